This is an optimization exercise on Yosys and OpenROAD, whose aim is small area and a short achievable clock period, not a production implementation. RTL that was checked went through simulation tests only; none was proved equivalent to the original. Order is by start time. A run may have started before the one above it ended, and the first run may already hold edits. Some runs may be left out. An edit can pass the tests and still lose a function that they never use. Only the layout flow was run in runs 6, 7, 11, 12, 14, 15, 17, 18, 22, 23, 25, 26 and 31; the RTL was not checked for function there. Power and IR drop assume default switching activity.

### design/flow/config.mk
export PLATFORM = sky130hd
export DESIGN_NAME = wallace_mult_top
export DESIGN_NICKNAME = wallace_mult_top
export VERILOG_FILES = /design/flow/design.v
export SDC_FILE = /design/flow/constraint.sdc
export NUM_CORES = 4
export LEC_CHECK = 0
export CAP_MARGIN = 20
export CORE_MARGIN = 2
export CORE_UTILIZATION = 40
export SLEW_MARGIN = 20
### design/flow/constraint.sdc
create_clock -name core_clock -period 8.5 [get_ports {clk}]
set_input_delay 1.7000 -clock core_clock [delete_from_list [all_inputs] [get_ports {clk}]]
set_output_delay 1.7000 -clock core_clock [all_outputs]
set_load 0.01 [all_outputs]
### design/flow/run.sh
#!/bin/bash
# synth_recipe.tcl (not shown) runs the flow's synth.tcl, then flattens the netlist and writes it again
# the make line also repeats each setting of config.mk as NAME=value (left out here)
make -C /OpenROAD-flow-scripts/flow DESIGN_CONFIG=/design/flow/config.mk WORK_HOME=/design/flow/orfs CLKGATE_MAP_FILE= SYNTH_SCRIPT=/design/flow/synth_recipe.tcl finish
### design/flow/design.v
module wallace_adder #(
	parameter W = 32,  
	parameter N = 2    
) (
	input  wire [W*N-1:0] in,
	output wire [W-1:0]   out
);
generate
if (N == 2) begin: base
	assign out = in[0 +: W] + in[W +: W];
end else begin: recurse
	localparam N_NEXT = N / 3 * 2 + N % 3;
	integer i;
	reg [N_NEXT*W-1:0] psum;
	wallace_adder #(
		.W(W),
		.N(N_NEXT)
	) wadd (
		.in(psum),
		.out(out)
	);
	always @ (*) begin
		for (i = 0; i < N; i = i + 3) begin
			if (N - i >= 3) begin
				psum[(i / 3 * 2 + 0) * W +: W] = in[(i + 0) * W +: W] ^ in[(i + 1) * W +: W] ^ in[(i + 2) * W +: W];
				psum[(i / 3 * 2 + 1) * W +: W] = (
					(in[(i + 0) * W +: W] & in[(i + 1) * W +: W]) |
					(in[(i + 1) * W +: W] & in[(i + 2) * W +: W]) |
					(in[(i + 2) * W +: W] & in[(i + 0) * W +: W])) << 1;
			end else if (N - i == 2) begin
				psum[i / 3 * 2 * W +: 2 * W] = in[i * W +: 2 * W];
			end else begin
				psum[i / 3 * 2 * W +: W] = in[i * W +: W];
			end
		end
	end
end
endgenerate
endmodule
module wallace_mult #(
	parameter W = 32
) (
	input wire            sext_a,
	input wire            sext_b,
	input wire  [W-1:0]   a,
	input wire  [W-1:0]   b,
	output wire [W*2-1:0] out
);
reg [W*W*2-1:0] pprod_noinv;
reg [W*W*2-1:0] pprod;
integer i;
always @ (*) begin
	for (i = 0; i < W; i = i + 1) begin
		pprod_noinv[i * W * 2 +: W * 2] = ({2*W{b[i]}} & {{W{sext_a && a[W-1]}}, a}) << i;
		if (sext_b && i == W - 1) begin
			pprod[i * W * 2 +: W * 2] = -pprod_noinv[i * W * 2 +: W * 2];
		end else begin
			pprod[i * W * 2 +: W * 2] =  pprod_noinv[i * W * 2 +: W * 2];
		end
	end
end
wallace_adder #(
	.W(W * 2),
	.N(W)
) add0 (
	.in(pprod),
	.out(out)
);
endmodule
module wallace_mult_top (
	input  wire        clk,
	input  wire        sext_a,
	input  wire        sext_b,
	input  wire [31:0] a,
	input  wire [31:0] b,
	output reg  [63:0] out
);
reg        sext_a_r;
reg        sext_b_r;
reg [31:0] a_r;
reg [31:0] b_r;
wire [63:0] prod;
always @ (posedge clk) begin
	sext_a_r <= sext_a;
	sext_b_r <= sext_b;
	a_r <= a;
	b_r <= b;
	out <= prod;
end
wallace_mult #(
	.W(32)
) mult (
	.sext_a (sext_a_r),
	.sext_b (sext_b_r),
	.a      (a_r),
	.b      (b_r),
	.out    (prod)
);
endmodule
==> results of run 1 <==
[metrics by stage]
| stage | hold slack [ns] | cells |
|---|---|---|
| finish | 0.788 | 5616 |
| floorplan | 0.524 | 4241 |
| detailed placement | 0.776 | 5583 |
| global placement | 0.769 | 5583 |
| global route | 0.831 | 5615 |
| CTS | 0.793 | 5615 |
[tightest hold or removal path, stage by stage, from the launching register on]
cell and delay (ns):
dfxtp_1 0.31, buf_4 0.23, and2_1 0.18
[area by class of cell]
| cell class | instances | area [um2] | area share, % |
|---|---|---|---|
| Clock inverter | 14 | 193 | 0.441 |
| Clock buffer | 18 | 439 | 1.01 |
| Timing Repair Buffer | 304 | 2860 | 6.55 |
| Inverter | 1061 | 3980 | 9.12 |
| Sequential cell | 130 | 2620 | 5.99 |
| Tap cell | 1287 | 1610 | 3.69 |
| Antenna cell | 1 | 2.50 | 0.00573 |
| Multi-Input combinational cell | 2801 | 32000 | 73.2 |
[registers in the layout, summed over array words and instances (netlist names)]
signal,cells
sext_a_r,1
sext_b_r,1
a_r,32
out,64
b_r,32
[repair_timing]
action,4_1_cts,5_1_grt
pin swaps,0,1
setup endpoints to repair,1,3
buffers inserted,0,0
resized for setup,3,19
[routing by layer]
metal  track usage [%]  routed length (um)  vias up
met1              30.5               46600    14500
met3              5.22                6910      118
li1                  -                   -    12200
met2              33.5               46800      670
met5                 0                  20        -
met4              5.74                2290        4
[logic make-up (layout without fill, tap and decap cells)]
| kind of cell | count (synthesis) | after routing | share of synthesized area, % |
|---|---|---|---|
| xor gates and xnor gates | 105 | 105 | 2.33 |
| buffers and inverters | 1310 | 1397 | 12.5 |
| other | 0 | 1 | 0 |
| and+or+nand+nor | 1249 | 1249 | 16.2 |
| DFF | 130 | 130 | 6.60 |
| AOI/OAI and AO/OA | 228 | 228 | 3.72 |
| adders and majority gates | 1219 | 1219 | 58.7 |
[worst paths after layout]
check | slack, ns | startpoint | endpoint | cells past startpoint
hold / removal | 0.79 | b_r[0] | out[0] | 2
hold reg to reg | 0.79 | b_r[0] | out[0] | 2
setup reg to reg | 0.24 | a_r[13] | out[62] | 26
setup / recovery | 0.24 | a_r[13] | out[62] | 26
[cells in the final DEF, fill, tap and decap left out, types with 17 or more instances in the layout]
cell type and instances:
clkbuf_16 17, fa_1 1056, nand3_1 20, nand2_1 520, xnor2_1 63, clkdlybuf4s50_1 130, a21o_1 19, buf_4 153
buf_12 20, ha_1 153, nor2_1 56, dfxtp_1 118, inv_1 1060, o21ai_0 52, nor3_1 20, and2_1 567
xor2_1 41, a21oi_1 71
==> key figures, run 1 <==
Timing
  – RSZ-0062 raised after global routing: no
  – Worst Tran Pin Value: 0.915 ns
  – Setup Skew: 0.0304 ns
  – Max-slew violations: 0
  – Fin crit share: 97.2%
  – Final setup vio count: 0
  – Setup TNS: 0 ns
  – Setup WS post-layout: 0.239 ns
  – Fmax: 121 MHz
  – Max_slew headroom: 38.9%
  – Final Hold Vio Count: 0
  – Final min period: 8.26 ns

Worst setup path
  – Most frequent CP cell: fa_1
  – Crit-path max cell delay: 0.56 ns
  – Element type at the critical path end: flop
  – CP Launch Type: flop
  – Slowest-stage cell, CP: fa_1
  – CP Class: reg -> reg
  – WP buf/inv: 4
  – CP max FO: 6
  – Required time worst endpoint: 8.92 ns
  – Data arrival time of the worst path: 8.68 ns
  – Cell family with most CP delay: adder cells

Detailed routing
  – DR pass1 iterations: 6
  – Post-route DRC: 0
  – Drt wl/cell: 18.3 um
  – Via Count: 27.5k
  – DR vias/cell: 4.90
  – 1st-iter DRT viols: 1,330
  – WL final: 103,000 um
  – Antenna viol nets, final: 0

CTS
  – Clock Sinks: 130
  – TritonCTS buffer count: 17
  – Htree depth: 4
  – CTS root buf: clkbuf_16
  – Clk slew on worst S/H paths: 0.07 ns
  – Clock Latency Late Sink: 0.54 ns
  – Hold_buf cts: 0
  – CTS tree: yes
  – CTS max path bufs: 2

GRT
  – First-pass GRT wire length: 170,000 um
  – Initial antenna violation count: 3
  – Largest net degree at the start of global routing: 39
  – Grt ovf: 0
  – Vias in the first global route: 30.3k
  – Total GRT Usage: 21.7%

Layout
  – Share of post-route cells with drive strength above 1: 5.45%
  – FILL cells: 9,432
  – Finished Cell Area: 43,700 um2
  – Area growth, synth to finish: 10.7%
  – Fin util: 44.6%
  – Nets: 5,591

Placed design
  – IO Port Bufs: 130
  – Placed Instance Area: 43,000 um2
  – Detail Placement HPWL: 86,800 um
  – GPL Wtd Cong: 0.858
  – Setup WS pre-CTS: -0.173 ns

Floorplan
  – Core area: 98,000 um2
  – Die Wd: 318 um
  – Total die area: 101,000 um2
  – Initial Util: 40.3%
  – Height of the die: 318 um
  – Site row count: 115
  – Io pins: 131

Yosys
  – Ys flop type: dfxtp_1
  – Register area share after synthesis: 6.60%
  – Post-synth EDFFs: 0
  – Synthesized area: 39,400 um2
  – Ys async rst share: 0%
  – Synth Area per Inst: 9.30 um2
  – #FFs+latches synth: 130
  – Cell type with the largest total area after synthesis: fa_1
  – Netlist cell types: 62
  – Most numerous cell in the Yosys netlist: inv_1
  – Top cells by count, synth: inv_1 (1,061), fa_1 (1,056), and2_1 (567), nand2_1 (520), clkbuf_1 (239)
  – Largest cells by area after synthesis: fa_1 (54%), inv_1 (10%), and2_1 (9.0%)
  – Ys Warns: 10
  – Gate Count Post-Synth: 4,241
  – Post-synth top area share: 53.6%

Run
  – Total of max-cap violations: 0

Min path
  – Worst min path class: reg -> reg

Outcome
  – Status: complete, no violations
Power of run 1 is not shown: default switching activity piles up to over one toggle a cycle in this logic, so the estimate is an artifact.
--- run 2: outline of the changes from run 1 ---
design/flow/design.v: 99 -> 4131 lines; modules unchanged: 0
  wallace_adder: edited, 39 -> 457 lines, not shown
  wallace_mult: edited, 30 -> 3620 lines, shown in part
  wallace_mult_top: edited, 30 -> 54 lines
==> module wallace_mult, changes in run 2, first 98 of 3648 lines <==
@@ -1,30 +1,3620 @@
-module wallace_mult #(
-	parameter W = 32
-) (
-	input wire            sext_a,
-	input wire            sext_b,
-	input wire  [W-1:0]   a,
-	input wire  [W-1:0]   b,
-	output wire [W*2-1:0] out
+module wallace_mult (
+	input  wire        clk,
+	input  wire [31:0] a_r,
+	input  wire        ae_r,
+	input  wire [15:0] one_r,
+	input  wire [15:0] two_r,
+	input  wire [15:0] neg_r,
+	input  wire        sel16_r,
+	output wire [63:0] x_r,
+	output wire [63:0] y_r
 );
-reg [W*W*2-1:0] pprod_noinv;
-reg [W*W*2-1:0] pprod;
-integer i;
-always @ (*) begin
-	for (i = 0; i < W; i = i + 1) begin
-		pprod_noinv[i * W * 2 +: W * 2] = ({2*W{b[i]}} & {{W{sext_a && a[W-1]}}, a}) << i;
-		if (sext_b && i == W - 1) begin
-			pprod[i * W * 2 +: W * 2] = -pprod_noinv[i * W * 2 +: W * 2];
-		end else begin
-			pprod[i * W * 2 +: W * 2] =  pprod_noinv[i * W * 2 +: W * 2];
-		end
-	end
+wire pp0_0;
+wire pp0_1;
+wire pp0_2;
+wire pp0_3;
+wire pp0_4;
+wire pp0_5;
+wire pp0_6;
+wire pp0_7;
+wire pp0_8;
+wire pp0_9;
+wire pp0_10;
+wire pp0_11;
+wire pp0_12;
+wire pp0_13;
+wire pp0_14;
+wire pp0_15;
+wire pp0_16;
+wire pp0_17;
+wire pp0_18;
+wire pp0_19;
+wire pp0_20;
+wire pp0_21;
+wire pp0_22;
+wire pp0_23;
+wire pp0_24;
+wire pp0_25;
+wire pp0_26;
+wire pp0_27;
+wire pp0_28;
+wire pp0_29;
+wire pp0_30;
+wire pp0_31;
+wire pp0_32;
+wire pp0_33;
+wire pp1_0;
+wire pp1_1;
+wire pp1_2;
+wire pp1_3;
+wire pp1_4;
+wire pp1_5;
+wire pp1_6;
+wire pp1_7;
+wire pp1_8;
+wire pp1_9;
+wire pp1_10;
+wire pp1_11;
+wire pp1_12;
+wire pp1_13;
+wire pp1_14;
+wire pp1_15;
+wire pp1_16;
+wire pp1_17;
+wire pp1_18;
+wire pp1_19;
+wire pp1_20;
+wire pp1_21;
+wire pp1_22;
+wire pp1_23;
+wire pp1_24;
+wire pp1_25;
+wire pp1_26;
+wire pp1_27;
+wire pp1_28;
+wire pp1_29;
+wire pp1_30;
+wire pp1_31;
==> module wallace_mult_top as of run 2 <==
module wallace_mult_top (
	input  wire        clk,
	input  wire        sext_a,
	input  wire        sext_b,
	input  wire [31:0] a,
	input  wire [31:0] b,
	output wire [63:0] out
);
reg  [31:0] a_r;
reg         ae_r;
reg  [15:0] one_r;
reg  [15:0] two_r;
reg  [15:0] neg_r;
reg         sel16_r;
wire [63:0] x_r;
wire [63:0] y_r;
integer i;
reg [15:0] one_d, two_d, neg_d;
reg        b2, b1, b0;
always @ (*) begin
	for (i = 0; i < 16; i = i + 1) begin
		b2 = b[2 * i + 1];
		b1 = b[2 * i];
		b0 = (i == 0) ? 1'b0 : b[2 * i - 1];
		one_d[i] = b1 ^ b0;
		two_d[i] = (b2 & ~b1 & ~b0) | (~b2 & b1 & b0);
		neg_d[i] = b2;
	end
end
always @ (posedge clk) begin
	a_r     <= a;
	ae_r    <= sext_a & a[31];
	one_r   <= one_d;
	two_r   <= two_d;
	neg_r   <= neg_d;
	sel16_r <= b[31] & ~sext_b;
end
wallace_mult mult (
	.clk     (clk),
	.a_r     (a_r),
	.ae_r    (ae_r),
	.one_r   (one_r),
	.two_r   (two_r),
	.neg_r   (neg_r),
	.sel16_r (sel16_r),
	.x_r     (x_r),
	.y_r     (y_r)
);
wallace_adder add (
	.x   (x_r),
	.y   (y_r),
	.out (out)
);
endmodule
==> key figures, run 2 <==
Min path
  – Hold path endpoint: mult.y63_q
  – Hold Path Depth: 3 (+1)
  – Min-Delay Startpoint: sel16_r
  – Worst min path class: reg -> reg

Yosys
  – Post-synth top area share: 33.3% (-20 points)
  – Most numerous cell in the Yosys netlist: a22oi_1
  – Top cells by count, synth: a22oi_1 (513), fa_1 (484), inv_1 (481), xor2_1 (318), clkbuf_1 (292)
  – Synthesized area: 29,100 um2 (-26%)
  – Post-synth EDFFs: 0 (unchanged)
  – Cell type with the largest total area after synthesis: fa_1
  – Largest cells by area after synthesis: fa_1 (33%), dfxtp_1 (14%), a22oi_1 (13%)
  – Ys Warns: 2 (-8)
  – Netlist cell types: 61 (-1.6%)
  – Ys async rst share: 0% (unchanged)
  – Ys flop type: dfxtp_1
  – Gate Count Post-Synth: 3,043 (-28%)
  – Register area share after synthesis: 14.4% (+7.8 points)
  – #FFs+latches synth: 209 (+61%)
  – Synth Area per Inst: 9.57 um2 (+2.9%)

GRT
  – Initial antenna violation count: 2 (-1)
  – First-pass GRT wire length: 151,000 um (-11%)
  – Grt ovf: 0 (unchanged)
  – Largest net degree at the start of global routing: 36 (-7.7%)
  – Total GRT Usage: 26.2% (+4.5 points)
  – Vias in the first global route: 24.9k (-18%)

Placed design
  – Placed cell count: 3,855 (-31%)
  – GPL Wtd Cong: 0.902 (+5.1%)
  – Detail Placement HPWL: 64,400 um (-26%)
  – IO Port Bufs: 130 (unchanged)

Timing
  – Max_slew headroom: 23.2% (-16 points)
  – Fmax: 156 MHz (+29%)
  – Worst Tran Pin Value: 1.15 ns (+0.237 ns)
  – Setup TNS: 0 ns (unchanged)
  – Max-slew violations: 0 (unchanged)
  – Fin crit share: 75.5% (-22 points)
  – Final min period: 6.41 ns (-1.85 ns)
  – Setup Skew: 0.0244 ns (-0.00608 ns)
  – RSZ-0062 raised after global routing: no
  – Final Hold Vio Count: 0 (unchanged)
  – Final setup vio count: 0 (unchanged)

Worst setup path
  – CP startpoint: mult.y0_q
  – Element type at the critical path end: output port
  – Worst r2r dst: mult.y32_q
  – CP Launch Type: flop
  – CP max FO: 4 (-2)
  – Required time worst endpoint: 6.80 ns (-2.12 ns)
  – Data arrival time of the worst path: 4.71 ns (-3.97 ns)
  – CP Class: reg -> out
  – R2R cell count: 12 (-54%)
  – R2R setup slack: 3.61 ns (+3.37 ns)
  – Worst R2R Start: one_r[6]

CTS
  – TritonCTS buffer count: 23 (+6)
  – CTS max path bufs: 3 (+1)
  – Post-CTS Setup Inserts: 0 (unchanged)
  – Htree depth: 1 (-3)
  – CTS tree: yes
  – Clock Sinks: 209 (+61%)
  – Clock Latency Late Sink: 0.58 ns (+0.04 ns)
  – Resized cells post-CTS: 0 (-3)
  – CTS root buf: clkbuf_16
  – Clk slew on worst S/H paths: 0.06 ns (about the same)
  – Hold_buf cts: 0 (unchanged)

Layout
  – Share of post-route cells with drive strength above 1: 5.73% (+0.28 points)
  – Max FFs per register: 32 (-50%)
  – Diodes inserted: 0 (-1)
  – Nets: 3,575 (-36%)
  – Commonest non-fill, non-tap cell in the layout: a22oi_1
  – Layout Cells excl Fill: 3,898 (-31%)
  – Biggest register: a_r
  – Area growth, synth to finish: 8.54%
  – Commonest cells after routing, fill and taps aside: a22oi_1 (513), fa_1 (484), inv_1 (481)

Floorplan
  – Total die area: 75,000 um2 (-26%)
  – Site row count: 98 (-15%)
  – Core area: 71,700 um2 (-27%)
  – Initial Util: 40.6% (+0.34 points)
  – Io pins: 131 (unchanged)
  – Height of the die: 274 um (-14%)
  – Die Wd: 274 um (-14%)

Detailed routing
  – Drt wl/cell: 25.2 um (+38%)
  – DR pass1 iterations: 6 (unchanged)
  – Post-route DRC: 0 (unchanged)
  – Antenna viol nets, final: 0 (unchanged)
  – Via Count: 23.1k (-16%)
  – 1st-iter DRT viols: 2,865 (+120%)
  – WL final: 98,100 um (-4.3%)
  – DR vias/cell: 5.91 (+21%)

Outcome
  – Status: complete, no violations

Run
  – Total of max-cap violations: 0 (unchanged)
==> run 2: changes by cell type after synthesis, moves of 30 or more <==
cell and change:
a21oi_1 -42, a22oi_1 +512, and2_1 -561, clkbuf_1 +53
dfxtp_1 +79, fa_1 -572, ha_1 -60, inv_1 -580
nand2_1 -452, nor2_1 -30, xnor2_1 +225, xor2_1 +276
==> run 2: layout make-up <==
type                            count  area [um2]
Multi-Input combinational cell   2025       21900
Clock inverter                      8        48.8
Sequential cell                   209        4260
Clock buffer                       34         657
Fill cell                        6815       40100
Timing Repair Buffer              188        1740
Tap cell                          950        1190
Inverter                          484        1820
==> run 2: cells by family (layout without fill, tap and decap cells) <==
group	after synthesis	in the layout	synth area share [%]
compound gates	664	664	16.6
xor+xnor	606	606	18.2
fa+ha+maj	577	577	37.3
buf+inv	809	714	10.4
flops	209	209	14.4
mux	2	2	0.0730
simple gates	176	176	3.03
==> run 2: per-layer routing <==
| layer | vias to the layer above | wire length (um) | track usage (%) |
|---|---|---|---|
| li1 | 9528 | - | - |
| met1 | 11600 | 37800 | 34.2 |
| met3 | 332 | 12200 | 7.58 |
| met5 | - | 26 | 0 |
| met2 | 1589 | 43600 | 40.6 |
| met4 | 4 | 4500 | 10.8 |
==> run 2: how the worst max path moves through the flow <==
stage                  to  slack [ns]  depth (start not counted)
3_3_place_gp      out[52]        2.57                         12
6_report          out[51]        2.09                         13
2_1_floorplan  mult.y32_q        4.16                         13
5_1_grt           out[51]        1.83                         13
4_1_cts           out[46]        1.93                         11
3_5_place_dp      out[46]        2.54                         11
==> run 2: critical path, stage by stage, from the launching register on <==
cell             delay [ns]
dfxtp_1                0.30
ha_1                   0.19
ha_1                   0.24
a211oi_1               0.29
nor3_1                 0.15
o21ai_1                0.61
a211oi_1               0.17
buf_4                  0.19
nor3_1                 0.74
o21bai_2               0.15
a21oi_2                0.26
o21bai_1               0.11
xnor2_1                0.15
clkdlybuf4s50_1        0.57
==> run 2: stage by stage <==
step	utilization [%]	cell area (um2)	setup slack (ns)	hold slack, ns
6_report	44.1	31600	2.09	0.811
5_1_grt	44.1	31600	1.83	0.843
4_1_cts	44.1	31600	1.93	0.804
3_5_place_dp	43.1	30900	2.54	0.794
3_3_place_gp	43.1	30900	2.57	0.776
2_1_floorplan	-	29100	4.16	0.329
Power of run 2 is not shown: the default activity estimate is doubtful for this run.
## Run 3: large edit since run 2, in outline
design/flow/design.v: 4131 -> 3599 lines; modules unchanged: 0
  fa: new, 4 lines
  ha: new, 4 lines
  bcel: new, 3 lines
  bceln: new, 3 lines
  wallace_mult_top: edited, 54 -> 3585 lines, shown in part
  removed: wallace_adder, wallace_mult
==> module fa as of run 3 <==
module fa (input wire a, input wire b, input wire c, output wire s, output wire co);
assign s = a ^ b ^ c;
assign co = (a & b) | (b & c) | (a & c);
endmodule
==> module ha as of run 3 <==
module ha (input wire a, input wire b, output wire s, output wire c);
assign s = a ^ b;
assign c = a & b;
endmodule
==> module bcel as of run 3 <==
module bcel (input wire one, input wire two, input wire neg, input wire x1, input wire x0, output wire p);
assign p = ((one & x1) | (two & x0)) ^ neg;
endmodule
==> module bceln as of run 3 <==
module bceln (input wire one, input wire two, input wire neg, input wire x1, input wire x0, output wire p);
assign p = ~((one & x1) | (two & x0)) ^ neg;
endmodule
==> module wallace_mult_top, changes in run 3, first 119 of 3582 lines <==
@@ -12,8 +12,6 @@
 reg  [15:0] two_r;
 reg  [15:0] neg_r;
 reg         sel16_r;
-wire [63:0] x_r;
-wire [63:0] y_r;
 integer i;
 reg [15:0] one_d, two_d, neg_d;
 reg        b2, b1, b0;
@@ -33,22 +31,3555 @@
 	one_r   <= one_d;
 	two_r   <= two_d;
 	neg_r   <= neg_d;
-	sel16_r <= b[31] & ~sext_b;
+	sel16_r <= b[31] & ~sext_b;    
 end
-wallace_mult mult (
-	.clk     (clk),
-	.a_r     (a_r),
-	.ae_r    (ae_r),
-	.one_r   (one_r),
-	.two_r   (two_r),
-	.neg_r   (neg_r),
-	.sel16_r (sel16_r),
-	.x_r     (x_r),
-	.y_r     (y_r)
-);
-wallace_adder add (
-	.x   (x_r),
-	.y   (y_r),
-	.out (out)
-);
+wire pp0_0;
+wire pp0_1;
+wire pp0_2;
+wire pp0_3;
+wire pp0_4;
+wire pp0_5;
+wire pp0_6;
+wire pp0_7;
+wire pp0_8;
+wire pp0_9;
+wire pp0_10;
+wire pp0_11;
+wire pp0_12;
+wire pp0_13;
+wire pp0_14;
+wire pp0_15;
+wire pp0_16;
+wire pp0_17;
+wire pp0_18;
+wire pp0_19;
+wire pp0_20;
+wire pp0_21;
+wire pp0_22;
+wire pp0_23;
+wire pp0_24;
+wire pp0_25;
+wire pp0_26;
+wire pp0_27;
+wire pp0_28;
+wire pp0_29;
+wire pp0_30;
+wire pp0_31;
+wire pp0_32;
+wire pp0_33;
+wire pp1_0;
+wire pp1_1;
+wire pp1_2;
+wire pp1_3;
+wire pp1_4;
+wire pp1_5;
+wire pp1_6;
+wire pp1_7;
+wire pp1_8;
+wire pp1_9;
+wire pp1_10;
+wire pp1_11;
+wire pp1_12;
+wire pp1_13;
+wire pp1_14;
+wire pp1_15;
+wire pp1_16;
+wire pp1_17;
+wire pp1_18;
+wire pp1_19;
+wire pp1_20;
+wire pp1_21;
+wire pp1_22;
+wire pp1_23;
+wire pp1_24;
+wire pp1_25;
+wire pp1_26;
+wire pp1_27;
+wire pp1_28;
+wire pp1_29;
+wire pp1_30;
+wire pp1_31;
+wire pp1_32;
+wire pp1_33;
+wire pp2_0;
+wire pp2_1;
+wire pp2_2;
+wire pp2_3;
+wire pp2_4;
+wire pp2_5;
+wire pp2_6;
+wire pp2_7;
+wire pp2_8;
+wire pp2_9;
+wire pp2_10;
+wire pp2_11;
+wire pp2_12;
+wire pp2_13;
+wire pp2_14;
+wire pp2_15;
+wire pp2_16;
+wire pp2_17;
+wire pp2_18;
--- a/design/flow/config.mk
+++ b/design/flow/config.mk
@@ -9,3 +9,5 @@
 export CORE_MARGIN = 2
 export CORE_UTILIZATION = 40
 export SLEW_MARGIN = 20
+export SYNTH_HIERARCHICAL = 1
+export SYNTH_MINIMUM_KEEP_SIZE = 0
==> key figures, run 3 <==
CTS
  – TritonCTS buffer count: 25 (+8.7%)
  – Resized cells post-CTS: 0 (unchanged)
  – Clock Latency Late Sink: 0.58 ns (about the same)
  – Hold_buf cts: 0 (unchanged)
  – Htree depth: 1 (unchanged)
  – CTS max path bufs: 3 (unchanged)
  – CTS root buf: clkbuf_16
  – Post-CTS Setup Inserts: 0 (unchanged)
  – Clk slew on worst S/H paths: 0.06 ns (about the same)
  – Clock Sinks: 209 (unchanged)
  – CTS tree: yes

Outcome
  – Status: complete, no violations

Yosys
  – Largest family of logic cells by synthesized area: adder cells
  – XOR/XNOR Fraction of Synth Area: 19.2% (+0.95 points)
  – Register area share after synthesis: 15.1% (+0.78 points)
  – Synth Area in Adders: 39.4% (+2.1 points)
  – Gate Count Post-Synth: 2,611 (-14%)
  – Compound-cell area share of the yosys netlist: 17.7% (+1.1 points)
  – Ys async rst share: 0% (unchanged)
  – Ys Warns: 7 (+5)
  – Most numerous cell in the Yosys netlist: xnor2_1
  – Largest cells by area after synthesis: fa_1 (35%), xnor2_1 (18%), dfxtp_1 (15%)
  – Cell type with the largest total area after synthesis: fa_1
  – Synth Area in Simple Gates: 3.46% (+0.44 points)
  – Post-synth top area share: 35.1% (+1.9 points)
  – Post-synth EDFFs: 0 (unchanged)
  – #FFs+latches synth: 209 (unchanged)
  – Ys flop type: dfxtp_1
  – Synth Area per Inst: 10.6 um2 (+11%)
  – Synthesized area: 27,600 um2 (-5.1%)
  – Netlist cell types: 62 (+1.6%)
  – Mux cell area share after synthesis: 0.0725% (-0.00059 points)
  – Top cells by count, synth: xnor2_1 (560), a22oi_1 (512), fa_1 (485), clkbuf_1 (298), dfxtp_1 (209)

Timing
  – Final setup vio count: 0 (unchanged)
  – Setup TNS: 0 ns (unchanged)
  – Fmax: 154 MHz (-1.4%)
  – Final min period: 6.50 ns (+0.0896 ns)
  – Setup Skew: 0.0127 ns (-0.0117 ns)
  – Max-slew violations: 0 (unchanged)
  – Worst Tran Pin Value: 1.11 ns (-0.0415 ns)
  – Fin crit share: 76.5% (+1.1 points)
  – Max_slew headroom: 26.0% (+2.8 points)
  – Final Hold Vio Count: 0 (unchanged)
  – RSZ-0062 raised after global routing: no

Detailed routing
  – DR pass1 iterations: 7 (+1)
  – WL final: 97,200 um (-0.99%)
  – Drt wl/cell: 28.4 um (+13%)
  – Via Count: 21.9k (-5.2%)
  – Antenna viol nets, final: 0 (unchanged)
  – DR vias/cell: 6.40 (+8.2%)
  – Post-route DRC: 0 (unchanged)
  – 1st-iter DRT viols: 2,925 (+2.1%)

Worst setup path
  – Element type at the critical path end: output port
  – Slowest-stage cell, CP: nor3_1
  – WP buf/inv: 1 (-1)
  – CP max FO: 7 (+3)
  – CP Cell Sequence: ha_1, nand4_1, nor3_1, a22o_1, o21a_1, o31a_1, a21o_2, a21oi_2, xnor2_1, clkdlybuf4s50_1
  – R2R setup slack: 3.36 ns (-0.25 ns)
  – Crit-path max cell delay: 0.68 ns (-0.06 ns)
  – CP Launch Type: flop
  – Required time worst endpoint: 6.80 ns (about the same)
  – CP Class: reg -> out
  – Data arrival time of the worst path: 4.80 ns (+0.09 ns)
  – Cell family with most CP delay: compound AO/OA/AOI/OAI gates

GRT
  – Grt ovf: 0 (unchanged)
  – Initial antenna violation count: 0 (-2)
  – Vias in the first global route: 23.7k (-4.9%)
  – Total GRT Usage: 27.2% (+1.0 points)
  – Largest net degree at the start of global routing: 36 (unchanged)
  – First-pass GRT wire length: 147,000 um (-2.6%)

Layout
  – Share of post-route cells with drive strength above 1: 7.02% (+1.3 points)
  – Biggest register: a_r
  – Area growth, synth to finish: 9.50%
  – Commonest non-fill, non-tap cell in the layout: xnor2_1
  – Diodes inserted: 0 (unchanged)
  – Max FFs per register: 32 (unchanged)
  – Commonest cells after routing, fill and taps aside: xnor2_1 (560), a22oi_1 (512), fa_1 (485)
  – Nets: 3,161 (-12%)

Floorplan
  – Die Wd: 267 um (-2.6%)
  – Total die area: 71,200 um2 (-5.0%)
  – Io pins: 131 (unchanged)
  – Core area: 68,500 um2 (-4.6%)
  – Height of the die: 267 um (-2.6%)
  – Site row count: 96 (-2.0%)
  – Initial Util: 40.4% (-0.24 points)

Min path
  – Worst min path class: reg -> reg

Run
  – Total of max-cap violations: 0 (unchanged)

Placed design
  – IO Port Bufs: 130 (unchanged)
  – GPL Wtd Cong: 0.960 (+6.4%)
  – Detail Placement HPWL: 61,400 um (-4.6%)
## run 3: worst reg2reg max path, cell delays in order (launching register included)
cell and delay (ns):
dfxtp_1 0.81, buf_4 0.45, a22oi_1 0.16, xnor2_1 0.24, fa_1 0.50, fa_1 0.48
fa_1 0.44, fa_1 0.44, fa_1 0.47, fa_1 0.44, fa_1 0.55
## run 3: layout make-up
class,instances,area [um2]
clock buffers,34,689
clock inverters,12,124
well taps,882,1100
flip-flops and latches,209,4240
repair buffers,205,1860
inverters,46,173
fillers,6311,38200
multi-input cells,2029,22100
## run 3: stage by stage
step / setup slack [ns] / util, % / cell area (um2) / cells / hold slack, ns
floorplan: 4.07 / - / 27600 / 2611 / 0.329
global placement: 2.56 / 43.0 / 29400 / 3371 / 0.771
detailed placement: 2.77 / 43.0 / 29400 / 3371 / 0.777
CTS: 2.12 / 44.2 / 30300 / 3417 / 0.787
global route: 1.88 / 44.2 / 30300 / 3417 / 0.797
finish: 2.00 / 44.2 / 30300 / 3417 / 0.778
## run 3: path summary, 6_finish.rpt
check / from / to / cells past startpoint
setup / recovery: x29_q / out[57] / 10
hold / removal: neg_r[0] / y0_q / 1
setup reg to reg: a_r[20] / y32_q / 10
hold reg to reg: neg_r[0] / y0_q / 1
## run 3: per-module statistics from Yosys (local to each module, per instance)
module | copies in the design | cells
wallace_mult_top | 1 | 2101
fa | 480 | 1
ha | 30 | 1
## run 3: kinds of logic after synthesis
| kind of cell | Yosys count |
|---|---|
| AO/OA/AOI/OAI | 666 |
| XOR/XNOR | 605 |
| adder cells (fa/ha/maj) | 578 |
| buffers and inverters | 373 |
| flip-flops | 209 |
| AND/OR/NAND/NOR | 178 |
| multiplexers | 2 |
## run 3: layer usage
layer	track usage (%)	vias up	part of all wire, %
li1	-	8725	-
met1	34.9	11100	37
met2	41.9	1641	45
met3	8.05	362	13
met4	13.1	0	5.4
met5	0.277	-	0
Power of run 3 is not shown: the default activity estimate is doubtful for this run.
==> run 4: changes to the inputs <==
--- a/design/flow/config.mk
+++ b/design/flow/config.mk
@@ -8,6 +8,7 @@
 export CAP_MARGIN = 20
 export CORE_MARGIN = 2
 export CORE_UTILIZATION = 40
+export SETUP_SLACK_MARGIN = 4.5
 export SLEW_MARGIN = 20
 export SYNTH_HIERARCHICAL = 1
 export SYNTH_MINIMUM_KEEP_SIZE = 0
==> key figures, run 4 <==
Detailed routing
  – DR WL met3: 15,300 um (+25%)
  – DR pass1 iterations: 10 (+3)
  – Max Used Layer: met5
  – WL final: 112,000 um (+15%)
  – DR vias/cell: 6.50 (+1.6%)
  – Post-route DRC: 0 (unchanged)
  – Via Count: 23.7k (+8.5%)
  – Antenna viol nets, final: 0 (unchanged)
  – Met2 wire len: 49,100 um (+13%)
  – 1st-iter DRT viols: 3,735 (+28%)
  – M1 WL: 39,400 um (+8.4%)
  – Drt wl/cell: 30.7 um (+8.0%)

Yosys
  – #FFs+latches synth: 209 (unchanged)
  – Ys async rst share: 0% (unchanged)
  – Largest cells by area after synthesis: fa_1 (35%), xnor2_1 (18%), dfxtp_1 (15%)
  – Cell type with the largest total area after synthesis: fa_1
  – Most numerous cell in the Yosys netlist: xnor2_1
  – Synth Area per Inst: 10.6 um2 (unchanged)
  – Ys Warns: 7 (unchanged)
  – Netlist cell types: 62 (unchanged)
  – Gate Count Post-Synth: 2,611 (unchanged)
  – Ys flop type: dfxtp_1
  – Top cells by count, synth: xnor2_1 (560), a22oi_1 (512), fa_1 (485), clkbuf_1 (298), dfxtp_1 (209)
  – Register area share after synthesis: 15.1% (unchanged)
  – Post-synth top area share: 35.1% (unchanged)
  – Synthesized area: 27,600 um2 (unchanged)
  – Post-synth EDFFs: 0 (unchanged)

Timing
  – Fin Hold WS: 0.618 ns (-0.160 ns)
  – Fmax: 197 MHz (+28%)
  – Final Hold Vio Count: 0 (unchanged)
  – Setup Skew: 0.0210 ns (+0.00832 ns)
  – Fin crit share: 59.7% (-17 points)
  – Max_slew headroom: 64.3% (+38 points)
  – Max-slew violations: 0 (unchanged)
  – Final setup vio count: 0 (unchanged)
  – Setup TNS: 0 ns (unchanged)
  – Worst Tran Pin Value: 0.531 ns (-0.580 ns)
  – Final min period: 5.07 ns (-1.43 ns)
  – RSZ-0062 raised after global routing: yes

GRT
  – Initial antenna violation count: 1 (+1)
  – Grt ovf: 0 (unchanged)
  – Vias in the first global route: 25.1k (+6.0%)
  – Largest net degree at the start of global routing: 36 (unchanged)
  – Total GRT Usage: 30.3% (+3.1 points)
  – First-pass GRT wire length: 160,000 um (+9.3%)

CTS
  – CTS max path bufs: 3 (unchanged)
  – CTS tree: yes
  – Htree depth: 1 (unchanged)
  – Clock Latency Late Sink: 0.59 ns (about the same)
  – Clk slew on worst S/H paths: 0.06 ns (about the same)
  – CTS root buf: clkbuf_16
  – Clock Sinks: 209 (unchanged)
  – TritonCTS buffer count: 26 (+4.0%)

Worst setup path
  – Slowest-stage cell, CP: a221o_1
  – CP Cell Sequence: ha_4, buf_4, a221oi_4, o211ai_4, a221o_1, o31a_4, buf_12, a21bo_4, a21oi_4, xnor2_2, buf_2
  – Required time worst endpoint: 6.80 ns (about the same)
  – CP Launch Type: flop
  – CP max FO: 4 (-3)
  – Crit-path max cell delay: 0.41 ns (-0.27 ns)
  – Element type at the critical path end: output port
  – CP Class: reg -> out
  – Data arrival time of the worst path: 3.37 ns (-1.43 ns)

Placed design
  – GPL Wtd Cong: 0.904 (-5.9%)
  – IO Port Bufs: 130 (unchanged)
  – Placed cell count: 3,373 (+0.059%)
  – Detail Placement HPWL: 63,200 um (+3.0%)

Min path
  – Worst min path class: reg -> reg

Floorplan
  – Initial Util: 40.4% (unchanged)
  – Die Wd: 267 um (unchanged)
  – Total die area: 71,200 um2 (unchanged)
  – Io pins: 131 (unchanged)
  – Core area: 68,500 um2 (unchanged)
  – Site row count: 96 (unchanged)
  – Height of the die: 267 um (unchanged)

Layout
  – Commonest cells after routing, fill and taps aside: xnor2_1 (520), a22oi_1 (449), fa_1 (361)
  – Area growth, synth to finish: 30.6%
  – Share of post-route cells with drive strength above 1: 32.0% (+25 points)
  – Layout Cells excl Fill: 3,650 (+6.8%)
  – Commonest non-fill, non-tap cell in the layout: xnor2_1
  – Nets: 3,392 (+7.3%)
  – Max FFs per register: 32 (unchanged)
  – Biggest register: a_r

Run
  – Total of max-cap violations: 0 (unchanged)

Outcome
  – Status: complete, no violations
==> run 4: cell counts after synthesis <==
Identical to the previous run, type by type.
==> run 4: worst paths after layout <==
| check | from | end | slack [ns] | depth (start not counted) |
|---|---|---|---|---|
| max | x19_q | out[55] | 3.43 | 11 |
| min reg2reg | neg_r[0] | y0_q | 0.62 | 1 |
| min | neg_r[0] | y0_q | 0.62 | 1 |
| max reg2reg | a_r[26] | y32_q | 4.34 | 9 |
==> run 4: cells by family after synthesis <==
logic type	Yosys count	share of synthesized area, %
compound gates	666	17.7
xor+xnor	605	19.2
fa+ha+maj	578	39.4
buf+inv	373	5.07
flops	209	15.1
simple gates	178	3.46
mux	2	0.0725
==> run 4: area by class of cell <==
type	instances	area, um2
inverter	46	173
clock inverter	18	269
multi-input combinational	2029	24200
antenna	1	2.50
timing repair buffer	435	5230
tap	882	1100
clock buffer	30	696
sequential	209	4410
fill	5730	32400
==> run 4: layer usage <==
metal / up-vias / GRT usage (%)
met3: 567 / 9.78
met1: 11900 / 37.1
met2: 2027 / 46.4
met4: 2 / 18.3
met5: - / 0
li1: 9208 / -
==> run 4: worst max-delay path, delay by kind of cell, from the launching register on <==
kind	cells	cell delay, ns
buf+inv	3	0.44
compound gates	6	1.62
fa+ha+maj	1	0.25
flops	1	0.33
xor+xnor	1	0.12
==> run 4: stage by stage <==
stage | util [%] | worst slack, ns | instance area, um2
4_1_cts | 49.7 | 3.35 | 34000
3_5_place_dp | 43.2 | 2.78 | 29600
5_1_grt | 52.7 | 3.34 | 36100
3_3_place_gp | 43.2 | 2.82 | 29600
6_report | 52.7 | 3.43 | 36100
2_1_floorplan | - | 4.37 | 28000
==> run 4: timing repair <==
action	4_1_cts	5_1_grt
cloned	20	8
gates resized for setup	708	286
setup buffers	129	71
pin swaps	132	179
hold buffers	0	0
endpoints found under the setup margin	125	98
==> run 4: Yosys stat by module, one instance, submodules excluded <==
module | area [um2] | flops+latches
wallace_mult_top | 17600 | 209
fa | 20.0 | 0
ha | 12.5 | 0
Power of run 4 is not shown: the default activity estimate is doubtful for this run.
==> run 5: changes to the inputs <==
--- a/design/flow/config.mk
+++ b/design/flow/config.mk
@@ -8,7 +8,7 @@
 export CAP_MARGIN = 20
 export CORE_MARGIN = 2
 export CORE_UTILIZATION = 40
-export SETUP_SLACK_MARGIN = 4.5
+export SETUP_SLACK_MARGIN = 3.5
 export SLEW_MARGIN = 20
 export SYNTH_HIERARCHICAL = 1
 export SYNTH_MINIMUM_KEEP_SIZE = 0
==> key figures, run 5 <==
Outcome
  – Status: complete, no violations

Placed design
  – GPL Wtd Cong: 0.960 (+6.2%)
  – Detail Placement HPWL: 61,400 um (-2.9%)
  – Placed cell count: 3,371 (-0.059%)
  – IO Port Bufs: 130 (unchanged)

Yosys
  – Post-synth top area share: 35.1% (unchanged)
  – Synth Area per Inst: 10.6 um2 (unchanged)
  – Gate Count Post-Synth: 2,611 (unchanged)
  – Register area share after synthesis: 15.1% (unchanged)
  – Ys flop type: dfxtp_1
  – #FFs+latches synth: 209 (unchanged)
  – Post-synth EDFFs: 0 (unchanged)
  – Synthesized area: 27,600 um2 (unchanged)
  – Ys async rst share: 0% (unchanged)
  – Cell type with the largest total area after synthesis: fa_1
  – Netlist cell types: 62 (unchanged)
  – Ys Warns: 7 (unchanged)
  – Top cells by count, synth: xnor2_1 (560), a22oi_1 (512), fa_1 (485), clkbuf_1 (298), dfxtp_1 (209)
  – Largest cells by area after synthesis: fa_1 (35%), xnor2_1 (18%), dfxtp_1 (15%)
  – Most numerous cell in the Yosys netlist: xnor2_1

Layout
  – Max FFs per register: 32 (unchanged)
  – Biggest register: a_r
  – Commonest non-fill, non-tap cell in the layout: xnor2_1
  – FILL cells: 6,187 (+8.0%)
  – Nets: 3,224 (-5.0%)
  – Layout Cells excl Fill: 3,480 (-4.7%)
  – Area growth, synth to finish: 14.4%
  – Share of post-route cells with drive strength above 1: 15.6% (-16 points)
  – Diodes inserted: 0 (-1)
  – Commonest cells after routing, fill and taps aside: xnor2_1 (556), a22oi_1 (512), fa_1 (484)

GRT
  – First-pass GRT wire length: 150,000 um (-6.4%)
  – Grt ovf: 0 (unchanged)
  – Initial antenna violation count: 0 (-1)
  – Vias in the first global route: 24.2k (-3.4%)
  – Total GRT Usage: 27.8% (-2.5 points)
  – Largest net degree at the start of global routing: 36 (unchanged)

CTS
  – Clk slew on worst S/H paths: 0.06 ns (about the same)
  – Htree depth: 1 (unchanged)
  – TritonCTS buffer count: 25 (-3.8%)
  – Clock Latency Late Sink: 0.59 ns (about the same)
  – Clock Sinks: 209 (unchanged)
  – CTS root buf: clkbuf_16
  – CTS tree: yes
  – Hold_buf cts: 0 (unchanged)
  – CTS max path bufs: 3 (unchanged)

Timing
  – Final Hold Vio Count: 0 (unchanged)
  – Fin crit share: 61.3% (+1.5 points)
  – Final setup vio count: 0 (unchanged)
  – Setup TNS: 0 ns (unchanged)
  – Final min period: 5.21 ns (+0.132 ns)
  – RSZ-0062 raised after global routing: yes
  – Setup Skew: 0.0234 ns (+0.00239 ns)
  – Max_slew headroom: 28.4% (-36 points)
  – Fmax: 192 MHz (-2.5%)
  – Worst Tran Pin Value: 1.07 ns (+0.541 ns)
  – Max-slew violations: 0 (unchanged)

Detailed routing
  – Via Count: 22.2k (-6.3%)
  – WL final: 99,500 um (-11%)
  – DR pass1 iterations: 7 (-3)
  – Drt wl/cell: 28.6 um (-6.9%)
  – Antenna viol nets, final: 0 (unchanged)
  – Post-route DRC: 0 (unchanged)
  – DR vias/cell: 6.39 (-1.7%)
  – 1st-iter DRT viols: 2,949 (-21%)

Worst setup path
  – CP Launch Type: flop
  – CP Cell Sequence: ha_4, a21o_1, a21o_1, a41o_1, a221o_2, buf_6, o31ai_4, nand2_2, a2111oi_4, xnor2_1, buf_2
  – Required time worst endpoint: 6.80 ns (about the same)
  – Element type at the critical path end: output port
  – Crit-path max cell delay: 0.50 ns (+0.09 ns)
  – Cell family with most CP delay: compound AO/OA/AOI/OAI gates
  – Data arrival time of the worst path: 3.51 ns (+0.14 ns)
  – CP Class: reg -> out
  – WP buf/inv: 2 (-1)
  – Worst r2r dst: y32_q
  – Worst R2R Start: two_r[8]
  – Most frequent CP cell: a21o_1
  – R2R cell count: 9 (unchanged)
  – R2R setup slack: 3.57 ns (-0.77 ns)
  – CP max FO: 5 (+1)
  – Slowest-stage cell, CP: a221o_2

Min path
  – Min-Delay Startpoint: neg_r[0]
  – Worst min path class: reg -> reg
  – Hold Path Depth: 1 (unchanged)
  – Hold path endpoint: y0_q

Floorplan
  – Die Wd: 267 um (unchanged)
  – Site row count: 96 (unchanged)
  – Height of the die: 267 um (unchanged)
  – Io pins: 131 (unchanged)
  – Total die area: 71,200 um2 (unchanged)
  – Initial Util: 40.4% (unchanged)
  – Core area: 68,500 um2 (unchanged)

Run
  – Total of max-cap violations: 0 (unchanged)
run 5: cell count changes in the layout (fill, tap and decap cells not counted), moves of 16 or more:
cell,before,now
bufbuf_16,16,0
buf_6,41,6
buf_2,49,22
xnor2_2,38,4
buf_12,80,3
fa_1,361,484
buf_4,149,129
fa_2,124,1
xnor2_1,520,556
dfxtp_4,41,5
a22oi_2,63,0
a22oi_1,449,512
dfxtp_1,114,139
run 5: Yosys stat by module, one instance, submodules excluded:
module            times used  flip-flops and latches  cells inside
fa                       480                       0             1
wallace_mult_top           1                     209          2101
ha                        30                       0             1
run 5: how the worst max path moves through the flow:
stage / startpoint / endpoint / slack (ns) / cells after the start
2_1_floorplan: neg_r[2] / y32_q / 4.07 / 10
4_1_cts: y19_q / out[63] / 3.35 / 11
3_5_place_dp: y36_q / out[57] / 2.77 / 10
5_1_grt: y45_q / out[63] / 3.20 / 11
3_3_place_gp: x36_q / out[58] / 2.56 / 10
6_report: y45_q / out[63] / 3.29 / 11
run 5: logic make-up (layout without fill, tap and decap cells):
kind of cell	Yosys count	after routing	synth area share (%)
AOI/OAI and AO/OA	666	666	17.7
xor gates and xnor gates	605	605	19.2
adders and majority gates	578	578	39.4
buffers and inverters	373	360	5.07
DFF	209	209	15.1
and+or+nand+nor	178	178	3.46
muxes	2	2	0.0725
run 5: metal layers:
layer  GRT usage (%)  share of wire [%]  up-vias
met5           0.277                  0        -
met2            43.4                 45     1698
met4            13.4                5.6        0
met3            8.20                 12      391
li1                -                  -     8840
met1            35.3                 37    11300
run 5: worst reg2reg max path, cell delays in order (launching register included):
cell,delay [ns]
dfxtp_2,1.03
a22oi_1,0.24
xnor2_1,0.22
fa_1,0.49
fa_1,0.52
fa_1,0.39
fa_1,0.43
fa_1,0.47
fa_1,0.44
fa_1,0.55
run 5: stage by stage:
step / instance area [um2] / utilization [%] / setup slack, ns / hold slack (ns)
after floorplan: 27600 / - / 4.07 / 0.329
after global placement: 29400 / 43.0 / 2.56 / 0.771
after detailed placement: 29400 / 43.0 / 2.77 / 0.777
after CTS: 31400 / 45.8 / 3.35 / 0.778
after global routing: 31600 / 46.2 / 3.20 / 0.785
final: 31600 / 46.2 / 3.29 / 0.766
run 5: what timing repair did:
action,CTS,global route
resized for setup,245,90
buffers inserted,47,16
setup endpoints to repair,55,47
pin swaps,65,43
run 5: layout make-up:
class,instances,area (um2),share of cell area [%]
well taps,882,1100,3.49
clock inverters,12,124,0.392
inverters,46,173,0.546
multi-input cells,2029,23000,72.8
repair buffers,268,2220,7.04
clock buffers,34,689,2.18
flip-flops and latches,209,4280,13.5
Power of run 5 is not shown: the default activity estimate is doubtful for this run.
## Run 6: large edit since run 5, in outline
design/flow/design.v: 3599 -> 3873 lines; modules unchanged: 4
  pg00: new, 4 lines
  pg01: new, 4 lines
  pg10: new, 4 lines
  pg11: new, 4 lines
  wallace_mult_top: edited, 3585 -> 3843 lines, shown in part
==> module pg00 as of run 6 <==
module pg00 (input wire gi, input wire pi, input wire gj, input wire pj, output wire go, output wire po);
assign go = ~(gi | (pi & gj));
assign po = ~(pi & pj);
endmodule
==> module pg01 as of run 6 <==
module pg01 (input wire gi, input wire pi, input wire gj, input wire pj, output wire go, output wire po);
assign go = ~(gi | (pi & ~gj));
assign po = ~(pi & ~pj);
endmodule
==> module pg10 as of run 6 <==
module pg10 (input wire gi, input wire pi, input wire gj, input wire pj, output wire go, output wire po);
assign go = (~gi | (~pi & gj));
assign po = (~pi & pj);
endmodule
==> module pg11 as of run 6 <==
module pg11 (input wire gi, input wire pi, input wire gj, input wire pj, output wire go, output wire po);
assign go = (~gi | (~pi & ~gj));
assign po = (~pi & ~pj);
endmodule
==> module wallace_mult_top, changes in run 6, first 51 of 1086 lines <==
@@ -3134,399 +3134,657 @@
 assign y_r[63] = y63_q;
 wire [63:0] g0 = x_r & y_r;
 wire [63:0] p0 = x_r ^ y_r;
-wire G1_1 = g0[1] | (p0[1] & g0[0]);
-wire P1_1 = p0[1] & p0[0];
-wire G1_3 = g0[3] | (p0[3] & g0[2]);
-wire P1_3 = p0[3] & p0[2];
-wire G1_5 = g0[5] | (p0[5] & g0[4]);
-wire P1_5 = p0[5] & p0[4];
-wire G1_7 = g0[7] | (p0[7] & g0[6]);
-wire P1_7 = p0[7] & p0[6];
-wire G1_9 = g0[9] | (p0[9] & g0[8]);
-wire P1_9 = p0[9] & p0[8];
-wire G1_11 = g0[11] | (p0[11] & g0[10]);
-wire P1_11 = p0[11] & p0[10];
-wire G1_13 = g0[13] | (p0[13] & g0[12]);
-wire P1_13 = p0[13] & p0[12];
-wire G1_15 = g0[15] | (p0[15] & g0[14]);
-wire P1_15 = p0[15] & p0[14];
-wire G1_17 = g0[17] | (p0[17] & g0[16]);
-wire P1_17 = p0[17] & p0[16];
-wire G1_19 = g0[19] | (p0[19] & g0[18]);
-wire P1_19 = p0[19] & p0[18];
-wire G1_21 = g0[21] | (p0[21] & g0[20]);
-wire P1_21 = p0[21] & p0[20];
-wire G1_23 = g0[23] | (p0[23] & g0[22]);
-wire P1_23 = p0[23] & p0[22];
-wire G1_25 = g0[25] | (p0[25] & g0[24]);
-wire P1_25 = p0[25] & p0[24];
-wire G1_27 = g0[27] | (p0[27] & g0[26]);
-wire P1_27 = p0[27] & p0[26];
-wire G1_29 = g0[29] | (p0[29] & g0[28]);
-wire P1_29 = p0[29] & p0[28];
-wire G1_31 = g0[31] | (p0[31] & g0[30]);
-wire P1_31 = p0[31] & p0[30];
-wire G1_33 = g0[33] | (p0[33] & g0[32]);
-wire P1_33 = p0[33] & p0[32];
-wire G1_35 = g0[35] | (p0[35] & g0[34]);
-wire P1_35 = p0[35] & p0[34];
-wire G1_37 = g0[37] | (p0[37] & g0[36]);
-wire P1_37 = p0[37] & p0[36];
-wire G1_39 = g0[39] | (p0[39] & g0[38]);
-wire P1_39 = p0[39] & p0[38];
-wire G1_41 = g0[41] | (p0[41] & g0[40]);
-wire P1_41 = p0[41] & p0[40];
-wire G1_43 = g0[43] | (p0[43] & g0[42]);
-wire P1_43 = p0[43] & p0[42];
-wire G1_45 = g0[45] | (p0[45] & g0[44]);
-wire P1_45 = p0[45] & p0[44];
-wire G1_47 = g0[47] | (p0[47] & g0[46]);
--- a/design/flow/config.mk
+++ b/design/flow/config.mk
@@ -8,7 +8,7 @@
 export CAP_MARGIN = 20
 export CORE_MARGIN = 2
 export CORE_UTILIZATION = 40
-export SETUP_SLACK_MARGIN = 3.5
+export SETUP_SLACK_MARGIN = 4.5
 export SLEW_MARGIN = 20
 export SYNTH_HIERARCHICAL = 1
 export SYNTH_MINIMUM_KEEP_SIZE = 0
==> key figures, run 6 <==
Outcome
  – Status: complete, no violations

GRT
  – Total GRT Usage: 31.3% (+3.5 points)
  – Largest net degree at the start of global routing: 36 (unchanged)
  – Initial antenna violation count: 3 (+3)
  – First-pass GRT wire length: 198,000 um (+32%)
  – Grt ovf: 0 (unchanged)
  – Vias in the first global route: 28.2k (+16%)

CTS
  – TritonCTS buffer count: 29 (+16%)
  – Clk slew on worst S/H paths: 0.06 ns (about the same)
  – CTS max path bufs: 3 (unchanged)
  – Hold_buf cts: 0 (unchanged)
  – Clock Sinks: 209 (unchanged)
  – Clock Latency Late Sink: 0.61 ns (+0.02 ns)
  – CTS tree: yes
  – CTS root buf: clkbuf_16
  – Htree depth: 1 (unchanged)

Worst setup path
  – CP max FO: 4 (-1)
  – R2R cell count: 9 (unchanged)
  – Required time worst endpoint: 6.80 ns (about the same)
  – Data arrival time of the worst path: 2.84 ns (-0.67 ns)
  – Worst R2R Start: one_r[6]
  – Element type at the critical path end: output port
  – R2R setup slack: 4.31 ns (+0.74 ns)
  – CP Launch Type: flop
  – CP Class: reg -> out
  – Worst r2r dst: y32_q
  – Worst setup endpoint: out[63]
  – CP startpoint: x8_q

Floorplan
  – Core area: 83,600 um2 (+22%)
  – Io pins: 131 (unchanged)
  – Height of the die: 294 um (+10%)
  – Site row count: 106 (+10%)
  – Total die area: 86,600 um2 (+22%)
  – Die Wd: 294 um (+10%)
  – Initial Util: 40.3% (about the same)

Timing
  – Fmax: 220 MHz (+15%)
  – Setup Skew: 0.0291 ns (+0.00572 ns)
  – Max-slew violations: 0 (unchanged)
  – Final Hold Vio Count: 0 (unchanged)
  – Final min period: 4.54 ns (-0.664 ns)
  – Fin crit share: 53.4% (-7.8 points)
  – Setup TNS: 0 ns (unchanged)
  – Max_slew headroom: 59.3% (+31 points)
  – RSZ-0062 raised after global routing: yes
  – Final setup vio count: 0 (unchanged)
  – Setup WS post-layout: 3.96 ns (+0.664 ns)
  – Worst Tran Pin Value: 0.610 ns (-0.462 ns)

Layout
  – Max FFs per register: 32 (unchanged)
  – Area growth, synth to finish: 34.5%
  – Commonest cells after routing, fill and taps aside: a22oi_2 (512), xnor2_1 (482), fa_1 (361)
  – Nets: 3,963 (+23%)
  – Commonest non-fill, non-tap cell in the layout: a22oi_2
  – FILL cells: 6,792 (+9.8%)
  – Share of post-route cells with drive strength above 1: 59.9% (+44 points)
  – Biggest register: a_r

Yosys
  – Ys Warns: 7 (unchanged)
  – Synthesized area: 33,700 um2 (+22%)
  – Synth Area per Inst: 11.4 um2 (+7.5%)
  – Gate Count Post-Synth: 2,961 (+13%)

Placed design
  – GPL Wtd Cong: 0.939 (-2.2%)
  – Detail Placement HPWL: 78,900 um (+29%)
  – Setup WS pre-CTS: 3.57 ns (+0.801 ns)
  – IO Port Bufs: 130 (unchanged)

Detailed routing
  – Antenna viol nets, final: 0 (unchanged)
  – Post-route DRC: 0 (unchanged)
  – 1st-iter DRT viols: 2,860 (-3.0%)
  – Drt wl/cell: 31.8 um (+11%)
  – Via Count: 27.2k (+22%)
  – DR vias/cell: 6.15 (-3.8%)
  – DR pass1 iterations: 5 (-2)
  – WL final: 141,000 um (+42%)

Min path
  – Worst min path class: reg -> reg

Run
  – Total of max-cap violations: 0 (unchanged)
[run 6: metal layers]
| metal | vias to the layer above | global-route usage [%] | part of all wire, % |
|---|---|---|---|
| met5 | - | 0 | 0.019 |
| met4 | 4 | 16.8 | 6.7 |
| met2 | 2018 | 47.4 | 43 |
| met3 | 565 | 9.84 | 13 |
| met1 | 13800 | 39.9 | 37 |
| li1 | 10800 | - | - |
[run 6: critical path, cell delays in order (launching register included)]
cell and delay, ns:
dfxtp_1 0.33, ha_4 0.33, nand2_4 0.11, nor2_4 0.22, nand2_4 0.10, o21ai_4 0.28
buf_6 0.15, a21oi_4 0.06, o21ai_4 0.22, xnor2_2 0.16, xnor2_2 0.13, buf_2 0.15
[run 6: stage by stage]
| stage | instances | util, % | hold WS (ns) | area (um2) |
|---|---|---|---|---|
| finish | 4428 | 54.2 | 0.616 | 45300 |
| detailed placement | 3927 | 40.8 | 0.788 | 34100 |
| floorplan | 2962 | - | 0.332 | 33700 |
| global route | 4427 | 54.2 | 0.630 | 45300 |
| global placement | 3927 | 40.8 | 0.790 | 34100 |
| CTS | 4306 | 51.5 | 0.651 | 43100 |
[run 6: final cells by class]
class	count	area [um2]	area share (%)
antenna	1	2.50	0.00552
clock buffer	33	771	1.70
clock inverter	21	215	0.475
inverter	37	139	0.306
multi-input combinational	2389	30600	67.5
sequential	209	4460	9.84
tap	1080	1350	2.98
timing repair buffer	658	7810	17.2
[run 6: how the worst min path moves through the flow]
stage	depth (start not counted)	to	from
2_1_floorplan	0	y0_q	neg_r[0]
3_3_place_gp	1	y0_q	neg_r[0]
3_5_place_dp	1	y0_q	neg_r[0]
4_1_cts	1	y0_q	neg_r[0]
5_1_grt	1	y0_q	neg_r[0]
6_report	1	y0_q	neg_r[0]
[run 6: repair_timing]
action	in CTS	in global routing
gates cloned	38	7
buffers inserted	287	114
resized for setup	1215	302
setup endpoints to repair	127	101
pin swaps	183	199
Power of run 6 is not shown: the default activity estimate is doubtful for this run.
## Run 7: large edit since run 6, in outline
design/flow/design.v: 3873 -> 3615 lines; modules unchanged: 8
  wallace_mult_top: edited, 3843 -> 3585 lines, shown in part
==> module wallace_mult_top, changes in run 7, first 35 of 869 lines <==
@@ -3136,708 +3136,450 @@
 wire [63:0] p0 = x_r ^ y_r;
 wire G1_1, P1_1;
 pg00 u_G1_1 (.gi(g0[1]), .pi(p0[1]), .gj(g0[0]), .pj(p0[0]), .go(G1_1), .po(P1_1));
-wire G1_2, P1_2;
-pg00 u_G1_2 (.gi(g0[2]), .pi(p0[2]), .gj(g0[1]), .pj(p0[1]), .go(G1_2), .po(P1_2));
 wire G1_3, P1_3;
 pg00 u_G1_3 (.gi(g0[3]), .pi(p0[3]), .gj(g0[2]), .pj(p0[2]), .go(G1_3), .po(P1_3));
-wire G1_4, P1_4;
-pg00 u_G1_4 (.gi(g0[4]), .pi(p0[4]), .gj(g0[3]), .pj(p0[3]), .go(G1_4), .po(P1_4));
 wire G1_5, P1_5;
 pg00 u_G1_5 (.gi(g0[5]), .pi(p0[5]), .gj(g0[4]), .pj(p0[4]), .go(G1_5), .po(P1_5));
-wire G1_6, P1_6;
-pg00 u_G1_6 (.gi(g0[6]), .pi(p0[6]), .gj(g0[5]), .pj(p0[5]), .go(G1_6), .po(P1_6));
 wire G1_7, P1_7;
 pg00 u_G1_7 (.gi(g0[7]), .pi(p0[7]), .gj(g0[6]), .pj(p0[6]), .go(G1_7), .po(P1_7));
-wire G1_8, P1_8;
-pg00 u_G1_8 (.gi(g0[8]), .pi(p0[8]), .gj(g0[7]), .pj(p0[7]), .go(G1_8), .po(P1_8));
 wire G1_9, P1_9;
 pg00 u_G1_9 (.gi(g0[9]), .pi(p0[9]), .gj(g0[8]), .pj(p0[8]), .go(G1_9), .po(P1_9));
-wire G1_10, P1_10;
-pg00 u_G1_10 (.gi(g0[10]), .pi(p0[10]), .gj(g0[9]), .pj(p0[9]), .go(G1_10), .po(P1_10));
 wire G1_11, P1_11;
 pg00 u_G1_11 (.gi(g0[11]), .pi(p0[11]), .gj(g0[10]), .pj(p0[10]), .go(G1_11), .po(P1_11));
-wire G1_12, P1_12;
-pg00 u_G1_12 (.gi(g0[12]), .pi(p0[12]), .gj(g0[11]), .pj(p0[11]), .go(G1_12), .po(P1_12));
 wire G1_13, P1_13;
 pg00 u_G1_13 (.gi(g0[13]), .pi(p0[13]), .gj(g0[12]), .pj(p0[12]), .go(G1_13), .po(P1_13));
-wire G1_14, P1_14;
-pg00 u_G1_14 (.gi(g0[14]), .pi(p0[14]), .gj(g0[13]), .pj(p0[13]), .go(G1_14), .po(P1_14));
 wire G1_15, P1_15;
 pg00 u_G1_15 (.gi(g0[15]), .pi(p0[15]), .gj(g0[14]), .pj(p0[14]), .go(G1_15), .po(P1_15));
-wire G1_16, P1_16;
-pg00 u_G1_16 (.gi(g0[16]), .pi(p0[16]), .gj(g0[15]), .pj(p0[15]), .go(G1_16), .po(P1_16));
 wire G1_17, P1_17;
==> key figures, run 7 <==
Outcome
  – Status: complete, no violations

Detailed routing
  – Post-route DRC: 0 (unchanged)
  – Antenna viol nets, final: 0 (unchanged)
  – Via Count: 23.8k (-13%)
  – DR pass1 iterations: 5 (unchanged)
  – WL final: 115,000 um (-18%)
  – DR vias/cell: 5.92 (-3.7%)
  – Drt wl/cell: 28.6 um (-10%)
  – 1st-iter DRT viols: 1,953 (-32%)

Worst setup path
  – Element type at the critical path end: output port
  – Cell family with most CP delay: buffers and inverters
  – Required time worst endpoint: 6.80 ns (about the same)
  – CP Cell Sequence: ha_1, nand2_2, nor2_4, nand2_2, o21ai_2, a21oi_4, buf_12, buf_4, buf_12, buf_4, o21ai_2, xor2_1, buf_2
  – WP buf/inv: 5 (+3)
  – Data arrival time of the worst path: 2.95 ns (+0.11 ns)
  – CP Launch Type: flop
  – Crit-path max cell delay: 0.38 ns (+0.05 ns)
  – CP max FO: 8 (+4)
  – CP Class: reg -> out
  – Slowest-stage cell, CP: ha_1

Timing
  – Fin crit share: 54.7% (+1.2 points)
  – RSZ-0062 raised after global routing: yes
  – Final setup vio count: 0 (unchanged)
  – Max-slew violations: 0 (unchanged)
  – Setup Skew: 0.0230 ns (-0.00613 ns)
  – Setup WS post-layout: 3.85 ns (-0.106 ns)
  – Final min period: 4.65 ns (+0.106 ns)
  – Worst Tran Pin Value: 0.742 ns (+0.132 ns)
  – Max_slew headroom: 50.5% (-8.8 points)
  – Setup TNS: 0 ns (unchanged)
  – Final Hold Vio Count: 0 (unchanged)
  – Fmax: 215 MHz (-2.3%)

Run
  – Total of max-cap violations: 0 (unchanged)

Layout
  – Area growth, synth to finish: 21.8%
  – Nets: 3,580 (-9.7%)
  – Commonest non-fill, non-tap cell in the layout: a22oi_2
  – Share of post-route cells with drive strength above 1: 48.0% (-12 points)
  – FILL cells: 6,998 (+3.0%)
  – Biggest register: a_r
  – Commonest cells after routing, fill and taps aside: a22oi_2 (512), xnor2_1 (511), fa_1 (387)
  – Finished Cell Area: 39,800 um2 (-12%)
  – Max FFs per register: 32 (unchanged)

Yosys
  – Synth Area per Inst: 11.8 um2 (+4.0%)
  – Gate Count Post-Synth: 2,762 (-6.7%)
  – Synthesized area: 32,700 um2 (-3.0%)
  – Ys Warns: 7 (unchanged)

GRT
  – Total GRT Usage: 26.9% (-4.4 points)
  – First-pass GRT wire length: 170,000 um (-14%)
  – GR Layer Usage met1: 32.0% (-7.9 points)
  – Initial antenna violation count: 1 (-2)
  – Vias in the first global route: 25.9k (-8.2%)
  – Most used routing layer: met2
  – Largest net degree at the start of global routing: 36 (unchanged)
  – GRT met3 Usage: 4.66% (-5.2 points)
  – Grt ovf: 0 (unchanged)
  – Met2 usage: 45.6% (-1.8 points)

Placed design
  – Placed Instance Area: 33,100 um2 (-2.8%)
  – IO Port Bufs: 130 (unchanged)
  – Setup WS pre-CTS: 3.05 ns (-0.518 ns)
  – Detail Placement HPWL: 67,100 um (-15%)
  – GPL Wtd Cong: 0.896 (-4.6%)

CTS
  – CTS tree: yes
  – Clk slew on worst S/H paths: 0.06 ns (about the same)
  – Clock Sinks: 209 (unchanged)
  – Clock Latency Late Sink: 0.58 ns (-0.03 ns)
  – CTS max path bufs: 3 (unchanged)
  – Htree depth: 1 (unchanged)
  – TritonCTS buffer count: 26 (-10%)
  – Hold_buf cts: 0 (unchanged)
  – CTS root buf: clkbuf_16

Floorplan
  – Total die area: 84,000 um2 (-2.9%)
  – Site row count: 104 (-1.9%)
  – Die Wd: 290 um (-1.5%)
  – Initial Util: 40.5% (+0.19 points)
  – Height of the die: 290 um (-1.5%)
  – Io pins: 131 (unchanged)
  – Core area: 80,700 um2 (-3.4%)

Power
  – Post-layout power: 17.0 mW
  – Worst VDD drop: 0.381 mV
  – Internal power: 8.92 mW
  – Leak pwr: 14.0 nW
  – Sequential power share: 10.5%
  – Combinational power share: 82.5%
  – Sw frac: 47.7%
  – P_sw: 8.13 mW
  – P per Cell Area: 428 nW/um2
  – Clk network pwr share: 7.0%

Min path
  – Worst min path class: reg -> reg
[run 7: stage by stage]
stage / instances / utilization, % / hold slack (ns)
finish: 4023 / 49.4 / 0.604
global route: 4021 / 49.3 / 0.628
CTS: 3962 / 47.7 / 0.624
detailed placement: 3709 / 41.0 / 0.781
global placement: 3709 / 41.0 / 0.784
floorplan: 2762 / - / 0.332
[run 7: area by class of cell]
cell class / count / area (um2) / area share (%)
flip-flops and latches: 209 / 4410 / 11.1
clock buffers: 29 / 703 / 1.77
well taps: 1060 / 1330 / 3.33
repair buffers: 477 / 5990 / 15.0
inverters: 96 / 393 / 0.987
diodes: 2 / 5.00 / 0.0126
multi-input cells: 2131 / 26800 / 67.2
clock inverters: 19 / 228 / 0.572
[run 7: final timing paths]
check | from | to | slack [ns] | depth (start not counted)
min | neg_r[0] | y0_q | 0.60 | 1
max reg2reg | a_r[26] | y32_q | 4.37 | 10
max | y27_q | out[35] | 3.85 | 13
min reg2reg | neg_r[0] | y0_q | 0.60 | 1
[run 7: repair_timing]
item / 4_1_cts / 5_1_grt
gates cloned: 37 / 2
resized for setup: 623 / 234
pin swaps: 72 / 114
endpoints found under the setup margin: 129 / 89
buffers inserted: 168 / 57
endpoints found under the hold margin: 0 / 0
[run 7: per-layer routing]
metal	part of all wire (%)	up-vias
met5	0.011	-
met4	7.1	2
met3	7.2	467
met2	49	1295
met1	37	12400
li1	-	9651
[run 7: power by group through the flow]
stage,clock (mW),sequential [mW],combinational (mW)
global route,1.27,1.81,15.4
global placement,0,1.80,12.2
floorplan,0,1.66,7.93
detailed placement,0,1.81,12.4
finish,1.20,1.79,14.1
CTS,1.23,1.78,13.6
## Run 8: large edit since run 7, in outline
design/flow/design.v: 3615 -> 3401 lines; modules unchanged: 6
  wallace_mult_top: edited, 3585 -> 3377 lines, shown in part
  removed: bcel, bceln
==> module wallace_mult_top as of run 8, first 117 of 3377 lines <==
module wallace_mult_top (
	input  wire        clk,
	input  wire        sext_a,
	input  wire        sext_b,
	input  wire [31:0] a,
	input  wire [31:0] b,
	output wire [63:0] out
);
reg  [31:0] a_r;
reg         ae_r;
reg  [15:0] one_r;
reg  [15:0] two_r;
reg  [15:0] neg_r;
reg         sel16_r;
integer i;
reg [15:0] one_d, two_d, neg_d;
reg        b2, b1, b0;
always @ (*) begin
	for (i = 0; i < 16; i = i + 1) begin
		b2 = b[2 * i + 1];
		b1 = b[2 * i];
		b0 = (i == 0) ? 1'b0 : b[2 * i - 1];
		one_d[i] = b1 ^ b0;
		two_d[i] = (b2 & ~b1 & ~b0) | (~b2 & b1 & b0);
		neg_d[i] = b2;
	end
end
always @ (posedge clk) begin
	a_r     <= a;
	ae_r    <= sext_a & a[31];
	one_r   <= one_d;
	two_r   <= two_d;
	neg_r   <= neg_d;
	sel16_r <= b[31] & ~sext_b;    
end
wire pp0_0;
wire pp0_1;
wire pp0_2;
wire pp0_3;
wire pp0_4;
wire pp0_5;
wire pp0_6;
wire pp0_7;
wire pp0_8;
wire pp0_9;
wire pp0_10;
wire pp0_11;
wire pp0_12;
wire pp0_13;
wire pp0_14;
wire pp0_15;
wire pp0_16;
wire pp0_17;
wire pp0_18;
wire pp0_19;
wire pp0_20;
wire pp0_21;
wire pp0_22;
wire pp0_23;
wire pp0_24;
wire pp0_25;
wire pp0_26;
wire pp0_27;
wire pp0_28;
wire pp0_29;
wire pp0_30;
wire pp0_31;
wire pp0_32;
wire pp0_33;
wire pp1_0;
wire pp1_1;
wire pp1_2;
wire pp1_3;
wire pp1_4;
wire pp1_5;
wire pp1_6;
wire pp1_7;
wire pp1_8;
wire pp1_9;
wire pp1_10;
wire pp1_11;
wire pp1_12;
wire pp1_13;
wire pp1_14;
wire pp1_15;
wire pp1_16;
wire pp1_17;
wire pp1_18;
wire pp1_19;
wire pp1_20;
wire pp1_21;
wire pp1_22;
wire pp1_23;
wire pp1_24;
wire pp1_25;
wire pp1_26;
wire pp1_27;
wire pp1_28;
wire pp1_29;
wire pp1_30;
wire pp1_31;
wire pp1_32;
wire pp1_33;
wire pp2_0;
wire pp2_1;
wire pp2_2;
wire pp2_3;
wire pp2_4;
wire pp2_5;
wire pp2_6;
wire pp2_7;
wire pp2_8;
wire pp2_9;
wire pp2_10;
wire pp2_11;
wire pp2_12;
wire pp2_13;
--- a/design/flow/config.mk
+++ b/design/flow/config.mk
@@ -8,7 +8,7 @@
 export CAP_MARGIN = 20
 export CORE_MARGIN = 2
 export CORE_UTILIZATION = 40
-export SETUP_SLACK_MARGIN = 4.5
+export SETUP_SLACK_MARGIN = 4.3
 export SLEW_MARGIN = 20
 export SYNTH_HIERARCHICAL = 1
 export SYNTH_MINIMUM_KEEP_SIZE = 0
==> key figures, run 8 <==
Timing
  – Setup TNS: 0 ns (unchanged)
  – Worst Tran Pin Value: 1.01 ns (+0.271 ns)
  – Final Hold Vio Count: 0 (unchanged)
  – Max-slew violations: 0 (unchanged)
  – Fin Hold WS: 0.734 ns (+0.130 ns)
  – RSZ-0062 raised after global routing: yes
  – Final min period: 4.61 ns (-0.0404 ns)
  – Fin crit share: 54.2% (-0.48 points)
  – Final setup vio count: 0 (unchanged)
  – Fmax: 217 MHz (+0.88%)
  – Max_slew headroom: 32.5% (-18 points)
  – Setup Skew: 0.0237 ns (+0.000726 ns)

GRT
  – Initial antenna violation count: 1 (unchanged)
  – Total GRT Usage: 27.3% (+0.45 points)
  – Largest net degree at the start of global routing: 38 (+5.6%)
  – Grt ovf: 0 (unchanged)
  – First-pass GRT wire length: 147,000 um (-13%)
  – Vias in the first global route: 23.7k (-8.6%)

Yosys
  – Cell type with the largest total area after synthesis: fa_1
  – Largest cells by area after synthesis: fa_1 (35%), xnor2_1 (17%), dfxtp_1 (14%)
  – Synthesized area: 28,100 um2 (-14%)
  – Gate Count Post-Synth: 2,728 (-1.2%)
  – Synth Area per Inst: 10.3 um2 (-13%)
  – Post-synth EDFFs: 0
  – Most numerous cell in the Yosys netlist: xnor2_1
  – #FFs+latches synth: 193
  – Ys async rst share: 0%
  – Register area share after synthesis: 13.7%
  – Ys flop type: dfxtp_1
  – Netlist cell types: 45
  – Ys Warns: 7 (unchanged)
  – Top cells by count, synth: xnor2_1 (553), a22oi_1 (511), fa_1 (486), clkbuf_1 (287), dfxtp_1 (193)
  – Post-synth top area share: 34.6%

Layout
  – Area growth, synth to finish: 13.9%
  – Diodes inserted: 0 (-2)
  – Share of post-route cells with drive strength above 1: 15.8% (-32 points)
  – Finished Cell Area: 32,000 um2 (-20%)
  – Commonest non-fill, non-tap cell in the layout: xnor2_1
  – Nets: 3,277 (-8.5%)
  – Max FFs per register: 32 (unchanged)
  – FILL cells: 6,333 (-9.5%)
  – Biggest register: a_r
  – Commonest cells after routing, fill and taps aside: xnor2_1 (551), a22oi_1 (509), fa_1 (475)

Worst setup path
  – Crit path depth: 11 (-2)
  – Required time worst endpoint: 6.80 ns (about the same)
  – Cell family with most CP delay: adder cells
  – WP buf/inv: 4 (-1)
  – Slowest-stage cell, CP: fa_2
  – Most frequent CP cell: a21oi_2
  – CP startpoint: x28_q
  – Worst r2r dst: y36_q
  – CP Cell Sequence: ha_1, a21oi_2, o21ai_4, a21oi_2, o21a_4, inv_8, a21oi_4, buf_12, inv_12, fa_2, buf_6
  – CP Launch Type: flop
  – Worst R2R Start: a_r[17]
  – Worst setup endpoint: out[49]
  – CP max FO: 6 (-2)
  – CP Class: reg -> out
  – R2R setup slack: 4.36 ns (about the same)
  – Data arrival time of the worst path: 2.91 ns (-0.04 ns)
  – Element type at the critical path end: output port
  – R2R cell count: 8 (-2)
  – Crit-path max cell delay: 0.53 ns (+0.15 ns)

Detailed routing
  – Drt wl/cell: 28.7 um (+0.22%)
  – Post-route DRC: 0 (unchanged)
  – Antenna viol nets, final: 0 (unchanged)
  – WL final: 103,000 um (-11%)
  – 1st-iter DRT viols: 2,799 (+43%)
  – DR pass1 iterations: 8 (+3)
  – Via Count: 22.4k (-5.9%)
  – DR vias/cell: 6.25 (+5.6%)

CTS
  – Htree depth: 4 (+3)
  – CTS root buf: clkbuf_16
  – CTS tree: yes
  – Clock Sinks: 193 (-7.7%)
  – Clock Latency Late Sink: 0.52 ns (-0.06 ns)
  – TritonCTS buffer count: 17 (-35%)
  – Clk slew on worst S/H paths: 0.08 ns (+0.02 ns)
  – CTS max path bufs: 2 (-1)

Floorplan
  – Site row count: 97 (-6.7%)
  – Height of the die: 269 um (-7.2%)
  – Io pins: 131 (unchanged)
  – Total die area: 72,400 um2 (-14%)
  – Initial Util: 40.3% (-0.24 points)
  – Die Wd: 269 um (-7.2%)
  – Core area: 69,800 um2 (-14%)

Placed design
  – IO Port Bufs: 130 (unchanged)
  – GPL Wtd Cong: 0.885 (-1.2%)
  – Detail Placement HPWL: 58,300 um (-13%)
  – Placed Instance Area: 29,300 um2 (-11%)

Run
  – Total of max-cap violations: 0 (unchanged)

Outcome
  – Status: complete, no violations

Min path
  – Worst min path class: reg -> reg
## run 8: changes by cell type in the layout (fill, tap and decap cells not counted), sizes merged, moves of 7 or more
cell / before / now
o21ai: 107 / 87
nand2: 84 / 77
buf: 367 / 167
nand2b: 42 / 32
bufbuf: 32 / 0
clkdlybuf4s50: 69 / 88
a21oi: 109 / 76
inv: 97 / 58
nor2b: 24 / 12
dfxtp: 209 / 193
xnor2: 560 / 553
## run 8: logic make-up (layout without fill, tap and decap cells)
kind of cell               Yosys count  after routing  synth area share (%)
AOI/OAI and AO/OA                  702            702                  18.1
DFF                                193            193                  13.7
and+or+nand+nor                    194            194                  3.40
buffers and inverters              445            361                  6.82
adders and majority gates          578            578                  38.7
muxes                                2              2                0.0712
xor gates and xnor gates           614            614                  19.1
## run 8: through the flow
step | util (%) | instances | setup WS [ns]
3_5_place_dp | 42.0 | 3459 | 3.18
6_report | 45.9 | 3584 | 3.89
2_1_floorplan | - | 2728 | 4.31
3_3_place_gp | 42.0 | 3459 | 3.18
4_1_cts | 44.2 | 3524 | 3.84
5_1_grt | 45.9 | 3584 | 3.75
## run 8: per-layer routing
layer,global-route usage (%),routed length [um],share of wire (%)
met1,34.6,38500,37
met2,42.3,44900,44
met3,7.77,13200,13
met4,14.6,6070,5.9
met5,0,0,0
## run 8: how the worst min path moves through the flow
stage	from	to	depth (start not counted)
after floorplan	neg_r[0]	s0_q	2
after global placement	sel16_r	x63_q	3
after detailed placement	sel16_r	y62_q	3
after CTS	neg_r[0]	s0_q	2
after global routing	neg_r[0]	s0_q	2
final	neg_r[0]	s0_q	2
## run 8: layout make-up
class,count,area (um2),share of cell area [%]
Timing Repair Buffer,277,3200,10.0
Multi-Input combinational cell,2090,22800,71.1
Clock inverter,13,168,0.524
Sequential cell,193,4050,12.7
Tap cell,940,1180,3.67
Inverter,53,219,0.684
Clock buffer,18,439,1.37
## run 8: worst reg2reg max path, cell delays in order (launching register included)
cell and delay [ns]:
dfxtp_4 0.63, a22oi_1 0.19, xnor2_1 0.18, fa_1 0.56, fa_1 0.43, fa_1 0.59, fa_1 0.50, fa_1 0.52
fa_1 0.40
## run 8: what timing repair did
item	4_1_cts	5_1_grt
hold buffers	0	0
pin swaps	26	31
buffers inserted	34	50
gates resized for setup	300	143
setup endpoints to repair	89	64
cloned	0	10
## run 8: modules after synthesis (local to each module, per instance)
module	copies in the design	cells inside	flops+latches
fa	480	1	0
ha	30	1	0
pg01	17	3	0
wallace_mult_top	1	2044	193
pg10	9	3	0
pg11	17	2	0
pg00	31	2	0
Power of run 8 is not shown: the default activity estimate is doubtful for this run.
==> run 9: changes to the inputs <==
--- a/design/flow/config.mk
+++ b/design/flow/config.mk
@@ -8,7 +8,7 @@
 export CAP_MARGIN = 20
 export CORE_MARGIN = 2
 export CORE_UTILIZATION = 40
-export SETUP_SLACK_MARGIN = 4.3
+export SETUP_SLACK_MARGIN = 4.0
 export SLEW_MARGIN = 20
 export SYNTH_HIERARCHICAL = 1
 export SYNTH_MINIMUM_KEEP_SIZE = 0
==> key figures, run 9 <==
Floorplan
  – Height of the die: 269 um (unchanged)
  – Site row count: 97 (unchanged)
  – Io pins: 131 (unchanged)
  – Die Wd: 269 um (unchanged)
  – Core area: 69,800 um2 (unchanged)
  – Total die area: 72,400 um2 (unchanged)
  – Initial Util: 40.3% (unchanged)

Yosys
  – Cell type with the largest total area after synthesis: fa_1
  – Largest cells by area after synthesis: fa_1 (35%), xnor2_1 (17%), dfxtp_1 (14%)
  – Most numerous cell in the Yosys netlist: xnor2_1
  – Gate Count Post-Synth: 2,728 (unchanged)
  – Top cells by count, synth: xnor2_1 (553), a22oi_1 (511), fa_1 (486), clkbuf_1 (287), dfxtp_1 (193)
  – Post-synth top area share: 34.6% (unchanged)
  – Ys Warns: 7 (unchanged)
  – #FFs+latches synth: 193 (unchanged)
  – Synth Area per Inst: 10.3 um2 (unchanged)
  – Ys async rst share: 0% (unchanged)
  – Ys flop type: dfxtp_1
  – Synthesized area: 28,100 um2 (unchanged)
  – Register area share after synthesis: 13.7% (unchanged)
  – Post-synth EDFFs: 0 (unchanged)
  – Netlist cell types: 45 (unchanged)

CTS
  – TritonCTS buffer count: 17 (unchanged)
  – Hold_buf cts: 0 (unchanged)
  – Clk slew on worst S/H paths: 0.08 ns (about the same)
  – CTS tree: yes
  – Clock Sinks: 193 (unchanged)
  – Clock Latency Late Sink: 0.52 ns (about the same)
  – CTS root buf: clkbuf_16
  – CTS max path bufs: 2 (unchanged)
  – Htree depth: 4 (unchanged)

Timing
  – Max_slew headroom: 24.6% (-7.8 points)
  – Max-slew violations: 0 (unchanged)
  – Final min period: 4.60 ns (-0.00900 ns)
  – Fin Hold WS: 0.807 ns (+0.0734 ns)
  – Setup WS post-layout: 3.90 ns (+0.00900 ns)
  – RSZ-0062 raised after global routing: yes
  – Worst Tran Pin Value: 1.13 ns (+0.117 ns)
  – Setup TNS: 0 ns (unchanged)
  – Setup Skew: 0.0232 ns (-0.000493 ns)
  – Final setup vio count: 0 (unchanged)
  – Final Hold Vio Count: 0 (unchanged)
  – Fmax: 217 MHz (+0.20%)
  – Fin crit share: 54.1% (-0.11 points)

Layout
  – Area growth, synth to finish: 8.45%
  – Commonest cells after routing, fill and taps aside: xnor2_1 (553), a22oi_1 (511), fa_1 (483)
  – Max FFs per register: 32 (unchanged)
  – Share of post-route cells with drive strength above 1: 11.0% (-4.8 points)
  – Nets: 3,204 (-2.2%)
  – Fin util: 43.7% (-2.2 points)
  – Commonest non-fill, non-tap cell in the layout: xnor2_1
  – Biggest register: a_r
  – Diodes inserted: 0 (unchanged)

Worst setup path
  – Worst setup endpoint: out[49]
  – CP Class: reg -> out
  – Most frequent CP cell: a21oi_4
  – R2R cell count: 9 (+1)
  – Slowest-stage cell, CP: fa_2
  – WP buf/inv: 5 (+1)
  – Cell family with most CP delay: compound AO/OA/AOI/OAI gates
  – Crit path depth: 12 (+1)
  – CP Cell Sequence: ha_4, a21oi_2, o21a_1, inv_2, a21oi_4, o21a_4, inv_8, a21oi_4, buf_12, inv_12, fa_2, buf_6
  – Crit-path max cell delay: 0.52 ns (about the same)
  – CP max FO: 6 (unchanged)
  – R2R setup slack: 4.09 ns (-0.27 ns)
  – CP startpoint: y20_q
  – Required time worst endpoint: 6.80 ns (about the same)
  – Worst R2R Start: a_r[24]
  – CP Launch Type: flop
  – Worst r2r dst: y36_q
  – Element type at the critical path end: output port
  – Data arrival time of the worst path: 2.90 ns (about the same)

Detailed routing
  – DR vias/cell: 6.14 (-1.8%)
  – DR pass1 iterations: 9 (+1)
  – DR WL met3: 10,500 um (-20%)
  – Via Count: 21.6k (-3.8%)
  – Max Used Layer: met5
  – Met2 wire len: 42,200 um (-6.1%)
  – Post-route DRC: 0 (unchanged)
  – M1 WL: 36,700 um (-4.8%)
  – 1st-iter DRT viols: 2,517 (-10%)
  – Drt wl/cell: 26.5 um (-7.6%)
  – WL final: 93,000 um (-9.5%)
  – Antenna viol nets, final: 0 (unchanged)

Min path
  – Hold Path Depth: 2 (unchanged)
  – Worst min path class: reg -> reg

Placed design
  – GPL Wtd Cong: 0.899 (+1.5%)
  – IO Port Bufs: 130 (unchanged)
  – Setup WS pre-CTS: 3.19 ns (+0.0117 ns)
  – Detail Placement HPWL: 57,600 um (-1.1%)

Outcome
  – Status: complete, no violations

GRT
  – Grt ovf: 0 (unchanged)
  – Initial antenna violation count: 3 (+2)
  – First-pass GRT wire length: 141,000 um (-4.1%)
  – Largest net degree at the start of global routing: 38 (unchanged)
  – Total GRT Usage: 26.0% (-1.3 points)
  – Vias in the first global route: 23.1k (-2.7%)

Run
  – Total of max-cap violations: 0 (unchanged)
-- run 9: cell counts after synthesis --
No cell type changed its count.
-- run 9: worst min-delay path, stage by stage, from the launching register on --
cell and delay (ns):
dfxtp_2 0.32, buf_6 0.24, xnor2_1 0.19
-- run 9: area by class of cell --
cell class | instances | area [um2]
fillers | 6449 | 39300
multi-input cells | 2090 | 22600
flip-flops and latches | 193 | 4010
repair buffers | 204 | 1900
well taps | 940 | 1180
clock buffers | 17 | 425
inverters | 53 | 219
clock inverters | 15 | 188
-- run 9: routing by layer --
metal / GRT usage (%) / vias to the layer above
met1: 33.4 / 11000
li1: - / 8796
met5: 0 / -
met4: 12.1 / 4
met2: 40.6 / 1437
met3: 7.20 / 281
-- run 9: kinds of logic after synthesis --
family | after synthesis | share of synthesized area (%)
multiplexers | 2 | 0.0712
buffers and inverters | 445 | 6.82
AO/OA/AOI/OAI | 702 | 18.1
XOR/XNOR | 614 | 19.1
adder cells (fa/ha/maj) | 578 | 38.7
flip-flops | 193 | 13.7
AND/OR/NAND/NOR | 194 | 3.40
-- run 9: worst min-delay path by stage --
| stage | start | endpoint | slack, ns |
|---|---|---|---|
| detailed placement | neg_r[0] | s0_q | 0.92 |
| finish | neg_r[0] | s0_q | 0.81 |
| floorplan | neg_r[0] | s0_q | 0.54 |
| global route | neg_r[0] | s0_q | 0.82 |
| global placement | neg_r[0] | s0_q | 0.90 |
| CTS | neg_r[0] | s0_q | 0.93 |
-- run 9: per-stage QoR --
stage | cell area, um2 | std cells
CTS | 30100 | 3500
floorplan | 28100 | 2728
global route | 30500 | 3512
global placement | 29300 | 3460
finish | 30500 | 3512
detailed placement | 29300 | 3460
-- run 9: Yosys stat by module, one instance, submodules excluded --
module,times used,cells inside,area [um2],flip-flops and latches
pg11,17,2,8.76,0
pg10,9,3,15.0,0
ha,30,1,12.5,0
fa,480,1,20.0,0
pg00,31,2,12.5,0
wallace_mult_top,1,2044,17100,193
pg01,17,3,18.8,0
-- run 9: repair_timing --
item	CTS	global route
resized for setup	180	69
pin swaps	14	20
gates cloned	0	0
endpoints found under the setup margin	49	50
buffers inserted	8	12
Power of run 9 is not shown: the default activity estimate is doubtful for this run.
==> run 10: changes to the inputs <==
--- a/design/flow/design.v
+++ b/design/flow/design.v
@@ -22,6 +22,9 @@
 assign go = (~gi | (~pi & ~gj));
 assign po = (~pi & ~pj);
 endmodule
+module sx0 (input wire p, input wire g, output wire s);
+assign s = p ^ g;
+endmodule
 module wallace_mult_top (
 	input  wire        clk,
 	input  wire        sext_a,
@@ -3288,52 +3291,98 @@
 wire hi_G6_44 = hi_G4_44 | (hi_P4_44 & hi_G5_31);
 wire hi_G6_45 = ~hi_G4_45 | (~hi_P4_45 & hi_G5_31);
 wire hi_G6_46 = ~hi_G4_46 | (~hi_P4_46 & hi_G5_31);
-wire hi_s0 = hi_p0 ^ cK_q;
-wire hi_s1 = hi_p1 ^ hi_G1_1;
-wire hi_s2 = hi_p2 ^ hi_G2_2;
-wire hi_s3 = hi_p3 ^ hi_G2_3;
-wire hi_s4 = hi_p4 ^ hi_G3_4;
-wire hi_s5 = hi_p5 ^ hi_G3_5;
-wire hi_s6 = hi_p6 ^ hi_G3_6;
-wire hi_s7 = hi_p7 ^ hi_G3_7;
-wire hi_s8 = hi_p8 ^ hi_G4_8;
-wire hi_s9 = hi_p9 ^ hi_G4_9;
-wire hi_s10 = hi_p10 ^ hi_G4_10;
-wire hi_s11 = hi_p11 ^ hi_G4_11;
-wire hi_s12 = hi_p12 ^ hi_G4_12;
-wire hi_s13 = hi_p13 ^ hi_G4_13;
-wire hi_s14 = hi_p14 ^ hi_G4_14;
-wire hi_s15 = hi_p15 ^ hi_G4_15;
-wire hi_s16 = hi_p16 ^ hi_G5_16;
-wire hi_s17 = hi_p17 ^ hi_G5_17;
-wire hi_s18 = hi_p18 ^ hi_G5_18;
-wire hi_s19 = hi_p19 ^ hi_G5_19;
-wire hi_s20 = hi_p20 ^ hi_G5_20;
-wire hi_s21 = hi_p21 ^ hi_G5_21;
-wire hi_s22 = hi_p22 ^ hi_G5_22;
-wire hi_s23 = hi_p23 ^ hi_G5_23;
-wire hi_s24 = hi_p24 ^ hi_G5_24;
-wire hi_s25 = hi_p25 ^ hi_G5_25;
-wire hi_s26 = hi_p26 ^ hi_G5_26;
-wire hi_s27 = hi_p27 ^ hi_G5_27;
-wire hi_s28 = hi_p28 ^ hi_G5_28;
-wire hi_s29 = hi_p29 ^ hi_G5_29;
-wire hi_s30 = hi_p30 ^ hi_G5_30;
-wire hi_s31 = hi_p31 ^ hi_G5_31;
-wire hi_s32 = hi_p32 ^ hi_G6_32;
-wire hi_s33 = hi_p33 ^ hi_G6_33;
-wire hi_s34 = hi_p34 ^ hi_G6_34;
-wire hi_s35 = hi_p35 ^ hi_G6_35;
-wire hi_s36 = hi_p36 ^ hi_G6_36;
-wire hi_s37 = hi_p37 ^ hi_G6_37;
-wire hi_s38 = hi_p38 ^ hi_G6_38;
-wire hi_s39 = hi_p39 ^ hi_G6_39;
-wire hi_s40 = hi_p40 ^ hi_G6_40;
-wire hi_s41 = hi_p41 ^ hi_G6_41;
-wire hi_s42 = hi_p42 ^ hi_G6_42;
-wire hi_s43 = hi_p43 ^ hi_G6_43;
-wire hi_s44 = hi_p44 ^ hi_G6_44;
-wire hi_s45 = hi_p45 ^ hi_G6_45;
+wire hi_s0;
+sx0 u_hi_s0 (.p(hi_p0), .g(cK_q), .s(hi_s0));
+wire hi_s1;
+sx0 u_hi_s1 (.p(hi_p1), .g(hi_G1_1), .s(hi_s1));
+wire hi_s2;
+sx0 u_hi_s2 (.p(hi_p2), .g(hi_G2_2), .s(hi_s2));
+wire hi_s3;
+sx0 u_hi_s3 (.p(hi_p3), .g(hi_G2_3), .s(hi_s3));
+wire hi_s4;
+sx0 u_hi_s4 (.p(hi_p4), .g(hi_G3_4), .s(hi_s4));
+wire hi_s5;
+sx0 u_hi_s5 (.p(hi_p5), .g(hi_G3_5), .s(hi_s5));
+wire hi_s6;
+sx0 u_hi_s6 (.p(hi_p6), .g(hi_G3_6), .s(hi_s6));
+wire hi_s7;
+sx0 u_hi_s7 (.p(hi_p7), .g(hi_G3_7), .s(hi_s7));
+wire hi_s8;
+sx0 u_hi_s8 (.p(hi_p8), .g(hi_G4_8), .s(hi_s8));
+wire hi_s9;
+sx0 u_hi_s9 (.p(hi_p9), .g(hi_G4_9), .s(hi_s9));
+wire hi_s10;
+sx0 u_hi_s10 (.p(hi_p10), .g(hi_G4_10), .s(hi_s10));
+wire hi_s11;
+sx0 u_hi_s11 (.p(hi_p11), .g(hi_G4_11), .s(hi_s11));
+wire hi_s12;
+sx0 u_hi_s12 (.p(hi_p12), .g(hi_G4_12), .s(hi_s12));
+wire hi_s13;
+sx0 u_hi_s13 (.p(hi_p13), .g(hi_G4_13), .s(hi_s13));
+wire hi_s14;
+sx0 u_hi_s14 (.p(hi_p14), .g(hi_G4_14), .s(hi_s14));
+wire hi_s15;
+sx0 u_hi_s15 (.p(hi_p15), .g(hi_G4_15), .s(hi_s15));
+wire hi_s16;
+sx0 u_hi_s16 (.p(hi_p16), .g(hi_G5_16), .s(hi_s16));
+wire hi_s17;
+sx0 u_hi_s17 (.p(hi_p17), .g(hi_G5_17), .s(hi_s17));
+wire hi_s18;
+sx0 u_hi_s18 (.p(hi_p18), .g(hi_G5_18), .s(hi_s18));
+wire hi_s19;
+sx0 u_hi_s19 (.p(hi_p19), .g(hi_G5_19), .s(hi_s19));
+wire hi_s20;
+sx0 u_hi_s20 (.p(hi_p20), .g(hi_G5_20), .s(hi_s20));
+wire hi_s21;
+sx0 u_hi_s21 (.p(hi_p21), .g(hi_G5_21), .s(hi_s21));
+wire hi_s22;
+sx0 u_hi_s22 (.p(hi_p22), .g(hi_G5_22), .s(hi_s22));
+wire hi_s23;
+sx0 u_hi_s23 (.p(hi_p23), .g(hi_G5_23), .s(hi_s23));
+wire hi_s24;
+sx0 u_hi_s24 (.p(hi_p24), .g(hi_G5_24), .s(hi_s24));
+wire hi_s25;
+sx0 u_hi_s25 (.p(hi_p25), .g(hi_G5_25), .s(hi_s25));
+wire hi_s26;
+sx0 u_hi_s26 (.p(hi_p26), .g(hi_G5_26), .s(hi_s26));
+wire hi_s27;
+sx0 u_hi_s27 (.p(hi_p27), .g(hi_G5_27), .s(hi_s27));
+wire hi_s28;
+sx0 u_hi_s28 (.p(hi_p28), .g(hi_G5_28), .s(hi_s28));
+wire hi_s29;
+sx0 u_hi_s29 (.p(hi_p29), .g(hi_G5_29), .s(hi_s29));
+wire hi_s30;
+sx0 u_hi_s30 (.p(hi_p30), .g(hi_G5_30), .s(hi_s30));
+wire hi_s31;
+sx0 u_hi_s31 (.p(hi_p31), .g(hi_G5_31), .s(hi_s31));
+wire hi_s32;
+sx0 u_hi_s32 (.p(hi_p32), .g(hi_G6_32), .s(hi_s32));
+wire hi_s33;
+sx0 u_hi_s33 (.p(hi_p33), .g(hi_G6_33), .s(hi_s33));
+wire hi_s34;
+sx0 u_hi_s34 (.p(hi_p34), .g(hi_G6_34), .s(hi_s34));
+wire hi_s35;
+sx0 u_hi_s35 (.p(hi_p35), .g(hi_G6_35), .s(hi_s35));
+wire hi_s36;
+sx0 u_hi_s36 (.p(hi_p36), .g(hi_G6_36), .s(hi_s36));
+wire hi_s37;
+sx0 u_hi_s37 (.p(hi_p37), .g(hi_G6_37), .s(hi_s37));
+wire hi_s38;
+sx0 u_hi_s38 (.p(hi_p38), .g(hi_G6_38), .s(hi_s38));
+wire hi_s39;
+sx0 u_hi_s39 (.p(hi_p39), .g(hi_G6_39), .s(hi_s39));
+wire hi_s40;
+sx0 u_hi_s40 (.p(hi_p40), .g(hi_G6_40), .s(hi_s40));
+wire hi_s41;
+sx0 u_hi_s41 (.p(hi_p41), .g(hi_G6_41), .s(hi_s41));
+wire hi_s42;
+sx0 u_hi_s42 (.p(hi_p42), .g(hi_G6_42), .s(hi_s42));
+wire hi_s43;
+sx0 u_hi_s43 (.p(hi_p43), .g(hi_G6_43), .s(hi_s43));
+wire hi_s44;
+sx0 u_hi_s44 (.p(hi_p44), .g(hi_G6_44), .s(hi_s44));
+wire hi_s45;
+sx0 u_hi_s45 (.p(hi_p45), .g(hi_G6_45), .s(hi_s45));
 assign out[0] = s0_q;
 assign out[1] = s1_q;
 assign out[2] = s2_q;
==> key figures, run 10 <==
Yosys
  – Cell type with the largest total area after synthesis: fa_1
  – Gate Count Post-Synth: 2,743 (+0.55%)
  – Compound-cell area share of the yosys netlist: 18.5% (+0.35 points)
  – Top cells by count, synth: xnor2_1 (536), a22oi_1 (511), fa_1 (480), clkbuf_1 (280), dfxtp_1 (193)
  – Synth Area in Simple Gates: 3.52% (+0.12 points)
  – Synthesized area: 28,300 um2 (+0.64%)
  – Register area share after synthesis: 13.7% (-0.088 points)
  – Mux cell area share after synthesis: 0.124% (+0.053 points)
  – Netlist cell types: 51 (+13%)
  – XOR/XNOR Fraction of Synth Area: 19.2% (+0.033 points)
  – Ys flop type: dfxtp_1
  – Synth Area per Inst: 10.3 um2 (about the same)
  – Ys async rst share: 0% (unchanged)
  – Largest cells by area after synthesis: fa_1 (34%), xnor2_1 (17%), dfxtp_1 (14%)
  – Ys Warns: 7 (unchanged)
  – Largest family of logic cells by synthesized area: adder cells
  – #FFs+latches synth: 193 (unchanged)
  – Post-synth top area share: 34.0% (-0.65 points)
  – Post-synth EDFFs: 0 (unchanged)
  – Synth Area in Adders: 38.1% (-0.63 points)
  – Most numerous cell in the Yosys netlist: xnor2_1

Layout
  – Area growth, synth to finish: 8.96%
  – Share of post-route cells with drive strength above 1: 11.0% (about the same)
  – Diodes inserted: 0 (unchanged)
  – Commonest cells after routing, fill and taps aside: xnor2_1 (536), a22oi_1 (511), fa_1 (480)
  – Biggest register: a_r
  – FILL cells: 6,528 (+1.2%)
  – Commonest non-fill, non-tap cell in the layout: xnor2_1
  – Nets: 3,226 (+0.69%)
  – Max FFs per register: 32 (unchanged)
  – Finished Cell Area: 30,800 um2 (+1.1%)

Worst setup path
  – CP Class: reg -> out
  – CP Cell Sequence: ha_4, a21oi_2, o21a_2, inv_2, a21oi_4, o21a_4, inv_8, a21oi_4, buf_12, inv_8, a21o_1, xor2_1, buf_2
  – CP max FO: 8 (+2)
  – Cell family with most CP delay: compound AO/OA/AOI/OAI gates
  – WP buf/inv: 5 (unchanged)
  – Element type at the critical path end: output port
  – CP Launch Type: flop
  – Required time worst endpoint: 6.80 ns (about the same)
  – Data arrival time of the worst path: 2.82 ns (-0.08 ns)
  – Slowest-stage cell, CP: dfxtp_2
  – Crit-path max cell delay: 0.34 ns (-0.18 ns)

CTS
  – Clock Latency Late Sink: 0.53 ns (about the same)
  – TritonCTS buffer count: 17 (unchanged)
  – Htree depth: 4 (unchanged)
  – Clock Sinks: 193 (unchanged)
  – CTS tree: yes
  – Hold_buf cts: 0 (unchanged)
  – Clk slew on worst S/H paths: 0.09 ns (about the same)
  – CTS root buf: clkbuf_16
  – CTS max path bufs: 2 (unchanged)

Floorplan
  – Core area: 70,000 um2 (+0.35%)
  – Io pins: 131 (unchanged)
  – Height of the die: 270 um (+0.32%)
  – Initial Util: 40.4% (+0.12 points)
  – Die Wd: 270 um (+0.32%)
  – Total die area: 72,900 um2 (+0.63%)
  – Site row count: 97 (unchanged)

Timing
  – Worst Tran Pin Value: 1.07 ns (-0.0627 ns)
  – Setup Skew: 0.0253 ns (+0.00206 ns)
  – Setup TNS: 0 ns (unchanged)
  – Final Hold Vio Count: 0 (unchanged)
  – Fmax: 221 MHz (+1.7%)
  – Max_slew headroom: 28.8% (+4.2 points)
  – RSZ-0062 raised after global routing: yes
  – Fin crit share: 53.2% (-0.92 points)
  – Final min period: 4.52 ns (-0.0785 ns)
  – Final setup vio count: 0 (unchanged)
  – Max-slew violations: 0 (unchanged)

Run
  – Total of max-cap violations: 0 (unchanged)

GRT
  – Total GRT Usage: 25.5% (-0.52 points)
  – Largest net degree at the start of global routing: 38 (unchanged)
  – Met2 usage: 40.3% (-0.31 points)
  – Initial antenna violation count: 1 (-2)
  – Most used routing layer: met2
  – GRT met3 Usage: 6.91% (-0.29 points)
  – GR Layer Usage met1: 32.9% (-0.45 points)
  – First-pass GRT wire length: 142,000 um (+0.83%)
  – Vias in the first global route: 23.2k (+0.56%)
  – Grt ovf: 0 (unchanged)

Detailed routing
  – 1st-iter DRT viols: 2,398 (-4.7%)
  – Post-route DRC: 0 (unchanged)
  – DR pass1 iterations: 7 (-2)
  – DR vias/cell: 6.14 (about the same)
  – Antenna viol nets, final: 0 (unchanged)
  – Drt wl/cell: 26.5 um (about the same)
  – WL final: 93,700 um (+0.68%)
  – Via Count: 21.7k (+0.72%)

Outcome
  – Status: complete, no violations

Placed design
  – GPL Wtd Cong: 0.883 (-1.8%)
  – Detail Placement HPWL: 59,600 um (+3.4%)
  – Placed Instance Area: 29,600 um2 (+0.77%)
  – IO Port Bufs: 130 (unchanged)

Min path
  – Worst min path class: reg -> reg
-- run 10: changes by cell type after synthesis, moves of 5 or more --
cell,before,now
fa_1,486,480
a21oi_1,26,15
xnor2_1,553,536
o21ai_0,60,54
clkbuf_1,287,280
buf_1,36,8
buf_2,4,41
xor2_1,61,83
a21o_1,5,30
o21a_1,5,0
-- run 10: per-stage QoR --
stage | hold slack [ns] | util (%) | cells | setup slack (ns)
4_1_cts | 0.808 | 43.5 | 3529 | 3.81
2_1_floorplan | 0.572 | - | 2743 | 4.09
3_3_place_gp | 0.886 | 42.2 | 3488 | 3.65
6_report | 0.807 | 44.0 | 3539 | 3.98
3_5_place_dp | 0.902 | 42.2 | 3488 | 3.62
5_1_grt | 0.828 | 44.0 | 3539 | 3.86
-- run 10: per-layer routing --
metal / wire length (um) / up-vias
li1: - / 8892
met1: 36600 / 11100
met2: 43200 / 1458
met3: 10500 / 246
met4: 3390 / 0
met5: 0 / -
-- run 10: final timing paths --
path / slack (ns) / start / cells past startpoint / endpoint
min reg2reg: 0.81 / neg_r[0] / 2 / s0_q
min: 0.81 / neg_r[0] / 2 / s0_q
max reg2reg: 4.08 / neg_r[7] / 11 / s16_q
max: 3.98 / y20_q / 13 / out[59]
-- run 10: worst reg2reg max path, delay by kind of cell (launching register included) --
| family | cells | cell delay (ns) |
|---|---|---|
| AOI/OAI and AO/OA | 2 | 0.58 |
| adders and majority gates | 5 | 2.45 |
| buffers and inverters | 2 | 0.72 |
| DFF | 1 | 0.33 |
| muxes | 1 | 0.07 |
| and+or+nand+nor | 1 | 0.14 |
-- run 10: timing repair --
action / 4_1_cts / 5_1_grt
resized for setup: 141 / 82
pin swaps: 11 / 13
setup buffers: 9 / 10
setup endpoints to repair: 52 / 46
gates cloned: 0 / 0
-- run 10: cells by family after synthesis --
family	after synthesis
compound gates	712
xor+xnor	619
fa+ha+maj	573
buf+inv	445
simple gates	198
flops	193
mux	3
-- run 10: layout make-up --
type / instances / area [um2] / area share (%)
multi-input combinational: 2105 / 22700 / 73.6
sequential: 193 / 3970 / 12.9
timing repair buffer: 218 / 2130 / 6.91
tap: 940 / 1180 / 3.82
clock buffer: 17 / 425 / 1.38
clock inverter: 15 / 224 / 0.727
inverter: 51 / 206 / 0.670
-- run 10: Yosys stat by module (local to each module, per instance) --
module | cells | flops+latches | area (um2)
fa | 1 | 0 | 20.0
ha | 1 | 0 | 12.5
pg00 | 2 | 0 | 12.5
pg01 | 3 | 0 | 18.8
pg10 | 3 | 0 | 15.0
pg11 | 2 | 0 | 8.76
sx0 | 1 | 0 | 8.76
wallace_mult_top | 2013 | 193 | 16900
Power of run 10 is not shown: the default activity estimate is doubtful for this run.
--- run 11: outline of the changes from run 10 ---
design/flow/design.v: 3450 -> 2864 lines; modules unchanged: 7
  sx1: new, 3 lines
  wallace_mult_top: edited, 3423 -> 2834 lines, shown in part
==> module sx1 as of run 11 <==
module sx1 (input wire p, input wire g, output wire s);
assign s = p ^ ~g;
endmodule
==> module wallace_mult_top, changes in run 11, first 64 of 5108 lines <==
@@ -8,30 +8,298 @@
 );
 reg  [31:0] a_r;
 reg         ae_r;
-reg  [15:0] one_r;
-reg  [15:0] two_r;
-reg  [15:0] neg_r;
-reg         sel16_r;
+reg  [34:0] t_r;      
+reg  [10:0] one_r, two_r, three_r, four_r, neg_r;
+wire        ae_d = sext_a & a[31];
+wire [32:0] bx = {sext_b & b[31], b};
+wire t3_g1 = a[1] & a[0];
+wire t3_p1 = a[1] ^ a[0];
+wire t3_g2 = a[2] & a[1];
+wire t3_p2 = a[2] ^ a[1];
+wire t3_g3 = a[3] & a[2];
+wire t3_p3 = a[3] ^ a[2];
+wire t3_g4 = a[4] & a[3];
+wire t3_p4 = a[4] ^ a[3];
+wire t3_g5 = a[5] & a[4];
+wire t3_p5 = a[5] ^ a[4];
+wire t3_g6 = a[6] & a[5];
+wire t3_p6 = a[6] ^ a[5];
+wire t3_g7 = a[7] & a[6];
+wire t3_p7 = a[7] ^ a[6];
+wire t3_g8 = a[8] & a[7];
+wire t3_p8 = a[8] ^ a[7];
+wire t3_g9 = a[9] & a[8];
+wire t3_p9 = a[9] ^ a[8];
+wire t3_g10 = a[10] & a[9];
+wire t3_p10 = a[10] ^ a[9];
+wire t3_g11 = a[11] & a[10];
+wire t3_p11 = a[11] ^ a[10];
+wire t3_g12 = a[12] & a[11];
+wire t3_p12 = a[12] ^ a[11];
+wire t3_g13 = a[13] & a[12];
+wire t3_p13 = a[13] ^ a[12];
+wire t3_g14 = a[14] & a[13];
+wire t3_p14 = a[14] ^ a[13];
+wire t3_g15 = a[15] & a[14];
+wire t3_p15 = a[15] ^ a[14];
+wire t3_g16 = a[16] & a[15];
+wire t3_p16 = a[16] ^ a[15];
+wire t3_g17 = a[17] & a[16];
+wire t3_p17 = a[17] ^ a[16];
+wire t3_g18 = a[18] & a[17];
+wire t3_p18 = a[18] ^ a[17];
+wire t3_g19 = a[19] & a[18];
+wire t3_p19 = a[19] ^ a[18];
+wire t3_g20 = a[20] & a[19];
+wire t3_p20 = a[20] ^ a[19];
+wire t3_g21 = a[21] & a[20];
+wire t3_p21 = a[21] ^ a[20];
+wire t3_g22 = a[22] & a[21];
+wire t3_p22 = a[22] ^ a[21];
+wire t3_g23 = a[23] & a[22];
+wire t3_p23 = a[23] ^ a[22];
+wire t3_g24 = a[24] & a[23];
+wire t3_p24 = a[24] ^ a[23];
+wire t3_g25 = a[25] & a[24];
+wire t3_p25 = a[25] ^ a[24];
+wire t3_g26 = a[26] & a[25];
+wire t3_p26 = a[26] ^ a[25];
==> key figures, run 11 <==
Outcome
  – Status: complete, no violations

CTS
  – Clock Sinks: 232 (+20%)
  – Htree depth: 1 (-3)
  – CTS max path bufs: 3 (+1)
  – Clock Latency Late Sink: 0.61 ns (+0.08 ns)
  – Clk slew on worst S/H paths: 0.06 ns (-0.03 ns)
  – CTS tree: yes
  – TritonCTS buffer count: 27 (+10)
  – CTS root buf: clkbuf_16
  – Hold_buf cts: 0 (unchanged)

GRT
  – First-pass GRT wire length: 157,000 um (+10%)
  – Initial antenna violation count: 1 (unchanged)
  – Vias in the first global route: 25.0k (+7.9%)
  – Grt ovf: 0 (unchanged)
  – Total GRT Usage: 27.4% (+1.9 points)
  – Largest net degree at the start of global routing: 42 (+11%)

Timing
  – Max-slew violations: 0 (unchanged)
  – Worst Tran Pin Value: 1.21 ns (+0.139 ns)
  – Final Hold Vio Count: 0 (unchanged)
  – Setup Skew: 0.0448 ns (+0.0195 ns)
  – Setup TNS: 0 ns (unchanged)
  – Final setup vio count: 0 (unchanged)
  – Fmax: 222 MHz (+0.27%)
  – Final min period: 4.51 ns (-0.0120 ns)
  – Max_slew headroom: 19.4% (-9.4 points)
  – Fin crit share: 53.0% (-0.14 points)
  – RSZ-0062 raised after global routing: yes

Worst setup path
  – Data arrival time of the worst path: 2.81 ns (about the same)
  – CP Launch Type: flop
  – CP max FO: 5 (-3)
  – Element type at the critical path end: output port
  – CP Class: reg -> out
  – Required time worst endpoint: 6.80 ns (about the same)

Detailed routing
  – DR pass1 iterations: 9 (+2)
  – Drt wl/cell: 27.6 um (+4.4%)
  – Antenna viol nets, final: 0 (unchanged)
  – 1st-iter DRT viols: 3,665 (+53%)
  – Post-route DRC: 0 (unchanged)
  – Via Count: 25.0k (+15%)
  – DR vias/cell: 6.65 (+8.4%)
  – WL final: 104,000 um (+11%)

Yosys
  – Synth Area per Inst: 9.64 um2 (-6.6%)
  – Gate Count Post-Synth: 2,973 (+8.4%)
  – Synthesized area: 28,600 um2 (+1.3%)
  – Ys Warns: 7 (unchanged)

Layout
  – Biggest register: t_r
  – Diodes inserted: 0 (unchanged)
  – Area growth, synth to finish: 8.61%
  – Share of post-route cells with drive strength above 1: 11.3% (+0.25 points)
  – Regs by FF count: t_r x35, a_r x31
  – Commonest cells after routing, fill and taps aside: xnor2_1 (394), a22o_1 (330), a221oi_1 (326)
  – Commonest non-fill, non-tap cell in the layout: xnor2_1
  – Max FFs per register: 35 (+9.4%)
  – FILL cells: 6,732 (+3.1%)
  – Nets: 3,329 (+3.2%)

Floorplan
  – Total die area: 73,800 um2 (+1.2%)
  – Initial Util: 40.2% (-0.18 points)
  – Die Wd: 272 um (+0.62%)
  – Height of the die: 272 um (+0.62%)
  – Io pins: 131 (unchanged)
  – Core area: 71,200 um2 (+1.7%)
  – Site row count: 98 (+1.0%)

Placed design
  – IO Port Bufs: 130 (unchanged)
  – GPL Wtd Cong: 0.959 (+8.6%)
  – Detail Placement HPWL: 66,800 um (+12%)

Run
  – Total of max-cap violations: 0 (unchanged)

Min path
  – Worst min path class: reg -> reg
## run 11: worst max-delay path, stage by stage (launching register included)
cell and delay (ns):
dfxtp_2 0.33, a21oi_4 0.15, o21a_1 0.19, inv_2 0.07, a21oi_4 0.21, o21a_4 0.22
clkinv_8 0.08, buf_12 0.13, buf_4 0.12, xor2_1 0.16, clkdlybuf4s50_1 0.56
## run 11: layout make-up
class / count / area [um2] / share of cell area, %
well taps: 950 / 1190 / 3.82
multi-input cells: 2230 / 22000 / 70.7
repair buffers: 206 / 1880 / 6.04
clock inverters: 17 / 196 / 0.631
inverters: 90 / 358 / 1.15
clock buffers: 33 / 748 / 2.40
flip-flops and latches: 232 / 4730 / 15.2
## run 11: path summary, 6_finish.rpt
check             startpoint  endpoint  slack (ns)  cells after the start
setup / recovery        cK_q   out[33]        3.99                     10
setup reg to reg     t_r[15]     s17_q        4.03                     12
hold reg to reg     neg_r[0]      s0_q        0.88                      2
hold / removal      neg_r[0]      s0_q        0.88                      2
## run 11: layer usage
layer	GRT usage, %	routed length, um	vias to the layer above
li1	-	-	10500
met1	35.7	40700	12300
met2	40.5	43300	1860
met4	11.3	4920	4
met3	10.2	14800	411
met5	0.899	92	-
## run 11: timing repair
item                       CTS  global route
resized for setup           65            89
hold endpoints to repair     0             0
setup buffers                3            11
pin swaps                    3            15
setup endpoints to repair   38            32
## run 11: per-stage QoR
step | utilization (%) | cell area (um2) | worst slack (ns) | instances | hold slack, ns
floorplan | - | 28700 | 4.34 | 2976 | 0.590
global placement | 41.9 | 29800 | 3.30 | 3694 | 0.892
detailed placement | 41.9 | 29800 | 3.20 | 3694 | 0.875
CTS | 43.3 | 30800 | 3.89 | 3747 | 0.891
global route | 43.7 | 31100 | 3.80 | 3758 | 0.914
finish | 43.7 | 31100 | 3.99 | 3758 | 0.883
Power of run 11 is not shown: the default activity estimate is doubtful for this run.
==> run 12: changes to the inputs <==
--- a/design/flow/design.v
+++ b/design/flow/design.v
@@ -2189,98 +2189,6 @@
 ha u_hs62_59 (.a(k62), .b(hc61_55), .s(hs62_59), .c(hc62_59));
 ha u_hs63_60 (.a(pp10_32), .b(k63), .s(hs63_60), .c(hc63_60));
 wire [18:0] lo_sum = {c16_242, c15_241, c14_240, c13_239, c12_238, c11_237, c10_236, c9_235, c8_234, c7_233, c6_232, hc5_58, hc4_57, hc3_56, hs3_56, pp0_2, pp0_1, neg_r[0]} + {s17_243, s16_242, s15_241, s14_240, s13_239, s12_238, s11_237, s10_236, s9_235, s8_234, s7_233, s6_232, hs5_58, hs4_57, pp1_0, 1'b0, 1'b0, pp0_0};
-wire gm18, pm18;
-ha u_gp18 (.a(c17_243), .b(s18_244), .s(pm18), .c(gm18));
-wire gm19, pm19;
-ha u_gp19 (.a(c18_244), .b(s19_245), .s(pm19), .c(gm19));
-wire gm20, pm20;
-ha u_gp20 (.a(c19_245), .b(s20_246), .s(pm20), .c(gm20));
-wire gm21, pm21;
-ha u_gp21 (.a(c20_246), .b(s21_247), .s(pm21), .c(gm21));
-wire gm22, pm22;
-ha u_gp22 (.a(c21_247), .b(s22_248), .s(pm22), .c(gm22));
-wire gm23, pm23;
-ha u_gp23 (.a(c22_248), .b(s23_249), .s(pm23), .c(gm23));
-wire gm24, pm24;
-ha u_gp24 (.a(c23_249), .b(s24_250), .s(pm24), .c(gm24));
-wire gm25, pm25;
-ha u_gp25 (.a(c24_250), .b(s25_251), .s(pm25), .c(gm25));
-wire gm26, pm26;
-ha u_gp26 (.a(c25_251), .b(s26_252), .s(pm26), .c(gm26));
-wire gm27, pm27;
-ha u_gp27 (.a(c26_252), .b(s27_253), .s(pm27), .c(gm27));
-wire gm28, pm28;
-ha u_gp28 (.a(c27_253), .b(s28_254), .s(pm28), .c(gm28));
-wire gm29, pm29;
-ha u_gp29 (.a(c28_254), .b(s29_255), .s(pm29), .c(gm29));
-wire gm30, pm30;
-ha u_gp30 (.a(c29_255), .b(s30_256), .s(pm30), .c(gm30));
-wire gm31, pm31;
-ha u_gp31 (.a(c30_256), .b(s31_257), .s(pm31), .c(gm31));
-wire gm32, pm32;
-ha u_gp32 (.a(c31_257), .b(s32_258), .s(pm32), .c(gm32));
-wire gm33, pm33;
-ha u_gp33 (.a(c32_258), .b(s33_259), .s(pm33), .c(gm33));
-wire gm34, pm34;
-ha u_gp34 (.a(c33_259), .b(s34_260), .s(pm34), .c(gm34));
-wire gm35, pm35;
-ha u_gp35 (.a(c34_260), .b(s35_261), .s(pm35), .c(gm35));
-wire gm36, pm36;
-ha u_gp36 (.a(c35_261), .b(s36_262), .s(pm36), .c(gm36));
-wire gm37, pm37;
-ha u_gp37 (.a(c36_262), .b(s37_263), .s(pm37), .c(gm37));
-wire gm38, pm38;
-ha u_gp38 (.a(c37_263), .b(s38_264), .s(pm38), .c(gm38));
-wire gm39, pm39;
-ha u_gp39 (.a(c38_264), .b(s39_265), .s(pm39), .c(gm39));
-wire gm40, pm40;
-ha u_gp40 (.a(c39_265), .b(s40_266), .s(pm40), .c(gm40));
-wire gm41, pm41;
-ha u_gp41 (.a(c40_266), .b(s41_267), .s(pm41), .c(gm41));
-wire gm42, pm42;
-ha u_gp42 (.a(c41_267), .b(s42_268), .s(pm42), .c(gm42));
-wire gm43, pm43;
-ha u_gp43 (.a(c42_268), .b(s43_269), .s(pm43), .c(gm43));
-wire gm44, pm44;
-ha u_gp44 (.a(c43_269), .b(s44_270), .s(pm44), .c(gm44));
-wire gm45, pm45;
-ha u_gp45 (.a(c44_270), .b(s45_271), .s(pm45), .c(gm45));
-wire gm46, pm46;
-ha u_gp46 (.a(c45_271), .b(s46_272), .s(pm46), .c(gm46));
-wire gm47, pm47;
-ha u_gp47 (.a(c46_272), .b(s47_273), .s(pm47), .c(gm47));
-wire gm48, pm48;
-ha u_gp48 (.a(c47_273), .b(s48_274), .s(pm48), .c(gm48));
-wire gm49, pm49;
-ha u_gp49 (.a(c48_274), .b(s49_275), .s(pm49), .c(gm49));
-wire gm50, pm50;
-ha u_gp50 (.a(c49_275), .b(s50_276), .s(pm50), .c(gm50));
-wire gm51, pm51;
-ha u_gp51 (.a(c50_276), .b(s51_277), .s(pm51), .c(gm51));
-wire gm52, pm52;
-ha u_gp52 (.a(c51_277), .b(s52_278), .s(pm52), .c(gm52));
-wire gm53, pm53;
-ha u_gp53 (.a(c52_278), .b(s53_279), .s(pm53), .c(gm53));
-wire gm54, pm54;
-ha u_gp54 (.a(c53_279), .b(s54_280), .s(pm54), .c(gm54));
-wire gm55, pm55;
-ha u_gp55 (.a(c54_280), .b(s55_281), .s(pm55), .c(gm55));
-wire gm56, pm56;
-ha u_gp56 (.a(c55_281), .b(s56_282), .s(pm56), .c(gm56));
-wire gm57, pm57;
-ha u_gp57 (.a(c56_282), .b(s57_283), .s(pm57), .c(gm57));
-wire gm58, pm58;
-ha u_gp58 (.a(c57_283), .b(s58_284), .s(pm58), .c(gm58));
-wire gm59, pm59;
-ha u_gp59 (.a(c58_284), .b(s59_285), .s(pm59), .c(gm59));
-wire gm60, pm60;
-ha u_gp60 (.a(c59_285), .b(s60_286), .s(pm60), .c(gm60));
-wire gm61, pm61;
-ha u_gp61 (.a(c60_286), .b(s61_287), .s(pm61), .c(gm61));
-wire gm62, pm62;
-ha u_gp62 (.a(c61_287), .b(hs62_59), .s(pm62), .c(gm62));
-wire gm63, pm63;
-ha u_gp63 (.a(hc62_59), .b(hs63_60), .s(pm63), .c(gm63));
 reg s0_q;
 reg s1_q;
 reg s2_q;
@@ -2300,98 +2208,98 @@
 reg s16_q;
 reg s17_q;
 reg cK_q;
-reg g18_q;
-reg p18_q;
-reg g19_q;
-reg p19_q;
-reg g20_q;
-reg p20_q;
-reg g21_q;
-reg p21_q;
-reg g22_q;
-reg p22_q;
-reg g23_q;
-reg p23_q;
-reg g24_q;
-reg p24_q;
-reg g25_q;
-reg p25_q;
-reg g26_q;
-reg p26_q;
-reg g27_q;
-reg p27_q;
-reg g28_q;
-reg p28_q;
-reg g29_q;
-reg p29_q;
-reg g30_q;
-reg p30_q;
-reg g31_q;
-reg p31_q;
-reg g32_q;
-reg p32_q;
-reg g33_q;
-reg p33_q;
-reg g34_q;
-reg p34_q;
-reg g35_q;
-reg p35_q;
-reg g36_q;
-reg p36_q;
-reg g37_q;
-reg p37_q;
-reg g38_q;
-reg p38_q;
-reg g39_q;
-reg p39_q;
-reg g40_q;
-reg p40_q;
-reg g41_q;
-reg p41_q;
-reg g42_q;
-reg p42_q;
-reg g43_q;
-reg p43_q;
-reg g44_q;
-reg p44_q;
-reg g45_q;
-reg p45_q;
-reg g46_q;
-reg p46_q;
-reg g47_q;
-reg p47_q;
-reg g48_q;
-reg p48_q;
-reg g49_q;
-reg p49_q;
-reg g50_q;
-reg p50_q;
-reg g51_q;
-reg p51_q;
-reg g52_q;
-reg p52_q;
-reg g53_q;
-reg p53_q;
-reg g54_q;
-reg p54_q;
-reg g55_q;
-reg p55_q;
-reg g56_q;
-reg p56_q;
-reg g57_q;
-reg p57_q;
-reg g58_q;
-reg p58_q;
-reg g59_q;
-reg p59_q;
-reg g60_q;
-reg p60_q;
-reg g61_q;
-reg p61_q;
-reg g62_q;
-reg p62_q;
-reg g63_q;
-reg p63_q;
+reg x18_q;
+reg y18_q;
+reg x19_q;
+reg y19_q;
+reg x20_q;
+reg y20_q;
+reg x21_q;
+reg y21_q;
+reg x22_q;
+reg y22_q;
+reg x23_q;
+reg y23_q;
+reg x24_q;
+reg y24_q;
+reg x25_q;
+reg y25_q;
+reg x26_q;
+reg y26_q;
+reg x27_q;
+reg y27_q;
+reg x28_q;
+reg y28_q;
+reg x29_q;
+reg y29_q;
+reg x30_q;
+reg y30_q;
+reg x31_q;
+reg y31_q;
+reg x32_q;
+reg y32_q;
+reg x33_q;
+reg y33_q;
+reg x34_q;
+reg y34_q;
+reg x35_q;
+reg y35_q;
+reg x36_q;
+reg y36_q;
+reg x37_q;
+reg y37_q;
+reg x38_q;
+reg y38_q;
+reg x39_q;
+reg y39_q;
+reg x40_q;
+reg y40_q;
+reg x41_q;
+reg y41_q;
+reg x42_q;
+reg y42_q;
+reg x43_q;
+reg y43_q;
+reg x44_q;
+reg y44_q;
+reg x45_q;
+reg y45_q;
+reg x46_q;
+reg y46_q;
+reg x47_q;
+reg y47_q;
+reg x48_q;
+reg y48_q;
+reg x49_q;
+reg y49_q;
+reg x50_q;
+reg y50_q;
+reg x51_q;
+reg y51_q;
+reg x52_q;
+reg y52_q;
+reg x53_q;
+reg y53_q;
+reg x54_q;
+reg y54_q;
+reg x55_q;
+reg y55_q;
+reg x56_q;
+reg y56_q;
+reg x57_q;
+reg y57_q;
+reg x58_q;
+reg y58_q;
+reg x59_q;
+reg y59_q;
+reg x60_q;
+reg y60_q;
+reg x61_q;
+reg y61_q;
+reg x62_q;
+reg y62_q;
+reg x63_q;
+reg y63_q;
 always @ (posedge clk) begin
 	s0_q <= lo_sum[0];
 	s1_q <= lo_sum[1];
@@ -2412,194 +2320,286 @@
 	s16_q <= lo_sum[16];
 	s17_q <= lo_sum[17];
 	cK_q <= lo_sum[18];
-	g18_q <= gm18;
-	p18_q <= pm18;
-	g19_q <= gm19;
-	p19_q <= pm19;
-	g20_q <= gm20;
-	p20_q <= pm20;
-	g21_q <= gm21;
-	p21_q <= pm21;
-	g22_q <= gm22;
-	p22_q <= pm22;
-	g23_q <= gm23;
-	p23_q <= pm23;
-	g24_q <= gm24;
-	p24_q <= pm24;
-	g25_q <= gm25;
-	p25_q <= pm25;
-	g26_q <= gm26;
-	p26_q <= pm26;
-	g27_q <= gm27;
-	p27_q <= pm27;
-	g28_q <= gm28;
-	p28_q <= pm28;
-	g29_q <= gm29;
-	p29_q <= pm29;
-	g30_q <= gm30;
-	p30_q <= pm30;
-	g31_q <= gm31;
-	p31_q <= pm31;
-	g32_q <= gm32;
-	p32_q <= pm32;
-	g33_q <= gm33;
-	p33_q <= pm33;
-	g34_q <= gm34;
-	p34_q <= pm34;
-	g35_q <= gm35;
-	p35_q <= pm35;
-	g36_q <= gm36;
-	p36_q <= pm36;
-	g37_q <= gm37;
-	p37_q <= pm37;
-	g38_q <= gm38;
-	p38_q <= pm38;
-	g39_q <= gm39;
-	p39_q <= pm39;
-	g40_q <= gm40;
-	p40_q <= pm40;
-	g41_q <= gm41;
-	p41_q <= pm41;
-	g42_q <= gm42;
-	p42_q <= pm42;
-	g43_q <= gm43;
-	p43_q <= pm43;
-	g44_q <= gm44;
-	p44_q <= pm44;
-	g45_q <= gm45;
-	p45_q <= pm45;
-	g46_q <= gm46;
-	p46_q <= pm46;
-	g47_q <= gm47;
-	p47_q <= pm47;
-	g48_q <= gm48;
-	p48_q <= pm48;
-	g49_q <= gm49;
-	p49_q <= pm49;
-	g50_q <= gm50;
-	p50_q <= pm50;
-	g51_q <= gm51;
-	p51_q <= pm51;
-	g52_q <= gm52;
-	p52_q <= pm52;
-	g53_q <= gm53;
-	p53_q <= pm53;
-	g54_q <= gm54;
-	p54_q <= pm54;
-	g55_q <= gm55;
-	p55_q <= pm55;
-	g56_q <= gm56;
-	p56_q <= pm56;
-	g57_q <= gm57;
-	p57_q <= pm57;
-	g58_q <= gm58;
-	p58_q <= pm58;
-	g59_q <= gm59;
-	p59_q <= pm59;
-	g60_q <= gm60;
-	p60_q <= pm60;
-	g61_q <= gm61;
-	p61_q <= pm61;
-	g62_q <= gm62;
-	p62_q <= pm62;
-	g63_q <= gm63;
-	p63_q <= pm63;
+	x18_q <= c17_243;
+	y18_q <= s18_244;
+	x19_q <= c18_244;
+	y19_q <= s19_245;
+	x20_q <= c19_245;
+	y20_q <= s20_246;
+	x21_q <= c20_246;
+	y21_q <= s21_247;
+	x22_q <= c21_247;
+	y22_q <= s22_248;
+	x23_q <= c22_248;
+	y23_q <= s23_249;
+	x24_q <= c23_249;
+	y24_q <= s24_250;
+	x25_q <= c24_250;
+	y25_q <= s25_251;
+	x26_q <= c25_251;
+	y26_q <= s26_252;
+	x27_q <= c26_252;
+	y27_q <= s27_253;
+	x28_q <= c27_253;
+	y28_q <= s28_254;
+	x29_q <= c28_254;
+	y29_q <= s29_255;
+	x30_q <= c29_255;
+	y30_q <= s30_256;
+	x31_q <= c30_256;
+	y31_q <= s31_257;
+	x32_q <= c31_257;
+	y32_q <= s32_258;
+	x33_q <= c32_258;
+	y33_q <= s33_259;
+	x34_q <= c33_259;
+	y34_q <= s34_260;
+	x35_q <= c34_260;
+	y35_q <= s35_261;
+	x36_q <= c35_261;
+	y36_q <= s36_262;
+	x37_q <= c36_262;
+	y37_q <= s37_263;
+	x38_q <= c37_263;
+	y38_q <= s38_264;
+	x39_q <= c38_264;
+	y39_q <= s39_265;
+	x40_q <= c39_265;
+	y40_q <= s40_266;
+	x41_q <= c40_266;
+	y41_q <= s41_267;
+	x42_q <= c41_267;
+	y42_q <= s42_268;
+	x43_q <= c42_268;
+	y43_q <= s43_269;
+	x44_q <= c43_269;
+	y44_q <= s44_270;
+	x45_q <= c44_270;
+	y45_q <= s45_271;
+	x46_q <= c45_271;
+	y46_q <= s46_272;
+	x47_q <= c46_272;
+	y47_q <= s47_273;
+	x48_q <= c47_273;
+	y48_q <= s48_274;
+	x49_q <= c48_274;
+	y49_q <= s49_275;
+	x50_q <= c49_275;
+	y50_q <= s50_276;
+	x51_q <= c50_276;
+	y51_q <= s51_277;
+	x52_q <= c51_277;
+	y52_q <= s52_278;
+	x53_q <= c52_278;
+	y53_q <= s53_279;
+	x54_q <= c53_279;
+	y54_q <= s54_280;
+	x55_q <= c54_280;
+	y55_q <= s55_281;
+	x56_q <= c55_281;
+	y56_q <= s56_282;
+	x57_q <= c56_282;
+	y57_q <= s57_283;
+	x58_q <= c57_283;
+	y58_q <= s58_284;
+	x59_q <= c58_284;
+	y59_q <= s59_285;
+	x60_q <= c59_285;
+	y60_q <= s60_286;
+	x61_q <= c60_286;
+	y61_q <= s61_287;
+	x62_q <= c61_287;
+	y62_q <= hs62_59;
+	x63_q <= hc62_59;
+	y63_q <= hs63_60;
 end
-wire hi_G1_1 = g18_q | (p18_q & cK_q);
+wire hi_g0 = x18_q & y18_q;
+wire hi_p0 = x18_q ^ y18_q;
+wire hi_g1 = x19_q & y19_q;
+wire hi_p1 = x19_q ^ y19_q;
+wire hi_g2 = x20_q & y20_q;
+wire hi_p2 = x20_q ^ y20_q;
+wire hi_g3 = x21_q & y21_q;
+wire hi_p3 = x21_q ^ y21_q;
+wire hi_g4 = x22_q & y22_q;
+wire hi_p4 = x22_q ^ y22_q;
+wire hi_g5 = x23_q & y23_q;
+wire hi_p5 = x23_q ^ y23_q;
+wire hi_g6 = x24_q & y24_q;
+wire hi_p6 = x24_q ^ y24_q;
+wire hi_g7 = x25_q & y25_q;
+wire hi_p7 = x25_q ^ y25_q;
+wire hi_g8 = x26_q & y26_q;
+wire hi_p8 = x26_q ^ y26_q;
+wire hi_g9 = x27_q & y27_q;
+wire hi_p9 = x27_q ^ y27_q;
+wire hi_g10 = x28_q & y28_q;
+wire hi_p10 = x28_q ^ y28_q;
+wire hi_g11 = x29_q & y29_q;
+wire hi_p11 = x29_q ^ y29_q;
+wire hi_g12 = x30_q & y30_q;
+wire hi_p12 = x30_q ^ y30_q;
+wire hi_g13 = x31_q & y31_q;
+wire hi_p13 = x31_q ^ y31_q;
+wire hi_g14 = x32_q & y32_q;
+wire hi_p14 = x32_q ^ y32_q;
+wire hi_g15 = x33_q & y33_q;
+wire hi_p15 = x33_q ^ y33_q;
+wire hi_g16 = x34_q & y34_q;
+wire hi_p16 = x34_q ^ y34_q;
+wire hi_g17 = x35_q & y35_q;
+wire hi_p17 = x35_q ^ y35_q;
+wire hi_g18 = x36_q & y36_q;
+wire hi_p18 = x36_q ^ y36_q;
+wire hi_g19 = x37_q & y37_q;
+wire hi_p19 = x37_q ^ y37_q;
+wire hi_g20 = x38_q & y38_q;
+wire hi_p20 = x38_q ^ y38_q;
+wire hi_g21 = x39_q & y39_q;
+wire hi_p21 = x39_q ^ y39_q;
+wire hi_g22 = x40_q & y40_q;
+wire hi_p22 = x40_q ^ y40_q;
+wire hi_g23 = x41_q & y41_q;
+wire hi_p23 = x41_q ^ y41_q;
+wire hi_g24 = x42_q & y42_q;
+wire hi_p24 = x42_q ^ y42_q;
+wire hi_g25 = x43_q & y43_q;
+wire hi_p25 = x43_q ^ y43_q;
+wire hi_g26 = x44_q & y44_q;
+wire hi_p26 = x44_q ^ y44_q;
+wire hi_g27 = x45_q & y45_q;
+wire hi_p27 = x45_q ^ y45_q;
+wire hi_g28 = x46_q & y46_q;
+wire hi_p28 = x46_q ^ y46_q;
+wire hi_g29 = x47_q & y47_q;
+wire hi_p29 = x47_q ^ y47_q;
+wire hi_g30 = x48_q & y48_q;
+wire hi_p30 = x48_q ^ y48_q;
+wire hi_g31 = x49_q & y49_q;
+wire hi_p31 = x49_q ^ y49_q;
+wire hi_g32 = x50_q & y50_q;
+wire hi_p32 = x50_q ^ y50_q;
+wire hi_g33 = x51_q & y51_q;
+wire hi_p33 = x51_q ^ y51_q;
+wire hi_g34 = x52_q & y52_q;
+wire hi_p34 = x52_q ^ y52_q;
+wire hi_g35 = x53_q & y53_q;
+wire hi_p35 = x53_q ^ y53_q;
+wire hi_g36 = x54_q & y54_q;
+wire hi_p36 = x54_q ^ y54_q;
+wire hi_g37 = x55_q & y55_q;
+wire hi_p37 = x55_q ^ y55_q;
+wire hi_g38 = x56_q & y56_q;
+wire hi_p38 = x56_q ^ y56_q;
+wire hi_g39 = x57_q & y57_q;
+wire hi_p39 = x57_q ^ y57_q;
+wire hi_g40 = x58_q & y58_q;
+wire hi_p40 = x58_q ^ y58_q;
+wire hi_g41 = x59_q & y59_q;
+wire hi_p41 = x59_q ^ y59_q;
+wire hi_g42 = x60_q & y60_q;
+wire hi_p42 = x60_q ^ y60_q;
+wire hi_g43 = x61_q & y61_q;
+wire hi_p43 = x61_q ^ y61_q;
+wire hi_g44 = x62_q & y62_q;
+wire hi_p44 = x62_q ^ y62_q;
+wire hi_g45 = x63_q & y63_q;
+wire hi_p45 = x63_q ^ y63_q;
+wire hi_G1_1 = hi_g0 | (hi_p0 & cK_q);
 wire hi_G1_3, hi_P1_3;
-pg00 u_hi_G1_3 (.gi(g20_q), .pi(p20_q), .gj(g19_q), .pj(p19_q), .go(hi_G1_3), .po(hi_P1_3));
+pg00 u_hi_G1_3 (.gi(hi_g2), .pi(hi_p2), .gj(hi_g1), .pj(hi_p1), .go(hi_G1_3), .po(hi_P1_3));
 wire hi_G1_5, hi_P1_5;
-pg00 u_hi_G1_5 (.gi(g22_q), .pi(p22_q), .gj(g21_q), .pj(p21_q), .go(hi_G1_5), .po(hi_P1_5));
+pg00 u_hi_G1_5 (.gi(hi_g4), .pi(hi_p4), .gj(hi_g3), .pj(hi_p3), .go(hi_G1_5), .po(hi_P1_5));
 wire hi_G1_7, hi_P1_7;
-pg00 u_hi_G1_7 (.gi(g24_q), .pi(p24_q), .gj(g23_q), .pj(p23_q), .go(hi_G1_7), .po(hi_P1_7));
+pg00 u_hi_G1_7 (.gi(hi_g6), .pi(hi_p6), .gj(hi_g5), .pj(hi_p5), .go(hi_G1_7), .po(hi_P1_7));
 wire hi_G1_9, hi_P1_9;
-pg00 u_hi_G1_9 (.gi(g26_q), .pi(p26_q), .gj(g25_q), .pj(p25_q), .go(hi_G1_9), .po(hi_P1_9));
+pg00 u_hi_G1_9 (.gi(hi_g8), .pi(hi_p8), .gj(hi_g7), .pj(hi_p7), .go(hi_G1_9), .po(hi_P1_9));
 wire hi_G1_11, hi_P1_11;
-pg00 u_hi_G1_11 (.gi(g28_q), .pi(p28_q), .gj(g27_q), .pj(p27_q), .go(hi_G1_11), .po(hi_P1_11));
+pg00 u_hi_G1_11 (.gi(hi_g10), .pi(hi_p10), .gj(hi_g9), .pj(hi_p9), .go(hi_G1_11), .po(hi_P1_11));
 wire hi_G1_13, hi_P1_13;
-pg00 u_hi_G1_13 (.gi(g30_q), .pi(p30_q), .gj(g29_q), .pj(p29_q), .go(hi_G1_13), .po(hi_P1_13));
+pg00 u_hi_G1_13 (.gi(hi_g12), .pi(hi_p12), .gj(hi_g11), .pj(hi_p11), .go(hi_G1_13), .po(hi_P1_13));
 wire hi_G1_15, hi_P1_15;
-pg00 u_hi_G1_15 (.gi(g32_q), .pi(p32_q), .gj(g31_q), .pj(p31_q), .go(hi_G1_15), .po(hi_P1_15));
+pg00 u_hi_G1_15 (.gi(hi_g14), .pi(hi_p14), .gj(hi_g13), .pj(hi_p13), .go(hi_G1_15), .po(hi_P1_15));
 wire hi_G1_17, hi_P1_17;
-pg00 u_hi_G1_17 (.gi(g34_q), .pi(p34_q), .gj(g33_q), .pj(p33_q), .go(hi_G1_17), .po(hi_P1_17));
+pg00 u_hi_G1_17 (.gi(hi_g16), .pi(hi_p16), .gj(hi_g15), .pj(hi_p15), .go(hi_G1_17), .po(hi_P1_17));
 wire hi_G1_19, hi_P1_19;
-pg00 u_hi_G1_19 (.gi(g36_q), .pi(p36_q), .gj(g35_q), .pj(p35_q), .go(hi_G1_19), .po(hi_P1_19));
+pg00 u_hi_G1_19 (.gi(hi_g18), .pi(hi_p18), .gj(hi_g17), .pj(hi_p17), .go(hi_G1_19), .po(hi_P1_19));
 wire hi_G1_21, hi_P1_21;
-pg00 u_hi_G1_21 (.gi(g38_q), .pi(p38_q), .gj(g37_q), .pj(p37_q), .go(hi_G1_21), .po(hi_P1_21));
+pg00 u_hi_G1_21 (.gi(hi_g20), .pi(hi_p20), .gj(hi_g19), .pj(hi_p19), .go(hi_G1_21), .po(hi_P1_21));
 wire hi_G1_23, hi_P1_23;
-pg00 u_hi_G1_23 (.gi(g40_q), .pi(p40_q), .gj(g39_q), .pj(p39_q), .go(hi_G1_23), .po(hi_P1_23));
+pg00 u_hi_G1_23 (.gi(hi_g22), .pi(hi_p22), .gj(hi_g21), .pj(hi_p21), .go(hi_G1_23), .po(hi_P1_23));
 wire hi_G1_25, hi_P1_25;
-pg00 u_hi_G1_25 (.gi(g42_q), .pi(p42_q), .gj(g41_q), .pj(p41_q), .go(hi_G1_25), .po(hi_P1_25));
+pg00 u_hi_G1_25 (.gi(hi_g24), .pi(hi_p24), .gj(hi_g23), .pj(hi_p23), .go(hi_G1_25), .po(hi_P1_25));
 wire hi_G1_27, hi_P1_27;
-pg00 u_hi_G1_27 (.gi(g44_q), .pi(p44_q), .gj(g43_q), .pj(p43_q), .go(hi_G1_27), .po(hi_P1_27));
+pg00 u_hi_G1_27 (.gi(hi_g26), .pi(hi_p26), .gj(hi_g25), .pj(hi_p25), .go(hi_G1_27), .po(hi_P1_27));
 wire hi_G1_29, hi_P1_29;
-pg00 u_hi_G1_29 (.gi(g46_q), .pi(p46_q), .gj(g45_q), .pj(p45_q), .go(hi_G1_29), .po(hi_P1_29));
+pg00 u_hi_G1_29 (.gi(hi_g28), .pi(hi_p28), .gj(hi_g27), .pj(hi_p27), .go(hi_G1_29), .po(hi_P1_29));
 wire hi_G1_31, hi_P1_31;
-pg00 u_hi_G1_31 (.gi(g48_q), .pi(p48_q), .gj(g47_q), .pj(p47_q), .go(hi_G1_31), .po(hi_P1_31));
+pg00 u_hi_G1_31 (.gi(hi_g30), .pi(hi_p30), .gj(hi_g29), .pj(hi_p29), .go(hi_G1_31), .po(hi_P1_31));
 wire hi_G1_33, hi_P1_33;
-pg00 u_hi_G1_33 (.gi(g50_q), .pi(p50_q), .gj(g49_q), .pj(p49_q), .go(hi_G1_33), .po(hi_P1_33));
+pg00 u_hi_G1_33 (.gi(hi_g32), .pi(hi_p32), .gj(hi_g31), .pj(hi_p31), .go(hi_G1_33), .po(hi_P1_33));
 wire hi_G1_35, hi_P1_35;
-pg00 u_hi_G1_35 (.gi(g52_q), .pi(p52_q), .gj(g51_q), .pj(p51_q), .go(hi_G1_35), .po(hi_P1_35));
+pg00 u_hi_G1_35 (.gi(hi_g34), .pi(hi_p34), .gj(hi_g33), .pj(hi_p33), .go(hi_G1_35), .po(hi_P1_35));
 wire hi_G1_37, hi_P1_37;
-pg00 u_hi_G1_37 (.gi(g54_q), .pi(p54_q), .gj(g53_q), .pj(p53_q), .go(hi_G1_37), .po(hi_P1_37));
+pg00 u_hi_G1_37 (.gi(hi_g36), .pi(hi_p36), .gj(hi_g35), .pj(hi_p35), .go(hi_G1_37), .po(hi_P1_37));
 wire hi_G1_39, hi_P1_39;
-pg00 u_hi_G1_39 (.gi(g56_q), .pi(p56_q), .gj(g55_q), .pj(p55_q), .go(hi_G1_39), .po(hi_P1_39));
+pg00 u_hi_G1_39 (.gi(hi_g38), .pi(hi_p38), .gj(hi_g37), .pj(hi_p37), .go(hi_G1_39), .po(hi_P1_39));
 wire hi_G1_41, hi_P1_41;
-pg00 u_hi_G1_41 (.gi(g58_q), .pi(p58_q), .gj(g57_q), .pj(p57_q), .go(hi_G1_41), .po(hi_P1_41));
+pg00 u_hi_G1_41 (.gi(hi_g40), .pi(hi_p40), .gj(hi_g39), .pj(hi_p39), .go(hi_G1_41), .po(hi_P1_41));
 wire hi_G1_43, hi_P1_43;
-pg00 u_hi_G1_43 (.gi(g60_q), .pi(p60_q), .gj(g59_q), .pj(p59_q), .go(hi_G1_43), .po(hi_P1_43));
+pg00 u_hi_G1_43 (.gi(hi_g42), .pi(hi_p42), .gj(hi_g41), .pj(hi_p41), .go(hi_G1_43), .po(hi_P1_43));
 wire hi_G1_45, hi_P1_45;
-pg00 u_hi_G1_45 (.gi(g62_q), .pi(p62_q), .gj(g61_q), .pj(p61_q), .go(hi_G1_45), .po(hi_P1_45));
-wire hi_G2_2 = g19_q | (p19_q & hi_G1_1);
+pg00 u_hi_G1_45 (.gi(hi_g44), .pi(hi_p44), .gj(hi_g43), .pj(hi_p43), .go(hi_G1_45), .po(hi_P1_45));
+wire hi_G2_2 = hi_g1 | (hi_p1 & hi_G1_1);
 wire hi_G2_3 = ~hi_G1_3 | (~hi_P1_3 & hi_G1_1);
 wire hi_G2_6, hi_P2_6;
-pg01 u_hi_G2_6 (.gi(g23_q), .pi(p23_q), .gj(hi_G1_5), .pj(hi_P1_5), .go(hi_G2_6), .po(hi_P2_6));
+pg01 u_hi_G2_6 (.gi(hi_g5), .pi(hi_p5), .gj(hi_G1_5), .pj(hi_P1_5), .go(hi_G2_6), .po(hi_P2_6));
 wire hi_G2_7, hi_P2_7;
 pg11 u_hi_G2_7 (.gi(hi_G1_7), .pi(hi_P1_7), .gj(hi_G1_5), .pj(hi_P1_5), .go(hi_G2_7), .po(hi_P2_7));
 wire hi_G2_10, hi_P2_10;
-pg01 u_hi_G2_10 (.gi(g27_q), .pi(p27_q), .gj(hi_G1_9), .pj(hi_P1_9), .go(hi_G2_10), .po(hi_P2_10));
+pg01 u_hi_G2_10 (.gi(hi_g9), .pi(hi_p9), .gj(hi_G1_9), .pj(hi_P1_9), .go(hi_G2_10), .po(hi_P2_10));
 wire hi_G2_11, hi_P2_11;
 pg11 u_hi_G2_11 (.gi(hi_G1_11), .pi(hi_P1_11), .gj(hi_G1_9), .pj(hi_P1_9), .go(hi_G2_11), .po(hi_P2_11));
 wire hi_G2_14, hi_P2_14;
-pg01 u_hi_G2_14 (.gi(g31_q), .pi(p31_q), .gj(hi_G1_13), .pj(hi_P1_13), .go(hi_G2_14), .po(hi_P2_14));
+pg01 u_hi_G2_14 (.gi(hi_g13), .pi(hi_p13), .gj(hi_G1_13), .pj(hi_P1_13), .go(hi_G2_14), .po(hi_P2_14));
 wire hi_G2_15, hi_P2_15;
 pg11 u_hi_G2_15 (.gi(hi_G1_15), .pi(hi_P1_15), .gj(hi_G1_13), .pj(hi_P1_13), .go(hi_G2_15), .po(hi_P2_15));
 wire hi_G2_18, hi_P2_18;
-pg01 u_hi_G2_18 (.gi(g35_q), .pi(p35_q), .gj(hi_G1_17), .pj(hi_P1_17), .go(hi_G2_18), .po(hi_P2_18));
+pg01 u_hi_G2_18 (.gi(hi_g17), .pi(hi_p17), .gj(hi_G1_17), .pj(hi_P1_17), .go(hi_G2_18), .po(hi_P2_18));
 wire hi_G2_19, hi_P2_19;
 pg11 u_hi_G2_19 (.gi(hi_G1_19), .pi(hi_P1_19), .gj(hi_G1_17), .pj(hi_P1_17), .go(hi_G2_19), .po(hi_P2_19));
 wire hi_G2_22, hi_P2_22;
-pg01 u_hi_G2_22 (.gi(g39_q), .pi(p39_q), .gj(hi_G1_21), .pj(hi_P1_21), .go(hi_G2_22), .po(hi_P2_22));
+pg01 u_hi_G2_22 (.gi(hi_g21), .pi(hi_p21), .gj(hi_G1_21), .pj(hi_P1_21), .go(hi_G2_22), .po(hi_P2_22));
 wire hi_G2_23, hi_P2_23;
 pg11 u_hi_G2_23 (.gi(hi_G1_23), .pi(hi_P1_23), .gj(hi_G1_21), .pj(hi_P1_21), .go(hi_G2_23), .po(hi_P2_23));
 wire hi_G2_26, hi_P2_26;
-pg01 u_hi_G2_26 (.gi(g43_q), .pi(p43_q), .gj(hi_G1_25), .pj(hi_P1_25), .go(hi_G2_26), .po(hi_P2_26));
+pg01 u_hi_G2_26 (.gi(hi_g25), .pi(hi_p25), .gj(hi_G1_25), .pj(hi_P1_25), .go(hi_G2_26), .po(hi_P2_26));
 wire hi_G2_27, hi_P2_27;
 pg11 u_hi_G2_27 (.gi(hi_G1_27), .pi(hi_P1_27), .gj(hi_G1_25), .pj(hi_P1_25), .go(hi_G2_27), .po(hi_P2_27));
 wire hi_G2_30, hi_P2_30;
-pg01 u_hi_G2_30 (.gi(g47_q), .pi(p47_q), .gj(hi_G1_29), .pj(hi_P1_29), .go(hi_G2_30), .po(hi_P2_30));
+pg01 u_hi_G2_30 (.gi(hi_g29), .pi(hi_p29), .gj(hi_G1_29), .pj(hi_P1_29), .go(hi_G2_30), .po(hi_P2_30));
 wire hi_G2_31, hi_P2_31;
 pg11 u_hi_G2_31 (.gi(hi_G1_31), .pi(hi_P1_31), .gj(hi_G1_29), .pj(hi_P1_29), .go(hi_G2_31), .po(hi_P2_31));
 wire hi_G2_34, hi_P2_34;
-pg01 u_hi_G2_34 (.gi(g51_q), .pi(p51_q), .gj(hi_G1_33), .pj(hi_P1_33), .go(hi_G2_34), .po(hi_P2_34));
+pg01 u_hi_G2_34 (.gi(hi_g33), .pi(hi_p33), .gj(hi_G1_33), .pj(hi_P1_33), .go(hi_G2_34), .po(hi_P2_34));
 wire hi_G2_35, hi_P2_35;
 pg11 u_hi_G2_35 (.gi(hi_G1_35), .pi(hi_P1_35), .gj(hi_G1_33), .pj(hi_P1_33), .go(hi_G2_35), .po(hi_P2_35));
 wire hi_G2_38, hi_P2_38;
-pg01 u_hi_G2_38 (.gi(g55_q), .pi(p55_q), .gj(hi_G1_37), .pj(hi_P1_37), .go(hi_G2_38), .po(hi_P2_38));
+pg01 u_hi_G2_38 (.gi(hi_g37), .pi(hi_p37), .gj(hi_G1_37), .pj(hi_P1_37), .go(hi_G2_38), .po(hi_P2_38));
 wire hi_G2_39, hi_P2_39;
 pg11 u_hi_G2_39 (.gi(hi_G1_39), .pi(hi_P1_39), .gj(hi_G1_37), .pj(hi_P1_37), .go(hi_G2_39), .po(hi_P2_39));
 wire hi_G2_42, hi_P2_42;
-pg01 u_hi_G2_42 (.gi(g59_q), .pi(p59_q), .gj(hi_G1_41), .pj(hi_P1_41), .go(hi_G2_42), .po(hi_P2_42));
+pg01 u_hi_G2_42 (.gi(hi_g41), .pi(hi_p41), .gj(hi_G1_41), .pj(hi_P1_41), .go(hi_G2_42), .po(hi_P2_42));
 wire hi_G2_43, hi_P2_43;
 pg11 u_hi_G2_43 (.gi(hi_G1_43), .pi(hi_P1_43), .gj(hi_G1_41), .pj(hi_P1_41), .go(hi_G2_43), .po(hi_P2_43));
 wire hi_G2_46, hi_P2_46;
-pg01 u_hi_G2_46 (.gi(g63_q), .pi(p63_q), .gj(hi_G1_45), .pj(hi_P1_45), .go(hi_G2_46), .po(hi_P2_46));
-wire hi_G3_4 = g21_q | (p21_q & hi_G2_3);
+pg01 u_hi_G2_46 (.gi(hi_g45), .pi(hi_p45), .gj(hi_G1_45), .pj(hi_P1_45), .go(hi_G2_46), .po(hi_P2_46));
+wire hi_G3_4 = hi_g3 | (hi_p3 & hi_G2_3);
 wire hi_G3_5 = ~hi_G1_5 | (~hi_P1_5 & hi_G2_3);
 wire hi_G3_6 = ~hi_G2_6 | (~hi_P2_6 & hi_G2_3);
 wire hi_G3_7 = hi_G2_7 | (hi_P2_7 & hi_G2_3);
 wire hi_G3_12, hi_P3_12;
-pg00 u_hi_G3_12 (.gi(g29_q), .pi(p29_q), .gj(hi_G2_11), .pj(hi_P2_11), .go(hi_G3_12), .po(hi_P3_12));
+pg00 u_hi_G3_12 (.gi(hi_g11), .pi(hi_p11), .gj(hi_G2_11), .pj(hi_P2_11), .go(hi_G3_12), .po(hi_P3_12));
 wire hi_G3_13, hi_P3_13;
 pg10 u_hi_G3_13 (.gi(hi_G1_13), .pi(hi_P1_13), .gj(hi_G2_11), .pj(hi_P2_11), .go(hi_G3_13), .po(hi_P3_13));
 wire hi_G3_14, hi_P3_14;
@@ -2607,7 +2607,7 @@
 wire hi_G3_15, hi_P3_15;
 pg00 u_hi_G3_15 (.gi(hi_G2_15), .pi(hi_P2_15), .gj(hi_G2_11), .pj(hi_P2_11), .go(hi_G3_15), .po(hi_P3_15));
 wire hi_G3_20, hi_P3_20;
-pg00 u_hi_G3_20 (.gi(g37_q), .pi(p37_q), .gj(hi_G2_19), .pj(hi_P2_19), .go(hi_G3_20), .po(hi_P3_20));
+pg00 u_hi_G3_20 (.gi(hi_g19), .pi(hi_p19), .gj(hi_G2_19), .pj(hi_P2_19), .go(hi_G3_20), .po(hi_P3_20));
 wire hi_G3_21, hi_P3_21;
 pg10 u_hi_G3_21 (.gi(hi_G1_21), .pi(hi_P1_21), .gj(hi_G2_19), .pj(hi_P2_19), .go(hi_G3_21), .po(hi_P3_21));
 wire hi_G3_22, hi_P3_22;
@@ -2615,7 +2615,7 @@
 wire hi_G3_23, hi_P3_23;
 pg00 u_hi_G3_23 (.gi(hi_G2_23), .pi(hi_P2_23), .gj(hi_G2_19), .pj(hi_P2_19), .go(hi_G3_23), .po(hi_P3_23));
 wire hi_G3_28, hi_P3_28;
-pg00 u_hi_G3_28 (.gi(g45_q), .pi(p45_q), .gj(hi_G2_27), .pj(hi_P2_27), .go(hi_G3_28), .po(hi_P3_28));
+pg00 u_hi_G3_28 (.gi(hi_g27), .pi(hi_p27), .gj(hi_G2_27), .pj(hi_P2_27), .go(hi_G3_28), .po(hi_P3_28));
 wire hi_G3_29, hi_P3_29;
 pg10 u_hi_G3_29 (.gi(hi_G1_29), .pi(hi_P1_29), .gj(hi_G2_27), .pj(hi_P2_27), .go(hi_G3_29), .po(hi_P3_29));
 wire hi_G3_30, hi_P3_30;
@@ -2623,7 +2623,7 @@
 wire hi_G3_31, hi_P3_31;
 pg00 u_hi_G3_31 (.gi(hi_G2_31), .pi(hi_P2_31), .gj(hi_G2_27), .pj(hi_P2_27), .go(hi_G3_31), .po(hi_P3_31));
 wire hi_G3_36, hi_P3_36;
-pg00 u_hi_G3_36 (.gi(g53_q), .pi(p53_q), .gj(hi_G2_35), .pj(hi_P2_35), .go(hi_G3_36), .po(hi_P3_36));
+pg00 u_hi_G3_36 (.gi(hi_g35), .pi(hi_p35), .gj(hi_G2_35), .pj(hi_P2_35), .go(hi_G3_36), .po(hi_P3_36));
 wire hi_G3_37, hi_P3_37;
 pg10 u_hi_G3_37 (.gi(hi_G1_37), .pi(hi_P1_37), .gj(hi_G2_35), .pj(hi_P2_35), .go(hi_G3_37), .po(hi_P3_37));
 wire hi_G3_38, hi_P3_38;
@@ -2631,12 +2631,12 @@
 wire hi_G3_39, hi_P3_39;
 pg00 u_hi_G3_39 (.gi(hi_G2_39), .pi(hi_P2_39), .gj(hi_G2_35), .pj(hi_P2_35), .go(hi_G3_39), .po(hi_P3_39));
 wire hi_G3_44, hi_P3_44;
-pg00 u_hi_G3_44 (.gi(g61_q), .pi(p61_q), .gj(hi_G2_43), .pj(hi_P2_43), .go(hi_G3_44), .po(hi_P3_44));
+pg00 u_hi_G3_44 (.gi(hi_g43), .pi(hi_p43), .gj(hi_G2_43), .pj(hi_P2_43), .go(hi_G3_44), .po(hi_P3_44));
 wire hi_G3_45, hi_P3_45;
 pg10 u_hi_G3_45 (.gi(hi_G1_45), .pi(hi_P1_45), .gj(hi_G2_43), .pj(hi_P2_43), .go(hi_G3_45), .po(hi_P3_45));
 wire hi_G3_46, hi_P3_46;
 pg10 u_hi_G3_46 (.gi(hi_G2_46), .pi(hi_P2_46), .gj(hi_G2_43), .pj(hi_P2_43), .go(hi_G3_46), .po(hi_P3_46));
-wire hi_G4_8 = g25_q | (p25_q & hi_G3_7);
+wire hi_G4_8 = hi_g7 | (hi_p7 & hi_G3_7);
 wire hi_G4_9 = ~hi_G1_9 | (~hi_P1_9 & hi_G3_7);
 wire hi_G4_10 = ~hi_G2_10 | (~hi_P2_10 & hi_G3_7);
 wire hi_G4_11 = hi_G2_11 | (hi_P2_11 & hi_G3_7);
@@ -2645,7 +2645,7 @@
 wire hi_G4_14 = hi_G3_14 | (hi_P3_14 & hi_G3_7);
 wire hi_G4_15 = ~hi_G3_15 | (~hi_P3_15 & hi_G3_7);
 wire hi_G4_24, hi_P4_24;
-pg01 u_hi_G4_24 (.gi(g41_q), .pi(p41_q), .gj(hi_G3_23), .pj(hi_P3_23), .go(hi_G4_24), .po(hi_P4_24));
+pg01 u_hi_G4_24 (.gi(hi_g23), .pi(hi_p23), .gj(hi_G3_23), .pj(hi_P3_23), .go(hi_G4_24), .po(hi_P4_24));
 wire hi_G4_25, hi_P4_25;
 pg11 u_hi_G4_25 (.gi(hi_G1_25), .pi(hi_P1_25), .gj(hi_G3_23), .pj(hi_P3_23), .go(hi_G4_25), .po(hi_P4_25));
 wire hi_G4_26, hi_P4_26;
@@ -2661,7 +2661,7 @@
 wire hi_G4_31, hi_P4_31;
 pg11 u_hi_G4_31 (.gi(hi_G3_31), .pi(hi_P3_31), .gj(hi_G3_23), .pj(hi_P3_23), .go(hi_G4_31), .po(hi_P4_31));
 wire hi_G4_40, hi_P4_40;
-pg01 u_hi_G4_40 (.gi(g57_q), .pi(p57_q), .gj(hi_G3_39), .pj(hi_P3_39), .go(hi_G4_40), .po(hi_P4_40));
+pg01 u_hi_G4_40 (.gi(hi_g39), .pi(hi_p39), .gj(hi_G3_39), .pj(hi_P3_39), .go(hi_G4_40), .po(hi_P4_40));
 wire hi_G4_41, hi_P4_41;
 pg11 u_hi_G4_41 (.gi(hi_G1_41), .pi(hi_P1_41), .gj(hi_G3_39), .pj(hi_P3_39), .go(hi_G4_41), .po(hi_P4_41));
 wire hi_G4_42, hi_P4_42;
@@ -2674,7 +2674,7 @@
 pg01 u_hi_G4_45 (.gi(hi_G3_45), .pi(hi_P3_45), .gj(hi_G3_39), .pj(hi_P3_39), .go(hi_G4_45), .po(hi_P4_45));
 wire hi_G4_46, hi_P4_46;
 pg01 u_hi_G4_46 (.gi(hi_G3_46), .pi(hi_P3_46), .gj(hi_G3_39), .pj(hi_P3_39), .go(hi_G4_46), .po(hi_P4_46));
-wire hi_G5_16 = g33_q | (p33_q & hi_G4_15);
+wire hi_G5_16 = hi_g15 | (hi_p15 & hi_G4_15);
 wire hi_G5_17 = ~hi_G1_17 | (~hi_P1_17 & hi_G4_15);
 wire hi_G5_18 = ~hi_G2_18 | (~hi_P2_18 & hi_G4_15);
 wire hi_G5_19 = hi_G2_19 | (hi_P2_19 & hi_G4_15);
@@ -2690,7 +2690,7 @@
 wire hi_G5_29 = ~hi_G4_29 | (~hi_P4_29 & hi_G4_15);
 wire hi_G5_30 = ~hi_G4_30 | (~hi_P4_30 & hi_G4_15);
 wire hi_G5_31 = hi_G4_31 | (hi_P4_31 & hi_G4_15);
-wire hi_G6_32 = g49_q | (p49_q & hi_G5_31);
+wire hi_G6_32 = hi_g31 | (hi_p31 & hi_G5_31);
 wire hi_G6_33 = ~hi_G1_33 | (~hi_P1_33 & hi_G5_31);
 wire hi_G6_34 = ~hi_G2_34 | (~hi_P2_34 & hi_G5_31);
 wire hi_G6_35 = hi_G2_35 | (hi_P2_35 & hi_G5_31);
@@ -2706,97 +2706,97 @@
 wire hi_G6_45 = ~hi_G4_45 | (~hi_P4_45 & hi_G5_31);
 wire hi_G6_46 = ~hi_G4_46 | (~hi_P4_46 & hi_G5_31);
 wire hi_s0;
-sx0 u_hi_s0 (.p(p18_q), .g(cK_q), .s(hi_s0));
+sx0 u_hi_s0 (.p(hi_p0), .g(cK_q), .s(hi_s0));
 wire hi_s1;
-sx0 u_hi_s1 (.p(p19_q), .g(hi_G1_1), .s(hi_s1));
+sx0 u_hi_s1 (.p(hi_p1), .g(hi_G1_1), .s(hi_s1));
 wire hi_s2;
-sx0 u_hi_s2 (.p(p20_q), .g(hi_G2_2), .s(hi_s2));
+sx0 u_hi_s2 (.p(hi_p2), .g(hi_G2_2), .s(hi_s2));
 wire hi_s3;
-sx0 u_hi_s3 (.p(p21_q), .g(hi_G2_3), .s(hi_s3));
+sx0 u_hi_s3 (.p(hi_p3), .g(hi_G2_3), .s(hi_s3));
 wire hi_s4;
-sx0 u_hi_s4 (.p(p22_q), .g(hi_G3_4), .s(hi_s4));
+sx0 u_hi_s4 (.p(hi_p4), .g(hi_G3_4), .s(hi_s4));
 wire hi_s5;
-sx0 u_hi_s5 (.p(p23_q), .g(hi_G3_5), .s(hi_s5));
+sx0 u_hi_s5 (.p(hi_p5), .g(hi_G3_5), .s(hi_s5));
 wire hi_s6;
-sx0 u_hi_s6 (.p(p24_q), .g(hi_G3_6), .s(hi_s6));
+sx0 u_hi_s6 (.p(hi_p6), .g(hi_G3_6), .s(hi_s6));
 wire hi_s7;
-sx0 u_hi_s7 (.p(p25_q), .g(hi_G3_7), .s(hi_s7));
+sx0 u_hi_s7 (.p(hi_p7), .g(hi_G3_7), .s(hi_s7));
 wire hi_s8;
-sx0 u_hi_s8 (.p(p26_q), .g(hi_G4_8), .s(hi_s8));
+sx0 u_hi_s8 (.p(hi_p8), .g(hi_G4_8), .s(hi_s8));
 wire hi_s9;
-sx0 u_hi_s9 (.p(p27_q), .g(hi_G4_9), .s(hi_s9));
+sx0 u_hi_s9 (.p(hi_p9), .g(hi_G4_9), .s(hi_s9));
 wire hi_s10;
-sx0 u_hi_s10 (.p(p28_q), .g(hi_G4_10), .s(hi_s10));
+sx0 u_hi_s10 (.p(hi_p10), .g(hi_G4_10), .s(hi_s10));
 wire hi_s11;
-sx0 u_hi_s11 (.p(p29_q), .g(hi_G4_11), .s(hi_s11));
+sx0 u_hi_s11 (.p(hi_p11), .g(hi_G4_11), .s(hi_s11));
 wire hi_s12;
-sx0 u_hi_s12 (.p(p30_q), .g(hi_G4_12), .s(hi_s12));
+sx0 u_hi_s12 (.p(hi_p12), .g(hi_G4_12), .s(hi_s12));
 wire hi_s13;
-sx0 u_hi_s13 (.p(p31_q), .g(hi_G4_13), .s(hi_s13));
+sx0 u_hi_s13 (.p(hi_p13), .g(hi_G4_13), .s(hi_s13));
 wire hi_s14;
-sx0 u_hi_s14 (.p(p32_q), .g(hi_G4_14), .s(hi_s14));
+sx0 u_hi_s14 (.p(hi_p14), .g(hi_G4_14), .s(hi_s14));
 wire hi_s15;
-sx0 u_hi_s15 (.p(p33_q), .g(hi_G4_15), .s(hi_s15));
+sx0 u_hi_s15 (.p(hi_p15), .g(hi_G4_15), .s(hi_s15));
 wire hi_s16;
-sx0 u_hi_s16 (.p(p34_q), .g(hi_G5_16), .s(hi_s16));
+sx0 u_hi_s16 (.p(hi_p16), .g(hi_G5_16), .s(hi_s16));
 wire hi_s17;
-sx0 u_hi_s17 (.p(p35_q), .g(hi_G5_17), .s(hi_s17));
+sx0 u_hi_s17 (.p(hi_p17), .g(hi_G5_17), .s(hi_s17));
 wire hi_s18;
-sx0 u_hi_s18 (.p(p36_q), .g(hi_G5_18), .s(hi_s18));
+sx0 u_hi_s18 (.p(hi_p18), .g(hi_G5_18), .s(hi_s18));
 wire hi_s19;
-sx0 u_hi_s19 (.p(p37_q), .g(hi_G5_19), .s(hi_s19));
+sx0 u_hi_s19 (.p(hi_p19), .g(hi_G5_19), .s(hi_s19));
 wire hi_s20;
-sx0 u_hi_s20 (.p(p38_q), .g(hi_G5_20), .s(hi_s20));
+sx0 u_hi_s20 (.p(hi_p20), .g(hi_G5_20), .s(hi_s20));
 wire hi_s21;
-sx0 u_hi_s21 (.p(p39_q), .g(hi_G5_21), .s(hi_s21));
+sx0 u_hi_s21 (.p(hi_p21), .g(hi_G5_21), .s(hi_s21));
 wire hi_s22;
-sx0 u_hi_s22 (.p(p40_q), .g(hi_G5_22), .s(hi_s22));
+sx0 u_hi_s22 (.p(hi_p22), .g(hi_G5_22), .s(hi_s22));
 wire hi_s23;
-sx0 u_hi_s23 (.p(p41_q), .g(hi_G5_23), .s(hi_s23));
+sx0 u_hi_s23 (.p(hi_p23), .g(hi_G5_23), .s(hi_s23));
 wire hi_s24;
-sx0 u_hi_s24 (.p(p42_q), .g(hi_G5_24), .s(hi_s24));
+sx0 u_hi_s24 (.p(hi_p24), .g(hi_G5_24), .s(hi_s24));
 wire hi_s25;
-sx0 u_hi_s25 (.p(p43_q), .g(hi_G5_25), .s(hi_s25));
+sx0 u_hi_s25 (.p(hi_p25), .g(hi_G5_25), .s(hi_s25));
 wire hi_s26;
-sx0 u_hi_s26 (.p(p44_q), .g(hi_G5_26), .s(hi_s26));
+sx0 u_hi_s26 (.p(hi_p26), .g(hi_G5_26), .s(hi_s26));
 wire hi_s27;
-sx0 u_hi_s27 (.p(p45_q), .g(hi_G5_27), .s(hi_s27));
+sx0 u_hi_s27 (.p(hi_p27), .g(hi_G5_27), .s(hi_s27));
 wire hi_s28;
-sx0 u_hi_s28 (.p(p46_q), .g(hi_G5_28), .s(hi_s28));
+sx0 u_hi_s28 (.p(hi_p28), .g(hi_G5_28), .s(hi_s28));
 wire hi_s29;
-sx0 u_hi_s29 (.p(p47_q), .g(hi_G5_29), .s(hi_s29));
+sx0 u_hi_s29 (.p(hi_p29), .g(hi_G5_29), .s(hi_s29));
 wire hi_s30;
-sx0 u_hi_s30 (.p(p48_q), .g(hi_G5_30), .s(hi_s30));
+sx0 u_hi_s30 (.p(hi_p30), .g(hi_G5_30), .s(hi_s30));
 wire hi_s31;
-sx0 u_hi_s31 (.p(p49_q), .g(hi_G5_31), .s(hi_s31));
+sx0 u_hi_s31 (.p(hi_p31), .g(hi_G5_31), .s(hi_s31));
 wire hi_s32;
-sx0 u_hi_s32 (.p(p50_q), .g(hi_G6_32), .s(hi_s32));
+sx0 u_hi_s32 (.p(hi_p32), .g(hi_G6_32), .s(hi_s32));
 wire hi_s33;
-sx0 u_hi_s33 (.p(p51_q), .g(hi_G6_33), .s(hi_s33));
+sx0 u_hi_s33 (.p(hi_p33), .g(hi_G6_33), .s(hi_s33));
 wire hi_s34;
-sx0 u_hi_s34 (.p(p52_q), .g(hi_G6_34), .s(hi_s34));
+sx0 u_hi_s34 (.p(hi_p34), .g(hi_G6_34), .s(hi_s34));
 wire hi_s35;
-sx0 u_hi_s35 (.p(p53_q), .g(hi_G6_35), .s(hi_s35));
+sx0 u_hi_s35 (.p(hi_p35), .g(hi_G6_35), .s(hi_s35));
 wire hi_s36;
-sx0 u_hi_s36 (.p(p54_q), .g(hi_G6_36), .s(hi_s36));
+sx0 u_hi_s36 (.p(hi_p36), .g(hi_G6_36), .s(hi_s36));
 wire hi_s37;
-sx0 u_hi_s37 (.p(p55_q), .g(hi_G6_37), .s(hi_s37));
+sx0 u_hi_s37 (.p(hi_p37), .g(hi_G6_37), .s(hi_s37));
 wire hi_s38;
-sx0 u_hi_s38 (.p(p56_q), .g(hi_G6_38), .s(hi_s38));
+sx0 u_hi_s38 (.p(hi_p38), .g(hi_G6_38), .s(hi_s38));
 wire hi_s39;
-sx0 u_hi_s39 (.p(p57_q), .g(hi_G6_39), .s(hi_s39));
+sx0 u_hi_s39 (.p(hi_p39), .g(hi_G6_39), .s(hi_s39));
 wire hi_s40;
-sx0 u_hi_s40 (.p(p58_q), .g(hi_G6_40), .s(hi_s40));
+sx0 u_hi_s40 (.p(hi_p40), .g(hi_G6_40), .s(hi_s40));
 wire hi_s41;
-sx0 u_hi_s41 (.p(p59_q), .g(hi_G6_41), .s(hi_s41));
+sx0 u_hi_s41 (.p(hi_p41), .g(hi_G6_41), .s(hi_s41));
 wire hi_s42;
-sx0 u_hi_s42 (.p(p60_q), .g(hi_G6_42), .s(hi_s42));
+sx0 u_hi_s42 (.p(hi_p42), .g(hi_G6_42), .s(hi_s42));
 wire hi_s43;
-sx0 u_hi_s43 (.p(p61_q), .g(hi_G6_43), .s(hi_s43));
+sx0 u_hi_s43 (.p(hi_p43), .g(hi_G6_43), .s(hi_s43));
 wire hi_s44;
-sx0 u_hi_s44 (.p(p62_q), .g(hi_G6_44), .s(hi_s44));
+sx0 u_hi_s44 (.p(hi_p44), .g(hi_G6_44), .s(hi_s44));
 wire hi_s45;
-sx0 u_hi_s45 (.p(p63_q), .g(hi_G6_45), .s(hi_s45));
+sx0 u_hi_s45 (.p(hi_p45), .g(hi_G6_45), .s(hi_s45));
 assign out[0] = s0_q;
 assign out[1] = s1_q;
 assign out[2] = s2_q;
==> key figures, run 12 <==
Timing
  – Final Hold Vio Count: 0 (unchanged)
  – Max-slew violations: 0 (unchanged)
  – Max_slew headroom: 26.9% (+7.5 points)
  – Setup Skew: 0.0381 ns (-0.00667 ns)
  – Final min period: 4.63 ns (+0.123 ns)
  – Fmax: 216 MHz (-2.7%)
  – RSZ-0062 raised after global routing: yes
  – Worst Tran Pin Value: 1.10 ns (-0.111 ns)
  – Setup TNS: 0 ns (unchanged)
  – Final setup vio count: 0 (unchanged)
  – Fin crit share: 54.5% (+1.4 points)

Worst setup path
  – R2R setup slack: 4.16 ns (+0.13 ns)
  – CP Class: reg -> out
  – Worst r2r dst: y37_q
  – Data arrival time of the worst path: 2.93 ns (+0.12 ns)
  – R2R cell count: 9 (-3)
  – Required time worst endpoint: 6.80 ns (about the same)
  – Element type at the critical path end: output port
  – Worst R2R Start: a_r[13]
  – CP Launch Type: flop
  – CP max FO: 8 (+3)

GRT
  – Initial antenna violation count: 0 (-1)
  – Grt ovf: 0 (unchanged)
  – Largest net degree at the start of global routing: 39 (-7.1%)
  – Total GRT Usage: 27.2% (-0.19 points)
  – First-pass GRT wire length: 157,000 um (about the same)
  – Vias in the first global route: 25.4k (+1.6%)

Layout
  – Area growth, synth to finish: 9.16%
  – Commonest non-fill, non-tap cell in the layout: xnor2_1
  – Register area: 4720 um2 (-0.24%)
  – Max FFs per register: 35 (unchanged)
  – Biggest register: t_r
  – Diodes inserted: 0 (unchanged)
  – Regs by FF count: t_r x35, a_r x31
  – FILL cells: 6,789 (+0.85%)
  – Multi-input logic area: 22,200 um2 (+1.1%)
  – Nets: 3,358 (+0.87%)
  – Share of post-route cells with drive strength above 1: 12.5% (+1.3 points)
  – Commonest cells after routing, fill and taps aside: xnor2_1 (396), a221oi_1 (330), a22o_1 (330)

CTS
  – TritonCTS buffer count: 28 (+3.7%)
  – Hold_buf cts: 0 (unchanged)
  – Clock Latency Late Sink: 0.61 ns (about the same)
  – CTS tree: yes
  – CTS root buf: clkbuf_16
  – Clock Sinks: 233 (+0.43%)
  – Clk slew on worst S/H paths: 0.06 ns (about the same)
  – Htree depth: 1 (unchanged)
  – CTS max path bufs: 3 (unchanged)

Placed design
  – Detail Placement HPWL: 67,300 um (+0.65%)
  – GPL Wtd Cong: 0.924 (-3.6%)
  – IO Port Bufs: 130 (unchanged)

Run
  – Total of max-cap violations: 0 (unchanged)

Detailed routing
  – WL final: 103,000 um (-0.75%)
  – Drt wl/cell: 27.2 um (-1.6%)
  – DR pass1 iterations: 9 (unchanged)
  – 1st-iter DRT viols: 3,029 (-17%)
  – DR vias/cell: 6.58 (-1.1%)
  – Antenna viol nets, final: 0 (unchanged)
  – Via Count: 24.9k (-0.25%)
  – Post-route DRC: 0 (unchanged)

Floorplan
  – Core area: 71,400 um2 (+0.17%)
  – Initial Util: 40.3% (+0.080 points)
  – Io pins: 131 (unchanged)
  – Height of the die: 272 um (+0.18%)
  – Die Wd: 272 um (+0.18%)
  – Site row count: 98 (unchanged)
  – Total die area: 74,000 um2 (+0.36%)

Min path
  – Worst min path class: reg -> reg
  – Hold Path Depth: 2 (unchanged)
  – Min-Delay Startpoint: neg_r[0]
  – Hold path endpoint: s0_q

Yosys
  – Synthesized area: 28,800 um2 (+0.37%)
  – Gate Count Post-Synth: 2,986 (+0.44%)
  – Ys Warns: 7 (unchanged)
  – Synth Area per Inst: 9.63 um2 (about the same)

Outcome
  – Status: complete, no violations
[run 12: critical path, cell delays in order (launching register included)]
cell	delay, ns
dfxtp_2	0.33
ha_4	0.25
a21oi_2	0.11
o21a_1	0.16
inv_2	0.06
a21oi_4	0.19
o21a_4	0.21
inv_8	0.06
a21oi_4	0.22
buf_6	0.16
inv_8	0.04
a21o_1	0.19
xor2_1	0.19
buf_2	0.16
[run 12: metal layers]
metal	global-route usage (%)	up-vias	part of all wire (%)
met5	1.16	-	0.10
met1	34.6	12100	39
li1	-	10500	-
met4	11.8	2	5.0
met2	40.7	1827	42
met3	10.6	425	14
[run 12: cell type report]
cell class / instances / area share, %
timing repair buffer: 222 / 6.06
clock buffer: 33 / 2.42
multi-input combinational: 2241 / 70.9
clock inverter: 19 / 0.694
tap: 950 / 3.79
sequential: 233 / 15.0
inverter: 91 / 1.14
[run 12: worst max path at each step]
stage	end	start
3_3_place_gp	out[56]	x18_q
3_5_place_dp	out[60]	x18_q
6_report	out[50]	y20_q
2_1_floorplan	out[55]	x18_q
5_1_grt	out[50]	x18_q
4_1_cts	out[60]	y18_q
[run 12: timing repair]
item / CTS / global route
setup buffers: 10 / 8
resized for setup: 148 / 56
endpoints found under the setup margin: 39 / 41
pin swaps: 26 / 26
[run 12: metrics by stage]
step | setup WS (ns) | utilization [%] | std cells | hold slack [ns] | area [um2]
2_1_floorplan | 4.41 | - | 2989 | 0.557 | 28800
6_report | 3.87 | 44.0 | 3789 | 0.899 | 31400
5_1_grt | 3.75 | 44.0 | 3789 | 0.943 | 31400
4_1_cts | 3.78 | 43.6 | 3781 | 0.914 | 31100
3_3_place_gp | 3.08 | 42.1 | 3719 | 0.885 | 30000
3_5_place_dp | 2.94 | 42.1 | 3719 | 0.902 | 30000
Power of run 12 is not shown: the default activity estimate is doubtful for this run.
==> run 13: changes to the inputs <==
==> design/flow/design.v: back to that of run 10 <==
--- a/design/flow/config.mk
+++ b/design/flow/config.mk
@@ -8,6 +8,8 @@
 export CAP_MARGIN = 20
 export CORE_MARGIN = 2
 export CORE_UTILIZATION = 40
+export CTS_CLUSTER_DIAMETER = 200
+export CTS_CLUSTER_SIZE = 30
 export SETUP_SLACK_MARGIN = 4.0
 export SLEW_MARGIN = 20
 export SYNTH_HIERARCHICAL = 1
==> key figures, run 13 <==
Outcome
  – Status: complete, no violations

Layout
  – Register area: 3970 um2 (-16%)
  – Share of post-route cells with drive strength above 1: 11.0% (-1.5 points)
  – Max FFs per register: 32 (-8.6%)
  – FILL cells: 6,528 (-3.8%)
  – Layout Cells excl Fill: 3,539 (-6.6%)
  – Biggest register: a_r
  – Nets: 3,226 (-3.9%)
  – Commonest non-fill, non-tap cell in the layout: xnor2_1
  – Diodes inserted: 0 (unchanged)
  – Commonest cells after routing, fill and taps aside: xnor2_1 (536), a22oi_1 (511), fa_1 (480)
  – Multi-input logic area: 22,700 um2 (+2.0%)
  – Area growth, synth to finish: 8.96%

Yosys
  – Synthesized area: 28,300 um2 (-1.6%)
  – Post-synth top area share: 34.0%
  – Ys async rst share: 0%
  – Register area share after synthesis: 13.7%
  – #FFs+latches synth: 193
  – Netlist cell types: 51
  – Cell type with the largest total area after synthesis: fa_1
  – Post-synth EDFFs: 0
  – Gate Count Post-Synth: 2,743 (-8.1%)
  – Synth Area per Inst: 10.3 um2 (+7.1%)
  – Largest cells by area after synthesis: fa_1 (34%), xnor2_1 (17%), dfxtp_1 (14%)
  – Ys Warns: 7 (unchanged)
  – Most numerous cell in the Yosys netlist: xnor2_1
  – Top cells by count, synth: xnor2_1 (536), a22oi_1 (511), fa_1 (480), clkbuf_1 (280), dfxtp_1 (193)
  – Ys flop type: dfxtp_1

CTS
  – Htree depth: 4 (+3)
  – Hold_buf cts: 0 (unchanged)
  – Clock Sinks: 193 (-17%)
  – CTS max path bufs: 2 (-1)
  – Clk slew on worst S/H paths: 0.09 ns (+0.03 ns)
  – Clock Latency Late Sink: 0.53 ns (-0.08 ns)
  – CTS root buf: clkbuf_16
  – TritonCTS buffer count: 17 (-39%)
  – CTS tree: yes

Worst setup path
  – R2R setup slack: 4.08 ns (-0.08 ns)
  – CP max FO: 8 (unchanged)
  – Data arrival time of the worst path: 2.82 ns (-0.11 ns)
  – Element type at the critical path end: output port
  – CP Launch Type: flop
  – Required time worst endpoint: 6.80 ns (about the same)
  – CP Class: reg -> out

Floorplan
  – Height of the die: 270 um (-0.80%)
  – Initial Util: 40.4% (+0.10 points)
  – Die Wd: 270 um (-0.80%)
  – Io pins: 131 (unchanged)
  – Total die area: 72,900 um2 (-1.6%)
  – Site row count: 97 (-1.0%)
  – Core area: 70,000 um2 (-1.9%)

Detailed routing
  – DR pass1 iterations: 7 (-2)
  – DR vias/cell: 6.14 (-6.8%)
  – WL final: 93,700 um (-9.1%)
  – Drt wl/cell: 26.5 um (-2.7%)
  – 1st-iter DRT viols: 2,398 (-21%)
  – Antenna viol nets, final: 0 (unchanged)
  – Post-route DRC: 0 (unchanged)
  – Via Count: 21.7k (-13%)

Placed design
  – Placed cell count: 3,488 (-6.2%)
  – IO Port Bufs: 130 (unchanged)
  – GPL Wtd Cong: 0.883 (-4.4%)
  – Detail Placement HPWL: 59,600 um (-11%)

Timing
  – Max_slew headroom: 28.8% (+1.9 points)
  – Fmax: 221 MHz (+2.5%)
  – Max-slew violations: 0 (unchanged)
  – Final min period: 4.52 ns (-0.111 ns)
  – Setup TNS: 0 ns (unchanged)
  – Worst Tran Pin Value: 1.07 ns (-0.0282 ns)
  – Setup Skew: 0.0253 ns (-0.0128 ns)
  – Final setup vio count: 0 (unchanged)
  – Fin crit share: 53.2% (-1.3 points)
  – RSZ-0062 raised after global routing: yes
  – Final Hold Vio Count: 0 (unchanged)

GRT
  – Grt ovf: 0 (unchanged)
  – Initial antenna violation count: 1 (+1)
  – First-pass GRT wire length: 142,000 um (-9.2%)
  – Total GRT Usage: 25.5% (-1.7 points)
  – Vias in the first global route: 23.2k (-8.8%)
  – Largest net degree at the start of global routing: 38 (-2.6%)

Run
  – Total of max-cap violations: 0 (unchanged)

Min path
  – Worst min path class: reg -> reg
-- run 13: changes by cell type in the layout (fill, tap and decap cells not counted), moves of 35 or more --
cell      before  now
nor2_1        90   22
fa_1         288  480
dfxtp_1      189  141
buf_4         87   52
a22o_1       330    0
xnor2_1      396  536
inv_1         88   48
a22oi_1       42  511
a21oi_2       86   48
a221oi_1     330    0
ha_1         176   86
-- run 13: Yosys stat by module, one instance, submodules excluded, excerpt --
| module | flip-flops and latches | cells inside | times used |
|---|---|---|---|
| ha | 0 | 1 | 30 |
| wallace_mult_top | 193 | 2013 | 1 |
| pg11 | 0 | 2 | 17 |
| sx0 | 0 | 1 | 46 |
| pg00 | 0 | 2 | 31 |
| pg10 | 0 | 3 | 9 |
| fa | 0 | 1 | 480 |
-- run 13: critical path, cell delays in order (launching register included) --
cell and delay, ns:
dfxtp_2 0.34, ha_4 0.24, a21oi_2 0.13, o21a_2 0.17, inv_2 0.06, a21oi_4 0.21
o21a_4 0.21, inv_8 0.06, a21oi_4 0.16, buf_12 0.15, inv_8 0.05, a21o_1 0.18
xor2_1 0.16, buf_2 0.15
-- run 13: repair_timing --
action / 4_1_cts / 5_1_grt
resized for setup: 141 / 82
setup buffers: 9 / 10
hold endpoints to repair: 0 / 0
setup endpoints to repair: 52 / 46
pin swaps: 11 / 13
-- run 13: cells by family (layout without fill, tap and decap cells) --
group | Yosys count | in the layout | synth area share, %
compound gates | 712 | 712 | 18.5
xor+xnor | 619 | 619 | 19.2
fa+ha+maj | 573 | 573 | 38.1
buf+inv | 445 | 301 | 6.98
simple gates | 198 | 198 | 3.52
flops | 193 | 193 | 13.7
mux | 3 | 3 | 0.124
-- run 13: metrics by stage --
stage	setup slack, ns	util (%)	hold slack [ns]	area [um2]
finish	3.98	44.0	0.807	30800
global route	3.86	44.0	0.828	30800
CTS	3.81	43.5	0.808	30500
detailed placement	3.62	42.2	0.902	29600
global placement	3.65	42.2	0.886	29600
floorplan	4.09	-	0.572	28300
-- run 13: worst paths after layout --
kind | from | to | cells after the start
setup / recovery | y20_q | out[59] | 13
hold / removal | neg_r[0] | s0_q | 2
setup reg to reg | neg_r[7] | s16_q | 11
hold reg to reg | neg_r[0] | s0_q | 2
-- run 13: final cells by class --
class                   instances  area share [%]
clock buffers                  17            1.38
clock inverters                15           0.727
inverters                      51           0.670
multi-input cells            2105            73.6
flip-flops and latches        193            12.9
well taps                     940            3.82
repair buffers                218            6.91
-- run 13: layer usage --
| metal | up-vias | global-route usage (%) | routed length [um] |
|---|---|---|---|
| met2 | 1458 | 40.3 | 43200 |
| li1 | 8892 | - | - |
| met4 | 0 | 10.4 | 3390 |
| met3 | 246 | 6.91 | 10500 |
| met1 | 11100 | 32.9 | 36600 |
| met5 | - | 0 | 0 |
Power of run 13 is not shown: the default activity estimate is doubtful for this run.
--- run 14: outline of the changes from run 13 ---
design/flow/design.v: 3450 -> 2743 lines; modules unchanged: 7
  sx1: new, 3 lines
  wallace_mult_top: edited, 3423 -> 2713 lines, shown in part
==> module sx1 as of run 14 <==
module sx1 (input wire p, input wire g, output wire s);
assign s = p ^ ~g;
endmodule
==> module wallace_mult_top, changes in run 14, first 33 of 5019 lines <==
@@ -8,30 +8,41 @@
 );
 reg  [31:0] a_r;
 reg         ae_r;
-reg  [15:0] one_r;
-reg  [15:0] two_r;
-reg  [15:0] neg_r;
-reg         sel16_r;
+reg  [34:0] t_r;      
+reg  [10:0] one_r, two_r, three_r, four_r, neg_r;
+wire        ae_d = sext_a & a[31];
+wire [32:0] bx = {sext_b & b[31], b};
+wire [34:0] t3_sum = {ae_d, ae_d, ae_d, a[31], a[30], a[29], a[28], a[27], a[26], a[25], a[24], a[23], a[22], a[21], a[20], a[19], a[18], a[17], a[16], a[15], a[14], a[13], a[12], a[11], a[10], a[9], a[8], a[7], a[6], a[5], a[4], a[3], a[2], a[1], a[0]} + {ae_d, ae_d, a[31], a[30], a[29], a[28], a[27], a[26], a[25], a[24], a[23], a[22], a[21], a[20], a[19], a[18], a[17], a[16], a[15], a[14], a[13], a[12], a[11], a[10], a[9], a[8], a[7], a[6], a[5], a[4], a[3], a[2], a[1], a[0], 1'b0};
+wire [34:0] t_d = {t3_sum[34], t3_sum[33], t3_sum[32], t3_sum[31], t3_sum[30], t3_sum[29], t3_sum[28], t3_sum[27], t3_sum[26], t3_sum[25], t3_sum[24], t3_sum[23], t3_sum[22], t3_sum[21], t3_sum[20], t3_sum[19], t3_sum[18], t3_sum[17], t3_sum[16], t3_sum[15], t3_sum[14], t3_sum[13], t3_sum[12], t3_sum[11], t3_sum[10], t3_sum[9], t3_sum[8], t3_sum[7], t3_sum[6], t3_sum[5], t3_sum[4], t3_sum[3], t3_sum[2], t3_sum[1], t3_sum[0]};
 integer i;
-reg [15:0] one_d, two_d, neg_d;
-reg        b2, b1, b0;
+reg [10:0] one_d, two_d, three_d, four_d, neg_d;
+reg        b2, b1, b0, bm;
+reg  [2:0] m;
 always @ (*) begin
-	for (i = 0; i < 16; i = i + 1) begin
-		b2 = b[2 * i + 1];
-		b1 = b[2 * i];
-		b0 = (i == 0) ? 1'b0 : b[2 * i - 1];
-		one_d[i] = b1 ^ b0;
-		two_d[i] = (b2 & ~b1 & ~b0) | (~b2 & b1 & b0);
-		neg_d[i] = b2;
+	for (i = 0; i < 11; i = i + 1) begin
+		b2 = bx[3 * i + 2];
+		b1 = bx[3 * i + 1];
+		b0 = bx[3 * i];
+		bm = (i == 0) ? 1'b0 : bx[3 * i - 1];
--- a/design/flow/config.mk
+++ b/design/flow/config.mk
@@ -8,8 +8,6 @@
 export CAP_MARGIN = 20
 export CORE_MARGIN = 2
 export CORE_UTILIZATION = 40
-export CTS_CLUSTER_DIAMETER = 200
-export CTS_CLUSTER_SIZE = 30
 export SETUP_SLACK_MARGIN = 4.0
 export SLEW_MARGIN = 20
 export SYNTH_HIERARCHICAL = 1
==> key figures, run 14 <==
Worst setup path
  – Slowest-stage cell, CP: dfxtp_1
  – CP Cell Sequence: a22o_1, a221oi_1, xnor2_1, fa_1, fa_1, fa_1, fa_1, fa_1, ha_1
  – Required time worst endpoint: 8.95 ns (+2.15 ns)
  – Crit-path max cell delay: 1.04 ns (+0.70 ns)
  – Most frequent CP cell: fa_1
  – CP Launch Type: flop
  – Data arrival time of the worst path: 4.89 ns (+2.07 ns)
  – Element type at the critical path end: flop
  – CP Class: reg -> reg
  – CP max FO: 11 (+3)

CTS
  – CTS root buf: clkbuf_16
  – Hold_buf cts: 0 (unchanged)
  – CTS tree: yes
  – CTS max path bufs: 3 (+1)
  – Htree depth: 1 (-3)
  – TritonCTS buffer count: 26 (+9)
  – Clock Sinks: 231 (+20%)
  – Clk slew on worst S/H paths: 0.06 ns (-0.03 ns)
  – Clock Latency Late Sink: 0.59 ns (+0.06 ns)

Layout
  – Nets: 3,385 (+4.9%)
  – Layout Cells excl Fill: 3,815 (+7.8%)
  – Fin util: 43.7% (-0.31 points)
  – Commonest cells after routing, fill and taps aside: xnor2_1 (386), a22o_1 (331), a221oi_1 (331)
  – Biggest register: t_r
  – Commonest non-fill, non-tap cell in the layout: xnor2_1
  – Max FFs per register: 34 (+6.3%)
  – Share of post-route cells with drive strength above 1: 10.1% (-0.99 points)
  – Area growth, synth to finish: 8.28%
  – Regs by FF count: t_r x34, a_r x31

Run
  – Total of max-cap violations: 0 (unchanged)

Yosys
  – Gate Count Post-Synth: 3,024 (+10%)
  – Synth Area per Inst: 9.54 um2 (-7.5%)
  – Ys Warns: 7 (unchanged)
  – Synthesized area: 28,900 um2 (+2.0%)

Floorplan
  – Height of the die: 273 um (+0.97%)
  – Die Wd: 273 um (+0.97%)
  – Io pins: 131 (unchanged)
  – Site row count: 98 (+1.0%)
  – Total die area: 74,300 um2 (+2.0%)
  – Initial Util: 40.4% (about the same)
  – Core area: 71,500 um2 (+2.1%)

Min path
  – Worst min path class: reg -> reg

GRT
  – Grt ovf: 0 (unchanged)
  – Vias in the first global route: 26.2k (+13%)
  – First-pass GRT wire length: 162,000 um (+14%)
  – Total GRT Usage: 28.1% (+2.6 points)
  – Initial antenna violation count: 2 (+1)
  – Largest net degree at the start of global routing: 37 (-2.6%)

Placed design
  – GPL Wtd Cong: 0.934 (+5.7%)
  – IO Port Bufs: 130 (unchanged)
  – Placed cell count: 3,755 (+7.7%)
  – Detail Placement HPWL: 69,000 um (+16%)

Detailed routing
  – Drt wl/cell: 28.0 um (+5.8%)
  – DR pass1 iterations: 8 (+1)
  – 1st-iter DRT viols: 3,485 (+45%)
  – Via Count: 25.8k (+19%)
  – WL final: 107,000 um (+14%)
  – DR vias/cell: 6.76 (+10%)
  – Antenna viol nets, final: 0 (unchanged)
  – Post-route DRC: 0 (unchanged)

Timing
  – Fin crit share: 52.3% (-0.93 points)
  – Max-slew violations: 0 (unchanged)
  – Worst Tran Pin Value: 1.16 ns (+0.0968 ns)
  – Final Hold Vio Count: 0 (unchanged)
  – Setup TNS: 0 ns (unchanged)
  – Max_slew headroom: 22.3% (-6.6 points)
  – Setup Skew: 0.0300 ns (+0.00468 ns)
  – RSZ-0062 raised after global routing: yes
  – Fmax: 225 MHz (+1.8%)
  – Final setup vio count: 0 (unchanged)
  – Final min period: 4.44 ns (-0.0787 ns)

Outcome
  – Status: complete, no violations
-- run 14: changes by cell type in the layout (fill, tap and decap cells not counted), sizes merged, moves of 92 or more --
cell    change
fa        -191
a22o      +331
a22oi     -471
ha         +92
xnor2     -150
a221oi    +331
-- run 14: final timing paths --
path	start	end	slack [ns]	cells past startpoint
setup reg to reg	t_r[20]	p37_q	4.06	9
setup / recovery	t_r[20]	p37_q	4.06	9
hold / removal	neg_r[0]	s0_q	0.93	2
hold reg to reg	neg_r[0]	s0_q	0.93	2
-- run 14: critical path, delay by kind of cell (launching register included) --
family,cells,cell delay (ns)
xor+xnor,1,0.34
fa+ha+maj,6,2.60
flops,1,1.04
compound gates,2,0.31
-- run 14: final cells by class --
type,instances,area [um2]
Fill cell,6793,40200
Multi-Input combinational cell,2274,22100
Sequential cell,231,4690
Timing Repair Buffer,222,1950
Tap cell,950,1190
Clock buffer,36,738
Inverter,89,342
Clock inverter,12,190
Antenna cell,1,2.50
-- run 14: what timing repair did --
| item | 4_1_cts | 5_1_grt |
|---|---|---|
| endpoints found under the setup margin | 39 | 29 |
| setup buffers | 7 | 4 |
| pin swaps | 5 | 7 |
| gates resized for setup | 45 | 53 |
-- run 14: routing by layer --
metal	routed length (um)	share of wire (%)	global-route usage (%)
met1	41400	39	36.3
met2	46100	43	43.0
met4	4890	4.6	11.5
met5	16	0.015	0
met3	14500	14	9.51
-- run 14: per-stage QoR --
step | hold slack (ns) | instance area [um2] | worst slack, ns
floorplan | 0.548 | 28900 | 4.55
global placement | 0.926 | 30200 | 3.50
detailed placement | 0.933 | 30200 | 3.39
CTS | 0.942 | 31200 | 3.88
global route | 0.968 | 31200 | 3.95
finish | 0.933 | 31200 | 4.06
Power of run 14 is not shown: the default activity estimate is doubtful for this run.
==> run 15: changes to the inputs <==
--- a/design/flow/config.mk
+++ b/design/flow/config.mk
@@ -8,7 +8,7 @@
 export CAP_MARGIN = 20
 export CORE_MARGIN = 2
 export CORE_UTILIZATION = 40
-export SETUP_SLACK_MARGIN = 4.0
+export SETUP_SLACK_MARGIN = 4.4
 export SLEW_MARGIN = 20
 export SYNTH_HIERARCHICAL = 1
 export SYNTH_MINIMUM_KEEP_SIZE = 0
==> key figures, run 15 <==
CTS
  – Clock Latency Late Sink: 0.59 ns (about the same)
  – Clk slew on worst S/H paths: 0.06 ns (about the same)
  – CTS root buf: clkbuf_16
  – Clock Sinks: 231 (unchanged)
  – CTS tree: yes
  – Hold_buf cts: 0 (unchanged)
  – CTS max path bufs: 3 (unchanged)
  – TritonCTS buffer count: 26 (unchanged)
  – Htree depth: 1 (unchanged)

Timing
  – Final min period: 4.35 ns (-0.0937 ns)
  – Fin Hold WS: 0.940 ns (+0.00628 ns)
  – Fmax: 230 MHz (+2.2%)
  – Final setup vio count: 0 (unchanged)
  – Setup Skew: 0.0301 ns (+0.000136 ns)
  – Setup WS post-layout: 4.15 ns (+0.0937 ns)
  – Final Hold Vio Count: 0 (unchanged)
  – Max-slew violations: 0 (unchanged)
  – RSZ-0062 raised after global routing: yes
  – Worst Tran Pin Value: 0.904 ns (-0.261 ns)
  – Max_slew headroom: 39.7% (+17 points)
  – Setup TNS: 0 ns (unchanged)
  – Fin crit share: 51.2% (-1.1 points)

Floorplan
  – Site row count: 98 (unchanged)
  – Die Wd: 273 um (unchanged)
  – Total die area: 74,300 um2 (unchanged)
  – Core area: 71,500 um2 (unchanged)
  – Initial Util: 40.4% (unchanged)
  – Height of the die: 273 um (unchanged)
  – Io pins: 131 (unchanged)

Detailed routing
  – Antenna viol nets, final: 0 (unchanged)
  – DR pass1 iterations: 9 (+1)
  – 1st-iter DRT viols: 3,631 (+4.2%)
  – Drt wl/cell: 28.3 um (+1.1%)
  – DR vias/cell: 6.74 (-0.35%)
  – Post-route DRC: 0 (unchanged)
  – Via Count: 25.9k (+0.33%)
  – WL final: 109,000 um (+1.8%)

Worst setup path
  – CP Launch Type: flop
  – Most frequent CP cell: a21oi_4
  – CP Class: reg -> out
  – CP max FO: 8 (-3)
  – Crit-path max cell delay: 0.33 ns (-0.71 ns)
  – Data arrival time of the worst path: 2.65 ns (-2.24 ns)
  – Element type at the critical path end: output port
  – WP buf/inv: 5 (+5)
  – Slowest-stage cell, CP: dfxtp_2
  – CP Cell Sequence: a21oi_4, o21a_1, inv_2, a21oi_4, o21a_4, inv_8, a21oi_4, buf_6, inv_8, a21o_1, xor2_1, buf_2
  – Required time worst endpoint: 6.80 ns (-2.15 ns)
  – Cell family with most CP delay: compound AO/OA/AOI/OAI gates

Placed design
  – IO Port Bufs: 130 (unchanged)
  – Setup WS pre-CTS: 3.39 ns (unchanged)
  – Placed Instance Area: 30,200 um2 (unchanged)
  – Detail Placement HPWL: 69,000 um (unchanged)
  – GPL Wtd Cong: 0.934 (unchanged)

Yosys
  – Gate Count Post-Synth: 3,024 (unchanged)
  – Ys Warns: 7 (unchanged)
  – Synthesized area: 28,900 um2 (unchanged)
  – Synth Area per Inst: 9.54 um2 (unchanged)

Layout
  – Biggest register: t_r
  – Finished Cell Area: 32,100 um2 (+2.7%)
  – Area growth, synth to finish: 11.3%
  – Max FFs per register: 34 (unchanged)
  – Commonest non-fill, non-tap cell in the layout: xnor2_1
  – Diodes inserted: 0 (-1)
  – FILL cells: 6,748 (-0.66%)
  – Commonest cells after routing, fill and taps aside: xnor2_1 (385), a22o_1 (331), a221oi_1 (291)
  – Regs by FF count: t_r x34, a_r x31
  – Nets: 3,412 (+0.80%)
  – Share of post-route cells with drive strength above 1: 15.1% (+5.0 points)

Min path
  – Worst min path class: reg -> reg

Run
  – Total of max-cap violations: 0 (unchanged)

GRT
  – Vias in the first global route: 26.2k (+0.24%)
  – Initial antenna violation count: 0 (-2)
  – Total GRT Usage: 28.2% (+0.12 points)
  – First-pass GRT wire length: 163,000 um (+0.40%)
  – Grt ovf: 0 (unchanged)
  – Largest net degree at the start of global routing: 37 (unchanged)

Outcome
  – Status: complete, no violations
run 15: cell types whose count changed in the layout (fill, tap and decap cells not counted), sizes merged:
cell           change
clkinvlp           +1
dlymetal6s2s       -3
clkdlybuf4s15      -1
clkdlybuf4s50     -13
clkbuf             -1
diode              -1
inv                -1
dlygate4sd2       -10
buf               +55
run 15: worst paths after layout:
path,slack [ns],depth (start not counted),startpoint,end
setup / recovery,4.15,12,p18_q,out[55]
hold / removal,0.94,2,neg_r[0],s0_q
setup reg to reg,4.41,10,four_r[5],p37_q
hold reg to reg,0.94,2,neg_r[0],s0_q
run 15: metrics by stage:
stage | cells | utilization [%]
5_1_grt | 3841 | 44.9
3_5_place_dp | 3755 | 42.2
2_1_floorplan | 3024 | -
3_3_place_gp | 3755 | 42.2
6_report | 3841 | 44.9
4_1_cts | 3816 | 43.7
run 15: timing repair:
action                                  4_1_cts  5_1_grt
buffers inserted                             13       25
pin swaps                                    19       40
endpoints found under the setup margin       62       78
resized for setup                           206      177
run 15: per-layer routing:
layer	vias up	share of wire (%)	global-route usage [%]
met2	1901	43	42.9
met5	-	0.043	0
met1	12700	39	36.5
met3	497	13	9.68
met4	2	5.2	11.9
li1	10700	-	-
run 15: layout make-up:
| cell class | instances | area, um2 | area share (%) |
|---|---|---|---|
| clock buffers | 36 | 738 | 2.30 |
| multi-input cells | 2274 | 22600 | 70.3 |
| clock inverters | 12 | 190 | 0.593 |
| flip-flops and latches | 231 | 4770 | 14.9 |
| well taps | 950 | 1190 | 3.70 |
| repair buffers | 249 | 2310 | 7.18 |
| inverters | 89 | 353 | 1.10 |
run 15: tightest hold or removal path, stage by stage (launching register included):
cell and delay (ns):
dfxtp_2 0.31, buf_4 0.30, xnor2_1 0.25
Power of run 15 is not shown: the default activity estimate is doubtful for this run.
==> run 16: changes to the inputs <==
==> design/flow/design.v: back to that of run 10 <==
--- a/design/flow/config.mk
+++ b/design/flow/config.mk
@@ -8,7 +8,7 @@
 export CAP_MARGIN = 20
 export CORE_MARGIN = 2
 export CORE_UTILIZATION = 40
-export SETUP_SLACK_MARGIN = 4.4
+export SETUP_SLACK_MARGIN = 4.3
 export SLEW_MARGIN = 20
 export SYNTH_HIERARCHICAL = 1
 export SYNTH_MINIMUM_KEEP_SIZE = 0
==> key figures, run 16 <==
Worst setup path
  – Most frequent CP cell: buf_6
  – Crit path depth: 13 (+1)
  – CP max FO: 4 (-4)
  – R2R cell count: 14 (+4)
  – CP Launch Type: flop
  – Cell family with most CP delay: compound AO/OA/AOI/OAI gates
  – Worst r2r dst: s16_q
  – Worst R2R Start: a_r[11]
  – Element type at the critical path end: output port
  – Data arrival time of the worst path: 2.79 ns (+0.14 ns)
  – CP Cell Sequence: ha_4, a21oi_2, o21a_2, inv_2, a21oi_4, o21a_4, inv_8, buf_4, buf_6, buf_6, a21o_1, xor2_1, buf_2
  – Slowest-stage cell, CP: dfxtp_2
  – R2R setup slack: 4.31 ns (-0.10 ns)
  – CP Class: reg -> out
  – Required time worst endpoint: 6.80 ns (about the same)
  – Crit-path max cell delay: 0.34 ns (about the same)
  – WP buf/inv: 6 (+1)

CTS
  – CTS max path bufs: 2 (-1)
  – CTS tree: yes
  – CTS root buf: clkbuf_16
  – Clk slew on worst S/H paths: 0.09 ns (+0.03 ns)
  – Hold_buf cts: 0 (unchanged)
  – Clock Sinks: 193 (-16%)
  – Clock Latency Late Sink: 0.51 ns (-0.08 ns)
  – Htree depth: 4 (+3)
  – TritonCTS buffer count: 17 (-35%)

GRT
  – Largest net degree at the start of global routing: 38 (+2.7%)
  – First-pass GRT wire length: 146,000 um (-10%)
  – Initial antenna violation count: 2 (+2)
  – Grt ovf: 0 (unchanged)
  – Vias in the first global route: 23.5k (-10%)
  – Total GRT Usage: 26.4% (-1.9 points)

Layout
  – Fin util: 45.5% (+0.59 points)
  – Commonest non-fill, non-tap cell in the layout: xnor2_1
  – Max FFs per register: 32 (-5.9%)
  – Nets: 3,266 (-4.3%)
  – Commonest cells after routing, fill and taps aside: xnor2_1 (532), a22oi_1 (507), fa_1 (475)
  – Finished Cell Area: 31,900 um2 (-0.75%)
  – Biggest register: a_r
  – Share of post-route cells with drive strength above 1: 14.6% (-0.49 points)
  – Area growth, synth to finish: 12.6%
  – FILL cells: 6,420 (-4.9%)

Timing
  – Setup WS post-layout: 4.01 ns (-0.140 ns)
  – Final Hold Vio Count: 0 (unchanged)
  – Setup TNS: 0 ns (unchanged)
  – Max-slew violations: 0 (unchanged)
  – Fmax: 223 MHz (-3.1%)
  – Fin crit share: 52.8% (+1.6 points)
  – Final min period: 4.49 ns (+0.140 ns)
  – RSZ-0062 raised after global routing: yes
  – Max_slew headroom: 33.9% (-5.8 points)
  – Worst Tran Pin Value: 0.992 ns (+0.0883 ns)
  – Setup Skew: 0.0211 ns (-0.00896 ns)
  – Final setup vio count: 0 (unchanged)

Yosys
  – Top cells by count, synth: xnor2_1 (536), a22oi_1 (511), fa_1 (480), clkbuf_1 (280), dfxtp_1 (193)
  – Synthesized area: 28,300 um2 (-1.9%)
  – Ys flop type: dfxtp_1
  – Post-synth EDFFs: 0
  – Cell type with the largest total area after synthesis: fa_1
  – #FFs+latches synth: 193
  – Largest cells by area after synthesis: fa_1 (34%), xnor2_1 (17%), dfxtp_1 (14%)
  – Netlist cell types: 51
  – Gate Count Post-Synth: 2,743 (-9.3%)
  – Synth Area per Inst: 10.3 um2 (+8.1%)
  – Register area share after synthesis: 13.7%
  – Post-synth top area share: 34.0%
  – Ys Warns: 7 (unchanged)
  – Ys async rst share: 0%
  – Most numerous cell in the Yosys netlist: xnor2_1

Detailed routing
  – Post-route DRC: 0 (unchanged)
  – Antenna viol nets, final: 0 (unchanged)
  – DR pass1 iterations: 7 (-2)
  – Drt wl/cell: 27.6 um (-2.5%)
  – 1st-iter DRT viols: 2,698 (-26%)
  – DR vias/cell: 6.18 (-8.3%)
  – Via Count: 22.1k (-14%)
  – WL final: 98,800 um (-9.1%)

Min path
  – Worst min path class: reg -> reg
  – Hold path endpoint: s0_q
  – Hold Path Depth: 2 (unchanged)
  – Min-Delay Startpoint: neg_r[0]

Placed design
  – IO Port Bufs: 130 (unchanged)
  – Setup WS pre-CTS: 3.60 ns (+0.211 ns)
  – GPL Wtd Cong: 0.886 (-5.2%)
  – Placed Instance Area: 29,600 um2 (-1.9%)
  – Detail Placement HPWL: 59,400 um (-14%)

Floorplan
  – Height of the die: 270 um (-0.96%)
  – Die Wd: 270 um (-0.96%)
  – Site row count: 97 (-1.0%)
  – Initial Util: 40.4% (about the same)
  – Io pins: 131 (unchanged)
  – Total die area: 72,900 um2 (-1.9%)
  – Core area: 70,000 um2 (-2.0%)

Run
  – Total of max-cap violations: 0 (unchanged)

Outcome
  – Status: complete, no violations
run 16: cell families (layout without fill, tap and decap cells):
group | count (synthesis) | in the layout | synth area share (%)
fa+ha+maj | 573 | 573 | 38.1
mux | 3 | 3 | 0.124
buf+inv | 445 | 341 | 6.98
simple gates | 198 | 198 | 3.52
other cells | 0 | 1 | 0
flops | 193 | 193 | 13.7
xor+xnor | 619 | 619 | 19.2
compound gates | 712 | 712 | 18.5
run 16: worst register-to-register path: stages, from the launching register on:
cell and delay, ns:
dfxtp_4 0.38, buf_12 0.16, a22oi_2 0.23, xnor2_2 0.15, fa_1 0.46, fa_2 0.36
fa_1 0.49, fa_1 0.59, ha_4 0.24, a21o_1 0.17, a21oi_2 0.18, o21bai_4 0.09
or3_1 0.32, mux2i_1 0.18, a2111oi_2 0.05
run 16: cell type report:
| type | count | area [um2] | share of cell area, % |
|---|---|---|---|
| tap | 940 | 1180 | 3.69 |
| clock inverter | 14 | 159 | 0.499 |
| multi-input combinational | 2105 | 22900 | 71.8 |
| inverter | 51 | 206 | 0.648 |
| clock buffer | 18 | 439 | 1.38 |
| sequential | 193 | 4000 | 12.6 |
| timing repair buffer | 258 | 3010 | 9.44 |
| antenna | 1 | 2.50 | 0.00786 |
run 16: routing by layer:
metal	GRT usage [%]	part of all wire, %
met1	33.3	38
met5	0	0.037
met4	12.0	4.8
met2	41.6	45
met3	7.71	12
run 16: worst max path at each step:
stage | end | slack, ns | start
6_report | out[46] | 4.01 | y18_q
4_1_cts | out[62] | 3.90 | y18_q
3_5_place_dp | out[62] | 3.60 | x20_q
2_1_floorplan | s16_q | 4.30 | two_r[0]
5_1_grt | out[53] | 3.85 | y18_q
3_3_place_gp | out[60] | 3.64 | x20_q
run 16: per-module statistics from Yosys (local to each module, per instance):
module / copies in the design / cell area [um2] / cells
fa: 480 / 20.0 / 1
ha: 30 / 12.5 / 1
pg00: 31 / 12.5 / 2
pg01: 17 / 18.8 / 3
pg10: 9 / 15.0 / 3
pg11: 17 / 8.76 / 2
sx0: 46 / 8.76 / 1
wallace_mult_top: 1 / 16900 / 2013
run 16: stage by stage:
step                      hold slack, ns  std cells
after floorplan                    0.572       2743
after global placement             0.894       3488
after detailed placement           0.901       3488
after CTS                          0.787       3545
after global routing               0.816       3579
final                              0.769       3580
run 16: repair_timing:
item | CTS | global route
setup buffers | 20 | 28
cloned | 5 | 6
endpoints found under the setup margin | 78 | 67
gates resized for setup | 280 | 148
pin swaps | 25 | 35
Power of run 16 is not shown: the default activity estimate is doubtful for this run.
--- run 17: outline of the changes from run 16 ---
design/flow/design.v: 3450 -> 3702 lines; modules unchanged: 5
  wallace_mult_top: edited, 3423 -> 3683 lines, shown in part
  removed: pg01, pg10
==> module wallace_mult_top, changes in run 17, first 59 of 886 lines <==
@@ -2747,7 +2747,7 @@
 fa u_s61_477 (.a(pp15_31), .b(c60_418), .c(s61_419), .s(s61_477), .co(c61_477));
 fa u_s62_478 (.a(k62), .b(pp15_32), .c(c61_419), .s(s62_478), .co(c62_478));
 fa u_s63_479 (.a(pp16_31), .b(pp16_30), .c(pp15_33), .s(s63_479), .co(c63_479));
-wire [18:0] lo_sum = {c16_432, c15_431, c14_430, c13_429, c12_428, c11_427, c10_426, c9_425, c8_424, c7_423, c6_422, c5_421, c4_420, hc3_29, hc2_28, hs2_28, pp0_1, neg_r[0]} + {s17_433, s16_432, s15_431, s14_430, s13_429, s12_428, s11_427, s10_426, s9_425, s8_424, s7_423, s6_422, s5_421, s4_420, hs3_29, pp1_0, 1'b0, pp0_0};
+wire [14:0] lo_sum = {c12_428, c11_427, c10_426, c9_425, c8_424, c7_423, c6_422, c5_421, c4_420, hc3_29, hc2_28, hs2_28, pp0_1, neg_r[0]} + {s13_429, s12_428, s11_427, s10_426, s9_425, s8_424, s7_423, s6_422, s5_421, s4_420, hs3_29, pp1_0, 1'b0, pp0_0};
 reg s0_q;
 reg s1_q;
 reg s2_q;
@@ -2762,11 +2762,15 @@
 reg s11_q;
 reg s12_q;
 reg s13_q;
-reg s14_q;
-reg s15_q;
-reg s16_q;
-reg s17_q;
 reg cK_q;
+reg x14_q;
+reg y14_q;
+reg x15_q;
+reg y15_q;
+reg x16_q;
+reg y16_q;
+reg x17_q;
+reg y17_q;
 reg x18_q;
 reg y18_q;
 reg x19_q;
@@ -2874,11 +2878,15 @@
 	s11_q <= lo_sum[11];
 	s12_q <= lo_sum[12];
 	s13_q <= lo_sum[13];
-	s14_q <= lo_sum[14];
-	s15_q <= lo_sum[15];
-	s16_q <= lo_sum[16];
-	s17_q <= lo_sum[17];
-	cK_q <= lo_sum[18];
+	cK_q <= lo_sum[14];
+	x14_q <= c13_429;
+	y14_q <= s14_430;
+	x15_q <= c14_430;
+	y15_q <= s15_431;
+	x16_q <= c15_431;
+	y16_q <= s16_432;
+	x17_q <= c16_432;
+	y17_q <= s17_433;
 	x18_q <= c17_433;
 	y18_q <= s18_434;
 	x19_q <= c18_434;
@@ -2972,298 +2980,542 @@
 	x63_q <= c62_478;
 	y63_q <= s63_479;
 end
-wire hi_g0 = x18_q & y18_q;
-wire hi_p0 = x18_q ^ y18_q;
-wire hi_g1 = x19_q & y19_q;
-wire hi_p1 = x19_q ^ y19_q;
-wire hi_g2 = x20_q & y20_q;
==> key figures, run 17 <==
Worst setup path
  – Cell family with most CP delay: compound AO/OA/AOI/OAI gates
  – CP Launch Type: flop
  – Element type at the critical path end: output port
  – CP max FO: 4 (unchanged)
  – CP Class: reg -> out
  – Data arrival time of the worst path: 2.57 ns (-0.22 ns)
  – Slowest-stage cell, CP: dfxtp_2
  – Most frequent CP cell: buf_6
  – Required time worst endpoint: 6.80 ns (about the same)
  – CP Cell Sequence: ha_4, a21oi_4, o21a_1, inv_2, a21oi_4, buf_6, buf_6, inv_4, a21o_4, xor2_4, buf_6
  – Crit-path max cell delay: 0.34 ns (about the same)
  – WP buf/inv: 5 (-1)
  – R2R cell count: 9 (-5)
  – Crit path depth: 11 (-2)

Yosys
  – Synthesized area: 29,200 um2 (+3.4%)
  – Ys Warns: 7 (unchanged)
  – Register area share after synthesis: 13.5% (-0.17 points)
  – Most numerous cell in the Yosys netlist: xnor2_1
  – Largest cells by area after synthesis: fa_1 (33%), xnor2_1 (16%), dfxtp_1 (13%)
  – Cell type with the largest total area after synthesis: fa_1
  – Netlist cell types: 42 (-18%)
  – Post-synth EDFFs: 0 (unchanged)
  – #FFs+latches synth: 197 (+2.1%)
  – Ys async rst share: 0% (unchanged)
  – Synth Area per Inst: 9.97 um2 (-3.3%)
  – Top cells by count, synth: xnor2_1 (533), a22oi_1 (511), fa_1 (480), clkbuf_1 (271), dfxtp_1 (197)
  – Ys flop type: dfxtp_1
  – Post-synth top area share: 32.9% (-1.1 points)
  – Gate Count Post-Synth: 2,933 (+6.9%)

Detailed routing
  – Via Count: 24.3k (+10%)
  – 1st-iter DRT viols: 3,233 (+20%)
  – WL final: 114,000 um (+15%)
  – DR vias/cell: 6.34 (+2.6%)
  – DR pass1 iterations: 6 (-1)
  – Antenna viol nets, final: 0 (unchanged)
  – Drt wl/cell: 29.7 um (+7.5%)
  – Post-route DRC: 0 (unchanged)

Min path
  – Worst min path class: reg -> reg
  – Hold Path Depth: 2 (unchanged)

Timing
  – Max-slew violations: 0 (unchanged)
  – Final Hold Vio Count: 0 (unchanged)
  – Setup Skew: 0.0197 ns (-0.00148 ns)
  – Fmax: 234 MHz (+5.0%)
  – Final setup vio count: 0 (unchanged)
  – Final min period: 4.27 ns (-0.214 ns)
  – Fin crit share: 50.3% (-2.5 points)
  – Max_slew headroom: 43.0% (+9.1 points)
  – Worst Tran Pin Value: 0.855 ns (-0.137 ns)
  – Setup TNS: 0 ns (unchanged)
  – RSZ-0062 raised after global routing: yes

CTS
  – Clock Latency Late Sink: 0.49 ns (-0.02 ns)
  – CTS tree: yes
  – CTS max path bufs: 2 (unchanged)
  – Clock Sinks: 197 (+2.1%)
  – Clk slew on worst S/H paths: 0.08 ns (about the same)
  – CTS root buf: clkbuf_16
  – Hold_buf cts: 0 (unchanged)
  – Htree depth: 4 (unchanged)
  – TritonCTS buffer count: 17 (unchanged)

Layout
  – Max FFs per register: 32 (unchanged)
  – Biggest register: a_r
  – Nets: 3,505 (+7.3%)
  – Commonest cells after routing, fill and taps aside: xnor2_1 (533), a22oi_1 (510), fa_1 (477)
  – Register area: 4100 um2 (+2.5%)
  – Area growth, synth to finish: 20.1%
  – Commonest non-fill, non-tap cell in the layout: xnor2_1
  – Share of post-route cells with drive strength above 1: 25.5% (+11 points)
  – Multi-input logic area: 25,700 um2 (+13%)
  – FILL cells: 6,465 (+0.70%)

Floorplan
  – Total die area: 75,300 um2 (+3.3%)
  – Height of the die: 274 um (+1.6%)
  – Site row count: 99 (+2.1%)
  – Io pins: 131 (unchanged)
  – Core area: 72,700 um2 (+3.8%)
  – Initial Util: 40.2% (-0.18 points)
  – Die Wd: 274 um (+1.6%)

GRT
  – Total GRT Usage: 29.5% (+3.1 points)
  – Vias in the first global route: 25.9k (+11%)
  – First-pass GRT wire length: 165,000 um (+13%)
  – Grt ovf: 0 (unchanged)
  – Initial antenna violation count: 8 (+6)
  – Largest net degree at the start of global routing: 38 (unchanged)

Placed design
  – Detail Placement HPWL: 70,500 um (+19%)
  – IO Port Bufs: 130 (unchanged)
  – GPL Wtd Cong: 1.01 (+14%)

Run
  – Total of max-cap violations: 0 (unchanged)

Outcome
  – Status: complete, no violations
==> run 17: cell count changes in the layout (fill, tap and decap cells not counted), moves of 33 or more <==
cell | before | now
a21oi_4 | 5 | 42
nor2_4 | 4 | 55
ha_1 | 80 | 44
buf_4 | 48 | 83
ha_4 | 10 | 43
nand2_2 | 4 | 43
==> run 17: path summary, 6_finish.rpt <==
path / startpoint / end / slack, ns
setup / recovery: x15_q / out[36] / 4.23
hold / removal: neg_r[0] / s0_q / 0.79
setup reg to reg: one_r[9] / y37_q / 4.33
hold reg to reg: neg_r[0] / s0_q / 0.79
==> run 17: logic make-up (layout without fill, tap and decap cells) <==
group / Yosys count / count (layout) / share of synthesized area [%]
other: 0 / 2 / 0
adder cells (fa/ha/maj): 573 / 573 / 36.8
AO/OA/AOI/OAI: 821 / 821 / 20.2
multiplexers: 1 / 1 / 0.0342
XOR/XNOR: 617 / 617 / 18.5
buffers and inverters: 427 / 371 / 6.52
flip-flops: 197 / 197 / 13.5
AND/OR/NAND/NOR: 297 / 297 / 4.38
==> run 17: final cells by class <==
type	instances	area share, %
sequential	197	11.7
multi-input combinational	2309	73.3
antenna	2	0.0143
tap	959	3.42
timing repair buffer	303	9.43
clock buffer	17	1.21
clock inverter	14	0.510
inverter	37	0.417
==> run 17: worst register-to-register path, stage by stage (launching register included) <==
cell,delay [ns]
dfxtp_1,0.36
buf_12,0.24
a22oi_1,0.22
xnor2_1,0.18
fa_1,0.49
fa_1,0.58
fa_1,0.46
fa_1,0.41
fa_1,0.56
fa_2,0.51
==> run 17: metrics by stage <==
step	instance area (um2)	instances	hold slack, ns	utilization (%)	setup slack [ns]
final	35100	3838	0.791	48.3	4.23
after global routing	35100	3836	0.814	48.3	4.13
after CTS	33700	3776	0.812	46.3	4.10
after detailed placement	30500	3702	0.903	42.0	3.09
after global placement	30500	3702	0.906	42.0	3.00
after floorplan	29200	2933	0.554	-	4.44
==> run 17: metal layers <==
metal,GRT usage (%),vias to the layer above,part of all wire [%]
met5,0,-,0.023
met4,14.5,4,5.1
met3,10.4,412,13
met2,45.1,1946,44
met1,36.9,12200,38
li1,-,9768,-
==> run 17: modules after synthesis, one instance, submodules excluded <==
module            cells  cell area (um2)  copies in the design  flip-flops and latches
fa                    1             20.0                   480                       0
pg11                  2             8.76                    80                       0
ha                    1             12.5                    30                       0
wallace_mult_top   1997            16800                     1                     197
sx0                   1             8.76                    50                       0
pg00                  2             12.5                   108                       0
==> run 17: repair_timing <==
action,CTS,global route
gates resized for setup,648,299
endpoints found under the setup margin,90,70
setup buffers,43,48
pin swaps,90,113
cloned,0,12
hold endpoints to repair,0,0
Power of run 17 is not shown: the default activity estimate is doubtful for this run.
==> run 18: changes to the inputs <==
--- a/design/flow/design.v
+++ b/design/flow/design.v
@@ -10,6 +10,14 @@
 assign go = ~(gi | (pi & gj));
 assign po = ~(pi & pj);
 endmodule
+module pg01 (input wire gi, input wire pi, input wire gj, input wire pj, output wire go, output wire po);
+assign go = ~(gi | (pi & ~gj));
+assign po = ~(pi & ~pj);
+endmodule
+module pg10 (input wire gi, input wire pi, input wire gj, input wire pj, output wire go, output wire po);
+assign go = (~gi | (~pi & gj));
+assign po = (~pi & pj);
+endmodule
 module pg11 (input wire gi, input wire pi, input wire gj, input wire pj, output wire go, output wire po);
 assign go = (~gi | (~pi & ~gj));
 assign po = (~pi & ~pj);
@@ -3100,441 +3108,227 @@
 wire hi_g49 = x63_q & y63_q;
 wire hi_p49 = x63_q ^ y63_q;
 wire hi_G1_1 = hi_g0 | (hi_p0 & cK_q);
-wire hi_G1_2, hi_P1_2;
-pg00 u_hi_G1_2 (.gi(hi_g1), .pi(hi_p1), .gj(hi_g0), .pj(hi_p0), .go(hi_G1_2), .po(hi_P1_2));
 wire hi_G1_3, hi_P1_3;
 pg00 u_hi_G1_3 (.gi(hi_g2), .pi(hi_p2), .gj(hi_g1), .pj(hi_p1), .go(hi_G1_3), .po(hi_P1_3));
-wire hi_G1_4, hi_P1_4;
-pg00 u_hi_G1_4 (.gi(hi_g3), .pi(hi_p3), .gj(hi_g2), .pj(hi_p2), .go(hi_G1_4), .po(hi_P1_4));
 wire hi_G1_5, hi_P1_5;
 pg00 u_hi_G1_5 (.gi(hi_g4), .pi(hi_p4), .gj(hi_g3), .pj(hi_p3), .go(hi_G1_5), .po(hi_P1_5));
-wire hi_G1_6, hi_P1_6;
-pg00 u_hi_G1_6 (.gi(hi_g5), .pi(hi_p5), .gj(hi_g4), .pj(hi_p4), .go(hi_G1_6), .po(hi_P1_6));
 wire hi_G1_7, hi_P1_7;
 pg00 u_hi_G1_7 (.gi(hi_g6), .pi(hi_p6), .gj(hi_g5), .pj(hi_p5), .go(hi_G1_7), .po(hi_P1_7));
-wire hi_G1_8, hi_P1_8;
-pg00 u_hi_G1_8 (.gi(hi_g7), .pi(hi_p7), .gj(hi_g6), .pj(hi_p6), .go(hi_G1_8), .po(hi_P1_8));
 wire hi_G1_9, hi_P1_9;
 pg00 u_hi_G1_9 (.gi(hi_g8), .pi(hi_p8), .gj(hi_g7), .pj(hi_p7), .go(hi_G1_9), .po(hi_P1_9));
-wire hi_G1_10, hi_P1_10;
-pg00 u_hi_G1_10 (.gi(hi_g9), .pi(hi_p9), .gj(hi_g8), .pj(hi_p8), .go(hi_G1_10), .po(hi_P1_10));
 wire hi_G1_11, hi_P1_11;
 pg00 u_hi_G1_11 (.gi(hi_g10), .pi(hi_p10), .gj(hi_g9), .pj(hi_p9), .go(hi_G1_11), .po(hi_P1_11));
-wire hi_G1_12, hi_P1_12;
-pg00 u_hi_G1_12 (.gi(hi_g11), .pi(hi_p11), .gj(hi_g10), .pj(hi_p10), .go(hi_G1_12), .po(hi_P1_12));
 wire hi_G1_13, hi_P1_13;
 pg00 u_hi_G1_13 (.gi(hi_g12), .pi(hi_p12), .gj(hi_g11), .pj(hi_p11), .go(hi_G1_13), .po(hi_P1_13));
-wire hi_G1_14, hi_P1_14;
-pg00 u_hi_G1_14 (.gi(hi_g13), .pi(hi_p13), .gj(hi_g12), .pj(hi_p12), .go(hi_G1_14), .po(hi_P1_14));
 wire hi_G1_15, hi_P1_15;
 pg00 u_hi_G1_15 (.gi(hi_g14), .pi(hi_p14), .gj(hi_g13), .pj(hi_p13), .go(hi_G1_15), .po(hi_P1_15));
-wire hi_G1_16, hi_P1_16;
-pg00 u_hi_G1_16 (.gi(hi_g15), .pi(hi_p15), .gj(hi_g14), .pj(hi_p14), .go(hi_G1_16), .po(hi_P1_16));
 wire hi_G1_17, hi_P1_17;
 pg00 u_hi_G1_17 (.gi(hi_g16), .pi(hi_p16), .gj(hi_g15), .pj(hi_p15), .go(hi_G1_17), .po(hi_P1_17));
-wire hi_G1_18, hi_P1_18;
-pg00 u_hi_G1_18 (.gi(hi_g17), .pi(hi_p17), .gj(hi_g16), .pj(hi_p16), .go(hi_G1_18), .po(hi_P1_18));
 wire hi_G1_19, hi_P1_19;
 pg00 u_hi_G1_19 (.gi(hi_g18), .pi(hi_p18), .gj(hi_g17), .pj(hi_p17), .go(hi_G1_19), .po(hi_P1_19));
-wire hi_G1_20, hi_P1_20;
-pg00 u_hi_G1_20 (.gi(hi_g19), .pi(hi_p19), .gj(hi_g18), .pj(hi_p18), .go(hi_G1_20), .po(hi_P1_20));
 wire hi_G1_21, hi_P1_21;
 pg00 u_hi_G1_21 (.gi(hi_g20), .pi(hi_p20), .gj(hi_g19), .pj(hi_p19), .go(hi_G1_21), .po(hi_P1_21));
-wire hi_G1_22, hi_P1_22;
-pg00 u_hi_G1_22 (.gi(hi_g21), .pi(hi_p21), .gj(hi_g20), .pj(hi_p20), .go(hi_G1_22), .po(hi_P1_22));
 wire hi_G1_23, hi_P1_23;
 pg00 u_hi_G1_23 (.gi(hi_g22), .pi(hi_p22), .gj(hi_g21), .pj(hi_p21), .go(hi_G1_23), .po(hi_P1_23));
-wire hi_G1_24, hi_P1_24;
-pg00 u_hi_G1_24 (.gi(hi_g23), .pi(hi_p23), .gj(hi_g22), .pj(hi_p22), .go(hi_G1_24), .po(hi_P1_24));
 wire hi_G1_25, hi_P1_25;
 pg00 u_hi_G1_25 (.gi(hi_g24), .pi(hi_p24), .gj(hi_g23), .pj(hi_p23), .go(hi_G1_25), .po(hi_P1_25));
-wire hi_G1_26, hi_P1_26;
-pg00 u_hi_G1_26 (.gi(hi_g25), .pi(hi_p25), .gj(hi_g24), .pj(hi_p24), .go(hi_G1_26), .po(hi_P1_26));
 wire hi_G1_27, hi_P1_27;
 pg00 u_hi_G1_27 (.gi(hi_g26), .pi(hi_p26), .gj(hi_g25), .pj(hi_p25), .go(hi_G1_27), .po(hi_P1_27));
-wire hi_G1_28, hi_P1_28;
-pg00 u_hi_G1_28 (.gi(hi_g27), .pi(hi_p27), .gj(hi_g26), .pj(hi_p26), .go(hi_G1_28), .po(hi_P1_28));
 wire hi_G1_29, hi_P1_29;
 pg00 u_hi_G1_29 (.gi(hi_g28), .pi(hi_p28), .gj(hi_g27), .pj(hi_p27), .go(hi_G1_29), .po(hi_P1_29));
-wire hi_G1_30, hi_P1_30;
-pg00 u_hi_G1_30 (.gi(hi_g29), .pi(hi_p29), .gj(hi_g28), .pj(hi_p28), .go(hi_G1_30), .po(hi_P1_30));
 wire hi_G1_31, hi_P1_31;
 pg00 u_hi_G1_31 (.gi(hi_g30), .pi(hi_p30), .gj(hi_g29), .pj(hi_p29), .go(hi_G1_31), .po(hi_P1_31));
-wire hi_G1_32, hi_P1_32;
-pg00 u_hi_G1_32 (.gi(hi_g31), .pi(hi_p31), .gj(hi_g30), .pj(hi_p30), .go(hi_G1_32), .po(hi_P1_32));
 wire hi_G1_33, hi_P1_33;
 pg00 u_hi_G1_33 (.gi(hi_g32), .pi(hi_p32), .gj(hi_g31), .pj(hi_p31), .go(hi_G1_33), .po(hi_P1_33));
-wire hi_G1_34, hi_P1_34;
-pg00 u_hi_G1_34 (.gi(hi_g33), .pi(hi_p33), .gj(hi_g32), .pj(hi_p32), .go(hi_G1_34), .po(hi_P1_34));
 wire hi_G1_35, hi_P1_35;
 pg00 u_hi_G1_35 (.gi(hi_g34), .pi(hi_p34), .gj(hi_g33), .pj(hi_p33), .go(hi_G1_35), .po(hi_P1_35));
-wire hi_G1_36, hi_P1_36;
-pg00 u_hi_G1_36 (.gi(hi_g35), .pi(hi_p35), .gj(hi_g34), .pj(hi_p34), .go(hi_G1_36), .po(hi_P1_36));
 wire hi_G1_37, hi_P1_37;
 pg00 u_hi_G1_37 (.gi(hi_g36), .pi(hi_p36), .gj(hi_g35), .pj(hi_p35), .go(hi_G1_37), .po(hi_P1_37));
-wire hi_G1_38, hi_P1_38;
-pg00 u_hi_G1_38 (.gi(hi_g37), .pi(hi_p37), .gj(hi_g36), .pj(hi_p36), .go(hi_G1_38), .po(hi_P1_38));
 wire hi_G1_39, hi_P1_39;
 pg00 u_hi_G1_39 (.gi(hi_g38), .pi(hi_p38), .gj(hi_g37), .pj(hi_p37), .go(hi_G1_39), .po(hi_P1_39));
-wire hi_G1_40, hi_P1_40;
-pg00 u_hi_G1_40 (.gi(hi_g39), .pi(hi_p39), .gj(hi_g38), .pj(hi_p38), .go(hi_G1_40), .po(hi_P1_40));
 wire hi_G1_41, hi_P1_41;
 pg00 u_hi_G1_41 (.gi(hi_g40), .pi(hi_p40), .gj(hi_g39), .pj(hi_p39), .go(hi_G1_41), .po(hi_P1_41));
-wire hi_G1_42, hi_P1_42;
-pg00 u_hi_G1_42 (.gi(hi_g41), .pi(hi_p41), .gj(hi_g40), .pj(hi_p40), .go(hi_G1_42), .po(hi_P1_42));
 wire hi_G1_43, hi_P1_43;
 pg00 u_hi_G1_43 (.gi(hi_g42), .pi(hi_p42), .gj(hi_g41), .pj(hi_p41), .go(hi_G1_43), .po(hi_P1_43));
-wire hi_G1_44, hi_P1_44;
-pg00 u_hi_G1_44 (.gi(hi_g43), .pi(hi_p43), .gj(hi_g42), .pj(hi_p42), .go(hi_G1_44), .po(hi_P1_44));
 wire hi_G1_45, hi_P1_45;
 pg00 u_hi_G1_45 (.gi(hi_g44), .pi(hi_p44), .gj(hi_g43), .pj(hi_p43), .go(hi_G1_45), .po(hi_P1_45));
-wire hi_G1_46, hi_P1_46;
-pg00 u_hi_G1_46 (.gi(hi_g45), .pi(hi_p45), .gj(hi_g44), .pj(hi_p44), .go(hi_G1_46), .po(hi_P1_46));
 wire hi_G1_47, hi_P1_47;
 pg00 u_hi_G1_47 (.gi(hi_g46), .pi(hi_p46), .gj(hi_g45), .pj(hi_p45), .go(hi_G1_47), .po(hi_P1_47));
-wire hi_G1_48, hi_P1_48;
-pg00 u_hi_G1_48 (.gi(hi_g47), .pi(hi_p47), .gj(hi_g46), .pj(hi_p46), .go(hi_G1_48), .po(hi_P1_48));
 wire hi_G1_49, hi_P1_49;
 pg00 u_hi_G1_49 (.gi(hi_g48), .pi(hi_p48), .gj(hi_g47), .pj(hi_p47), .go(hi_G1_49), .po(hi_P1_49));
-wire hi_G1_50, hi_P1_50;
-pg00 u_hi_G1_50 (.gi(hi_g49), .pi(hi_p49), .gj(hi_g48), .pj(hi_p48), .go(hi_G1_50), .po(hi_P1_50));
-wire hi_G2_2 = ~hi_G1_2 | (~hi_P1_2 & cK_q);
+wire hi_G2_2 = hi_g1 | (hi_p1 & hi_G1_1);
 wire hi_G2_3 = ~hi_G1_3 | (~hi_P1_3 & hi_G1_1);
-wire hi_G2_4, hi_P2_4;
-pg11 u_hi_G2_4 (.gi(hi_G1_4), .pi(hi_P1_4), .gj(hi_G1_2), .pj(hi_P1_2), .go(hi_G2_4), .po(hi_P2_4));
-wire hi_G2_5, hi_P2_5;
-pg11 u_hi_G2_5 (.gi(hi_G1_5), .pi(hi_P1_5), .gj(hi_G1_3), .pj(hi_P1_3), .go(hi_G2_5), .po(hi_P2_5));
 wire hi_G2_6, hi_P2_6;
-pg11 u_hi_G2_6 (.gi(hi_G1_6), .pi(hi_P1_6), .gj(hi_G1_4), .pj(hi_P1_4), .go(hi_G2_6), .po(hi_P2_6));
+pg01 u_hi_G2_6 (.gi(hi_g5), .pi(hi_p5), .gj(hi_G1_5), .pj(hi_P1_5), .go(hi_G2_6), .po(hi_P2_6));
 wire hi_G2_7, hi_P2_7;
 pg11 u_hi_G2_7 (.gi(hi_G1_7), .pi(hi_P1_7), .gj(hi_G1_5), .pj(hi_P1_5), .go(hi_G2_7), .po(hi_P2_7));
-wire hi_G2_8, hi_P2_8;
-pg11 u_hi_G2_8 (.gi(hi_G1_8), .pi(hi_P1_8), .gj(hi_G1_6), .pj(hi_P1_6), .go(hi_G2_8), .po(hi_P2_8));
-wire hi_G2_9, hi_P2_9;
-pg11 u_hi_G2_9 (.gi(hi_G1_9), .pi(hi_P1_9), .gj(hi_G1_7), .pj(hi_P1_7), .go(hi_G2_9), .po(hi_P2_9));
 wire hi_G2_10, hi_P2_10;
-pg11 u_hi_G2_10 (.gi(hi_G1_10), .pi(hi_P1_10), .gj(hi_G1_8), .pj(hi_P1_8), .go(hi_G2_10), .po(hi_P2_10));
+pg01 u_hi_G2_10 (.gi(hi_g9), .pi(hi_p9), .gj(hi_G1_9), .pj(hi_P1_9), .go(hi_G2_10), .po(hi_P2_10));
 wire hi_G2_11, hi_P2_11;
 pg11 u_hi_G2_11 (.gi(hi_G1_11), .pi(hi_P1_11), .gj(hi_G1_9), .pj(hi_P1_9), .go(hi_G2_11), .po(hi_P2_11));
-wire hi_G2_12, hi_P2_12;
-pg11 u_hi_G2_12 (.gi(hi_G1_12), .pi(hi_P1_12), .gj(hi_G1_10), .pj(hi_P1_10), .go(hi_G2_12), .po(hi_P2_12));
-wire hi_G2_13, hi_P2_13;
-pg11 u_hi_G2_13 (.gi(hi_G1_13), .pi(hi_P1_13), .gj(hi_G1_11), .pj(hi_P1_11), .go(hi_G2_13), .po(hi_P2_13));
 wire hi_G2_14, hi_P2_14;
-pg11 u_hi_G2_14 (.gi(hi_G1_14), .pi(hi_P1_14), .gj(hi_G1_12), .pj(hi_P1_12), .go(hi_G2_14), .po(hi_P2_14));
+pg01 u_hi_G2_14 (.gi(hi_g13), .pi(hi_p13), .gj(hi_G1_13), .pj(hi_P1_13), .go(hi_G2_14), .po(hi_P2_14));
 wire hi_G2_15, hi_P2_15;
 pg11 u_hi_G2_15 (.gi(hi_G1_15), .pi(hi_P1_15), .gj(hi_G1_13), .pj(hi_P1_13), .go(hi_G2_15), .po(hi_P2_15));
-wire hi_G2_16, hi_P2_16;
-pg11 u_hi_G2_16 (.gi(hi_G1_16), .pi(hi_P1_16), .gj(hi_G1_14), .pj(hi_P1_14), .go(hi_G2_16), .po(hi_P2_16));
-wire hi_G2_17, hi_P2_17;
-pg11 u_hi_G2_17 (.gi(hi_G1_17), .pi(hi_P1_17), .gj(hi_G1_15), .pj(hi_P1_15), .go(hi_G2_17), .po(hi_P2_17));
 wire hi_G2_18, hi_P2_18;
-pg11 u_hi_G2_18 (.gi(hi_G1_18), .pi(hi_P1_18), .gj(hi_G1_16), .pj(hi_P1_16), .go(hi_G2_18), .po(hi_P2_18));
+pg01 u_hi_G2_18 (.gi(hi_g17), .pi(hi_p17), .gj(hi_G1_17), .pj(hi_P1_17), .go(hi_G2_18), .po(hi_P2_18));
 wire hi_G2_19, hi_P2_19;
 pg11 u_hi_G2_19 (.gi(hi_G1_19), .pi(hi_P1_19), .gj(hi_G1_17), .pj(hi_P1_17), .go(hi_G2_19), .po(hi_P2_19));
-wire hi_G2_20, hi_P2_20;
-pg11 u_hi_G2_20 (.gi(hi_G1_20), .pi(hi_P1_20), .gj(hi_G1_18), .pj(hi_P1_18), .go(hi_G2_20), .po(hi_P2_20));
-wire hi_G2_21, hi_P2_21;
-pg11 u_hi_G2_21 (.gi(hi_G1_21), .pi(hi_P1_21), .gj(hi_G1_19), .pj(hi_P1_19), .go(hi_G2_21), .po(hi_P2_21));
 wire hi_G2_22, hi_P2_22;
-pg11 u_hi_G2_22 (.gi(hi_G1_22), .pi(hi_P1_22), .gj(hi_G1_20), .pj(hi_P1_20), .go(hi_G2_22), .po(hi_P2_22));
+pg01 u_hi_G2_22 (.gi(hi_g21), .pi(hi_p21), .gj(hi_G1_21), .pj(hi_P1_21), .go(hi_G2_22), .po(hi_P2_22));
 wire hi_G2_23, hi_P2_23;
 pg11 u_hi_G2_23 (.gi(hi_G1_23), .pi(hi_P1_23), .gj(hi_G1_21), .pj(hi_P1_21), .go(hi_G2_23), .po(hi_P2_23));
-wire hi_G2_24, hi_P2_24;
-pg11 u_hi_G2_24 (.gi(hi_G1_24), .pi(hi_P1_24), .gj(hi_G1_22), .pj(hi_P1_22), .go(hi_G2_24), .po(hi_P2_24));
-wire hi_G2_25, hi_P2_25;
-pg11 u_hi_G2_25 (.gi(hi_G1_25), .pi(hi_P1_25), .gj(hi_G1_23), .pj(hi_P1_23), .go(hi_G2_25), .po(hi_P2_25));
 wire hi_G2_26, hi_P2_26;
-pg11 u_hi_G2_26 (.gi(hi_G1_26), .pi(hi_P1_26), .gj(hi_G1_24), .pj(hi_P1_24), .go(hi_G2_26), .po(hi_P2_26));
+pg01 u_hi_G2_26 (.gi(hi_g25), .pi(hi_p25), .gj(hi_G1_25), .pj(hi_P1_25), .go(hi_G2_26), .po(hi_P2_26));
 wire hi_G2_27, hi_P2_27;
 pg11 u_hi_G2_27 (.gi(hi_G1_27), .pi(hi_P1_27), .gj(hi_G1_25), .pj(hi_P1_25), .go(hi_G2_27), .po(hi_P2_27));
-wire hi_G2_28, hi_P2_28;
-pg11 u_hi_G2_28 (.gi(hi_G1_28), .pi(hi_P1_28), .gj(hi_G1_26), .pj(hi_P1_26), .go(hi_G2_28), .po(hi_P2_28));
-wire hi_G2_29, hi_P2_29;
-pg11 u_hi_G2_29 (.gi(hi_G1_29), .pi(hi_P1_29), .gj(hi_G1_27), .pj(hi_P1_27), .go(hi_G2_29), .po(hi_P2_29));
 wire hi_G2_30, hi_P2_30;
-pg11 u_hi_G2_30 (.gi(hi_G1_30), .pi(hi_P1_30), .gj(hi_G1_28), .pj(hi_P1_28), .go(hi_G2_30), .po(hi_P2_30));
+pg01 u_hi_G2_30 (.gi(hi_g29), .pi(hi_p29), .gj(hi_G1_29), .pj(hi_P1_29), .go(hi_G2_30), .po(hi_P2_30));
 wire hi_G2_31, hi_P2_31;
 pg11 u_hi_G2_31 (.gi(hi_G1_31), .pi(hi_P1_31), .gj(hi_G1_29), .pj(hi_P1_29), .go(hi_G2_31), .po(hi_P2_31));
-wire hi_G2_32, hi_P2_32;
-pg11 u_hi_G2_32 (.gi(hi_G1_32), .pi(hi_P1_32), .gj(hi_G1_30), .pj(hi_P1_30), .go(hi_G2_32), .po(hi_P2_32));
-wire hi_G2_33, hi_P2_33;
-pg11 u_hi_G2_33 (.gi(hi_G1_33), .pi(hi_P1_33), .gj(hi_G1_31), .pj(hi_P1_31), .go(hi_G2_33), .po(hi_P2_33));
 wire hi_G2_34, hi_P2_34;
-pg11 u_hi_G2_34 (.gi(hi_G1_34), .pi(hi_P1_34), .gj(hi_G1_32), .pj(hi_P1_32), .go(hi_G2_34), .po(hi_P2_34));
+pg01 u_hi_G2_34 (.gi(hi_g33), .pi(hi_p33), .gj(hi_G1_33), .pj(hi_P1_33), .go(hi_G2_34), .po(hi_P2_34));
 wire hi_G2_35, hi_P2_35;
 pg11 u_hi_G2_35 (.gi(hi_G1_35), .pi(hi_P1_35), .gj(hi_G1_33), .pj(hi_P1_33), .go(hi_G2_35), .po(hi_P2_35));
-wire hi_G2_36, hi_P2_36;
-pg11 u_hi_G2_36 (.gi(hi_G1_36), .pi(hi_P1_36), .gj(hi_G1_34), .pj(hi_P1_34), .go(hi_G2_36), .po(hi_P2_36));
-wire hi_G2_37, hi_P2_37;
-pg11 u_hi_G2_37 (.gi(hi_G1_37), .pi(hi_P1_37), .gj(hi_G1_35), .pj(hi_P1_35), .go(hi_G2_37), .po(hi_P2_37));
 wire hi_G2_38, hi_P2_38;
-pg11 u_hi_G2_38 (.gi(hi_G1_38), .pi(hi_P1_38), .gj(hi_G1_36), .pj(hi_P1_36), .go(hi_G2_38), .po(hi_P2_38));
+pg01 u_hi_G2_38 (.gi(hi_g37), .pi(hi_p37), .gj(hi_G1_37), .pj(hi_P1_37), .go(hi_G2_38), .po(hi_P2_38));
 wire hi_G2_39, hi_P2_39;
 pg11 u_hi_G2_39 (.gi(hi_G1_39), .pi(hi_P1_39), .gj(hi_G1_37), .pj(hi_P1_37), .go(hi_G2_39), .po(hi_P2_39));
-wire hi_G2_40, hi_P2_40;
-pg11 u_hi_G2_40 (.gi(hi_G1_40), .pi(hi_P1_40), .gj(hi_G1_38), .pj(hi_P1_38), .go(hi_G2_40), .po(hi_P2_40));
-wire hi_G2_41, hi_P2_41;
-pg11 u_hi_G2_41 (.gi(hi_G1_41), .pi(hi_P1_41), .gj(hi_G1_39), .pj(hi_P1_39), .go(hi_G2_41), .po(hi_P2_41));
 wire hi_G2_42, hi_P2_42;
-pg11 u_hi_G2_42 (.gi(hi_G1_42), .pi(hi_P1_42), .gj(hi_G1_40), .pj(hi_P1_40), .go(hi_G2_42), .po(hi_P2_42));
+pg01 u_hi_G2_42 (.gi(hi_g41), .pi(hi_p41), .gj(hi_G1_41), .pj(hi_P1_41), .go(hi_G2_42), .po(hi_P2_42));
 wire hi_G2_43, hi_P2_43;
 pg11 u_hi_G2_43 (.gi(hi_G1_43), .pi(hi_P1_43), .gj(hi_G1_41), .pj(hi_P1_41), .go(hi_G2_43), .po(hi_P2_43));
-wire hi_G2_44, hi_P2_44;
-pg11 u_hi_G2_44 (.gi(hi_G1_44), .pi(hi_P1_44), .gj(hi_G1_42), .pj(hi_P1_42), .go(hi_G2_44), .po(hi_P2_44));
-wire hi_G2_45, hi_P2_45;
-pg11 u_hi_G2_45 (.gi(hi_G1_45), .pi(hi_P1_45), .gj(hi_G1_43), .pj(hi_P1_43), .go(hi_G2_45), .po(hi_P2_45));
 wire hi_G2_46, hi_P2_46;
-pg11 u_hi_G2_46 (.gi(hi_G1_46), .pi(hi_P1_46), .gj(hi_G1_44), .pj(hi_P1_44), .go(hi_G2_46), .po(hi_P2_46));
+pg01 u_hi_G2_46 (.gi(hi_g45), .pi(hi_p45), .gj(hi_G1_45), .pj(hi_P1_45), .go(hi_G2_46), .po(hi_P2_46));
 wire hi_G2_47, hi_P2_47;
 pg11 u_hi_G2_47 (.gi(hi_G1_47), .pi(hi_P1_47), .gj(hi_G1_45), .pj(hi_P1_45), .go(hi_G2_47), .po(hi_P2_47));
-wire hi_G2_48, hi_P2_48;
-pg11 u_hi_G2_48 (.gi(hi_G1_48), .pi(hi_P1_48), .gj(hi_G1_46), .pj(hi_P1_46), .go(hi_G2_48), .po(hi_P2_48));
-wire hi_G2_49, hi_P2_49;
-pg11 u_hi_G2_49 (.gi(hi_G1_49), .pi(hi_P1_49), .gj(hi_G1_47), .pj(hi_P1_47), .go(hi_G2_49), .po(hi_P2_49));
 wire hi_G2_50, hi_P2_50;
-pg11 u_hi_G2_50 (.gi(hi_G1_50), .pi(hi_P1_50), .gj(hi_G1_48), .pj(hi_P1_48), .go(hi_G2_50), .po(hi_P2_50));
-wire hi_G3_4 = hi_G2_4 | (hi_P2_4 & cK_q);
-wire hi_G3_5 = hi_G2_5 | (hi_P2_5 & hi_G1_1);
-wire hi_G3_6 = hi_G2_6 | (hi_P2_6 & hi_G2_2);
+pg01 u_hi_G2_50 (.gi(hi_g49), .pi(hi_p49), .gj(hi_G1_49), .pj(hi_P1_49), .go(hi_G2_50), .po(hi_P2_50));
+wire hi_G3_4 = hi_g3 | (hi_p3 & hi_G2_3);
+wire hi_G3_5 = ~hi_G1_5 | (~hi_P1_5 & hi_G2_3);
+wire hi_G3_6 = ~hi_G2_6 | (~hi_P2_6 & hi_G2_3);
 wire hi_G3_7 = hi_G2_7 | (hi_P2_7 & hi_G2_3);
-wire hi_G3_8, hi_P3_8;
-pg00 u_hi_G3_8 (.gi(hi_G2_8), .pi(hi_P2_8), .gj(hi_G2_4), .pj(hi_P2_4), .go(hi_G3_8), .po(hi_P3_8));
-wire hi_G3_9, hi_P3_9;
-pg00 u_hi_G3_9 (.gi(hi_G2_9), .pi(hi_P2_9), .gj(hi_G2_5), .pj(hi_P2_5), .go(hi_G3_9), .po(hi_P3_9));
-wire hi_G3_10, hi_P3_10;
-pg00 u_hi_G3_10 (.gi(hi_G2_10), .pi(hi_P2_10), .gj(hi_G2_6), .pj(hi_P2_6), .go(hi_G3_10), .po(hi_P3_10));
-wire hi_G3_11, hi_P3_11;
-pg00 u_hi_G3_11 (.gi(hi_G2_11), .pi(hi_P2_11), .gj(hi_G2_7), .pj(hi_P2_7), .go(hi_G3_11), .po(hi_P3_11));
 wire hi_G3_12, hi_P3_12;
-pg00 u_hi_G3_12 (.gi(hi_G2_12), .pi(hi_P2_12), .gj(hi_G2_8), .pj(hi_P2_8), .go(hi_G3_12), .po(hi_P3_12));
+pg00 u_hi_G3_12 (.gi(hi_g11), .pi(hi_p11), .gj(hi_G2_11), .pj(hi_P2_11), .go(hi_G3_12), .po(hi_P3_12));
 wire hi_G3_13, hi_P3_13;
-pg00 u_hi_G3_13 (.gi(hi_G2_13), .pi(hi_P2_13), .gj(hi_G2_9), .pj(hi_P2_9), .go(hi_G3_13), .po(hi_P3_13));
+pg10 u_hi_G3_13 (.gi(hi_G1_13), .pi(hi_P1_13), .gj(hi_G2_11), .pj(hi_P2_11), .go(hi_G3_13), .po(hi_P3_13));
 wire hi_G3_14, hi_P3_14;
-pg00 u_hi_G3_14 (.gi(hi_G2_14), .pi(hi_P2_14), .gj(hi_G2_10), .pj(hi_P2_10), .go(hi_G3_14), .po(hi_P3_14));
+pg10 u_hi_G3_14 (.gi(hi_G2_14), .pi(hi_P2_14), .gj(hi_G2_11), .pj(hi_P2_11), .go(hi_G3_14), .po(hi_P3_14));
 wire hi_G3_15, hi_P3_15;
 pg00 u_hi_G3_15 (.gi(hi_G2_15), .pi(hi_P2_15), .gj(hi_G2_11), .pj(hi_P2_11), .go(hi_G3_15), .po(hi_P3_15));
-wire hi_G3_16, hi_P3_16;
-pg00 u_hi_G3_16 (.gi(hi_G2_16), .pi(hi_P2_16), .gj(hi_G2_12), .pj(hi_P2_12), .go(hi_G3_16), .po(hi_P3_16));
-wire hi_G3_17, hi_P3_17;
-pg00 u_hi_G3_17 (.gi(hi_G2_17), .pi(hi_P2_17), .gj(hi_G2_13), .pj(hi_P2_13), .go(hi_G3_17), .po(hi_P3_17));
-wire hi_G3_18, hi_P3_18;
-pg00 u_hi_G3_18 (.gi(hi_G2_18), .pi(hi_P2_18), .gj(hi_G2_14), .pj(hi_P2_14), .go(hi_G3_18), .po(hi_P3_18));
-wire hi_G3_19, hi_P3_19;
-pg00 u_hi_G3_19 (.gi(hi_G2_19), .pi(hi_P2_19), .gj(hi_G2_15), .pj(hi_P2_15), .go(hi_G3_19), .po(hi_P3_19));
 wire hi_G3_20, hi_P3_20;
-pg00 u_hi_G3_20 (.gi(hi_G2_20), .pi(hi_P2_20), .gj(hi_G2_16), .pj(hi_P2_16), .go(hi_G3_20), .po(hi_P3_20));
+pg00 u_hi_G3_20 (.gi(hi_g19), .pi(hi_p19), .gj(hi_G2_19), .pj(hi_P2_19), .go(hi_G3_20), .po(hi_P3_20));
 wire hi_G3_21, hi_P3_21;
-pg00 u_hi_G3_21 (.gi(hi_G2_21), .pi(hi_P2_21), .gj(hi_G2_17), .pj(hi_P2_17), .go(hi_G3_21), .po(hi_P3_21));
+pg10 u_hi_G3_21 (.gi(hi_G1_21), .pi(hi_P1_21), .gj(hi_G2_19), .pj(hi_P2_19), .go(hi_G3_21), .po(hi_P3_21));
 wire hi_G3_22, hi_P3_22;
-pg00 u_hi_G3_22 (.gi(hi_G2_22), .pi(hi_P2_22), .gj(hi_G2_18), .pj(hi_P2_18), .go(hi_G3_22), .po(hi_P3_22));
+pg10 u_hi_G3_22 (.gi(hi_G2_22), .pi(hi_P2_22), .gj(hi_G2_19), .pj(hi_P2_19), .go(hi_G3_22), .po(hi_P3_22));
 wire hi_G3_23, hi_P3_23;
 pg00 u_hi_G3_23 (.gi(hi_G2_23), .pi(hi_P2_23), .gj(hi_G2_19), .pj(hi_P2_19), .go(hi_G3_23), .po(hi_P3_23));
-wire hi_G3_24, hi_P3_24;
-pg00 u_hi_G3_24 (.gi(hi_G2_24), .pi(hi_P2_24), .gj(hi_G2_20), .pj(hi_P2_20), .go(hi_G3_24), .po(hi_P3_24));
-wire hi_G3_25, hi_P3_25;
-pg00 u_hi_G3_25 (.gi(hi_G2_25), .pi(hi_P2_25), .gj(hi_G2_21), .pj(hi_P2_21), .go(hi_G3_25), .po(hi_P3_25));
-wire hi_G3_26, hi_P3_26;
-pg00 u_hi_G3_26 (.gi(hi_G2_26), .pi(hi_P2_26), .gj(hi_G2_22), .pj(hi_P2_22), .go(hi_G3_26), .po(hi_P3_26));
-wire hi_G3_27, hi_P3_27;
-pg00 u_hi_G3_27 (.gi(hi_G2_27), .pi(hi_P2_27), .gj(hi_G2_23), .pj(hi_P2_23), .go(hi_G3_27), .po(hi_P3_27));
 wire hi_G3_28, hi_P3_28;
-pg00 u_hi_G3_28 (.gi(hi_G2_28), .pi(hi_P2_28), .gj(hi_G2_24), .pj(hi_P2_24), .go(hi_G3_28), .po(hi_P3_28));
+pg00 u_hi_G3_28 (.gi(hi_g27), .pi(hi_p27), .gj(hi_G2_27), .pj(hi_P2_27), .go(hi_G3_28), .po(hi_P3_28));
 wire hi_G3_29, hi_P3_29;
-pg00 u_hi_G3_29 (.gi(hi_G2_29), .pi(hi_P2_29), .gj(hi_G2_25), .pj(hi_P2_25), .go(hi_G3_29), .po(hi_P3_29));
+pg10 u_hi_G3_29 (.gi(hi_G1_29), .pi(hi_P1_29), .gj(hi_G2_27), .pj(hi_P2_27), .go(hi_G3_29), .po(hi_P3_29));
 wire hi_G3_30, hi_P3_30;
-pg00 u_hi_G3_30 (.gi(hi_G2_30), .pi(hi_P2_30), .gj(hi_G2_26), .pj(hi_P2_26), .go(hi_G3_30), .po(hi_P3_30));
+pg10 u_hi_G3_30 (.gi(hi_G2_30), .pi(hi_P2_30), .gj(hi_G2_27), .pj(hi_P2_27), .go(hi_G3_30), .po(hi_P3_30));
 wire hi_G3_31, hi_P3_31;
 pg00 u_hi_G3_31 (.gi(hi_G2_31), .pi(hi_P2_31), .gj(hi_G2_27), .pj(hi_P2_27), .go(hi_G3_31), .po(hi_P3_31));
-wire hi_G3_32, hi_P3_32;
-pg00 u_hi_G3_32 (.gi(hi_G2_32), .pi(hi_P2_32), .gj(hi_G2_28), .pj(hi_P2_28), .go(hi_G3_32), .po(hi_P3_32));
-wire hi_G3_33, hi_P3_33;
-pg00 u_hi_G3_33 (.gi(hi_G2_33), .pi(hi_P2_33), .gj(hi_G2_29), .pj(hi_P2_29), .go(hi_G3_33), .po(hi_P3_33));
-wire hi_G3_34, hi_P3_34;
-pg00 u_hi_G3_34 (.gi(hi_G2_34), .pi(hi_P2_34), .gj(hi_G2_30), .pj(hi_P2_30), .go(hi_G3_34), .po(hi_P3_34));
-wire hi_G3_35, hi_P3_35;
-pg00 u_hi_G3_35 (.gi(hi_G2_35), .pi(hi_P2_35), .gj(hi_G2_31), .pj(hi_P2_31), .go(hi_G3_35), .po(hi_P3_35));
 wire hi_G3_36, hi_P3_36;
-pg00 u_hi_G3_36 (.gi(hi_G2_36), .pi(hi_P2_36), .gj(hi_G2_32), .pj(hi_P2_32), .go(hi_G3_36), .po(hi_P3_36));
+pg00 u_hi_G3_36 (.gi(hi_g35), .pi(hi_p35), .gj(hi_G2_35), .pj(hi_P2_35), .go(hi_G3_36), .po(hi_P3_36));
 wire hi_G3_37, hi_P3_37;
-pg00 u_hi_G3_37 (.gi(hi_G2_37), .pi(hi_P2_37), .gj(hi_G2_33), .pj(hi_P2_33), .go(hi_G3_37), .po(hi_P3_37));
+pg10 u_hi_G3_37 (.gi(hi_G1_37), .pi(hi_P1_37), .gj(hi_G2_35), .pj(hi_P2_35), .go(hi_G3_37), .po(hi_P3_37));
 wire hi_G3_38, hi_P3_38;
-pg00 u_hi_G3_38 (.gi(hi_G2_38), .pi(hi_P2_38), .gj(hi_G2_34), .pj(hi_P2_34), .go(hi_G3_38), .po(hi_P3_38));
+pg10 u_hi_G3_38 (.gi(hi_G2_38), .pi(hi_P2_38), .gj(hi_G2_35), .pj(hi_P2_35), .go(hi_G3_38), .po(hi_P3_38));
 wire hi_G3_39, hi_P3_39;
 pg00 u_hi_G3_39 (.gi(hi_G2_39), .pi(hi_P2_39), .gj(hi_G2_35), .pj(hi_P2_35), .go(hi_G3_39), .po(hi_P3_39));
-wire hi_G3_40, hi_P3_40;
-pg00 u_hi_G3_40 (.gi(hi_G2_40), .pi(hi_P2_40), .gj(hi_G2_36), .pj(hi_P2_36), .go(hi_G3_40), .po(hi_P3_40));
-wire hi_G3_41, hi_P3_41;
-pg00 u_hi_G3_41 (.gi(hi_G2_41), .pi(hi_P2_41), .gj(hi_G2_37), .pj(hi_P2_37), .go(hi_G3_41), .po(hi_P3_41));
-wire hi_G3_42, hi_P3_42;
-pg00 u_hi_G3_42 (.gi(hi_G2_42), .pi(hi_P2_42), .gj(hi_G2_38), .pj(hi_P2_38), .go(hi_G3_42), .po(hi_P3_42));
-wire hi_G3_43, hi_P3_43;
-pg00 u_hi_G3_43 (.gi(hi_G2_43), .pi(hi_P2_43), .gj(hi_G2_39), .pj(hi_P2_39), .go(hi_G3_43), .po(hi_P3_43));
 wire hi_G3_44, hi_P3_44;
-pg00 u_hi_G3_44 (.gi(hi_G2_44), .pi(hi_P2_44), .gj(hi_G2_40), .pj(hi_P2_40), .go(hi_G3_44), .po(hi_P3_44));
+pg00 u_hi_G3_44 (.gi(hi_g43), .pi(hi_p43), .gj(hi_G2_43), .pj(hi_P2_43), .go(hi_G3_44), .po(hi_P3_44));
 wire hi_G3_45, hi_P3_45;
-pg00 u_hi_G3_45 (.gi(hi_G2_45), .pi(hi_P2_45), .gj(hi_G2_41), .pj(hi_P2_41), .go(hi_G3_45), .po(hi_P3_45));
+pg10 u_hi_G3_45 (.gi(hi_G1_45), .pi(hi_P1_45), .gj(hi_G2_43), .pj(hi_P2_43), .go(hi_G3_45), .po(hi_P3_45));
 wire hi_G3_46, hi_P3_46;
-pg00 u_hi_G3_46 (.gi(hi_G2_46), .pi(hi_P2_46), .gj(hi_G2_42), .pj(hi_P2_42), .go(hi_G3_46), .po(hi_P3_46));
+pg10 u_hi_G3_46 (.gi(hi_G2_46), .pi(hi_P2_46), .gj(hi_G2_43), .pj(hi_P2_43), .go(hi_G3_46), .po(hi_P3_46));
 wire hi_G3_47, hi_P3_47;
 pg00 u_hi_G3_47 (.gi(hi_G2_47), .pi(hi_P2_47), .gj(hi_G2_43), .pj(hi_P2_43), .go(hi_G3_47), .po(hi_P3_47));
-wire hi_G3_48, hi_P3_48;
-pg00 u_hi_G3_48 (.gi(hi_G2_48), .pi(hi_P2_48), .gj(hi_G2_44), .pj(hi_P2_44), .go(hi_G3_48), .po(hi_P3_48));
-wire hi_G3_49, hi_P3_49;
-pg00 u_hi_G3_49 (.gi(hi_G2_49), .pi(hi_P2_49), .gj(hi_G2_45), .pj(hi_P2_45), .go(hi_G3_49), .po(hi_P3_49));
-wire hi_G3_50, hi_P3_50;
-pg00 u_hi_G3_50 (.gi(hi_G2_50), .pi(hi_P2_50), .gj(hi_G2_46), .pj(hi_P2_46), .go(hi_G3_50), .po(hi_P3_50));
-wire hi_G4_8 = ~hi_G3_8 | (~hi_P3_8 & cK_q);
-wire hi_G4_9 = ~hi_G3_9 | (~hi_P3_9 & hi_G1_1);
-wire hi_G4_10 = ~hi_G3_10 | (~hi_P3_10 & hi_G2_2);
-wire hi_G4_11 = ~hi_G3_11 | (~hi_P3_11 & hi_G2_3);
-wire hi_G4_12 = ~hi_G3_12 | (~hi_P3_12 & hi_G3_4);
-wire hi_G4_13 = ~hi_G3_13 | (~hi_P3_13 & hi_G3_5);
-wire hi_G4_14 = ~hi_G3_14 | (~hi_P3_14 & hi_G3_6);
+wire hi_G4_8 = hi_g7 | (hi_p7 & hi_G3_7);
+wire hi_G4_9 = ~hi_G1_9 | (~hi_P1_9 & hi_G3_7);
+wire hi_G4_10 = ~hi_G2_10 | (~hi_P2_10 & hi_G3_7);
+wire hi_G4_11 = hi_G2_11 | (hi_P2_11 & hi_G3_7);
+wire hi_G4_12 = ~hi_G3_12 | (~hi_P3_12 & hi_G3_7);
+wire hi_G4_13 = hi_G3_13 | (hi_P3_13 & hi_G3_7);
+wire hi_G4_14 = hi_G3_14 | (hi_P3_14 & hi_G3_7);
 wire hi_G4_15 = ~hi_G3_15 | (~hi_P3_15 & hi_G3_7);
-wire hi_G4_16, hi_P4_16;
-pg11 u_hi_G4_16 (.gi(hi_G3_16), .pi(hi_P3_16), .gj(hi_G3_8), .pj(hi_P3_8), .go(hi_G4_16), .po(hi_P4_16));
-wire hi_G4_17, hi_P4_17;
-pg11 u_hi_G4_17 (.gi(hi_G3_17), .pi(hi_P3_17), .gj(hi_G3_9), .pj(hi_P3_9), .go(hi_G4_17), .po(hi_P4_17));
-wire hi_G4_18, hi_P4_18;
-pg11 u_hi_G4_18 (.gi(hi_G3_18), .pi(hi_P3_18), .gj(hi_G3_10), .pj(hi_P3_10), .go(hi_G4_18), .po(hi_P4_18));
-wire hi_G4_19, hi_P4_19;
-pg11 u_hi_G4_19 (.gi(hi_G3_19), .pi(hi_P3_19), .gj(hi_G3_11), .pj(hi_P3_11), .go(hi_G4_19), .po(hi_P4_19));
-wire hi_G4_20, hi_P4_20;
-pg11 u_hi_G4_20 (.gi(hi_G3_20), .pi(hi_P3_20), .gj(hi_G3_12), .pj(hi_P3_12), .go(hi_G4_20), .po(hi_P4_20));
-wire hi_G4_21, hi_P4_21;
-pg11 u_hi_G4_21 (.gi(hi_G3_21), .pi(hi_P3_21), .gj(hi_G3_13), .pj(hi_P3_13), .go(hi_G4_21), .po(hi_P4_21));
-wire hi_G4_22, hi_P4_22;
-pg11 u_hi_G4_22 (.gi(hi_G3_22), .pi(hi_P3_22), .gj(hi_G3_14), .pj(hi_P3_14), .go(hi_G4_22), .po(hi_P4_22));
-wire hi_G4_23, hi_P4_23;
-pg11 u_hi_G4_23 (.gi(hi_G3_23), .pi(hi_P3_23), .gj(hi_G3_15), .pj(hi_P3_15), .go(hi_G4_23), .po(hi_P4_23));
 wire hi_G4_24, hi_P4_24;
-pg11 u_hi_G4_24 (.gi(hi_G3_24), .pi(hi_P3_24), .gj(hi_G3_16), .pj(hi_P3_16), .go(hi_G4_24), .po(hi_P4_24));
+pg01 u_hi_G4_24 (.gi(hi_g23), .pi(hi_p23), .gj(hi_G3_23), .pj(hi_P3_23), .go(hi_G4_24), .po(hi_P4_24));
 wire hi_G4_25, hi_P4_25;
-pg11 u_hi_G4_25 (.gi(hi_G3_25), .pi(hi_P3_25), .gj(hi_G3_17), .pj(hi_P3_17), .go(hi_G4_25), .po(hi_P4_25));
+pg11 u_hi_G4_25 (.gi(hi_G1_25), .pi(hi_P1_25), .gj(hi_G3_23), .pj(hi_P3_23), .go(hi_G4_25), .po(hi_P4_25));
 wire hi_G4_26, hi_P4_26;
-pg11 u_hi_G4_26 (.gi(hi_G3_26), .pi(hi_P3_26), .gj(hi_G3_18), .pj(hi_P3_18), .go(hi_G4_26), .po(hi_P4_26));
+pg11 u_hi_G4_26 (.gi(hi_G2_26), .pi(hi_P2_26), .gj(hi_G3_23), .pj(hi_P3_23), .go(hi_G4_26), .po(hi_P4_26));
 wire hi_G4_27, hi_P4_27;
-pg11 u_hi_G4_27 (.gi(hi_G3_27), .pi(hi_P3_27), .gj(hi_G3_19), .pj(hi_P3_19), .go(hi_G4_27), .po(hi_P4_27));
+pg01 u_hi_G4_27 (.gi(hi_G2_27), .pi(hi_P2_27), .gj(hi_G3_23), .pj(hi_P3_23), .go(hi_G4_27), .po(hi_P4_27));
 wire hi_G4_28, hi_P4_28;
-pg11 u_hi_G4_28 (.gi(hi_G3_28), .pi(hi_P3_28), .gj(hi_G3_20), .pj(hi_P3_20), .go(hi_G4_28), .po(hi_P4_28));
+pg11 u_hi_G4_28 (.gi(hi_G3_28), .pi(hi_P3_28), .gj(hi_G3_23), .pj(hi_P3_23), .go(hi_G4_28), .po(hi_P4_28));
 wire hi_G4_29, hi_P4_29;
-pg11 u_hi_G4_29 (.gi(hi_G3_29), .pi(hi_P3_29), .gj(hi_G3_21), .pj(hi_P3_21), .go(hi_G4_29), .po(hi_P4_29));
+pg01 u_hi_G4_29 (.gi(hi_G3_29), .pi(hi_P3_29), .gj(hi_G3_23), .pj(hi_P3_23), .go(hi_G4_29), .po(hi_P4_29));
 wire hi_G4_30, hi_P4_30;
-pg11 u_hi_G4_30 (.gi(hi_G3_30), .pi(hi_P3_30), .gj(hi_G3_22), .pj(hi_P3_22), .go(hi_G4_30), .po(hi_P4_30));
+pg01 u_hi_G4_30 (.gi(hi_G3_30), .pi(hi_P3_30), .gj(hi_G3_23), .pj(hi_P3_23), .go(hi_G4_30), .po(hi_P4_30));
 wire hi_G4_31, hi_P4_31;
 pg11 u_hi_G4_31 (.gi(hi_G3_31), .pi(hi_P3_31), .gj(hi_G3_23), .pj(hi_P3_23), .go(hi_G4_31), .po(hi_P4_31));
-wire hi_G4_32, hi_P4_32;
-pg11 u_hi_G4_32 (.gi(hi_G3_32), .pi(hi_P3_32), .gj(hi_G3_24), .pj(hi_P3_24), .go(hi_G4_32), .po(hi_P4_32));
-wire hi_G4_33, hi_P4_33;
-pg11 u_hi_G4_33 (.gi(hi_G3_33), .pi(hi_P3_33), .gj(hi_G3_25), .pj(hi_P3_25), .go(hi_G4_33), .po(hi_P4_33));
-wire hi_G4_34, hi_P4_34;
-pg11 u_hi_G4_34 (.gi(hi_G3_34), .pi(hi_P3_34), .gj(hi_G3_26), .pj(hi_P3_26), .go(hi_G4_34), .po(hi_P4_34));
-wire hi_G4_35, hi_P4_35;
-pg11 u_hi_G4_35 (.gi(hi_G3_35), .pi(hi_P3_35), .gj(hi_G3_27), .pj(hi_P3_27), .go(hi_G4_35), .po(hi_P4_35));
-wire hi_G4_36, hi_P4_36;
-pg11 u_hi_G4_36 (.gi(hi_G3_36), .pi(hi_P3_36), .gj(hi_G3_28), .pj(hi_P3_28), .go(hi_G4_36), .po(hi_P4_36));
-wire hi_G4_37, hi_P4_37;
-pg11 u_hi_G4_37 (.gi(hi_G3_37), .pi(hi_P3_37), .gj(hi_G3_29), .pj(hi_P3_29), .go(hi_G4_37), .po(hi_P4_37));
-wire hi_G4_38, hi_P4_38;
-pg11 u_hi_G4_38 (.gi(hi_G3_38), .pi(hi_P3_38), .gj(hi_G3_30), .pj(hi_P3_30), .go(hi_G4_38), .po(hi_P4_38));
-wire hi_G4_39, hi_P4_39;
-pg11 u_hi_G4_39 (.gi(hi_G3_39), .pi(hi_P3_39), .gj(hi_G3_31), .pj(hi_P3_31), .go(hi_G4_39), .po(hi_P4_39));
 wire hi_G4_40, hi_P4_40;
-pg11 u_hi_G4_40 (.gi(hi_G3_40), .pi(hi_P3_40), .gj(hi_G3_32), .pj(hi_P3_32), .go(hi_G4_40), .po(hi_P4_40));
+pg01 u_hi_G4_40 (.gi(hi_g39), .pi(hi_p39), .gj(hi_G3_39), .pj(hi_P3_39), .go(hi_G4_40), .po(hi_P4_40));
 wire hi_G4_41, hi_P4_41;
-pg11 u_hi_G4_41 (.gi(hi_G3_41), .pi(hi_P3_41), .gj(hi_G3_33), .pj(hi_P3_33), .go(hi_G4_41), .po(hi_P4_41));
+pg11 u_hi_G4_41 (.gi(hi_G1_41), .pi(hi_P1_41), .gj(hi_G3_39), .pj(hi_P3_39), .go(hi_G4_41), .po(hi_P4_41));
 wire hi_G4_42, hi_P4_42;
-pg11 u_hi_G4_42 (.gi(hi_G3_42), .pi(hi_P3_42), .gj(hi_G3_34), .pj(hi_P3_34), .go(hi_G4_42), .po(hi_P4_42));
+pg11 u_hi_G4_42 (.gi(hi_G2_42), .pi(hi_P2_42), .gj(hi_G3_39), .pj(hi_P3_39), .go(hi_G4_42), .po(hi_P4_42));
 wire hi_G4_43, hi_P4_43;
-pg11 u_hi_G4_43 (.gi(hi_G3_43), .pi(hi_P3_43), .gj(hi_G3_35), .pj(hi_P3_35), .go(hi_G4_43), .po(hi_P4_43));
+pg01 u_hi_G4_43 (.gi(hi_G2_43), .pi(hi_P2_43), .gj(hi_G3_39), .pj(hi_P3_39), .go(hi_G4_43), .po(hi_P4_43));
 wire hi_G4_44, hi_P4_44;
-pg11 u_hi_G4_44 (.gi(hi_G3_44), .pi(hi_P3_44), .gj(hi_G3_36), .pj(hi_P3_36), .go(hi_G4_44), .po(hi_P4_44));
+pg11 u_hi_G4_44 (.gi(hi_G3_44), .pi(hi_P3_44), .gj(hi_G3_39), .pj(hi_P3_39), .go(hi_G4_44), .po(hi_P4_44));
 wire hi_G4_45, hi_P4_45;
-pg11 u_hi_G4_45 (.gi(hi_G3_45), .pi(hi_P3_45), .gj(hi_G3_37), .pj(hi_P3_37), .go(hi_G4_45), .po(hi_P4_45));
+pg01 u_hi_G4_45 (.gi(hi_G3_45), .pi(hi_P3_45), .gj(hi_G3_39), .pj(hi_P3_39), .go(hi_G4_45), .po(hi_P4_45));
 wire hi_G4_46, hi_P4_46;
-pg11 u_hi_G4_46 (.gi(hi_G3_46), .pi(hi_P3_46), .gj(hi_G3_38), .pj(hi_P3_38), .go(hi_G4_46), .po(hi_P4_46));
+pg01 u_hi_G4_46 (.gi(hi_G3_46), .pi(hi_P3_46), .gj(hi_G3_39), .pj(hi_P3_39), .go(hi_G4_46), .po(hi_P4_46));
 wire hi_G4_47, hi_P4_47;
 pg11 u_hi_G4_47 (.gi(hi_G3_47), .pi(hi_P3_47), .gj(hi_G3_39), .pj(hi_P3_39), .go(hi_G4_47), .po(hi_P4_47));
-wire hi_G4_48, hi_P4_48;
-pg11 u_hi_G4_48 (.gi(hi_G3_48), .pi(hi_P3_48), .gj(hi_G3_40), .pj(hi_P3_40), .go(hi_G4_48), .po(hi_P4_48));
-wire hi_G4_49, hi_P4_49;
-pg11 u_hi_G4_49 (.gi(hi_G3_49), .pi(hi_P3_49), .gj(hi_G3_41), .pj(hi_P3_41), .go(hi_G4_49), .po(hi_P4_49));
-wire hi_G4_50, hi_P4_50;
-pg11 u_hi_G4_50 (.gi(hi_G3_50), .pi(hi_P3_50), .gj(hi_G3_42), .pj(hi_P3_42), .go(hi_G4_50), .po(hi_P4_50));
-wire hi_G5_16 = hi_G4_16 | (hi_P4_16 & cK_q);
-wire hi_G5_17 = hi_G4_17 | (hi_P4_17 & hi_G1_1);
-wire hi_G5_18 = hi_G4_18 | (hi_P4_18 & hi_G2_2);
-wire hi_G5_19 = hi_G4_19 | (hi_P4_19 & hi_G2_3);
-wire hi_G5_20 = hi_G4_20 | (hi_P4_20 & hi_G3_4);
-wire hi_G5_21 = hi_G4_21 | (hi_P4_21 & hi_G3_5);
-wire hi_G5_22 = hi_G4_22 | (hi_P4_22 & hi_G3_6);
-wire hi_G5_23 = hi_G4_23 | (hi_P4_23 & hi_G3_7);
-wire hi_G5_24 = hi_G4_24 | (hi_P4_24 & hi_G4_8);
-wire hi_G5_25 = hi_G4_25 | (hi_P4_25 & hi_G4_9);
-wire hi_G5_26 = hi_G4_26 | (hi_P4_26 & hi_G4_10);
-wire hi_G5_27 = hi_G4_27 | (hi_P4_27 & hi_G4_11);
-wire hi_G5_28 = hi_G4_28 | (hi_P4_28 & hi_G4_12);
-wire hi_G5_29 = hi_G4_29 | (hi_P4_29 & hi_G4_13);
-wire hi_G5_30 = hi_G4_30 | (hi_P4_30 & hi_G4_14);
+wire hi_G5_16 = hi_g15 | (hi_p15 & hi_G4_15);
+wire hi_G5_17 = ~hi_G1_17 | (~hi_P1_17 & hi_G4_15);
+wire hi_G5_18 = ~hi_G2_18 | (~hi_P2_18 & hi_G4_15);
+wire hi_G5_19 = hi_G2_19 | (hi_P2_19 & hi_G4_15);
+wire hi_G5_20 = ~hi_G3_20 | (~hi_P3_20 & hi_G4_15);
+wire hi_G5_21 = hi_G3_21 | (hi_P3_21 & hi_G4_15);
+wire hi_G5_22 = hi_G3_22 | (hi_P3_22 & hi_G4_15);
+wire hi_G5_23 = ~hi_G3_23 | (~hi_P3_23 & hi_G4_15);
+wire hi_G5_24 = ~hi_G4_24 | (~hi_P4_24 & hi_G4_15);
+wire hi_G5_25 = hi_G4_25 | (hi_P4_25 & hi_G4_15);
+wire hi_G5_26 = hi_G4_26 | (hi_P4_26 & hi_G4_15);
+wire hi_G5_27 = ~hi_G4_27 | (~hi_P4_27 & hi_G4_15);
+wire hi_G5_28 = hi_G4_28 | (hi_P4_28 & hi_G4_15);
+wire hi_G5_29 = ~hi_G4_29 | (~hi_P4_29 & hi_G4_15);
+wire hi_G5_30 = ~hi_G4_30 | (~hi_P4_30 & hi_G4_15);
 wire hi_G5_31 = hi_G4_31 | (hi_P4_31 & hi_G4_15);
-wire hi_G5_32, hi_P5_32;
-pg00 u_hi_G5_32 (.gi(hi_G4_32), .pi(hi_P4_32), .gj(hi_G4_16), .pj(hi_P4_16), .go(hi_G5_32), .po(hi_P5_32));
-wire hi_G5_33, hi_P5_33;
-pg00 u_hi_G5_33 (.gi(hi_G4_33), .pi(hi_P4_33), .gj(hi_G4_17), .pj(hi_P4_17), .go(hi_G5_33), .po(hi_P5_33));
-wire hi_G5_34, hi_P5_34;
-pg00 u_hi_G5_34 (.gi(hi_G4_34), .pi(hi_P4_34), .gj(hi_G4_18), .pj(hi_P4_18), .go(hi_G5_34), .po(hi_P5_34));
-wire hi_G5_35, hi_P5_35;
-pg00 u_hi_G5_35 (.gi(hi_G4_35), .pi(hi_P4_35), .gj(hi_G4_19), .pj(hi_P4_19), .go(hi_G5_35), .po(hi_P5_35));
-wire hi_G5_36, hi_P5_36;
-pg00 u_hi_G5_36 (.gi(hi_G4_36), .pi(hi_P4_36), .gj(hi_G4_20), .pj(hi_P4_20), .go(hi_G5_36), .po(hi_P5_36));
-wire hi_G5_37, hi_P5_37;
-pg00 u_hi_G5_37 (.gi(hi_G4_37), .pi(hi_P4_37), .gj(hi_G4_21), .pj(hi_P4_21), .go(hi_G5_37), .po(hi_P5_37));
-wire hi_G5_38, hi_P5_38;
-pg00 u_hi_G5_38 (.gi(hi_G4_38), .pi(hi_P4_38), .gj(hi_G4_22), .pj(hi_P4_22), .go(hi_G5_38), .po(hi_P5_38));
-wire hi_G5_39, hi_P5_39;
-pg00 u_hi_G5_39 (.gi(hi_G4_39), .pi(hi_P4_39), .gj(hi_G4_23), .pj(hi_P4_23), .go(hi_G5_39), .po(hi_P5_39));
-wire hi_G5_40, hi_P5_40;
-pg00 u_hi_G5_40 (.gi(hi_G4_40), .pi(hi_P4_40), .gj(hi_G4_24), .pj(hi_P4_24), .go(hi_G5_40), .po(hi_P5_40));
-wire hi_G5_41, hi_P5_41;
-pg00 u_hi_G5_41 (.gi(hi_G4_41), .pi(hi_P4_41), .gj(hi_G4_25), .pj(hi_P4_25), .go(hi_G5_41), .po(hi_P5_41));
-wire hi_G5_42, hi_P5_42;
-pg00 u_hi_G5_42 (.gi(hi_G4_42), .pi(hi_P4_42), .gj(hi_G4_26), .pj(hi_P4_26), .go(hi_G5_42), .po(hi_P5_42));
-wire hi_G5_43, hi_P5_43;
-pg00 u_hi_G5_43 (.gi(hi_G4_43), .pi(hi_P4_43), .gj(hi_G4_27), .pj(hi_P4_27), .go(hi_G5_43), .po(hi_P5_43));
-wire hi_G5_44, hi_P5_44;
-pg00 u_hi_G5_44 (.gi(hi_G4_44), .pi(hi_P4_44), .gj(hi_G4_28), .pj(hi_P4_28), .go(hi_G5_44), .po(hi_P5_44));
-wire hi_G5_45, hi_P5_45;
-pg00 u_hi_G5_45 (.gi(hi_G4_45), .pi(hi_P4_45), .gj(hi_G4_29), .pj(hi_P4_29), .go(hi_G5_45), .po(hi_P5_45));
-wire hi_G5_46, hi_P5_46;
-pg00 u_hi_G5_46 (.gi(hi_G4_46), .pi(hi_P4_46), .gj(hi_G4_30), .pj(hi_P4_30), .go(hi_G5_46), .po(hi_P5_46));
-wire hi_G5_47, hi_P5_47;
-pg00 u_hi_G5_47 (.gi(hi_G4_47), .pi(hi_P4_47), .gj(hi_G4_31), .pj(hi_P4_31), .go(hi_G5_47), .po(hi_P5_47));
 wire hi_G5_48, hi_P5_48;
-pg00 u_hi_G5_48 (.gi(hi_G4_48), .pi(hi_P4_48), .gj(hi_G4_32), .pj(hi_P4_32), .go(hi_G5_48), .po(hi_P5_48));
+pg00 u_hi_G5_48 (.gi(hi_g47), .pi(hi_p47), .gj(hi_G4_47), .pj(hi_P4_47), .go(hi_G5_48), .po(hi_P5_48));
 wire hi_G5_49, hi_P5_49;
-pg00 u_hi_G5_49 (.gi(hi_G4_49), .pi(hi_P4_49), .gj(hi_G4_33), .pj(hi_P4_33), .go(hi_G5_49), .po(hi_P5_49));
+pg10 u_hi_G5_49 (.gi(hi_G1_49), .pi(hi_P1_49), .gj(hi_G4_47), .pj(hi_P4_47), .go(hi_G5_49), .po(hi_P5_49));
 wire hi_G5_50, hi_P5_50;
-pg00 u_hi_G5_50 (.gi(hi_G4_50), .pi(hi_P4_50), .gj(hi_G4_34), .pj(hi_P4_34), .go(hi_G5_50), .po(hi_P5_50));
-wire hi_G6_32 = ~hi_G5_32 | (~hi_P5_32 & cK_q);
-wire hi_G6_33 = ~hi_G5_33 | (~hi_P5_33 & hi_G1_1);
-wire hi_G6_34 = ~hi_G5_34 | (~hi_P5_34 & hi_G2_2);
-wire hi_G6_35 = ~hi_G5_35 | (~hi_P5_35 & hi_G2_3);
-wire hi_G6_36 = ~hi_G5_36 | (~hi_P5_36 & hi_G3_4);
-wire hi_G6_37 = ~hi_G5_37 | (~hi_P5_37 & hi_G3_5);
-wire hi_G6_38 = ~hi_G5_38 | (~hi_P5_38 & hi_G3_6);
-wire hi_G6_39 = ~hi_G5_39 | (~hi_P5_39 & hi_G3_7);
-wire hi_G6_40 = ~hi_G5_40 | (~hi_P5_40 & hi_G4_8);
-wire hi_G6_41 = ~hi_G5_41 | (~hi_P5_41 & hi_G4_9);
-wire hi_G6_42 = ~hi_G5_42 | (~hi_P5_42 & hi_G4_10);
-wire hi_G6_43 = ~hi_G5_43 | (~hi_P5_43 & hi_G4_11);
-wire hi_G6_44 = ~hi_G5_44 | (~hi_P5_44 & hi_G4_12);
-wire hi_G6_45 = ~hi_G5_45 | (~hi_P5_45 & hi_G4_13);
-wire hi_G6_46 = ~hi_G5_46 | (~hi_P5_46 & hi_G4_14);
-wire hi_G6_47 = ~hi_G5_47 | (~hi_P5_47 & hi_G4_15);
-wire hi_G6_48 = ~hi_G5_48 | (~hi_P5_48 & hi_G5_16);
-wire hi_G6_49 = ~hi_G5_49 | (~hi_P5_49 & hi_G5_17);
-wire hi_G6_50 = ~hi_G5_50 | (~hi_P5_50 & hi_G5_18);
+pg10 u_hi_G5_50 (.gi(hi_G2_50), .pi(hi_P2_50), .gj(hi_G4_47), .pj(hi_P4_47), .go(hi_G5_50), .po(hi_P5_50));
+wire hi_G6_32 = hi_g31 | (hi_p31 & hi_G5_31);
+wire hi_G6_33 = ~hi_G1_33 | (~hi_P1_33 & hi_G5_31);
+wire hi_G6_34 = ~hi_G2_34 | (~hi_P2_34 & hi_G5_31);
+wire hi_G6_35 = hi_G2_35 | (hi_P2_35 & hi_G5_31);
+wire hi_G6_36 = ~hi_G3_36 | (~hi_P3_36 & hi_G5_31);
+wire hi_G6_37 = hi_G3_37 | (hi_P3_37 & hi_G5_31);
+wire hi_G6_38 = hi_G3_38 | (hi_P3_38 & hi_G5_31);
+wire hi_G6_39 = ~hi_G3_39 | (~hi_P3_39 & hi_G5_31);
+wire hi_G6_40 = ~hi_G4_40 | (~hi_P4_40 & hi_G5_31);
+wire hi_G6_41 = hi_G4_41 | (hi_P4_41 & hi_G5_31);
+wire hi_G6_42 = hi_G4_42 | (hi_P4_42 & hi_G5_31);
+wire hi_G6_43 = ~hi_G4_43 | (~hi_P4_43 & hi_G5_31);
+wire hi_G6_44 = hi_G4_44 | (hi_P4_44 & hi_G5_31);
+wire hi_G6_45 = ~hi_G4_45 | (~hi_P4_45 & hi_G5_31);
+wire hi_G6_46 = ~hi_G4_46 | (~hi_P4_46 & hi_G5_31);
+wire hi_G6_47 = hi_G4_47 | (hi_P4_47 & hi_G5_31);
+wire hi_G6_48 = ~hi_G5_48 | (~hi_P5_48 & hi_G5_31);
+wire hi_G6_49 = hi_G5_49 | (hi_P5_49 & hi_G5_31);
+wire hi_G6_50 = hi_G5_50 | (hi_P5_50 & hi_G5_31);
 wire hi_s0;
 sx0 u_hi_s0 (.p(hi_p0), .g(cK_q), .s(hi_s0));
 wire hi_s1;
==> key figures, run 18 <==
Outcome
  – Status: complete, no violations

Worst setup path
  – Element type at the critical path end: output port
  – Data arrival time of the worst path: 2.68 ns (+0.11 ns)
  – R2R cell count: 9 (unchanged)
  – CP max FO: 5 (+1)
  – Crit-path max cell delay: 0.33 ns (about the same)
  – Required time worst endpoint: 6.80 ns (about the same)
  – Worst R2R Start: two_r[6]
  – CP Class: reg -> out
  – Slowest-stage cell, CP: dfxtp_2
  – Worst r2r dst: y36_q
  – R2R setup slack: 4.33 ns (about the same)
  – CP Cell Sequence: ha_4, nand2_1, o21a_2, inv_2, a21oi_4, o21a_4, buf_12, buf_16, buf_6, o21ai_4, xor2_1, buf_2
  – CP Launch Type: flop

Timing
  – Final Hold Vio Count: 0 (unchanged)
  – Worst Tran Pin Value: 0.965 ns (+0.110 ns)
  – Max-slew violations: 0 (unchanged)
  – Setup Skew: 0.0190 ns (-0.000654 ns)
  – Fmax: 228 MHz (-2.5%)
  – Final min period: 4.38 ns (+0.108 ns)
  – Setup TNS: 0 ns (unchanged)
  – Fin crit share: 51.6% (+1.3 points)
  – RSZ-0062 raised after global routing: yes
  – Final setup vio count: 0 (unchanged)
  – Max_slew headroom: 35.7% (-7.3 points)

Layout
  – Multi-input logic area: 23,400 um2 (-9.2%)
  – Register area: 4070 um2 (-0.67%)
  – FILL cells: 6,391 (-1.1%)
  – Diodes inserted: 0 (-2)
  – Commonest non-fill, non-tap cell in the layout: xnor2_1
  – Max FFs per register: 32 (unchanged)
  – Share of post-route cells with drive strength above 1: 17.3% (-8.2 points)
  – Biggest register: a_r
  – Nets: 3,325 (-5.1%)
  – Area growth, synth to finish: 13.9%
  – Commonest cells after routing, fill and taps aside: xnor2_1 (533), a22oi_1 (511), fa_1 (480)

Yosys
  – Post-synth EDFFs: 0 (unchanged)
  – Top cells by count, synth: xnor2_1 (533), a22oi_1 (511), fa_1 (480), clkbuf_1 (273), dfxtp_1 (197)
  – Largest cells by area after synthesis: fa_1 (34%), xnor2_1 (16%), dfxtp_1 (14%)
  – Synthesized area: 28,500 um2 (-2.7%)
  – Post-synth top area share: 33.8% (+0.90 points)
  – Ys async rst share: 0% (unchanged)
  – Synth Area in Simple Gates: 3.71% (-0.67 points)
  – #FFs+latches synth: 197 (unchanged)
  – Cell type with the largest total area after synthesis: fa_1
  – Gate Count Post-Synth: 2,774 (-5.4%)
  – Mux cell area share after synthesis: 0.0352% (+0.00093 points)
  – Register area share after synthesis: 13.9% (+0.37 points)
  – Most numerous cell in the Yosys netlist: xnor2_1
  – Netlist cell types: 45 (+7.1%)
  – Largest family of logic cells by synthesized area: adder cells
  – Synth Area in Adders: 37.8% (+1.0 points)
  – XOR/XNOR Fraction of Synth Area: 19.0% (+0.50 points)
  – Ys flop type: dfxtp_1
  – Synth Area per Inst: 10.3 um2 (+2.9%)
  – Ys Warns: 7 (unchanged)
  – Compound-cell area share of the yosys netlist: 18.5% (-1.7 points)

GRT
  – Largest net degree at the start of global routing: 38 (unchanged)
  – Initial antenna violation count: 1 (-7)
  – Vias in the first global route: 24.6k (-5.2%)
  – First-pass GRT wire length: 150,000 um (-8.8%)
  – Grt ovf: 0 (unchanged)
  – Total GRT Usage: 26.9% (-2.6 points)

Detailed routing
  – DR pass1 iterations: 6 (unchanged)
  – Post-route DRC: 0 (unchanged)
  – Antenna viol nets, final: 0 (unchanged)
  – DR vias/cell: 6.27 (-1.2%)
  – Via Count: 22.8k (-6.4%)
  – WL final: 101,000 um (-11%)
  – Drt wl/cell: 27.8 um (-6.4%)
  – 1st-iter DRT viols: 2,673 (-17%)

CTS
  – Clk slew on worst S/H paths: 0.08 ns (about the same)
  – CTS tree: yes
  – Clock Latency Late Sink: 0.51 ns (+0.02 ns)
  – Hold_buf cts: 0 (unchanged)
  – CTS max path bufs: 2 (unchanged)
  – Clock Sinks: 197 (unchanged)
  – Htree depth: 4 (unchanged)
  – TritonCTS buffer count: 17 (unchanged)
  – CTS root buf: clkbuf_16

Min path
  – Hold Path Depth: 2 (unchanged)
  – Min-Delay Startpoint: sel16_r
  – Worst min path class: reg -> reg
  – Hold path endpoint: x63_q

Placed design
  – Detail Placement HPWL: 58,700 um (-17%)
  – IO Port Bufs: 130 (unchanged)
  – GPL Wtd Cong: 0.873 (-13%)

Floorplan
  – Io pins: 131 (unchanged)
  – Core area: 70,300 um2 (-3.4%)
  – Height of the die: 271 um (-1.3%)
  – Total die area: 73,300 um2 (-2.6%)
  – Initial Util: 40.5% (+0.29 points)
  – Site row count: 97 (-2.0%)
  – Die Wd: 271 um (-1.3%)

Run
  – Total of max-cap violations: 0 (unchanged)
run 18: worst max path at each step:
stage | startpoint | end | slack, ns | cells after the start
3_3_place_gp | x31_q | out[62] | 3.55 | 10
4_1_cts | y14_q | out[62] | 4.03 | 11
5_1_grt | y19_q | out[55] | 4.01 | 11
2_1_floorplan | x37_q | out[46] | 4.52 | 10
3_5_place_dp | x31_q | out[62] | 3.47 | 10
6_report | x16_q | out[63] | 4.12 | 12
run 18: modules after synthesis (local to each module, per instance):
module            cell area (um2)  cells inside  flops+latches  copies in the design
wallace_mult_top            16900          2016            197                     1
ha                           12.5             1              0                    30
fa                           20.0             1              0                   480
pg01                         18.8             3              0                    19
pg11                         8.76             2              0                    19
sx0                          8.76             1              0                    50
pg00                         12.5             2              0                    35
pg10                         15.0             3              0                    11
run 18: what timing repair did:
item                       4_1_cts  5_1_grt
gates resized for setup        341      160
pin swaps                       53       44
setup endpoints to repair       78       73
gates cloned                     4        1
buffers inserted                33       48
run 18: kinds of logic (layout without fill, tap and decap cells):
logic type | Yosys count | after routing
compound gates | 726 | 726
xor+xnor | 617 | 617
fa+ha+maj | 573 | 573
buf+inv | 449 | 373
simple gates | 211 | 211
flops | 197 | 197
mux | 1 | 1
run 18: per-stage QoR:
step / instances / utilization (%) / area, um2 / hold WS, ns / worst slack (ns)
after detailed placement: 3520 / 42.3 / 29800 / 0.666 / 3.47
after global placement: 3520 / 42.3 / 29800 / 0.646 / 3.55
final: 3638 / 46.1 / 32400 / 0.681 / 4.12
after floorplan: 2774 / - / 28500 / 0.544 / 4.52
after global routing: 3638 / 46.1 / 32400 / 0.745 / 4.01
after CTS: 3589 / 44.5 / 31300 / 0.689 / 4.03
run 18: final cells by class:
class | instances | share of cell area, %
inverter | 54 | 0.672
timing repair buffer | 287 | 9.24
multi-input combinational | 2128 | 72.1
clock buffer | 19 | 1.37
clock inverter | 13 | 0.425
tap | 940 | 3.63
sequential | 197 | 12.6
run 18: critical path, delay by kind of cell (launching register included):
| kind | cells | cell delay (ns) |
|---|---|---|
| XOR/XNOR | 1 | 0.16 |
| AND/OR/NAND/NOR | 1 | 0.05 |
| AO/OA/AOI/OAI | 4 | 0.67 |
| adder cells (fa/ha/maj) | 1 | 0.28 |
| buffers and inverters | 5 | 0.66 |
| flip-flops | 1 | 0.33 |
run 18: per-layer routing:
metal | share of wire, % | global-route usage, % | vias to the layer above
li1 | - | - | 9133
met1 | 38 | 33.5 | 11700
met2 | 45 | 42.7 | 1614
met3 | 12 | 8.15 | 371
met4 | 4.9 | 12.5 | 2
met5 | 0.011 | 0 | -
Power of run 18 is not shown: the default activity estimate is doubtful for this run.
==> run 19: changes to the inputs <==
==> design/flow/design.v: back to that of run 10 <==
==> design/flow/config.mk (replaced) <==
export PLATFORM = sky130hd
export DESIGN_NAME = wallace_mult_top
export DESIGN_NICKNAME = wallace_mult_top
export VERILOG_FILES = /design/flow/design.v
export SDC_FILE = /design/flow/constraint.sdc
export NUM_CORES = 4
export LEC_CHECK = 0
export CAP_MARGIN = 0
export CORE_MARGIN = 2
export CORE_UTILIZATION = 40
export SETUP_SLACK_MARGIN = 4.0
export SLEW_MARGIN = 0
export SYNTH_HIERARCHICAL = 1
export SYNTH_MINIMUM_KEEP_SIZE = 0
==> key figures, run 19 <==
Timing
  – Fin crit share: 53.2% (+1.6 points)
  – Fmax: 221 MHz (-3.0%)
  – Final setup vio count: 0 (unchanged)
  – Setup Skew: 0.0224 ns (+0.00344 ns)
  – Worst Tran Pin Value: 1.09 ns (+0.126 ns)
  – Setup TNS: 0 ns (unchanged)
  – Max-slew violations: 0 (unchanged)
  – Final Hold Vio Count: 0 (unchanged)
  – Final min period: 4.52 ns (+0.137 ns)
  – Max_slew headroom: 27.3% (-8.4 points)
  – Setup WS post-layout: 3.98 ns (-0.137 ns)
  – RSZ-0062 raised after global routing: yes

Worst setup path
  – Crit-path max cell delay: 0.34 ns (about the same)
  – Slowest-stage cell, CP: dfxtp_2
  – Required time worst endpoint: 6.80 ns (about the same)
  – Most frequent CP cell: a21oi_4
  – CP max FO: 8 (+3)
  – Element type at the critical path end: output port
  – CP Class: reg -> out
  – CP Cell Sequence: ha_4, a21oi_4, o21a_2, inv_4, a21oi_4, o21a_4, inv_8, a21oi_4, buf_12, inv_8, a21o_1, xor2_1, clkbuf_2
  – Data arrival time of the worst path: 2.82 ns (+0.14 ns)
  – CP Launch Type: flop

CTS
  – TritonCTS buffer count: 17 (unchanged)
  – Clock Latency Late Sink: 0.53 ns (+0.02 ns)
  – CTS root buf: clkbuf_16
  – Clock Sinks: 193 (-2.0%)
  – Htree depth: 4 (unchanged)
  – CTS max path bufs: 2 (unchanged)
  – CTS tree: yes
  – Clk slew on worst S/H paths: 0.09 ns (about the same)
  – Hold_buf cts: 0 (unchanged)

Layout
  – Max FFs per register: 32 (unchanged)
  – Nets: 3,231 (-2.8%)
  – Area growth, synth to finish: 9.25%
  – Biggest register: a_r
  – Commonest non-fill, non-tap cell in the layout: xnor2_1
  – Commonest cells after routing, fill and taps aside: xnor2_1 (536), a22oi_1 (511), fa_1 (480)
  – Diodes inserted: 0 (unchanged)
  – Layout Cells excl Fill: 3,544 (-2.6%)
  – Share of post-route cells with drive strength above 1: 11.4% (-5.9 points)

Yosys
  – Post-synth top area share: 34.0% (+0.21 points)
  – Ys async rst share: 0% (unchanged)
  – Register area share after synthesis: 13.7% (-0.20 points)
  – Post-synth EDFFs: 0 (unchanged)
  – Top cells by count, synth: xnor2_1 (536), a22oi_1 (511), fa_1 (480), clkbuf_1 (280), dfxtp_1 (193)
  – #FFs+latches synth: 193 (-2.0%)
  – Synthesized area: 28,300 um2 (-0.61%)
  – Synth Area per Inst: 10.3 um2 (+0.51%)
  – Netlist cell types: 51 (+13%)
  – Cell type with the largest total area after synthesis: fa_1
  – Most numerous cell in the Yosys netlist: xnor2_1
  – Ys flop type: dfxtp_1
  – Gate Count Post-Synth: 2,743 (-1.1%)
  – Largest cells by area after synthesis: fa_1 (34%), xnor2_1 (17%), dfxtp_1 (14%)
  – Ys Warns: 7 (unchanged)

Placed design
  – Setup WS pre-CTS: 3.63 ns (+0.156 ns)
  – Detail Placement HPWL: 59,500 um (+1.4%)
  – Placed cell count: 3,488 (-0.91%)
  – IO Port Bufs: 130 (unchanged)
  – GPL Wtd Cong: 0.883 (+1.2%)

Detailed routing
  – 1st-iter DRT viols: 2,413 (-9.7%)
  – Post-route DRC: 0 (unchanged)
  – Drt wl/cell: 26.4 um (-4.9%)
  – Via Count: 21.7k (-4.8%)
  – WL final: 93,600 um (-7.4%)
  – DR vias/cell: 6.13 (-2.2%)
  – Antenna viol nets, final: 0 (unchanged)
  – DR pass1 iterations: 7 (+1)

Floorplan
  – Height of the die: 270 um (-0.30%)
  – Total die area: 72,900 um2 (-0.60%)
  – Initial Util: 40.4% (-0.11 points)
  – Site row count: 97 (unchanged)
  – Die Wd: 270 um (-0.30%)
  – Io pins: 131 (unchanged)
  – Core area: 70,000 um2 (-0.35%)

GRT
  – Vias in the first global route: 23.3k (-5.1%)
  – Largest net degree at the start of global routing: 38 (unchanged)
  – Grt ovf: 0 (unchanged)
  – Initial antenna violation count: 1 (unchanged)
  – First-pass GRT wire length: 143,000 um (-5.1%)
  – Total GRT Usage: 25.5% (-1.4 points)

Outcome
  – Status: complete, no violations

Run
  – Total of max-cap violations: 0 (unchanged)

Min path
  – Worst min path class: reg -> reg
run 19: cell count changes after synthesis, moves of 4 or more:
cell | previous run | this run
dfxtp_1 | 197 | 193
nand2_1 | 85 | 73
a21oi_2 | 55 | 51
o21a_1 | 5 | 0
inv_1 | 52 | 48
nand3_1 | 1 | 6
clkbuf_1 | 273 | 280
o221ai_1 | 9 | 0
o21ai_0 | 65 | 54
buf_2 | 51 | 41
a21o_1 | 17 | 30
nand2b_1 | 43 | 33
run 19: Yosys stat by module (local to each module, per instance):
module / flops+latches / cells
fa: 0 / 1
ha: 0 / 1
pg00: 0 / 2
pg01: 0 / 3
pg10: 0 / 3
pg11: 0 / 2
sx0: 0 / 1
wallace_mult_top: 193 / 2013
run 19: cells by family (layout without fill, tap and decap cells):
| group | after synthesis | after routing | share of synthesized area (%) |
|---|---|---|---|
| fa+ha+maj | 573 | 573 | 38.1 |
| compound gates | 712 | 712 | 18.5 |
| buf+inv | 445 | 306 | 6.98 |
| simple gates | 198 | 198 | 3.52 |
| mux | 3 | 3 | 0.124 |
| flops | 193 | 193 | 13.7 |
| xor+xnor | 619 | 619 | 19.2 |
run 19: routing by layer:
layer,up-vias,GRT usage (%),share of wire [%]
li1,8896,-,-
met1,11100,32.9,39
met2,1440,40.6,46
met3,256,6.53,11
met4,0,10.4,3.7
met5,-,0,0
run 19: cell type report:
| class | count | area [um2] |
|---|---|---|
| Tap cell | 940 | 1180 |
| Sequential cell | 193 | 3970 |
| Multi-Input combinational cell | 2105 | 22700 |
| Fill cell | 6522 | 39100 |
| Clock inverter | 15 | 224 |
| Clock buffer | 17 | 425 |
| Inverter | 51 | 209 |
| Timing Repair Buffer | 223 | 2210 |
run 19: stage by stage:
step / area [um2] / utilization [%] / hold WS [ns]
2_1_floorplan: 28300 / - / 0.572
3_3_place_gp: 29600 / 42.2 / 0.886
3_5_place_dp: 29600 / 42.2 / 0.900
4_1_cts: 30500 / 43.5 / 0.804
5_1_grt: 30900 / 44.1 / 0.899
6_report: 30900 / 44.1 / 0.852
run 19: worst paths after layout:
check	cells past startpoint	to	slack, ns	startpoint
hold / removal	4	s0_q	0.85	one_r[0]
hold reg to reg	4	s0_q	0.85	one_r[0]
setup / recovery	13	out[59]	3.98	y18_q
setup reg to reg	8	y37_q	4.02	neg_r[10]
run 19: timing repair:
item	4_1_cts	5_1_grt
pin swaps	10	17
setup buffers	10	12
gates resized for setup	140	98
cloned	0	2
endpoints found under the setup margin	51	38
run 19: critical path, delay by kind of cell, from the launching register on:
kind	cells	cell delay [ns]
xor gates and xnor gates	1	0.16
AOI/OAI and AO/OA	6	1.07
adders and majority gates	1	0.25
buffers and inverters	5	0.45
DFF	1	0.34
Power of run 19 is not shown: the default activity estimate is doubtful for this run.
==> run 20: changes to the inputs <==
==> design/flow/config.mk (replaced) <==
export PLATFORM = sky130hd
export DESIGN_NAME = wallace_mult_top
export DESIGN_NICKNAME = wallace_mult_top
export VERILOG_FILES = /design/flow/design.v
export SDC_FILE = /design/flow/constraint.sdc
export NUM_CORES = 4
export LEC_CHECK = 0
export CAP_MARGIN = 20
export CORE_MARGIN = 2
export CORE_UTILIZATION = 75
export SETUP_SLACK_MARGIN = 4.0
export SLEW_MARGIN = 20
export SYNTH_HIERARCHICAL = 1
export SYNTH_MINIMUM_KEEP_SIZE = 0
==> key figures, run 20 <==
CTS
  – Clock Sinks: 193 (unchanged)
  – CTS max path bufs: 2 (unchanged)
  – Htree depth: 4 (unchanged)
  – Hold_buf cts: 0 (unchanged)
  – Clk slew on worst S/H paths: 0.07 ns (-0.02 ns)
  – TritonCTS buffer count: 17 (unchanged)
  – CTS tree: yes
  – CTS root buf: clkbuf_16
  – Clock Latency Late Sink: 0.49 ns (-0.04 ns)

Timing
  – Max_slew headroom: 25.5% (-1.8 points)
  – Final Hold Vio Count: 0 (unchanged)
  – Fin crit share: 54.2% (+1.1 points)
  – Worst Tran Pin Value: 1.12 ns (+0.0270 ns)
  – Fmax: 217 MHz (-1.9%)
  – Setup Skew: 0.0109 ns (-0.0115 ns)
  – RSZ-0062 raised after global routing: yes
  – Final min period: 4.61 ns (+0.0896 ns)
  – Max-slew violations: 0 (unchanged)
  – Setup TNS: 0 ns (unchanged)
  – Final setup vio count: 0 (unchanged)

Detailed routing
  – 1st-iter DRT viols: 3,661 (+52%)
  – WL final: 88,900 um (-4.9%)
  – Post-route DRC: 0 (unchanged)
  – Antenna viol nets, final: 0 (unchanged)
  – Via Count: 22.7k (+4.7%)
  – Drt wl/cell: 28.5 um (+8.0%)
  – DR vias/cell: 7.29 (+19%)
  – DR pass1 iterations: 10 (+3)

Floorplan
  – Io pins: 131 (unchanged)
  – Core area: 37,400 um2 (-47%)
  – Die Wd: 198 um (-27%)
  – Total die area: 39,300 um2 (-46%)
  – Site row count: 71 (-27%)
  – Initial Util: 75.6% (+35 points)
  – Height of the die: 198 um (-27%)

GRT
  – Initial antenna violation count: 1 (unchanged)
  – Total GRT Usage: 46.0% (+21 points)
  – Vias in the first global route: 24.1k (+3.3%)
  – Largest net degree at the start of global routing: 38 (unchanged)
  – First-pass GRT wire length: 135,000 um (-5.1%)
  – Grt ovf: 0 (unchanged)

Yosys
  – Top cells by count, synth: xnor2_1 (536), a22oi_1 (511), fa_1 (480), clkbuf_1 (280), dfxtp_1 (193)
  – Synth Area per Inst: 10.3 um2 (unchanged)
  – Cell type with the largest total area after synthesis: fa_1
  – #FFs+latches synth: 193 (unchanged)
  – Post-synth top area share: 34.0% (unchanged)
  – Synth Area in Adders: 38.1% (unchanged)
  – Synth Area in Simple Gates: 3.52% (unchanged)
  – Netlist cell types: 51 (unchanged)
  – Ys async rst share: 0% (unchanged)
  – Most numerous cell in the Yosys netlist: xnor2_1
  – Compound-cell area share of the yosys netlist: 18.5% (unchanged)
  – Largest family of logic cells by synthesized area: adder cells
  – Post-synth EDFFs: 0 (unchanged)
  – Synthesized area: 28,300 um2 (unchanged)
  – Mux cell area share after synthesis: 0.124% (unchanged)
  – Gate Count Post-Synth: 2,743 (unchanged)
  – XOR/XNOR Fraction of Synth Area: 19.2% (unchanged)
  – Largest cells by area after synthesis: fa_1 (34%), xnor2_1 (17%), dfxtp_1 (14%)
  – Ys Warns: 7 (unchanged)
  – Register area share after synthesis: 13.7% (unchanged)
  – Ys flop type: dfxtp_1

Worst setup path
  – CP Class: reg -> out
  – CP max FO: 7 (-1)
  – Required time worst endpoint: 6.80 ns (about the same)
  – Worst R2R Start: a_r[11]
  – R2R cell count: 14 (+6)
  – Data arrival time of the worst path: 2.91 ns (+0.09 ns)
  – R2R setup slack: 3.97 ns (-0.05 ns)
  – Worst r2r dst: s16_q
  – Element type at the critical path end: output port
  – CP Launch Type: flop

Placed design
  – IO Port Bufs: 130 (unchanged)
  – Detail Placement HPWL: 55,300 um (-7.0%)
  – GPL Wtd Cong: 0.921 (+4.3%)

Layout
  – Share of post-route cells with drive strength above 1: 10.2% (-1.1 points)
  – Diodes inserted: 0 (unchanged)
  – FILL cells: 2,361 (-64%)
  – Multi-input logic area: 22,700 um2 (about the same)
  – Nets: 3,235 (+0.12%)
  – Register area: 3930 um2 (-1.1%)
  – Commonest cells after routing, fill and taps aside: xnor2_1 (535), a22oi_1 (510), fa_1 (480)
  – Biggest register: a_r
  – Commonest non-fill, non-tap cell in the layout: xnor2_1
  – Max FFs per register: 32 (unchanged)
  – Area growth, synth to finish: 6.54%

Outcome
  – Status: complete, no violations

Min path
  – Worst min path class: reg -> reg
  – Hold path endpoint: x63_q
  – Min-Delay Startpoint: a_r[30]
  – Hold Path Depth: 2 (-2)

Run
  – Total of max-cap violations: 0 (unchanged)
-- run 20: cell count changes in the layout (fill, tap and decap cells not counted), sizes merged --
cell and delta:
clkdlybuf4s50 +6, dlygate4sd2 +2, clkdlybuf4s15 -1, inv -8, clkinvlp +3, dlymetal6s2s -1
clkbuf -5, buf +7
-- run 20: Yosys stat by module (local to each module, per instance), excerpt --
module            cells  cell area, um2
pg00                  2            12.5
ha                    1            12.5
pg01                  3            18.8
pg10                  3            15.0
wallace_mult_top   2013           16900
sx0                   1            8.76
fa                    1            20.0
-- run 20: layer usage --
metal  up-vias  track usage [%]  wire length [um]
met5         -             1.40                80
met2      2159             67.3             38100
met1     11100             58.0             31300
li1       8900                -                 -
met3       545             19.0             14300
met4         4             25.0              5230
-- run 20: metrics by stage --
step           worst slack (ns)  instances  hold WS [ns]  util (%)  cell area [um2]
2_1_floorplan              4.09       2743         0.572         -            28300
3_3_place_gp               3.62       3064         0.693      77.6            29000
3_5_place_dp               3.49       3064         0.713      77.6            29000
4_1_cts                    3.91       3109         0.731      79.7            29800
5_1_grt                    3.82       3118         0.763      80.6            30100
6_report                   3.89       3118         0.722      80.6            30100
-- run 20: area by class of cell --
cell class                 count  area share (%)
multi-input combinational   2105            75.3
tap                          511            2.12
inverter                      51           0.685
sequential                   193            13.0
timing repair inverter         1          0.0208
clock inverter                 9           0.249
clock buffer                  22            1.54
timing repair buffer         226            7.04
-- run 20: cell families after synthesis --
family                     count (synthesis)
DFF                                      193
muxes                                      3
AOI/OAI and AO/OA                        712
and+or+nand+nor                          198
buffers and inverters                    445
xor gates and xnor gates                 619
adders and majority gates                573
-- run 20: worst max-delay path by stage --
| stage | start | to | slack [ns] | cells past startpoint |
|---|---|---|---|---|
| after floorplan | neg_r[1] | s16_q | 4.09 | 14 |
| after global placement | one_r[1] | s16_q | 3.62 | 12 |
| after detailed placement | one_r[1] | s16_q | 3.49 | 13 |
| after CTS | x18_q | out[56] | 3.91 | 14 |
| after global routing | y19_q | out[27] | 3.82 | 9 |
| final | x18_q | out[51] | 3.89 | 14 |
-- run 20: worst max-delay path, cell delays in order, from the launching register on --
cell and delay (ns):
dfxtp_2 0.34, ha_4 0.25, a21oi_4 0.15, o21a_2 0.18
inv_2 0.07, a21oi_4 0.20, o21a_4 0.20, buf_12 0.12
inv_8 0.04, a21oi_4 0.13, buf_12 0.15, buf_12 0.15
o21ai_4 0.05, xor2_1 0.21, buf_4 0.18
-- run 20: what timing repair did --
item                                   CTS  global route
cloned                                   1             1
pin swaps                                8            13
endpoints found under the hold margin    0             0
setup endpoints to repair               58            37
setup buffers                           13             8
gates resized for setup                130            61
Power of run 20 is not shown: the default activity estimate is doubtful for this run.
==> run 21: changes to the inputs <==
--- a/design/flow/config.mk
+++ b/design/flow/config.mk
@@ -7,8 +7,8 @@
 export LEC_CHECK = 0
 export CAP_MARGIN = 20
 export CORE_MARGIN = 2
-export CORE_UTILIZATION = 75
-export SETUP_SLACK_MARGIN = 4.0
+export CORE_UTILIZATION = 60
+export SETUP_SLACK_MARGIN = 4.2
 export SLEW_MARGIN = 20
 export SYNTH_HIERARCHICAL = 1
 export SYNTH_MINIMUM_KEEP_SIZE = 0
==> key figures, run 21 <==
Outcome
  – Status: complete, no violations

Yosys
  – Post-synth EDFFs: 0 (unchanged)
  – Synth Area per Inst: 10.3 um2 (unchanged)
  – Ys Warns: 7 (unchanged)
  – Cell type with the largest total area after synthesis: fa_1
  – Gate Count Post-Synth: 2,743 (unchanged)
  – Register area share after synthesis: 13.7% (unchanged)
  – Top cells by count, synth: xnor2_1 (536), a22oi_1 (511), fa_1 (480), clkbuf_1 (280), dfxtp_1 (193)
  – Ys flop type: dfxtp_1
  – Largest cells by area after synthesis: fa_1 (34%), xnor2_1 (17%), dfxtp_1 (14%)
  – Netlist cell types: 51 (unchanged)
  – #FFs+latches synth: 193 (unchanged)
  – Synthesized area: 28,300 um2 (unchanged)
  – Post-synth top area share: 34.0% (unchanged)
  – Ys async rst share: 0% (unchanged)
  – Most numerous cell in the Yosys netlist: xnor2_1

Floorplan
  – Site row count: 79 (+11%)
  – Core area: 46,600 um2 (+24%)
  – Io pins: 131 (unchanged)
  – Initial Util: 60.8% (-15 points)
  – Height of the die: 221 um (+12%)
  – Total die area: 48,900 um2 (+24%)
  – Die Wd: 221 um (+12%)

CTS
  – CTS max path bufs: 2 (unchanged)
  – Hold_buf cts: 0 (unchanged)
  – Clk slew on worst S/H paths: 0.08 ns (about the same)
  – Clock Latency Late Sink: 0.53 ns (+0.04 ns)
  – TritonCTS buffer count: 17 (unchanged)
  – Htree depth: 4 (unchanged)
  – Clock Sinks: 193 (unchanged)
  – CTS tree: yes
  – CTS root buf: clkbuf_16

Timing
  – Fmax: 224 MHz (+3.1%)
  – Final setup vio count: 0 (unchanged)
  – Max-slew violations: 0 (unchanged)
  – Worst Tran Pin Value: 1.04 ns (-0.0759 ns)
  – RSZ-0062 raised after global routing: yes
  – Setup WS post-layout: 4.03 ns (+0.139 ns)
  – Max_slew headroom: 30.5% (+5.1 points)
  – Final Hold Vio Count: 0 (unchanged)
  – Fin crit share: 52.6% (-1.6 points)
  – Final min period: 4.47 ns (-0.139 ns)
  – Setup TNS: 0 ns (unchanged)
  – Setup Skew: 0.0313 ns (+0.0204 ns)

Worst setup path
  – CP Launch Type: flop
  – Worst R2R Start: one_r[12]
  – Required time worst endpoint: 6.80 ns (about the same)
  – CP max FO: 8 (+1)
  – R2R cell count: 7 (-7)
  – CP Class: reg -> out
  – R2R setup slack: 4.25 ns (+0.28 ns)
  – Element type at the critical path end: output port
  – Data arrival time of the worst path: 2.77 ns (-0.14 ns)
  – Worst r2r dst: y38_q

Layout
  – Nets: 3,249 (+0.43%)
  – Commonest non-fill, non-tap cell in the layout: xnor2_1
  – Layout Cells excl Fill: 3,231 (+3.6%)
  – Max FFs per register: 32 (unchanged)
  – Area growth, synth to finish: 9.48%
  – Fin util: 66.5% (-14 points)
  – Biggest register: a_r
  – Share of post-route cells with drive strength above 1: 13.0% (+2.8 points)
  – Commonest cells after routing, fill and taps aside: xnor2_1 (535), a22oi_1 (510), fa_1 (478)

Placed design
  – Placed cell count: 3,162 (+3.2%)
  – IO Port Bufs: 130 (unchanged)
  – GPL Wtd Cong: 0.884 (-4.0%)
  – Detail Placement HPWL: 57,100 um (+3.2%)
  – Setup WS pre-CTS: 3.77 ns (+0.281 ns)

Detailed routing
  – 1st-iter DRT viols: 2,769 (-24%)
  – Via Count: 21.9k (-3.5%)
  – Antenna viol nets, final: 0 (unchanged)
  – DR pass1 iterations: 7 (-3)
  – WL final: 91,400 um (+2.7%)
  – DR vias/cell: 6.79 (-6.9%)
  – Drt wl/cell: 28.3 um (-0.86%)
  – Post-route DRC: 0 (unchanged)

GRT
  – Initial antenna violation count: 1 (unchanged)
  – Largest net degree at the start of global routing: 38 (unchanged)
  – First-pass GRT wire length: 138,000 um (+1.6%)
  – Total GRT Usage: 36.8% (-9.2 points)
  – Grt ovf: 0 (unchanged)
  – Vias in the first global route: 22.9k (-5.1%)

Min path
  – Min-Delay Startpoint: neg_r[0]
  – Worst min path class: reg -> reg
  – Hold path endpoint: s0_q
  – Hold Path Depth: 2 (unchanged)

Run
  – Total of max-cap violations: 0 (unchanged)
[run 21: cell counts after synthesis]
No cell type changed its count.
[run 21: layout make-up]
| type | count | area, um2 |
|---|---|---|
| Clock inverter | 14 | 190 |
| Timing Repair Buffer | 241 | 2550 |
| Clock buffer | 18 | 439 |
| Antenna cell | 2 | 5.00 |
| Tap cell | 607 | 759 |
| Inverter | 51 | 206 |
| Sequential cell | 193 | 3950 |
| Fill cell | 3655 | 15600 |
| Multi-Input combinational cell | 2105 | 22900 |
[run 21: metal layers]
metal  track usage, %  up-vias  wire length, um
li1                 -     8940                -
met1             50.5    11100            36000
met2             53.9     1628            39600
met3             13.3      257            13000
met4             12.7        2             2640
met5                0        -               13
[run 21: how the worst max path moves through the flow]
stage                     slack (ns)     start       to
after CTS                       4.01     y18_q  out[56]
after floorplan                 4.21  neg_r[0]    s16_q
after detailed placement        3.77     x20_q  out[63]
final                           4.03     y20_q  out[55]
after global routing            3.92     y20_q  out[59]
after global placement          3.81     x20_q  out[59]
[run 21: timing repair]
item	4_1_cts	5_1_grt
buffers inserted	14	12
endpoints found under the setup margin	63	57
pin swaps	26	33
resized for setup	217	144
cloned	2	7
endpoints found under the hold margin	0	0
[run 21: per-module statistics from Yosys, one instance, submodules excluded]
| module | times used | flops+latches |
|---|---|---|
| sx0 | 46 | 0 |
| pg00 | 31 | 0 |
| fa | 480 | 0 |
| pg11 | 17 | 0 |
| ha | 30 | 0 |
| pg01 | 17 | 0 |
| wallace_mult_top | 1 | 193 |
| pg10 | 9 | 0 |
[run 21: per-stage QoR]
| stage | hold WS [ns] | area (um2) |
|---|---|---|
| after floorplan | 0.572 | 28300 |
| after global placement | 0.874 | 29200 |
| after detailed placement | 0.891 | 29200 |
| after CTS | 0.801 | 30300 |
| after global routing | 0.800 | 31000 |
| final | 0.771 | 31000 |
[run 21: cells by family after synthesis]
family | share of synthesized area (%)
multiplexers | 0.124
AND/OR/NAND/NOR | 3.52
flip-flops | 13.7
buffers and inverters | 6.98
AO/OA/AOI/OAI | 18.5
XOR/XNOR | 19.2
adder cells (fa/ha/maj) | 38.1
[run 21: worst max-delay path, stage by stage (launching register included)]
cell and delay [ns]:
dfxtp_2 0.33, ha_4 0.24, a21oi_2 0.12, o21a_2 0.17, inv_2 0.06, a21oi_4 0.20, o21a_4 0.21, inv_8 0.04
a21oi_4 0.16, buf_12 0.17, inv_8 0.06, a21o_1 0.18, xor2_1 0.15, buf_2 0.14
Power of run 21 is not shown: the default activity estimate is doubtful for this run.
## Run 22: large edit since run 21, in outline
design/flow/design.v: 3450 -> 3470 lines; modules unchanged: 7
  ao4: new, 3 lines
  sx1: new, 3 lines
  wallace_mult_top: edited, 3423 -> 3437 lines, shown in part
==> module ao4 as of run 22 <==
module ao4 (input wire s1, input wire x1, input wire s2, input wire x2, input wire s3, input wire x3, input wire s4, input wire x4, output wire y);
assign y = ~(~((s1 & x1) | (s2 & x2)) & ~((s3 & x3) | (s4 & x4)));
endmodule
==> module sx1 as of run 22 <==
module sx1 (input wire p, input wire g, output wire s);
assign s = p ^ ~g;
endmodule
==> module wallace_mult_top, changes in run 22, first 33 of 5743 lines <==
@@ -8,30 +8,41 @@
 );
 reg  [31:0] a_r;
 reg         ae_r;
-reg  [15:0] one_r;
-reg  [15:0] two_r;
-reg  [15:0] neg_r;
-reg         sel16_r;
+reg  [34:0] t_r;      
+reg  [10:0] one_r, two_r, three_r, four_r, neg_r;
+wire        ae_d = sext_a & a[31];
+wire [32:0] bx = {sext_b & b[31], b};
+wire [34:0] t3_sum = {ae_d, ae_d, ae_d, a[31], a[30], a[29], a[28], a[27], a[26], a[25], a[24], a[23], a[22], a[21], a[20], a[19], a[18], a[17], a[16], a[15], a[14], a[13], a[12], a[11], a[10], a[9], a[8], a[7], a[6], a[5], a[4], a[3], a[2], a[1], a[0]} + {ae_d, ae_d, a[31], a[30], a[29], a[28], a[27], a[26], a[25], a[24], a[23], a[22], a[21], a[20], a[19], a[18], a[17], a[16], a[15], a[14], a[13], a[12], a[11], a[10], a[9], a[8], a[7], a[6], a[5], a[4], a[3], a[2], a[1], a[0], 1'b0};
+wire [34:0] t_d = {t3_sum[34], t3_sum[33], t3_sum[32], t3_sum[31], t3_sum[30], t3_sum[29], t3_sum[28], t3_sum[27], t3_sum[26], t3_sum[25], t3_sum[24], t3_sum[23], t3_sum[22], t3_sum[21], t3_sum[20], t3_sum[19], t3_sum[18], t3_sum[17], t3_sum[16], t3_sum[15], t3_sum[14], t3_sum[13], t3_sum[12], t3_sum[11], t3_sum[10], t3_sum[9], t3_sum[8], t3_sum[7], t3_sum[6], t3_sum[5], t3_sum[4], t3_sum[3], t3_sum[2], t3_sum[1], t3_sum[0]};
 integer i;
-reg [15:0] one_d, two_d, neg_d;
-reg        b2, b1, b0;
+reg [10:0] one_d, two_d, three_d, four_d, neg_d;
+reg        b2, b1, b0, bm;
+reg  [2:0] m;
 always @ (*) begin
-	for (i = 0; i < 16; i = i + 1) begin
-		b2 = b[2 * i + 1];
-		b1 = b[2 * i];
-		b0 = (i == 0) ? 1'b0 : b[2 * i - 1];
-		one_d[i] = b1 ^ b0;
-		two_d[i] = (b2 & ~b1 & ~b0) | (~b2 & b1 & b0);
-		neg_d[i] = b2;
+	for (i = 0; i < 11; i = i + 1) begin
+		b2 = bx[3 * i + 2];
+		b1 = bx[3 * i + 1];
+		b0 = bx[3 * i];
+		bm = (i == 0) ? 1'b0 : bx[3 * i - 1];
--- a/design/flow/config.mk
+++ b/design/flow/config.mk
@@ -8,7 +8,7 @@
 export CAP_MARGIN = 20
 export CORE_MARGIN = 2
 export CORE_UTILIZATION = 60
-export SETUP_SLACK_MARGIN = 4.2
+export SETUP_SLACK_MARGIN = 4.3
 export SLEW_MARGIN = 20
 export SYNTH_HIERARCHICAL = 1
 export SYNTH_MINIMUM_KEEP_SIZE = 0
==> key figures, run 22 <==
Outcome
  – Status: complete, no violations

CTS
  – CTS root buf: clkbuf_16
  – CTS tree: yes
  – Hold_buf cts: 0 (unchanged)
  – TritonCTS buffer count: 27 (+10)
  – Clock Latency Late Sink: 0.60 ns (+0.07 ns)
  – Clock Sinks: 231 (+20%)
  – Clk slew on worst S/H paths: 0.06 ns (-0.02 ns)
  – Htree depth: 1 (-3)
  – CTS max path bufs: 3 (+1)

Worst setup path
  – R2R setup slack: 4.31 ns (+0.06 ns)
  – Data arrival time of the worst path: 2.79 ns (+0.02 ns)
  – Worst R2R Start: t_r[22]
  – CP max FO: 8 (unchanged)
  – CP Cell Sequence: a21oi_2, o21a_1, inv_2, a21oi_4, o21a_4, inv_6, a21oi_4, buf_6, inv_6, a21o_1, xor2_1, buf_2
  – CP Class: reg -> out
  – Element type at the critical path end: output port
  – Required time worst endpoint: 6.80 ns (about the same)
  – Crit-path max cell delay: 0.32 ns (about the same)
  – Slowest-stage cell, CP: dfxtp_2
  – CP startpoint: p18_q
  – CP Launch Type: flop

Detailed routing
  – Antenna viol nets, final: 0 (unchanged)
  – DR vias/cell: 6.98 (+2.8%)
  – WL final: 99,200 um (+8.5%)
  – Drt wl/cell: 25.7 um (-9.0%)
  – DR pass1 iterations: 22 (+15)
  – 1st-iter DRT viols: 3,862 (+39%)
  – Via Count: 26.9k (+23%)
  – Post-route DRC: 0 (unchanged)

Floorplan
  – Die Wd: 222 um (+0.28%)
  – Height of the die: 222 um (+0.28%)
  – Initial Util: 61.0% (+0.22 points)
  – Total die area: 49,200 um2 (+0.56%)
  – Core area: 46,700 um2 (+0.21%)
  – Io pins: 131 (unchanged)
  – Site row count: 79 (unchanged)

GRT
  – Total GRT Usage: 39.8% (+3.0 points)
  – Grt ovf: 0 (unchanged)
  – First-pass GRT wire length: 155,000 um (+13%)
  – Initial antenna violation count: 0 (-1)
  – Vias in the first global route: 27.2k (+19%)
  – Largest net degree at the start of global routing: 74 (+95%)

Layout
  – Nets: 3,771 (+16%)
  – Finished Cell Area: 31,700 um2 (+2.2%)
  – Fin util: 67.9% (+1.3 points)
  – Commonest non-fill, non-tap cell in the layout: a22oi_1
  – Area growth, synth to finish: 11.3%
  – Max FFs per register: 34 (+6.3%)
  – Share of post-route cells with drive strength above 1: 10.4% (-2.6 points)
  – FILL cells: 3,780 (+3.4%)
  – Register area: 4700 um2 (+19%)
  – Diodes inserted: 0 (-2)
  – Biggest register: t_r
  – Multi-input logic area: 22,900 um2 (about the same)
  – Regs by FF count: t_r x34, a_r x31
  – Commonest cells after routing, fill and taps aside: a22oi_1 (735), nand2_1 (435), xor2_1 (420)

Timing
  – Max-slew violations: 0 (unchanged)
  – Setup TNS: 0 ns (unchanged)
  – Fin Hold WS: 0.883 ns (+0.111 ns)
  – RSZ-0062 raised after global routing: yes
  – Fmax: 223 MHz (-0.44%)
  – Worst Tran Pin Value: 1.04 ns (-0.00152 ns)
  – Fin crit share: 52.8% (+0.23 points)
  – Final setup vio count: 0 (unchanged)
  – Final Hold Vio Count: 0 (unchanged)
  – Final min period: 4.49 ns (+0.0196 ns)
  – Setup Skew: 0.0183 ns (-0.0130 ns)
  – Max_slew headroom: 30.6% (+0.10 points)

Min path
  – Min-Delay Startpoint: neg_r[0]
  – Worst min path class: reg -> reg

Yosys
  – Synthesized area: 28,400 um2 (+0.57%)
  – Ys Warns: 7 (unchanged)
  – Gate Count Post-Synth: 3,094 (+13%)
  – Synth Area per Inst: 9.20 um2 (-11%)

Run
  – Total of max-cap violations: 0 (unchanged)

Placed design
  – GPL Wtd Cong: 0.951 (+7.6%)
  – IO Port Bufs: 130 (unchanged)
  – Detail Placement HPWL: 66,500 um (+16%)
  – Placed Instance Area: 30,400 um2 (+4.2%)
run 22: per-layer routing:
metal,GRT usage [%],wire [um]
met5,0.489,0
met1,51.6,37200
met2,60.5,42700
met3,12.3,13400
met4,18.7,5890
run 22: path summary, 6_finish.rpt:
check	endpoint	cells after the start
min reg2reg	s0_q	2
max	out[60]	12
max reg2reg	p29_q	9
min	s0_q	2
run 22: through the flow:
| step | std cells | setup WS (ns) |
|---|---|---|
| after detailed placement | 3786 | 3.86 |
| after floorplan | 3094 | 4.49 |
| final | 3854 | 4.01 |
| after CTS | 3848 | 4.00 |
| after global placement | 3786 | 4.01 |
| after global routing | 3854 | 3.84 |
run 22: layout make-up:
class                   count  area share [%]
clock buffers              40            2.57
clock inverters             8           0.490
inverters                  89            1.09
multi-input cells        2645            72.2
flip-flops and latches    231            14.9
well taps                 607            2.40
repair buffers            233            6.39
repair inverters            1          0.0119
run 22: worst max-delay path, delay by kind of cell (launching register included):
| kind | cells | cell delay [ns] |
|---|---|---|
| XOR/XNOR | 1 | 0.16 |
| buffers and inverters | 5 | 0.49 |
| AO/OA/AOI/OAI | 6 | 1.22 |
| flip-flops | 1 | 0.32 |
run 22: what timing repair did:
item                       4_1_cts  5_1_grt
pin swaps                       17       11
gates cloned                     1        0
resized for setup              133       81
hold endpoints to repair         0        0
setup buffers                   13        6
setup endpoints to repair       51       60
Power of run 22 is not shown: the default activity estimate is doubtful for this run.
==> run 23: too many edits to list; what changed since run 22 <==
design/flow/design.v: 3470 -> 3512 lines; modules unchanged: 9
  wallace_mult_top: edited, 3437 -> 3479 lines, shown in part
==> module wallace_mult_top, changes in run 23, first 47 of 1274 lines <==
@@ -2762,98 +2762,213 @@
 sx0 u_lo_s16 (.p(lo_p16), .g(lo_G4_15), .s(lo_s16));
 wire lo_s17;
 sx1 u_lo_s17 (.p(lo_p17), .g(lo_G5_16), .s(lo_s17));
-wire gm18, pm18;
-ha u_gp18 (.a(c17_243), .b(s18_244), .s(pm18), .c(gm18));
-wire gm19, pm19;
-ha u_gp19 (.a(c18_244), .b(s19_245), .s(pm19), .c(gm19));
-wire gm20, pm20;
-ha u_gp20 (.a(c19_245), .b(s20_246), .s(pm20), .c(gm20));
-wire gm21, pm21;
-ha u_gp21 (.a(c20_246), .b(s21_247), .s(pm21), .c(gm21));
-wire gm22, pm22;
-ha u_gp22 (.a(c21_247), .b(s22_248), .s(pm22), .c(gm22));
-wire gm23, pm23;
-ha u_gp23 (.a(c22_248), .b(s23_249), .s(pm23), .c(gm23));
-wire gm24, pm24;
-ha u_gp24 (.a(c23_249), .b(s24_250), .s(pm24), .c(gm24));
-wire gm25, pm25;
-ha u_gp25 (.a(c24_250), .b(s25_251), .s(pm25), .c(gm25));
-wire gm26, pm26;
-ha u_gp26 (.a(c25_251), .b(s26_252), .s(pm26), .c(gm26));
-wire gm27, pm27;
-ha u_gp27 (.a(c26_252), .b(s27_253), .s(pm27), .c(gm27));
-wire gm28, pm28;
-ha u_gp28 (.a(c27_253), .b(s28_254), .s(pm28), .c(gm28));
-wire gm29, pm29;
-ha u_gp29 (.a(c28_254), .b(s29_255), .s(pm29), .c(gm29));
-wire gm30, pm30;
-ha u_gp30 (.a(c29_255), .b(s30_256), .s(pm30), .c(gm30));
-wire gm31, pm31;
-ha u_gp31 (.a(c30_256), .b(s31_257), .s(pm31), .c(gm31));
-wire gm32, pm32;
-ha u_gp32 (.a(c31_257), .b(s32_258), .s(pm32), .c(gm32));
-wire gm33, pm33;
-ha u_gp33 (.a(c32_258), .b(s33_259), .s(pm33), .c(gm33));
-wire gm34, pm34;
-ha u_gp34 (.a(c33_259), .b(s34_260), .s(pm34), .c(gm34));
-wire gm35, pm35;
-ha u_gp35 (.a(c34_260), .b(s35_261), .s(pm35), .c(gm35));
-wire gm36, pm36;
-ha u_gp36 (.a(c35_261), .b(s36_262), .s(pm36), .c(gm36));
-wire gm37, pm37;
-ha u_gp37 (.a(c36_262), .b(s37_263), .s(pm37), .c(gm37));
-wire gm38, pm38;
-ha u_gp38 (.a(c37_263), .b(s38_264), .s(pm38), .c(gm38));
-wire gm39, pm39;
==> key figures, run 23 <==
Floorplan
  – Site row count: 80 (+1.3%)
  – Initial Util: 61.1% (+0.13 points)
  – Total die area: 50,600 um2 (+2.9%)
  – Height of the die: 225 um (+1.5%)
  – Io pins: 131 (unchanged)
  – Core area: 47,900 um2 (+2.8%)
  – Die Wd: 225 um (+1.5%)

CTS
  – Htree depth: 1 (unchanged)
  – Clock Latency Late Sink: 0.64 ns (+0.04 ns)
  – CTS tree: yes
  – Hold_buf cts: 0 (unchanged)
  – CTS root buf: clkbuf_16
  – CTS max path bufs: 3 (unchanged)
  – Clk slew on worst S/H paths: 0.06 ns (about the same)
  – TritonCTS buffer count: 29 (+7.4%)
  – Clock Sinks: 253 (+9.5%)

Placed design
  – IO Port Bufs: 130 (unchanged)
  – Setup WS pre-CTS: 3.80 ns (-0.0562 ns)
  – Detail Placement HPWL: 69,200 um (+4.2%)
  – Placed Instance Area: 31,200 um2 (+2.7%)
  – GPL Wtd Cong: 0.985 (+3.5%)

Layout
  – Regs by FF count: t_r x34, a_r x31
  – Commonest cells after routing, fill and taps aside: a22oi_1 (694), nand2_1 (404), xor2_1 (373)
  – Nets: 3,882 (+2.9%)
  – Area growth, synth to finish: 19.2%
  – Commonest non-fill, non-tap cell in the layout: a22oi_1
  – FILL cells: 3,597 (-4.8%)
  – Biggest register: t_r
  – Share of post-route cells with drive strength above 1: 16.8% (+6.4 points)
  – Fin util: 72.8% (+5.0 points)
  – Finished Cell Area: 34,900 um2 (+10%)
  – Max FFs per register: 34 (unchanged)

GRT
  – Initial antenna violation count: 2 (+2)
  – Grt ovf: 0 (unchanged)
  – Total GRT Usage: 43.6% (+3.9 points)
  – Vias in the first global route: 27.8k (+1.9%)
  – First-pass GRT wire length: 168,000 um (+7.9%)
  – Largest net degree at the start of global routing: 37 (-50%)

Detailed routing
  – 1st-iter DRT viols: 4,621 (+20%)
  – DR vias/cell: 7.24 (+3.7%)
  – Drt wl/cell: 29.8 um (+16%)
  – Via Count: 28.5k (+5.9%)
  – Post-route DRC: 0 (unchanged)
  – DR pass1 iterations: 14 (-36%)
  – Antenna viol nets, final: 0 (unchanged)
  – WL final: 117,000 um (+18%)

Timing
  – Setup Skew: 0.0222 ns (+0.00386 ns)
  – Setup TNS: 0 ns (unchanged)
  – Setup WS post-layout: 4.17 ns (+0.164 ns)
  – Final Hold Vio Count: 0 (unchanged)
  – Max_slew headroom: 46.0% (+15 points)
  – Worst Tran Pin Value: 0.808 ns (-0.232 ns)
  – Final min period: 4.33 ns (-0.164 ns)
  – Fin crit share: 50.9% (-1.9 points)
  – RSZ-0062 raised after global routing: yes
  – Fmax: 231 MHz (+3.8%)
  – Max-slew violations: 0 (unchanged)
  – Final setup vio count: 0 (unchanged)

Min path
  – Worst min path class: reg -> reg
  – Hold Path Depth: 2 (unchanged)

Yosys
  – Ys Warns: 7 (unchanged)
  – Synth Area per Inst: 9.47 um2 (+3.0%)
  – Gate Count Post-Synth: 3,093 (-0.032%)
  – Synthesized area: 29,300 um2 (+3.0%)

Worst setup path
  – Slowest-stage cell, CP: dfxtp_4
  – Data arrival time of the worst path: 2.63 ns (-0.16 ns)
  – R2R cell count: 9 (unchanged)
  – CP Class: reg -> out
  – CP Cell Sequence: a21oi_4, o21ai_4, a21oi_4, o21ai_4, buf_12, buf_6, a21oi_4, mux2_4, buf_6
  – Required time worst endpoint: 6.80 ns (about the same)
  – CP max FO: 5 (-3)
  – Crit-path max cell delay: 0.36 ns (+0.04 ns)
  – CP Launch Type: flop
  – Most frequent CP cell: a21oi_4
  – Element type at the critical path end: output port

Outcome
  – Status: complete, no violations

Run
  – Total of max-cap violations: 0 (unchanged)
==> run 23: per-layer routing <==
layer  global-route usage [%]  vias up  part of all wire [%]
li1                         -    11600                     -
met1                     54.9    13600                    35
met2                     62.9     2578                    40
met3                     18.7      805                    17
met4                     24.1        6                   8.1
met5                        0        -                  0.19
==> run 23: critical path, delay by kind of cell (launching register included) <==
kind | cells | cell delay (ns)
multiplexers | 1 | 0.32
buffers and inverters | 3 | 0.40
flip-flops | 1 | 0.36
AO/OA/AOI/OAI | 5 | 0.89
==> run 23: area by class of cell <==
cell class	count	area [um2]	area share [%]
repair buffers	296	3460	9.92
flip-flops and latches	253	5300	15.2
well taps	615	769	2.20
clock buffers	34	806	2.31
inverters	113	424	1.21
multi-input cells	2604	23900	68.4
clock inverters	20	272	0.777
diodes	3	7.51	0.0215
==> run 23: repair_timing <==
item	CTS	global route
setup buffers	45	47
gates cloned	1	6
pin swaps	23	64
resized for setup	247	230
setup endpoints to repair	90	62
==> run 23: stage by stage <==
step           hold slack [ns]  std cells
6_report                 0.816       3938
5_1_grt                  0.848       3937
4_1_cts                  0.808       3882
3_5_place_dp             0.895       3782
3_3_place_gp             0.888       3782
2_1_floorplan            0.548       3093
==> run 23: final timing paths <==
kind | start | to | slack, ns
max | P22_q | out[61] | 4.17
max reg2reg | t_r[2] | s032_q | 4.23
min reg2reg | neg_r[0] | s0_q | 0.82
min | neg_r[0] | s0_q | 0.82
Power of run 23 is not shown: default switching activity piles up to over one toggle a cycle in this logic, so the estimate is an artifact.
==> run 24: changes to the inputs <==
==> design/flow/design.v: back to that of run 10 <==
--- a/design/flow/config.mk
+++ b/design/flow/config.mk
@@ -8,7 +8,7 @@
 export CAP_MARGIN = 20
 export CORE_MARGIN = 2
 export CORE_UTILIZATION = 60
-export SETUP_SLACK_MARGIN = 4.3
+export SETUP_SLACK_MARGIN = 4.0
 export SLEW_MARGIN = 20
 export SYNTH_HIERARCHICAL = 1
 export SYNTH_MINIMUM_KEEP_SIZE = 0
==> key figures, run 24 <==
Yosys
  – Synthesized area: 28,300 um2 (-3.5%)
  – Largest family of logic cells by synthesized area: adder cells
  – XOR/XNOR Fraction of Synth Area: 19.2%
  – Netlist cell types: 51
  – Compound-cell area share of the yosys netlist: 18.5%
  – Largest cells by area after synthesis: fa_1 (34%), xnor2_1 (17%), dfxtp_1 (14%)
  – Ys Warns: 7 (unchanged)
  – Synth Area per Inst: 10.3 um2 (+8.9%)
  – Register area share after synthesis: 13.7%
  – Ys async rst share: 0%
  – Post-synth top area share: 34.0%
  – Gate Count Post-Synth: 2,743 (-11%)
  – #FFs+latches synth: 193
  – Synth Area in Adders: 38.1%
  – Cell type with the largest total area after synthesis: fa_1
  – Top cells by count, synth: xnor2_1 (536), a22oi_1 (511), fa_1 (480), clkbuf_1 (280), dfxtp_1 (193)
  – Mux cell area share after synthesis: 0.124%
  – Ys flop type: dfxtp_1
  – Post-synth EDFFs: 0
  – Most numerous cell in the Yosys netlist: xnor2_1
  – Synth Area in Simple Gates: 3.52%

Worst setup path
  – Data arrival time of the worst path: 2.79 ns (+0.16 ns)
  – Element type at the critical path end: output port
  – Required time worst endpoint: 6.80 ns (about the same)
  – CP Launch Type: flop
  – CP Class: reg -> out
  – R2R cell count: 8 (-1)
  – CP max FO: 8 (+3)

Layout
  – FILL cells: 3,746 (+4.1%)
  – Biggest register: a_r
  – Commonest cells after routing, fill and taps aside: xnor2_1 (536), a22oi_1 (511), fa_1 (480)
  – Diodes inserted: 0 (-3)
  – Area growth, synth to finish: 6.60%
  – Nets: 3,229 (-17%)
  – Commonest non-fill, non-tap cell in the layout: xnor2_1
  – Max FFs per register: 32 (-5.9%)
  – Share of post-route cells with drive strength above 1: 9.84% (-6.9 points)

Placed design
  – Detail Placement HPWL: 57,100 um (-18%)
  – GPL Wtd Cong: 0.860 (-13%)
  – IO Port Bufs: 130 (unchanged)

CTS
  – CTS root buf: clkbuf_16
  – Clock Sinks: 193 (-24%)
  – CTS tree: yes
  – Clk slew on worst S/H paths: 0.08 ns (+0.02 ns)
  – Htree depth: 4 (+3)
  – Hold_buf cts: 0 (unchanged)
  – TritonCTS buffer count: 17 (-41%)
  – Clock Latency Late Sink: 0.52 ns (-0.12 ns)
  – CTS max path bufs: 2 (-1)

Timing
  – Max_slew headroom: 30.6% (-15 points)
  – Final min period: 4.49 ns (+0.169 ns)
  – Final setup vio count: 0 (unchanged)
  – Fmax: 222 MHz (-3.8%)
  – Final Hold Vio Count: 0 (unchanged)
  – Worst Tran Pin Value: 1.04 ns (+0.232 ns)
  – Setup Skew: 0.0291 ns (+0.00693 ns)
  – Setup TNS: 0 ns (unchanged)
  – RSZ-0062 raised after global routing: yes
  – Max-slew violations: 0 (unchanged)
  – Fin crit share: 52.9% (+2.0 points)

Detailed routing
  – WL final: 88,700 um (-24%)
  – Via Count: 21.7k (-24%)
  – DR pass1 iterations: 7 (-7)
  – DR vias/cell: 6.75 (-6.8%)
  – 1st-iter DRT viols: 2,591 (-44%)
  – Post-route DRC: 0 (unchanged)
  – Antenna viol nets, final: 0 (unchanged)
  – Drt wl/cell: 27.6 um (-7.2%)

Run
  – Total of max-cap violations: 0 (unchanged)

Min path
  – Hold Path Depth: 2 (unchanged)
  – Worst min path class: reg -> reg

Floorplan
  – Initial Util: 60.8% (-0.35 points)
  – Height of the die: 221 um (-1.7%)
  – Core area: 46,600 um2 (-2.9%)
  – Total die area: 48,900 um2 (-3.4%)
  – Die Wd: 221 um (-1.7%)
  – Io pins: 131 (unchanged)
  – Site row count: 79 (-1.3%)

GRT
  – Vias in the first global route: 22.9k (-17%)
  – Largest net degree at the start of global routing: 38 (+2.7%)
  – First-pass GRT wire length: 137,000 um (-19%)
  – Total GRT Usage: 36.4% (-7.2 points)
  – Grt ovf: 0 (unchanged)
  – Initial antenna violation count: 2 (unchanged)

Outcome
  – Status: complete, no violations
==> run 24: area by class of cell <==
type | count | area (um2) | share of cell area, %
Sequential cell | 193 | 3920 | 13.0
Clock buffer | 17 | 425 | 1.41
Tap cell | 607 | 759 | 2.52
Multi-Input combinational cell | 2105 | 22600 | 74.9
Clock inverter | 15 | 221 | 0.734
Inverter | 51 | 206 | 0.685
Timing Repair Buffer | 221 | 2040 | 6.78
==> run 24: worst max-delay path, stage by stage (launching register included) <==
cell	delay, ns
dfxtp_2	0.33
ha_4	0.25
a21oi_2	0.13
o21a_2	0.18
inv_2	0.06
a21oi_4	0.21
o21a_4	0.21
inv_8	0.05
a21oi_4	0.16
buf_12	0.17
inv_8	0.05
a21o_1	0.18
xor2_1	0.15
buf_2	0.14
==> run 24: worst paths after layout <==
check	start	end	slack, ns
worst min register to register	neg_r[0]	s0_q	0.80
worst max-delay path	y20_q	out[53]	4.01
worst min-delay path	neg_r[0]	s0_q	0.80
worst max register to register	two_r[9]	y37_q	4.09
==> run 24: logic make-up after synthesis <==
logic type / after synthesis
adder cells (fa/ha/maj): 573
XOR/XNOR: 619
buffers and inverters: 445
flip-flops: 193
AO/OA/AOI/OAI: 712
multiplexers: 3
AND/OR/NAND/NOR: 198
==> run 24: timing repair <==
| action | 4_1_cts | 5_1_grt |
|---|---|---|
| buffers inserted | 7 | 9 |
| pin swaps | 9 | 17 |
| endpoints found under the setup margin | 38 | 35 |
| gates cloned | 0 | 1 |
| resized for setup | 108 | 53 |
==> run 24: per-layer routing <==
metal	track usage, %	vias to the layer above	wire length [um]
li1	-	8888	-
met1	50.7	11000	35900
met2	52.7	1549	38100
met3	13.4	224	12200
met4	11.8	2	2350
met5	0	-	13
==> run 24: through the flow <==
step | util [%] | area, um2 | hold WS [ns] | cells | setup slack [ns]
floorplan | - | 28300 | 0.572 | 2743 | 4.09
global placement | 62.6 | 29200 | 0.875 | 3160 | 3.81
detailed placement | 62.6 | 29200 | 0.894 | 3160 | 3.75
CTS | 64.2 | 29900 | 0.810 | 3199 | 3.83
global route | 64.8 | 30200 | 0.825 | 3209 | 3.87
finish | 64.8 | 30200 | 0.797 | 3209 | 4.01
==> run 24: Yosys stat by module (local to each module, per instance) <==
module / area, um2 / copies in the design / flops+latches / cells
pg10: 15.0 / 9 / 0 / 3
sx0: 8.76 / 46 / 0 / 1
ha: 12.5 / 30 / 0 / 1
wallace_mult_top: 16900 / 1 / 193 / 2013
pg11: 8.76 / 17 / 0 / 2
pg01: 18.8 / 17 / 0 / 3
pg00: 12.5 / 31 / 0 / 2
fa: 20.0 / 480 / 0 / 1
Power of run 24 is not shown: the default activity estimate is doubtful for this run.
--- run 25: outline of the changes from run 24 ---
design/flow/design.v: 3450 -> 3520 lines; modules unchanged: 7
  wallace_mult_top: edited, 3423 -> 3493 lines, shown in part
==> module wallace_mult_top, changes in run 25, first 31 of 1137 lines <==
@@ -2747,7 +2747,111 @@
 fa u_s61_477 (.a(pp15_31), .b(c60_418), .c(s61_419), .s(s61_477), .co(c61_477));
 fa u_s62_478 (.a(k62), .b(pp15_32), .c(c61_419), .s(s62_478), .co(c62_478));
 fa u_s63_479 (.a(pp16_31), .b(pp16_30), .c(pp15_33), .s(s63_479), .co(c63_479));
-wire [18:0] lo_sum = {c16_432, c15_431, c14_430, c13_429, c12_428, c11_427, c10_426, c9_425, c8_424, c7_423, c6_422, c5_421, c4_420, hc3_29, hc2_28, hs2_28, pp0_1, neg_r[0]} + {s17_433, s16_432, s15_431, s14_430, s13_429, s12_428, s11_427, s10_426, s9_425, s8_424, s7_423, s6_422, s5_421, s4_420, hs3_29, pp1_0, 1'b0, pp0_0};
+wire [12:0] lo_sum = {c10_426, c9_425, c8_424, c7_423, c6_422, c5_421, c4_420, hc3_29, hc2_28, hs2_28, pp0_1, neg_r[0]} + {s11_427, s10_426, s9_425, s8_424, s7_423, s6_422, s5_421, s4_420, hs3_29, pp1_0, 1'b0, pp0_0};
+wire gm12, pm12;
+ha u_gp12 (.a(c11_427), .b(s12_428), .s(pm12), .c(gm12));
+wire gm13, pm13;
+ha u_gp13 (.a(c12_428), .b(s13_429), .s(pm13), .c(gm13));
+wire gm14, pm14;
+ha u_gp14 (.a(c13_429), .b(s14_430), .s(pm14), .c(gm14));
+wire gm15, pm15;
+ha u_gp15 (.a(c14_430), .b(s15_431), .s(pm15), .c(gm15));
+wire gm16, pm16;
+ha u_gp16 (.a(c15_431), .b(s16_432), .s(pm16), .c(gm16));
+wire gm17, pm17;
+ha u_gp17 (.a(c16_432), .b(s17_433), .s(pm17), .c(gm17));
+wire gm18, pm18;
+ha u_gp18 (.a(c17_433), .b(s18_434), .s(pm18), .c(gm18));
+wire gm19, pm19;
+ha u_gp19 (.a(c18_434), .b(s19_435), .s(pm19), .c(gm19));
+wire gm20, pm20;
+ha u_gp20 (.a(c19_435), .b(s20_436), .s(pm20), .c(gm20));
+wire gm21, pm21;
+ha u_gp21 (.a(c20_436), .b(s21_437), .s(pm21), .c(gm21));
+wire gm22, pm22;
+ha u_gp22 (.a(c21_437), .b(s22_438), .s(pm22), .c(gm22));
+wire gm23, pm23;
+ha u_gp23 (.a(c22_438), .b(s23_439), .s(pm23), .c(gm23));
+wire gm24, pm24;
==> key figures, run 25 <==
Floorplan
  – Die Wd: 221 um (+0.13%)
  – Total die area: 49,000 um2 (+0.25%)
  – Site row count: 79 (unchanged)
  – Initial Util: 60.9% (+0.16 points)
  – Io pins: 131 (unchanged)
  – Height of the die: 221 um (+0.13%)
  – Core area: 46,600 um2 (unchanged)

Worst setup path
  – Element type at the critical path end: flop
  – CP Launch Type: flop
  – Crit-path max cell delay: 1.08 ns (+0.75 ns)
  – Most frequent CP cell: fa_1
  – CP Cell Sequence: a22oi_1, xnor2_1, fa_1, fa_1, fa_1, fa_1, fa_1, ha_1
  – Cell family with most CP delay: adder cells
  – Required time worst endpoint: 8.91 ns (+2.11 ns)
  – CP Class: reg -> reg
  – Data arrival time of the worst path: 4.90 ns (+2.11 ns)
  – Slowest-stage cell, CP: dfxtp_2
  – WP buf/inv: 0 (-5)
  – CP max FO: 33 (+25)

Yosys
  – Synthesized area: 28,400 um2 (+0.26%)
  – Post-synth top area share: 33.9% (-0.088 points)
  – Register area share after synthesis: 14.0% (+0.32 points)
  – Largest cells by area after synthesis: fa_1 (34%), xnor2_1 (16%), dfxtp_1 (14%)
  – Synth Area in Adders: 38.0% (-0.055 points)
  – Cell type with the largest total area after synthesis: fa_1
  – XOR/XNOR Fraction of Synth Area: 19.1% (-0.050 points)
  – Synth Area per Inst: 10.3 um2 (about the same)
  – Synth Area in Simple Gates: 3.52% (-0.0048 points)
  – Most numerous cell in the Yosys netlist: xnor2_1
  – #FFs+latches synth: 198 (+2.6%)
  – Ys Warns: 7 (unchanged)
  – Mux cell area share after synthesis: 0.0353% (-0.089 points)
  – Ys flop type: dfxtp_1
  – Netlist cell types: 43 (-16%)
  – Gate Count Post-Synth: 2,752 (+0.33%)
  – Top cells by count, synth: xnor2_1 (530), a22oi_1 (511), fa_1 (480), clkbuf_1 (277), dfxtp_1 (198)
  – Post-synth EDFFs: 0 (unchanged)
  – Largest family of logic cells by synthesized area: adder cells
  – Ys async rst share: 0% (unchanged)
  – Compound-cell area share of the yosys netlist: 18.3% (-0.17 points)

CTS
  – CTS tree: yes
  – CTS max path bufs: 2 (unchanged)
  – CTS root buf: clkbuf_16
  – TritonCTS buffer count: 17 (unchanged)
  – Clock Latency Late Sink: 0.53 ns (about the same)
  – Clk slew on worst S/H paths: 0.09 ns (about the same)
  – Hold_buf cts: 0 (unchanged)
  – Htree depth: 4 (unchanged)
  – Clock Sinks: 198 (+2.6%)

Timing
  – Max-slew violations: 0 (unchanged)
  – Max_slew headroom: 25.1% (-5.6 points)
  – Worst Tran Pin Value: 1.12 ns (+0.0836 ns)
  – Fin crit share: 52.8% (-0.085 points)
  – RSZ-0062 raised after global routing: yes
  – Setup Skew: 0.0233 ns (-0.00585 ns)
  – Final setup vio count: 0 (unchanged)
  – Final min period: 4.49 ns (-0.00721 ns)
  – Final Hold Vio Count: 0 (unchanged)
  – Fmax: 223 MHz (+0.16%)
  – Setup TNS: 0 ns (unchanged)

Detailed routing
  – DR pass1 iterations: 27 (+20)
  – Via Count: 22.1k (+1.9%)
  – 1st-iter DRT viols: 2,684 (+3.6%)
  – Post-route DRC: 0 (unchanged)
  – DR vias/cell: 6.85 (+1.5%)
  – Antenna viol nets, final: 0 (unchanged)
  – WL final: 94,200 um (+6.2%)
  – Drt wl/cell: 29.2 um (+5.8%)

Placed design
  – IO Port Bufs: 130 (unchanged)
  – Detail Placement HPWL: 57,400 um (+0.50%)
  – GPL Wtd Cong: 0.890 (+3.6%)

Layout
  – Max FFs per register: 32 (unchanged)
  – Nets: 3,242 (+0.40%)
  – Commonest non-fill, non-tap cell in the layout: xnor2_1
  – Commonest cells after routing, fill and taps aside: xnor2_1 (530), a22oi_1 (511), fa_1 (480)
  – FILL cells: 3,665 (-2.2%)
  – Area growth, synth to finish: 7.95%
  – Share of post-route cells with drive strength above 1: 12.2% (+2.3 points)
  – Biggest register: a_r

Run
  – Total of max-cap violations: 0 (unchanged)

GRT
  – Total GRT Usage: 38.5% (+2.0 points)
  – Grt ovf: 0 (unchanged)
  – First-pass GRT wire length: 142,000 um (+4.3%)
  – Initial antenna violation count: 0 (-2)
  – Vias in the first global route: 23.8k (+3.8%)
  – Largest net degree at the start of global routing: 36 (-5.3%)

Min path
  – Worst min path class: reg -> reg

Outcome
  – Status: complete, no violations
==> run 25: cell type report <==
| class | count | area [um2] | share of cell area [%] |
|---|---|---|---|
| diodes | 1 | 2.50 | 0.00817 |
| clock buffers | 17 | 425 | 1.39 |
| clock inverters | 15 | 224 | 0.732 |
| inverters | 57 | 231 | 0.756 |
| multi-input cells | 2102 | 22600 | 74.0 |
| flip-flops and latches | 198 | 4110 | 13.4 |
| well taps | 607 | 759 | 2.48 |
| repair buffers | 225 | 2220 | 7.26 |
==> run 25: per-stage QoR <==
step	worst slack [ns]	utilization [%]	cell area (um2)	hold slack [ns]	cells
after global routing	3.92	65.8	30600	0.798	3221
final	4.01	65.8	30600	0.742	3222
after detailed placement	3.01	62.8	29200	0.831	3165
after CTS	3.81	65.0	30300	0.760	3212
after global placement	3.14	62.8	29200	0.831	3165
after floorplan	4.14	-	28400	0.544	2752
==> run 25: worst min-delay path: cells and delay by family (launching register included) <==
| kind | cells | cell delay, ns |
|---|---|---|
| flops | 1 | 0.41 |
| fa+ha+maj | 1 | 0.13 |
| simple gates | 1 | 0.09 |
| xor+xnor | 1 | 0.06 |
==> run 25: layer usage <==
layer	track usage, %	share of wire (%)
met1	49.9	38
met4	18.6	4.6
met3	12.3	13
met2	58.3	44
met5	0.978	0
==> run 25: kinds of logic (layout without fill, tap and decap cells) <==
kind of cell	after synthesis	count (layout)
other cells	0	1
fa+ha+maj	574	574
simple gates	196	196
flops	198	198
compound gates	711	712
buf+inv	453	314
xor+xnor	619	619
mux	1	1
==> run 25: final timing paths <==
| path | startpoint | end | slack (ns) | cells past startpoint |
|---|---|---|---|---|
| setup / recovery | two_r[11] | p42_q | 4.01 | 8 |
| hold reg to reg | one_r[0] | s0_q | 0.74 | 3 |
| hold / removal | one_r[0] | s0_q | 0.74 | 3 |
| setup reg to reg | two_r[11] | p42_q | 4.01 | 8 |
==> run 25: what timing repair did <==
item / in CTS / in global routing
setup endpoints to repair: 68 / 64
pin swaps: 20 / 12
cloned: 2 / 0
resized for setup: 173 / 85
buffers inserted: 13 / 9
==> run 25: Yosys stat by module, one instance, submodules excluded, excerpt <==
module            flops+latches  cell area, um2  times used  cells inside
ha                            0            12.5          82             1
fa                            0            20.0         480             1
pg10                          0            15.0          12             3
pg11                          0            8.76          20             2
wallace_mult_top            198           16100           1          1928
sx0                           0            8.76          52             1
pg01                          0            18.8          20             3
Power of run 25 is not shown: the default activity estimate is doubtful for this run.
==> run 26: changes to the inputs <==
--- a/design/flow/config.mk
+++ b/design/flow/config.mk
@@ -8,7 +8,7 @@
 export CAP_MARGIN = 20
 export CORE_MARGIN = 2
 export CORE_UTILIZATION = 60
-export SETUP_SLACK_MARGIN = 4.0
+export SETUP_SLACK_MARGIN = 4.3
 export SLEW_MARGIN = 20
 export SYNTH_HIERARCHICAL = 1
 export SYNTH_MINIMUM_KEEP_SIZE = 0
==> key figures, run 26 <==
Outcome
  – Status: complete, no violations

CTS
  – Hold_buf cts: 0 (unchanged)
  – CTS root buf: clkbuf_16
  – CTS tree: yes
  – CTS max path bufs: 2 (unchanged)
  – Htree depth: 4 (unchanged)
  – TritonCTS buffer count: 17 (unchanged)
  – Clock Sinks: 198 (unchanged)
  – Clk slew on worst S/H paths: 0.08 ns (about the same)
  – Clock Latency Late Sink: 0.50 ns (-0.03 ns)

Layout
  – Commonest non-fill, non-tap cell in the layout: xnor2_1
  – Commonest cells after routing, fill and taps aside: xnor2_1 (520), a22oi_1 (473), fa_1 (435)
  – Finished Cell Area: 33,000 um2 (+7.9%)
  – Share of post-route cells with drive strength above 1: 21.2% (+9.1 points)
  – FILL cells: 3,337 (-8.9%)
  – Biggest register: a_r
  – Nets: 3,344 (+3.1%)
  – Area growth, synth to finish: 16.5%
  – Layout Cells excl Fill: 3,323 (+3.1%)
  – Max FFs per register: 32 (unchanged)

Timing
  – Max_slew headroom: 58.4% (+33 points)
  – Final setup vio count: 0 (unchanged)
  – Worst Tran Pin Value: 0.618 ns (-0.506 ns)
  – Setup TNS: 0 ns (unchanged)
  – Max-slew violations: 0 (unchanged)
  – Fin crit share: 50.1% (-2.6 points)
  – Fmax: 235 MHz (+5.3%)
  – Fin Hold WS: 0.714 ns (-0.0276 ns)
  – RSZ-0062 raised after global routing: yes
  – Final min period: 4.26 ns (-0.225 ns)
  – Setup Skew: 0.0192 ns (-0.00402 ns)
  – Final Hold Vio Count: 0 (unchanged)

GRT
  – First-pass GRT wire length: 145,000 um (+1.8%)
  – Initial antenna violation count: 2 (+2)
  – Largest net degree at the start of global routing: 38 (+5.6%)
  – Total GRT Usage: 39.0% (+0.54 points)
  – Grt ovf: 0 (unchanged)
  – Vias in the first global route: 23.9k (+0.42%)

Floorplan
  – Total die area: 49,000 um2 (unchanged)
  – Io pins: 131 (unchanged)
  – Core area: 46,600 um2 (unchanged)
  – Initial Util: 60.9% (unchanged)
  – Die Wd: 221 um (unchanged)
  – Site row count: 79 (unchanged)
  – Height of the die: 221 um (unchanged)

Yosys
  – Ys flop type: dfxtp_1
  – Post-synth top area share: 33.9% (unchanged)
  – Register area share after synthesis: 14.0% (unchanged)
  – #FFs+latches synth: 198 (unchanged)
  – Top cells by count, synth: xnor2_1 (530), a22oi_1 (511), fa_1 (480), clkbuf_1 (277), dfxtp_1 (198)
  – Most numerous cell in the Yosys netlist: xnor2_1
  – Cell type with the largest total area after synthesis: fa_1
  – Synth Area per Inst: 10.3 um2 (unchanged)
  – Gate Count Post-Synth: 2,752 (unchanged)
  – Netlist cell types: 43 (unchanged)
  – Synthesized area: 28,400 um2 (unchanged)
  – Ys Warns: 7 (unchanged)
  – Post-synth EDFFs: 0 (unchanged)
  – Largest cells by area after synthesis: fa_1 (34%), xnor2_1 (16%), dfxtp_1 (14%)
  – Ys async rst share: 0% (unchanged)

Run
  – Total of max-cap violations: 0 (unchanged)

Worst setup path
  – Worst R2R Start: a_r[25]
  – Cell family with most CP delay: compound AO/OA/AOI/OAI gates
  – WP buf/inv: 3 (+3)
  – CP Cell Sequence: a21oi_4, o21ai_4, a21oi_4, o21ai_4, a2111oi_4, or2_4, buf_6, inv_8, a21o_1, xor2_1, buf_2
  – Data arrival time of the worst path: 2.56 ns (-2.34 ns)
  – Crit-path max cell delay: 0.37 ns (-0.71 ns)
  – Element type at the critical path end: output port
  – Required time worst endpoint: 6.80 ns (-2.11 ns)
  – CP Launch Type: flop
  – CP Class: reg -> out
  – Slowest-stage cell, CP: dfxtp_4
  – CP startpoint: p36_q
  – CP max FO: 11 (-67%)

Detailed routing
  – DR vias/cell: 6.97 (+1.8%)
  – DR pass1 iterations: 9 (-67%)
  – Antenna viol nets, final: 0 (unchanged)
  – Drt wl/cell: 30.4 um (+4.0%)
  – WL final: 101,000 um (+7.3%)
  – 1st-iter DRT viols: 3,019 (+12%)
  – Post-route DRC: 0 (unchanged)
  – Via Count: 23.2k (+5.0%)

Placed design
  – IO Port Bufs: 130 (unchanged)
  – Detail Placement HPWL: 56,700 um (-1.1%)
  – GPL Wtd Cong: 0.899 (+1.0%)
  – Placed cell count: 3,165 (unchanged)
  – Placed Instance Area: 29,200 um2 (unchanged)

Min path
  – Worst min path class: reg -> reg
  – Min-Delay Startpoint: neg_r[0]
-- run 26: cell types whose count changed in the layout (fill, tap and decap cells not counted), sizes merged, moves of 2 or more --
cell / change
clkdlybuf4s15: -3
clkbuf: +28
clkinv: +2
bufbuf: +9
inv: -4
dlymetal6s2s: -2
buf: +78
clkdlybuf4s50: -9
-- run 26: worst reg2reg max path, delay by kind of cell, from the launching register on --
family	cells	cell delay [ns]
fa+ha+maj	7	3.32
compound gates	1	0.26
xor+xnor	1	0.12
flops	1	0.36
buf+inv	1	0.15
-- run 26: path summary, 6_finish.rpt --
path / end / slack (ns) / cells past startpoint
max reg2reg: p36_q / 4.25 / 10
max: out[49] / 4.24 / 11
min: s0_q / 0.71 / 2
min reg2reg: s0_q / 0.71 / 2
-- run 26: per-module statistics from Yosys, one instance, submodules excluded --
module / flops+latches / cells inside / cell area, um2 / times used
wallace_mult_top: 198 / 1928 / 16100 / 1
pg10: 0 / 3 / 15.0 / 12
pg01: 0 / 3 / 18.8 / 20
fa: 0 / 1 / 20.0 / 480
pg00: 0 / 2 / 12.5 / 37
sx0: 0 / 1 / 8.76 / 52
pg11: 0 / 2 / 8.76 / 20
ha: 0 / 1 / 12.5 / 82
-- run 26: timing repair --
action / in CTS / in global routing
buffers inserted: 38 / 61
setup endpoints to repair: 93 / 65
gates resized for setup: 344 / 267
pin swaps: 31 / 92
gates cloned: 11 / 16
-- run 26: cells by family (layout without fill, tap and decap cells) --
| family | after synthesis | after routing | synth area share, % |
|---|---|---|---|
| other cells | 0 | 1 | 0 |
| compound gates | 711 | 712 | 18.3 |
| fa+ha+maj | 574 | 574 | 38.0 |
| buf+inv | 453 | 415 | 7.03 |
| flops | 198 | 198 | 14.0 |
| mux | 1 | 1 | 0.0353 |
| simple gates | 196 | 196 | 3.52 |
| xor+xnor | 619 | 619 | 19.1 |
-- run 26: layer usage --
| layer | up-vias | GRT usage (%) | wire length (um) | part of all wire, % |
|---|---|---|---|---|
| met4 | 6 | 17.6 | 5820 | 5.8 |
| met5 | - | 1.27 | 113 | 0.11 |
| met3 | 460 | 13.1 | 14800 | 15 |
| li1 | 9139 | - | - | - |
| met2 | 1958 | 60.0 | 44000 | 44 |
| met1 | 11600 | 50.0 | 36200 | 36 |
-- run 26: area by class of cell --
cell class | instances | area, um2 | share of cell area (%)
multi-input cells | 2102 | 23200 | 70.2
clock inverters | 14 | 183 | 0.553
flip-flops and latches | 198 | 4190 | 12.7
repair buffers | 327 | 4040 | 12.2
inverters | 57 | 229 | 0.693
well taps | 607 | 759 | 2.30
diodes | 1 | 2.50 | 0.00757
clock buffers | 17 | 425 | 1.29
-- run 26: stage by stage --
step / utilization (%) / worst slack, ns
final: 71.0 / 4.24
after global routing: 71.0 / 4.13
after CTS: 67.2 / 4.04
after detailed placement: 62.8 / 3.05
after global placement: 62.8 / 3.08
after floorplan: - / 4.31
Power of run 26 is not shown: the default activity estimate is doubtful for this run.
==> run 27: changes to the inputs <==
==> design/flow/design.v: back to that of run 10 <==
--- a/design/flow/config.mk
+++ b/design/flow/config.mk
@@ -8,7 +8,8 @@
 export CAP_MARGIN = 20
 export CORE_MARGIN = 2
 export CORE_UTILIZATION = 60
-export SETUP_SLACK_MARGIN = 4.3
+export SETUP_SLACK_MARGIN = 4.0
 export SLEW_MARGIN = 20
 export SYNTH_HIERARCHICAL = 1
 export SYNTH_MINIMUM_KEEP_SIZE = 0
+export TNS_END_PERCENT = 30
==> key figures, run 27 <==
GRT
  – Vias in the first global route: 22.9k (-4.1%)
  – First-pass GRT wire length: 136,000 um (-5.9%)
  – Largest net degree at the start of global routing: 38 (unchanged)
  – Initial antenna violation count: 2 (unchanged)
  – Total GRT Usage: 36.4% (-2.6 points)
  – Grt ovf: 0 (unchanged)

Worst setup path
  – WP buf/inv: 5 (+2)
  – Crit path depth: 13 (+2)
  – CP Cell Sequence: ha_4, a21oi_2, o21a_2, inv_2, a21oi_4, o21a_4, inv_8, a21oi_4, buf_12, buf_4, o21ai_1, xor2_1, clkdlybuf4s15_1
  – Most frequent CP cell: a21oi_4
  – Element type at the critical path end: output port
  – Data arrival time of the worst path: 2.86 ns (+0.30 ns)
  – Cell family with most CP delay: compound AO/OA/AOI/OAI gates
  – Worst R2R Start: two_r[8]
  – Required time worst endpoint: 6.80 ns (about the same)
  – Slowest-stage cell, CP: dfxtp_1
  – CP startpoint: x18_q
  – CP Class: reg -> out
  – CP max FO: 9 (-2)
  – CP Launch Type: flop
  – Crit-path max cell delay: 0.37 ns (about the same)
  – R2R cell count: 9 (-1)

Timing
  – Fmax: 219 MHz (-6.6%)
  – Fin Hold WS: 0.795 ns (+0.0809 ns)
  – Worst Tran Pin Value: 1.04 ns (+0.420 ns)
  – RSZ-0062 raised after global routing: yes
  – Final min period: 4.56 ns (+0.302 ns)
  – Max-slew violations: 0 (unchanged)
  – Final setup vio count: 0 (unchanged)
  – Setup TNS: 0 ns (unchanged)
  – Final Hold Vio Count: 0 (unchanged)
  – Max_slew headroom: 30.8% (-28 points)
  – Setup Skew: 0.0286 ns (+0.00931 ns)
  – Fin crit share: 53.7% (+3.6 points)

Layout
  – Nets: 3,226 (-3.5%)
  – Register area: 3910 um2 (-6.6%)
  – Area growth, synth to finish: 7.07%
  – FILL cells: 3,732 (+12%)
  – Biggest register: a_r
  – Max FFs per register: 32 (unchanged)
  – Commonest non-fill, non-tap cell in the layout: xnor2_1
  – Diodes inserted: 0 (-1)
  – Layout Cells excl Fill: 3,206 (-3.5%)
  – Multi-input logic area: 22,600 um2 (-2.7%)
  – Fin util: 65.1% (-5.9 points)
  – Share of post-route cells with drive strength above 1: 9.62% (-12 points)
  – Commonest cells after routing, fill and taps aside: xnor2_1 (536), a22oi_1 (511), fa_1 (480)

Floorplan
  – Initial Util: 60.8% (-0.16 points)
  – Die Wd: 221 um (-0.13%)
  – Io pins: 131 (unchanged)
  – Total die area: 48,900 um2 (-0.25%)
  – Site row count: 79 (unchanged)
  – Height of the die: 221 um (-0.13%)
  – Core area: 46,600 um2 (unchanged)

CTS
  – CTS tree: yes
  – CTS root buf: clkbuf_16
  – Clock Latency Late Sink: 0.52 ns (+0.02 ns)
  – Htree depth: 4 (unchanged)
  – TritonCTS buffer count: 17 (unchanged)
  – Clk slew on worst S/H paths: 0.08 ns (about the same)
  – Clock Sinks: 193 (-2.5%)
  – CTS max path bufs: 2 (unchanged)
  – Hold_buf cts: 0 (unchanged)

Yosys
  – Post-synth EDFFs: 0 (unchanged)
  – Post-synth top area share: 34.0% (+0.088 points)
  – Synthesized area: 28,300 um2 (-0.26%)
  – #FFs+latches synth: 193 (-2.5%)
  – Register area share after synthesis: 13.7% (-0.32 points)
  – Ys flop type: dfxtp_1
  – Ys Warns: 7 (unchanged)
  – Synth Area per Inst: 10.3 um2 (about the same)
  – Cell type with the largest total area after synthesis: fa_1
  – Netlist cell types: 51 (+19%)
  – Ys async rst share: 0% (unchanged)
  – Top cells by count, synth: xnor2_1 (536), a22oi_1 (511), fa_1 (480), clkbuf_1 (280), dfxtp_1 (193)
  – Largest cells by area after synthesis: fa_1 (34%), xnor2_1 (17%), dfxtp_1 (14%)
  – Most numerous cell in the Yosys netlist: xnor2_1
  – Gate Count Post-Synth: 2,743 (-0.33%)

Detailed routing
  – 1st-iter DRT viols: 2,618 (-13%)
  – Post-route DRC: 0 (unchanged)
  – Via Count: 21.7k (-6.5%)
  – DR vias/cell: 6.76 (-3.1%)
  – WL final: 89,000 um (-12%)
  – Drt wl/cell: 27.7 um (-8.7%)
  – Antenna viol nets, final: 0 (unchanged)
  – DR pass1 iterations: 7 (-2)

Min path
  – Hold Path Depth: 2 (unchanged)
  – Min-Delay Startpoint: neg_r[0]
  – Worst min path class: reg -> reg

Placed design
  – Placed cell count: 3,160 (-0.16%)
  – GPL Wtd Cong: 0.860 (-4.4%)
  – Detail Placement HPWL: 57,100 um (+0.58%)
  – IO Port Bufs: 130 (unchanged)

Outcome
  – Status: complete, no violations

Run
  – Total of max-cap violations: 0 (unchanged)
run 27: cell count changes after synthesis, moves of 5 or more:
cell | before | now
a21oi_2 | 59 | 51
buf_1 | 22 | 8
buf_2 | 31 | 41
dfxtp_1 | 198 | 193
inv_1 | 54 | 48
nor2_1 | 23 | 29
xnor2_1 | 530 | 536
xor2_1 | 89 | 83
run 27: metal layers:
layer  up-vias  track usage (%)  wire (um)
met5         -                0         13
met4         2             12.0       2190
met3       214             13.4      12300
met2      1570             52.6      38600
met1     11000             50.7      35900
li1       8882                -          -
run 27: path summary, 6_finish.rpt:
| kind | endpoint | slack, ns |
|---|---|---|
| max reg2reg | y37_q | 3.96 |
| min reg2reg | s0_q | 0.80 |
| min | s0_q | 0.80 |
| max | out[61] | 3.94 |
run 27: per-module statistics from Yosys, one instance, submodules excluded:
module / cell area, um2 / times used
sx0: 8.76 / 46
fa: 20.0 / 480
pg00: 12.5 / 31
wallace_mult_top: 16900 / 1
pg10: 15.0 / 9
ha: 12.5 / 30
pg01: 18.8 / 17
pg11: 8.76 / 17
run 27: area by class of cell:
cell class / instances / area share, %
Sequential cell: 193 / 12.9
Multi-Input combinational cell: 2105 / 74.5
Inverter: 51 / 0.665
Clock inverter: 15 / 0.731
Clock buffer: 17 / 1.40
Timing Repair Buffer: 218 / 7.23
Tap cell: 607 / 2.51
run 27: tightest hold or removal path, cell delays in order, from the launching register on:
cell and delay [ns]:
dfxtp_2 0.32, buf_6 0.23, xnor2_1 0.19
run 27: metrics by stage:
| step | cell area (um2) | setup WS (ns) |
|---|---|---|
| after global routing | 30300 | 3.83 |
| after floorplan | 28300 | 4.09 |
| after CTS | 29900 | 3.83 |
| after detailed placement | 29200 | 3.75 |
| final | 30300 | 3.94 |
| after global placement | 29200 | 3.81 |
run 27: logic make-up (layout without fill, tap and decap cells):
family | after synthesis | count (layout) | share of synthesized area, %
AO/OA/AOI/OAI | 712 | 712 | 18.5
XOR/XNOR | 619 | 619 | 19.2
adder cells (fa/ha/maj) | 573 | 573 | 38.1
buffers and inverters | 445 | 301 | 6.98
flip-flops | 193 | 193 | 13.7
multiplexers | 3 | 3 | 0.124
AND/OR/NAND/NOR | 198 | 198 | 3.52
run 27: repair_timing:
| item | in CTS | in global routing |
|---|---|---|
| setup buffers | 7 | 3 |
| setup endpoints to repair | 38 | 54 |
| cloned | 0 | 4 |
| resized for setup | 67 | 94 |
| pin swaps | 7 | 9 |
Power of run 27 is not shown: the default activity estimate is doubtful for this run.
==> run 28: changes to the inputs <==
==> design/flow/flow/run.sh (new file) <==
#!/bin/bash
# The standard layout (standard.sh, with the standard flow's synthesis and settings), except that
# the port buffers that global placement inserts are buf_1 cells instead of the
# default choice. make's own output goes to standard.log; each tool's log is under
# orfs/logs/.
set -euo pipefail
bash standard.sh 'BUFFER_PORTS_ARGS=-buffer_cell sky130_fd_sc_hd__buf_1' finish > standard.log 2>&1
==> design/flow/standard.sh (new file) <==
#!/bin/bash
# synth_recipe.tcl (not shown) runs the flow's synth.tcl, then flattens the netlist and writes it again
# the make line also repeats each setting of config.mk as NAME=value (left out here)
make -C /OpenROAD-flow-scripts/flow DESIGN_CONFIG=/design/flow/config.mk WORK_HOME=/design/flow/orfs CLKGATE_MAP_FILE= SYNTH_SCRIPT=/design/flow/synth_recipe.tcl "${@:-finish}"
--- a/design/flow/config.mk
+++ b/design/flow/config.mk
@@ -12,4 +12,3 @@
 export SLEW_MARGIN = 20
 export SYNTH_HIERARCHICAL = 1
 export SYNTH_MINIMUM_KEEP_SIZE = 0
-export TNS_END_PERCENT = 30
removed: design/flow/run.sh
==> key figures, run 28 <==
Worst setup path
  – Most frequent CP cell: a21oi_4
  – Slowest-stage cell, CP: dfxtp_2
  – Required time worst endpoint: 6.80 ns (about the same)
  – R2R cell count: 8 (-1)
  – Worst R2R Start: two_r[9]
  – WP buf/inv: 5 (unchanged)
  – Crit-path max cell delay: 0.34 ns (-0.03 ns)
  – CP Launch Type: flop
  – CP Cell Sequence: ha_4, a21oi_4, o21a_2, inv_2, a21oi_4, o21a_4, inv_8, a21oi_4, buf_12, inv_8, a21o_1, xor2_1, buf_2
  – Data arrival time of the worst path: 2.80 ns (-0.06 ns)
  – Worst r2r dst: y36_q
  – CP Class: reg -> out
  – R2R setup slack: 4.06 ns (+0.10 ns)
  – Element type at the critical path end: output port
  – CP max FO: 8 (-1)
  – Cell family with most CP delay: compound AO/OA/AOI/OAI gates
  – CP startpoint: y18_q

Yosys
  – Ys async rst share: 0% (unchanged)
  – Post-synth EDFFs: 0 (unchanged)
  – Ys Warns: 7 (unchanged)
  – Largest cells by area after synthesis: fa_1 (34%), xnor2_1 (17%), dfxtp_1 (14%)
  – Top cells by count, synth: xnor2_1 (536), a22oi_1 (511), fa_1 (480), clkbuf_1 (280), dfxtp_1 (193)
  – Synthesized area: 28,300 um2 (unchanged)
  – Cell type with the largest total area after synthesis: fa_1
  – Synth Area per Inst: 10.3 um2 (unchanged)
  – Gate Count Post-Synth: 2,743 (unchanged)
  – Post-synth top area share: 34.0% (unchanged)
  – Netlist cell types: 51 (unchanged)
  – #FFs+latches synth: 193 (unchanged)
  – Register area share after synthesis: 13.7% (unchanged)
  – Most numerous cell in the Yosys netlist: xnor2_1
  – Ys flop type: dfxtp_1

Detailed routing
  – DR vias/cell: 6.69 (-0.97%)
  – Via Count: 21.5k (-0.75%)
  – Antenna viol nets, final: 0 (unchanged)
  – Post-route DRC: 0 (unchanged)
  – WL final: 88,400 um (-0.63%)
  – DR pass1 iterations: 6 (-1)
  – Drt wl/cell: 27.5 um (-0.85%)
  – 1st-iter DRT viols: 2,552 (-2.5%)

Layout
  – Biggest register: a_r
  – Diodes inserted: 0 (unchanged)
  – FILL cells: 3,849 (+3.1%)
  – Layout Cells excl Fill: 3,213 (+0.22%)
  – Share of post-route cells with drive strength above 1: 9.55% (-0.064 points)
  – Nets: 3,233 (+0.22%)
  – Commonest non-fill, non-tap cell in the layout: xnor2_1
  – Multi-input logic area: 22,600 um2 (about the same)
  – Finished Cell Area: 29,400 um2 (-3.0%)
  – Max FFs per register: 32 (unchanged)
  – Register area: 3910 um2 (about the same)
  – Commonest cells after routing, fill and taps aside: xnor2_1 (536), a22oi_1 (511), fa_1 (480)
  – Area growth, synth to finish: 3.80%

Timing
  – Final min period: 4.50 ns (-0.0671 ns)
  – Max-slew violations: 0 (unchanged)
  – Setup Skew: 0.0258 ns (-0.00271 ns)
  – Final setup vio count: 0 (unchanged)
  – Fin crit share: 52.9% (-0.79 points)
  – Setup TNS: 0 ns (unchanged)
  – Fin Hold WS: 0.796 ns (+0.00133 ns)
  – RSZ-0062 raised after global routing: yes
  – Fmax: 222 MHz (+1.5%)
  – Max_slew headroom: 33.0% (+2.2 points)
  – Worst Tran Pin Value: 1.00 ns (-0.0332 ns)
  – Final Hold Vio Count: 0 (unchanged)

CTS
  – Clk slew on worst S/H paths: 0.09 ns (about the same)
  – Hold_buf cts: 0 (unchanged)
  – Clock Sinks: 193 (unchanged)
  – CTS tree: yes
  – Clock Latency Late Sink: 0.52 ns (about the same)
  – CTS root buf: clkbuf_16
  – TritonCTS buffer count: 17 (unchanged)
  – Htree depth: 4 (unchanged)
  – CTS max path bufs: 2 (unchanged)

Floorplan
  – Die Wd: 221 um (unchanged)
  – Initial Util: 60.8% (unchanged)
  – Site row count: 79 (unchanged)
  – Core area: 46,600 um2 (unchanged)
  – Height of the die: 221 um (unchanged)
  – Total die area: 48,900 um2 (unchanged)
  – Io pins: 131 (unchanged)

Outcome
  – Status: complete, no violations

Placed design
  – Placed Instance Area: 28,400 um2 (-2.7%)
  – GPL Wtd Cong: 0.888 (+3.3%)
  – IO Port Bufs: 130 (unchanged)
  – Detail Placement HPWL: 57,300 um (+0.35%)
  – Placed cell count: 3,165 (+0.16%)

Min path
  – Hold path endpoint: y63_q
  – Hold Path Depth: 2 (unchanged)
  – Min-Delay Startpoint: neg_r[15]
  – Worst min path class: reg -> reg

GRT
  – First-pass GRT wire length: 136,000 um (-0.52%)
  – Initial antenna violation count: 3 (+1)
  – Largest net degree at the start of global routing: 38 (unchanged)
  – Vias in the first global route: 22.7k (-0.95%)
  – Grt ovf: 0 (unchanged)
  – Total GRT Usage: 36.2% (-0.18 points)

Run
  – Total of max-cap violations: 0 (unchanged)
[run 28: cell count changes in the layout (fill, tap and decap cells not counted), moves of 10 or more]
| cell | before | now |
|---|---|---|
| dlymetal6s2s_1 | 11 | 0 |
| buf_1 | 0 | 118 |
| o21ai_1 | 35 | 25 |
| clkdlybuf4s50_1 | 104 | 0 |
| buf_4 | 57 | 70 |
[run 28: kinds of logic (layout without fill, tap and decap cells)]
| kind of cell | Yosys count | after routing | share of synthesized area (%) |
|---|---|---|---|
| buf+inv | 445 | 308 | 6.98 |
| compound gates | 712 | 712 | 18.5 |
| mux | 3 | 3 | 0.124 |
| simple gates | 198 | 198 | 3.52 |
| fa+ha+maj | 573 | 573 | 38.1 |
| xor+xnor | 619 | 619 | 19.2 |
| flops | 193 | 193 | 13.7 |
[run 28: worst max path at each step]
| stage | end | slack, ns | cells past startpoint |
|---|---|---|---|
| after floorplan | s16_q | 4.09 | 14 |
| after detailed placement | s16_q | 3.61 | 13 |
| after CTS | out[59] | 3.99 | 13 |
| after global routing | out[59] | 3.89 | 13 |
| after global placement | s16_q | 3.69 | 13 |
| final | out[59] | 4.00 | 13 |
[run 28: per-stage QoR]
step	util, %	setup slack, ns
3_3_place_gp	61.0	3.69
6_report	63.1	4.00
5_1_grt	63.1	3.89
2_1_floorplan	-	4.09
4_1_cts	62.7	3.99
3_5_place_dp	61.0	3.61
[run 28: worst reg2reg max path, delay by kind of cell (launching register included)]
family | cells | cell delay [ns]
fa+ha+maj | 6 | 2.87
flops | 1 | 0.98
compound gates | 1 | 0.24
xor+xnor | 1 | 0.22
[run 28: what timing repair did]
item | 4_1_cts | 5_1_grt
pin swaps | 15 | 8
resized for setup | 39 | 37
setup buffers | 9 | 7
setup endpoints to repair | 26 | 29
[run 28: area by class of cell]
| cell class | instances | share of cell area, % |
|---|---|---|
| Clock buffer | 18 | 1.50 |
| Tap cell | 607 | 2.59 |
| Timing Repair Buffer | 225 | 4.50 |
| Clock inverter | 14 | 0.554 |
| Inverter | 51 | 0.703 |
| Multi-Input combinational cell | 2105 | 76.8 |
| Sequential cell | 193 | 13.3 |
[run 28: modules after synthesis (local to each module, per instance)]
module	times used	flops+latches	cells inside	area [um2]
ha	30	0	1	12.5
pg00	31	0	2	12.5
pg01	17	0	3	18.8
sx0	46	0	1	8.76
fa	480	0	1	20.0
pg10	9	0	3	15.0
wallace_mult_top	1	193	2013	16900
pg11	17	0	2	8.76
[run 28: per-layer routing]
metal | share of wire [%] | GRT usage, % | wire length, um
met1 | 41 | 50.0 | 35900
met2 | 44 | 53.6 | 38800
met3 | 13 | 12.4 | 11400
met4 | 2.6 | 11.8 | 2260
met5 | 0.044 | 0 | 39
Power of run 28 is not shown: the default activity estimate is doubtful for this run.
==> run 29: changes to the inputs <==
--- a/design/flow/flow/run.sh
+++ b/design/flow/flow/run.sh
@@ -4,4 +4,4 @@
 # default choice. make's own output goes to standard.log; each tool's log is under
 # orfs/logs/.
 set -euo pipefail
-bash standard.sh 'BUFFER_PORTS_ARGS=-buffer_cell sky130_fd_sc_hd__buf_1' finish > standard.log 2>&1
+bash standard.sh 'BUFFER_PORTS_ARGS=-buffer_cell sky130_fd_sc_hd__buf_1' SKIP_GATE_CLONING=1 finish > standard.log 2>&1
==> key figures, run 29 <==
CTS
  – Hold_buf cts: 0 (unchanged)
  – TritonCTS buffer count: 17 (unchanged)
  – Clock Sinks: 193 (unchanged)
  – CTS tree: yes
  – CTS max path bufs: 2 (unchanged)
  – CTS root buf: clkbuf_16
  – Htree depth: 4 (unchanged)
  – Clk slew on worst S/H paths: 0.09 ns (about the same)
  – Clock Latency Late Sink: 0.52 ns (about the same)

Yosys
  – Most numerous cell in the Yosys netlist: xnor2_1
  – Synth Area per Inst: 10.3 um2 (unchanged)
  – Register area share after synthesis: 13.7% (unchanged)
  – Gate Count Post-Synth: 2,743 (unchanged)
  – Post-synth EDFFs: 0 (unchanged)
  – Post-synth top area share: 34.0% (unchanged)
  – Cell type with the largest total area after synthesis: fa_1
  – Synthesized area: 28,300 um2 (unchanged)
  – Top cells by count, synth: xnor2_1 (536), a22oi_1 (511), fa_1 (480), clkbuf_1 (280), dfxtp_1 (193)
  – Netlist cell types: 51 (unchanged)
  – Ys Warns: 7 (unchanged)
  – Ys flop type: dfxtp_1
  – Largest cells by area after synthesis: fa_1 (34%), xnor2_1 (17%), dfxtp_1 (14%)
  – #FFs+latches synth: 193 (unchanged)
  – Ys async rst share: 0% (unchanged)

Run
  – Total of max-cap violations: 0 (unchanged)

Timing
  – Fmax: 222 MHz (unchanged)
  – Max-slew violations: 0 (unchanged)
  – Final Hold Vio Count: 0 (unchanged)
  – Final setup vio count: 0 (unchanged)
  – Fin crit share: 52.9% (unchanged)
  – Max_slew headroom: 33.0% (unchanged)
  – RSZ-0062 raised after global routing: yes
  – Final min period: 4.50 ns (unchanged)
  – Worst Tran Pin Value: 1.00 ns (unchanged)
  – Setup TNS: 0 ns (unchanged)
  – Setup Skew: 0.0258 ns (unchanged)

GRT
  – Initial antenna violation count: 3 (unchanged)
  – Grt ovf: 0 (unchanged)
  – Vias in the first global route: 22.7k (unchanged)
  – First-pass GRT wire length: 136,000 um (unchanged)
  – Largest net degree at the start of global routing: 38 (unchanged)
  – Total GRT Usage: 36.2% (unchanged)

Worst setup path
  – Data arrival time of the worst path: 2.80 ns (about the same)
  – CP Launch Type: flop
  – CP max FO: 8 (unchanged)
  – Required time worst endpoint: 6.80 ns (about the same)
  – CP Class: reg -> out
  – Element type at the critical path end: output port

Min path
  – Worst min path class: reg -> reg

Detailed routing
  – Drt wl/cell: 27.5 um (unchanged)
  – DR pass1 iterations: 6 (unchanged)
  – DR vias/cell: 6.69 (unchanged)
  – 1st-iter DRT viols: 2,552 (unchanged)
  – Via Count: 21.5k (unchanged)
  – Antenna viol nets, final: 0 (unchanged)
  – WL final: 88,400 um (unchanged)
  – Post-route DRC: 0 (unchanged)

Placed design
  – IO Port Bufs: 130 (unchanged)
  – GPL Wtd Cong: 0.888 (unchanged)
  – Detail Placement HPWL: 57,300 um (unchanged)

Layout
  – Share of post-route cells with drive strength above 1: 9.55% (unchanged)
  – Nets: 3,233 (unchanged)
  – Register area: 3910 um2 (unchanged)
  – Fin util: 63.1% (unchanged)
  – Biggest register: a_r
  – Multi-input logic area: 22,600 um2 (unchanged)
  – Max FFs per register: 32 (unchanged)
  – FILL cells: 3,849 (unchanged)
  – Commonest cells after routing, fill and taps aside: xnor2_1 (536), a22oi_1 (511), fa_1 (480)
  – Area growth, synth to finish: 3.80% (unchanged)
  – Diodes inserted: 0 (unchanged)
  – Commonest non-fill, non-tap cell in the layout: xnor2_1

Floorplan
  – Site row count: 79 (unchanged)
  – Die Wd: 221 um (unchanged)
  – Initial Util: 60.8% (unchanged)
  – Io pins: 131 (unchanged)
  – Core area: 46,600 um2 (unchanged)
  – Height of the die: 221 um (unchanged)
  – Total die area: 48,900 um2 (unchanged)

Outcome
  – Status: complete, no violations
run 29: cell counts after synthesis:
No cell type changed its count.
run 29: cells by family (layout without fill, tap and decap cells):
| family | count (synthesis) | after routing | synth area share, % |
|---|---|---|---|
| buffers and inverters | 445 | 308 | 6.98 |
| xor gates and xnor gates | 619 | 619 | 19.2 |
| adders and majority gates | 573 | 573 | 38.1 |
| muxes | 3 | 3 | 0.124 |
| AOI/OAI and AO/OA | 712 | 712 | 18.5 |
| DFF | 193 | 193 | 13.7 |
| and+or+nand+nor | 198 | 198 | 3.52 |
run 29: path summary, 6_finish.rpt:
path | from | end | slack (ns) | cells after the start
worst max-delay path | y18_q | out[59] | 4.00 | 13
worst min-delay path | neg_r[15] | y63_q | 0.80 | 2
worst max register to register | two_r[9] | y36_q | 4.06 | 8
worst min register to register | neg_r[15] | y63_q | 0.80 | 2
run 29: per-layer routing:
metal | global-route usage [%] | share of wire [%] | up-vias
met1 | 50.0 | 41 | 11000
met4 | 11.8 | 2.6 | 6
met5 | 0 | 0.044 | -
li1 | - | - | 8905
met2 | 53.6 | 44 | 1397
met3 | 12.4 | 13 | 189
run 29: through the flow:
step	instance area (um2)	cells	worst slack [ns]	hold slack, ns
after detailed placement	28400	3165	3.61	0.812
after CTS	29200	3206	3.99	0.809
after global routing	29400	3213	3.89	0.820
after floorplan	28300	2743	4.09	0.572
after global placement	28400	3165	3.69	0.790
final	29400	3213	4.00	0.796
run 29: repair_timing:
| action | in CTS | in global routing |
|---|---|---|
| hold endpoints to repair | 0 | 0 |
| gates resized for setup | 39 | 37 |
| setup endpoints to repair | 26 | 29 |
| buffers inserted | 9 | 7 |
| pin swaps | 15 | 8 |
run 29: layout make-up:
| class | instances | share of cell area, % |
|---|---|---|
| flip-flops and latches | 193 | 13.3 |
| repair buffers | 225 | 4.50 |
| clock inverters | 14 | 0.554 |
| well taps | 607 | 2.59 |
| multi-input cells | 2105 | 76.8 |
| clock buffers | 18 | 1.50 |
| inverters | 51 | 0.703 |
run 29: worst max-delay path, cell delays in order, from the launching register on:
cell	delay [ns]
dfxtp_2	0.34
ha_4	0.25
a21oi_4	0.23
o21a_2	0.19
inv_2	0.05
a21oi_4	0.15
o21a_4	0.22
inv_8	0.04
a21oi_4	0.13
buf_12	0.16
inv_8	0.05
a21o_1	0.16
xor2_1	0.15
buf_2	0.14
run 29: per-module statistics from Yosys, one instance, submodules excluded:
module            area, um2  cells inside  times used
fa                     20.0             1         480
wallace_mult_top      16900          2013           1
ha                     12.5             1          30
pg10                   15.0             3           9
pg00                   12.5             2          31
sx0                    8.76             1          46
pg01                   18.8             3          17
pg11                   8.76             2          17
Power of run 29 is not shown: the default activity estimate is doubtful for this run.
==> run 30: changes to the inputs <==
==> design/flow/flow/run.sh (replaced) <==
#!/bin/bash
# The standard layout (standard.sh, with the standard flow's synthesis and settings), except that
# the port buffers that global placement inserts are buf_1 cells instead of the
# default choice. make's own output goes to standard.log; each tool's log is under
# orfs/logs/.
set -euo pipefail
bash standard.sh 'BUFFER_PORTS_ARGS=-buffer_cell sky130_fd_sc_hd__buf_1' finish > standard.log 2>&1
--- a/design/flow/config.mk
+++ b/design/flow/config.mk
@@ -8,7 +8,7 @@
 export CAP_MARGIN = 20
 export CORE_MARGIN = 2
 export CORE_UTILIZATION = 60
-export SETUP_SLACK_MARGIN = 4.0
+export SETUP_SLACK_MARGIN = 4.15
 export SLEW_MARGIN = 20
 export SYNTH_HIERARCHICAL = 1
 export SYNTH_MINIMUM_KEEP_SIZE = 0
==> key figures, run 30 <==
Worst setup path
  – R2R setup slack: 4.21 ns (+0.15 ns)
  – Worst r2r dst: s16_q
  – Required time worst endpoint: 6.80 ns (about the same)
  – CP max FO: 8 (unchanged)
  – R2R cell count: 14 (+6)
  – Crit-path max cell delay: 0.34 ns (about the same)
  – Slowest-stage cell, CP: dfxtp_2
  – CP Class: reg -> out
  – Data arrival time of the worst path: 2.85 ns (+0.05 ns)
  – Worst R2R Start: a_r[10]
  – Element type at the critical path end: output port
  – WP buf/inv: 5 (unchanged)
  – Cell family with most CP delay: compound AO/OA/AOI/OAI gates
  – Most frequent CP cell: a21oi_4
  – CP Launch Type: flop
  – CP Cell Sequence: ha_4, a21oi_4, o21a_2, inv_2, a21oi_4, o21a_4, inv_8, a21oi_4, buf_12, inv_8, a21o_1, xor2_1, buf_2

Detailed routing
  – DR vias/cell: 6.70 (about the same)
  – Drt wl/cell: 27.7 um (+0.77%)
  – Post-route DRC: 0 (unchanged)
  – DR pass1 iterations: 7 (+1)
  – WL final: 89,400 um (+1.1%)
  – Via Count: 21.6k (+0.45%)
  – Antenna viol nets, final: 0 (unchanged)
  – 1st-iter DRT viols: 2,920 (+14%)

Yosys
  – Post-synth top area share: 34.0% (unchanged)
  – Cell type with the largest total area after synthesis: fa_1
  – Register area share after synthesis: 13.7% (unchanged)
  – Synth Area per Inst: 10.3 um2 (unchanged)
  – Ys Warns: 7 (unchanged)
  – Ys async rst share: 0% (unchanged)
  – Top cells by count, synth: xnor2_1 (536), a22oi_1 (511), fa_1 (480), clkbuf_1 (280), dfxtp_1 (193)
  – Largest cells by area after synthesis: fa_1 (34%), xnor2_1 (17%), dfxtp_1 (14%)
  – Netlist cell types: 51 (unchanged)
  – Most numerous cell in the Yosys netlist: xnor2_1
  – Gate Count Post-Synth: 2,743 (unchanged)
  – Ys flop type: dfxtp_1
  – Post-synth EDFFs: 0 (unchanged)
  – Synthesized area: 28,300 um2 (unchanged)
  – #FFs+latches synth: 193 (unchanged)

Min path
  – Min-Delay Startpoint: one_r[0]
  – Worst min path class: reg -> reg
  – Hold Path Depth: 4 (+2)
  – Hold path endpoint: s0_q

Layout
  – Finished Cell Area: 29,900 um2 (+2.0%)
  – Commonest non-fill, non-tap cell in the layout: xnor2_1
  – Share of post-route cells with drive strength above 1: 11.3% (+1.7 points)
  – Area growth, synth to finish: 5.85%
  – Fin util: 64.3% (+1.2 points)
  – Max FFs per register: 32 (unchanged)
  – Nets: 3,245 (+0.37%)
  – Commonest cells after routing, fill and taps aside: xnor2_1 (535), a22oi_1 (509), fa_1 (480)
  – Biggest register: a_r
  – Diodes inserted: 0 (unchanged)

Floorplan
  – Io pins: 131 (unchanged)
  – Core area: 46,600 um2 (unchanged)
  – Initial Util: 60.8% (unchanged)
  – Total die area: 48,900 um2 (unchanged)
  – Die Wd: 221 um (unchanged)
  – Height of the die: 221 um (unchanged)
  – Site row count: 79 (unchanged)

Timing
  – Setup TNS: 0 ns (unchanged)
  – Setup Skew: 0.0304 ns (+0.00455 ns)
  – RSZ-0062 raised after global routing: yes
  – Final Hold Vio Count: 0 (unchanged)
  – Final setup vio count: 0 (unchanged)
  – Fin crit share: 53.6% (+0.68 points)
  – Fmax: 220 MHz (-1.3%)
  – Max-slew violations: 0 (unchanged)
  – Max_slew headroom: 42.6% (+9.5 points)
  – Fin Hold WS: 0.838 ns (+0.0419 ns)
  – Final min period: 4.55 ns (+0.0574 ns)
  – Worst Tran Pin Value: 0.862 ns (-0.143 ns)

Placed design
  – Detail Placement HPWL: 56,700 um (-1.0%)
  – GPL Wtd Cong: 0.883 (-0.52%)
  – Placed Instance Area: 28,400 um2 (-0.11%)
  – IO Port Bufs: 130 (unchanged)

GRT
  – Total GRT Usage: 36.0% (-0.21 points)
  – Grt ovf: 0 (unchanged)
  – Vias in the first global route: 22.5k (-0.72%)
  – Largest net degree at the start of global routing: 38 (unchanged)
  – First-pass GRT wire length: 135,000 um (-0.23%)
  – Initial antenna violation count: 1 (-2)

CTS
  – CTS root buf: clkbuf_16
  – Hold_buf cts: 0 (unchanged)
  – CTS tree: yes
  – Clock Latency Late Sink: 0.54 ns (+0.02 ns)
  – Htree depth: 4 (unchanged)
  – Clock Sinks: 193 (unchanged)
  – TritonCTS buffer count: 17 (unchanged)
  – Clk slew on worst S/H paths: 0.08 ns (about the same)
  – CTS max path bufs: 2 (unchanged)

Run
  – Total of max-cap violations: 0 (unchanged)

Outcome
  – Status: complete, no violations
==> run 30: worst max-delay path by stage <==
stage,cells past startpoint,end,slack [ns],from
floorplan,14,s16_q,4.21,neg_r[0]
global placement,11,s16_q,3.81,neg_r[2]
detailed placement,14,s16_q,3.72,a_r[12]
CTS,13,out[55],3.91,y18_q
global route,13,out[59],3.83,y18_q
finish,13,out[56],3.95,y18_q
==> run 30: logic make-up after synthesis <==
group,Yosys count,synth area share [%]
compound gates,712,18.5
buf+inv,445,6.98
fa+ha+maj,573,38.1
flops,193,13.7
simple gates,198,3.52
mux,3,0.124
xor+xnor,619,19.2
==> run 30: layout make-up <==
type | instances | area [um2]
tap | 607 | 759
inverter | 51 | 206
clock buffer | 17 | 425
sequential | 193 | 3950
multi-input combinational | 2105 | 22600
clock inverter | 15 | 198
fill | 3850 | 16600
timing repair buffer | 237 | 1780
==> run 30: what timing repair did <==
item,4_1_cts,5_1_grt
gates cloned,0,7
pin swaps,14,21
endpoints found under the hold margin,0,0
setup endpoints to repair,52,56
gates resized for setup,84,100
setup buffers,10,15
==> run 30: per-stage QoR <==
stage	setup slack (ns)	cells
2_1_floorplan	4.21	2743
3_3_place_gp	3.81	3161
6_report	3.95	3225
3_5_place_dp	3.72	3161
4_1_cts	3.91	3203
5_1_grt	3.83	3225
==> run 30: Yosys stat by module, one instance, submodules excluded <==
module            cell area [um2]  cells inside
pg01                         18.8             3
ha                           12.5             1
pg00                         12.5             2
pg11                         8.76             2
pg10                         15.0             3
wallace_mult_top            16900          2013
fa                           20.0             1
sx0                          8.76             1
==> run 30: layer usage <==
layer	wire length, um	track usage (%)	vias up
met1	36300	51.3	11000
li1	-	-	8931
met4	2070	11.5	4
met2	39100	52.1	1507
met5	152	0	-
met3	11800	11.8	177
==> run 30: tightest hold or removal path, cell delays in order, from the launching register on <==
cell	delay [ns]
dfxtp_1	0.33
buf_12	0.17
nand2_1	0.08
ha_1	0.13
xnor2_1	0.06
Power of run 30 is not shown: the default activity estimate is doubtful for this run.
==> run 31: changes to the inputs <==
--- a/design/flow/design.v
+++ b/design/flow/design.v
@@ -2774,7 +2774,7 @@
 fa u_s61_477 (.a(pp15_31), .b(c60_418), .c(s61_419), .s(s61_477), .co(c61_477));
 fa u_s62_478 (.a(k62), .b(pp15_32), .c(c61_419), .s(s62_478), .co(c62_478));
 fa u_s63_479 (.a(pp16_31), .b(pp16_30), .c(pp15_33), .s(s63_479), .co(c63_479));
-wire [18:0] lo_sum = {c16_432, c15_431, c14_430, c13_429, c12_428, c11_427, c10_426, c9_425, c8_424, c7_423, c6_422, c5_421, c4_420, hc3_29, hc2_28, hs2_28, pp0_1, neg_r[0]} + {s17_433, s16_432, s15_431, s14_430, s13_429, s12_428, s11_427, s10_426, s9_425, s8_424, s7_423, s6_422, s5_421, s4_420, hs3_29, pp1_0, 1'b0, pp0_0};
+wire [16:0] lo_sum = {c14_430, c13_429, c12_428, c11_427, c10_426, c9_425, c8_424, c7_423, c6_422, c5_421, c4_420, hc3_29, hc2_28, hs2_28, pp0_1, neg_r[0]} + {s15_431, s14_430, s13_429, s12_428, s11_427, s10_426, s9_425, s8_424, s7_423, s6_422, s5_421, s4_420, hs3_29, pp1_0, 1'b0, pp0_0};
 reg s0_q;
 reg s1_q;
 reg s2_q;
@@ -2791,9 +2791,11 @@
 reg s13_q;
 reg s14_q;
 reg s15_q;
-reg s16_q;
-reg s17_q;
 reg cK_q;
+reg x16_q;
+reg y16_q;
+reg x17_q;
+reg y17_q;
 reg x18_q;
 reg y18_q;
 reg x19_q;
@@ -2903,9 +2905,11 @@
 	s13_q <= lo_sum[13];
 	s14_q <= lo_sum[14];
 	s15_q <= lo_sum[15];
-	s16_q <= lo_sum[16];
-	s17_q <= lo_sum[17];
-	cK_q <= lo_sum[18];
+	cK_q <= lo_sum[16];
+	x16_q <= c15_431;
+	y16_q <= s16_432;
+	x17_q <= c16_432;
+	y17_q <= s17_433;
 	x18_q <= c17_433;
 	y18_q <= s18_434;
 	x19_q <= c18_434;
@@ -2999,98 +3003,102 @@
 	x63_q <= c62_478;
 	y63_q <= s63_479;
 end
-wire hi_g0 = x18_q & y18_q;
-wire hi_p0 = x18_q ^ y18_q;
-wire hi_g1 = x19_q & y19_q;
-wire hi_p1 = x19_q ^ y19_q;
-wire hi_g2 = x20_q & y20_q;
-wire hi_p2 = x20_q ^ y20_q;
-wire hi_g3 = x21_q & y21_q;
-wire hi_p3 = x21_q ^ y21_q;
-wire hi_g4 = x22_q & y22_q;
-wire hi_p4 = x22_q ^ y22_q;
-wire hi_g5 = x23_q & y23_q;
-wire hi_p5 = x23_q ^ y23_q;
-wire hi_g6 = x24_q & y24_q;
-wire hi_p6 = x24_q ^ y24_q;
-wire hi_g7 = x25_q & y25_q;
-wire hi_p7 = x25_q ^ y25_q;
-wire hi_g8 = x26_q & y26_q;
-wire hi_p8 = x26_q ^ y26_q;
-wire hi_g9 = x27_q & y27_q;
-wire hi_p9 = x27_q ^ y27_q;
-wire hi_g10 = x28_q & y28_q;
-wire hi_p10 = x28_q ^ y28_q;
-wire hi_g11 = x29_q & y29_q;
-wire hi_p11 = x29_q ^ y29_q;
-wire hi_g12 = x30_q & y30_q;
-wire hi_p12 = x30_q ^ y30_q;
-wire hi_g13 = x31_q & y31_q;
-wire hi_p13 = x31_q ^ y31_q;
-wire hi_g14 = x32_q & y32_q;
-wire hi_p14 = x32_q ^ y32_q;
-wire hi_g15 = x33_q & y33_q;
-wire hi_p15 = x33_q ^ y33_q;
-wire hi_g16 = x34_q & y34_q;
-wire hi_p16 = x34_q ^ y34_q;
-wire hi_g17 = x35_q & y35_q;
-wire hi_p17 = x35_q ^ y35_q;
-wire hi_g18 = x36_q & y36_q;
-wire hi_p18 = x36_q ^ y36_q;
-wire hi_g19 = x37_q & y37_q;
-wire hi_p19 = x37_q ^ y37_q;
-wire hi_g20 = x38_q & y38_q;
-wire hi_p20 = x38_q ^ y38_q;
-wire hi_g21 = x39_q & y39_q;
-wire hi_p21 = x39_q ^ y39_q;
-wire hi_g22 = x40_q & y40_q;
-wire hi_p22 = x40_q ^ y40_q;
-wire hi_g23 = x41_q & y41_q;
-wire hi_p23 = x41_q ^ y41_q;
-wire hi_g24 = x42_q & y42_q;
-wire hi_p24 = x42_q ^ y42_q;
-wire hi_g25 = x43_q & y43_q;
-wire hi_p25 = x43_q ^ y43_q;
-wire hi_g26 = x44_q & y44_q;
-wire hi_p26 = x44_q ^ y44_q;
-wire hi_g27 = x45_q & y45_q;
-wire hi_p27 = x45_q ^ y45_q;
-wire hi_g28 = x46_q & y46_q;
-wire hi_p28 = x46_q ^ y46_q;
-wire hi_g29 = x47_q & y47_q;
-wire hi_p29 = x47_q ^ y47_q;
-wire hi_g30 = x48_q & y48_q;
-wire hi_p30 = x48_q ^ y48_q;
-wire hi_g31 = x49_q & y49_q;
-wire hi_p31 = x49_q ^ y49_q;
-wire hi_g32 = x50_q & y50_q;
-wire hi_p32 = x50_q ^ y50_q;
-wire hi_g33 = x51_q & y51_q;
-wire hi_p33 = x51_q ^ y51_q;
-wire hi_g34 = x52_q & y52_q;
-wire hi_p34 = x52_q ^ y52_q;
-wire hi_g35 = x53_q & y53_q;
-wire hi_p35 = x53_q ^ y53_q;
-wire hi_g36 = x54_q & y54_q;
-wire hi_p36 = x54_q ^ y54_q;
-wire hi_g37 = x55_q & y55_q;
-wire hi_p37 = x55_q ^ y55_q;
-wire hi_g38 = x56_q & y56_q;
-wire hi_p38 = x56_q ^ y56_q;
-wire hi_g39 = x57_q & y57_q;
-wire hi_p39 = x57_q ^ y57_q;
-wire hi_g40 = x58_q & y58_q;
-wire hi_p40 = x58_q ^ y58_q;
-wire hi_g41 = x59_q & y59_q;
-wire hi_p41 = x59_q ^ y59_q;
-wire hi_g42 = x60_q & y60_q;
-wire hi_p42 = x60_q ^ y60_q;
-wire hi_g43 = x61_q & y61_q;
-wire hi_p43 = x61_q ^ y61_q;
-wire hi_g44 = x62_q & y62_q;
-wire hi_p44 = x62_q ^ y62_q;
-wire hi_g45 = x63_q & y63_q;
-wire hi_p45 = x63_q ^ y63_q;
+wire hi_g0 = x16_q & y16_q;
+wire hi_p0 = x16_q ^ y16_q;
+wire hi_g1 = x17_q & y17_q;
+wire hi_p1 = x17_q ^ y17_q;
+wire hi_g2 = x18_q & y18_q;
+wire hi_p2 = x18_q ^ y18_q;
+wire hi_g3 = x19_q & y19_q;
+wire hi_p3 = x19_q ^ y19_q;
+wire hi_g4 = x20_q & y20_q;
+wire hi_p4 = x20_q ^ y20_q;
+wire hi_g5 = x21_q & y21_q;
+wire hi_p5 = x21_q ^ y21_q;
+wire hi_g6 = x22_q & y22_q;
+wire hi_p6 = x22_q ^ y22_q;
+wire hi_g7 = x23_q & y23_q;
+wire hi_p7 = x23_q ^ y23_q;
+wire hi_g8 = x24_q & y24_q;
+wire hi_p8 = x24_q ^ y24_q;
+wire hi_g9 = x25_q & y25_q;
+wire hi_p9 = x25_q ^ y25_q;
+wire hi_g10 = x26_q & y26_q;
+wire hi_p10 = x26_q ^ y26_q;
+wire hi_g11 = x27_q & y27_q;
+wire hi_p11 = x27_q ^ y27_q;
+wire hi_g12 = x28_q & y28_q;
+wire hi_p12 = x28_q ^ y28_q;
+wire hi_g13 = x29_q & y29_q;
+wire hi_p13 = x29_q ^ y29_q;
+wire hi_g14 = x30_q & y30_q;
+wire hi_p14 = x30_q ^ y30_q;
+wire hi_g15 = x31_q & y31_q;
+wire hi_p15 = x31_q ^ y31_q;
+wire hi_g16 = x32_q & y32_q;
+wire hi_p16 = x32_q ^ y32_q;
+wire hi_g17 = x33_q & y33_q;
+wire hi_p17 = x33_q ^ y33_q;
+wire hi_g18 = x34_q & y34_q;
+wire hi_p18 = x34_q ^ y34_q;
+wire hi_g19 = x35_q & y35_q;
+wire hi_p19 = x35_q ^ y35_q;
+wire hi_g20 = x36_q & y36_q;
+wire hi_p20 = x36_q ^ y36_q;
+wire hi_g21 = x37_q & y37_q;
+wire hi_p21 = x37_q ^ y37_q;
+wire hi_g22 = x38_q & y38_q;
+wire hi_p22 = x38_q ^ y38_q;
+wire hi_g23 = x39_q & y39_q;
+wire hi_p23 = x39_q ^ y39_q;
+wire hi_g24 = x40_q & y40_q;
+wire hi_p24 = x40_q ^ y40_q;
+wire hi_g25 = x41_q & y41_q;
+wire hi_p25 = x41_q ^ y41_q;
+wire hi_g26 = x42_q & y42_q;
+wire hi_p26 = x42_q ^ y42_q;
+wire hi_g27 = x43_q & y43_q;
+wire hi_p27 = x43_q ^ y43_q;
+wire hi_g28 = x44_q & y44_q;
+wire hi_p28 = x44_q ^ y44_q;
+wire hi_g29 = x45_q & y45_q;
+wire hi_p29 = x45_q ^ y45_q;
+wire hi_g30 = x46_q & y46_q;
+wire hi_p30 = x46_q ^ y46_q;
+wire hi_g31 = x47_q & y47_q;
+wire hi_p31 = x47_q ^ y47_q;
+wire hi_g32 = x48_q & y48_q;
+wire hi_p32 = x48_q ^ y48_q;
+wire hi_g33 = x49_q & y49_q;
+wire hi_p33 = x49_q ^ y49_q;
+wire hi_g34 = x50_q & y50_q;
+wire hi_p34 = x50_q ^ y50_q;
+wire hi_g35 = x51_q & y51_q;
+wire hi_p35 = x51_q ^ y51_q;
+wire hi_g36 = x52_q & y52_q;
+wire hi_p36 = x52_q ^ y52_q;
+wire hi_g37 = x53_q & y53_q;
+wire hi_p37 = x53_q ^ y53_q;
+wire hi_g38 = x54_q & y54_q;
+wire hi_p38 = x54_q ^ y54_q;
+wire hi_g39 = x55_q & y55_q;
+wire hi_p39 = x55_q ^ y55_q;
+wire hi_g40 = x56_q & y56_q;
+wire hi_p40 = x56_q ^ y56_q;
+wire hi_g41 = x57_q & y57_q;
+wire hi_p41 = x57_q ^ y57_q;
+wire hi_g42 = x58_q & y58_q;
+wire hi_p42 = x58_q ^ y58_q;
+wire hi_g43 = x59_q & y59_q;
+wire hi_p43 = x59_q ^ y59_q;
+wire hi_g44 = x60_q & y60_q;
+wire hi_p44 = x60_q ^ y60_q;
+wire hi_g45 = x61_q & y61_q;
+wire hi_p45 = x61_q ^ y61_q;
+wire hi_g46 = x62_q & y62_q;
+wire hi_p46 = x62_q ^ y62_q;
+wire hi_g47 = x63_q & y63_q;
+wire hi_p47 = x63_q ^ y63_q;
 wire hi_G1_1 = hi_g0 | (hi_p0 & cK_q);
 wire hi_G1_3, hi_P1_3;
 pg00 u_hi_G1_3 (.gi(hi_g2), .pi(hi_p2), .gj(hi_g1), .pj(hi_p1), .go(hi_G1_3), .po(hi_P1_3));
@@ -3136,6 +3144,8 @@
 pg00 u_hi_G1_43 (.gi(hi_g42), .pi(hi_p42), .gj(hi_g41), .pj(hi_p41), .go(hi_G1_43), .po(hi_P1_43));
 wire hi_G1_45, hi_P1_45;
 pg00 u_hi_G1_45 (.gi(hi_g44), .pi(hi_p44), .gj(hi_g43), .pj(hi_p43), .go(hi_G1_45), .po(hi_P1_45));
+wire hi_G1_47, hi_P1_47;
+pg00 u_hi_G1_47 (.gi(hi_g46), .pi(hi_p46), .gj(hi_g45), .pj(hi_p45), .go(hi_G1_47), .po(hi_P1_47));
 wire hi_G2_2 = hi_g1 | (hi_p1 & hi_G1_1);
 wire hi_G2_3 = ~hi_G1_3 | (~hi_P1_3 & hi_G1_1);
 wire hi_G2_6, hi_P2_6;
@@ -3180,6 +3190,8 @@
 pg11 u_hi_G2_43 (.gi(hi_G1_43), .pi(hi_P1_43), .gj(hi_G1_41), .pj(hi_P1_41), .go(hi_G2_43), .po(hi_P2_43));
 wire hi_G2_46, hi_P2_46;
 pg01 u_hi_G2_46 (.gi(hi_g45), .pi(hi_p45), .gj(hi_G1_45), .pj(hi_P1_45), .go(hi_G2_46), .po(hi_P2_46));
+wire hi_G2_47, hi_P2_47;
+pg11 u_hi_G2_47 (.gi(hi_G1_47), .pi(hi_P1_47), .gj(hi_G1_45), .pj(hi_P1_45), .go(hi_G2_47), .po(hi_P2_47));
 wire hi_G3_4 = hi_g3 | (hi_p3 & hi_G2_3);
 wire hi_G3_5 = ~hi_G1_5 | (~hi_P1_5 & hi_G2_3);
 wire hi_G3_6 = ~hi_G2_6 | (~hi_P2_6 & hi_G2_3);
@@ -3222,6 +3234,8 @@
 pg10 u_hi_G3_45 (.gi(hi_G1_45), .pi(hi_P1_45), .gj(hi_G2_43), .pj(hi_P2_43), .go(hi_G3_45), .po(hi_P3_45));
 wire hi_G3_46, hi_P3_46;
 pg10 u_hi_G3_46 (.gi(hi_G2_46), .pi(hi_P2_46), .gj(hi_G2_43), .pj(hi_P2_43), .go(hi_G3_46), .po(hi_P3_46));
+wire hi_G3_47, hi_P3_47;
+pg00 u_hi_G3_47 (.gi(hi_G2_47), .pi(hi_P2_47), .gj(hi_G2_43), .pj(hi_P2_43), .go(hi_G3_47), .po(hi_P3_47));
 wire hi_G4_8 = hi_g7 | (hi_p7 & hi_G3_7);
 wire hi_G4_9 = ~hi_G1_9 | (~hi_P1_9 & hi_G3_7);
 wire hi_G4_10 = ~hi_G2_10 | (~hi_P2_10 & hi_G3_7);
@@ -3260,6 +3274,8 @@
 pg01 u_hi_G4_45 (.gi(hi_G3_45), .pi(hi_P3_45), .gj(hi_G3_39), .pj(hi_P3_39), .go(hi_G4_45), .po(hi_P4_45));
 wire hi_G4_46, hi_P4_46;
 pg01 u_hi_G4_46 (.gi(hi_G3_46), .pi(hi_P3_46), .gj(hi_G3_39), .pj(hi_P3_39), .go(hi_G4_46), .po(hi_P4_46));
+wire hi_G4_47, hi_P4_47;
+pg11 u_hi_G4_47 (.gi(hi_G3_47), .pi(hi_P3_47), .gj(hi_G3_39), .pj(hi_P3_39), .go(hi_G4_47), .po(hi_P4_47));
 wire hi_G5_16 = hi_g15 | (hi_p15 & hi_G4_15);
 wire hi_G5_17 = ~hi_G1_17 | (~hi_P1_17 & hi_G4_15);
 wire hi_G5_18 = ~hi_G2_18 | (~hi_P2_18 & hi_G4_15);
@@ -3276,6 +3292,8 @@
 wire hi_G5_29 = ~hi_G4_29 | (~hi_P4_29 & hi_G4_15);
 wire hi_G5_30 = ~hi_G4_30 | (~hi_P4_30 & hi_G4_15);
 wire hi_G5_31 = hi_G4_31 | (hi_P4_31 & hi_G4_15);
+wire hi_G5_48, hi_P5_48;
+pg00 u_hi_G5_48 (.gi(hi_g47), .pi(hi_p47), .gj(hi_G4_47), .pj(hi_P4_47), .go(hi_G5_48), .po(hi_P5_48));
 wire hi_G6_32 = hi_g31 | (hi_p31 & hi_G5_31);
 wire hi_G6_33 = ~hi_G1_33 | (~hi_P1_33 & hi_G5_31);
 wire hi_G6_34 = ~hi_G2_34 | (~hi_P2_34 & hi_G5_31);
@@ -3291,6 +3309,8 @@
 wire hi_G6_44 = hi_G4_44 | (hi_P4_44 & hi_G5_31);
 wire hi_G6_45 = ~hi_G4_45 | (~hi_P4_45 & hi_G5_31);
 wire hi_G6_46 = ~hi_G4_46 | (~hi_P4_46 & hi_G5_31);
+wire hi_G6_47 = hi_G4_47 | (hi_P4_47 & hi_G5_31);
+wire hi_G6_48 = ~hi_G5_48 | (~hi_P5_48 & hi_G5_31);
 wire hi_s0;
 sx0 u_hi_s0 (.p(hi_p0), .g(cK_q), .s(hi_s0));
 wire hi_s1;
@@ -3383,6 +3403,10 @@
 sx0 u_hi_s44 (.p(hi_p44), .g(hi_G6_44), .s(hi_s44));
 wire hi_s45;
 sx0 u_hi_s45 (.p(hi_p45), .g(hi_G6_45), .s(hi_s45));
+wire hi_s46;
+sx0 u_hi_s46 (.p(hi_p46), .g(hi_G6_46), .s(hi_s46));
+wire hi_s47;
+sx0 u_hi_s47 (.p(hi_p47), .g(hi_G6_47), .s(hi_s47));
 assign out[0] = s0_q;
 assign out[1] = s1_q;
 assign out[2] = s2_q;
@@ -3399,52 +3423,52 @@
 assign out[13] = s13_q;
 assign out[14] = s14_q;
 assign out[15] = s15_q;
-assign out[16] = s16_q;
-assign out[17] = s17_q;
-assign out[18] = hi_s0;
-assign out[19] = hi_s1;
-assign out[20] = hi_s2;
-assign out[21] = hi_s3;
-assign out[22] = hi_s4;
-assign out[23] = hi_s5;
-assign out[24] = hi_s6;
-assign out[25] = hi_s7;
-assign out[26] = hi_s8;
-assign out[27] = hi_s9;
-assign out[28] = hi_s10;
-assign out[29] = hi_s11;
-assign out[30] = hi_s12;
-assign out[31] = hi_s13;
-assign out[32] = hi_s14;
-assign out[33] = hi_s15;
-assign out[34] = hi_s16;
-assign out[35] = hi_s17;
-assign out[36] = hi_s18;
-assign out[37] = hi_s19;
-assign out[38] = hi_s20;
-assign out[39] = hi_s21;
-assign out[40] = hi_s22;
-assign out[41] = hi_s23;
-assign out[42] = hi_s24;
-assign out[43] = hi_s25;
-assign out[44] = hi_s26;
-assign out[45] = hi_s27;
-assign out[46] = hi_s28;
-assign out[47] = hi_s29;
-assign out[48] = hi_s30;
-assign out[49] = hi_s31;
-assign out[50] = hi_s32;
-assign out[51] = hi_s33;
-assign out[52] = hi_s34;
-assign out[53] = hi_s35;
-assign out[54] = hi_s36;
-assign out[55] = hi_s37;
-assign out[56] = hi_s38;
-assign out[57] = hi_s39;
-assign out[58] = hi_s40;
-assign out[59] = hi_s41;
-assign out[60] = hi_s42;
-assign out[61] = hi_s43;
-assign out[62] = hi_s44;
-assign out[63] = hi_s45;
+assign out[16] = hi_s0;
+assign out[17] = hi_s1;
+assign out[18] = hi_s2;
+assign out[19] = hi_s3;
+assign out[20] = hi_s4;
+assign out[21] = hi_s5;
+assign out[22] = hi_s6;
+assign out[23] = hi_s7;
+assign out[24] = hi_s8;
+assign out[25] = hi_s9;
+assign out[26] = hi_s10;
+assign out[27] = hi_s11;
+assign out[28] = hi_s12;
+assign out[29] = hi_s13;
+assign out[30] = hi_s14;
+assign out[31] = hi_s15;
+assign out[32] = hi_s16;
+assign out[33] = hi_s17;
+assign out[34] = hi_s18;
+assign out[35] = hi_s19;
+assign out[36] = hi_s20;
+assign out[37] = hi_s21;
+assign out[38] = hi_s22;
+assign out[39] = hi_s23;
+assign out[40] = hi_s24;
+assign out[41] = hi_s25;
+assign out[42] = hi_s26;
+assign out[43] = hi_s27;
+assign out[44] = hi_s28;
+assign out[45] = hi_s29;
+assign out[46] = hi_s30;
+assign out[47] = hi_s31;
+assign out[48] = hi_s32;
+assign out[49] = hi_s33;
+assign out[50] = hi_s34;
+assign out[51] = hi_s35;
+assign out[52] = hi_s36;
+assign out[53] = hi_s37;
+assign out[54] = hi_s38;
+assign out[55] = hi_s39;
+assign out[56] = hi_s40;
+assign out[57] = hi_s41;
+assign out[58] = hi_s42;
+assign out[59] = hi_s43;
+assign out[60] = hi_s44;
+assign out[61] = hi_s45;
+assign out[62] = hi_s46;
+assign out[63] = hi_s47;
 endmodule
--- a/design/flow/config.mk
+++ b/design/flow/config.mk
@@ -8,7 +8,7 @@
 export CAP_MARGIN = 20
 export CORE_MARGIN = 2
 export CORE_UTILIZATION = 60
-export SETUP_SLACK_MARGIN = 4.15
+export SETUP_SLACK_MARGIN = 4.0
 export SLEW_MARGIN = 20
 export SYNTH_HIERARCHICAL = 1
 export SYNTH_MINIMUM_KEEP_SIZE = 0
==> key figures, run 31 <==
Layout
  – Commonest non-fill, non-tap cell in the layout: xnor2_1
  – Commonest cells after routing, fill and taps aside: xnor2_1 (536), a22oi_1 (511), fa_1 (480)
  – Multi-input logic area: 23,100 um2 (+2.1%)
  – Share of post-route cells with drive strength above 1: 12.3% (+1.0 points)
  – Biggest register: a_r
  – Register area: 4020 um2 (+1.9%)
  – Nets: 3,242 (-0.092%)
  – Area growth, synth to finish: 5.37%
  – FILL cells: 3,807 (-1.1%)
  – Max FFs per register: 32 (unchanged)
  – Fin util: 64.2% (-0.088 points)
  – Diodes inserted: 0 (unchanged)
  – Layout Cells excl Fill: 3,222 (-0.093%)

Detailed routing
  – Post-route DRC: 0 (unchanged)
  – DR vias/cell: 6.86 (+2.5%)
  – Drt wl/cell: 28.6 um (+3.2%)
  – DR pass1 iterations: 19 (+12)
  – Antenna viol nets, final: 0 (unchanged)
  – 1st-iter DRT viols: 2,413 (-17%)
  – WL final: 92,200 um (+3.1%)
  – Via Count: 22.1k (+2.4%)

Timing
  – Final Hold Vio Count: 0 (unchanged)
  – Setup TNS: 0 ns (unchanged)
  – Worst Tran Pin Value: 1.09 ns (+0.229 ns)
  – Fmax: 223 MHz (+1.6%)
  – Setup Skew: 0.0190 ns (-0.0113 ns)
  – Final setup vio count: 0 (unchanged)
  – Final min period: 4.48 ns (-0.0731 ns)
  – Max_slew headroom: 27.3% (-15 points)
  – RSZ-0062 raised after global routing: yes
  – Max-slew violations: 0 (unchanged)
  – Fin crit share: 52.7% (-0.86 points)

Yosys
  – Post-synth top area share: 33.8% (-0.18 points)
  – Cell type with the largest total area after synthesis: fa_1
  – Ys async rst share: 0% (unchanged)
  – Top cells by count, synth: xnor2_1 (536), a22oi_1 (511), fa_1 (480), clkbuf_1 (276), dfxtp_1 (195)
  – Most numerous cell in the Yosys netlist: xnor2_1
  – Register area share after synthesis: 13.7% (+0.069 points)
  – Netlist cell types: 49 (-3.9%)
  – Largest cells by area after synthesis: fa_1 (34%), xnor2_1 (17%), dfxtp_1 (14%)
  – Synthesized area: 28,400 um2 (+0.53%)
  – Ys Warns: 7 (unchanged)
  – Gate Count Post-Synth: 2,764 (+0.77%)
  – Synth Area per Inst: 10.3 um2 (-0.23%)
  – #FFs+latches synth: 195 (+1.0%)
  – Ys flop type: dfxtp_1
  – Post-synth EDFFs: 0 (unchanged)

Worst setup path
  – Worst R2R Start: one_r[6]
  – CP max FO: 34 (+26)
  – Most frequent CP cell: fa_1
  – Required time worst endpoint: 8.89 ns (+2.09 ns)
  – CP Launch Type: flop
  – R2R setup slack: 4.02 ns (-0.19 ns)
  – R2R cell count: 8 (-6)
  – Crit-path max cell delay: 0.94 ns (+0.60 ns)
  – Worst r2r dst: y35_q
  – Data arrival time of the worst path: 4.87 ns (+2.02 ns)
  – Element type at the critical path end: flop
  – CP Cell Sequence: a22oi_1, xnor2_1, fa_1, fa_1, fa_1, fa_1, fa_1, fa_1
  – Slowest-stage cell, CP: dfxtp_2
  – CP Class: reg -> reg

Placed design
  – IO Port Bufs: 130 (unchanged)
  – Detail Placement HPWL: 56,100 um (-1.1%)
  – Placed cell count: 3,164 (+0.095%)
  – GPL Wtd Cong: 0.867 (-1.9%)

Floorplan
  – Site row count: 79 (unchanged)
  – Height of the die: 222 um (+0.26%)
  – Initial Util: 61.0% (+0.19 points)
  – Core area: 46,700 um2 (+0.21%)
  – Die Wd: 222 um (+0.26%)
  – Io pins: 131 (unchanged)
  – Total die area: 49,200 um2 (+0.52%)

GRT
  – Initial antenna violation count: 3 (+2)
  – Total GRT Usage: 37.6% (+1.6 points)
  – Grt ovf: 0 (unchanged)
  – Largest net degree at the start of global routing: 38 (unchanged)
  – First-pass GRT wire length: 140,000 um (+3.5%)
  – Vias in the first global route: 23.7k (+5.4%)

Min path
  – Min-Delay Startpoint: a_r[30]
  – Hold Path Depth: 2 (-2)
  – Worst min path class: reg -> reg
  – Hold path endpoint: x63_q

CTS
  – Hold_buf cts: 0 (unchanged)
  – CTS max path bufs: 2 (unchanged)
  – CTS root buf: clkbuf_16
  – Htree depth: 4 (unchanged)
  – CTS tree: yes
  – TritonCTS buffer count: 17 (unchanged)
  – Clock Latency Late Sink: 0.52 ns (-0.02 ns)
  – Clk slew on worst S/H paths: 0.08 ns (about the same)
  – Clock Sinks: 195 (+1.0%)

Run
  – Total of max-cap violations: 0 (unchanged)

Outcome
  – Status: complete, no violations
==> run 31: cell count changes in the layout (fill, tap and decap cells not counted), sizes merged, moves of 8 or more <==
cell	previous run	this run
buf	221	203
o221ai	0	8
nand2	73	82
clkbuf	33	25
a21o	30	20
nand2b	33	41
==> run 31: critical path, delay by kind of cell, from the launching register on <==
family                     cells  cell delay [ns]
DFF                            1             0.94
AOI/OAI and AO/OA              1             0.23
xor gates and xnor gates       1             0.21
adders and majority gates      6             2.94
==> run 31: area by class of cell <==
type	count	share of cell area [%]
flip-flops and latches	195	13.4
clock inverters	15	0.818
inverters	55	0.727
repair buffers	211	3.97
well taps	607	2.53
clock buffers	17	1.42
multi-input cells	2122	77.1
==> run 31: stage by stage <==
stage / hold WS, ns / setup WS [ns] / instance area, um2
2_1_floorplan: 0.572 / 4.44 / 28400
3_3_place_gp: 0.690 / 3.93 / 28400
3_5_place_dp: 0.703 / 3.88 / 28400
4_1_cts: 0.712 / 4.00 / 29300
5_1_grt: 0.783 / 3.92 / 30000
6_report: 0.730 / 4.02 / 30000
==> run 31: cell families after synthesis <==
family | Yosys count | synth area share, %
buffers and inverters | 449 | 7.07
flip-flops | 195 | 13.7
multiplexers | 2 | 0.0704
XOR/XNOR | 620 | 19.1
AO/OA/AOI/OAI | 720 | 18.5
adder cells (fa/ha/maj) | 573 | 37.9
AND/OR/NAND/NOR | 205 | 3.67
==> run 31: how the worst max path moves through the flow <==
stage / startpoint / cells past startpoint / slack, ns / endpoint
after CTS: x16_q / 11 / 4.00 / out[60]
after global routing: y34_q / 11 / 3.92 / out[50]
final: one_r[6] / 8 / 4.02 / y35_q
after floorplan: neg_r[0] / 13 / 4.44 / s15_q
after detailed placement: x16_q / 10 / 3.88 / out[47]
after global placement: x16_q / 10 / 3.93 / out[47]
==> run 31: per-module statistics from Yosys (local to each module, per instance) <==
module,cells,flops+latches,area (um2),times used
pg00,2,0,12.5,33
fa,1,0,20.0,480
pg01,3,0,18.8,19
pg11,2,0,8.76,19
sx0,1,0,8.76,48
pg10,3,0,15.0,10
wallace_mult_top,2015,195,16900,1
ha,1,0,12.5,30
==> run 31: metal layers <==
metal | wire length [um] | track usage [%] | vias up
met5 | 13 | 0.196 | -
li1 | - | - | 8960
met1 | 34800 | 48.7 | 11100
met2 | 40800 | 56.8 | 1654
met4 | 4590 | 19.4 | 2
met3 | 11900 | 11.8 | 358
==> run 31: timing repair <==
item	4_1_cts	5_1_grt
pin swaps	9	26
endpoints found under the hold margin	0	0
setup endpoints to repair	34	45
gates resized for setup	50	108
cloned	2	2
setup buffers	10	12
Power of run 31 is not shown: the default activity estimate is doubtful for this run.
==> run 32: changes to the inputs <==
==> design/flow/design.v: back to that of run 10 <==
--- a/design/flow/config.mk
+++ b/design/flow/config.mk
@@ -8,7 +8,7 @@
 export CAP_MARGIN = 20
 export CORE_MARGIN = 2
 export CORE_UTILIZATION = 60
-export SETUP_SLACK_MARGIN = 4.0
+export SETUP_SLACK_MARGIN = 3.85
 export SLEW_MARGIN = 20
 export SYNTH_HIERARCHICAL = 1
 export SYNTH_MINIMUM_KEEP_SIZE = 0
==> key figures, run 32 <==
Detailed routing
  – Drt wl/cell: 27.4 um (-4.0%)
  – DR pass1 iterations: 6 (-13)
  – 1st-iter DRT viols: 2,594 (+7.5%)
  – WL final: 88,000 um (-4.5%)
  – Antenna viol nets, final: 0 (unchanged)
  – DR vias/cell: 6.71 (-2.2%)
  – Post-route DRC: 0 (unchanged)
  – Via Count: 21.5k (-2.6%)

Yosys
  – Netlist cell types: 51 (+4.1%)
  – Synth Area per Inst: 10.3 um2 (+0.23%)
  – Most numerous cell in the Yosys netlist: xnor2_1
  – Register area share after synthesis: 13.7% (-0.069 points)
  – Ys Warns: 7 (unchanged)
  – Top cells by count, synth: xnor2_1 (536), a22oi_1 (511), fa_1 (480), clkbuf_1 (280), dfxtp_1 (193)
  – Synthesized area: 28,300 um2 (-0.53%)
  – Ys flop type: dfxtp_1
  – Largest cells by area after synthesis: fa_1 (34%), xnor2_1 (17%), dfxtp_1 (14%)
  – Ys async rst share: 0% (unchanged)
  – Gate Count Post-Synth: 2,743 (-0.76%)
  – Cell type with the largest total area after synthesis: fa_1
  – Post-synth EDFFs: 0 (unchanged)
  – #FFs+latches synth: 193 (-1.0%)
  – Post-synth top area share: 34.0% (+0.18 points)

Floorplan
  – Height of the die: 221 um (-0.26%)
  – Initial Util: 60.8% (-0.19 points)
  – Core area: 46,600 um2 (-0.21%)
  – Site row count: 79 (unchanged)
  – Die Wd: 221 um (-0.26%)
  – Io pins: 131 (unchanged)
  – Total die area: 48,900 um2 (-0.52%)

Layout
  – Commonest cells after routing, fill and taps aside: xnor2_1 (536), a22oi_1 (511), fa_1 (480)
  – Commonest non-fill, non-tap cell in the layout: xnor2_1
  – Share of post-route cells with drive strength above 1: 8.92% (-3.4 points)
  – Area growth, synth to finish: 3.22%
  – Nets: 3,228 (-0.43%)
  – Biggest register: a_r
  – Max FFs per register: 32 (unchanged)
  – Diodes inserted: 0 (unchanged)

Min path
  – Hold path endpoint: y63_q
  – Min-Delay Startpoint: neg_r[15]
  – Worst min path class: reg -> reg
  – Hold Path Depth: 2 (unchanged)

Worst setup path
  – Most frequent CP cell: a21oi_4
  – Element type at the critical path end: output port
  – CP Class: reg -> out
  – Crit-path max cell delay: 0.34 ns (-0.60 ns)
  – CP Cell Sequence: ha_4, a21oi_4, o21a_2, inv_4, a21oi_4, o21a_4, inv_8, a21oi_4, buf_12, inv_8, a21o_1, xor2_1, buf_2
  – R2R cell count: 13 (+5)
  – Worst r2r dst: s16_q
  – CP max FO: 8 (-76%)
  – Worst R2R Start: a_r[13]
  – CP Launch Type: flop
  – Data arrival time of the worst path: 2.88 ns (-1.99 ns)
  – R2R setup slack: 3.97 ns (-0.05 ns)
  – Slowest-stage cell, CP: dfxtp_2
  – Required time worst endpoint: 6.80 ns (-2.09 ns)

Run
  – Total of max-cap violations: 0 (unchanged)

GRT
  – Total GRT Usage: 36.2% (-1.4 points)
  – Largest net degree at the start of global routing: 38 (unchanged)
  – Vias in the first global route: 22.6k (-4.7%)
  – Initial antenna violation count: 3 (unchanged)
  – Grt ovf: 0 (unchanged)
  – First-pass GRT wire length: 135,000 um (-3.3%)

CTS
  – CTS max path bufs: 2 (unchanged)
  – Htree depth: 4 (unchanged)
  – CTS root buf: clkbuf_16
  – Clk slew on worst S/H paths: 0.08 ns (about the same)
  – Clock Latency Late Sink: 0.52 ns (about the same)
  – TritonCTS buffer count: 17 (unchanged)
  – Clock Sinks: 193 (-1.0%)
  – CTS tree: yes

Placed design
  – GPL Wtd Cong: 0.888 (+2.5%)
  – Setup WS pre-CTS: 3.61 ns (-0.274 ns)
  – IO Port Bufs: 130 (unchanged)
  – Detail Placement HPWL: 57,300 um (+2.1%)

Timing
  – Max-slew violations: 0 (unchanged)
  – Worst Tran Pin Value: 0.966 ns (-0.124 ns)
  – Final Hold Vio Count: 0 (unchanged)
  – Max_slew headroom: 35.6% (+8.3 points)
  – Fmax: 218 MHz (-2.3%)
  – RSZ-0062 raised after global routing: yes
  – Final setup vio count: 0 (unchanged)
  – Setup WS post-layout: 3.92 ns (-0.103 ns)
  – Setup Skew: 0.0254 ns (+0.00631 ns)
  – Setup TNS: 0 ns (unchanged)
  – Fin crit share: 53.9% (+1.2 points)
  – Final min period: 4.58 ns (+0.103 ns)

Outcome
  – Status: complete, no violations
[run 32: critical path, delay by kind of cell, from the launching register on]
| kind | cells | cell delay, ns |
|---|---|---|
| adders and majority gates | 1 | 0.24 |
| DFF | 1 | 0.34 |
| xor gates and xnor gates | 1 | 0.15 |
| buffers and inverters | 5 | 0.44 |
| AOI/OAI and AO/OA | 6 | 1.18 |
[run 32: worst max-delay path by stage]
stage	start	end	slack, ns	cells after the start
2_1_floorplan	neg_r[1]	s16_q	4.09	14
3_3_place_gp	a_r[10]	s16_q	3.69	13
3_5_place_dp	a_r[10]	s16_q	3.61	13
4_1_cts	x34_q	out[63]	3.86	10
5_1_grt	a_r[13]	s16_q	3.81	13
6_report	y18_q	out[53]	3.92	13
[run 32: cell families (layout without fill, tap and decap cells)]
group	count (synthesis)	after routing	synth area share, %
xor gates and xnor gates	619	619	19.2
DFF	193	193	13.7
adders and majority gates	573	573	38.1
and+or+nand+nor	198	198	3.52
AOI/OAI and AO/OA	712	712	18.5
buffers and inverters	445	303	6.98
muxes	3	3	0.124
[run 32: final cells by class]
type | instances | area, um2
fillers | 3876 | 17400
clock buffers | 18 | 439
repair buffers | 220 | 1200
well taps | 607 | 759
clock inverters | 14 | 163
flip-flops and latches | 193 | 3900
inverters | 51 | 209
multi-input cells | 2105 | 22500
[run 32: routing by layer]
metal | GRT usage, % | part of all wire, %
met3 | 12.4 | 13
met1 | 49.9 | 41
met2 | 53.5 | 44
met4 | 11.8 | 2.8
met5 | 0 | 0.040
[run 32: timing repair]
| item | 4_1_cts | 5_1_grt |
|---|---|---|
| resized for setup | 15 | 21 |
| buffers inserted | 5 | 6 |
| hold endpoints to repair | 0 | 0 |
| pin swaps | 5 | 8 |
| hold buffers | 0 | 0 |
| endpoints found under the setup margin | 18 | 17 |
[run 32: Yosys stat by module, one instance, submodules excluded]
module            cell area (um2)  flops+latches  copies in the design
fa                           20.0              0                   480
ha                           12.5              0                    30
pg00                         12.5              0                    31
pg01                         18.8              0                    17
pg10                         15.0              0                     9
pg11                         8.76              0                    17
sx0                          8.76              0                    46
wallace_mult_top            16900            193                     1
[run 32: through the flow]
step                hold slack, ns  std cells  util (%)  area (um2)
floorplan                    0.572       2743         -       28300
global placement             0.790       3165      61.0       28400
detailed placement           0.812       3165      61.0       28400
CTS                          0.809       3202      62.5       29100
global route                 0.820       3208      62.7       29200
finish                       0.797       3208      62.7       29200
Power of run 32 is not shown: the default activity estimate is doubtful for this run.
==> run 33: changes to the inputs <==
--- a/design/flow/config.mk
+++ b/design/flow/config.mk
@@ -7,8 +7,8 @@
 export LEC_CHECK = 0
 export CAP_MARGIN = 20
 export CORE_MARGIN = 2
-export CORE_UTILIZATION = 60
-export SETUP_SLACK_MARGIN = 3.85
+export CORE_UTILIZATION = 65
+export SETUP_SLACK_MARGIN = 4.0
 export SLEW_MARGIN = 20
 export SYNTH_HIERARCHICAL = 1
 export SYNTH_MINIMUM_KEEP_SIZE = 0
==> key figures, run 33 <==
Yosys
  – Gate Count Post-Synth: 2,743 (unchanged)
  – Cell type with the largest total area after synthesis: fa_1
  – Ys async rst share: 0% (unchanged)
  – XOR/XNOR Fraction of Synth Area: 19.2% (unchanged)
  – Compound-cell area share of the yosys netlist: 18.5% (unchanged)
  – #FFs+latches synth: 193 (unchanged)
  – Register area share after synthesis: 13.7% (unchanged)
  – Top cells by count, synth: xnor2_1 (536), a22oi_1 (511), fa_1 (480), clkbuf_1 (280), dfxtp_1 (193)
  – Largest family of logic cells by synthesized area: adder cells
  – Synth Area per Inst: 10.3 um2 (unchanged)
  – Most numerous cell in the Yosys netlist: xnor2_1
  – Ys flop type: dfxtp_1
  – Synth Area in Adders: 38.1% (unchanged)
  – Post-synth top area share: 34.0% (unchanged)
  – Netlist cell types: 51 (unchanged)
  – Ys Warns: 7 (unchanged)
  – Synth Area in Simple Gates: 3.52% (unchanged)
  – Synthesized area: 28,300 um2 (unchanged)
  – Largest cells by area after synthesis: fa_1 (34%), xnor2_1 (17%), dfxtp_1 (14%)
  – Mux cell area share after synthesis: 0.124% (unchanged)
  – Post-synth EDFFs: 0 (unchanged)

Layout
  – Biggest register: a_r
  – Max FFs per register: 32 (unchanged)
  – Multi-input logic area: 22,500 um2 (about the same)
  – Register area: 3930 um2 (+0.61%)
  – Commonest cells after routing, fill and taps aside: xnor2_1 (535), a22oi_1 (511), fa_1 (480)
  – Area growth, synth to finish: 3.17% (about the same)
  – Commonest non-fill, non-tap cell in the layout: xnor2_1
  – Fin util: 67.9% (+5.2 points)
  – Nets: 3,218 (-0.31%)
  – Layout Cells excl Fill: 3,175 (-1.0%)
  – FILL cells: 3,460 (-11%)
  – Diodes inserted: 0 (unchanged)
  – Share of post-route cells with drive strength above 1: 9.19% (+0.27 points)

Worst setup path
  – CP max FO: 8 (unchanged)
  – Element type at the critical path end: output port
  – Data arrival time of the worst path: 2.90 ns (+0.02 ns)
  – CP Launch Type: flop
  – Required time worst endpoint: 6.80 ns (about the same)
  – CP Class: reg -> out

Timing
  – Max_slew headroom: 29.4% (-6.2 points)
  – Final min period: 4.60 ns (+0.0111 ns)
  – RSZ-0062 raised after global routing: yes
  – Final Hold Vio Count: 0 (unchanged)
  – Final setup vio count: 0 (unchanged)
  – Max-slew violations: 0 (unchanged)
  – Setup TNS: 0 ns (unchanged)
  – Fmax: 218 MHz (-0.24%)
  – Fin crit share: 54.1% (+0.13 points)
  – Worst Tran Pin Value: 1.06 ns (+0.0931 ns)
  – Setup Skew: 0.0202 ns (-0.00520 ns)

Detailed routing
  – 1st-iter DRT viols: 2,903 (+12%)
  – Post-route DRC: 0 (unchanged)
  – DR pass1 iterations: 7 (+1)
  – DR vias/cell: 6.80 (+1.4%)
  – WL final: 86,800 um (-1.4%)
  – Drt wl/cell: 27.3 um (-0.41%)
  – Antenna viol nets, final: 0 (unchanged)
  – Via Count: 21.6k (+0.33%)

Run
  – Total of max-cap violations: 0 (unchanged)

GRT
  – Largest net degree at the start of global routing: 38 (unchanged)
  – GR Layer Usage met1: 54.1% (+4.1 points)
  – Met2 usage: 58.0% (+4.5 points)
  – Most used routing layer: met2
  – Initial antenna violation count: 0 (-3)
  – GRT met3 Usage: 14.8% (+2.3 points)
  – Vias in the first global route: 22.7k (+0.32%)
  – First-pass GRT wire length: 134,000 um (-0.81%)
  – Grt ovf: 0 (unchanged)
  – Total GRT Usage: 39.9% (+3.7 points)

CTS
  – Clk slew on worst S/H paths: 0.07 ns (about the same)
  – Clock Sinks: 193 (unchanged)
  – CTS root buf: clkbuf_16
  – TritonCTS buffer count: 17 (unchanged)
  – Htree depth: 4 (unchanged)
  – CTS tree: yes
  – Clock Latency Late Sink: 0.51 ns (about the same)
  – CTS max path bufs: 2 (unchanged)

Placed design
  – Detail Placement HPWL: 56,000 um (-2.2%)
  – GPL Wtd Cong: 0.892 (+0.42%)
  – Placed cell count: 3,135 (-0.95%)
  – IO Port Bufs: 130 (unchanged)

Floorplan
  – Site row count: 76 (-3.8%)
  – Initial Util: 65.8% (+5.1 points)
  – Core area: 43,000 um2 (-7.7%)
  – Die Wd: 213 um (-3.9%)
  – Height of the die: 213 um (-3.9%)
  – Io pins: 131 (unchanged)
  – Total die area: 45,200 um2 (-7.6%)

Outcome
  – Status: complete, no violations

Min path
  – Worst min path class: reg -> reg
run 33: cell counts after synthesis:
No cell type changed its count.
run 33: per-module statistics from Yosys (local to each module, per instance):
| module | cells | flip-flops and latches | cell area, um2 | copies in the design |
|---|---|---|---|---|
| pg11 | 2 | 0 | 8.76 | 17 |
| sx0 | 1 | 0 | 8.76 | 46 |
| pg01 | 3 | 0 | 18.8 | 17 |
| fa | 1 | 0 | 20.0 | 480 |
| ha | 1 | 0 | 12.5 | 30 |
| pg10 | 3 | 0 | 15.0 | 9 |
| wallace_mult_top | 2013 | 193 | 16900 | 1 |
| pg00 | 2 | 0 | 12.5 | 31 |
run 33: worst paths after layout:
path | startpoint | end | slack [ns] | depth (start not counted)
worst max-delay path | y18_q | out[56] | 3.90 | 13
worst min-delay path | a_r[30] | x63_q | 0.75 | 2
worst max register to register | two_r[4] | s16_q | 4.02 | 13
worst min register to register | a_r[30] | x63_q | 0.75 | 2
run 33: kinds of logic (layout without fill, tap and decap cells):
kind of cell | count (synthesis) | in the layout
buffers and inverters | 445 | 292
xor gates and xnor gates | 619 | 619
DFF | 193 | 193
adders and majority gates | 573 | 573
AOI/OAI and AO/OA | 712 | 712
muxes | 3 | 3
and+or+nand+nor | 198 | 198
run 33: area by class of cell:
type	instances	area share [%]
Sequential cell	193	13.4
Tap cell	585	2.51
Timing Repair Buffer	210	4.20
Clock inverter	13	0.416
Clock buffer	18	1.47
Multi-Input combinational cell	2105	77.2
Inverter	51	0.716
run 33: worst max-delay path, stage by stage (launching register included):
cell and delay (ns):
dfxtp_2 0.33, ha_4 0.25, a21oi_4 0.24, o21a_4 0.19, inv_4 0.04, a21oi_4 0.20, o21a_4 0.22, inv_8 0.04
a21oi_4 0.14, buf_12 0.16, inv_8 0.05, a21o_1 0.18, xor2_1 0.18, buf_2 0.16
run 33: timing repair:
action / 4_1_cts / 5_1_grt
setup endpoints to repair: 24 / 42
pin swaps: 13 / 11
buffers inserted: 6 / 3
gates resized for setup: 45 / 46
hold buffers: 0 / 0
gates cloned: 0 / 0
run 33: metal layers:
layer	up-vias	part of all wire, %
li1	8864	-
met1	10800	39
met2	1630	43
met4	0	3.4
met5	-	0
met3	276	14
run 33: through the flow:
step           setup WS (ns)  area (um2)  hold slack [ns]
2_1_floorplan           4.09       28300            0.572
3_5_place_dp            3.74       28300            0.714
5_1_grt                 3.80       29200            0.786
4_1_cts                 3.91       29000            0.756
6_report                3.90       29200            0.749
3_3_place_gp            3.49       28300            0.707
Power of run 33 is not shown: the default activity estimate is doubtful for this run.
==> run 34: changes to the inputs <==
--- a/design/flow/config.mk
+++ b/design/flow/config.mk
@@ -7,7 +7,7 @@
 export LEC_CHECK = 0
 export CAP_MARGIN = 20
 export CORE_MARGIN = 2
-export CORE_UTILIZATION = 65
+export CORE_UTILIZATION = 55
 export SETUP_SLACK_MARGIN = 4.0
 export SLEW_MARGIN = 20
 export SYNTH_HIERARCHICAL = 1
==> key figures, run 34 <==
CTS
  – Clk slew on worst S/H paths: 0.08 ns (about the same)
  – Hold_buf cts: 0 (unchanged)
  – CTS root buf: clkbuf_16
  – CTS max path bufs: 2 (unchanged)
  – Clock Sinks: 193 (unchanged)
  – Htree depth: 4 (unchanged)
  – CTS tree: yes
  – TritonCTS buffer count: 17 (unchanged)
  – Clock Latency Late Sink: 0.52 ns (about the same)

Outcome
  – Status: complete, no violations

Yosys
  – Ys async rst share: 0% (unchanged)
  – Netlist cell types: 51 (unchanged)
  – Most numerous cell in the Yosys netlist: xnor2_1
  – Compound-cell area share of the yosys netlist: 18.5% (unchanged)
  – Gate Count Post-Synth: 2,743 (unchanged)
  – #FFs+latches synth: 193 (unchanged)
  – Synthesized area: 28,300 um2 (unchanged)
  – Largest family of logic cells by synthesized area: adder cells
  – Synth Area per Inst: 10.3 um2 (unchanged)
  – Post-synth top area share: 34.0% (unchanged)
  – Ys Warns: 7 (unchanged)
  – Largest cells by area after synthesis: fa_1 (34%), xnor2_1 (17%), dfxtp_1 (14%)
  – Ys flop type: dfxtp_1
  – Post-synth EDFFs: 0 (unchanged)
  – XOR/XNOR Fraction of Synth Area: 19.2% (unchanged)
  – Synth Area in Simple Gates: 3.52% (unchanged)
  – Register area share after synthesis: 13.7% (unchanged)
  – Top cells by count, synth: xnor2_1 (536), a22oi_1 (511), fa_1 (480), clkbuf_1 (280), dfxtp_1 (193)
  – Cell type with the largest total area after synthesis: fa_1
  – Synth Area in Adders: 38.1% (unchanged)
  – Mux cell area share after synthesis: 0.124% (unchanged)

Timing
  – Max-slew violations: 0 (unchanged)
  – Final Hold Vio Count: 0 (unchanged)
  – Max_slew headroom: 44.4% (+15 points)
  – Fmax: 220 MHz (+1.3%)
  – Final setup vio count: 0 (unchanged)
  – Final min period: 4.54 ns (-0.0589 ns)
  – RSZ-0062 raised after global routing: yes
  – Setup Skew: 0.0210 ns (+0.000850 ns)
  – Fin Hold WS: 0.796 ns (+0.0468 ns)
  – Fin crit share: 53.4% (-0.69 points)
  – Worst Tran Pin Value: 0.833 ns (-0.226 ns)
  – Setup TNS: 0 ns (unchanged)

Layout
  – Layout Cells excl Fill: 3,279 (+3.3%)
  – Commonest cells after routing, fill and taps aside: xnor2_1 (535), a22oi_1 (511), fa_1 (480)
  – Nets: 3,226 (+0.25%)
  – Commonest non-fill, non-tap cell in the layout: xnor2_1
  – Area growth, synth to finish: 4.17%
  – Share of post-route cells with drive strength above 1: 9.50% (+0.31 points)
  – Diodes inserted: 0 (unchanged)
  – Biggest register: a_r
  – Max FFs per register: 32 (unchanged)

Placed design
  – GPL Wtd Cong: 0.865 (-3.0%)
  – Detail Placement HPWL: 56,900 um (+1.6%)
  – IO Port Bufs: 130 (unchanged)
  – Placed cell count: 3,236 (+3.2%)

Detailed routing
  – 1st-iter DRT viols: 2,261 (-22%)
  – Drt wl/cell: 27.0 um (-1.3%)
  – Via Count: 21.4k (-0.90%)
  – Antenna viol nets, final: 0 (unchanged)
  – WL final: 88,500 um (+1.9%)
  – DR vias/cell: 6.53 (-4.0%)
  – DR pass1 iterations: 8 (+1)
  – Post-route DRC: 0 (unchanged)

Worst setup path
  – R2R cell count: 13 (unchanged)
  – Worst R2R Start: a_r[8]
  – Element type at the critical path end: output port
  – R2R setup slack: 4.00 ns (-0.02 ns)
  – CP Class: reg -> out
  – Worst r2r dst: s16_q
  – CP max FO: 8 (unchanged)
  – Data arrival time of the worst path: 2.84 ns (-0.06 ns)
  – Required time worst endpoint: 6.80 ns (about the same)
  – CP Launch Type: flop

Min path
  – Hold Path Depth: 2 (unchanged)
  – Worst min path class: reg -> reg
  – Min-Delay Startpoint: neg_r[0]
  – Hold path endpoint: s0_q

GRT
  – Vias in the first global route: 22.5k (-0.89%)
  – Initial antenna violation count: 0 (unchanged)
  – Grt ovf: 0 (unchanged)
  – Total GRT Usage: 33.7% (-6.2 points)
  – Largest net degree at the start of global routing: 38 (unchanged)
  – First-pass GRT wire length: 135,000 um (+0.39%)

Floorplan
  – Core area: 51,100 um2 (+19%)
  – Die Wd: 231 um (+8.5%)
  – Site row count: 83 (+9.2%)
  – Initial Util: 55.4% (-10 points)
  – Height of the die: 231 um (+8.5%)
  – Total die area: 53,300 um2 (+18%)
  – Io pins: 131 (unchanged)

Run
  – Total of max-cap violations: 0 (unchanged)
-- run 34: cell count changes in the layout (fill, tap and decap cells not counted), moves of 3 or more --
cell        change
clkinvlp_4      -3
buf_1           +7
buf_2           -5
buf_4           +5
clkinv_8        +3
-- run 34: per-layer routing --
metal	part of all wire, %	global-route usage (%)	routed length [um]
met1	40	45.2	35400
met2	44	50.1	39100
met3	13	12.2	11700
met4	2.6	11.8	2290
met5	0	0.919	0
-- run 34: logic make-up (layout without fill, tap and decap cells) --
kind of cell / count (synthesis) / in the layout
simple gates: 198 / 198
mux: 3 / 3
xor+xnor: 619 / 619
compound gates: 712 / 712
flops: 193 / 193
fa+ha+maj: 573 / 573
buf+inv: 445 / 301
-- run 34: Yosys stat by module, one instance, submodules excluded --
module,flops+latches,cell area [um2],cells,copies in the design
pg00,0,12.5,2,31
ha,0,12.5,1,30
pg10,0,15.0,3,9
sx0,0,8.76,1,46
wallace_mult_top,193,16900,2013,1
pg11,0,8.76,2,17
pg01,0,18.8,3,17
fa,0,20.0,1,480
-- run 34: area by class of cell --
type	count	area [um2]
flip-flops and latches	193	3920
repair buffers	218	1290
well taps	680	851
multi-input cells	2105	22600
inverters	51	209
clock buffers	18	439
clock inverters	14	184
fillers	4519	21600
-- run 34: worst max-delay path by stage --
stage,startpoint,to,slack [ns]
floorplan,neg_r[1],s16_q,4.09
global placement,a_r[10],s16_q,3.75
detailed placement,a_r[10],s16_q,3.65
CTS,y18_q,out[62],3.92
global route,a_r[12],s16_q,3.83
finish,y18_q,out[62],3.96
-- run 34: worst max-delay path, stage by stage, from the launching register on --
cell	delay [ns]
dfxtp_2	0.34
ha_4	0.25
a21oi_4	0.23
o21a_4	0.18
inv_4	0.04
a21oi_4	0.17
o21a_4	0.21
inv_8	0.04
a21oi_4	0.14
buf_12	0.16
inv_8	0.05
a21o_1	0.17
xor2_1	0.18
buf_2	0.16
-- run 34: per-stage QoR --
| step | setup WS (ns) | instance area [um2] | utilization [%] |
|---|---|---|---|
| after global routing | 3.83 | 29500 | 57.7 |
| final | 3.96 | 29500 | 57.7 |
| after detailed placement | 3.65 | 28500 | 55.7 |
| after floorplan | 4.09 | 28300 | - |
| after global placement | 3.75 | 28500 | 55.7 |
| after CTS | 3.92 | 29300 | 57.3 |
-- run 34: what timing repair did --
item,4_1_cts,5_1_grt
resized for setup,43,52
setup buffers,7,4
pin swaps,7,16
setup endpoints to repair,26,32
Power of run 34 is not shown: the default activity estimate is doubtful for this run.
==> run 35: changes to the inputs <==
--- a/design/flow/config.mk
+++ b/design/flow/config.mk
@@ -7,7 +7,8 @@
 export LEC_CHECK = 0
 export CAP_MARGIN = 20
 export CORE_MARGIN = 2
-export CORE_UTILIZATION = 55
+export CORE_UTILIZATION = 60
+export GPL_TIMING_DRIVEN = 0
 export SETUP_SLACK_MARGIN = 4.0
 export SLEW_MARGIN = 20
 export SYNTH_HIERARCHICAL = 1
==> key figures, run 35 <==
Floorplan
  – Site row count: 79 (-4.8%)
  – Initial Util: 60.8% (+5.4 points)
  – Total die area: 48,900 um2 (-8.2%)
  – Core area: 46,600 um2 (-8.9%)
  – Io pins: 131 (unchanged)
  – Height of the die: 221 um (-4.2%)
  – Die Wd: 221 um (-4.2%)

Timing
  – Final setup vio count: 0 (unchanged)
  – Max-slew violations: 0 (unchanged)
  – Final Hold Vio Count: 0 (unchanged)
  – Setup TNS: 0 ns (unchanged)
  – Fmax: 212 MHz (-3.8%)
  – Worst Tran Pin Value: 1.14 ns (+0.304 ns)
  – Fin crit share: 55.5% (+2.1 points)
  – Setup WS post-layout: 3.78 ns (-0.179 ns)
  – RSZ-0062 raised after global routing: yes
  – Max_slew headroom: 24.2% (-20 points)
  – Setup Skew: 0.0247 ns (+0.00372 ns)
  – Final min period: 4.72 ns (+0.179 ns)

GRT
  – Largest net degree at the start of global routing: 20 (-47%)
  – Initial antenna violation count: 3 (+3)
  – Vias in the first global route: 24.1k (+7.2%)
  – Grt ovf: 0 (unchanged)
  – Total GRT Usage: 43.7% (+10 points)
  – First-pass GRT wire length: 157,000 um (+16%)

Detailed routing
  – WL final: 108,000 um (+22%)
  – DR vias/cell: 6.75 (+3.4%)
  – Via Count: 23.9k (+12%)
  – DR pass1 iterations: 9 (+1)
  – Post-route DRC: 0 (unchanged)
  – 1st-iter DRT viols: 3,499 (+55%)
  – Drt wl/cell: 30.5 um (+13%)
  – Antenna viol nets, final: 0 (unchanged)

CTS
  – CTS root buf: clkbuf_16
  – Clock Latency Late Sink: 0.52 ns (about the same)
  – Clk slew on worst S/H paths: 0.07 ns (about the same)
  – CTS tree: yes
  – Hold_buf cts: 0 (unchanged)
  – TritonCTS buffer count: 17 (unchanged)
  – Htree depth: 4 (unchanged)
  – CTS max path bufs: 2 (unchanged)
  – Clock Sinks: 193 (unchanged)

Worst setup path
  – WP buf/inv: 6 (+1)
  – Cell family with most CP delay: compound AO/OA/AOI/OAI gates
  – Worst r2r dst: y31_q
  – Worst R2R Start: a_r[0]
  – CP Cell Sequence: ha_4, a21oi_4, o21a_4, inv_4, a21oi_4, o21a_4, inv_8, a21oi_4, buf_12, inv_8, a21o_1, xor2_1, buf_4, buf_6
  – Most frequent CP cell: a21oi_4
  – CP Launch Type: flop
  – Slowest-stage cell, CP: dfxtp_4
  – CP max FO: 8 (unchanged)
  – CP Class: reg -> out
  – Element type at the critical path end: output port
  – R2R cell count: 9 (-4)
  – Required time worst endpoint: 6.80 ns (about the same)
  – Crit-path max cell delay: 0.36 ns (+0.02 ns)
  – CP startpoint: y18_q
  – R2R setup slack: 3.83 ns (-0.17 ns)
  – Data arrival time of the worst path: 3.02 ns (+0.18 ns)

Yosys
  – Register area share after synthesis: 13.7% (unchanged)
  – Post-synth EDFFs: 0 (unchanged)
  – XOR/XNOR Fraction of Synth Area: 19.2% (unchanged)
  – Ys Warns: 7 (unchanged)
  – Synth Area per Inst: 10.3 um2 (unchanged)
  – Post-synth top area share: 34.0% (unchanged)
  – Largest family of logic cells by synthesized area: adder cells
  – Most numerous cell in the Yosys netlist: xnor2_1
  – Top cells by count, synth: xnor2_1 (536), a22oi_1 (511), fa_1 (480), clkbuf_1 (280), dfxtp_1 (193)
  – #FFs+latches synth: 193 (unchanged)
  – Ys flop type: dfxtp_1
  – Gate Count Post-Synth: 2,743 (unchanged)
  – Cell type with the largest total area after synthesis: fa_1
  – Mux cell area share after synthesis: 0.124% (unchanged)
  – Synth Area in Simple Gates: 3.52% (unchanged)
  – Largest cells by area after synthesis: fa_1 (34%), xnor2_1 (17%), dfxtp_1 (14%)
  – Synthesized area: 28,300 um2 (unchanged)
  – Compound-cell area share of the yosys netlist: 18.5% (unchanged)
  – Netlist cell types: 51 (unchanged)
  – Ys async rst share: 0% (unchanged)
  – Synth Area in Adders: 38.1% (unchanged)

Layout
  – Commonest cells after routing, fill and taps aside: xnor2_1 (534), a22oi_1 (511), fa_1 (480)
  – Finished Cell Area: 31,200 um2 (+6.0%)
  – Biggest register: a_r
  – Max FFs per register: 32 (unchanged)
  – Area growth, synth to finish: 10.4%
  – Share of post-route cells with drive strength above 1: 17.3% (+7.8 points)
  – FILL cells: 3,647 (-19%)
  – Commonest non-fill, non-tap cell in the layout: xnor2_1
  – Nets: 3,551 (+10%)

Min path
  – Worst min path class: reg -> reg
  – Hold path endpoint: s0_q
  – Min-Delay Startpoint: neg_r[0]
  – Hold Path Depth: 2 (unchanged)

Run
  – Total of max-cap violations: 0 (unchanged)

Placed design
  – Detail Placement HPWL: 83,300 um (+46%)
  – Placed Instance Area: 29,500 um2 (+3.8%)
  – IO Port Bufs: 130 (unchanged)
  – Setup WS pre-CTS: 2.92 ns (-0.730 ns)
  – GPL Wtd Cong: 1.06 (+23%)

Outcome
  – Status: complete, no violations
## run 35: cell counts after synthesis
Identical to the previous run, type by type.
## run 35: routing by layer
layer / track usage (%) / wire length (um) / part of all wire (%) / vias to the layer above
met5: 0 / 0 / 0 / -
met2: 62.8 / 44800 / 42 / 2002
met3: 14.8 / 14800 / 14 / 464
met1: 59.2 / 41700 / 39 / 11800
li1: - / - / - / 9562
met4: 21.5 / 6440 / 6.0 / 0
## run 35: kinds of logic after synthesis
group,after synthesis
compound gates,712
xor+xnor,619
fa+ha+maj,573
buf+inv,445
flops,193
mux,3
simple gates,198
## run 35: worst register-to-register path, stage by stage, from the launching register on
cell      delay [ns]
dfxtp_1         0.32
buf_2           0.24
clkbuf_1        0.87
nand2_1         0.16
xnor2_1         0.50
fa_1            0.54
fa_1            0.46
fa_1            0.49
fa_1            0.54
fa_1            0.41
## run 35: final cells by class
class	instances	area (um2)	area share, %
multi-input cells	2105	22700	72.6
clock inverters	14	140	0.449
clock buffers	18	429	1.37
flip-flops and latches	193	3870	12.4
inverters	51	209	0.669
diodes	5	12.5	0.0401
plain buffers	394	2280	7.30
well taps	607	759	2.43
repair buffers	149	847	2.71
## run 35: timing repair
item,4_1_cts,5_1_grt
endpoints found under the setup margin,77,72
pin swaps,15,18
resized for setup,254,293
gates cloned,0,0
setup buffers,8,11
## run 35: Yosys stat by module (local to each module, per instance)
module / area (um2) / cells inside
wallace_mult_top: 16900 / 2013
fa: 20.0 / 1
pg01: 18.8 / 3
pg10: 15.0 / 3
ha: 12.5 / 1
pg00: 12.5 / 2
pg11: 8.76 / 2
sx0: 8.76 / 1
## run 35: worst max-delay path by stage
stage,slack (ns),endpoint,cells past startpoint
3_5_place_dp,2.92,s16_q,15
2_1_floorplan,4.09,s16_q,14
4_1_cts,3.81,out[59],14
6_report,3.78,out[55],14
5_1_grt,3.69,out[55],14
3_3_place_gp,3.00,s16_q,15
## run 35: metrics by stage
stage / hold slack (ns) / std cells / utilization (%)
3_3_place_gp: 0.638 / 3480 / 63.4
5_1_grt: 0.694 / 3531 / 67.1
6_report: 0.670 / 3536 / 67.1
4_1_cts: 0.675 / 3520 / 65.9
2_1_floorplan: 0.572 / 2743 / -
3_5_place_dp: 0.660 / 3480 / 63.4
Power of run 35 is not shown: the default activity estimate is doubtful for this run.

-- static timing again, ports no longer ideal --
In the flow no input, the clock included, has a driving cell. The finished layouts below were timed again as built, in two steps. Step 1 sets driving cells, clkbuf_16 on the clock port and buf_2 on the other inputs (assumed; they add their load-dependent delay and slew). Step 2 times the ports against the registers' clock, not the clock port: input delays grow and output delays shrink by t, the midpoint of the rising clock arrivals with the driver on. a / b / c = no drivers / after step 1 / after step 2; a / b = the first two.
| run | t (ns) | setup slack, ns | worst data-port slew with drivers (ns) | pins driven straight from the clock port |
|---|---|---|---|---|
| run 1 | 0.589 | 0.239 / 0.239 / 0.239 | 0.11 | 1 |
| run 2 | 0.633 | 2.086 / 2.018 / 2.651 | 0.08 | 1 |
| run 3 | 0.643 | 1.996 / 1.932 / 2.574 | 0.04 | 1 |
| run 4 | 0.647 | 3.425 / 3.361 / 4.009 | 0.06 | 1 |
| run 5 | 0.636 | 3.293 / 3.236 / 3.566 | 0.05 | 1 |
| run 6 | 0.669 | 3.957 / 3.886 / 4.306 | 0.05 | 1 |
| run 7 | 0.641 | 3.851 / 3.779 / 4.373 | 0.10 | 1 |
| run 8 | 0.570 | 3.892 / 3.830 / 4.357 | 0.05 | 1 |
| run 9 | 0.566 | 3.901 / 3.842 / 4.091 | 0.05 | 1 |
| run 10 | 0.577 | 3.979 / 3.922 / 4.080 | 0.07 | 1 |
| run 11 | 0.647 | 3.991 / 3.935 / 3.658 | 0.07 | 1 |
| run 12 | 0.650 | 3.868 / 3.808 / 3.589 | 0.07 | 1 |
| run 13 | 0.577 | 3.979 / 3.922 / 4.080 | 0.07 | 1 |
| run 14 | 0.638 | 4.058 / 4.058 / 3.751 | 0.08 | 1 |
| run 15 | 0.643 | 4.152 / 4.088 / 3.854 | 0.08 | 1 |
| run 16 | 0.559 | 4.012 / 3.954 / 4.310 | 0.06 | 1 |
| run 17 | 0.548 | 4.226 / 4.162 / 4.332 | 0.04 | 1 |
| run 18 | 0.558 | 4.118 / 4.059 / 4.329 | 0.05 | 1 |
| run 19 | 0.575 | 3.981 / 3.921 / 4.021 | 0.07 | 1 |
| run 20 | 0.544 | 3.891 / 3.831 / 3.968 | 0.07 | 1 |
| run 21 | 0.581 | 4.030 / 3.968 / 4.252 | 0.09 | 1 |
| run 22 | 0.655 | 4.011 / 3.946 / 4.025 | 0.07 | 1 |
| run 23 | 0.691 | 4.175 / 4.111 / 3.929 | 0.04 | 1 |
| run 24 | 0.561 | 4.006 / 3.946 / 4.090 | 0.10 | 1 |
| run 25 | 0.585 | 4.013 / 3.983 / 4.013 | 0.08 | 1 |
| run 26 | 0.560 | 4.238 / 4.170 / 4.247 | 0.08 | 1 |
| run 27 | 0.562 | 3.936 / 3.877 / 3.959 | 0.10 | 1 |
| run 28 | 0.572 | 4.003 / 3.940 / 4.059 | 0.07 | 1 |
| run 29 | 0.572 | 4.003 / 3.940 / 4.059 | 0.07 | 1 |
| run 30 | 0.578 | 3.945 / 3.887 / 4.214 | 0.07 | 1 |
| run 31 | 0.581 | 4.019 / 3.978 / 4.019 | 0.05 | 1 |
| run 32 | 0.570 | 3.915 / 3.853 / 3.969 | 0.07 | 1 |
| run 33 | 0.563 | 3.904 / 3.843 / 4.018 | 0.05 | 1 |
| run 34 | 0.577 | 3.963 / 3.899 / 3.996 | 0.07 | 1 |
| run 35 | 0.568 | 3.784 / 3.721 / 3.833 | 0.04 | 1 |
After both steps setup and hold are still met in every run listed. The setup slack of run 11, which loses most, moves by -0.056 ns with the drivers and by -0.333 ns with both steps.
